Background: an optimization exercise with open tools, aiming at small area and a short achievable clock period. Do not read the settings as production practice.
At most, simulation tests tie the RTL to the original design; equivalence was not proved.
Runs are listed by start time; runs that overlapped did not see each other's results, and the first one shown may already differ from the original design.
The series may have gaps, and a smaller design here may also do less where the tests do not look.
The RTL of runs 4 and 5 was laid out without a check of its function.

==> flow/design.v <==
module Multi_Flop_Synchronizer #(
    parameter NUM_STAGES =2 
) (
    input  wire  async,
    input  wire  clk  ,
    input  wire  en   ,
    input  wire  rst  ,
    output reg   sync
);
reg [NUM_STAGES-2:0] Q  ;
    always @(posedge clk or negedge rst) begin
        if (!rst) begin
            {sync,Q}<='b0;
        end else if (en) begin
            {sync,Q}<={Q[NUM_STAGES-2:0],async};
        end
    end
endmodule
module Multi_Flop_Synchronizer_Multi_bits #(
    parameter NUM_STAGES =2,BUS_WIDTH=5
) (
    input  wire [BUS_WIDTH-1:0] ASYNC,
    input  wire  CLK  ,
    input  wire  EN   ,
    input  wire  RST  ,
    output wire  [BUS_WIDTH-1:0] SYNC
);
genvar i;
    generate
        for (i =0 ;i<=BUS_WIDTH-1; i=i+1 ) begin
            Multi_Flop_Synchronizer #(.NUM_STAGES(NUM_STAGES)) u0  (.async(ASYNC[i]),.clk(CLK),.en(EN),.rst(RST),.sync(SYNC[i])) ;
        end
    endgenerate
endmodule
module Pulse_Gen (
    input  wire Signal_in,
    input  wire clk      ,
    input  wire en       ,
    input  wire rst      ,
    output wire Pulse_out
);
    reg Q;
    always @(posedge clk or negedge rst) begin
        if (!rst) begin
            Q<='b0;
        end else if (en) begin
            Q<=Signal_in;
        end
    end
    assign Pulse_out= ((~Q) & Signal_in);
endmodule
module Data_Sync #(
    parameter NUM_STAGES =2,UNSYNC_BUS_WIDTH=8,BUS_WIDTH=1
) (
    input  wire [UNSYNC_BUS_WIDTH-1:0] Unsync_Bus,
    input  wire                        Enable    ,
    input  wire                        clk       ,
    input  wire                        en        ,
    input  wire                        rst       ,
    output reg  [UNSYNC_BUS_WIDTH-1:0] Sync_Bus  ,
    output reg                         Enable_Pulse              
);
    wire Enable_Sync ;
    wire Pulse_out;
    always @(posedge clk or negedge rst) begin
        if (!rst) begin
            Sync_Bus<='b0;
        end else if (en && Pulse_out) begin
            Sync_Bus<=Unsync_Bus;
        end 
    end
    always @(posedge clk or negedge rst) begin
        if (!rst) begin
            Enable_Pulse<='b0;
        end else if (en) begin
            Enable_Pulse<=Pulse_out;
        end 
    end
    Multi_Flop_Synchronizer_Multi_bits #(
        .NUM_STAGES (NUM_STAGES ),
        .BUS_WIDTH  (BUS_WIDTH  )
    )
    u_Multi_Flop_Synchronizer_Multi_bits(
    	.ASYNC (Enable ),
        .CLK   (clk   ),
        .EN    (en    ),
        .RST   (rst   ),
        .SYNC  (Enable_Sync  )
    );
    Pulse_Gen u_Pulse_Gen(
    	.Signal_in (Enable_Sync ),
        .clk       (clk       ),
        .en        (en        ),
        .rst       (rst       ),
        .Pulse_out (Pulse_out )
    );
endmodule
module RST_Sync #(
    parameter NUM_STAGES =2
) (
    input wire RST,
    input wire clk,
    output wire Sync_RST
);
    Multi_Flop_Synchronizer #(
        .NUM_STAGES (NUM_STAGES )
    )
    u_Multi_Flop_Synchronizer(
    	.async (1'b1 ),
        .clk   (clk   ),
        .en    (1'b1  ),
        .rst   (RST   ),
        .sync  (Sync_RST )
    );
endmodule
module Clock_Divider #(
    parameter Division_Limit='d4
) (
    input  wire                      i_ref_clk  ,
    input  wire                      i_rst_n    ,
    input  wire                      i_clk_en   , 
    input  wire [Division_Limit-1:0] i_div_ratio,
    output reg                       o_div_tick
);
reg div_clk,odd_edge_tog;
wire Is_zero,Is_one,Is_odd,clk_en;
wire flip_even,flip_odd;
reg [Division_Limit-1:0] couter;
wire [Division_Limit-1:0] flip_pos,flip_neg;
always @(posedge i_ref_clk or negedge i_rst_n ) begin
    if (!i_rst_n) begin
        div_clk<='b0;
        couter<='b0;
        odd_edge_tog<='b1;
    end else if (clk_en) begin
        if (flip_even) begin
            div_clk<=~div_clk;
            couter<='b0;
        end else if (flip_odd) begin
            div_clk<=~div_clk;
            couter<='b0;
            odd_edge_tog<=~odd_edge_tog;         
        end else begin
            couter<=couter+1'b1;
        end
    end 
end
assign Is_zero=~|(i_div_ratio);
assign Is_one =(i_div_ratio=='b1);
assign Is_odd =(i_div_ratio[0]=='b1);
assign flip_neg=(i_div_ratio>>1);
assign flip_pos=flip_neg - 1'b1 ;
assign clk_en=i_clk_en & ~Is_zero & ~Is_one;
assign flip_even=(!Is_odd)&&(couter==flip_pos);
assign flip_odd=(Is_odd &&(couter==flip_pos)&&odd_edge_tog) ||(Is_odd && (couter==flip_neg) && !odd_edge_tog);
always @(*) begin
    if (clk_en) begin
        o_div_tick=(!div_clk) && (flip_even || flip_odd);
    end else begin
        o_div_tick=1'b1;
    end
end
endmodule
module Bits_Counter #(
    parameter Counter_Size='d3, Start_Point='d0,Num_of_Bits=3'b111
) (
    input   wire                     clk    ,
    input   wire                     rst    ,
    input   wire                     enable ,
    output  reg [Counter_Size-1:0]   bits_counter,
    output  wire                      finish
);
    always @(posedge clk or negedge rst) begin
        if (!rst) begin
            bits_counter<=Start_Point;
        end else if (enable) begin
            bits_counter<=bits_counter+'b1;
        end
    end
   assign finish=(bits_counter==Num_of_Bits) & enable;
endmodule
module Edge_Bit_Counter #(
    parameter Counter_Size='d5, Start_Point='d0
) (
    input   wire                     clk    ,
    input   wire                     rst    ,
    input   wire                     enable , 
    input   wire [Counter_Size-1:0]  Prescale   ,
    output  reg  [Counter_Size-1:0]  edge_cnt,
    output  reg                     finish
);
wire counter_rst;
    always @(posedge clk or negedge rst) begin
        if (!rst) begin
            edge_cnt<=Start_Point;
        end else if (!counter_rst) begin
            edge_cnt<=Start_Point;
        end else begin
            edge_cnt<=edge_cnt+'b1;
        end
    end
    always @(posedge clk or negedge rst) begin
        if (!rst) begin
            finish<='b0;
        end else if (edge_cnt==Prescale-'d1) begin
            finish<='b1;
        end else begin
            finish<='b0;
        end
    end
    assign counter_rst=(~finish & enable );
endmodule
module Counter_Unit #(
    parameter Counter_Size='d5
) (
    input  wire clk,
    input  wire rst,
    input  wire enable,
    input  wire Data_enable, 
    input  wire [Counter_Size-1:0]  Prescale   ,
    output wire                     Finish_edge,
    output wire                     Finish_data,
    output wire [2:0]               bits_counter,
    output wire [Counter_Size-1:0]  edge_cnt
);
    wire Bits_counter_enable;
    assign Bits_counter_enable= Finish_edge & Data_enable;  
    Bits_Counter  u_Bits_Counter(
    	.clk    (clk    ),
        .rst    (rst    ),
        .enable (Bits_counter_enable ),
        .bits_counter(bits_counter),
        .finish (Finish_data )
    );
    Edge_Bit_Counter  u_Edge_Bit_Counter(
    	.clk      (clk      ),
        .rst      (rst      ),
        .enable   (enable   ),
        .Prescale (Prescale ),
        .edge_cnt (edge_cnt ),
        .finish   (Finish_edge   )
    );
endmodule
module Data_Sampling (
    input  wire                    RX_in   ,
    input  wire                    clk     ,
    input  wire                    rst     ,
    input  wire                    data_samp_en,
    output reg                     sampled_bit
);
reg [2:0] bits;
always @(posedge clk or negedge rst) begin
    if (!rst) begin
        bits<='b0;
    end else if (data_samp_en) begin
        bits<={bits[1:0],RX_in};
    end else begin
        bits<=bits;
    end
end
always @(*) begin
    if (!data_samp_en) begin
        if ((bits[0] & bits[1])||(bits[0] & bits[2])||(bits[2] & bits[1])) begin
            sampled_bit=1'b1;
        end else begin
            sampled_bit=1'b0;
        end
    end else begin
        sampled_bit=1'b0;
    end
end
endmodule
module Deserializer #(
    parameter bits_couner_size='d3 , Data_size='d8
) (
    input  wire sampled_bit,
    input  wire clk        ,
    input  wire rst        , 
    input  wire deser_en   ,
    input  wire [bits_couner_size-1:0] bits_counter, 
    output reg  [Data_size-1:0] Data 
);
always @(posedge clk or negedge rst) begin
    if (!rst) begin
        Data<='b0;
    end else if(deser_en) begin
        Data[bits_counter]<=sampled_bit;
    end
end
endmodule
module Error_Unit (
    input  wire  clk,
    input  wire  rst,
    input  wire  sampled_bit,
    input  wire  Compared_bit,
    input  wire  Enable,
    output  reg  Error
);
    always @(*) begin
        if (!Enable) begin
            Error='b0;
        end else if (sampled_bit!=Compared_bit) begin
            Error='b1;
        end else begin
             Error='b0;
        end
    end
endmodule
module RX_FSM #(parameter Counter_Size='d5) (
    input  wire clk,
    input  wire rst,
    input  wire RX_IN,  
    input  wire PAR_EN,  
    input  wire [1:0] Prescale,
    input  wire bit_cnt,  
    input  wire data_finish_flag, 
    input  wire [Counter_Size-1:0] edge_cnt,  
    input  wire [7:0] P_DATA ,
    input   wire PAR_TYP,
    input   wire Error,
    output  reg Compared_bit,
    output reg counter_en,  
    output reg bits_counter_en,  
    output reg Error_Unit_En,
    output reg data_samp_en,
    output reg deser_en,
    output reg data_valid
);
reg [2:0] CurrentState,NextState;
wire start_first,start_sec,start_third;
reg Rest_data_valid;
reg Error_REG;
reg Out_data_valid;
localparam Idle =3'b000, 
           Start=3'b001,
           Data =3'b011,
           Parity=3'b010,
           Stop=3'b110;
always @(posedge clk or negedge rst ) begin
    if (!rst) begin
        CurrentState<=Idle;
    end else begin
        CurrentState<=NextState;
    end 
end           
always @(*) begin
    counter_en='b0;
    Error_Unit_En='b0;
    bits_counter_en='b0;
    deser_en='b0;
    Compared_bit='b0;
    Rest_data_valid='b0;
    Out_data_valid='b0;
    case (CurrentState)
       Idle : begin
        if (!RX_IN) begin
            NextState=Start;
            counter_en='b1;
        end else begin
            NextState=Idle;
            counter_en='b0;
        end
       end
       Start:begin
        Compared_bit='b0;
        Rest_data_valid='b1;
        Error_Unit_En=((Prescale[0]==1'b0)&(edge_cnt>=5'b00110))|((Prescale>=2'b01)&(edge_cnt>=5'b01000)) |((Prescale[1]==1'b1)&(edge_cnt>=5'b01100));
        if (Error) begin
            NextState=Idle;
            counter_en='b0;
        end else begin
            if (!bit_cnt) begin
            NextState=Start;
            counter_en='b1;
        end else begin
            NextState=Data;
            counter_en='b0;
        end
        end
       end
       Data:begin
        deser_en=((Prescale[0]==1'b0)&(edge_cnt>=5'b00110))|((Prescale>=2'b01)&(edge_cnt>=5'b01000)) |((Prescale[1]==1'b1)&(edge_cnt>=5'b01100));
        bits_counter_en='b1;
        if (!data_finish_flag) begin
            NextState=Data;
            counter_en='b1;
            bits_counter_en='b1;
        end else if (!PAR_EN) begin
            NextState=Stop;
            counter_en='b0;
        end else begin
            NextState=Parity;
            counter_en='b0;
        end
       end
       Parity:begin
        Error_Unit_En=((Prescale[0]==1'b0)&(edge_cnt>=5'b00110))|((Prescale>=2'b01)&(edge_cnt>=5'b01000)) |((Prescale[1]==1'b1)&(edge_cnt>=5'b01100));
        if (!PAR_TYP) begin
            Compared_bit=^P_DATA;
        end else begin
            Compared_bit=~^P_DATA;
        end
        if (!bit_cnt) begin
            NextState=Parity;
            counter_en='b1;
        end else begin
            NextState=Stop;
            counter_en='b0;
        end
       end
       Stop:begin
        Compared_bit='b1;
        Error_Unit_En=((Prescale[0]==1'b0)&(edge_cnt>=5'b00110))|((Prescale>=2'b01)&(edge_cnt>=5'b01000)) |((Prescale[1]==1'b1)&(edge_cnt>=5'b01100));
        if (!bit_cnt) begin
            NextState=Stop;
            counter_en='b1;
        end else  if (!RX_IN) begin 
            NextState=Start;
            counter_en='b0;
            Out_data_valid='b1;
        end else begin
            NextState=Idle;
            Out_data_valid='b1;
            counter_en='b0;
        end
        end
        default: begin
            NextState=Idle;
        end
    endcase
end
always @(posedge clk or negedge rst) begin
    if (!rst) begin
        data_valid<='b0;
    end else if(Out_data_valid) begin
        data_valid<=~Error_REG;
    end else begin
        data_valid<='b0;
    end
end
always @(posedge clk or negedge rst) begin
    if (!rst) begin
        Error_REG<='b0;
    end else if(Rest_data_valid)begin
        Error_REG<='b0;
    end else if (Error_Unit_En)  begin   
        Error_REG<=Error|Error_REG;
    end
end
always @(*) begin
    if (start_first || start_sec || start_third) begin
        data_samp_en='b1;
    end else begin
        data_samp_en='b0;
    end
end
assign start_first=(Prescale[0]==1'b0)&((edge_cnt==5'b00010)|(edge_cnt==5'b00011)|(edge_cnt==5'b00100));
assign start_sec=(Prescale==2'b01)&((edge_cnt==5'b00100)|(edge_cnt==5'b00101)|(edge_cnt==5'b00110));
assign start_third=(Prescale[1]==1'b1)&((edge_cnt==5'b01000)|(edge_cnt==5'b01001)|(edge_cnt==5'b01010));    
endmodule
module RX #(
    parameter Counter_Size='d5, Start_Point='d1
) (
    input  wire                    clk_Top     ,
    input  wire                    rst_Top     ,
    input  wire                    RX_IN_Top   ,
    input  wire [Counter_Size-1:0] Prescale_Top,
    input  wire                    PAR_EN_TOP  ,
    input  wire                    PAR_TYP_Top ,
    output wire                    Data_Valid_Top,
    output wire [7:0]              P_Data_Top
);
wire bit_cnt_Top;  
wire [Counter_Size-1:0] edge_cnt_Top;  
wire enable_Top;  
wire par_err_Top,start_err_Top,stop_err_Top;  
wire par_check_en_Top,start_check_en_Top,stop_check_en_Top;  
wire data_samp_en_Top;  
wire deser_en_Top,deser_en_FSM_Top;  
wire sampled_bit_Top;
wire data_finish_flag_Top,bits_counter_en_Top;
wire [2:0] bits_counter_Top;
wire Compared_bit_Top,Error_Unit_En_Top,Error_Top;
RX_FSM u_RX_FSM(
    .clk              (clk_Top              ),
    .rst              (rst_Top              ),
    .RX_IN            (RX_IN_Top            ),
    .PAR_EN           (PAR_EN_TOP           ),
    .Prescale         (Prescale_Top[4:3]          ),
    .bit_cnt          (bit_cnt_Top          ),
    .data_finish_flag (data_finish_flag_Top ),
    .edge_cnt         (edge_cnt_Top         ),
    .P_DATA           (P_Data_Top           ),  
    .PAR_TYP          (PAR_TYP_Top          ),  
    .Error            (Error_Top            ),
    .Compared_bit     (Compared_bit_Top     ),
    .counter_en       (enable_Top       ),
    .bits_counter_en  (bits_counter_en_Top  ),
    .Error_Unit_En    (Error_Unit_En_Top    ), 
    .data_samp_en     (data_samp_en_Top     ),
    .deser_en         (deser_en_FSM_Top         ),
    .data_valid       (Data_Valid_Top       )
);
Error_Unit u_Error_Unit(
    .clk          (clk_Top          ),
    .rst          (rst_Top          ),
    .sampled_bit  (sampled_bit_Top  ),
    .Compared_bit (Compared_bit_Top ),
    .Enable       (Error_Unit_En_Top       ),
    .Error        (Error_Top        )
);
Counter_Unit u_Counter_Unit(
    .clk         (clk_Top         ),
    .rst         (rst_Top         ),
    .enable      (enable_Top       ),
    .Data_enable (bits_counter_en_Top ),
    .Prescale    (Prescale_Top    ),
    .Finish_edge (bit_cnt_Top ),
    .Finish_data (data_finish_flag_Top ),
    .bits_counter(bits_counter_Top),
    .edge_cnt    (edge_cnt_Top    )
);
    Data_Sampling  u_Data_Sampling(
    	.RX_in        (RX_IN_Top        ),
        .clk          (clk_Top          ),
        .rst          (rst_Top          ),
        .data_samp_en (data_samp_en_Top ),
        .sampled_bit  (sampled_bit_Top  )
    );
Deserializer u_Deserializer(
    .sampled_bit  (sampled_bit_Top  ),
    .clk          (clk_Top          ),
    .rst          (rst_Top          ),
    .deser_en     (deser_en_FSM_Top),  
    .bits_counter (bits_counter_Top ),
    .Data         (P_Data_Top         )
);
endmodule
module Counter #(
   parameter Data_Width=8
) (
    input wire RST,
    input wire clk,
    input wire tick,
    input wire Ser_En,
    output reg [2:0] Counter,
    output wire Finish
);
    always @(posedge clk or negedge RST ) begin
       if (!RST) begin
        Counter<=3'b0;
       end else if (!tick) begin
        Counter<=Counter;
       end else if (!Ser_En) begin
        Counter<=3'b0;
       end else begin
        Counter<= Counter+1'b1;
       end
    end
    assign Finish=(Counter==3'b111);
endmodule
module Serializer #(
   parameter Data_Width=8
) (
    input wire [Data_Width-1:0] P_Data,
    input wire clk,
    input wire tick,
    input wire rst,
    input wire Ser_En,
    input wire Data_Valid,
    input wire [2:0] Counter,
    output wire Ser_Data
);
reg [Data_Width-1:0] Data;
always @(posedge clk or negedge rst) begin
    if (!rst) begin
        Data<='b0;
    end else if(!tick) begin
        Data<=Data;
    end else if(Data_Valid) begin
        Data<=P_Data;
    end else if(Ser_En) begin
        Data<=Data>>1;
    end
end
assign Ser_Data=Data[0];
endmodule
module Serializer_Top (
    input wire Ser_En,
    input wire RST,
    input wire clk,
    input wire tick,
    input wire Data_Valid,
    input wire [7:0] P_Data_Top,
    output wire Ser_Data_Top,
    output wire Ser_Done
);
wire [2:0] Counter_Top;
Counter u_Counter(
    .RST     (RST     ),
    .clk     (clk     ),
    .tick    (tick    ),
    .Counter (Counter_Top ),
    .Ser_En  (Ser_En) ,
    .Finish  (Ser_Done  )
);
Serializer u_Serializer(
    .P_Data   (P_Data_Top   ),
    .clk      (clk      ),
    .tick     (tick     ),
    .rst(RST),
    .Ser_En(Ser_En),
    .Data_Valid(Data_Valid),
    .Counter  (Counter_Top  ),
    .Ser_Data (Ser_Data_Top )
);
endmodule
module FSM (
    input wire clk,
    input wire tick,
    input wire RST,
    input wire Data_Valid,
    input wire Par_En,
    input wire Ser_done,
    output reg Ser_En,
    output reg Busy,
    output reg [1:0] Mux_Sel
);
reg [1:0] Current_State;
reg [1:0] Next_State;
    localparam Idle =2'b00,
               Start=2'b01,
               Data=2'b11,
               Parity=2'b10;
always @(posedge clk or negedge RST) begin
    if (!RST) begin
        Current_State<=Idle;
    end else if (tick) begin
        Current_State<=Next_State;
    end
end
always @(*) begin
    case (Current_State)
        Idle:begin
            Mux_Sel=2'b01;
            Busy=1'b0;
            Ser_En=1'b0;
            if (Data_Valid) begin
                Next_State=Start;
            end else begin
                Next_State=Idle;
            end
        end
        Start:begin
            Mux_Sel=2'b00;
            Busy=1'b1;
            Ser_En=1'b0;
            Next_State=Data;
        end
        Data:begin
            Mux_Sel=2'b10;
            Busy=1'b1;
            Ser_En=1'b1;
            if (!Ser_done) begin
                Next_State=Data;
            end else begin
                if (Par_En) begin
                     Next_State=Parity;
                end else begin
                    Next_State=Idle;
                end
            end
        end
        Parity:begin
            Mux_Sel=2'b11;
            Busy=1'b1;
            Ser_En=1'b0;
            if (Data_Valid) begin
                Next_State=Start;
            end else begin
                Next_State=Idle;
            end
        end 
    endcase
end
endmodule
module Parity_Unit (
    input wire clk,
    input wire tick,
    input wire Data_Valid,
    input wire [7:0] P_Data,
    input wire Par_Type,
    output reg Par_Bit
);
always @(posedge clk ) begin
    if (!tick) begin
        Par_Bit<=Par_Bit;
    end
    else if (!Par_Type) begin
        Par_Bit<=^P_Data; 
    end
    else begin
        Par_Bit<=~^P_Data; 
    end
end
endmodule
module Mux_4 (
    input wire clk,
    input wire [1:0] Mux_Sel,
    input wire Ser_Data,
    input wire Par_Bit,
    output reg TX_Out
);
wire Start_Bit=1'b0;
wire Stop_Bit=1'b1;
always @(* ) begin
    case (Mux_Sel)
    2'b00: begin
        TX_Out<=Start_Bit;
    end
    2'b01: begin
        TX_Out<=Stop_Bit;
    end
    2'b10: begin
        TX_Out<=Ser_Data;
    end
    2'b11: begin
        TX_Out<=Par_Bit;
    end
endcase
end
endmodule
module UART_TX_Top #(
    parameter Data_Width=8
) (
    input wire clk,
    input wire tick,
    input wire RST,
    input wire [7:0] P_Data_UART,
    input wire Data_Valid_UART,
    input wire Par_En_UART,
    input wire Par_Type_UART,
    output wire TX_Out_UART,
    output wire Busy_UART
);
wire Ser_Done,Ser_Data_Top,Ser_En;
wire [1:0] Mux_Sel;
wire Par_Bit;
Serializer_Top u_Serializer_Top(
    .Ser_En       (Ser_En       ),
    .RST          (RST          ),
    .clk          (clk          ),
    .tick         (tick         ),
    .Data_Valid(Data_Valid_UART),
    .P_Data_Top   (P_Data_UART   ),
    .Ser_Data_Top (Ser_Data_Top ),
    .Ser_Done     (Ser_Done     )
);
FSM u_FSM(
    .clk        (clk        ),
    .tick       (tick       ),
    .RST        (RST        ),
    .Data_Valid (Data_Valid_UART ),
    .Par_En     (Par_En_UART     ),
    .Ser_done   (Ser_Done   ),
    .Ser_En     (Ser_En     ),
    .Busy       (Busy_UART       ),
    .Mux_Sel    (Mux_Sel    )
);
Parity_Unit u_Parity_Unit(
    .clk        (clk        ),
    .tick       (tick       ),
    .Data_Valid (Data_Valid_UART ),
    .P_Data     (P_Data_UART     ),
    .Par_Type   (Par_Type_UART   ),
    .Par_Bit    (Par_Bit    )
);
Mux_4 u_Mux_4(
    .clk      (clk      ),
    .Mux_Sel  (Mux_Sel  ),
    .Ser_Data (Ser_Data_Top ),
    .Par_Bit  (Par_Bit  ),
    .TX_Out   (TX_Out_UART   )
);
endmodule
module UART #( parameter DATA_WIDTH = 8 , PRESCALE_WIDTH = 5 )
(
 input   wire                          RST,
 input   wire                          CLK,
 input   wire                          TX_TICK,
 input   wire                          RX_IN_S,
 output  wire   [DATA_WIDTH-1:0]       RX_OUT_P, 
 output  wire                          RX_OUT_V,
 input   wire   [DATA_WIDTH-1:0]       TX_IN_P, 
 input   wire                          TX_IN_V, 
 output  wire                          TX_OUT_S,
 output  wire                          TX_OUT_V,  
 input   wire   [PRESCALE_WIDTH-1:0]   Prescale,
 input   wire                          parity_enable,
 input   wire                          parity_type
);
RX u_RX1(
    .clk_Top        (CLK        ),
    .rst_Top        (RST        ),
    .RX_IN_Top      (RX_IN_S      ),
    .Prescale_Top   (Prescale   ),
    .PAR_EN_TOP     (parity_enable     ),
    .PAR_TYP_Top    (parity_type    ),
    .Data_Valid_Top (RX_OUT_V ),
    .P_Data_Top     (RX_OUT_P     )
);
UART_TX_Top u_UART_TX_Top1(
    .clk             (CLK            ),
    .tick            (TX_TICK        ),
    .RST             (RST             ),
    .P_Data_UART     (TX_IN_P     ),
    .Data_Valid_UART (TX_IN_V ),
    .Par_En_UART     (parity_enable     ),
    .Par_Type_UART   (parity_type   ),
    .TX_Out_UART     (TX_OUT_S     ),
    .Busy_UART       (TX_OUT_V       )
);
endmodule
module ALU #(
    parameter Data_width='d8,Output_Data_width='d16,Num_Of_instructions='d14,
    Decoder_Size=$clog2(Num_Of_instructions)
) (
    input  wire                      clk      ,
    input  wire                      Gate_En  ,
    input  wire                      rst      ,
    input  wire [Data_width-1:0]     Operand_A,
    input  wire [Data_width-1:0]     Operand_B,
    input  wire [Decoder_Size-1:0]   ALU_Fun  ,
    input  wire                      Enable   ,
    output reg  [Output_Data_width-1:0]     ALU_Out  ,
    output reg                       Out_Valid
);
reg [Output_Data_width-1:0] ALU_Out_Comb;
reg Out_Valid_Comb;
localparam Add ='d0, 
           Sub ='d1,
           Multi='d2,
           Div='d3,
           AND='d4,
           OR='d5,
           NAND='d6,
           NOR='d7,
           XOR='d8,
           XNOR='d9,
           CMP_Eq='d10,
           CMP_La='d11,
           CMP_Le='d12,
           Shift_Right='d13,
           Shift_Left='d14;
always @(posedge clk or negedge rst) begin
    if (!rst) begin
        ALU_Out<='b0;
        Out_Valid<='b0;
    end else begin
        if (Gate_En) begin
            ALU_Out<=ALU_Out_Comb;
        end
        Out_Valid<=Out_Valid_Comb;
    end
end
always @(*) begin
    Out_Valid_Comb='b0;
    ALU_Out_Comb='b0;
    if (Enable) begin
    Out_Valid_Comb='b1;
    case (ALU_Fun)
        Add:begin
            ALU_Out_Comb=Operand_A+Operand_B;
        end 
        Sub:begin
            ALU_Out_Comb=Operand_A-Operand_B;
        end
        Multi:begin
            ALU_Out_Comb=Operand_A*Operand_B;  
        end
        Div:begin
            if (Operand_B=='b0) begin
                ALU_Out_Comb='b0;
            end else begin
                ALU_Out_Comb=Operand_A/Operand_B;  
            end
        end
        AND:begin
            ALU_Out_Comb=Operand_A & Operand_B;
        end
        OR:begin
            ALU_Out_Comb=Operand_A | Operand_B;
        end
        NAND:begin
            ALU_Out_Comb=~(Operand_A & Operand_B);
        end
        NOR:begin
            ALU_Out_Comb=~(Operand_A | Operand_B);
        end
        XOR:begin
            ALU_Out_Comb=Operand_A ^ Operand_B;
        end
        XNOR:begin
            ALU_Out_Comb=~(Operand_A ^ Operand_B);
        end
        CMP_Eq:begin
            if (Operand_A==Operand_B) begin
                ALU_Out_Comb='b1;
            end else begin
                ALU_Out_Comb='b0;
            end
        end
        CMP_La:begin
            if (Operand_A>Operand_B) begin
                ALU_Out_Comb='b1;
            end else begin
                ALU_Out_Comb='b0;
            end
        end
        CMP_Le:begin
            if (Operand_A<Operand_B) begin
                ALU_Out_Comb='b1;
            end else begin
                ALU_Out_Comb='b0;
            end
        end
        Shift_Right:begin
            ALU_Out_Comb=Operand_A>>1;
        end
        Shift_Left:begin
            ALU_Out_Comb=Operand_A<<1;
        end
        default:ALU_Out_Comb='b0; 
    endcase
end else begin
    Out_Valid_Comb='b0;
    ALU_Out_Comb='b0;
end
end
endmodule
module REG_File #(
    parameter Data_width='d8,REG_File_Depth='d16,Address_Depth=$clog2(REG_File_Depth),ALU_Operand_A_RST='b0,ALU_Operand_B_RST='b0,
    UART_Config_RST='b000011100,  
    Div_Ratio_RST='b00001000
) (
    input  wire                      clk         , 
    input  wire                      rst         ,
    input  wire [Address_Depth-1:0]  Address     ,
    input  wire                      WrEn        ,
    input  wire                      RdEn        ,
    input  wire [Data_width-1:0]     WrData      ,
    output reg  [Data_width-1:0]      RdData       ,
    output reg                      RdData_Valid ,
    output wire [Data_width-1:0]    REG0_ALU_A   ,
    output wire [Data_width-1:0]    REG1_ALU_B   ,
    output wire [6:0]    REG2_UART    ,
    output wire [3:0]    REG3_DIV  
);
    integer i;
    reg [Data_width-1:0] Memory [0:REG_File_Depth-1];
    always @(posedge clk or negedge rst) begin
        if (!rst) begin
            Memory[0]<=ALU_Operand_A_RST;
            Memory[1]<=ALU_Operand_B_RST;
            Memory[2]<=UART_Config_RST; 
            Memory[3]<=Div_Ratio_RST; 
            for (i ='d4 ;i<REG_File_Depth ;i=i+1 ) begin
                Memory[i]<='b0;
            end
        end else if (WrEn) begin
            Memory[Address]<=WrData;
        end 
    end
    always @(posedge clk or negedge rst) begin
        if (!rst) begin
            RdData<='b0;
            RdData_Valid<='b0;
        end else begin
            RdData_Valid<=RdEn;
            if (RdEn) begin
                RdData<=Memory[Address];
            end
        end
    end
    assign REG0_ALU_A=Memory[0];
    assign REG1_ALU_B=Memory[1];
    assign REG2_UART=Memory[2];
    assign REG3_DIV=Memory[3];
endmodule
module RX_Controler #(
    parameter Data_width ='d8 ,REG_File_Depth='d16,
    Address_Depth=$clog2(REG_File_Depth),Num_Of_instructions='d14,
    Decoder_Size=$clog2(Num_Of_instructions)
) (
    input  wire                     clk         ,
    input  wire                     rst         ,
    input  wire                     ALU_Valid   ,
    output reg                      ALU_Enable  ,
    output reg [Decoder_Size-1:0]   ALU_Fun     , 
    output reg                      CLK_Gate_En ,
    output reg  [Address_Depth-1:0] REG_Address ,
    output reg                      REG_WrEn    ,
    output reg                      REG_RdEn    ,
    output reg  [Data_width-1:0]    REG_WrData  ,
    input  wire [Data_width-1:0]    Rx_P_Data    ,
    input  wire                     RX_Valid     
);
reg Save_En;
reg [Data_width-1:0] Saved_Data;
reg [2:0] Current_State,Next_State;
localparam Idle ='b000 ,
           REG_Wr_Add='b001 ,
           REG_Wr_Data='b011,
           REG_Rd_Add='b010 ,
           ALU_Wr_A=   'b110,
           ALU_Wr_B=   'b100,
           ALU_Fun_State='b101;
always @(posedge clk or negedge rst) begin
    if (!rst) begin
        Current_State<='b0;
    end else begin
        Current_State<=Next_State;
    end
end
always @(posedge clk or negedge rst) begin
    if (!rst) begin
        Saved_Data<='b0;
    end else if(Save_En) begin
        Saved_Data<=Rx_P_Data;
    end
end
always @(*) begin
    REG_WrEn='b0;
    REG_RdEn='b0;
    REG_WrData='b0;
    ALU_Fun='b0;
    CLK_Gate_En='b0;
    ALU_Enable='b0;
    Save_En='b0;
    REG_Address=Saved_Data;
    case (Current_State)
        Idle:begin
            if (RX_Valid) begin
                case (Rx_P_Data)
                'hAA:begin
                    Next_State=REG_Wr_Add;
                end 
                'hBB:begin
                    Next_State=REG_Rd_Add;
                end 
                'hCC:begin
                    Next_State=ALU_Wr_A;  
                end
                'hDD:begin
                    Next_State=ALU_Fun_State;
                    CLK_Gate_En='b1;
                end
                default: begin
                    Next_State=Idle;
                end 
            endcase
            end else begin
                Next_State=Idle;
            end
        end 
        REG_Wr_Add:begin
            if (RX_Valid) begin
                Save_En='b1;
                Next_State=REG_Wr_Data;
            end else begin
                Next_State=REG_Wr_Add;
            end
        end
        REG_Wr_Data:begin
            if (RX_Valid) begin
                REG_WrEn='b1;
                REG_Address=Saved_Data;
                REG_WrData=Rx_P_Data;  
                Next_State=Idle;
            end else begin
                Next_State=REG_Wr_Data;
            end
        end
        REG_Rd_Add:begin
            if (RX_Valid) begin
                REG_RdEn='b1;
                REG_Address=Rx_P_Data;
                Next_State=Idle;
            end else begin
                Next_State=REG_Rd_Add;
            end
        end
        ALU_Wr_A:begin
             if (RX_Valid) begin
                REG_Address='b0;
                REG_WrEn='b1;
                REG_WrData=Rx_P_Data;
                Next_State=ALU_Wr_B;
            end else begin
                Next_State=ALU_Wr_A;
            end
        end
        ALU_Wr_B:begin
             if (RX_Valid) begin
                REG_Address='d1;
                REG_WrEn='b1;
                CLK_Gate_En='b1;
                REG_WrData=Rx_P_Data;
                Next_State=ALU_Fun_State;
            end else begin
                Next_State=ALU_Wr_B;
            end
        end
        ALU_Fun_State:begin
             if (RX_Valid) begin
                CLK_Gate_En='b1;
                ALU_Enable='b1;
                ALU_Fun=Rx_P_Data;
                Next_State=Idle;
            end else begin
                Next_State=ALU_Fun_State;
            end
        end
        default: begin
            Next_State=Idle;
        end
    endcase
    end
endmodule
module Tx_Controler #(
    parameter Data_width ='d8,ALU_Output_Data_width='d16
) (
    input  wire                     clk         ,
    input  wire                     rst         ,
    input  wire [ALU_Output_Data_width-1:0]    ALU_Out     ,
    input  wire                     ALU_Valid   ,
    input  wire [Data_width-1:0]    REG_RdData  ,
    input  wire                     REG_Rd_Valid,
    input  wire                    Tx_Busy      ,
    output reg  [Data_width-1:0]   Tx_P_Data    ,
    output reg                     Tx_Valid     
); 
wire [1:0] Flags;
assign Flags={REG_Rd_Valid,ALU_Valid};
reg [2:0] Current_State,Next_State;
localparam Idle ='b000 ,
           REG_Packet='b001,
           ALU_Packet_1='b011,
           Wait='b010,
           ALU_Packet_2='b110;
always @(posedge clk or negedge rst) begin
    if (!rst) begin
        Current_State<=Idle;
    end else begin
        Current_State<=Next_State;
    end
end
always @(*) begin
   Tx_Valid='b0;
   Tx_P_Data='b0;
   case (Current_State)
    Idle:begin 
        if (!Tx_Busy) begin
            case (Flags)
            'b10:Next_State=REG_Packet;
            'b01: Next_State=ALU_Packet_1;
            default:Next_State=Idle; 
        endcase
        end else begin
            Next_State=Idle;
        end
    end 
    REG_Packet:begin
        Tx_Valid='b1;
        Tx_P_Data=REG_RdData;
        if (Tx_Busy) begin
           Next_State=Idle; 
        end else begin
            Next_State=REG_Packet;
        end
    end
    ALU_Packet_1:begin
        Tx_Valid='b1;
        Tx_P_Data=ALU_Out[Data_width-1:0];
        if (Tx_Busy) begin
           Next_State=Wait; 
        end else begin
            Next_State=ALU_Packet_1;
        end
    end
    Wait:begin
        if (!Tx_Busy) begin
            Next_State=ALU_Packet_2; 
        end else begin
            Next_State=Wait;
        end
    end
    ALU_Packet_2:begin
        Tx_Valid='b1;
        Tx_P_Data=ALU_Out[Data_width*2-1:Data_width];
        if (Tx_Busy) begin
           Next_State=Idle; 
        end else begin
            Next_State=ALU_Packet_2;
        end
    end
    default: Next_State=Idle; 
   endcase
end
endmodule
module Design_Top #(
    parameter Data_width='d8,REG_File_Depth='d16,
    Address_Depth=$clog2(REG_File_Depth),Num_Of_instructions='d14,
    Decoder_Size=$clog2(Num_Of_instructions),ALU_Output_Data_width='d16,
    ALU_Operand_A_RST='b0,ALU_Operand_B_RST='b0,
    UART_Config_RST='b000011100,  
    Div_Ratio_RST='b0000_1000
) (
    input  wire    CLK     ,
    input  wire    RST     , 
    input  wire       RX_IN,
    output wire    TX_OUT 
);
wire ALU_Enable_Top,CLK_Gate_En_Top;
wire [Decoder_Size-1:0] ALU_Fun_Top;
wire ALU_Out_Valid_Top;
wire [Data_width-1:0] Operand_A_Top,Operand_B_Top;
wire [ALU_Output_Data_width-1:0] ALU_Out_Top;
wire REG_WrEn_Top,REG_RdEn_Top;
wire  [Address_Depth-1:0] REG_Address_Top;
wire [Data_width-1:0] REG_WrData_Top;
wire REG_Rd_Valid_Top;
wire [Data_width-1:0] REG_RdData_Top;
wire [6:0] REG2_UART_Config_Top;
wire [3:0] REG3_DIV_Top;
wire RX_Valid_Top,RX_Valid_Syn;
wire [Data_width-1:0] Rx_P_Data_Top,Rx_P_Data_Syn;
wire Tx_Busy_Top,Tx_Valid_Top_UnSyn,Tx_Busy_UnSyn,TX_IN_V_Top_Syn;
wire [Data_width-1:0] Tx_P_Data_Top_UnSyn,TX_IN_P_Top_Syn;
wire REF_CLK_Sync_RST,UART_CLK_Sync_RST;
wire REF_CLK_MUX,UART_CLK_MUX;
wire TX_TICK;
wire REF_CLK_Sync_RST_MUX,RST_MUX,UART_CLK_Sync_RST_MUX;
assign REF_CLK_MUX=CLK;
assign UART_CLK_MUX=CLK;
assign RST_MUX=RST;
assign REF_CLK_Sync_RST_MUX=REF_CLK_Sync_RST;
assign UART_CLK_Sync_RST_MUX=UART_CLK_Sync_RST;
RX_Controler #(
    .Data_width     (Data_width     ),
    .REG_File_Depth (REG_File_Depth ),
    .Address_Depth  (Address_Depth  ),
    .Num_Of_instructions(Num_Of_instructions),
    .Decoder_Size(Decoder_Size)
)
u_RX_Controler(
    .clk         (REF_CLK_MUX         ),
    .rst         (REF_CLK_Sync_RST_MUX             ),
    .ALU_Valid   (ALU_Out_Valid_Top   ),
    .ALU_Enable  (ALU_Enable_Top  ),
    .ALU_Fun     (ALU_Fun_Top     ),
    .CLK_Gate_En (CLK_Gate_En_Top ),
    .REG_Address (REG_Address_Top ),
    .REG_WrEn    (REG_WrEn_Top    ),
    .REG_RdEn    (REG_RdEn_Top    ),
    .REG_WrData  (REG_WrData_Top  ),
    .Rx_P_Data   (Rx_P_Data_Syn   ),
    .RX_Valid    (RX_Valid_Syn    )
);
Data_Sync u_Data_Sync(
    .Unsync_Bus   (Rx_P_Data_Top   ),
    .Enable       (RX_Valid_Top       ),
    .clk          (REF_CLK_MUX          ),
    .en           (1'b1                 ),
    .rst          (REF_CLK_Sync_RST_MUX          ),
    .Sync_Bus     (Rx_P_Data_Syn     ),
    .Enable_Pulse (RX_Valid_Syn )
);
Tx_Controler #(
    .Data_width            (Data_width            ),
    .ALU_Output_Data_width (ALU_Output_Data_width )
)
u_Tx_Controler(
    .clk          (REF_CLK_MUX          ),
    .rst          (REF_CLK_Sync_RST_MUX          ), 
    .ALU_Out      (ALU_Out_Top      ),
    .ALU_Valid    (ALU_Out_Valid_Top    ),
    .REG_RdData   (REG_RdData_Top   ),
    .REG_Rd_Valid (REG_Rd_Valid_Top ),
    .Tx_Busy      (Tx_Busy_Top      ),
    .Tx_P_Data    (Tx_P_Data_Top_UnSyn    ),
    .Tx_Valid     (Tx_Valid_Top_UnSyn     )
);
ALU #(
    .Data_width          (Data_width          ),
    .Output_Data_width   (ALU_Output_Data_width),
    .Num_Of_instructions (Num_Of_instructions ),
    .Decoder_Size        (Decoder_Size        )
)
u_ALU(
    .clk       (REF_CLK_MUX   ),
    .Gate_En   (CLK_Gate_En_Top ),
    .rst       (REF_CLK_Sync_RST_MUX       ),
    .Operand_A (Operand_A_Top ),
    .Operand_B (Operand_B_Top ),
    .ALU_Fun   (ALU_Fun_Top   ),
    .Enable    (ALU_Enable_Top    ),
    .ALU_Out   (ALU_Out_Top   ),
    .Out_Valid (ALU_Out_Valid_Top )
);
REG_File #(
    .Data_width        (Data_width        ),
    .REG_File_Depth    (REG_File_Depth    ),
    .Address_Depth     (Address_Depth     ),
    .ALU_Operand_A_RST (ALU_Operand_A_RST ),
    .ALU_Operand_B_RST (ALU_Operand_B_RST ),
    .UART_Config_RST   (UART_Config_RST   ),
    .Div_Ratio_RST     (Div_Ratio_RST     )
)
u_REG_File(
    .clk          (REF_CLK_MUX          ),
    .rst          (REF_CLK_Sync_RST_MUX          ),
    .Address      (REG_Address_Top      ),
    .WrEn         (REG_WrEn_Top         ),
    .RdEn         (REG_RdEn_Top         ),
    .WrData       (REG_WrData_Top       ),
    .RdData       (REG_RdData_Top       ),
    .RdData_Valid (REG_Rd_Valid_Top ),
    .REG0_ALU_A   (Operand_A_Top   ),
    .REG1_ALU_B   (Operand_B_Top   ),
    .REG2_UART    (REG2_UART_Config_Top    ),
    .REG3_DIV     (REG3_DIV_Top     )
);
UART  u_UART(
    .RST           (UART_CLK_Sync_RST_MUX           ), 
    .CLK           (UART_CLK_MUX      ),
    .TX_TICK       (TX_TICK           ),
    .RX_IN_S       (RX_IN       ),
    .RX_OUT_P      (Rx_P_Data_Top      ),
    .RX_OUT_V      (RX_Valid_Top      ),
    .TX_IN_P       (TX_IN_P_Top_Syn       ),
    .TX_IN_V       (TX_IN_V_Top_Syn       ),
    .TX_OUT_S      (TX_OUT      ),
    .TX_OUT_V      (Tx_Busy_UnSyn      ),
    .Prescale      (REG2_UART_Config_Top [6:2]      ),
    .parity_enable (REG2_UART_Config_Top[0]  ),
    .parity_type   (REG2_UART_Config_Top[1]    )
);
Multi_Flop_Synchronizer u_Busy_Syn(
    .async (Tx_Busy_UnSyn ),
    .clk   (REF_CLK_MUX   ),
    .en    (1'b1          ),
    .rst   (REF_CLK_Sync_RST_MUX   ), 
    .sync  (Tx_Busy_Top  )
);  
Data_Sync u_Tx_Data_Syn(
    .Unsync_Bus   (Tx_P_Data_Top_UnSyn   ),
    .Enable       (Tx_Valid_Top_UnSyn       ),
    .clk          (UART_CLK_MUX        ),
    .en           (TX_TICK             ),
    .rst          (UART_CLK_Sync_RST_MUX          ),
    .Sync_Bus     (TX_IN_P_Top_Syn     ),
    .Enable_Pulse (TX_IN_V_Top_Syn )
);
Clock_Divider u_Clock_Divider(
    .i_ref_clk   (UART_CLK_MUX   ),
    .i_rst_n     (UART_CLK_Sync_RST_MUX     ),
    .i_clk_en    (1'b1    ),
    .i_div_ratio (REG3_DIV_Top ),
    .o_div_tick  (TX_TICK  )
);
RST_Sync u_REF_CLK_RST_SYN(
    .RST      (RST_MUX      ),
    .clk      (REF_CLK_MUX      ),
    .Sync_RST (REF_CLK_Sync_RST )
);
RST_Sync u_RST_Sync(
    .RST      (RST_MUX      ),
    .clk      (UART_CLK_MUX      ),
    .Sync_RST (UART_CLK_Sync_RST )
);
endmodule
==> flow/run.sh <==
#!/bin/bash
# synth_recipe.tcl (not shown) runs the flow's synth.tcl, then flattens the netlist and writes it again
# the make line also repeats each setting of config.mk as NAME=value (left out here)
make -C /OpenROAD-flow-scripts/flow DESIGN_CONFIG=/design/flow/config.mk WORK_HOME=/design/flow/orfs CLKGATE_MAP_FILE= SYNTH_SCRIPT=/design/flow/synth_recipe.tcl finish
==> flow/config.mk <==
export PLATFORM = sky130hd
export DESIGN_NAME = Design_Top
export DESIGN_NICKNAME = Design_Top
export VERILOG_FILES = /design/flow/design.v
export SDC_FILE = /design/flow/constraint.sdc
export NUM_CORES = 4
export LEC_CHECK = 0
export CAP_MARGIN = 20
export CORE_MARGIN = 2
export CORE_UTILIZATION = 40
export SLEW_MARGIN = 20
==> flow/constraint.sdc <==
create_clock -name core_clock -period 35.0 [get_ports {CLK}]
set_input_delay 7.0000 -clock core_clock [delete_from_list [all_inputs] [get_ports {CLK}]]
set_output_delay 7.0000 -clock core_clock [all_outputs]
set_load 0.01 [all_outputs]
==> summary.md, run 1 <==
| Metric | Value |
|---|---|
| Nets | `around 2400` |
| IO Count | `4` |
| Worst-Margin Slew | `around 1000 ps` |
| Setup Viol. Count Final | `0` |
| Reg2reg setup slack | `~2700 ps` |
| Relative slew slack | `0.3249` |
| Gr usage total | `0.2242` |
| Share of cells above drive strength 1 | `0.1230` |
| Wire per inst | `a little over 20 um` |
| Most common cell in the netlist | `dfrtp_1` |
| Post-synth top area cell | `dfrtp_1` |
| Final GP Congestion | `around 0.93` |
| Initial DRT Pass Iterations | `6` |
| Via count | `roughly 17000` |
| Cells on worst reg2reg path | `between 100 and 150` |
| Final hold violation count | `0` |
| Yosys cell types | `100` |
| Sequential share of the synthesized area | `0.3054` |
| Worst hold margin | `around 340 ps` |
| Top FF cell, synth | `dfrtp_1` |
| Largest net degree at the start of global routing | `83` |
| Crit path DAT | `~33000 ps` |
| Unrepaired setup endpoints after global routing | `no` |
| Via density | `just under 6` |
| Warnings from Yosys | `21` |
| Most used cell, CP | `o21a_1` |
| CP Max Fanout | `19` |
| CP Launch Type | `flop` |
| Slew Limit Fails | `0` |
| Core ar. | `between 0.04 and 0.05 sq mm` |
| Post-route ant nets | `0` |
| CTS max path bufs | `3` |
| CTS buffer count | `25` |
| CTS H-tree lvls | `1` |
| Fin Setup TNS | `0 ps` |
| Std cell rows | `80` |
| R2r startpoint | `u_REG_File.Memory[1][0]$_DFFE_PN0P_` |
| Nature of the critical path endpoint | `flop` |
| Die extent in y | `about 220 um` |
| N_diodes | `0` |
| Synth top area share | `0.2971` |
| First-pass GRT wire length | `about 91000 um` |
| Worst min path class | `reg -> async` |
| Die area | `~0.050 sq mm` |
| Detail Placement HPWL | `40110 um` |
| Area growth syn-to-layout | `8.631%` |
| Gr ovfl total | `0` |
| Post-Syn Instances | `roughly 2200` |
| Top post-synthesis cells by area | `dfrtp_1, ha_1, mux2_2, nand2_1, fa_1` |
| Maxcap violations | `0` |
| EDFF count, synth | `1` |
| WS Path Type | `reg -> reg` |
| Final WL | `~56000 um` |
| Clock Sinks | `roughly 240` |
| Root buf cell | `clkbuf_16` |
| Post-Syn Area | `about 0.019 sq mm` |
| Port buffer count | `3` |
| Tcrit/Tclk final | `0.9226` |
| Status | `finished clean` |
| Initial antenna violation count | `2` |
| RR Endpoint | `u_ALU.ALU_Out[0]$_DFFE_PN0P_` |
| DRC viols | `0` |
| Clock-pin slew on the worst setup and hold paths | `~60 ps` |
| Number of global-route vias before repair | `approximately 16000` |
| Ys async rst share | `0.9958` |
| Top cells by count, synth | `dfrtp_1, nand2_1, nor2_1` |
| Clk Latency, worst-skew pair | `between 500 and 600 ps` |
| Slowest CP cell | `dfrtp_1` |
| Initial Util | `0.4066` |
| Mean post-synth cell area | `roughly 9.0 sq um` |
| Min Tclk post-route | `approximately 32000 ps` |
| Clock Skews | `roughly 19 ps` |
| Die width | `about 220 um` |
| Hold buffers post-CTS | `0` |
| Req. time, crit path | `35400 ps` |
| Synth Register Bits | `roughly 240` |
| Peak Freq | `slightly above 30 MHz` |
| Initial DRC Count | `between 1000 and 1500` |
| CTS tree | `yes` |
| Critical path's largest stage delay | `about 700 ps` |
-- worst max path at each step --
| stage | start | cells past startpoint | endpoint | slack (ps) |
|---|---|---|---|---|
| 6_report | u_REG_File.Memory[1][0]$_DFFE_PN0P_ | 129 | u_ALU.ALU_Out[0]$_DFFE_PN0P_ | 2710 |
| 3_5_place_dp | u_REG_File.Memory[1][0]$_DFFE_PN0P_ | 129 | u_ALU.ALU_Out[0]$_DFFE_PN0P_ | 2530 |
| 5_1_grt | u_REG_File.Memory[1][0]$_DFFE_PN0P_ | 129 | u_ALU.ALU_Out[0]$_DFFE_PN0P_ | 20 |
| 3_3_place_gp | u_REG_File.Memory[1][0]$_DFFE_PN0P_ | 127 | u_ALU.ALU_Out[0]$_DFFE_PN0P_ | 3750 |
| 4_1_cts | u_REG_File.Memory[1][0]$_DFFE_PN0P_ | 129 | u_ALU.ALU_Out[0]$_DFFE_PN0P_ | 2370 |
| 2_1_floorplan | u_REG_File.Memory[1][0]$_DFFE_PN0P_ | 134 | u_ALU.ALU_Out[0]$_DFFE_PN0P_ | 6190 |
-- through the flow --
step	std cells	setup WS [ps]	utilization	area, sq um
CTS	2775	2371	0.4400	21050
global placement	2729	3749	0.4215	20170
finish	2777	2709	0.4417	21130
detailed placement	2729	2529	0.4215	20170
floorplan	2167	6189	-	19480
global route	2777	15.54	0.4417	21130
-- repair_timing --
item	in CTS	in global routing
setup buffers	0	0
endpoints found under the setup margin	0	1
gates resized for setup	0	2
-- layout by cell type (no fill, tap or decap), drive strengths merged, types with 32 or more instances in the layout --
cell    synthesis  final
inv           121    122
a22oi          38     38
fa             38     38
nor3           70     70
o21ai         130    130
clkbuf         72     39
mux2          143    143
o21a           37     37
dfrtp         231    231
nand2         219    219
xnor2          73     73
nor2          181    181
ha            177    177
nand3          41     41
xor2           32     32
a21oi         119    119
-- worst max-delay path, delay by kind of cell, from the launching register on --
family	cells	cell delay [ps]
AO/OA/AOI/OAI	77	18310
buffers and inverters	2	290
adder cells (fa/ha/maj)	15	4780
AND/OR/NAND/NOR	31	6640
flip-flops	1	720
multiplexers	4	1380
-- per-layer routing --
metal  part of all wire  track usage  vias up
li1                   -            -     7790
met1               0.45       0.3037     8122
met2               0.47       0.3804      524
met3              0.052      0.02155      110
met4              0.029      0.06665        4
met5            0.00041            0        -
-- final cells by class --
class / count / area, sq um
clock buffers: 39 / 778.2
clock inverters: 7 / 106.4
fillers: 4639 / 26710
inverters: 126 / 473.0
multi-input cells: 1721 / 12780
flip-flops and latches: 237 / 5946
well taps: 615 / 769.5
repair buffers: 32 / 284.0
-- cell families after synthesis --
| kind of cell | after synthesis | synth area share |
|---|---|---|
| multiplexers | 173 | 0.09859 |
| flip-flops | 237 | 0.3054 |
| buffers and inverters | 209 | 0.04180 |
| AO/OA/AOI/OAI | 566 | 0.1975 |
| XOR/XNOR | 105 | 0.04727 |
| other | 2 | 0.0003860 |
| adder cells (fa/ha/maj) | 215 | 0.1529 |
| AND/OR/NAND/NOR | 653 | 0.1561 |
-- flip-flops by register name, summed over array words and instances (netlist names), 2 cells and up, named ones only --
signal	count
u_RX_Controler.Current_State	3
u_Tx_Data_Syn.Sync_Bus	8
u_UART.u_RX1.u_Counter_Unit.u_Bits_Counter.bits_counter	3
u_UART.u_RX1.u_Data_Sampling.bits	3
u_UART.u_RX1.u_Deserializer.Data	8
u_Tx_Controler.Current_State	3
u_Clock_Divider.couter	4
u_UART.u_UART_TX_Top1.u_Serializer_Top.u_Counter.Counter	3
u_UART.u_UART_TX_Top1.u_Serializer_Top.u_Serializer.Data	8
u_UART.u_RX1.u_Counter_Unit.u_Edge_Bit_Counter.edge_cnt	5
u_REG_File.Memory	128
u_Data_Sync.Sync_Bus	8
u_UART.u_UART_TX_Top1.u_FSM.Current_State	2
u_UART.u_RX1.u_RX_FSM.CurrentState	3
u_REG_File.RdData	8
u_ALU.ALU_Out	16
u_RX_Controler.Saved_Data	4
Power of run 1 is not shown: default switching activity piles up to over one toggle a cycle in this logic, so the estimate is an artifact.
==> run 2: changes to the inputs <==
--- a/flow/design.v
+++ b/flow/design.v
@@ -62,10 +62,8 @@
 );
     wire Enable_Sync ;
     wire Pulse_out;
-    always @(posedge clk or negedge rst) begin
-        if (!rst) begin
-            Sync_Bus<='b0;
-        end else if (en && Pulse_out) begin
+    always @(posedge clk) begin
+        if (en && Pulse_out) begin
             Sync_Bus<=Unsync_Bus;
         end 
     end
@@ -536,411 +534,154 @@
     .Data         (P_Data_Top         )
 );
 endmodule
-module Counter #(
-   parameter Data_Width=8
-) (
-    input wire RST,
-    input wire clk,
-    input wire tick,
-    input wire Ser_En,
-    output reg [2:0] Counter,
-    output wire Finish
-);
-    always @(posedge clk or negedge RST ) begin
-       if (!RST) begin
-        Counter<=3'b0;
-       end else if (!tick) begin
-        Counter<=Counter;
-       end else if (!Ser_En) begin
-        Counter<=3'b0;
-       end else begin
-        Counter<= Counter+1'b1;
-       end
-    end
-    assign Finish=(Counter==3'b111);
-endmodule
-module Serializer #(
-   parameter Data_Width=8
-) (
-    input wire [Data_Width-1:0] P_Data,
-    input wire clk,
-    input wire tick,
-    input wire rst,
-    input wire Ser_En,
-    input wire Data_Valid,
-    input wire [2:0] Counter,
-    output wire Ser_Data
-);
-reg [Data_Width-1:0] Data;
-always @(posedge clk or negedge rst) begin
-    if (!rst) begin
-        Data<='b0;
-    end else if(!tick) begin
-        Data<=Data;
-    end else if(Data_Valid) begin
-        Data<=P_Data;
-    end else if(Ser_En) begin
-        Data<=Data>>1;
-    end
-end
-assign Ser_Data=Data[0];
-endmodule
-module Serializer_Top (
-    input wire Ser_En,
-    input wire RST,
-    input wire clk,
-    input wire tick,
-    input wire Data_Valid,
-    input wire [7:0] P_Data_Top,
-    output wire Ser_Data_Top,
-    output wire Ser_Done
-);
-wire [2:0] Counter_Top;
-Counter u_Counter(
-    .RST     (RST     ),
-    .clk     (clk     ),
-    .tick    (tick    ),
-    .Counter (Counter_Top ),
-    .Ser_En  (Ser_En) ,
-    .Finish  (Ser_Done  )
-);
-Serializer u_Serializer(
-    .P_Data   (P_Data_Top   ),
-    .clk      (clk      ),
-    .tick     (tick     ),
-    .rst(RST),
-    .Ser_En(Ser_En),
-    .Data_Valid(Data_Valid),
-    .Counter  (Counter_Top  ),
-    .Ser_Data (Ser_Data_Top )
-);
-endmodule
-module FSM (
-    input wire clk,
-    input wire tick,
-    input wire RST,
-    input wire Data_Valid,
-    input wire Par_En,
-    input wire Ser_done,
-    output reg Ser_En,
-    output reg Busy,
-    output reg [1:0] Mux_Sel
-);
-reg [1:0] Current_State;
-reg [1:0] Next_State;
-    localparam Idle =2'b00,
-               Start=2'b01,
-               Data=2'b11,
-               Parity=2'b10;
-always @(posedge clk or negedge RST) begin
-    if (!RST) begin
-        Current_State<=Idle;
-    end else if (tick) begin
-        Current_State<=Next_State;
-    end
-end
+module UART_TX_Top (
+    input  wire       clk,
+    input  wire       tick,
+    input  wire       RST,
+    input  wire [7:0] P_Data_UART,
+    input  wire       Data_Valid_UART,
+    input  wire       Par_En_UART,
+    input  wire       Par_Type_UART,
+    output reg        TX_Out_UART,
+    output wire       Busy_UART
+);
+localparam Idle  = 2'b00,
+           Start = 2'b01,
+           Data  = 2'b11,
+           Parity= 2'b10;
+reg  [1:0] Current_State, Next_State, State_N;
+reg  [2:0] Counter;
+reg  [7:0] Data_Reg;    
+reg        Par_Bit;
+reg  [7:0] Data_N;
+reg        Par_N;
+reg        Out_N;
+wire Ser_En   = (Current_State == Data);
+wire Ser_Done = (Counter == 3'b111);
+assign Busy_UART = (Current_State != Idle);
 always @(*) begin
     case (Current_State)
-        Idle:begin
-            Mux_Sel=2'b01;
-            Busy=1'b0;
-            Ser_En=1'b0;
-            if (Data_Valid) begin
-                Next_State=Start;
-            end else begin
-                Next_State=Idle;
-            end
-        end
-        Start:begin
-            Mux_Sel=2'b00;
-            Busy=1'b1;
-            Ser_En=1'b0;
-            Next_State=Data;
-        end
-        Data:begin
-            Mux_Sel=2'b10;
-            Busy=1'b1;
-            Ser_En=1'b1;
-            if (!Ser_done) begin
-                Next_State=Data;
-            end else begin
-                if (Par_En) begin
-                     Next_State=Parity;
-                end else begin
-                    Next_State=Idle;
-                end
-            end
-        end
-        Parity:begin
-            Mux_Sel=2'b11;
-            Busy=1'b1;
-            Ser_En=1'b0;
-            if (Data_Valid) begin
-                Next_State=Start;
-            end else begin
-                Next_State=Idle;
-            end
-        end 
+        Idle:    Next_State = Data_Valid_UART ? Start : Idle;
+        Start:   Next_State = Data;
+        Data:    Next_State = Ser_Done ? (Par_En_UART ? Parity : Idle) : Data;
+        default: Next_State = Data_Valid_UART ? Start : Idle;
     endcase
 end
-endmodule
-module Parity_Unit (
-    input wire clk,
-    input wire tick,
-    input wire Data_Valid,
-    input wire [7:0] P_Data,
-    input wire Par_Type,
-    output reg Par_Bit
-);
-always @(posedge clk ) begin
-    if (!tick) begin
-        Par_Bit<=Par_Bit;
-    end
-    else if (!Par_Type) begin
-        Par_Bit<=^P_Data; 
-    end
-    else begin
-        Par_Bit<=~^P_Data; 
-    end
-end
-endmodule
-module Mux_4 (
-    input wire clk,
-    input wire [1:0] Mux_Sel,
-    input wire Ser_Data,
-    input wire Par_Bit,
-    output reg TX_Out
-);
-wire Start_Bit=1'b0;
-wire Stop_Bit=1'b1;
-always @(* ) begin
-    case (Mux_Sel)
-    2'b00: begin
-        TX_Out<=Start_Bit;
-    end
-    2'b01: begin
-        TX_Out<=Stop_Bit;
-    end
-    2'b10: begin
-        TX_Out<=Ser_Data;
-    end
-    2'b11: begin
-        TX_Out<=Par_Bit;
-    end
-endcase
+always @(*) begin
+    State_N = tick ? Next_State : Current_State;
+    if (!tick)
+        Data_N = Data_Reg;
+    else if (Data_Valid_UART)
+        Data_N = P_Data_UART;
+    else if (Ser_En)
+        Data_N = Data_Reg >> 1;
+    else
+        Data_N = Data_Reg;
+    Par_N = tick ? (Par_Type_UART ? ~^P_Data_UART : ^P_Data_UART) : Par_Bit;
+    case (State_N)
+        Idle:    Out_N = 1'b1;
+        Start:   Out_N = 1'b0;
+        Data:    Out_N = Data_N[0];
+        default: Out_N = Par_N;
+    endcase
 end
-endmodule
-module UART_TX_Top #(
-    parameter Data_Width=8
-) (
-    input wire clk,
-    input wire tick,
-    input wire RST,
-    input wire [7:0] P_Data_UART,
-    input wire Data_Valid_UART,
-    input wire Par_En_UART,
-    input wire Par_Type_UART,
-    output wire TX_Out_UART,
-    output wire Busy_UART
-);
-wire Ser_Done,Ser_Data_Top,Ser_En;
-wire [1:0] Mux_Sel;
-wire Par_Bit;
-Serializer_Top u_Serializer_Top(
-    .Ser_En       (Ser_En       ),
-    .RST          (RST          ),
-    .clk          (clk          ),
-    .tick         (tick         ),
-    .Data_Valid(Data_Valid_UART),
-    .P_Data_Top   (P_Data_UART   ),
-    .Ser_Data_Top (Ser_Data_Top ),
-    .Ser_Done     (Ser_Done     )
-);
-FSM u_FSM(
-    .clk        (clk        ),
-    .tick       (tick       ),
-    .RST        (RST        ),
-    .Data_Valid (Data_Valid_UART ),
-    .Par_En     (Par_En_UART     ),
-    .Ser_done   (Ser_Done   ),
-    .Ser_En     (Ser_En     ),
-    .Busy       (Busy_UART       ),
-    .Mux_Sel    (Mux_Sel    )
-);
-Parity_Unit u_Parity_Unit(
-    .clk        (clk        ),
-    .tick       (tick       ),
-    .Data_Valid (Data_Valid_UART ),
-    .P_Data     (P_Data_UART     ),
-    .Par_Type   (Par_Type_UART   ),
-    .Par_Bit    (Par_Bit    )
-);
-Mux_4 u_Mux_4(
-    .clk      (clk      ),
-    .Mux_Sel  (Mux_Sel  ),
-    .Ser_Data (Ser_Data_Top ),
-    .Par_Bit  (Par_Bit  ),
-    .TX_Out   (TX_Out_UART   )
-);
-endmodule
-module UART #( parameter DATA_WIDTH = 8 , PRESCALE_WIDTH = 5 )
-(
- input   wire                          RST,
- input   wire                          CLK,
- input   wire                          TX_TICK,
- input   wire                          RX_IN_S,
- output  wire   [DATA_WIDTH-1:0]       RX_OUT_P, 
- output  wire                          RX_OUT_V,
- input   wire   [DATA_WIDTH-1:0]       TX_IN_P, 
- input   wire                          TX_IN_V, 
- output  wire                          TX_OUT_S,
- output  wire                          TX_OUT_V,  
- input   wire   [PRESCALE_WIDTH-1:0]   Prescale,
- input   wire                          parity_enable,
- input   wire                          parity_type
-);
-RX u_RX1(
-    .clk_Top        (CLK        ),
-    .rst_Top        (RST        ),
-    .RX_IN_Top      (RX_IN_S      ),
-    .Prescale_Top   (Prescale   ),
-    .PAR_EN_TOP     (parity_enable     ),
-    .PAR_TYP_Top    (parity_type    ),
-    .Data_Valid_Top (RX_OUT_V ),
-    .P_Data_Top     (RX_OUT_P     )
-);
-UART_TX_Top u_UART_TX_Top1(
-    .clk             (CLK            ),
-    .tick            (TX_TICK        ),
-    .RST             (RST             ),
-    .P_Data_UART     (TX_IN_P     ),
-    .Data_Valid_UART (TX_IN_V ),
-    .Par_En_UART     (parity_enable     ),
-    .Par_Type_UART   (parity_type   ),
-    .TX_Out_UART     (TX_OUT_S     ),
-    .Busy_UART       (TX_OUT_V       )
-);
-endmodule
-module ALU #(
-    parameter Data_width='d8,Output_Data_width='d16,Num_Of_instructions='d14,
-    Decoder_Size=$clog2(Num_Of_instructions)
-) (
-    input  wire                      clk      ,
-    input  wire                      Gate_En  ,
-    input  wire                      rst      ,
-    input  wire [Data_width-1:0]     Operand_A,
-    input  wire [Data_width-1:0]     Operand_B,
-    input  wire [Decoder_Size-1:0]   ALU_Fun  ,
-    input  wire                      Enable   ,
-    output reg  [Output_Data_width-1:0]     ALU_Out  ,
-    output reg                       Out_Valid
-);
-reg [Output_Data_width-1:0] ALU_Out_Comb;
-reg Out_Valid_Comb;
-localparam Add ='d0, 
-           Sub ='d1,
-           Multi='d2,
-           Div='d3,
-           AND='d4,
-           OR='d5,
-           NAND='d6,
-           NOR='d7,
-           XOR='d8,
-           XNOR='d9,
-           CMP_Eq='d10,
-           CMP_La='d11,
-           CMP_Le='d12,
-           Shift_Right='d13,
-           Shift_Left='d14;
+always @(posedge clk or negedge RST) begin
+    if (!RST) begin
+        Current_State <= Idle;
+        Counter       <= 3'b0;
+        TX_Out_UART   <= 1'b1;
+    end else begin
+        Current_State <= State_N;
+        TX_Out_UART   <= Out_N;
+        if (tick)
+            Counter <= Ser_En ? Counter + 1'b1 : 3'b0;
+    end
+end
+always @(posedge clk) begin
+    Data_Reg <= Data_N;
+    Par_Bit  <= Par_N;
+end
+endmodule
+module ALU (
+    input  wire        clk      ,
+    input  wire        Gate_En  ,
+    input  wire        rst      ,
+    input  wire [7:0]  Operand_A,
+    input  wire [7:0]  Operand_B,
+    input  wire [3:0]  ALU_Fun  ,
+    input  wire        Enable   ,
+    input  wire        Restart  ,
+    output reg  [15:0] ALU_Out  ,
+    output reg         Out_Valid
+);
+reg  [3:0] cnt;
+reg  [7:0] R, Q;    
+reg  [7:0] H, L;    
+wire       clr  = Restart | (cnt == 4'd15);
+wire       run  = ~cnt[3];
+wire       a_bit = Operand_A[~cnt[2:0]];
+wire       b_bit = Operand_B[cnt[2:0]];
+wire [8:0] T    = {R, a_bit};
+wire [9:0] D    = {1'b0, T} - {2'b0, Operand_B};
+wire       ge   = ~D[9];
+wire [8:0] S    = {1'b0, H} + (b_bit ? {1'b0, Operand_A} : 9'd0);
 always @(posedge clk or negedge rst) begin
     if (!rst) begin
-        ALU_Out<='b0;
-        Out_Valid<='b0;
-    end else begin
-        if (Gate_En) begin
-            ALU_Out<=ALU_Out_Comb;
-        end
-        Out_Valid<=Out_Valid_Comb;
+        cnt <= 4'd15;
+    end else if (Restart) begin
+        cnt <= 4'd0;
+    end else if (cnt == 4'd15) begin
+        cnt <= 4'd0;
+    end else if (run) begin
+        cnt <= cnt + 1'b1;
+    end
+end
+always @(posedge clk) begin
+    if (clr) begin
+        R <= 8'd0;
+        H <= 8'd0;
+    end else if (run) begin
+        R <= ge ? D[7:0] : T[7:0];
+        Q <= {Q[6:0], ge};
+        H <= S[8:1];
+        L <= {S[0], L[7:1]};
     end
 end
+reg [15:0] res;
 always @(*) begin
-    Out_Valid_Comb='b0;
-    ALU_Out_Comb='b0;
-    if (Enable) begin
-    Out_Valid_Comb='b1;
     case (ALU_Fun)
-        Add:begin
-            ALU_Out_Comb=Operand_A+Operand_B;
-        end 
-        Sub:begin
-            ALU_Out_Comb=Operand_A-Operand_B;
-        end
-        Multi:begin
-            ALU_Out_Comb=Operand_A*Operand_B;  
-        end
-        Div:begin
-            if (Operand_B=='b0) begin
-                ALU_Out_Comb='b0;
-            end else begin
-                ALU_Out_Comb=Operand_A/Operand_B;  
-            end
-        end
-        AND:begin
-            ALU_Out_Comb=Operand_A & Operand_B;
-        end
-        OR:begin
-            ALU_Out_Comb=Operand_A | Operand_B;
-        end
-        NAND:begin
-            ALU_Out_Comb=~(Operand_A & Operand_B);
-        end
-        NOR:begin
-            ALU_Out_Comb=~(Operand_A | Operand_B);
-        end
-        XOR:begin
-            ALU_Out_Comb=Operand_A ^ Operand_B;
-        end
-        XNOR:begin
-            ALU_Out_Comb=~(Operand_A ^ Operand_B);
-        end
-        CMP_Eq:begin
-            if (Operand_A==Operand_B) begin
-                ALU_Out_Comb='b1;
-            end else begin
-                ALU_Out_Comb='b0;
-            end
-        end
-        CMP_La:begin
-            if (Operand_A>Operand_B) begin
-                ALU_Out_Comb='b1;
-            end else begin
-                ALU_Out_Comb='b0;
-            end
-        end
-        CMP_Le:begin
-            if (Operand_A<Operand_B) begin
-                ALU_Out_Comb='b1;
-            end else begin
-                ALU_Out_Comb='b0;
-            end
-        end
-        Shift_Right:begin
-            ALU_Out_Comb=Operand_A>>1;
-        end
-        Shift_Left:begin
-            ALU_Out_Comb=Operand_A<<1;
-        end
-        default:ALU_Out_Comb='b0; 
+        4'd0:  res = {7'd0, {1'b0, Operand_A} + {1'b0, Operand_B}};
+        4'd1:  res = {8'd0, Operand_A} - {8'd0, Operand_B};
+        4'd2:  res = {H, L};
+        4'd3:  res = (Operand_B == 8'd0) ? 16'd0 : {8'd0, Q};
+        4'd4:  res = {8'd0, Operand_A & Operand_B};
+        4'd5:  res = {8'd0, Operand_A | Operand_B};
+        4'd6:  res = {8'hFF, ~(Operand_A & Operand_B)};
+        4'd7:  res = {8'hFF, ~(Operand_A | Operand_B)};
+        4'd8:  res = {8'd0, Operand_A ^ Operand_B};
+        4'd9:  res = {8'hFF, ~(Operand_A ^ Operand_B)};
+        4'd10: res = {15'd0, Operand_A == Operand_B};
+        4'd11: res = {15'd0, Operand_A > Operand_B};
+        4'd12: res = {15'd0, Operand_A < Operand_B};
+        4'd13: res = {9'd0, Operand_A[7:1]};
+        4'd14: res = {7'd0, Operand_A, 1'b0};
+        default: res = 16'd0;
     endcase
-end else begin
-    Out_Valid_Comb='b0;
-    ALU_Out_Comb='b0;
 end
+always @(posedge clk) begin
+    if (Gate_En)
+        ALU_Out <= Enable ? res : 16'd0;
+end
+always @(posedge clk or negedge rst) begin
+    if (!rst)
+        Out_Valid <= 1'b0;
+    else
+        Out_Valid <= Enable;
 end
 endmodule
 module REG_File #(
     parameter Data_width='d8,REG_File_Depth='d16,Address_Depth=$clog2(REG_File_Depth),ALU_Operand_A_RST='b0,ALU_Operand_B_RST='b0,
-    UART_Config_RST='b000011100,  
+    UART_Config_RST='b000011100,
     Div_Ratio_RST='b00001000
 ) (
     input  wire                      clk         , 
@@ -973,13 +714,14 @@
     end
     always @(posedge clk or negedge rst) begin
         if (!rst) begin
-            RdData<='b0;
             RdData_Valid<='b0;
         end else begin
             RdData_Valid<=RdEn;
-            if (RdEn) begin
-                RdData<=Memory[Address];
-            end
+        end
+    end
+    always @(posedge clk) begin
+        if (RdEn) begin
+            RdData<=Memory[Address];
         end
     end
     assign REG0_ALU_A=Memory[0];
@@ -1006,7 +748,7 @@
     input  wire                     RX_Valid     
 );
 reg Save_En;
-reg [Data_width-1:0] Saved_Data;
+reg [Address_Depth-1:0] Saved_Data;
 reg [2:0] Current_State,Next_State;
 localparam Idle ='b000 ,
            REG_Wr_Add='b001 ,
@@ -1022,11 +764,9 @@
         Current_State<=Next_State;
     end
 end
-always @(posedge clk or negedge rst) begin
-    if (!rst) begin
-        Saved_Data<='b0;
-    end else if(Save_En) begin
-        Saved_Data<=Rx_P_Data;
+always @(posedge clk) begin
+    if(Save_En) begin
+        Saved_Data<=Rx_P_Data[Address_Depth-1:0];
     end
 end
 always @(*) begin
@@ -1084,7 +824,7 @@
         REG_Rd_Add:begin
             if (RX_Valid) begin
                 REG_RdEn='b1;
-                REG_Address=Rx_P_Data;
+                REG_Address=Rx_P_Data[Address_Depth-1:0];
                 Next_State=Idle;
             end else begin
                 Next_State=REG_Rd_Add;
@@ -1115,7 +855,7 @@
              if (RX_Valid) begin
                 CLK_Gate_En='b1;
                 ALU_Enable='b1;
-                ALU_Fun=Rx_P_Data;
+                ALU_Fun=Rx_P_Data[Decoder_Size-1:0];
                 Next_State=Idle;
             end else begin
                 Next_State=ALU_Fun_State;
@@ -1208,175 +948,139 @@
    endcase
 end
 endmodule
-module Design_Top #(
-    parameter Data_width='d8,REG_File_Depth='d16,
-    Address_Depth=$clog2(REG_File_Depth),Num_Of_instructions='d14,
-    Decoder_Size=$clog2(Num_Of_instructions),ALU_Output_Data_width='d16,
-    ALU_Operand_A_RST='b0,ALU_Operand_B_RST='b0,
-    UART_Config_RST='b000011100,  
-    Div_Ratio_RST='b0000_1000
-) (
+module Design_Top (
     input  wire    CLK     ,
     input  wire    RST     , 
-    input  wire       RX_IN,
+    input  wire    RX_IN   ,
     output wire    TX_OUT 
 );
-wire ALU_Enable_Top,CLK_Gate_En_Top;
-wire [Decoder_Size-1:0] ALU_Fun_Top;
-wire ALU_Out_Valid_Top;
-wire [Data_width-1:0] Operand_A_Top,Operand_B_Top;
-wire [ALU_Output_Data_width-1:0] ALU_Out_Top;
-wire REG_WrEn_Top,REG_RdEn_Top;
-wire  [Address_Depth-1:0] REG_Address_Top;
-wire [Data_width-1:0] REG_WrData_Top;
-wire REG_Rd_Valid_Top;
-wire [Data_width-1:0] REG_RdData_Top;
+wire Sync_RST;
+RST_Sync u_RST_Sync (
+    .RST      (RST      ),
+    .clk      (CLK      ),
+    .Sync_RST (Sync_RST )
+);
+wire       RX_Valid_Top;
+wire [7:0] Rx_P_Data_Top;
 wire [6:0] REG2_UART_Config_Top;
 wire [3:0] REG3_DIV_Top;
-wire RX_Valid_Top,RX_Valid_Syn;
-wire [Data_width-1:0] Rx_P_Data_Top,Rx_P_Data_Syn;
-wire Tx_Busy_Top,Tx_Valid_Top_UnSyn,Tx_Busy_UnSyn,TX_IN_V_Top_Syn;
-wire [Data_width-1:0] Tx_P_Data_Top_UnSyn,TX_IN_P_Top_Syn;
-wire REF_CLK_Sync_RST,UART_CLK_Sync_RST;
-wire REF_CLK_MUX,UART_CLK_MUX;
-wire TX_TICK;
-wire REF_CLK_Sync_RST_MUX,RST_MUX,UART_CLK_Sync_RST_MUX;
-assign REF_CLK_MUX=CLK;
-assign UART_CLK_MUX=CLK;
-assign RST_MUX=RST;
-assign REF_CLK_Sync_RST_MUX=REF_CLK_Sync_RST;
-assign UART_CLK_Sync_RST_MUX=UART_CLK_Sync_RST;
-RX_Controler #(
-    .Data_width     (Data_width     ),
-    .REG_File_Depth (REG_File_Depth ),
-    .Address_Depth  (Address_Depth  ),
-    .Num_Of_instructions(Num_Of_instructions),
-    .Decoder_Size(Decoder_Size)
-)
-u_RX_Controler(
-    .clk         (REF_CLK_MUX         ),
-    .rst         (REF_CLK_Sync_RST_MUX             ),
-    .ALU_Valid   (ALU_Out_Valid_Top   ),
-    .ALU_Enable  (ALU_Enable_Top  ),
-    .ALU_Fun     (ALU_Fun_Top     ),
-    .CLK_Gate_En (CLK_Gate_En_Top ),
-    .REG_Address (REG_Address_Top ),
-    .REG_WrEn    (REG_WrEn_Top    ),
-    .REG_RdEn    (REG_RdEn_Top    ),
-    .REG_WrData  (REG_WrData_Top  ),
-    .Rx_P_Data   (Rx_P_Data_Syn   ),
-    .RX_Valid    (RX_Valid_Syn    )
-);
-Data_Sync u_Data_Sync(
-    .Unsync_Bus   (Rx_P_Data_Top   ),
-    .Enable       (RX_Valid_Top       ),
-    .clk          (REF_CLK_MUX          ),
-    .en           (1'b1                 ),
-    .rst          (REF_CLK_Sync_RST_MUX          ),
-    .Sync_Bus     (Rx_P_Data_Syn     ),
-    .Enable_Pulse (RX_Valid_Syn )
-);
-Tx_Controler #(
-    .Data_width            (Data_width            ),
-    .ALU_Output_Data_width (ALU_Output_Data_width )
-)
-u_Tx_Controler(
-    .clk          (REF_CLK_MUX          ),
-    .rst          (REF_CLK_Sync_RST_MUX          ), 
-    .ALU_Out      (ALU_Out_Top      ),
-    .ALU_Valid    (ALU_Out_Valid_Top    ),
-    .REG_RdData   (REG_RdData_Top   ),
-    .REG_Rd_Valid (REG_Rd_Valid_Top ),
-    .Tx_Busy      (Tx_Busy_Top      ),
-    .Tx_P_Data    (Tx_P_Data_Top_UnSyn    ),
-    .Tx_Valid     (Tx_Valid_Top_UnSyn     )
-);
-ALU #(
-    .Data_width          (Data_width          ),
-    .Output_Data_width   (ALU_Output_Data_width),
-    .Num_Of_instructions (Num_Of_instructions ),
-    .Decoder_Size        (Decoder_Size        )
-)
-u_ALU(
-    .clk       (REF_CLK_MUX   ),
-    .Gate_En   (CLK_Gate_En_Top ),
-    .rst       (REF_CLK_Sync_RST_MUX       ),
-    .Operand_A (Operand_A_Top ),
-    .Operand_B (Operand_B_Top ),
-    .ALU_Fun   (ALU_Fun_Top   ),
-    .Enable    (ALU_Enable_Top    ),
-    .ALU_Out   (ALU_Out_Top   ),
-    .Out_Valid (ALU_Out_Valid_Top )
-);
-REG_File #(
-    .Data_width        (Data_width        ),
-    .REG_File_Depth    (REG_File_Depth    ),
-    .Address_Depth     (Address_Depth     ),
-    .ALU_Operand_A_RST (ALU_Operand_A_RST ),
-    .ALU_Operand_B_RST (ALU_Operand_B_RST ),
-    .UART_Config_RST   (UART_Config_RST   ),
-    .Div_Ratio_RST     (Div_Ratio_RST     )
-)
-u_REG_File(
-    .clk          (REF_CLK_MUX          ),
-    .rst          (REF_CLK_Sync_RST_MUX          ),
-    .Address      (REG_Address_Top      ),
-    .WrEn         (REG_WrEn_Top         ),
-    .RdEn         (REG_RdEn_Top         ),
-    .WrData       (REG_WrData_Top       ),
-    .RdData       (REG_RdData_Top       ),
+RX u_RX1(
+    .clk_Top        (CLK                         ),
+    .rst_Top        (Sync_RST                    ),
+    .RX_IN_Top      (RX_IN                       ),
+    .Prescale_Top   (REG2_UART_Config_Top[6:2]   ),
+    .PAR_EN_TOP     (REG2_UART_Config_Top[0]     ),
+    .PAR_TYP_Top    (REG2_UART_Config_Top[1]     ),
+    .Data_Valid_Top (RX_Valid_Top                ),
+    .P_Data_Top     (Rx_P_Data_Top               )
+);
+reg [2:0] RX_Valid_Dly;
+always @(posedge CLK or negedge Sync_RST) begin
+    if (!Sync_RST)
+        RX_Valid_Dly <= 3'b0;
+    else
+        RX_Valid_Dly <= {RX_Valid_Dly[1:0], RX_Valid_Top};
+end
+wire RX_Valid_Syn = RX_Valid_Dly[2];
+wire       ALU_Enable_Top, CLK_Gate_En_Top;
+wire [3:0] ALU_Fun_Top;
+wire       ALU_Out_Valid_Top;
+wire       REG_WrEn_Top, REG_RdEn_Top;
+wire [3:0] REG_Address_Top;
+wire [7:0] REG_WrData_Top;
+RX_Controler u_RX_Controler(
+    .clk         (CLK               ),
+    .rst         (Sync_RST          ),
+    .ALU_Valid   (ALU_Out_Valid_Top ),
+    .ALU_Enable  (ALU_Enable_Top    ),
+    .ALU_Fun     (ALU_Fun_Top       ),
+    .CLK_Gate_En (CLK_Gate_En_Top   ),
+    .REG_Address (REG_Address_Top   ),
+    .REG_WrEn    (REG_WrEn_Top      ),
+    .REG_RdEn    (REG_RdEn_Top      ),
+    .REG_WrData  (REG_WrData_Top    ),
+    .Rx_P_Data   (Rx_P_Data_Top     ),
+    .RX_Valid    (RX_Valid_Syn      )
+);
+wire       REG_Rd_Valid_Top;
+wire [7:0] REG_RdData_Top;
+wire [7:0] Operand_A_Top, Operand_B_Top;
+REG_File u_REG_File(
+    .clk          (CLK              ),
+    .rst          (Sync_RST         ),
+    .Address      (REG_Address_Top  ),
+    .WrEn         (REG_WrEn_Top     ),
+    .RdEn         (REG_RdEn_Top     ),
+    .WrData       (REG_WrData_Top   ),
+    .RdData       (REG_RdData_Top   ),
     .RdData_Valid (REG_Rd_Valid_Top ),
-    .REG0_ALU_A   (Operand_A_Top   ),
-    .REG1_ALU_B   (Operand_B_Top   ),
-    .REG2_UART    (REG2_UART_Config_Top    ),
+    .REG0_ALU_A   (Operand_A_Top    ),
+    .REG1_ALU_B   (Operand_B_Top    ),
+    .REG2_UART    (REG2_UART_Config_Top),
     .REG3_DIV     (REG3_DIV_Top     )
 );
-UART  u_UART(
-    .RST           (UART_CLK_Sync_RST_MUX           ), 
-    .CLK           (UART_CLK_MUX      ),
-    .TX_TICK       (TX_TICK           ),
-    .RX_IN_S       (RX_IN       ),
-    .RX_OUT_P      (Rx_P_Data_Top      ),
-    .RX_OUT_V      (RX_Valid_Top      ),
-    .TX_IN_P       (TX_IN_P_Top_Syn       ),
-    .TX_IN_V       (TX_IN_V_Top_Syn       ),
-    .TX_OUT_S      (TX_OUT      ),
-    .TX_OUT_V      (Tx_Busy_UnSyn      ),
-    .Prescale      (REG2_UART_Config_Top [6:2]      ),
-    .parity_enable (REG2_UART_Config_Top[0]  ),
-    .parity_type   (REG2_UART_Config_Top[1]    )
+wire [15:0] ALU_Out_Top;
+ALU u_ALU(
+    .clk       (CLK               ),
+    .Gate_En   (CLK_Gate_En_Top   ),
+    .rst       (Sync_RST          ),
+    .Operand_A (Operand_A_Top     ),
+    .Operand_B (Operand_B_Top     ),
+    .ALU_Fun   (ALU_Fun_Top       ),
+    .Enable    (ALU_Enable_Top    ),
+    .Restart   (REG_WrEn_Top & (REG_Address_Top[3:1] == 3'b000)),
+    .ALU_Out   (ALU_Out_Top       ),
+    .Out_Valid (ALU_Out_Valid_Top )
+);
+wire       Tx_Busy_Top, Tx_Busy_UnSyn;
+wire       Tx_Valid_Top_UnSyn;
+wire [7:0] Tx_P_Data_Top_UnSyn;
+Tx_Controler u_Tx_Controler(
+    .clk          (CLK                 ),
+    .rst          (Sync_RST            ),
+    .ALU_Out      (ALU_Out_Top         ),
+    .ALU_Valid    (ALU_Out_Valid_Top   ),
+    .REG_RdData   (REG_RdData_Top      ),
+    .REG_Rd_Valid (REG_Rd_Valid_Top    ),
+    .Tx_Busy      (Tx_Busy_Top         ),
+    .Tx_P_Data    (Tx_P_Data_Top_UnSyn ),
+    .Tx_Valid     (Tx_Valid_Top_UnSyn  )
 );
 Multi_Flop_Synchronizer u_Busy_Syn(
     .async (Tx_Busy_UnSyn ),
-    .clk   (REF_CLK_MUX   ),
+    .clk   (CLK           ),
     .en    (1'b1          ),
-    .rst   (REF_CLK_Sync_RST_MUX   ), 
-    .sync  (Tx_Busy_Top  )
-);  
-Data_Sync u_Tx_Data_Syn(
-    .Unsync_Bus   (Tx_P_Data_Top_UnSyn   ),
-    .Enable       (Tx_Valid_Top_UnSyn       ),
-    .clk          (UART_CLK_MUX        ),
-    .en           (TX_TICK             ),
-    .rst          (UART_CLK_Sync_RST_MUX          ),
-    .Sync_Bus     (TX_IN_P_Top_Syn     ),
-    .Enable_Pulse (TX_IN_V_Top_Syn )
+    .rst   (Sync_RST      ),
+    .sync  (Tx_Busy_Top   )
 );
+wire       TX_TICK;
+wire       TX_IN_V_Top_Syn;
+wire [7:0] TX_IN_P_Top_Syn;
 Clock_Divider u_Clock_Divider(
-    .i_ref_clk   (UART_CLK_MUX   ),
-    .i_rst_n     (UART_CLK_Sync_RST_MUX     ),
-    .i_clk_en    (1'b1    ),
+    .i_ref_clk   (CLK          ),
+    .i_rst_n     (Sync_RST     ),
+    .i_clk_en    (1'b1         ),
     .i_div_ratio (REG3_DIV_Top ),
-    .o_div_tick  (TX_TICK  )
+    .o_div_tick  (TX_TICK      )
 );
-RST_Sync u_REF_CLK_RST_SYN(
-    .RST      (RST_MUX      ),
-    .clk      (REF_CLK_MUX      ),
-    .Sync_RST (REF_CLK_Sync_RST )
-);
-RST_Sync u_RST_Sync(
-    .RST      (RST_MUX      ),
-    .clk      (UART_CLK_MUX      ),
-    .Sync_RST (UART_CLK_Sync_RST )
+Data_Sync u_Tx_Data_Syn(
+    .Unsync_Bus   (Tx_P_Data_Top_UnSyn ),
+    .Enable       (Tx_Valid_Top_UnSyn  ),
+    .clk          (CLK                 ),
+    .en           (TX_TICK             ),
+    .rst          (Sync_RST            ),
+    .Sync_Bus     (TX_IN_P_Top_Syn     ),
+    .Enable_Pulse (TX_IN_V_Top_Syn     )
+);
+UART_TX_Top u_UART_TX_Top1(
+    .clk             (CLK                     ),
+    .tick            (TX_TICK                 ),
+    .RST             (Sync_RST                ),
+    .P_Data_UART     (TX_IN_P_Top_Syn         ),
+    .Data_Valid_UART (TX_IN_V_Top_Syn         ),
+    .Par_En_UART     (REG2_UART_Config_Top[0] ),
+    .Par_Type_UART   (REG2_UART_Config_Top[1] ),
+    .TX_Out_UART     (TX_OUT                  ),
+    .Busy_UART       (Tx_Busy_UnSyn           )
 );
 endmodule
==> summary.md, run 2 <==
| Metric | Value |
|---|---|
| Number of global-route vias before repair | `11270 (was 16280)` |
| Post-Syn Area | `0.01460 sq mm (was 0.01945 sq mm)` |
| Hold Path Cell Cnt | `0` |
| Via density | `5.810 (was 5.960)` |
| Core ar. | `0.03574 sq mm (was 0.04785 sq mm)` |
| Initial DRT Pass Iterations | `5 (was 6)` |
| Gr ovfl total | `0 (unchanged)` |
| Std cell rows | `69 (was 80)` |
| Post-route ant nets | `0 (unchanged)` |
| XOR/XNOR share of the synthesized area | `0.03343 (was 0.04727)` |
| Area growth syn-to-layout | `10.31% (was 8.631%)` |
| Clk Latency, worst-skew pair | `570 ps (was 550 ps)` |
| CTS tree | `yes (unchanged)` |
| Clock Skews | `17.15 ps (was 18.93 ps)` |
| Share of cells above drive strength 1 | `0.1011 (was 0.1230)` |
| EDFF count, synth | `59 (was 1)` |
| Max reg flops | `128 (unchanged)` |
| Detail Placement HPWL | `27860 um (was 40110 um)` |
| Final WL | `40890 um (was 56360 um)` |
| Largest regs | `u_REG_File.Memory (128), u_ALU.ALU_Out (16) (unchanged)` |
| Initial Util | `0.4084 (was 0.4066)` |
| Post-CTS setup buffer count | `0 (unchanged)` |
| WS Path Type | `reg -> out (was reg -> reg)` |
| Sequential share of the synthesized area | `0.4692 (was 0.3054)` |
| R2r startpoint | `u_RX1.u_Deserializer.Data[2]$_DFFE_PN0P_ (was u_REG_File.Memory[1][0]$_DFFE_PN0P_)` |
| Hold buffers post-CTS | `0 (unchanged)` |
| Register with the most flip-flops | `u_REG_File.Memory (unchanged)` |
| Crit path DAT | `1580 ps (was 32690 ps)` |
| Wire per inst | `20.70 um (was 20.30 um)` |
| Hold EP | `RX_Valid_Dly[0]$_DFF_PN0_` |
| CTS buffer count | `31 (was 25)` |
| Reg2reg setup slack | `31050 ps (was 2710 ps)` |
| Fin Setup TNS | `0 ps (unchanged)` |
| Most common cell in the netlist | `nand2_1 (was dfrtp_1)` |
| Status | `finished clean (unchanged)` |
| CP Launch Type | `flop (unchanged)` |
| Synth top area share | `0.3051 (was 0.2971)` |
| Tcrit/Tclk final | `0.2452 (was 0.9226)` |
| Top cells by count, synth | `nand2_1, dfrtp_1, o21ai_0 (was dfrtp_1, nand2_1, nor2_1)` |
| Critical path's largest stage delay | `520 ps (was 720 ps)` |
| Wire length on met3 | `2399 um (was 2943 um)` |
| Most frequent cells in the layout | `nand2_1, dfrtp_1, o21ai_0 (was dfrtp_1, nand2_1, nor2_1)` |
| Critical-path cell list | `clkdlybuf4s50_1` |
| Cells on worst reg2reg path | `6 (was 129)` |
| Warnings from Yosys | `18 (was 21)` |
| Initial antenna violation count | `0 (was 2)` |
| CTS H-tree lvls | `1 (unchanged)` |
| Die width | `195.0 um (was 224.5 um)` |
| Final hold violation count | `0 (unchanged)` |
| Mean post-synth cell area | `9.604 sq um (was 9.007 sq um)` |
| Yosys cell types | `80 (was 100)` |
| Via count | `11480 (was 16550)` |
| Clock Sinks | `265 (was 237)` |
| Unrepaired setup endpoints after global routing | `no (unchanged)` |
| Largest net degree at the start of global routing | `67 (was 83)` |
| Min-delay src | `u_RX1.u_RX_FSM.data_valid$_DFF_PN0_` |
| Post-synth top area cell | `dfrtp_1 (unchanged)` |
| CP Max Fanout | `1 (was 19)` |
| CP top delay family | `buffers and inverters (was compound AO/OA/AOI/OAI gates)` |
| Final GP Congestion | `0.9347 (was 0.9253)` |
| Gr usage total | `0.2170 (was 0.2242)` |
| Relative slew slack | `0.2194 (was 0.3249)` |
| Buf+Inv Stages, Crit Path | `1 (was 2)` |
| Main combinational cell family by area after synthesis | `compound AO/OA/AOI/OAI gates (unchanged)` |
| Clock-pin slew on the worst setup and hold paths | `60 ps (about the same)` |
| Slowest CP cell | `clkdlybuf4s50_1 (was dfrtp_1)` |
| Initial DRC Count | `1239 (was 1244)` |
| Root buf cell | `clkbuf_16 (unchanged)` |
| Ys async rst share | `0.7094 (was 0.9958)` |
| Port buffer count | `3 (unchanged)` |
| Multi-input gate area | `0.007223 sq mm (was 0.01278 sq mm)` |
| Register area | `0.006853 sq mm (was 0.005946 sq mm)` |
| Min Tclk post-route | `8583 ps (was 32290 ps)` |
| Synth Register Bits | `265 (was 237)` |
| Maxcap violations | `0 (unchanged)` |
| Req. time, crit path | `28000 ps (was 35400 ps)` |
| Top FF cell, synth | `dfrtp_1 (unchanged)` |
| Slew Limit Fails | `0 (unchanged)` |
| Top post-synthesis cells by area | `dfrtp_1, edfxtp_1, nand2_1, ha_1, o21ai_0 (was dfrtp_1, ha_1, mux2_2, nand2_1, fa_1)` |
| Top sig layer | `met4 (was met5)` |
| Nets | `1564 (was 2361)` |
| DRC viols | `0 (unchanged)` |
| Compound-Gate Fraction of Synth Area | `0.1791 (was 0.1975)` |
| M1 WL | `18810 um (was 25110 um)` |
| IO Count | `4 (unchanged)` |
| Quantity of gates resized following cts | `0 (unchanged)` |
| Die area | `0.03804 sq mm (was 0.05042 sq mm)` |
| Die extent in y | `195.0 um (was 224.5 um)` |
| Peak Freq | `116.5 MHz (was 30.97 MHz)` |
| Simple-gate share of the synthesized area | `0.1526 (was 0.1561)` |
| Worst-Margin Slew | `1159 ps (was 1005 ps)` |
| First-pass GRT wire length | `65580 um (was 90650 um)` |
| Commonest non-fill, non-tap cell in the layout | `nand2_1 (was dfrtp_1)` |
| Setup Viol. Count Final | `0 (unchanged)` |
| Met2 WL | `18570 um (was 26650 um)` |
| Post-Syn Instances | `1520 (was 2160)` |
| Synth Area in Adders | `0.06377 (was 0.1529)` |
| Mux share of post-synthesis cell area | `0.06488 (was 0.09859)` |
| CTS max path bufs | `3 (unchanged)` |
| Worst min path class | `reg -> reg (was reg -> async)` |
| Fill cells | `3483 (was 4639)` |
| Nature of the critical path endpoint | `output pin (was flop)` |
| RR Endpoint | `u_ALU.ALU_Out[8]$_SDFFCE_PN0P_ (was u_ALU.ALU_Out[0]$_DFFE_PN0P_)` |
## run 2: cell count changes after synthesis, moves of 34 or more
cell and delta:
dfrtp_1 -53, a21oi_1 -58, xnor2_1 -40, nor2_1 -65
nor3_1 -37, inv_1 -68, fa_1 -34, ha_1 -109
mux2_2 -88, o21ai_0 +42, edfxtp_1 +58
## run 2: worst max path at each step
| stage | start | to | cells past startpoint |
|---|---|---|---|
| after floorplan | RX_IN | flop | 5 |
| after global placement | RX_IN | flop | 6 |
| after detailed placement | RX_IN | flop | 6 |
| after CTS | u_UART_TX_Top1.TX_Out_UART$_DFF_PN1_ | TX_OUT | 1 |
| after global routing | u_UART_TX_Top1.TX_Out_UART$_DFF_PN1_ | TX_OUT | 1 |
| final | u_UART_TX_Top1.TX_Out_UART$_DFF_PN1_ | TX_OUT | 1 |
## run 2: per-stage QoR
stage          hold slack (ps)  instances  setup slack [ps]  area [sq um]  utilization
5_1_grt                  353.9       1974             26370         16100       0.4505
4_1_cts                  347.5       1974             26400         16090       0.4502
2_1_floorplan            331.2       1520             27280         14600            -
3_3_place_gp             337.6       1917             26760         15010       0.4200
6_report                 344.5       1975             26420         16100       0.4505
3_5_place_dp             336.3       1917             26740         15010       0.4200
## run 2: cell families (layout without fill, tap and decap cells)
| group | Yosys count | in the layout |
|---|---|---|
| mux | 83 | 83 |
| fa+ha+maj | 72 | 72 |
| simple gates | 499 | 499 |
| other cells | 1 | 2 |
| buf+inv | 139 | 132 |
| xor+xnor | 54 | 54 |
| flops | 265 | 265 |
| compound gates | 407 | 407 |
## run 2: routing by layer
metal | track usage | vias to the layer above
li1 | - | 5400
met4 | 0.06474 | 0
met5 | 0 | -
met3 | 0.02832 | 76
met1 | 0.3076 | 5611
met2 | 0.3478 | 388
## run 2: final cells by class
| cell class | count | share of cell area |
|---|---|---|
| diodes | 1 | 0.0001554 |
| repair buffers | 21 | 0.01026 |
| flip-flops and latches | 265 | 0.4256 |
| clock buffers | 41 | 0.05237 |
| inverters | 54 | 0.01259 |
| multi-input cells | 1116 | 0.4486 |
| clock inverters | 16 | 0.01469 |
| well taps | 461 | 0.03582 |
Power of run 2 is not shown: the default activity estimate is doubtful for this run.
==> run 3: changes to the inputs <==
--- a/flow/design.v
+++ b/flow/design.v
@@ -611,29 +611,33 @@
     input  wire [3:0]  ALU_Fun  ,
     input  wire        Enable   ,
     input  wire        Restart  ,
-    output reg  [15:0] ALU_Out  ,
-    output reg         Out_Valid
+    output wire [7:0]  ALU_Lo_N ,
+    output reg  [7:0]  ALU_Hi   ,
+    output reg         Out_Valid,
+    output reg         Clearing ,
+    output reg  [3:0]  Eng_Cnt
 );
-reg  [3:0] cnt;
 reg  [7:0] R, Q;    
 reg  [7:0] H, L;    
-wire       clr  = Restart | (cnt == 4'd15);
-wire       run  = ~cnt[3];
-wire       a_bit = Operand_A[~cnt[2:0]];
-wire       b_bit = Operand_B[cnt[2:0]];
-wire [8:0] T    = {R, a_bit};
-wire [9:0] D    = {1'b0, T} - {2'b0, Operand_B};
-wire       ge   = ~D[9];
-wire [8:0] S    = {1'b0, H} + (b_bit ? {1'b0, Operand_A} : 9'd0);
+wire       clr   = Restart | (Eng_Cnt == 4'd15);
+wire       run   = ~Eng_Cnt[3];
+wire       a_bit = Operand_A[~Eng_Cnt[2:0]];
+wire       b_bit = Operand_B[Eng_Cnt[2:0]];
+wire [8:0] T     = {R, a_bit};
+wire [9:0] D     = {1'b0, T} - {2'b0, Operand_B};
+wire       ge    = ~D[9];
+wire [8:0] S     = {1'b0, H} + (b_bit ? {1'b0, Operand_A} : 9'd0);
 always @(posedge clk or negedge rst) begin
     if (!rst) begin
-        cnt <= 4'd15;
-    end else if (Restart) begin
-        cnt <= 4'd0;
-    end else if (cnt == 4'd15) begin
-        cnt <= 4'd0;
-    end else if (run) begin
-        cnt <= cnt + 1'b1;
+        Eng_Cnt  <= 4'd15;
+        Clearing <= 1'b1;
+    end else begin
+        if (Restart || Eng_Cnt == 4'd15)
+            Eng_Cnt <= 4'd0;
+        else if (run)
+            Eng_Cnt <= Eng_Cnt + 1'b1;
+        if (Eng_Cnt == 4'd7)
+            Clearing <= 1'b0;
     end
 end
 always @(posedge clk) begin
@@ -647,30 +651,42 @@
         L <= {S[0], L[7:1]};
     end
 end
-reg [15:0] res;
+wire       sub  = |ALU_Fun;
+wire [8:0] sum  = {1'b0, Operand_A} + {1'b0, Operand_B ^ {8{sub}}} + {8'd0, sub};
+wire [7:0] x    = Operand_A ^ Operand_B;
+wire [7:0] a    = Operand_A & Operand_B;
+wire [7:0] o    = Operand_A | Operand_B;
+wire       eq   = ~|x;
+wire       lt   = ~sum[8];
+wire       gt   = sum[8] & ~eq;
+wire       bz   = ~|Operand_B;
+reg [7:0] lo, hi;
 always @(*) begin
+    lo = 8'd0;
+    hi = 8'd0;
     case (ALU_Fun)
-        4'd0:  res = {7'd0, {1'b0, Operand_A} + {1'b0, Operand_B}};
-        4'd1:  res = {8'd0, Operand_A} - {8'd0, Operand_B};
-        4'd2:  res = {H, L};
-        4'd3:  res = (Operand_B == 8'd0) ? 16'd0 : {8'd0, Q};
-        4'd4:  res = {8'd0, Operand_A & Operand_B};
-        4'd5:  res = {8'd0, Operand_A | Operand_B};
-        4'd6:  res = {8'hFF, ~(Operand_A & Operand_B)};
-        4'd7:  res = {8'hFF, ~(Operand_A | Operand_B)};
-        4'd8:  res = {8'd0, Operand_A ^ Operand_B};
-        4'd9:  res = {8'hFF, ~(Operand_A ^ Operand_B)};
-        4'd10: res = {15'd0, Operand_A == Operand_B};
-        4'd11: res = {15'd0, Operand_A > Operand_B};
-        4'd12: res = {15'd0, Operand_A < Operand_B};
-        4'd13: res = {9'd0, Operand_A[7:1]};
-        4'd14: res = {7'd0, Operand_A, 1'b0};
-        default: res = 16'd0;
+        4'd0:  begin lo = sum[7:0]; hi = {7'd0, sum[8]}; end
+        4'd1:  begin lo = sum[7:0]; hi = {8{~sum[8]}}; end
+        4'd2:  begin lo = L; hi = H; end
+        4'd3:  lo = bz ? 8'd0 : Q;
+        4'd4:  lo = a;
+        4'd5:  lo = o;
+        4'd6:  begin lo = ~a; hi = 8'hFF; end
+        4'd7:  begin lo = ~o; hi = 8'hFF; end
+        4'd8:  lo = x;
+        4'd9:  begin lo = ~x; hi = 8'hFF; end
+        4'd10: lo = {7'd0, eq};
+        4'd11: lo = {7'd0, gt};
+        4'd12: lo = {7'd0, lt};
+        4'd13: lo = {1'b0, Operand_A[7:1]};
+        4'd14: begin lo = {Operand_A[6:0], 1'b0}; hi = {7'd0, Operand_A[7]}; end
+        default: ;
     endcase
 end
+assign ALU_Lo_N = Enable ? lo : 8'd0;
 always @(posedge clk) begin
     if (Gate_En)
-        ALU_Out <= Enable ? res : 16'd0;
+        ALU_Hi <= Enable ? hi : 8'd0;
 end
 always @(posedge clk or negedge rst) begin
     if (!rst)
@@ -679,55 +695,62 @@
         Out_Valid <= Enable;
 end
 endmodule
-module REG_File #(
-    parameter Data_width='d8,REG_File_Depth='d16,Address_Depth=$clog2(REG_File_Depth),ALU_Operand_A_RST='b0,ALU_Operand_B_RST='b0,
-    UART_Config_RST='b000011100,
-    Div_Ratio_RST='b00001000
-) (
-    input  wire                      clk         , 
-    input  wire                      rst         ,
-    input  wire [Address_Depth-1:0]  Address     ,
-    input  wire                      WrEn        ,
-    input  wire                      RdEn        ,
-    input  wire [Data_width-1:0]     WrData      ,
-    output reg  [Data_width-1:0]      RdData       ,
-    output reg                      RdData_Valid ,
-    output wire [Data_width-1:0]    REG0_ALU_A   ,
-    output wire [Data_width-1:0]    REG1_ALU_B   ,
-    output wire [6:0]    REG2_UART    ,
-    output wire [3:0]    REG3_DIV  
+module REG_File (
+    input  wire        clk         , 
+    input  wire        rst         ,
+    input  wire [3:0]  Address     ,
+    input  wire        WrEn        ,
+    input  wire        RdEn        ,
+    input  wire [7:0]  WrData      ,
+    input  wire [15:0] Clr_Row     ,
+    input  wire        Clearing    ,
+    output wire [7:0]  RdData_N    ,
+    output reg         RdData_Valid,
+    output wire [7:0]  REG0_ALU_A  ,
+    output wire [7:0]  REG1_ALU_B  ,
+    output wire [6:0]  REG2_UART   ,
+    output wire [3:0]  REG3_DIV  
 );
-    integer i;
-    reg [Data_width-1:0] Memory [0:REG_File_Depth-1];
-    always @(posedge clk or negedge rst) begin
-        if (!rst) begin
-            Memory[0]<=ALU_Operand_A_RST;
-            Memory[1]<=ALU_Operand_B_RST;
-            Memory[2]<=UART_Config_RST; 
-            Memory[3]<=Div_Ratio_RST; 
-            for (i ='d4 ;i<REG_File_Depth ;i=i+1 ) begin
-                Memory[i]<='b0;
+    wire [7:0]  Wr_Val = Clearing ? 8'd0 : WrData;
+    wire [15:0] Row_We;
+    wire [7:0]  Row [0:15];
+    reg  [7:0]  Cfg2, Cfg3;
+    genvar k;
+    generate
+        for (k = 0; k < 16; k = k + 1) begin : g_row
+            assign Row_We[k] = WrEn && (Address == k);
+            if (k == 2 || k == 3) begin : g_rst
+                assign Row[k] = (k == 2) ? Cfg2 : Cfg3;
+            end else begin : g_nrst
+                reg [7:0] Data;
+                always @(posedge clk) begin
+                    if (Row_We[k] || Clr_Row[k])
+                        Data <= Wr_Val;
+                end
+                assign Row[k] = Data;
             end
-        end else if (WrEn) begin
-            Memory[Address]<=WrData;
-        end 
-    end
+        end
+    endgenerate
     always @(posedge clk or negedge rst) begin
         if (!rst) begin
-            RdData_Valid<='b0;
+            Cfg2 <= 8'h1C;
+            Cfg3 <= 8'h08;
         end else begin
-            RdData_Valid<=RdEn;
-        end
-    end
-    always @(posedge clk) begin
-        if (RdEn) begin
-            RdData<=Memory[Address];
+            if (Row_We[2]) Cfg2 <= WrData;
+            if (Row_We[3]) Cfg3 <= WrData;
         end
     end
-    assign REG0_ALU_A=Memory[0];
-    assign REG1_ALU_B=Memory[1];
-    assign REG2_UART=Memory[2];
-    assign REG3_DIV=Memory[3];
+    always @(posedge clk or negedge rst) begin
+        if (!rst)
+            RdData_Valid <= 1'b0;
+        else
+            RdData_Valid <= RdEn;
+    end
+    assign RdData_N   = Row[Address];
+    assign REG0_ALU_A = Row[0];
+    assign REG1_ALU_B = Row[1];
+    assign REG2_UART  = Cfg2[6:0];
+    assign REG3_DIV   = Cfg3[3:0];
 endmodule
 module RX_Controler #(
     parameter Data_width ='d8 ,REG_File_Depth='d16,
@@ -872,13 +895,15 @@
 ) (
     input  wire                     clk         ,
     input  wire                     rst         ,
-    input  wire [ALU_Output_Data_width-1:0]    ALU_Out     ,
+    input  wire [Data_width-1:0]    ALU_Hi      ,
     input  wire                     ALU_Valid   ,
-    input  wire [Data_width-1:0]    REG_RdData  ,
+    input  wire [Data_width-1:0]    Shared_Lo   ,    
     input  wire                     REG_Rd_Valid,
     input  wire                    Tx_Busy      ,
     output reg  [Data_width-1:0]   Tx_P_Data    ,
-    output reg                     Tx_Valid     
+    output reg                     Tx_Valid     ,
+    output wire                    In_REG_Packet,
+    output wire                    In_ALU_Packet_1
 ); 
 wire [1:0] Flags;
 assign Flags={REG_Rd_Valid,ALU_Valid};
@@ -888,6 +913,8 @@
            ALU_Packet_1='b011,
            Wait='b010,
            ALU_Packet_2='b110;
+assign In_REG_Packet   = (Current_State == REG_Packet);
+assign In_ALU_Packet_1 = (Current_State == ALU_Packet_1);
 always @(posedge clk or negedge rst) begin
     if (!rst) begin
         Current_State<=Idle;
@@ -912,7 +939,7 @@
     end 
     REG_Packet:begin
         Tx_Valid='b1;
-        Tx_P_Data=REG_RdData;
+        Tx_P_Data=Shared_Lo;
         if (Tx_Busy) begin
            Next_State=Idle; 
         end else begin
@@ -921,7 +948,7 @@
     end
     ALU_Packet_1:begin
         Tx_Valid='b1;
-        Tx_P_Data=ALU_Out[Data_width-1:0];
+        Tx_P_Data=Shared_Lo;
         if (Tx_Busy) begin
            Next_State=Wait; 
         end else begin
@@ -937,7 +964,7 @@
     end
     ALU_Packet_2:begin
         Tx_Valid='b1;
-        Tx_P_Data=ALU_Out[Data_width*2-1:Data_width];
+        Tx_P_Data=ALU_Hi;
         if (Tx_Busy) begin
            Next_State=Idle; 
         end else begin
@@ -1003,8 +1030,24 @@
     .RX_Valid    (RX_Valid_Syn      )
 );
 wire       REG_Rd_Valid_Top;
-wire [7:0] REG_RdData_Top;
+wire [7:0] REG_RdData_N;
 wire [7:0] Operand_A_Top, Operand_B_Top;
+wire       Clearing;
+wire [3:0] Eng_Cnt;
+wire [15:0] Clr_Row;
+genvar k;
+generate
+    for (k = 0; k < 16; k = k + 1) begin : g_clr
+        if (k < 2)
+            assign Clr_Row[k] = Clearing && (Eng_Cnt == 4'd15);
+        else if (k < 4)
+            assign Clr_Row[k] = 1'b0;
+        else if (k < 12)
+            assign Clr_Row[k] = Clearing && (Eng_Cnt == k - 4);
+        else
+            assign Clr_Row[k] = Clearing && (Eng_Cnt == k - 12);
+    end
+endgenerate
 REG_File u_REG_File(
     .clk          (CLK              ),
     .rst          (Sync_RST         ),
@@ -1012,14 +1055,17 @@
     .WrEn         (REG_WrEn_Top     ),
     .RdEn         (REG_RdEn_Top     ),
     .WrData       (REG_WrData_Top   ),
-    .RdData       (REG_RdData_Top   ),
+    .Clr_Row      (Clr_Row          ),
+    .Clearing     (Clearing         ),
+    .RdData_N     (REG_RdData_N     ),
     .RdData_Valid (REG_Rd_Valid_Top ),
     .REG0_ALU_A   (Operand_A_Top    ),
     .REG1_ALU_B   (Operand_B_Top    ),
     .REG2_UART    (REG2_UART_Config_Top),
     .REG3_DIV     (REG3_DIV_Top     )
 );
-wire [15:0] ALU_Out_Top;
+wire [7:0] ALU_Lo_N;
+wire [7:0] ALU_Hi;
 ALU u_ALU(
     .clk       (CLK               ),
     .Gate_En   (CLK_Gate_En_Top   ),
@@ -1029,22 +1075,35 @@
     .ALU_Fun   (ALU_Fun_Top       ),
     .Enable    (ALU_Enable_Top    ),
     .Restart   (REG_WrEn_Top & (REG_Address_Top[3:1] == 3'b000)),
-    .ALU_Out   (ALU_Out_Top       ),
-    .Out_Valid (ALU_Out_Valid_Top )
+    .ALU_Lo_N  (ALU_Lo_N          ),
+    .ALU_Hi    (ALU_Hi            ),
+    .Out_Valid (ALU_Out_Valid_Top ),
+    .Clearing  (Clearing          ),
+    .Eng_Cnt   (Eng_Cnt           )
 );
+wire       In_REG_Packet, In_ALU_Packet_1;
+reg  [7:0] Shared_Lo;
+always @(posedge CLK) begin
+    if (REG_RdEn_Top && !In_ALU_Packet_1)
+        Shared_Lo <= REG_RdData_N;
+    else if (CLK_Gate_En_Top && !In_REG_Packet)
+        Shared_Lo <= ALU_Lo_N;
+end
 wire       Tx_Busy_Top, Tx_Busy_UnSyn;
 wire       Tx_Valid_Top_UnSyn;
 wire [7:0] Tx_P_Data_Top_UnSyn;
 Tx_Controler u_Tx_Controler(
     .clk          (CLK                 ),
     .rst          (Sync_RST            ),
-    .ALU_Out      (ALU_Out_Top         ),
+    .ALU_Hi       (ALU_Hi              ),
     .ALU_Valid    (ALU_Out_Valid_Top   ),
-    .REG_RdData   (REG_RdData_Top      ),
+    .Shared_Lo    (Shared_Lo           ),
     .REG_Rd_Valid (REG_Rd_Valid_Top    ),
     .Tx_Busy      (Tx_Busy_Top         ),
     .Tx_P_Data    (Tx_P_Data_Top_UnSyn ),
-    .Tx_Valid     (Tx_Valid_Top_UnSyn  )
+    .Tx_Valid     (Tx_Valid_Top_UnSyn  ),
+    .In_REG_Packet   (In_REG_Packet    ),
+    .In_ALU_Packet_1 (In_ALU_Packet_1  )
 );
 Multi_Flop_Synchronizer u_Busy_Syn(
     .async (Tx_Busy_UnSyn ),
==> summary.md, run 3 <==
| Metric | Value |
|---|---|
| Status | `finished clean (unchanged)` |
| Clock Sinks | `258 (was 265)` |
| WS Path Type | `reg -> out (unchanged)` |
| Synth top area share | `0.3520 (was 0.3051)` |
| CP top delay family | `buffers and inverters (unchanged)` |
| Worst-Margin Slew | `1202 ps (was 1159 ps)` |
| Warnings from Yosys | `17 (was 18)` |
| Initial antenna violation count | `0 (unchanged)` |
| CTS H-tree lvls | `1 (unchanged)` |
| Setup Viol. Count Final | `0 (unchanged)` |
| Min Tclk post-route | `8574 ps (was 8583 ps)` |
| Nets | `1335 (was 1564)` |
| Die extent in y | `190.4 um (was 195.0 um)` |
| Commonest non-fill, non-tap cell in the layout | `edfxtp_1 (was nand2_1)` |
| Slew Limit Fails | `0 (unchanged)` |
| Worst min path class | `reg -> async (was reg -> reg)` |
| CP Launch Type | `flop (unchanged)` |
| Root buf cell | `clkbuf_16 (unchanged)` |
| Gr usage total | `0.2058 (was 0.2170)` |
| Initial DRT Pass Iterations | `6 (was 5)` |
| Clock Skews | `31.44 ps (was 17.15 ps)` |
| Top post-synthesis cells by area | `edfxtp_1, dfrtp_1, ha_1, nand2_1, xnor2_1 (was dfrtp_1, edfxtp_1, nand2_1, ha_1, o21ai_0)` |
| Post-CTS setup buffer count | `0 (unchanged)` |
| Fin Setup TNS | `0 ps (unchanged)` |
| Relative slew slack | `0.1984 (was 0.2194)` |
| Critical path's largest stage delay | `520 ps (about the same)` |
| Port buffer count | `3 (unchanged)` |
| Top cells by count, synth | `edfxtp_1, nand2_1, nor2_1 (was nand2_1, dfrtp_1, o21ai_0)` |
| Largest net degree at the start of global routing | `76 (was 67)` |
| Quantity of gates resized following cts | `0 (unchanged)` |
| Die width | `190.4 um (was 195.0 um)` |
| Max reg flops | `112 (was 128)` |
| Register with the most flip-flops | `u_REG_File.g_row.g_nrst.Data (was u_REG_File.Memory)` |
| EDFF count, synth | `163 (was 59)` |
| Peak Freq | `116.6 MHz (was 116.5 MHz)` |
| CP Max Fanout | `1 (unchanged)` |
| Unrepaired setup endpoints after global routing | `no (unchanged)` |
| CTS tree | `yes (unchanged)` |
| Detail Placement HPWL | `25050 um (was 27860 um)` |
| RR Endpoint | `u_ALU.ALU_Hi[0]$_SDFFCE_PN0P_ (was u_ALU.ALU_Out[8]$_SDFFCE_PN0P_)` |
| Std cell rows | `68 (was 69)` |
| Sequential share of the synthesized area | `0.5175 (was 0.4692)` |
| Ys async rst share | `0.2984 (was 0.7094)` |
| Fill cells | `3239 (was 3483)` |
| Buf+Inv Stages, Crit Path | `1 (unchanged)` |
| Via density | `5.802 (was 5.810)` |
| DRC viols | `0 (unchanged)` |
| Core ar. | `0.03437 sq mm (was 0.03574 sq mm)` |
| N_diodes | `0 (was 1)` |
| First-pass GRT wire length | `57530 um (was 65580 um)` |
| Post-Syn Instances | `1266 (was 1520)` |
| Cells on worst reg2reg path | `13 (was 6)` |
| Maxcap violations | `0 (unchanged)` |
| Post-route ant nets | `0 (unchanged)` |
| Final hold violation count | `0 (unchanged)` |
| Slowest CP cell | `clkdlybuf4s50_1 (unchanged)` |
| Mean post-synth cell area | `10.98 sq um (was 9.604 sq um)` |
| Final WL | `37070 um (was 40890 um)` |
| Most frequent cells in the layout | `edfxtp_1, nand2_1, nor2_1 (was nand2_1, dfrtp_1, o21ai_0)` |
| Top FF cell, synth | `edfxtp_1 (was dfrtp_1)` |
| Synth Register Bits | `258 (was 265)` |
| Wire per inst | `21.36 um (was 20.70 um)` |
| Reg2reg setup slack | `30230 ps (was 31050 ps)` |
| Share of cells above drive strength 1 | `0.1109 (was 0.1011)` |
| Clk Latency, worst-skew pair | `570 ps (about the same)` |
| Tcrit/Tclk final | `0.2450 (was 0.2452)` |
| R2r startpoint | `u_RX1.u_Deserializer.Data[1]$_DFFE_PN0P_ (was u_RX1.u_Deserializer.Data[2]$_DFFE_PN0P_)` |
| Most common cell in the netlist | `edfxtp_1 (was nand2_1)` |
| Yosys cell types | `95 (was 80)` |
| Number of global-route vias before repair | `9629 (was 11270)` |
| Post-Syn Area | `0.01390 sq mm (was 0.01460 sq mm)` |
| Hold buffers post-CTS | `0 (unchanged)` |
| Crit path DAT | `1570 ps (was 1580 ps)` |
| CTS buffer count | `29 (was 31)` |
| Initial Util | `0.4045 (was 0.4084)` |
| Die area | `0.03627 sq mm (was 0.03804 sq mm)` |
| Initial DRC Count | `1007 (was 1239)` |
| IO Count | `4 (unchanged)` |
| Clock-pin slew on the worst setup and hold paths | `60 ps (about the same)` |
| Nature of the critical path endpoint | `output pin (unchanged)` |
| Req. time, crit path | `28000 ps (about the same)` |
| Final GP Congestion | `0.8949 (was 0.9347)` |
| Post-synth top area cell | `edfxtp_1 (was dfrtp_1)` |
| Multi-input gate area | `0.006215 sq mm (was 0.007223 sq mm)` |
| Register area | `0.007199 sq mm (was 0.006853 sq mm)` |
| CTS max path bufs | `3 (unchanged)` |
| Critical-path cell list | `clkdlybuf4s50_1 (unchanged)` |
| Area growth syn-to-layout | `10.41% (was 10.31%)` |
| Via count | `10070 (was 11480)` |
| Gr ovfl total | `0 (unchanged)` |
[run 3: changes by cell type after synthesis, sizes merged, moves of 11 or more]
cell,before,now
nor2,117,94
o22ai,9,27
buf,15,30
dfrtp,178,66
clkbuf,70,28
mux2,53,25
a22o,4,17
and2,6,17
o21ai,169,72
nand2,230,150
edfxtp,59,163
[run 3: cells by family (layout without fill, tap and decap cells)]
group,Yosys count,in the layout,synth area share
buf+inv,114,129,0.03770
simple gates,404,404,0.1408
fa+ha+maj,74,74,0.06821
other cells,1,1,0.0002697
mux,55,55,0.04544
flops,258,258,0.5175
compound gates,303,303,0.1531
xor+xnor,57,57,0.03698
[run 3: how the worst max path moves through the flow]
stage | to | from | cells after the start | slack (ps)
after floorplan | TX_OUT | u_UART_TX_Top1.TX_Out_UART$_DFF_PN1_ | 0 | 27480
after global placement | flop | RX_IN | 5 | 26870
after detailed placement | flop | RX_IN | 5 | 26860
after CTS | TX_OUT | u_UART_TX_Top1.TX_Out_UART$_DFF_PN1_ | 1 | 26400
after global routing | TX_OUT | u_UART_TX_Top1.TX_Out_UART$_DFF_PN1_ | 1 | 26390
final | TX_OUT | u_UART_TX_Top1.TX_Out_UART$_DFF_PN1_ | 1 | 26430
[run 3: routing by layer]
layer / wire (um) / up-vias / track usage
met5: 0 / - / 0
met4: 1298 / 0 / 0.07126
met3: 2492 / 92 / 0.03202
met2: 16680 / 355 / 0.3190
met1: 16600 / 4948 / 0.2935
li1: - / 4678 / -
[run 3: cell type report]
class                           instances  share of cell area
Multi-Input combinational cell        894              0.4048
Sequential cell                       258              0.4689
Clock buffer                           33             0.04825
Inverter                               56             0.01369
Timing Repair Buffer                   19             0.01108
Clock inverter                         21             0.01614
Tap cell                              455             0.03708
[run 3: stage by stage]
stage	instance area, sq um	utilization	cells	setup WS, ps	hold WS, ps
after CTS	15300	0.4451	1734	26400	353.4
after global routing	15350	0.4466	1736	26390	297.4
after global placement	14300	0.4160	1680	26870	335.7
after detailed placement	14310	0.4163	1680	26860	338.5
after floorplan	13900	-	1266	27480	331.2
final	15350	0.4466	1736	26430	253.6
Power of run 3 is not shown: the default activity estimate is doubtful for this run.
==> run 4: changes to the inputs <==
--- a/flow/design.v
+++ b/flow/design.v
@@ -8,7 +8,7 @@
     output reg   sync
 );
 reg [NUM_STAGES-2:0] Q  ;
-    always @(posedge clk or negedge rst) begin
+    always @(posedge clk) begin
         if (!rst) begin
             {sync,Q}<='b0;
         end else if (en) begin
@@ -40,7 +40,7 @@
     output wire Pulse_out
 );
     reg Q;
-    always @(posedge clk or negedge rst) begin
+    always @(posedge clk) begin
         if (!rst) begin
             Q<='b0;
         end else if (en) begin
@@ -67,7 +67,7 @@
             Sync_Bus<=Unsync_Bus;
         end 
     end
-    always @(posedge clk or negedge rst) begin
+    always @(posedge clk) begin
         if (!rst) begin
             Enable_Pulse<='b0;
         end else if (en) begin
@@ -93,23 +93,21 @@
         .Pulse_out (Pulse_out )
     );
 endmodule
-module RST_Sync #(
-    parameter NUM_STAGES =2
-) (
-    input wire RST,
-    input wire clk,
-    output wire Sync_RST
+module RST_Sync (
+    input  wire RST,
+    input  wire clk,
+    output reg  Sync_RST
 );
-    Multi_Flop_Synchronizer #(
-        .NUM_STAGES (NUM_STAGES )
-    )
-    u_Multi_Flop_Synchronizer(
-    	.async (1'b1 ),
-        .clk   (clk   ),
-        .en    (1'b1  ),
-        .rst   (RST   ),
-        .sync  (Sync_RST )
-    );
+    reg Q;
+    always @(posedge clk or negedge RST) begin
+        if (!RST) begin
+            Q        <= 1'b0;
+            Sync_RST <= 1'b0;
+        end else begin
+            Q        <= 1'b1;
+            Sync_RST <= Q;
+        end
+    end
 endmodule
 module Clock_Divider #(
     parameter Division_Limit='d4
@@ -125,7 +123,7 @@
 wire flip_even,flip_odd;
 reg [Division_Limit-1:0] couter;
 wire [Division_Limit-1:0] flip_pos,flip_neg;
-always @(posedge i_ref_clk or negedge i_rst_n ) begin
+always @(posedge i_ref_clk) begin
     if (!i_rst_n) begin
         div_clk<='b0;
         couter<='b0;
@@ -168,7 +166,7 @@
     output  reg [Counter_Size-1:0]   bits_counter,
     output  wire                      finish
 );
-    always @(posedge clk or negedge rst) begin
+    always @(posedge clk) begin
         if (!rst) begin
             bits_counter<=Start_Point;
         end else if (enable) begin
@@ -188,7 +186,7 @@
     output  reg                     finish
 );
 wire counter_rst;
-    always @(posedge clk or negedge rst) begin
+    always @(posedge clk) begin
         if (!rst) begin
             edge_cnt<=Start_Point;
         end else if (!counter_rst) begin
@@ -197,7 +195,7 @@
             edge_cnt<=edge_cnt+'b1;
         end
     end
-    always @(posedge clk or negedge rst) begin
+    always @(posedge clk) begin
         if (!rst) begin
             finish<='b0;
         end else if (edge_cnt==Prescale-'d1) begin
@@ -247,7 +245,7 @@
     output reg                     sampled_bit
 );
 reg [2:0] bits;
-always @(posedge clk or negedge rst) begin
+always @(posedge clk) begin
     if (!rst) begin
         bits<='b0;
     end else if (data_samp_en) begin
@@ -278,7 +276,7 @@
     input  wire [bits_couner_size-1:0] bits_counter, 
     output reg  [Data_size-1:0] Data 
 );
-always @(posedge clk or negedge rst) begin
+always @(posedge clk) begin
     if (!rst) begin
         Data<='b0;
     end else if(deser_en) begin
@@ -334,7 +332,7 @@
            Data =3'b011,
            Parity=3'b010,
            Stop=3'b110;
-always @(posedge clk or negedge rst ) begin
+always @(posedge clk) begin
     if (!rst) begin
         CurrentState<=Idle;
     end else begin
@@ -427,7 +425,7 @@
         end
     endcase
 end
-always @(posedge clk or negedge rst) begin
+always @(posedge clk) begin
     if (!rst) begin
         data_valid<='b0;
     end else if(Out_data_valid) begin
@@ -436,7 +434,7 @@
         data_valid<='b0;
     end
 end
-always @(posedge clk or negedge rst) begin
+always @(posedge clk) begin
     if (!rst) begin
         Error_REG<='b0;
     end else if(Rest_data_valid)begin
@@ -585,18 +583,22 @@
         default: Out_N = Par_N;
     endcase
 end
-always @(posedge clk or negedge RST) begin
+always @(posedge clk) begin
     if (!RST) begin
         Current_State <= Idle;
         Counter       <= 3'b0;
-        TX_Out_UART   <= 1'b1;
     end else begin
         Current_State <= State_N;
-        TX_Out_UART   <= Out_N;
         if (tick)
             Counter <= Ser_En ? Counter + 1'b1 : 3'b0;
     end
 end
+always @(posedge clk or negedge RST) begin
+    if (!RST)
+        TX_Out_UART <= 1'b1;
+    else
+        TX_Out_UART <= Out_N;
+end
 always @(posedge clk) begin
     Data_Reg <= Data_N;
     Par_Bit  <= Par_N;
@@ -627,7 +629,7 @@
 wire [9:0] D     = {1'b0, T} - {2'b0, Operand_B};
 wire       ge    = ~D[9];
 wire [8:0] S     = {1'b0, H} + (b_bit ? {1'b0, Operand_A} : 9'd0);
-always @(posedge clk or negedge rst) begin
+always @(posedge clk) begin
     if (!rst) begin
         Eng_Cnt  <= 4'd15;
         Clearing <= 1'b1;
@@ -688,7 +690,7 @@
     if (Gate_En)
         ALU_Hi <= Enable ? hi : 8'd0;
 end
-always @(posedge clk or negedge rst) begin
+always @(posedge clk) begin
     if (!rst)
         Out_Valid <= 1'b0;
     else
@@ -731,7 +733,7 @@
             end
         end
     endgenerate
-    always @(posedge clk or negedge rst) begin
+    always @(posedge clk) begin
         if (!rst) begin
             Cfg2 <= 8'h1C;
             Cfg3 <= 8'h08;
@@ -740,7 +742,7 @@
             if (Row_We[3]) Cfg3 <= WrData;
         end
     end
-    always @(posedge clk or negedge rst) begin
+    always @(posedge clk) begin
         if (!rst)
             RdData_Valid <= 1'b0;
         else
@@ -780,7 +782,7 @@
            ALU_Wr_A=   'b110,
            ALU_Wr_B=   'b100,
            ALU_Fun_State='b101;
-always @(posedge clk or negedge rst) begin
+always @(posedge clk) begin
     if (!rst) begin
         Current_State<='b0;
     end else begin
@@ -915,7 +917,7 @@
            ALU_Packet_2='b110;
 assign In_REG_Packet   = (Current_State == REG_Packet);
 assign In_ALU_Packet_1 = (Current_State == ALU_Packet_1);
-always @(posedge clk or negedge rst) begin
+always @(posedge clk) begin
     if (!rst) begin
         Current_State<=Idle;
     end else begin
@@ -1002,7 +1004,7 @@
     .P_Data_Top     (Rx_P_Data_Top               )
 );
 reg [2:0] RX_Valid_Dly;
-always @(posedge CLK or negedge Sync_RST) begin
+always @(posedge CLK) begin
     if (!Sync_RST)
         RX_Valid_Dly <= 3'b0;
     else
--- a/flow/config.mk
+++ b/flow/config.mk
@@ -5,7 +5,11 @@
 export SDC_FILE = /design/flow/constraint.sdc
 export NUM_CORES = 4
 export LEC_CHECK = 0
+export ABC_AREA = 1
 export CAP_MARGIN = 20
 export CORE_MARGIN = 2
-export CORE_UTILIZATION = 40
+export CORE_UTILIZATION = 55
+export CTS_BUF_LIST = sky130_fd_sc_hd__clkbuf_8
+export CTS_CLUSTER_DIAMETER = 60
+export CTS_CLUSTER_SIZE = 20
 export SLEW_MARGIN = 20
==> summary.md, run 4 <==
| Metric | Value |
|---|---|
| Status | `finished clean (unchanged)` |
| Synth top area share | `0.3543 (was 0.3520)` |
| Hold buffers post-CTS | `0 (unchanged)` |
| Quantity of gates resized following cts | `0 (unchanged)` |
| Most common cell in the netlist | `nand2_1 (was edfxtp_1)` |
| Gr usage total | `0.2699 (was 0.2058)` |
| Die area | `0.02640 sq mm (was 0.03627 sq mm)` |
| Final hold violation count | `0 (unchanged)` |
| EDFF count, synth | `163 (unchanged)` |
| Worst hold margin | `381.4 ps (was 253.6 ps)` |
| Commonest non-fill, non-tap cell in the layout | `nand2_1 (was edfxtp_1)` |
| Slew Limit Fails | `0 (unchanged)` |
| Clock Sinks | `258 (unchanged)` |
| Initial Util | `0.5550 (was 0.4045)` |
| IO Count | `4 (unchanged)` |
| Port buffer count | `3 (unchanged)` |
| Worst-Margin Slew | `1173 ps (was 1202 ps)` |
| Mean post-synth cell area | `8.450 sq um (was 10.98 sq um)` |
| Wire per inst | `17.61 um (was 21.36 um)` |
| Std cell rows | `58 (was 68)` |
| Maxcap violations | `0 (unchanged)` |
| Post-Syn Instances | `1635 (was 1266)` |
| Share of cells above drive strength 1 | `0.07476 (was 0.1109)` |
| CTS max path bufs | `3 (unchanged)` |
| Final WL | `35260 um (was 37070 um)` |
| Peak Freq | `115.6 MHz (was 116.6 MHz)` |
| Initial DRT Pass Iterations | `5 (was 6)` |
| CP Max Fanout | `1 (unchanged)` |
| First-pass GRT wire length | `55330 um (was 57530 um)` |
| Design area | `0.01488 sq mm (was 0.01535 sq mm)` |
| Most frequent cells in the layout | `nand2_1, inv_1, edfxtp_1 (was edfxtp_1, nand2_1, nor2_1)` |
| Initial DRC Count | `999 (was 1007)` |
| R2r startpoint | `u_RX_Controler.Current_State[2]$_SDFF_PN0_ (was u_RX1.u_Deserializer.Data[1]$_DFFE_PN0P_)` |
| WS Path Type | `reg -> out (unchanged)` |
| Worst min path class | `reg -> reg (was reg -> async)` |
| Req. time, crit path | `28000 ps (about the same)` |
| Area growth syn-to-layout | `7.698% (was 10.41%)` |
| CTS tree | `yes (unchanged)` |
| Fin Setup TNS | `0 ps (unchanged)` |
| Top post-synthesis cells by area | `edfxtp_1, dfxtp_1, nand2_1, ha_1, inv_1 (was edfxtp_1, dfrtp_1, ha_1, nand2_1, xnor2_1)` |
| Top FF cell, synth | `edfxtp_1 (unchanged)` |
| Critical-path cell list | `clkdlybuf4s50_1 (unchanged)` |
| Nature of the critical path endpoint | `output pin (unchanged)` |
| Setup crit start | `u_UART_TX_Top1.TX_Out_UART$_DFF_PN1_ (unchanged)` |
| Dpl cell area | `0.01425 sq mm (was 0.01431 sq mm)` |
| Yosys cell types | `53 (was 95)` |
| Sequential share of the synthesized area | `0.4931 (was 0.5175)` |
| Synth Register Bits | `258 (unchanged)` |
| N_diodes | `0 (unchanged)` |
| Top cells by count, synth | `nand2_1, inv_1, edfxtp_1 (was edfxtp_1, nand2_1, nor2_1)` |
| Min Tclk post-route | `8648 ps (was 8574 ps)` |
| Post-Syn Area | `0.01382 sq mm (was 0.01390 sq mm)` |
| Critical path's largest stage delay | `530 ps (was 520 ps)` |
| Slowest CP cell | `dfstp_2 (was clkdlybuf4s50_1)` |
| CTS H-tree lvls | `1 (unchanged)` |
| Max reg flops | `112 (unchanged)` |
| Warnings from Yosys | `18 (was 17)` |
| Post-CTS setup buffer count | `0 (unchanged)` |
| Ys async rst share | `0.01163 (was 0.2984)` |
| Clk Latency, worst-skew pair | `600 ps (was 570 ps)` |
| Unrepaired setup endpoints after global routing | `no (unchanged)` |
| Min-delay src | `u_RST_Sync.Q$_DFF_PN0_` |
| Via density | `5.469 (was 5.802)` |
| Tcrit/Tclk final | `0.2471 (was 0.2450)` |
| Clock-pin slew on the worst setup and hold paths | `120 ps (was 60 ps)` |
| Crit path DAT | `1650 ps (was 1570 ps)` |
| Register with the most flip-flops | `u_REG_File.g_row.g_nrst.Data (unchanged)` |
| Detail Placement HPWL | `25400 um (was 25050 um)` |
| DRC viols | `0 (unchanged)` |
| CP top delay family | `flip-flops (was buffers and inverters)` |
| Setup Viol. Count Final | `0 (unchanged)` |
| Initial antenna violation count | `0 (unchanged)` |
| Die extent in y | `162.5 um (was 190.4 um)` |
| Post-route ant nets | `0 (unchanged)` |
| Root buf cell | `clkbuf_8 (was clkbuf_16)` |
| CTS buffer count | `25 (was 29)` |
| Number of global-route vias before repair | `10180 (was 9629)` |
| Post-synth top area cell | `edfxtp_1 (unchanged)` |
| Final core utilization | `0.5978 (was 0.4466)` |
| Largest net degree at the start of global routing | `35 (was 76)` |
| Final GP Congestion | `0.9322 (was 0.8949)` |
| Die width | `162.5 um (was 190.4 um)` |
| Via count | `10950 (was 10070)` |
| Clock Skews | `31.58 ps (was 31.44 ps)` |
| Nets | `1729 (was 1335)` |
| CP Launch Type | `flop (unchanged)` |
| Relative slew slack | `0.2135 (was 0.1984)` |
| Gr ovfl total | `0 (unchanged)` |
| Buf+Inv Stages, Crit Path | `1 (unchanged)` |
| Core ar. | `0.02489 sq mm (was 0.03437 sq mm)` |
==> run 4: cell type report <==
| class | count | area, sq um |
|---|---|---|
| repair buffers | 15 | 120.1 |
| fillers | 2260 | 10010 |
| multi-input cells | 1161 | 6181 |
| flip-flops and latches | 258 | 6813 |
| clock inverters | 21 | 285.3 |
| inverters | 192 | 723.2 |
| clock buffers | 25 | 344.1 |
| well taps | 330 | 412.9 |
==> run 4: kinds of logic (layout without fill, tap and decap cells) <==
group,after synthesis,after routing,share of synthesized area
fa+ha+maj,73,73,0.06774
simple gates,798,798,0.2489
flops,258,258,0.4931
buf+inv,216,253,0.06095
compound gates,255,255,0.1075
xor+xnor,34,34,0.02155
other cells,1,1,0.0002714
==> run 4: metal layers <==
metal / share of wire / GRT usage / vias up
met5: 0 / 0 / -
met3: 0.073 / 0.03922 / 73
met4: 0.030 / 0.08327 / 0
li1: - / - / 5494
met1: 0.44 / 0.3777 / 5048
met2: 0.45 / 0.4371 / 334
==> run 4: final timing paths <==
check | end | slack (ps) | cells after the start
hold / removal | u_RST_Sync.Sync_RST$_DFF_PN0_ | 380 | 0
setup reg to reg | u_ALU.ALU_Hi[2]$_SDFFCE_PN0P_ | 31050 | 13
max in group asynchronous | u_RST_Sync.Sync_RST$_DFF_PN0_ | 28320 | 1
setup / recovery | TX_OUT | 26350 | 1
hold reg to reg | u_RST_Sync.Sync_RST$_DFF_PN0_ | 380 | 0
min in group asynchronous | u_UART_TX_Top1.TX_Out_UART$_DFF_PN1_ | 620 | 1
==> run 4: per-stage QoR <==
stage          std cells  setup WS, ps
2_1_floorplan       1635         27430
3_3_place_gp        1956         26840
3_5_place_dp        1956         26790
4_1_cts             2002         26320
5_1_grt             2002         26280
6_report            2002         26350
Power of run 4 is not shown: the default activity estimate is doubtful for this run.
==> run 5: changes to the inputs <==
--- a/flow/config.mk
+++ b/flow/config.mk
@@ -9,7 +9,7 @@
 export CAP_MARGIN = 20
 export CORE_MARGIN = 2
 export CORE_UTILIZATION = 55
-export CTS_BUF_LIST = sky130_fd_sc_hd__clkbuf_8
-export CTS_CLUSTER_DIAMETER = 60
-export CTS_CLUSTER_SIZE = 20
+export CTS_BUF_LIST = sky130_fd_sc_hd__clkbuf_4
+export CTS_CLUSTER_DIAMETER = 40
+export CTS_CLUSTER_SIZE = 10
 export SLEW_MARGIN = 20
==> summary.md, run 5 <==
| Metric | Value |
|---|---|
| Status | `finished clean (unchanged)` |
| Area growth syn-to-layout | `8.486% (was 7.698%)` |
| Initial Util | `0.5550 (unchanged)` |
| Placed insts | `1956 (unchanged)` |
| Gr ovfl total | `0 (unchanged)` |
| Core ar. | `0.02489 sq mm (unchanged)` |
| Final std cells w/o fill | `2034 (was 2002)` |
| Mean post-synth cell area | `8.450 sq um (unchanged)` |
| IO Count | `4 (unchanged)` |
| Ys async rst share | `0.01163 (unchanged)` |
| Die extent in y | `162.5 um (unchanged)` |
| CTS H-tree lvls | `2 (was 1)` |
| Number of global-route vias before repair | `10360 (was 10180)` |
| Hold buffers post-CTS | `0 (unchanged)` |
| Initial antenna violation count | `1 (was 0)` |
| Via count | `11030 (was 10950)` |
| Worst-Margin Slew | `904.5 ps (was 1173 ps)` |
| Clock Skews | `61.58 ps (was 31.58 ps)` |
| Clock-pin slew on the worst setup and hold paths | `100 ps (was 120 ps)` |
| Min Tclk post-route | `8701 ps (was 8648 ps)` |
| Critical-path cell list | `clkdlybuf4s50_1 (unchanged)` |
| CTS buffer count | `41 (was 25)` |
| Top post-synthesis cells by area | `edfxtp_1, dfxtp_1, nand2_1, ha_1, inv_1 (unchanged)` |
| Register with the most flip-flops | `u_REG_File.g_row.g_nrst.Data (unchanged)` |
| Fin Setup TNS | `0 ps (unchanged)` |
| Die area | `0.02640 sq mm (unchanged)` |
| Mux share of post-synthesis cell area | `0 (unchanged)` |
| Most common cell in the netlist | `nand2_1 (unchanged)` |
| Via density | `5.423 (was 5.469)` |
| Root buf cell | `clkbuf_4 (was clkbuf_8)` |
| Die width | `162.5 um (unchanged)` |
| Wire per inst | `17.47 um (was 17.61 um)` |
| Most frequent cells in the layout | `nand2_1, inv_1, edfxtp_1 (unchanged)` |
| Final core utilization | `0.6021 (was 0.5978)` |
| Nets | `1746 (was 1729)` |
| Yosys cell types | `53 (unchanged)` |
| Setup Viol. Count Final | `0 (unchanged)` |
| Critical path's largest stage delay | `520 ps (was 530 ps)` |
| Commonest non-fill, non-tap cell in the layout | `nand2_1 (unchanged)` |
| Sequential share of the synthesized area | `0.4931 (unchanged)` |
| Detail Placement HPWL | `25400 um (unchanged)` |
| Post-Syn Area | `0.01382 sq mm (unchanged)` |
| CP Max Fanout | `1 (unchanged)` |
| Post-Syn Instances | `1635 (unchanged)` |
| Fill cells | `2255 (was 2260)` |
| CTS max path bufs | `3 (unchanged)` |
| Clock Sinks | `258 (unchanged)` |
| CP Launch Type | `flop (unchanged)` |
| Synth Area in Adders | `0.06774 (unchanged)` |
| Top FF cell, synth | `edfxtp_1 (unchanged)` |
| Tcrit/Tclk final | `0.2486 (was 0.2471)` |
| WS Path Type | `reg -> out (unchanged)` |
| Post-route ant nets | `0 (unchanged)` |
| Gr usage total | `0.2735 (was 0.2699)` |
| Largest net degree at the start of global routing | `35 (unchanged)` |
| Initial DRT Pass Iterations | `5 (unchanged)` |
| Req. time, crit path | `28000 ps (about the same)` |
| Share of cells above drive strength 1 | `0.09102 (was 0.07476)` |
| Unrepaired setup endpoints after global routing | `no (unchanged)` |
| Maxcap violations | `0 (unchanged)` |
| Max reg flops | `112 (unchanged)` |
| Crit path DAT | `1700 ps (was 1650 ps)` |
| Nature of the critical path endpoint | `output pin (unchanged)` |
| Quantity of gates resized following cts | `0 (unchanged)` |
| Slowest CP cell | `dfstp_2 (unchanged)` |
| First-pass GRT wire length | `55750 um (was 55330 um)` |
| Setup crit start | `u_UART_TX_Top1.TX_Out_UART$_DFF_PN1_ (unchanged)` |
| Final WL | `35540 um (was 35260 um)` |
| Post-synth top area cell | `edfxtp_1 (unchanged)` |
| XOR/XNOR share of the synthesized area | `0.02155 (unchanged)` |
| Min-delay src | `u_RST_Sync.Q$_DFF_PN0_ (unchanged)` |
| R2r startpoint | `u_RX_Controler.Current_State[2]$_SDFF_PN0_ (unchanged)` |
| Relative slew slack | `0.3964 (was 0.2135)` |
| Synth Register Bits | `258 (unchanged)` |
| Synth top area share | `0.3543 (unchanged)` |
| EDFF count, synth | `163 (unchanged)` |
| Simple-gate share of the synthesized area | `0.2489 (unchanged)` |
| Peak Freq | `114.9 MHz (was 115.6 MHz)` |
| Clk Latency, worst-skew pair | `690 ps (was 600 ps)` |
| Worst min path class | `reg -> reg (unchanged)` |
| Buf+Inv Stages, Crit Path | `1 (unchanged)` |
| CTS tree | `yes (unchanged)` |
| DRC viols | `0 (unchanged)` |
| Top cells by count, synth | `nand2_1, inv_1, edfxtp_1 (unchanged)` |
| Compound-Gate Fraction of Synth Area | `0.1075 (unchanged)` |
| Port buffer count | `3 (unchanged)` |
| Slew Limit Fails | `0 (unchanged)` |
| Warnings from Yosys | `18 (unchanged)` |
| Final hold violation count | `0 (unchanged)` |
| Post-CTS setup buffer count | `0 (unchanged)` |
| Std cell rows | `58 (unchanged)` |
| Initial DRC Count | `1014 (was 999)` |
| Final GP Congestion | `0.9322 (unchanged)` |
| CP top delay family | `flip-flops (unchanged)` |
| Main combinational cell family by area after synthesis | `simple AND/OR/NAND/NOR gates (unchanged)` |
==> run 5: worst paths after layout <==
path	slack (ps)	to	cells after the start
worst max-delay path	26300	TX_OUT	1
worst min-delay path	360	u_RST_Sync.Sync_RST$_DFF_PN0_	0
worst max register to register	31050	u_ALU.ALU_Hi[2]$_SDFFCE_PN0P_	13
worst min register to register	360	u_RST_Sync.Sync_RST$_DFF_PN0_	0
max in group asynchronous	28360	u_RST_Sync.Q$_DFF_PN0_	1
min in group asynchronous	610	u_UART_TX_Top1.TX_Out_UART$_DFF_PN1_	1
==> run 5: layout make-up <==
class,instances,area [sq um],area share
repair buffers,16,127.6,0.008515
flip-flops and latches,258,6813,0.4545
clock inverters,24,337.8,0.02254
diodes,1,2.502,0.0001670
well taps,330,412.9,0.02755
multi-input cells,1161,6181,0.4124
inverters,192,723.2,0.04825
clock buffers,52,390.4,0.02605
==> run 5: routing by layer <==
metal	track usage	part of all wire	wire [um]	vias up
li1	-	-	-	5543
met1	0.3760	0.45	15930	5097
met2	0.4381	0.46	16240	316
met3	0.05067	0.065	2306	75
met4	0.09292	0.030	1069	0
met5	0	0	0	-
==> run 5: cell families after synthesis <==
logic type      Yosys count
simple gates            798
flops                   258
compound gates          255
xor+xnor                 34
fa+ha+maj                73
other cells               1
buf+inv                 216
==> run 5: metrics by stage <==
step                      setup WS, ps  hold slack (ps)  instance area, sq um
after floorplan                  27430            258.2                 13820
after global placement           26840            344.7                 14250
after detailed placement         26790            367.0                 14250
after CTS                        26250            372.0                 14980
after global routing             26200            376.8                 14990
final                            26300            361.4                 14990
Power of run 5 is not shown: the default activity estimate is doubtful for this run.
==> run 6: changes to the inputs <==
--- a/flow/design.v
+++ b/flow/design.v
@@ -540,7 +540,7 @@
     input  wire       Data_Valid_UART,
     input  wire       Par_En_UART,
     input  wire       Par_Type_UART,
-    output reg        TX_Out_UART,
+    output wire       TX_Out_UART,
     output wire       Busy_UART
 );
 localparam Idle  = 2'b00,
@@ -593,12 +593,14 @@
             Counter <= Ser_En ? Counter + 1'b1 : 3'b0;
     end
 end
+reg TX_Out_Inv;
 always @(posedge clk or negedge RST) begin
     if (!RST)
-        TX_Out_UART <= 1'b1;
+        TX_Out_Inv <= 1'b0;
     else
-        TX_Out_UART <= Out_N;
+        TX_Out_Inv <= ~Out_N;
 end
+assign TX_Out_UART = ~TX_Out_Inv;
 always @(posedge clk) begin
     Data_Reg <= Data_N;
     Par_Bit  <= Par_N;
@@ -700,8 +702,8 @@
 module REG_File (
     input  wire        clk         , 
     input  wire        rst         ,
-    input  wire [3:0]  Address     ,
-    input  wire        WrEn        ,
+    input  wire [3:0]  Rd_Address  ,
+    input  wire [15:0] Row_We      ,
     input  wire        RdEn        ,
     input  wire [7:0]  WrData      ,
     input  wire [15:0] Clr_Row     ,
@@ -714,13 +716,11 @@
     output wire [3:0]  REG3_DIV  
 );
     wire [7:0]  Wr_Val = Clearing ? 8'd0 : WrData;
-    wire [15:0] Row_We;
     wire [7:0]  Row [0:15];
     reg  [7:0]  Cfg2, Cfg3;
     genvar k;
     generate
         for (k = 0; k < 16; k = k + 1) begin : g_row
-            assign Row_We[k] = WrEn && (Address == k);
             if (k == 2 || k == 3) begin : g_rst
                 assign Row[k] = (k == 2) ? Cfg2 : Cfg3;
             end else begin : g_nrst
@@ -748,149 +748,80 @@
         else
             RdData_Valid <= RdEn;
     end
-    assign RdData_N   = Row[Address];
+    assign RdData_N   = Row[Rd_Address];
     assign REG0_ALU_A = Row[0];
     assign REG1_ALU_B = Row[1];
     assign REG2_UART  = Cfg2[6:0];
     assign REG3_DIV   = Cfg3[3:0];
 endmodule
-module RX_Controler #(
-    parameter Data_width ='d8 ,REG_File_Depth='d16,
-    Address_Depth=$clog2(REG_File_Depth),Num_Of_instructions='d14,
-    Decoder_Size=$clog2(Num_Of_instructions)
-) (
-    input  wire                     clk         ,
-    input  wire                     rst         ,
-    input  wire                     ALU_Valid   ,
-    output reg                      ALU_Enable  ,
-    output reg [Decoder_Size-1:0]   ALU_Fun     , 
-    output reg                      CLK_Gate_En ,
-    output reg  [Address_Depth-1:0] REG_Address ,
-    output reg                      REG_WrEn    ,
-    output reg                      REG_RdEn    ,
-    output reg  [Data_width-1:0]    REG_WrData  ,
-    input  wire [Data_width-1:0]    Rx_P_Data    ,
-    input  wire                     RX_Valid     
+module RX_Controler (
+    input  wire        clk        ,
+    input  wire        rst        ,
+    output wire        ALU_Enable ,
+    output wire        CLK_Gate_En,
+    output wire [15:0] Row_We     ,
+    output wire        REG_RdEn   ,
+    input  wire [7:0]  Rx_P_Data  ,
+    input  wire        RX_Valid
 );
-reg Save_En;
-reg [Address_Depth-1:0] Saved_Data;
-reg [2:0] Current_State,Next_State;
-localparam Idle ='b000 ,
-           REG_Wr_Add='b001 ,
-           REG_Wr_Data='b011,
-           REG_Rd_Add='b010 ,
-           ALU_Wr_A=   'b110,
-           ALU_Wr_B=   'b100,
-           ALU_Fun_State='b101;
-always @(posedge clk) begin
-    if (!rst) begin
-        Current_State<='b0;
-    end else begin
-        Current_State<=Next_State;
+localparam Idle         = 3'b000,
+           REG_Wr_Add   = 3'b001,
+           REG_Wr_Data  = 3'b011,
+           REG_Rd_Add   = 3'b010,
+           ALU_Wr_A     = 3'b110,
+           ALU_Wr_B     = 3'b100,
+           ALU_Fun_State= 3'b101;
+reg [2:0] Current_State, Next_State;
+reg [3:0] Saved_Data;    
+wire In_Wr_Add  = (Current_State == REG_Wr_Add);
+wire In_Wr_Data = (Current_State == REG_Wr_Data);
+wire In_Wr_A    = (Current_State == ALU_Wr_A);
+wire In_Wr_B    = (Current_State == ALU_Wr_B);
+wire In_Fun     = (Current_State == ALU_Fun_State);
+wire Cmd_DD     = (Rx_P_Data == 8'hDD);
+assign REG_RdEn    = RX_Valid && (Current_State == REG_Rd_Add);
+assign ALU_Enable  = RX_Valid && In_Fun;
+assign CLK_Gate_En = RX_Valid && ((Current_State == Idle && Cmd_DD) || In_Wr_B || In_Fun);
+genvar k;
+generate
+    for (k = 0; k < 16; k = k + 1) begin : g_we
+        assign Row_We[k] = RX_Valid && ((In_Wr_Data && Saved_Data == k) ||
+                                        (k == 0 && In_Wr_A) || (k == 1 && In_Wr_B));
     end
+endgenerate
+always @(posedge clk) begin
+    if (!rst)
+        Current_State <= Idle;
+    else
+        Current_State <= Next_State;
 end
 always @(posedge clk) begin
-    if(Save_En) begin
-        Saved_Data<=Rx_P_Data[Address_Depth-1:0];
-    end
+    if (RX_Valid && In_Wr_Add)
+        Saved_Data <= Rx_P_Data[3:0];
 end
 always @(*) begin
-    REG_WrEn='b0;
-    REG_RdEn='b0;
-    REG_WrData='b0;
-    ALU_Fun='b0;
-    CLK_Gate_En='b0;
-    ALU_Enable='b0;
-    Save_En='b0;
-    REG_Address=Saved_Data;
+    Next_State = Current_State;
     case (Current_State)
-        Idle:begin
+        Idle: begin
             if (RX_Valid) begin
                 case (Rx_P_Data)
-                'hAA:begin
-                    Next_State=REG_Wr_Add;
-                end 
-                'hBB:begin
-                    Next_State=REG_Rd_Add;
-                end 
-                'hCC:begin
-                    Next_State=ALU_Wr_A;  
-                end
-                'hDD:begin
-                    Next_State=ALU_Fun_State;
-                    CLK_Gate_En='b1;
-                end
-                default: begin
-                    Next_State=Idle;
-                end 
-            endcase
-            end else begin
-                Next_State=Idle;
-            end
-        end 
-        REG_Wr_Add:begin
-            if (RX_Valid) begin
-                Save_En='b1;
-                Next_State=REG_Wr_Data;
-            end else begin
-                Next_State=REG_Wr_Add;
-            end
-        end
-        REG_Wr_Data:begin
-            if (RX_Valid) begin
-                REG_WrEn='b1;
-                REG_Address=Saved_Data;
-                REG_WrData=Rx_P_Data;  
-                Next_State=Idle;
-            end else begin
-                Next_State=REG_Wr_Data;
+                    8'hAA:   Next_State = REG_Wr_Add;
+                    8'hBB:   Next_State = REG_Rd_Add;
+                    8'hCC:   Next_State = ALU_Wr_A;
+                    8'hDD:   Next_State = ALU_Fun_State;
+                    default: Next_State = Idle;
+                endcase
             end
         end
-        REG_Rd_Add:begin
-            if (RX_Valid) begin
-                REG_RdEn='b1;
-                REG_Address=Rx_P_Data[Address_Depth-1:0];
-                Next_State=Idle;
-            end else begin
-                Next_State=REG_Rd_Add;
-            end
-        end
-        ALU_Wr_A:begin
-             if (RX_Valid) begin
-                REG_Address='b0;
-                REG_WrEn='b1;
-                REG_WrData=Rx_P_Data;
-                Next_State=ALU_Wr_B;
-            end else begin
-                Next_State=ALU_Wr_A;
-            end
-        end
-        ALU_Wr_B:begin
-             if (RX_Valid) begin
-                REG_Address='d1;
-                REG_WrEn='b1;
-                CLK_Gate_En='b1;
-                REG_WrData=Rx_P_Data;
-                Next_State=ALU_Fun_State;
-            end else begin
-                Next_State=ALU_Wr_B;
-            end
-        end
-        ALU_Fun_State:begin
-             if (RX_Valid) begin
-                CLK_Gate_En='b1;
-                ALU_Enable='b1;
-                ALU_Fun=Rx_P_Data[Decoder_Size-1:0];
-                Next_State=Idle;
-            end else begin
-                Next_State=ALU_Fun_State;
-            end
-        end
-        default: begin
-            Next_State=Idle;
-        end
+        REG_Wr_Add:    if (RX_Valid) Next_State = REG_Wr_Data;
+        REG_Wr_Data:   if (RX_Valid) Next_State = Idle;
+        REG_Rd_Add:    if (RX_Valid) Next_State = Idle;
+        ALU_Wr_A:      if (RX_Valid) Next_State = ALU_Wr_B;
+        ALU_Wr_B:      if (RX_Valid) Next_State = ALU_Fun_State;
+        ALU_Fun_State: if (RX_Valid) Next_State = Idle;
+        default:       Next_State = Idle;
     endcase
-    end
+end
 endmodule
 module Tx_Controler #(
     parameter Data_width ='d8,ALU_Output_Data_width='d16
@@ -1011,23 +942,17 @@
         RX_Valid_Dly <= {RX_Valid_Dly[1:0], RX_Valid_Top};
 end
 wire RX_Valid_Syn = RX_Valid_Dly[2];
-wire       ALU_Enable_Top, CLK_Gate_En_Top;
-wire [3:0] ALU_Fun_Top;
-wire       ALU_Out_Valid_Top;
-wire       REG_WrEn_Top, REG_RdEn_Top;
-wire [3:0] REG_Address_Top;
-wire [7:0] REG_WrData_Top;
+wire        ALU_Enable_Top, CLK_Gate_En_Top;
+wire        ALU_Out_Valid_Top;
+wire [15:0] Row_We;
+wire        REG_RdEn_Top;
 RX_Controler u_RX_Controler(
     .clk         (CLK               ),
     .rst         (Sync_RST          ),
-    .ALU_Valid   (ALU_Out_Valid_Top ),
     .ALU_Enable  (ALU_Enable_Top    ),
-    .ALU_Fun     (ALU_Fun_Top       ),
     .CLK_Gate_En (CLK_Gate_En_Top   ),
-    .REG_Address (REG_Address_Top   ),
-    .REG_WrEn    (REG_WrEn_Top      ),
+    .Row_We      (Row_We            ),
     .REG_RdEn    (REG_RdEn_Top      ),
-    .REG_WrData  (REG_WrData_Top    ),
     .Rx_P_Data   (Rx_P_Data_Top     ),
     .RX_Valid    (RX_Valid_Syn      )
 );
@@ -1053,10 +978,10 @@
 REG_File u_REG_File(
     .clk          (CLK              ),
     .rst          (Sync_RST         ),
-    .Address      (REG_Address_Top  ),
-    .WrEn         (REG_WrEn_Top     ),
+    .Rd_Address   (Rx_P_Data_Top[3:0]),
+    .Row_We       (Row_We           ),
     .RdEn         (REG_RdEn_Top     ),
-    .WrData       (REG_WrData_Top   ),
+    .WrData       (Rx_P_Data_Top    ),
     .Clr_Row      (Clr_Row          ),
     .Clearing     (Clearing         ),
     .RdData_N     (REG_RdData_N     ),
@@ -1074,9 +999,9 @@
     .rst       (Sync_RST          ),
     .Operand_A (Operand_A_Top     ),
     .Operand_B (Operand_B_Top     ),
-    .ALU_Fun   (ALU_Fun_Top       ),
+    .ALU_Fun   (Rx_P_Data_Top[3:0]),
     .Enable    (ALU_Enable_Top    ),
-    .Restart   (REG_WrEn_Top & (REG_Address_Top[3:1] == 3'b000)),
+    .Restart   (Row_We[0] | Row_We[1]),
     .ALU_Lo_N  (ALU_Lo_N          ),
     .ALU_Hi    (ALU_Hi            ),
     .Out_Valid (ALU_Out_Valid_Top ),
==> flow/config.mk (replaced) <==
export PLATFORM = sky130hd
export DESIGN_NAME = Design_Top
export DESIGN_NICKNAME = Design_Top
export VERILOG_FILES = /design/flow/design.v
export SDC_FILE = /design/flow/constraint.sdc
export NUM_CORES = 4
export LEC_CHECK = 0
export ABC_AREA = 1
export CAP_MARGIN = 0
export CORE_MARGIN = 2
export CORE_UTILIZATION = 55
export CTS_BUF_LIST = sky130_fd_sc_hd__clkbuf_8
export CTS_CLUSTER_DIAMETER = 60
export CTS_CLUSTER_SIZE = 20
export SLEW_MARGIN = 0
==> summary.md, run 6 <==
| Metric | Value |
|---|---|
| Final WL | `35610 um (was 35540 um)` |
| Clk Latency, worst-skew pair | `600 ps (was 690 ps)` |
| Initial Util | `0.5606 (was 0.5550)` |
| Sequential share of the synthesized area | `0.5161 (was 0.4931)` |
| Most frequent cells in the layout | `nand2_1, edfxtp_1, inv_1 (was nand2_1, inv_1, edfxtp_1)` |
| Req. time, crit path | `28000 ps (about the same)` |
| IO Count | `4 (unchanged)` |
| Warnings from Yosys | `18 (unchanged)` |
| Cells on worst reg2reg path | `7 (was 13)` |
| Post-Syn Instances | `1435 (was 1635)` |
| N_diodes | `0 (was 1)` |
| Maxcap violations | `0 (unchanged)` |
| Status | `finished clean (unchanged)` |
| Relative slew slack | `0.1484 (was 0.3964)` |
| Top post-synthesis cells by area | `edfxtp_1, dfxtp_1, nand2_1, ha_1, inv_1 (unchanged)` |
| CTS buffer count | `26 (was 41)` |
| Top FF cell, synth | `edfxtp_1 (unchanged)` |
| Commonest non-fill, non-tap cell in the layout | `nand2_1 (unchanged)` |
| Core ar. | `0.02354 sq mm (was 0.02489 sq mm)` |
| Mean post-synth cell area | `9.197 sq um (was 8.450 sq um)` |
| WS Path Type | `reg -> out (unchanged)` |
| Multi-input gate area | `0.005618 sq mm (was 0.006181 sq mm)` |
| Post-Syn Area | `0.01320 sq mm (was 0.01382 sq mm)` |
| Final hold violation count | `0 (unchanged)` |
| Clock Sinks | `258 (unchanged)` |
| Clock-pin slew on the worst setup and hold paths | `90 ps (was 100 ps)` |
| Post-CTS setup buffer count | `0 (unchanged)` |
| R2r startpoint | `u_RX1.u_Deserializer.Data[3]$_SDFFE_PN0P_ (was u_RX_Controler.Current_State[2]$_SDFF_PN0_)` |
| Slew Limit Fails | `0 (unchanged)` |
| Area growth syn-to-layout | `7.205% (was 8.486%)` |
| Register area | `0.006812 sq mm (was 0.006813 sq mm)` |
| DRC viols | `0 (unchanged)` |
| Hold buffers post-CTS | `0 (unchanged)` |
| Design area | `0.01415 sq mm (was 0.01499 sq mm)` |
| Dpl cell area | `0.01354 sq mm (was 0.01425 sq mm)` |
| Quantity of gates resized following cts | `0 (unchanged)` |
| CTS H-tree lvls | `1 (was 2)` |
| Ys async rst share | `0.01163 (unchanged)` |
| Worst min path class | `reg -> async (was reg -> reg)` |
| First-pass GRT wire length | `55890 um (was 55750 um)` |
| Most common cell in the netlist | `nand2_1 (unchanged)` |
| Initial antenna violation count | `0 (was 1)` |
| Die extent in y | `158.9 um (was 162.5 um)` |
| Nets | `1521 (was 1746)` |
| Final core utilization | `0.6010 (was 0.6021)` |
| Die width | `158.9 um (was 162.5 um)` |
| CP Max Fanout | `1 (unchanged)` |
| Clock Skews | `45.52 ps (was 61.58 ps)` |
| Final GP Congestion | `0.9471 (was 0.9322)` |
| Detail Placement HPWL | `25640 um (was 25400 um)` |
| Synth Register Bits | `258 (unchanged)` |
| Share of cells above drive strength 1 | `0.06840 (was 0.09102)` |
| Max reg flops | `112 (unchanged)` |
| Synth top area share | `0.3709 (was 0.3543)` |
| Root buf cell | `clkbuf_8 (was clkbuf_4)` |
| Reg2reg setup slack | `31380 ps (was 31050 ps)` |
| CTS tree | `yes (unchanged)` |
| Nature of the critical path endpoint | `output pin (unchanged)` |
| Top cells by count, synth | `nand2_1, edfxtp_1, inv_1 (was nand2_1, inv_1, edfxtp_1)` |
| Min Tclk post-route | `8488 ps (was 8701 ps)` |
| Gr usage total | `0.2816 (was 0.2735)` |
| Setup Viol. Count Final | `0 (unchanged)` |
| Unrepaired setup endpoints after global routing | `no (unchanged)` |
| Peak Freq | `117.8 MHz (was 114.9 MHz)` |
| Yosys cell types | `59 (was 53)` |
| Port buffer count | `3 (unchanged)` |
| Fill cells | `2100 (was 2255)` |
| Crit path DAT | `1490 ps (was 1700 ps)` |
| Via density | `5.852 (was 5.423)` |
| EDFF count, synth | `163 (unchanged)` |
| Wire per inst | `19.99 um (was 17.47 um)` |
| Register with the most flip-flops | `u_REG_File.g_row.g_nrst.Data (unchanged)` |
| Std cell rows | `56 (was 58)` |
| Worst-Margin Slew | `1273 ps (was 904.5 ps)` |
| Post-synth top area cell | `edfxtp_1 (unchanged)` |
| RR Endpoint | `Shared_Lo[7]$_DFFE_PP_ (was u_ALU.ALU_Hi[2]$_SDFFCE_PN0P_)` |
| Number of global-route vias before repair | `9787 (was 10360)` |
| Initial DRT Pass Iterations | `6 (was 5)` |
| Fin Setup TNS | `0 ps (unchanged)` |
| Tcrit/Tclk final | `0.2425 (was 0.2486)` |
| CP Launch Type | `flop (unchanged)` |
| Worst hold margin | `291.9 ps (was 361.4 ps)` |
| Largest net degree at the start of global routing | `48 (was 35)` |
| CTS max path bufs | `3 (unchanged)` |
| Gr ovfl total | `0 (unchanged)` |
| Via count | `10420 (was 11030)` |
| Post-route ant nets | `0 (unchanged)` |
| Die area | `0.02525 sq mm (was 0.02640 sq mm)` |
| Initial DRC Count | `1120 (was 1014)` |
==> run 6: worst max path at each step <==
| stage | startpoint | to | slack [ps] | depth (start not counted) |
|---|---|---|---|---|
| CTS | u_UART_TX_Top1.TX_Out_Inv$_DFF_PN0_ | TX_OUT | 26480 | 2 |
| floorplan | RX_IN | flop | 27390 | 6 |
| global route | u_UART_TX_Top1.TX_Out_Inv$_DFF_PN0_ | TX_OUT | 26450 | 2 |
| global placement | RX_IN | flop | 26880 | 7 |
| detailed placement | RX_IN | flop | 26870 | 7 |
| finish | u_UART_TX_Top1.TX_Out_Inv$_DFF_PN0_ | TX_OUT | 26510 | 2 |
==> run 6: logic make-up (layout without fill, tap and decap cells) <==
| group | after synthesis | after routing | share of synthesized area |
|---|---|---|---|
| AO/OA/AOI/OAI | 313 | 313 | 0.1428 |
| XOR/XNOR | 32 | 32 | 0.02124 |
| adder cells (fa/ha/maj) | 76 | 76 | 0.07376 |
| buffers and inverters | 197 | 224 | 0.05916 |
| flip-flops | 258 | 258 | 0.5161 |
| other | 1 | 1 | 0.0002841 |
| AND/OR/NAND/NOR | 558 | 558 | 0.1867 |
==> run 6: final cells by class <==
type	instances	area share
multi-input combinational	980	0.3971
clock buffer	27	0.02626
clock inverter	21	0.01698
sequential	258	0.4814
tap	319	0.02821
timing repair buffer	10	0.005837
inverter	166	0.04422
==> run 6: routing by layer <==
| layer | wire [um] | track usage | share of wire | vias to the layer above |
|---|---|---|---|---|
| li1 | - | - | - | 5006 |
| met1 | 15420 | 0.3996 | 0.43 | 4922 |
| met2 | 16160 | 0.4492 | 0.45 | 412 |
| met3 | 2841 | 0.04206 | 0.080 | 83 |
| met4 | 1185 | 0.08967 | 0.033 | 0 |
| met5 | 0 | 0 | 0 | - |
==> run 6: critical path, stage by stage, from the launching register on <==
cell and delay (ps):
dfrtp_1 370, inv_1 40, clkdlybuf4s50_1 520
==> run 6: stage by stage <==
stage	instances	setup WS [ps]
final	1781	26510
after global routing	1781	26450
after CTS	1781	26480
after detailed placement	1733	26870
after global placement	1733	26880
after floorplan	1435	27390
Power of run 6 is not shown: the default activity estimate is doubtful for this run.
==> run 7: changes to the inputs <==
==> flow/flow/run.sh (new file) <==
#!/bin/bash
# The standard layout, with the port buffers made of sky130 buf_4 cells
# (buffer_ports would otherwise pick the slow clkdlybuf4s50_1).
set -euo pipefail
bash standard.sh "BUFFER_PORTS_ARGS=-buffer_cell sky130_fd_sc_hd__buf_4" finish > standard.log 2>&1
==> flow/standard.sh (new file) <==
#!/bin/bash
# synth_recipe.tcl (not shown) runs the flow's synth.tcl, then flattens the netlist and writes it again
# the make line also repeats each setting of config.mk as NAME=value (left out here)
make -C /OpenROAD-flow-scripts/flow DESIGN_CONFIG=/design/flow/config.mk WORK_HOME=/design/flow/orfs CLKGATE_MAP_FILE= SYNTH_SCRIPT=/design/flow/synth_recipe.tcl "${@:-finish}"
removed: flow/run.sh
==> summary.md, run 7 <==
| Metric | Value |
|---|---|
| Area growth syn-to-layout | `7.290% (was 7.205%)` |
| Final WL | `35660 um (was 35610 um)` |
| Most common cell in the netlist | `nand2_1 (unchanged)` |
| Std cell rows | `56 (unchanged)` |
| Clock-pin slew on the worst setup and hold paths | `80 ps (was 90 ps)` |
| Unrepaired setup endpoints after global routing | `no (unchanged)` |
| Worst-Margin Slew | `1177 ps (was 1273 ps)` |
| Gr ovfl total | `0 (unchanged)` |
| Top FF cell, synth | `edfxtp_1 (unchanged)` |
| First-pass GRT wire length | `56350 um (was 55890 um)` |
| EDFF count, synth | `163 (unchanged)` |
| Crit path DAT | `1060 ps (was 1490 ps)` |
| Largest net degree at the start of global routing | `48 (unchanged)` |
| Nature of the critical path endpoint | `output pin (unchanged)` |
| Top post-synthesis cells by area | `edfxtp_1, dfxtp_1, nand2_1, ha_1, inv_1 (unchanged)` |
| Core ar. | `0.02354 sq mm (unchanged)` |
| Req. time, crit path | `28000 ps (about the same)` |
| DP Worst Slack | `27250 ps (was 26870 ps)` |
| Post-Syn Area | `0.01320 sq mm (unchanged)` |
| Relative slew slack | `0.2126 (was 0.1484)` |
| GR met2 Demand/Resource | `0.4488 (was 0.4492)` |
| N_diodes | `0 (unchanged)` |
| Synth Register Bits | `258 (unchanged)` |
| Worst min path class | `reg -> async (unchanged)` |
| Placed insts | `1732 (was 1733)` |
| Tcrit/Tclk final | `0.2302 (was 0.2425)` |
| Maxcap violations | `0 (unchanged)` |
| DRC viols | `0 (unchanged)` |
| Port buffer count | `3 (unchanged)` |
| CTS tree | `yes (unchanged)` |
| Share of cells above drive strength 1 | `0.07064 (was 0.06840)` |
| CTS max path bufs | `3 (unchanged)` |
| Die area | `0.02525 sq mm (unchanged)` |
| Register with the most flip-flops | `u_REG_File.g_row.g_nrst.Data (unchanged)` |
| Post-CTS setup buffer count | `0 (unchanged)` |
| Initial antenna violation count | `0 (unchanged)` |
| Detail Placement HPWL | `25730 um (was 25640 um)` |
| Slew Limit Fails | `0 (unchanged)` |
| IO Count | `4 (unchanged)` |
| Peak Freq | `124.1 MHz (was 117.8 MHz)` |
| Clock Sinks | `258 (unchanged)` |
| Nets | `1519 (was 1521)` |
| Status | `finished clean (unchanged)` |
| CTS H-tree lvls | `1 (unchanged)` |
| Clock Skews | `48.23 ps (was 45.52 ps)` |
| Via count | `10310 (was 10420)` |
| CP Launch Type | `flop (unchanged)` |
| Yosys cell types | `59 (unchanged)` |
| Number of global-route vias before repair | `9731 (was 9787)` |
| Met1 Use GR | `0.4109 (was 0.3996)` |
| Initial DRT Pass Iterations | `5 (was 6)` |
| Via density | `5.800 (was 5.852)` |
| Top cells by count, synth | `nand2_1, edfxtp_1, inv_1 (unchanged)` |
| Root buf cell | `clkbuf_8 (unchanged)` |
| Final std cells w/o fill | `1777 (was 1781)` |
| Busiest grt layer | `met2 (unchanged)` |
| Min Tclk post-route | `8058 ps (was 8488 ps)` |
| Quantity of gates resized following cts | `0 (unchanged)` |
| Post-route worst setup slack | `26940 ps (was 26510 ps)` |
| CP Max Fanout | `1 (unchanged)` |
| Post-synth top area cell | `edfxtp_1 (unchanged)` |
| Commonest non-fill, non-tap cell in the layout | `nand2_1 (unchanged)` |
| Hold buffers post-CTS | `0 (unchanged)` |
| Die width | `158.9 um (unchanged)` |
| Gr usage total | `0.2834 (was 0.2816)` |
| Setup Viol. Count Final | `0 (unchanged)` |
| Fin Setup TNS | `0 ps (unchanged)` |
| Final hold violation count | `0 (unchanged)` |
| Initial Util | `0.5606 (unchanged)` |
| Mean post-synth cell area | `9.197 sq um (unchanged)` |
| Worst hold margin | `324.6 ps (was 291.9 ps)` |
| Post-Syn Instances | `1435 (unchanged)` |
| Ys async rst share | `0.01163 (unchanged)` |
| Clk Latency, worst-skew pair | `590 ps (was 600 ps)` |
| Max reg flops | `112 (unchanged)` |
| Die extent in y | `158.9 um (unchanged)` |
| GR Util met3 | `0.03448 (was 0.04206)` |
| Warnings from Yosys | `18 (unchanged)` |
| Synth top area share | `0.3709 (unchanged)` |
| WS Path Type | `reg -> out (unchanged)` |
| Most frequent cells in the layout | `nand2_1, edfxtp_1, inv_1 (unchanged)` |
| Post-route ant nets | `0 (unchanged)` |
| Wire per inst | `20.07 um (was 19.99 um)` |
| Sequential share of the synthesized area | `0.5161 (unchanged)` |
| CTS buffer count | `25 (was 26)` |
| Initial DRC Count | `1063 (was 1120)` |
| Final GP Congestion | `0.9675 (was 0.9471)` |
run 7: cell counts after synthesis:
Identical to the previous run, type by type.
run 7: critical path: stages, from the launching register on:
cell	delay (ps)
dfrtp_1	360
inv_1	50
buf_4	100
run 7: cell families (layout without fill, tap and decap cells):
logic type	count (synthesis)	in the layout	share of synthesized area
other	1	1	0.0002841
AND/OR/NAND/NOR	558	558	0.1867
XOR/XNOR	32	32	0.02124
buffers and inverters	197	220	0.05916
flip-flops	258	258	0.5161
AO/OA/AOI/OAI	313	313	0.1428
adder cells (fa/ha/maj)	76	76	0.07376
run 7: per-layer routing:
metal / vias to the layer above / wire (um)
met5: - / 0
met1: 4834 / 15890
met4: 0 / 1198
met2: 399 / 15990
li1: 5006 / -
met3: 68 / 2582
run 7: area by class of cell:
| class | instances | area (sq um) |
|---|---|---|
| fillers | 2086 | 9383 |
| flip-flops and latches | 258 | 6812 |
| multi-input cells | 980 | 5618 |
| inverters | 166 | 625.6 |
| well taps | 319 | 399.1 |
| clock buffers | 25 | 344.1 |
| clock inverters | 20 | 294.0 |
| repair buffers | 9 | 67.56 |
run 7: final timing paths:
kind	startpoint	endpoint	slack, ps	cells after the start
worst max-delay path	u_UART_TX_Top1.TX_Out_Inv$_DFF_PN0_	TX_OUT	26940	2
worst min-delay path	u_RST_Sync.Sync_RST$_DFF_PN0_	u_UART_TX_Top1.TX_Out_Inv$_DFF_PN0_	320	1
worst max register to register	u_RX1.u_Deserializer.Data[3]$_SDFFE_PN0P_	Shared_Lo[4]$_DFFE_PP_	31390	7
worst min register to register	u_RST_Sync.Sync_RST$_DFF_PN0_	u_UART_TX_Top1.TX_Out_Inv$_DFF_PN0_	320	1
max in group asynchronous	RST	u_RST_Sync.Sync_RST$_DFF_PN0_	28690	1
min in group core_clock	u_RX1.u_RX_FSM.data_valid$_SDFF_PN0_	RX_Valid_Dly[0]$_SDFF_PN0_	410	2
run 7: metrics by stage:
stage	instance area [sq um]	utilization
3_5_place_dp	13520	0.5744
5_1_grt	14160	0.6015
4_1_cts	14160	0.6015
2_1_floorplan	13200	-
6_report	14160	0.6015
3_3_place_gp	13520	0.5744
Power of run 7 is not shown: the default activity estimate is doubtful for this run.
==> run 8: changes to the inputs <==
--- a/flow/config.mk
+++ b/flow/config.mk
@@ -9,7 +9,7 @@
 export CAP_MARGIN = 0
 export CORE_MARGIN = 2
 export CORE_UTILIZATION = 55
-export CTS_BUF_LIST = sky130_fd_sc_hd__clkbuf_8
+export CTS_BUF_LIST = sky130_fd_sc_hd__clkbuf_8 sky130_fd_sc_hd__clkbuf_16
 export CTS_CLUSTER_DIAMETER = 60
-export CTS_CLUSTER_SIZE = 20
+export CTS_CLUSTER_SIZE = 25
 export SLEW_MARGIN = 0
==> summary.md, run 8 <==
| Metric | Value |
|---|---|
| Std cell rows | `56 (unchanged)` |
| CP Max Fanout | `1 (unchanged)` |
| Most common cell in the netlist | `nand2_1 (unchanged)` |
| Post-route worst setup slack | `26980 ps (was 26940 ps)` |
| CTS H-tree lvls | `1 (unchanged)` |
| Warnings from Yosys | `18 (unchanged)` |
| WS Path Type | `reg -> out (unchanged)` |
| Gr ovfl total | `0 (unchanged)` |
| Top cells by count, synth | `nand2_1, edfxtp_1, inv_1 (unchanged)` |
| Core ar. | `0.02354 sq mm (unchanged)` |
| Cells on worst reg2reg path | `7 (unchanged)` |
| Final WL | `35640 um (was 35660 um)` |
| Final GP Congestion | `0.9675 (unchanged)` |
| Die width | `158.9 um (unchanged)` |
| Slew Limit Fails | `0 (unchanged)` |
| Setup Viol. Count Final | `0 (unchanged)` |
| Commonest non-fill, non-tap cell in the layout | `nand2_1 (unchanged)` |
| Peak Freq | `124.7 MHz (was 124.1 MHz)` |
| Maxcap violations | `0 (unchanged)` |
| Wire per inst | `20.06 um (was 20.07 um)` |
| Synth Register Bits | `258 (unchanged)` |
| Detail Placement HPWL | `25730 um (unchanged)` |
| Post-route ant nets | `0 (unchanged)` |
| Reg2reg setup slack | `31320 ps (was 31390 ps)` |
| Critical-path cell list | `inv_1 -> buf_4 (unchanged)` |
| N_diodes | `0 (unchanged)` |
| CP Launch Type | `flop (unchanged)` |
| Clock Sinks | `258 (unchanged)` |
| CTS tree | `yes (unchanged)` |
| Nets | `1518 (was 1519)` |
| Fill cells | `2049 (was 2086)` |
| Mean post-synth cell area | `9.197 sq um (unchanged)` |
| Hold buffers post-CTS | `0 (unchanged)` |
| Multi-input gate area | `0.005618 sq mm (unchanged)` |
| Via density | `5.828 (was 5.800)` |
| Gr usage total | `0.2835 (was 0.2834)` |
| CTS buffer count | `24 (was 25)` |
| Port buffer count | `3 (unchanged)` |
| Slowest CP cell | `dfrtp_1 (unchanged)` |
| Req. time, crit path | `28000 ps (about the same)` |
| Buf+Inv Stages, Crit Path | `2 (unchanged)` |
| R2r startpoint | `u_RX1.u_Deserializer.Data[3]$_SDFFE_PN0P_ (unchanged)` |
| Number of global-route vias before repair | `9779 (was 9731)` |
| Clock-pin slew on the worst setup and hold paths | `60 ps (was 80 ps)` |
| Clock Skews | `47.06 ps (was 48.23 ps)` |
| Post-Syn Instances | `1435 (unchanged)` |
| Unrepaired setup endpoints after global routing | `no (unchanged)` |
| RR Endpoint | `Shared_Lo[4]$_DFFE_PP_ (unchanged)` |
| Area growth syn-to-layout | `9.357% (was 7.290%)` |
| Largest net degree at the start of global routing | `48 (unchanged)` |
| Initial Util | `0.5606 (unchanged)` |
| Post-synth top area cell | `edfxtp_1 (unchanged)` |
| Ys async rst share | `0.01163 (unchanged)` |
| Die extent in y | `158.9 um (unchanged)` |
| Status | `finished clean (unchanged)` |
| Fin Setup TNS | `0 ps (unchanged)` |
| Synth top area share | `0.3709 (unchanged)` |
| Worst-Margin Slew | `1196 ps (was 1177 ps)` |
| Most frequent cells in the layout | `nand2_1, edfxtp_1, inv_1 (unchanged)` |
| Worst min path class | `reg -> async (unchanged)` |
| Root buf cell | `clkbuf_16 (was clkbuf_8)` |
| Die area | `0.02525 sq mm (unchanged)` |
| Register area | `0.006812 sq mm (unchanged)` |
| Final hold violation count | `0 (unchanged)` |
| Share of cells above drive strength 1 | `0.07001 (was 0.07064)` |
| Post-Syn Area | `0.01320 sq mm (unchanged)` |
| Initial DRT Pass Iterations | `5 (unchanged)` |
| Setup crit start | `u_UART_TX_Top1.TX_Out_Inv$_DFF_PN0_ (unchanged)` |
| Sequential share of the synthesized area | `0.5161 (unchanged)` |
| DRC viols | `0 (unchanged)` |
| Yosys cell types | `59 (unchanged)` |
| Initial antenna violation count | `0 (unchanged)` |
| Register with the most flip-flops | `u_REG_File.g_row.g_nrst.Data (unchanged)` |
| Quantity of gates resized following cts | `0 (unchanged)` |
| First-pass GRT wire length | `56220 um (was 56350 um)` |
| Post-CTS setup buffer count | `0 (unchanged)` |
| Initial DRC Count | `1140 (was 1063)` |
| DP Worst Slack | `27250 ps (unchanged)` |
| Top FF cell, synth | `edfxtp_1 (unchanged)` |
| Max reg flops | `112 (unchanged)` |
| Tcrit/Tclk final | `0.2290 (was 0.2302)` |
| CP top delay family | `flip-flops (unchanged)` |
| Top post-synthesis cells by area | `edfxtp_1, dfxtp_1, nand2_1, ha_1, inv_1 (unchanged)` |
| IO Count | `4 (unchanged)` |
| Clk Latency, worst-skew pair | `550 ps (was 590 ps)` |
| Crit path DAT | `1020 ps (was 1060 ps)` |
| Critical path's largest stage delay | `360 ps (about the same)` |
| Relative slew slack | `0.1994 (was 0.2126)` |
| Via count | `10350 (was 10310)` |
| CTS max path bufs | `3 (unchanged)` |
| EDFF count, synth | `163 (unchanged)` |
| Nature of the critical path endpoint | `output pin (unchanged)` |
| Min Tclk post-route | `8017 ps (was 8058 ps)` |
run 8: logic make-up (layout without fill, tap and decap cells):
family | after synthesis | count (layout) | synth area share
and+or+nand+nor | 558 | 558 | 0.1867
AOI/OAI and AO/OA | 313 | 313 | 0.1428
DFF | 258 | 258 | 0.5161
buffers and inverters | 197 | 219 | 0.05916
adders and majority gates | 76 | 76 | 0.07376
xor gates and xnor gates | 32 | 32 | 0.02124
other | 1 | 1 | 0.0002841
run 8: area by class of cell:
| type | count | area share |
|---|---|---|
| multi-input cells | 980 | 0.3893 |
| well taps | 319 | 0.02765 |
| clock inverters | 18 | 0.01803 |
| clock buffers | 26 | 0.04508 |
| inverters | 166 | 0.04335 |
| flip-flops and latches | 258 | 0.4720 |
| repair buffers | 9 | 0.004681 |
run 8: per-stage QoR:
stage          hold WS (ps)  instance area, sq um  cells    util
2_1_floorplan         4.397                 13200   1435       -
3_3_place_gp          319.6                 13520   1732  0.5744
3_5_place_dp          319.8                 13520   1732  0.5744
4_1_cts               336.0                 14430   1776  0.6130
5_1_grt               354.7                 14430   1776  0.6130
6_report              319.2                 14430   1776  0.6130
run 8: how the worst max path moves through the flow:
stage / end / slack [ps] / cells after the start
finish: TX_OUT / 26980 / 2
global route: TX_OUT / 26940 / 2
CTS: TX_OUT / 26960 / 2
detailed placement: flop / 27250 / 7
global placement: flop / 27260 / 7
floorplan: flop / 27390 / 6
run 8: metal layers:
layer  wire length (um)  track usage  vias up
li1                   -            -     5004
met1              15630       0.4062     4858
met2              15940       0.4464      405
met3               2768      0.04180       84
met4               1299      0.09339        0
met5                  0            0        -
Power of run 8 is not shown: the default activity estimate is doubtful for this run.
==> run 9: changes to the inputs <==
--- a/flow/config.mk
+++ b/flow/config.mk
@@ -9,7 +9,7 @@
 export CAP_MARGIN = 0
 export CORE_MARGIN = 2
 export CORE_UTILIZATION = 55
-export CTS_BUF_LIST = sky130_fd_sc_hd__clkbuf_8 sky130_fd_sc_hd__clkbuf_16
-export CTS_CLUSTER_DIAMETER = 60
-export CTS_CLUSTER_SIZE = 25
+export CTS_BUF_LIST = sky130_fd_sc_hd__clkbuf_16
+export CTS_CLUSTER_DIAMETER = 80
+export CTS_CLUSTER_SIZE = 30
 export SLEW_MARGIN = 0
==> summary.md, run 9 <==
| Metric | Value |
|---|---|
| Cells on worst reg2reg path | `7 (unchanged)` |
| IO Count | `4 (unchanged)` |
| Min Tclk post-route | `8003 ps (was 8017 ps)` |
| Placed insts | `1732 (unchanged)` |
| Most frequent cells in the layout | `nand2_1, edfxtp_1, inv_1 (unchanged)` |
| Initial DRT Pass Iterations | `5 (unchanged)` |
| Hold buffers post-CTS | `0 (unchanged)` |
| CP Launch Type | `flop (unchanged)` |
| Core ar. | `0.02354 sq mm (unchanged)` |
| Post-route ant nets | `0 (unchanged)` |
| R2r startpoint | `u_RX1.u_Deserializer.Data[3]$_SDFFE_PN0P_ (unchanged)` |
| Max reg flops | `112 (unchanged)` |
| Commonest non-fill, non-tap cell in the layout | `nand2_1 (unchanged)` |
| Yosys cell types | `59 (unchanged)` |
| Detail Placement HPWL | `25730 um (unchanged)` |
| Die extent in y | `158.9 um (unchanged)` |
| Worst-Margin Slew | `1155 ps (was 1196 ps)` |
| First-pass GRT wire length | `55730 um (was 56220 um)` |
| Final WL | `35240 um (was 35640 um)` |
| Share of cells above drive strength 1 | `0.05637 (was 0.07001)` |
| Ys async rst share | `0.01163 (unchanged)` |
| Initial antenna violation count | `0 (unchanged)` |
| Via count | `10280 (was 10350)` |
| Post-Syn Instances | `1435 (unchanged)` |
| Clock-pin slew on the worst setup and hold paths | `100 ps (was 60 ps)` |
| Top sig layer | `met4 (unchanged)` |
| Status | `finished clean (unchanged)` |
| Crit path DAT | `1000 ps (was 1020 ps)` |
| Worst min path class | `reg -> async (unchanged)` |
| Top FF cell, synth | `edfxtp_1 (unchanged)` |
| Port buffer count | `3 (unchanged)` |
| Via density | `5.852 (was 5.828)` |
| Initial DRC Count | `1204 (was 1140)` |
| Critical path's largest stage delay | `370 ps (was 360 ps)` |
| Reg2reg setup slack | `31380 ps (was 31320 ps)` |
| Tcrit/Tclk final | `0.2287 (was 0.2290)` |
| Initial Util | `0.5606 (unchanged)` |
| CTS tree | `yes (unchanged)` |
| Root buf cell | `clkbuf_16 (unchanged)` |
| Setup Viol. Count Final | `0 (unchanged)` |
| M1 WL | `15490 um (was 15630 um)` |
| CTS H-tree lvls | `1 (unchanged)` |
| Largest net degree at the start of global routing | `48 (unchanged)` |
| Quantity of gates resized following cts | `0 (unchanged)` |
| RR Endpoint | `Shared_Lo[4]$_DFFE_PP_ (unchanged)` |
| Critical-path cell list | `inv_1 -> buf_4 (unchanged)` |
| N_diodes | `0 (unchanged)` |
| Mean post-synth cell area | `9.197 sq um (unchanged)` |
| WS Path Type | `reg -> out (unchanged)` |
| Wire per inst | `20.07 um (was 20.06 um)` |
| CP Max Fanout | `1 (unchanged)` |
| Wire length on met3 | `2566 um (was 2768 um)` |
| Synth Register Bits | `258 (unchanged)` |
| Post-CTS setup buffer count | `0 (unchanged)` |
| Gr usage total | `0.2811 (was 0.2835)` |
| Nets | `1508 (was 1518)` |
| CTS buffer count | `14 (was 24)` |
| Area growth syn-to-layout | `6.143% (was 9.357%)` |
| Final std cells w/o fill | `1756 (was 1776)` |
| Worst hold margin | `318.2 ps (was 319.2 ps)` |
| CTS max path bufs | `3 (unchanged)` |
| Gr ovfl total | `0 (unchanged)` |
| Warnings from Yosys | `18 (unchanged)` |
| Nature of the critical path endpoint | `output pin (unchanged)` |
| EDFF count, synth | `163 (unchanged)` |
| Post-synth top area cell | `edfxtp_1 (unchanged)` |
| Slew Limit Fails | `0 (unchanged)` |
| Top cells by count, synth | `nand2_1, edfxtp_1, inv_1 (unchanged)` |
| Register with the most flip-flops | `u_REG_File.g_row.g_nrst.Data (unchanged)` |
| Relative slew slack | `0.2270 (was 0.1994)` |
| Maxcap violations | `0 (unchanged)` |
| Synth top area share | `0.3709 (unchanged)` |
| Die width | `158.9 um (unchanged)` |
| DRC viols | `0 (unchanged)` |
| Slowest CP cell | `dfrtp_1 (unchanged)` |
| Most common cell in the netlist | `nand2_1 (unchanged)` |
| Clock Sinks | `258 (unchanged)` |
| Clk Latency, worst-skew pair | `510 ps (was 550 ps)` |
| Unrepaired setup endpoints after global routing | `no (unchanged)` |
| Number of global-route vias before repair | `9634 (was 9779)` |
| Met2 WL | `15840 um (was 15940 um)` |
| Top post-synthesis cells by area | `edfxtp_1, dfxtp_1, nand2_1, ha_1, inv_1 (unchanged)` |
| Clock Skews | `28.03 ps (was 47.06 ps)` |
| Peak Freq | `125.0 MHz (was 124.7 MHz)` |
| Post-Syn Area | `0.01320 sq mm (unchanged)` |
| Final hold violation count | `0 (unchanged)` |
| Req. time, crit path | `28000 ps (about the same)` |
| Sequential share of the synthesized area | `0.5161 (unchanged)` |
| Die area | `0.02525 sq mm (unchanged)` |
| Fin Setup TNS | `0 ps (unchanged)` |
| Std cell rows | `56 (unchanged)` |
| Final GP Congestion | `0.9675 (unchanged)` |
| Fill cells | `2091 (was 2049)` |
==> run 9: cell counts after synthesis <==
Identical to the previous run, type by type.
==> run 9: cell families after synthesis <==
| logic type | share of synthesized area |
|---|---|
| xor gates and xnor gates | 0.02124 |
| DFF | 0.5161 |
| buffers and inverters | 0.05916 |
| and+or+nand+nor | 0.1867 |
| AOI/OAI and AO/OA | 0.1428 |
| other | 0.0002841 |
| adders and majority gates | 0.07376 |
==> run 9: layout make-up <==
type	instances	area (sq um)	area share
Sequential cell	258	6812	0.4862
Clock buffer	15	375.4	0.02680
Timing Repair Buffer	9	67.56	0.004823
Multi-Input combinational cell	980	5618	0.4010
Clock inverter	9	111.4	0.007949
Tap cell	319	399.1	0.02849
Inverter	166	625.6	0.04466
==> run 9: stage by stage <==
step                instance area, sq um  setup WS (ps)    util
floorplan                          13200          27390       -
global placement                   13520          27260  0.5744
detailed placement                 13520          27250  0.5744
CTS                                14010          26970  0.5950
global route                       14010          26950  0.5950
finish                             14010          27000  0.5950
==> run 9: how the worst max path moves through the flow <==
stage | start | endpoint | slack (ps)
floorplan | RX_IN | flop | 27390
global placement | RX_IN | flop | 27260
detailed placement | RX_IN | flop | 27250
CTS | u_UART_TX_Top1.TX_Out_Inv$_DFF_PN0_ | TX_OUT | 26970
global route | u_UART_TX_Top1.TX_Out_Inv$_DFF_PN0_ | TX_OUT | 26950
finish | u_UART_TX_Top1.TX_Out_Inv$_DFF_PN0_ | TX_OUT | 27000
==> run 9: critical path: cells and delay by family, from the launching register on <==
family	cells	cell delay, ps
flip-flops	1	370
buffers and inverters	2	150
==> run 9: layer usage <==
layer,up-vias,global-route usage
met5,-,0
met4,0,0.08926
li1,4971,-
met3,85,0.03657
met1,4811,0.4057
met2,409,0.4446
Power of run 9 is not shown: the default activity estimate is doubtful for this run.
==> run 10: changes to the inputs <==
==> flow/flow/run.sh (replaced) <==
#!/bin/bash
# The standard layout, with the port buffers made of sky130 buf_4 cells
# (buffer_ports would otherwise pick the slow clkdlybuf4s50_1), and timing
# repair asked to keep a larger setup margin.
set -euo pipefail
bash standard.sh "BUFFER_PORTS_ARGS=-buffer_cell sky130_fd_sc_hd__buf_4" "SETUP_SLACK_MARGIN=27.6" finish > standard.log 2>&1
==> summary.md, run 10 <==
| Metric | Value |
|---|---|
| CTS buffer count | `14 (unchanged)` |
| Initial DRC Count | `1198 (was 1204)` |
| Area growth syn-to-layout | `6.219% (was 6.143%)` |
| Tcrit/Tclk final | `0.2287 (about the same)` |
| Clock-pin slew on the worst setup and hold paths | `100 ps (about the same)` |
| Slowest CP cell | `dfrtp_1 (unchanged)` |
| Top cells by count, synth | `nand2_1, edfxtp_1, inv_1 (unchanged)` |
| Die extent in y | `158.9 um (unchanged)` |
| N_diodes | `0 (unchanged)` |
| Top post-synthesis cells by area | `edfxtp_1, dfxtp_1, nand2_1, ha_1, inv_1 (unchanged)` |
| Slew Limit Fails | `0 (unchanged)` |
| Die area | `0.02525 sq mm (unchanged)` |
| Register with the most flip-flops | `u_REG_File.g_row.g_nrst.Data (unchanged)` |
| Post-CTS setup buffer count | `0 (unchanged)` |
| DRC viols | `0 (unchanged)` |
| Cells on worst reg2reg path | `7 (unchanged)` |
| CTS max path bufs | `3 (unchanged)` |
| CTS H-tree lvls | `1 (unchanged)` |
| Reg2reg setup slack | `31510 ps (was 31380 ps)` |
| Yosys cell types | `59 (unchanged)` |
| Fill cells | `2124 (was 2091)` |
| Setup Viol. Count Final | `0 (unchanged)` |
| Crit path DAT | `1000 ps (about the same)` |
| WS Path Type | `reg -> out (unchanged)` |
| Std cell rows | `56 (unchanged)` |
| Worst min path class | `reg -> async (unchanged)` |
| Largest net degree at the start of global routing | `48 (unchanged)` |
| Sequential share of the synthesized area | `0.5161 (unchanged)` |
| CP Max Fanout | `1 (unchanged)` |
| Worst-Margin Slew | `1266 ps (was 1155 ps)` |
| Nature of the critical path endpoint | `output pin (unchanged)` |
| Final GP Congestion | `0.9851 (was 0.9675)` |
| Synth top area share | `0.3709 (unchanged)` |
| Wire per inst | `19.98 um (was 20.07 um)` |
| Mean post-synth cell area | `9.197 sq um (unchanged)` |
| RR Endpoint | `Shared_Lo[3]$_DFFE_PP_ (was Shared_Lo[4]$_DFFE_PP_)` |
| Initial DRT Pass Iterations | `6 (was 5)` |
| Fin Setup TNS | `0 ps (unchanged)` |
| Max reg flops | `112 (unchanged)` |
| Maxcap violations | `0 (unchanged)` |
| DP Worst Slack | `27230 ps (was 27250 ps)` |
| Critical path's largest stage delay | `380 ps (was 370 ps)` |
| Core ar. | `0.02354 sq mm (unchanged)` |
| Number of global-route vias before repair | `9559 (was 9634)` |
| Final core utilization | `0.5955 (was 0.5950)` |
| Top FF cell, synth | `edfxtp_1 (unchanged)` |
| Root buf cell | `clkbuf_16 (unchanged)` |
| Min Tclk post-route | `8003 ps (about the same)` |
| Setup crit start | `u_UART_TX_Top1.TX_Out_Inv$_DFF_PN0_ (unchanged)` |
| Nets | `1508 (unchanged)` |
| CP Launch Type | `flop (unchanged)` |
| Initial Util | `0.5606 (unchanged)` |
| Post-Syn Instances | `1435 (unchanged)` |
| Post-synth top area cell | `edfxtp_1 (unchanged)` |
| Status | `finished clean (unchanged)` |
| Synth Register Bits | `258 (unchanged)` |
| Share of cells above drive strength 1 | `0.05706 (was 0.05637)` |
| Clk Latency, worst-skew pair | `510 ps (about the same)` |
| Detail Placement HPWL | `25600 um (was 25730 um)` |
| Post-Syn Area | `0.01320 sq mm (unchanged)` |
| Clock Sinks | `258 (unchanged)` |
| Req. time, crit path | `28000 ps (about the same)` |
| Clock Skews | `31.02 ps (was 28.03 ps)` |
| Peak Freq | `124.9 MHz (was 125.0 MHz)` |
| IO Count | `4 (unchanged)` |
| Most frequent cells in the layout | `nand2_1, edfxtp_1, inv_1 (unchanged)` |
| Die width | `158.9 um (unchanged)` |
| First-pass GRT wire length | `54450 um (was 55730 um)` |
| EDFF count, synth | `163 (unchanged)` |
| CTS tree | `yes (unchanged)` |
| Commonest non-fill, non-tap cell in the layout | `nand2_1 (unchanged)` |
| Design area | `0.01402 sq mm (was 0.01401 sq mm)` |
| Post-route worst setup slack | `27000 ps (about the same)` |
| Post-route ant nets | `0 (unchanged)` |
| Via density | `5.858 (was 5.852)` |
| Ys async rst share | `0.01163 (unchanged)` |
| Unrepaired setup endpoints after global routing | `yes (was no)` |
| Critical-path cell list | `inv_2 -> buf_6 (was inv_1 -> buf_4)` |
| Final hold violation count | `0 (unchanged)` |
| Final WL | `35080 um (was 35240 um)` |
| Warnings from Yosys | `18 (unchanged)` |
| Gr usage total | `0.2753 (was 0.2811)` |
| Via count | `10290 (was 10280)` |
| R2r startpoint | `u_RX1.u_Deserializer.Data[3]$_SDFFE_PN0P_ (unchanged)` |
| Port buffer count | `3 (unchanged)` |
| Gr ovfl total | `0 (unchanged)` |
| Relative slew slack | `0.1529 (was 0.2270)` |
| Most common cell in the netlist | `nand2_1 (unchanged)` |
| Initial antenna violation count | `0 (unchanged)` |
| Dpl cell area | `0.01354 sq mm (was 0.01352 sq mm)` |
## run 10: cell counts after synthesis
No cell type changed its count.
## run 10: critical path, delay by kind of cell (launching register included)
family / cells / cell delay [ps]
buffers and inverters: 2 / 140
DFF: 1 / 380
## run 10: worst max path at each step
stage | end | cells past startpoint
2_1_floorplan | flop | 6
3_3_place_gp | flop | 7
3_5_place_dp | flop | 7
4_1_cts | TX_OUT | 2
5_1_grt | TX_OUT | 2
6_report | TX_OUT | 2
## run 10: layout make-up
cell class                 count  area, sq um  share of cell area
clock buffer                  15        375.4             0.02678
clock inverter                 9        96.34            0.006873
inverter                     166        638.1             0.04552
multi-input combinational    980         5627              0.4014
sequential                   258         6812              0.4859
tap                          319        399.1             0.02847
timing repair buffer           9        71.32            0.005087
## run 10: cell families after synthesis
group | Yosys count | synth area share
adder cells (fa/ha/maj) | 76 | 0.07376
AO/OA/AOI/OAI | 313 | 0.1428
XOR/XNOR | 32 | 0.02124
other | 1 | 0.0002841
buffers and inverters | 197 | 0.05916
flip-flops | 258 | 0.5161
AND/OR/NAND/NOR | 558 | 0.1867
## run 10: per-layer routing
layer,GRT usage,up-vias,wire [um]
li1,-,4976,-
met1,0.3887,4842,15600
met2,0.4381,388,15580
met3,0.04127,81,2589
met4,0.09380,0,1305
met5,0,-,0
## run 10: metrics by stage
stage	hold slack, ps	instances
4_1_cts	318.4	1756
5_1_grt	361.7	1756
6_report	302.8	1756
3_3_place_gp	310.9	1732
2_1_floorplan	4.397	1435
3_5_place_dp	304.7	1732
## run 10: repair_timing
action / in CTS / in global routing
pin swaps: 0 / 0
hold buffers: 0 / 0
endpoints found under the setup margin: 1 / 1
gates cloned: 0 / 0
gates resized for setup: 1 / 0
Power of run 10 is not shown: the default activity estimate is doubtful for this run.
==> run 11: changes to the inputs <==
==> flow/flow/run.sh (replaced) <==
#!/bin/bash
# The standard layout, with the port buffers made of sky130 buf_4 cells
# (buffer_ports would otherwise pick the slow clkdlybuf4s50_1).
set -euo pipefail
bash standard.sh "BUFFER_PORTS_ARGS=-buffer_cell sky130_fd_sc_hd__buf_4" finish > standard.log 2>&1
--- a/flow/config.mk
+++ b/flow/config.mk
@@ -8,7 +8,7 @@
 export ABC_AREA = 1
 export CAP_MARGIN = 0
 export CORE_MARGIN = 2
-export CORE_UTILIZATION = 55
+export CORE_UTILIZATION = 70
 export CTS_BUF_LIST = sky130_fd_sc_hd__clkbuf_16
 export CTS_CLUSTER_DIAMETER = 80
 export CTS_CLUSTER_SIZE = 30
==> summary.md, run 11 <==
| Metric | Value |
|---|---|
| Status | `finished clean (unchanged)` |
| Busiest grt layer | `met2 (unchanged)` |
| Initial DRC Count | `1276 (was 1198)` |
| CP Launch Type | `flop (unchanged)` |
| Fin Setup TNS | `0 ps (unchanged)` |
| Peak Freq | `124.8 MHz (was 124.9 MHz)` |
| Std cell rows | `50 (was 56)` |
| CTS buffer count | `13 (was 14)` |
| Gr ovfl total | `0 (unchanged)` |
| Max reg flops | `112 (unchanged)` |
| Quantity of gates resized following cts | `0 (was 1)` |
| Area growth syn-to-layout | `4.892% (was 6.219%)` |
| Via density | `6.312 (was 5.858)` |
| Hold buffers post-CTS | `0 (unchanged)` |
| Synth Register Bits | `258 (unchanged)` |
| Unrepaired setup endpoints after global routing | `no (was yes)` |
| Via count | `10570 (was 10290)` |
| Clk Latency, worst-skew pair | `520 ps (was 510 ps)` |
| Req. time, crit path | `28000 ps (about the same)` |
| Sequential share of the synthesized area | `0.5161 (unchanged)` |
| Post-Syn Area | `0.01320 sq mm (unchanged)` |
| Largest net degree at the start of global routing | `48 (unchanged)` |
| Wire per inst | `20.10 um (was 19.98 um)` |
| Min Tclk post-route | `8013 ps (was 8003 ps)` |
| GR Util met3 | `0.06277 (was 0.04127)` |
| Worst min path class | `reg -> async (unchanged)` |
| CTS max path bufs | `3 (unchanged)` |
| Port buffer count | `3 (unchanged)` |
| Die area | `0.01997 sq mm (was 0.02525 sq mm)` |
| Final hold violation count | `0 (unchanged)` |
| Post-CTS setup buffer count | `0 (unchanged)` |
| Share of cells above drive strength 1 | `0.05556 (was 0.05706)` |
| Nature of the critical path endpoint | `output pin (unchanged)` |
| Commonest non-fill, non-tap cell in the layout | `nand2_1 (unchanged)` |
| Nets | `1512 (was 1508)` |
| WS Path Type | `reg -> out (unchanged)` |
| Final WL | `33640 um (was 35080 um)` |
| CTS H-tree lvls | `1 (unchanged)` |
| Top cells by count, synth | `nand2_1, edfxtp_1, inv_1 (unchanged)` |
| Post-synth top area cell | `edfxtp_1 (unchanged)` |
| Warnings from Yosys | `18 (unchanged)` |
| Tcrit/Tclk final | `0.2289 (was 0.2287)` |
| GR met2 Demand/Resource | `0.5470 (was 0.4381)` |
| Register with the most flip-flops | `u_REG_File.g_row.g_nrst.Data (unchanged)` |
| Number of global-route vias before repair | `9774 (was 9559)` |
| Initial DRT Pass Iterations | `7 (was 6)` |
| Setup Viol. Count Final | `0 (unchanged)` |
| Relative slew slack | `0.1265 (was 0.1529)` |
| Gr usage total | `0.3352 (was 0.2753)` |
| Top post-synthesis cells by area | `edfxtp_1, dfxtp_1, nand2_1, ha_1, inv_1 (unchanged)` |
| Yosys cell types | `59 (unchanged)` |
| Top FF cell, synth | `edfxtp_1 (unchanged)` |
| IO Count | `4 (unchanged)` |
| N_diodes | `0 (unchanged)` |
| Post-route ant nets | `0 (unchanged)` |
| Initial antenna violation count | `1 (was 0)` |
| CTS tree | `yes (unchanged)` |
| Die width | `141.3 um (was 158.9 um)` |
| Clock Skews | `31.47 ps (was 31.02 ps)` |
| CP Max Fanout | `1 (unchanged)` |
| EDFF count, synth | `163 (unchanged)` |
| Slew Limit Fails | `0 (unchanged)` |
| Most frequent cells in the layout | `nand2_1, edfxtp_1, inv_1 (unchanged)` |
| Final core utilization | `0.7451 (was 0.5955)` |
| Clock-pin slew on the worst setup and hold paths | `110 ps (was 100 ps)` |
| Maxcap violations | `0 (unchanged)` |
| Detail Placement HPWL | `24330 um (was 25600 um)` |
| Core ar. | `0.01858 sq mm (was 0.02354 sq mm)` |
| Ys async rst share | `0.01163 (unchanged)` |
| Final GP Congestion | `1.029 (was 0.9851)` |
| Met1 Use GR | `0.4471 (was 0.3887)` |
| Mean post-synth cell area | `9.197 sq um (unchanged)` |
| Initial Util | `0.7103 (was 0.5606)` |
| DRC viols | `0 (unchanged)` |
| Most common cell in the netlist | `nand2_1 (unchanged)` |
| Clock Sinks | `258 (unchanged)` |
| First-pass GRT wire length | `51830 um (was 54450 um)` |
| Synth top area share | `0.3709 (unchanged)` |
| Worst hold margin | `338.4 ps (was 302.8 ps)` |
| Root buf cell | `clkbuf_16 (unchanged)` |
| Crit path DAT | `1010 ps (was 1000 ps)` |
| Worst-Margin Slew | `1305 ps (was 1266 ps)` |
| Die extent in y | `141.3 um (was 158.9 um)` |
| Post-Syn Instances | `1435 (unchanged)` |
-- run 11: cell count changes in the layout (fill, tap and decap cells not counted), moves of 2 or more --
cell	change
inv_1	+4
o21ai_1	-4
buf_4	+6
inv_2	-2
clkbuf_16	-2
o21ai_0	+4
clkinv_8	-2
-- run 11: layout make-up --
class                      instances  area (sq um)
clock buffer                      13         325.3
clock inverter                     9         70.07
fill                            1375          4737
inverter                         166         625.6
multi-input combinational        980          5613
sequential                       258          6812
tap                              234         292.8
timing repair buffer              14         105.1
-- run 11: worst paths after layout --
check	startpoint	endpoint	slack (ps)	cells after the start
setup / recovery	u_UART_TX_Top1.TX_Out_Inv$_DFF_PN0_	TX_OUT	26990	2
hold / removal	u_RST_Sync.Sync_RST$_DFF_PN0_	u_UART_TX_Top1.TX_Out_Inv$_DFF_PN0_	340	1
setup reg to reg	u_RX1.u_Deserializer.Data[3]$_SDFFE_PN0P_	Shared_Lo[0]$_DFFE_PP_	31430	7
hold reg to reg	u_RST_Sync.Sync_RST$_DFF_PN0_	u_UART_TX_Top1.TX_Out_Inv$_DFF_PN0_	340	1
max in group asynchronous	RST	u_RST_Sync.Q$_DFF_PN0_	28650	1
min in group core_clock	u_RST_Sync.Q$_DFF_PN0_	u_RST_Sync.Sync_RST$_DFF_PN0_	360	0
-- run 11: kinds of logic after synthesis --
| family | Yosys count | share of synthesized area |
|---|---|---|
| AOI/OAI and AO/OA | 313 | 0.1428 |
| buffers and inverters | 197 | 0.05916 |
| DFF | 258 | 0.5161 |
| adders and majority gates | 76 | 0.07376 |
| xor gates and xnor gates | 32 | 0.02124 |
| and+or+nand+nor | 558 | 0.1867 |
| other | 1 | 0.0002841 |
-- run 11: metal layers --
| metal | vias to the layer above | part of all wire | wire length, um |
|---|---|---|---|
| met5 | - | 0 | 0 |
| met4 | 0 | 0.043 | 1434 |
| met3 | 109 | 0.096 | 3227 |
| met2 | 525 | 0.46 | 15500 |
| met1 | 4954 | 0.40 | 13480 |
| li1 | 4978 | - | - |
-- run 11: critical path, cell delays in order (launching register included) --
cell     delay, ps
dfrtp_1        370
inv_1           50
buf_4          100
-- run 11: per-stage QoR --
stage	area, sq um	cells	setup slack, ps
2_1_floorplan	13200	1435	27390
3_3_place_gp	13450	1652	27270
3_5_place_dp	13450	1652	27260
4_1_cts	13840	1674	26970
5_1_grt	13840	1674	26960
6_report	13840	1674	26990
Power of run 11 is not shown: the default activity estimate is doubtful for this run.
==> run 12: changes to the inputs <==
--- a/flow/design.v
+++ b/flow/design.v
@@ -618,7 +618,7 @@
     output wire [7:0]  ALU_Lo_N ,
     output reg  [7:0]  ALU_Hi   ,
     output reg         Out_Valid,
-    output reg         Clearing ,
+    output wire        Clearing ,
     output reg  [3:0]  Eng_Cnt
 );
 reg  [7:0] R, Q;    
@@ -627,66 +627,69 @@
 wire       run   = ~Eng_Cnt[3];
 wire       a_bit = Operand_A[~Eng_Cnt[2:0]];
 wire       b_bit = Operand_B[Eng_Cnt[2:0]];
-wire [8:0] T     = {R, a_bit};
-wire [9:0] D     = {1'b0, T} - {2'b0, Operand_B};
-wire       ge    = ~D[9];
+wire [7:0] T     = {R[6:0], a_bit};
+wire [8:0] sum;
+wire       ge    = R[7] | sum[8];
 wire [8:0] S     = {1'b0, H} + (b_bit ? {1'b0, Operand_A} : 9'd0);
+assign Clearing = (Eng_Cnt == 4'd15);
 always @(posedge clk) begin
-    if (!rst) begin
-        Eng_Cnt  <= 4'd15;
-        Clearing <= 1'b1;
-    end else begin
-        if (Restart || Eng_Cnt == 4'd15)
-            Eng_Cnt <= 4'd0;
-        else if (run)
-            Eng_Cnt <= Eng_Cnt + 1'b1;
-        if (Eng_Cnt == 4'd7)
-            Clearing <= 1'b0;
-    end
+    if (!rst)
+        Eng_Cnt <= 4'd15;
+    else if (Restart || Eng_Cnt == 4'd15)
+        Eng_Cnt <= 4'd0;
+    else if (run)
+        Eng_Cnt <= Eng_Cnt + 1'b1;
 end
 always @(posedge clk) begin
     if (clr) begin
         R <= 8'd0;
         H <= 8'd0;
     end else if (run) begin
-        R <= ge ? D[7:0] : T[7:0];
+        R <= ge ? sum[7:0] : T;
         Q <= {Q[6:0], ge};
         H <= S[8:1];
         L <= {S[0], L[7:1]};
     end
 end
-wire       sub  = |ALU_Fun;
-wire [8:0] sum  = {1'b0, Operand_A} + {1'b0, Operand_B ^ {8{sub}}} + {8'd0, sub};
-wire [7:0] x    = Operand_A ^ Operand_B;
-wire [7:0] a    = Operand_A & Operand_B;
-wire [7:0] o    = Operand_A | Operand_B;
-wire       eq   = ~|x;
+wire [3:0] F    = ALU_Fun;
+wire       sub  = run | (|F);
+wire [7:0] X    = run ? T : Operand_A;
+assign     sum  = {1'b0, X} + {1'b0, Operand_B ^ {8{sub}}} + {8'd0, sub};
+wire       eq   = (Operand_A == Operand_B);
 wire       lt   = ~sum[8];
 wire       gt   = sum[8] & ~eq;
 wire       bz   = ~|Operand_B;
-reg [7:0] lo, hi;
+reg  [3:0] tt;
 always @(*) begin
-    lo = 8'd0;
-    hi = 8'd0;
-    case (ALU_Fun)
-        4'd0:  begin lo = sum[7:0]; hi = {7'd0, sum[8]}; end
-        4'd1:  begin lo = sum[7:0]; hi = {8{~sum[8]}}; end
-        4'd2:  begin lo = L; hi = H; end
-        4'd3:  lo = bz ? 8'd0 : Q;
-        4'd4:  lo = a;
-        4'd5:  lo = o;
-        4'd6:  begin lo = ~a; hi = 8'hFF; end
-        4'd7:  begin lo = ~o; hi = 8'hFF; end
-        4'd8:  lo = x;
-        4'd9:  begin lo = ~x; hi = 8'hFF; end
-        4'd10: lo = {7'd0, eq};
-        4'd11: lo = {7'd0, gt};
-        4'd12: lo = {7'd0, lt};
-        4'd13: lo = {1'b0, Operand_A[7:1]};
-        4'd14: begin lo = {Operand_A[6:0], 1'b0}; hi = {7'd0, Operand_A[7]}; end
-        default: ;
+    case (F)
+        4'd4:    tt = 4'b1000;
+        4'd5:    tt = 4'b1110;
+        4'd6:    tt = 4'b0111;
+        4'd7:    tt = 4'b0001;
+        4'd8:    tt = 4'b0110;
+        4'd9:    tt = 4'b1001;
+        default: tt = 4'b0000;
     endcase
 end
+wire [7:0] lg;
+genvar i;
+generate
+    for (i = 0; i < 8; i = i + 1) begin : g_lg
+        assign lg[i] = tt[{Operand_A[i], Operand_B[i]}];
+    end
+endgenerate
+wire s_sum = (F == 4'd0) | (F == 4'd1);
+wire s_L   = (F == 4'd2);
+wire s_Q   = (F == 4'd3) & ~bz;
+wire s_sr  = (F == 4'd13);
+wire s_sl  = (F == 4'd14);
+wire cmp   = (F == 4'd10) ? eq : (F == 4'd11) ? gt : (F == 4'd12) ? lt : 1'b0;
+wire ones  = (F == 4'd6) | (F == 4'd7) | (F == 4'd9) | ((F == 4'd1) & ~sum[8]);
+wire [7:0] lo = ({8{s_sum}} & sum[7:0]) | ({8{s_L}} & L) | ({8{s_Q}} & Q) | lg
+              | ({8{s_sr}} & {1'b0, Operand_A[7:1]}) | ({8{s_sl}} & {Operand_A[6:0], 1'b0})
+              | {7'd0, cmp};
+wire [7:0] hi = {8{ones}} | ({8{s_L}} & H)
+              | {7'd0, ((F == 4'd0) & sum[8]) | (s_sl & Operand_A[7])};
 assign ALU_Lo_N = Enable ? lo : 8'd0;
 always @(posedge clk) begin
     if (Gate_En)
@@ -961,20 +964,7 @@
 wire [7:0] Operand_A_Top, Operand_B_Top;
 wire       Clearing;
 wire [3:0] Eng_Cnt;
-wire [15:0] Clr_Row;
-genvar k;
-generate
-    for (k = 0; k < 16; k = k + 1) begin : g_clr
-        if (k < 2)
-            assign Clr_Row[k] = Clearing && (Eng_Cnt == 4'd15);
-        else if (k < 4)
-            assign Clr_Row[k] = 1'b0;
-        else if (k < 12)
-            assign Clr_Row[k] = Clearing && (Eng_Cnt == k - 4);
-        else
-            assign Clr_Row[k] = Clearing && (Eng_Cnt == k - 12);
-    end
-endgenerate
+wire [15:0] Clr_Row = {16{Clearing}};
 REG_File u_REG_File(
     .clk          (CLK              ),
     .rst          (Sync_RST         ),
--- a/flow/config.mk
+++ b/flow/config.mk
@@ -8,7 +8,7 @@
 export ABC_AREA = 1
 export CAP_MARGIN = 0
 export CORE_MARGIN = 2
-export CORE_UTILIZATION = 70
+export CORE_UTILIZATION = 55
 export CTS_BUF_LIST = sky130_fd_sc_hd__clkbuf_16
 export CTS_CLUSTER_DIAMETER = 80
 export CTS_CLUSTER_SIZE = 30
==> summary.md, run 12 <==
| Metric | Value |
|---|---|
| Status | `finished clean (unchanged)` |
| Ys async rst share | `0.01167 (was 0.01163)` |
| IO Count | `4 (unchanged)` |
| GR met2 Demand/Resource | `0.4271 (was 0.5470)` |
| Via count | `9595 (was 10570)` |
| Die extent in y | `155.2 um (was 141.3 um)` |
| Busiest grt layer | `met2 (unchanged)` |
| Crit path DAT | `1040 ps (was 1010 ps)` |
| Quantity of gates resized following cts | `0 (unchanged)` |
| Dpl cell area | `0.01290 sq mm (was 0.01345 sq mm)` |
| Setup Viol. Count Final | `0 (unchanged)` |
| Gr usage total | `0.2643 (was 0.3352)` |
| Share of cells above drive strength 1 | `0.04526 (was 0.05556)` |
| Detail Placement HPWL | `22640 um (was 24330 um)` |
| Mean post-synth cell area | `9.232 sq um (was 9.197 sq um)` |
| Most frequent cells in the layout | `nand2_1, inv_1, edfxtp_1 (was nand2_1, edfxtp_1, inv_1)` |
| Maxcap violations | `0 (unchanged)` |
| DRC viols | `0 (unchanged)` |
| Worst hold margin | `302.3 ps (was 338.4 ps)` |
| Wire per inst | `19.09 um (was 20.10 um)` |
| Fill cells | `2016 (was 1375)` |
| Port buffer count | `3 (unchanged)` |
| CP Launch Type | `flop (unchanged)` |
| Yosys cell types | `56 (was 59)` |
| Top cells by count, synth | `nand2_1, inv_1, edfxtp_1 (was nand2_1, edfxtp_1, inv_1)` |
| Via density | `5.798 (was 6.312)` |
| CTS buffer count | `14 (was 13)` |
| Core ar. | `0.02257 sq mm (was 0.01858 sq mm)` |
| Tcrit/Tclk final | `0.2299 (was 0.2289)` |
| Clock Sinks | `257 (was 258)` |
| Initial DRC Count | `864 (was 1276)` |
| Critical path's largest stage delay | `370 ps (about the same)` |
| Root buf cell | `clkbuf_16 (unchanged)` |
| Sequential share of the synthesized area | `0.5401 (was 0.5161)` |
| Initial Util | `0.5571 (was 0.7103)` |
| Register area | `0.006792 sq mm (was 0.006812 sq mm)` |
| Design area | `0.01339 sq mm (was 0.01384 sq mm)` |
| Min Tclk post-route | `8045 ps (was 8013 ps)` |
| Warnings from Yosys | `18 (unchanged)` |
| Initial antenna violation count | `0 (was 1)` |
| Synth Register Bits | `257 (was 258)` |
| Gr ovfl total | `0 (unchanged)` |
| Peak Freq | `124.3 MHz (was 124.8 MHz)` |
| Hold buffers post-CTS | `0 (unchanged)` |
| First-pass GRT wire length | `49680 um (was 51830 um)` |
| Unrepaired setup endpoints after global routing | `no (unchanged)` |
| Post-synth top area cell | `edfxtp_1 (unchanged)` |
| CTS tree | `yes (unchanged)` |
| Area growth syn-to-layout | `6.467% (was 4.892%)` |
| CP top delay family | `flip-flops (unchanged)` |
| Req. time, crit path | `28000 ps (about the same)` |
| Die area | `0.02409 sq mm (was 0.01997 sq mm)` |
| Post-route worst setup slack | `26960 ps (was 26990 ps)` |
| Clk Latency, worst-skew pair | `520 ps (about the same)` |
| Synth top area share | `0.3893 (was 0.3709)` |
| Post-CTS setup buffer count | `0 (unchanged)` |
| Slew Limit Fails | `0 (unchanged)` |
| Number of global-route vias before repair | `8945 (was 9774)` |
| Max reg flops | `112 (unchanged)` |
| Register with the most flip-flops | `u_REG_File.g_row.g_nrst.Data (unchanged)` |
| Fin Setup TNS | `0 ps (unchanged)` |
| Top FF cell, synth | `edfxtp_1 (unchanged)` |
| Buf+Inv Stages, Crit Path | `2 (unchanged)` |
| Nets | `1417 (was 1512)` |
| EDFF count, synth | `163 (unchanged)` |
| WS Path Type | `reg -> out (unchanged)` |
| Clock-pin slew on the worst setup and hold paths | `110 ps (about the same)` |
| N_diodes | `0 (unchanged)` |
| Met1 Use GR | `0.3829 (was 0.4471)` |
| Clock Skews | `29.29 ps (was 31.47 ps)` |
| Relative slew slack | `0.1506 (was 0.1265)` |
| Final GP Congestion | `0.9498 (was 1.029)` |
| Most common cell in the netlist | `nand2_1 (unchanged)` |
| Slowest CP cell | `dfrtp_1 (unchanged)` |
| Std cell rows | `55 (was 50)` |
| Critical-path cell list | `inv_1 -> buf_4 (unchanged)` |
| Worst-Margin Slew | `1261 ps (was 1305 ps)` |
| CP Max Fanout | `1 (unchanged)` |
| Commonest non-fill, non-tap cell in the layout | `nand2_1 (unchanged)` |
| Nature of the critical path endpoint | `output pin (unchanged)` |
| Post-Syn Instances | `1362 (was 1435)` |
| Final hold violation count | `0 (unchanged)` |
| Die width | `155.2 um (was 141.3 um)` |
| Post-route ant nets | `0 (unchanged)` |
| Worst min path class | `reg -> async (unchanged)` |
| CTS max path bufs | `3 (unchanged)` |
| Largest net degree at the start of global routing | `45 (was 48)` |
| Multi-input gate area | `0.004949 sq mm (was 0.005613 sq mm)` |
| Post-Syn Area | `0.01257 sq mm (was 0.01320 sq mm)` |
| CTS H-tree lvls | `1 (unchanged)` |
| Final WL | `31600 um (was 33640 um)` |
| DP Worst Slack | `27170 ps (was 27260 ps)` |
| Initial DRT Pass Iterations | `5 (was 7)` |
| Top post-synthesis cells by area | `edfxtp_1, dfxtp_1, nand2_1, inv_1, ha_1 (was edfxtp_1, dfxtp_1, nand2_1, ha_1, inv_1)` |
| GR Util met3 | `0.02897 (was 0.06277)` |
[run 12: cell count changes after synthesis, sizes merged, moves of 9 or more]
cell and delta:
ha -25, nand2 -24, nor2 -21, inv +20, a21oi -13, nand4 -13, o21ai -9
[run 12: through the flow]
step / cells / utilization
floorplan: 1362 / -
global placement: 1633 / 0.5717
detailed placement: 1633 / 0.5717
CTS: 1655 / 0.5931
global route: 1655 / 0.5931
finish: 1655 / 0.5931
[run 12: per-layer routing]
metal  vias up  wire length [um]  part of all wire
met2       284             14520              0.46
met4         0               801             0.025
met3        53              1741             0.055
met1      4597             14530              0.46
met5         -                 0                 0
li1       4661                 -                 -
[run 12: path summary, 6_finish.rpt]
check	start	cells past startpoint	to	slack, ps
max in group asynchronous	RST	1	u_RST_Sync.Q$_DFF_PN0_	28680
worst max-delay path	u_UART_TX_Top1.TX_Out_Inv$_DFF_PN0_	2	TX_OUT	26960
worst min-delay path	u_RST_Sync.Sync_RST$_DFF_PN0_	1	u_UART_TX_Top1.TX_Out_Inv$_DFF_PN0_	300
min in group core_clock	u_RST_Sync.Q$_DFF_PN0_	0	u_RST_Sync.Sync_RST$_DFF_PN0_	380
worst max register to register	u_ALU.Eng_Cnt[3]$_SDFF_PN1_	8	u_ALU.R[4]$_SDFFE_PN0N_	31010
worst min register to register	u_RST_Sync.Sync_RST$_DFF_PN0_	1	u_UART_TX_Top1.TX_Out_Inv$_DFF_PN0_	300
[run 12: cell type report]
cell class,count,area share
flip-flops and latches,257,0.5073
multi-input cells,891,0.3696
inverters,185,0.05187
clock buffers,16,0.02991
well taps,285,0.02664
repair buffers,15,0.008411
clock inverters,6,0.006262
[run 12: kinds of logic after synthesis]
kind of cell | synth area share
xor gates and xnor gates | 0.03065
muxes | 0.0007961
adders and majority gates | 0.05095
DFF | 0.5401
other | 0.0002982
buffers and inverters | 0.06637
and+or+nand+nor | 0.1674
AOI/OAI and AO/OA | 0.1435
[run 12: worst register-to-register path, stage by stage (launching register included)]
cell and delay, ps:
dfxtp_1 710, nand3_1 770, o311ai_2 310, buf_4 230, nor2_1 90, nand2_1 420, clkinv_1 880, o211ai_1 330
o21ai_0 120
Power of run 12 is not shown: the default activity estimate is doubtful for this run.
==> run 13: changes to the inputs <==
==> flow/flow/run.sh (replaced) <==
#!/bin/bash
# The standard layout with two changes: the port buffers are sky130 buf_4
# cells (buffer_ports would otherwise pick the slow clkdlybuf4s50_1), and
# synthesis leaves adders to ABC instead of extracting half/full-adder cells
# first (ADDER_MAP_FILE empty). Registers are the standard synthesis's.
set -euo pipefail
bash standard.sh "BUFFER_PORTS_ARGS=-buffer_cell sky130_fd_sc_hd__buf_4" "ADDER_MAP_FILE=" finish > standard.log 2>&1
==> summary.md, run 13 <==
| Metric | Value |
|---|---|
| Die area | `0.02381 sq mm (was 0.02409 sq mm)` |
| RR Endpoint | `Shared_Lo[3]$_DFFE_PP_ (was u_ALU.R[4]$_SDFFE_PN0N_)` |
| Clock-pin slew on the worst setup and hold paths | `100 ps (was 110 ps)` |
| Fin Setup TNS | `0 ps (unchanged)` |
| Initial DRC Count | `1164 (was 864)` |
| M1 WL | `14720 um (was 14530 um)` |
| EDFF count, synth | `163 (unchanged)` |
| Cells on worst reg2reg path | `10 (was 8)` |
| Relative slew slack | `0.1954 (was 0.1506)` |
| Peak Freq | `124.8 MHz (was 124.3 MHz)` |
| Top FF cell, synth | `edfxtp_1 (unchanged)` |
| Worst min path class | `reg -> async (unchanged)` |
| Max reg flops | `112 (unchanged)` |
| Most frequent cells in the layout | `nand2_1, inv_1, edfxtp_1 (unchanged)` |
| Min Tclk post-route | `8014 ps (was 8045 ps)` |
| Port buffer count | `3 (unchanged)` |
| Nature of the critical path endpoint | `output pin (unchanged)` |
| WS Path Type | `reg -> out (unchanged)` |
| Register with the most flip-flops | `u_REG_File.g_row.g_nrst.Data (unchanged)` |
| CTS tree | `yes (unchanged)` |
| Share of cells above drive strength 1 | `0.06392 (was 0.04526)` |
| Initial Util | `0.5640 (was 0.5571)` |
| Post-synth top area cell | `edfxtp_1 (unchanged)` |
| Quantity of gates resized following cts | `0 (unchanged)` |
| Clock Skews | `35.09 ps (was 29.29 ps)` |
| Wire length on met3 | `2077 um (was 1741 um)` |
| Crit path DAT | `1010 ps (was 1040 ps)` |
| Post-route ant nets | `0 (unchanged)` |
| Most common cell in the netlist | `nand2_1 (unchanged)` |
| Final hold violation count | `0 (unchanged)` |
| First-pass GRT wire length | `51780 um (was 49680 um)` |
| Worst hold margin | `311.3 ps (was 302.3 ps)` |
| Gr ovfl total | `0 (unchanged)` |
| Final WL | `32540 um (was 31600 um)` |
| Nets | `1449 (was 1417)` |
| Detail Placement HPWL | `23310 um (was 22640 um)` |
| Sequential share of the synthesized area | `0.5467 (was 0.5401)` |
| Std cell rows | `54 (was 55)` |
| Synth Register Bits | `257 (unchanged)` |
| Worst-Margin Slew | `1203 ps (was 1261 ps)` |
| IO Count | `4 (unchanged)` |
| Slew Limit Fails | `0 (unchanged)` |
| Tcrit/Tclk final | `0.2290 (was 0.2299)` |
| Die width | `154.3 um (was 155.2 um)` |
| Setup crit start | `u_UART_TX_Top1.TX_Out_Inv$_DFF_PN0_ (unchanged)` |
| Area growth syn-to-layout | `7.020% (was 6.467%)` |
| Met2 WL | `14750 um (was 14520 um)` |
| CP Launch Type | `flop (unchanged)` |
| Via count | `9963 (was 9595)` |
| R2r startpoint | `u_RX1.u_Deserializer.Data[3]$_SDFFE_PN0P_ (was u_ALU.Eng_Cnt[3]$_SDFF_PN1_)` |
| Commonest non-fill, non-tap cell in the layout | `nand2_1 (unchanged)` |
| Ys async rst share | `0.01167 (unchanged)` |
| Clock Sinks | `257 (unchanged)` |
| Via density | `5.742 (was 5.798)` |
| N_diodes | `0 (unchanged)` |
| Top post-synthesis cells by area | `edfxtp_1, dfxtp_1, nand2_1, inv_1, nor2_1 (was edfxtp_1, dfxtp_1, nand2_1, inv_1, ha_1)` |
| Wire per inst | `18.76 um (was 19.09 um)` |
| Top cells by count, synth | `nand2_1, inv_1, edfxtp_1 (unchanged)` |
| Unrepaired setup endpoints after global routing | `no (unchanged)` |
| CTS buffer count | `15 (was 14)` |
| Top sig layer | `met4 (unchanged)` |
| Fill cells | `1978 (was 2016)` |
| Root buf cell | `clkbuf_16 (unchanged)` |
| Post-Syn Area | `0.01242 sq mm (was 0.01257 sq mm)` |
| Synth top area share | `0.3940 (was 0.3893)` |
| Core ar. | `0.02203 sq mm (was 0.02257 sq mm)` |
| Hold buffers post-CTS | `0 (unchanged)` |
| Largest net degree at the start of global routing | `39 (was 45)` |
| Setup Viol. Count Final | `0 (unchanged)` |
| CTS max path bufs | `3 (unchanged)` |
| CTS H-tree lvls | `1 (unchanged)` |
| Warnings from Yosys | `18 (unchanged)` |
| Number of global-route vias before repair | `9406 (was 8945)` |
| Gr usage total | `0.2784 (was 0.2643)` |
| Post-CTS setup buffer count | `0 (unchanged)` |
| Die extent in y | `154.3 um (was 155.2 um)` |
| Final GP Congestion | `0.9531 (was 0.9498)` |
| Status | `finished clean (unchanged)` |
| DRC viols | `0 (unchanged)` |
| Post-Syn Instances | `1439 (was 1362)` |
| Initial DRT Pass Iterations | `5 (unchanged)` |
| Reg2reg setup slack | `31790 ps (was 31010 ps)` |
| Maxcap violations | `0 (unchanged)` |
| Mean post-synth cell area | `8.633 sq um (was 9.232 sq um)` |
| CP Max Fanout | `1 (unchanged)` |
| Yosys cell types | `58 (was 56)` |
| Initial antenna violation count | `0 (unchanged)` |
| Req. time, crit path | `28000 ps (about the same)` |
| Clk Latency, worst-skew pair | `520 ps (about the same)` |
==> run 13: worst max-delay path by stage <==
stage / slack (ps) / to / depth (start not counted)
after CTS: 26970 / TX_OUT / 2
final: 26990 / TX_OUT / 2
after floorplan: 27410 / flop / 7
after detailed placement: 27210 / flop / 8
after global placement: 27250 / flop / 8
after global routing: 26930 / TX_OUT / 2
==> run 13: layer usage <==
metal  vias up  GRT usage
li1       4890          -
met1      4685     0.4028
met2       323     0.4437
met3        65    0.03362
met4         0    0.08554
met5         -          0
==> run 13: layout make-up <==
cell class	count	area [sq um]	share of cell area
Clock buffer	15	375.4	0.02823
Clock inverter	11	131.4	0.009881
Inverter	184	690.7	0.05195
Multi-Input combinational cell	971	4828	0.3632
Sequential cell	257	6792	0.5108
Tap cell	280	350.3	0.02635
Timing Repair Buffer	17	127.6	0.009599
==> run 13: stage by stage <==
step	utilization	area, sq um	setup slack [ps]	cells
after floorplan	-	12420	27410	1439
after global placement	0.5806	12790	27250	1709
after detailed placement	0.5806	12790	27210	1709
after CTS	0.6036	13300	26970	1735
after global routing	0.6036	13300	26930	1735
final	0.6036	13300	26990	1735
==> run 13: logic make-up after synthesis <==
group                      share of synthesized area
adders and majority gates                  0.0008058
and+or+nand+nor                               0.2335
DFF                                           0.5467
buffers and inverters                        0.06587
xor gates and xnor gates                     0.01893
other                                      0.0003019
AOI/OAI and AO/OA                             0.1340
==> run 13: critical path: stages, from the launching register on <==
cell     delay [ps]
dfrtp_1         370
inv_1            50
buf_4           100
Power of run 13 is not shown: the default activity estimate is doubtful for this run.
==> run 14: changes to the inputs <==
--- a/flow/design.v
+++ b/flow/design.v
@@ -109,53 +109,39 @@
         end
     end
 endmodule
-module Clock_Divider #(
-    parameter Division_Limit='d4
-) (
-    input  wire                      i_ref_clk  ,
-    input  wire                      i_rst_n    ,
-    input  wire                      i_clk_en   , 
-    input  wire [Division_Limit-1:0] i_div_ratio,
-    output reg                       o_div_tick
+module Clock_Divider (
+    input  wire       i_ref_clk  ,
+    input  wire       i_rst_n    ,
+    input  wire       i_clk_en   , 
+    input  wire [3:0] i_div_ratio,
+    output wire       o_div_tick
 );
-reg div_clk,odd_edge_tog;
-wire Is_zero,Is_one,Is_odd,clk_en;
-wire flip_even,flip_odd;
-reg [Division_Limit-1:0] couter;
-wire [Division_Limit-1:0] flip_pos,flip_neg;
+reg        div_clk, odd_edge_tog;
+reg  [3:0] couter;
+wire [3:0] inc    = couter + 4'd1;
+wire [3:0] half   = {1'b0, i_div_ratio[3:1]};
+wire       is_odd = i_div_ratio[0];
+wire       clk_en = i_clk_en & (|i_div_ratio[3:1]);
+wire       at_pos = (inc == half);       
+wire       at_neg = (couter == half);
+wire       flip   = is_odd ? (odd_edge_tog ? at_pos : at_neg) : at_pos;
 always @(posedge i_ref_clk) begin
     if (!i_rst_n) begin
-        div_clk<='b0;
-        couter<='b0;
-        odd_edge_tog<='b1;
+        div_clk      <= 1'b0;
+        couter       <= 4'd0;
+        odd_edge_tog <= 1'b1;
     end else if (clk_en) begin
-        if (flip_even) begin
-            div_clk<=~div_clk;
-            couter<='b0;
-        end else if (flip_odd) begin
-            div_clk<=~div_clk;
-            couter<='b0;
-            odd_edge_tog<=~odd_edge_tog;         
+        if (flip) begin
+            div_clk <= ~div_clk;
+            couter  <= 4'd0;
+            if (is_odd)
+                odd_edge_tog <= ~odd_edge_tog;
         end else begin
-            couter<=couter+1'b1;
+            couter  <= inc;
         end
-    end 
-end
-assign Is_zero=~|(i_div_ratio);
-assign Is_one =(i_div_ratio=='b1);
-assign Is_odd =(i_div_ratio[0]=='b1);
-assign flip_neg=(i_div_ratio>>1);
-assign flip_pos=flip_neg - 1'b1 ;
-assign clk_en=i_clk_en & ~Is_zero & ~Is_one;
-assign flip_even=(!Is_odd)&&(couter==flip_pos);
-assign flip_odd=(Is_odd &&(couter==flip_pos)&&odd_edge_tog) ||(Is_odd && (couter==flip_neg) && !odd_edge_tog);
-always @(*) begin
-    if (clk_en) begin
-        o_div_tick=(!div_clk) && (flip_even || flip_odd);
-    end else begin
-        o_div_tick=1'b1;
     end
 end
+assign o_div_tick = clk_en ? (~div_clk & flip) : 1'b1;
 endmodule
 module Bits_Counter #(
     parameter Counter_Size='d3, Start_Point='d0,Num_of_Bits=3'b111
@@ -175,36 +161,27 @@
     end
    assign finish=(bits_counter==Num_of_Bits) & enable;
 endmodule
-module Edge_Bit_Counter #(
-    parameter Counter_Size='d5, Start_Point='d0
-) (
-    input   wire                     clk    ,
-    input   wire                     rst    ,
-    input   wire                     enable , 
-    input   wire [Counter_Size-1:0]  Prescale   ,
-    output  reg  [Counter_Size-1:0]  edge_cnt,
-    output  reg                     finish
+module Edge_Bit_Counter (
+    input   wire        clk     ,
+    input   wire        rst     ,
+    input   wire        enable  , 
+    input   wire [4:0]  Prescale,
+    output  reg  [4:0]  edge_cnt,
+    output  reg         finish
 );
-wire counter_rst;
+    wire [5:0] edge_inc = {1'b0, edge_cnt} + 6'd1;
     always @(posedge clk) begin
-        if (!rst) begin
-            edge_cnt<=Start_Point;
-        end else if (!counter_rst) begin
-            edge_cnt<=Start_Point;
-        end else begin
-            edge_cnt<=edge_cnt+'b1;
-        end
+        if (!rst || finish || !enable)
+            edge_cnt <= 5'd0;
+        else
+            edge_cnt <= edge_inc[4:0];
     end
     always @(posedge clk) begin
-        if (!rst) begin
-            finish<='b0;
-        end else if (edge_cnt==Prescale-'d1) begin
-            finish<='b1;
-        end else begin
-            finish<='b0;
-        end
+        if (!rst)
+            finish <= 1'b0;
+        else
+            finish <= (edge_inc == {1'b0, Prescale});
     end
-    assign counter_rst=(~finish & enable );
 endmodule
 module Counter_Unit #(
     parameter Counter_Size='d5
--- a/flow/config.mk
+++ b/flow/config.mk
@@ -8,7 +8,7 @@
 export ABC_AREA = 1
 export CAP_MARGIN = 0
 export CORE_MARGIN = 2
-export CORE_UTILIZATION = 55
+export CORE_UTILIZATION = 70
 export CTS_BUF_LIST = sky130_fd_sc_hd__clkbuf_16
 export CTS_CLUSTER_DIAMETER = 80
 export CTS_CLUSTER_SIZE = 30
==> summary.md, run 14 <==
| Metric | Value |
|---|---|
| Status | `finished clean (unchanged)` |
| Reg2reg setup slack | `31590 ps (was 31790 ps)` |
| CTS H-tree lvls | `1 (unchanged)` |
| Crit path DAT | `1000 ps (was 1010 ps)` |
| Clk Latency, worst-skew pair | `500 ps (was 520 ps)` |
| DRC viols | `0 (unchanged)` |
| Synth top area share | `0.3985 (was 0.3940)` |
| Std cell rows | `48 (was 54)` |
| Worst min path class | `reg -> async (unchanged)` |
| Fill cells | `1257 (was 1978)` |
| Post-synth top area cell | `edfxtp_1 (unchanged)` |
| Top sig layer | `met4 (unchanged)` |
| Simple-gate share of the synthesized area | `0.2172 (was 0.2335)` |
| Most common cell in the netlist | `nand2_1 (unchanged)` |
| Wire per inst | `19.07 um (was 18.76 um)` |
| Register with the most flip-flops | `u_REG_File.g_row.g_nrst.Data (unchanged)` |
| Min Tclk post-route | `8001 ps (was 8014 ps)` |
| CTS buffer count | `13 (was 15)` |
| First-pass GRT wire length | `48380 um (was 51780 um)` |
| CTS tree | `yes (unchanged)` |
| Die width | `136.5 um (was 154.3 um)` |
| Clock-pin slew on the worst setup and hold paths | `100 ps (about the same)` |
| Req. time, crit path | `28000 ps (about the same)` |
| Setup crit start | `u_UART_TX_Top1.TX_Out_Inv$_DFF_PN0_ (unchanged)` |
| Mux share of post-synthesis cell area | `0 (unchanged)` |
| WS Path Type | `reg -> out (unchanged)` |
| Post-route ant nets | `0 (unchanged)` |
| Hold buffers post-CTS | `0 (unchanged)` |
| R2r startpoint | `u_RX1.u_Deserializer.Data[1]$_SDFFE_PN0P_ (was u_RX1.u_Deserializer.Data[3]$_SDFFE_PN0P_)` |
| Final WL | `31260 um (was 32540 um)` |
| Cells on worst reg2reg path | `9 (was 10)` |
| CP Max Fanout | `1 (unchanged)` |
| Die extent in y | `136.5 um (was 154.3 um)` |
| Root buf cell | `clkbuf_16 (unchanged)` |
| Post-Syn Instances | `1398 (was 1439)` |
| EDFF count, synth | `163 (unchanged)` |
| Post-CTS setup buffer count | `0 (unchanged)` |
| CP Launch Type | `flop (unchanged)` |
| Maxcap violations | `0 (unchanged)` |
| Area growth syn-to-layout | `5.756% (was 7.020%)` |
| Top cells by count, synth | `nand2_1, inv_1, edfxtp_1 (unchanged)` |
| IO Count | `4 (unchanged)` |
| Via count | `10270 (was 9963)` |
| Met2 WL | `14480 um (was 14750 um)` |
| Synth Register Bits | `257 (unchanged)` |
| Synth Area in Adders | `0 (was 0.0008057)` |
| Tcrit/Tclk final | `0.2286 (was 0.2290)` |
| XOR/XNOR share of the synthesized area | `0.01711 (was 0.01893)` |
| Fin Setup TNS | `0 ps (unchanged)` |
| Setup Viol. Count Final | `0 (unchanged)` |
| Unrepaired setup endpoints after global routing | `no (unchanged)` |
| Via density | `6.263 (was 5.742)` |
| N_diodes | `0 (unchanged)` |
| Yosys cell types | `59 (was 58)` |
| Gr ovfl total | `0 (unchanged)` |
| RR Endpoint | `Shared_Lo[3]$_DFFE_PP_ (unchanged)` |
| Post-Syn Area | `0.01228 sq mm (was 0.01242 sq mm)` |
| Crit path to | `TX_OUT (unchanged)` |
| Main combinational cell family by area after synthesis | `simple AND/OR/NAND/NOR gates (unchanged)` |
| Die area | `0.01862 sq mm (was 0.02381 sq mm)` |
| Quantity of gates resized following cts | `0 (unchanged)` |
| Ys async rst share | `0.01167 (unchanged)` |
| Detail Placement HPWL | `22540 um (was 23310 um)` |
| Initial Util | `0.7126 (was 0.5640)` |
| Max reg flops | `112 (unchanged)` |
| Slew Limit Fails | `0 (unchanged)` |
| Nature of the critical path endpoint | `output pin (unchanged)` |
| Mean post-synth cell area | `8.786 sq um (was 8.633 sq um)` |
| Port buffer count | `3 (unchanged)` |
| Warnings from Yosys | `18 (unchanged)` |
| Core ar. | `0.01724 sq mm (was 0.02203 sq mm)` |
| Most frequent cells in the layout | `nand2_1, inv_1, edfxtp_1 (unchanged)` |
| Final hold violation count | `0 (unchanged)` |
| Sequential share of the synthesized area | `0.5529 (was 0.5467)` |
| Initial antenna violation count | `0 (unchanged)` |
| Top FF cell, synth | `edfxtp_1 (unchanged)` |
| Top post-synthesis cells by area | `edfxtp_1, dfxtp_1, nand2_1, inv_1, nor2_1 (unchanged)` |
| Final GP Congestion | `1.056 (was 0.9531)` |
| M1 WL | `12470 um (was 14720 um)` |
| Wire length on met3 | `3050 um (was 2077 um)` |
| CTS max path bufs | `3 (unchanged)` |
| Initial DRC Count | `1296 (was 1164)` |
| Multi-input gate area | `0.004720 sq mm (was 0.004828 sq mm)` |
| Peak Freq | `125.0 MHz (was 124.8 MHz)` |
| Largest net degree at the start of global routing | `41 (was 39)` |
| Worst-Margin Slew | `1202 ps (was 1203 ps)` |
| Gr usage total | `0.3390 (was 0.2784)` |
| Initial DRT Pass Iterations | `7 (was 5)` |
| Share of cells above drive strength 1 | `0.04950 (was 0.06392)` |
| Commonest non-fill, non-tap cell in the layout | `nand2_1 (unchanged)` |
| Nets | `1410 (was 1449)` |
| Clock Sinks | `257 (unchanged)` |
| Number of global-route vias before repair | `9265 (was 9406)` |
| Relative slew slack | `0.1959 (was 0.1954)` |
| Clock Skews | `25.99 ps (was 35.09 ps)` |
| Register area | `0.006792 sq mm (unchanged)` |
| Compound-Gate Fraction of Synth Area | `0.1496 (was 0.1340)` |
==> run 14: cell types whose count changed after synthesis, sizes merged, moves of 5 or more <==
cell    change
inv         -6
a221oi      +6
nor2        +5
a21oi      +11
o31ai       +5
nand3       -5
nand2      -53
nand4       -6
a22o       +10
==> run 14: worst max-delay path, cell delays in order (launching register included) <==
cell     delay, ps
dfrtp_1        370
inv_1           40
buf_4          100
==> run 14: logic make-up after synthesis <==
group           Yosys count
simple gates            622
buf+inv                 200
compound gates          294
other cells               1
xor+xnor                 24
flops                   257
==> run 14: stage by stage <==
step	util	area [sq um]	hold slack [ps]	cells	worst slack (ps)
finish	0.7536	12990	277.3	1639	27000
CTS	0.7536	12990	287.0	1639	26990
global placement	0.7307	12590	274.8	1617	27240
floorplan	-	12280	26.01	1398	27420
global route	0.7536	12990	316.8	1639	26950
detailed placement	0.7307	12590	270.2	1617	27180
==> run 14: area by class of cell <==
| cell class | instances | share of cell area |
|---|---|---|
| inverter | 175 | 0.05076 |
| clock inverter | 9 | 0.005394 |
| multi-input combinational | 941 | 0.3633 |
| sequential | 257 | 0.5228 |
| timing repair buffer | 19 | 0.01098 |
| clock buffer | 13 | 0.02504 |
| tap | 225 | 0.02167 |
==> run 14: worst min path at each step <==
| stage | from | endpoint | depth (start not counted) |
|---|---|---|---|
| 5_1_grt | u_RST_Sync.Sync_RST$_DFF_PN0_ | u_UART_TX_Top1.TX_Out_Inv$_DFF_PN0_ | 1 |
| 3_5_place_dp | u_RST_Sync.Sync_RST$_DFF_PN0_ | u_UART_TX_Top1.TX_Out_Inv$_DFF_PN0_ | 1 |
| 3_3_place_gp | u_RST_Sync.Sync_RST$_DFF_PN0_ | u_UART_TX_Top1.TX_Out_Inv$_DFF_PN0_ | 1 |
| 6_report | u_RST_Sync.Sync_RST$_DFF_PN0_ | u_UART_TX_Top1.TX_Out_Inv$_DFF_PN0_ | 1 |
| 4_1_cts | u_RST_Sync.Sync_RST$_DFF_PN0_ | u_UART_TX_Top1.TX_Out_Inv$_DFF_PN0_ | 1 |
| 2_1_floorplan | u_RST_Sync.Sync_RST$_DFF_PN0_ | u_UART_TX_Top1.TX_Out_Inv$_DFF_PN0_ | 0 |
==> run 14: layer usage <==
layer / global-route usage / vias up
li1: - / 4824
met1: 0.4701 / 4718
met2: 0.5481 / 619
met3: 0.04959 / 104
met4: 0.1204 / 0
met5: 0 / -
Power of run 14 is not shown: the default activity estimate is doubtful for this run.
==> run 15: changes to the inputs <==
--- a/flow/config.mk
+++ b/flow/config.mk
@@ -10,6 +10,6 @@
 export CORE_MARGIN = 2
 export CORE_UTILIZATION = 70
 export CTS_BUF_LIST = sky130_fd_sc_hd__clkbuf_16
-export CTS_CLUSTER_DIAMETER = 80
-export CTS_CLUSTER_SIZE = 30
+export CTS_CLUSTER_DIAMETER = 60
+export CTS_CLUSTER_SIZE = 40
 export SLEW_MARGIN = 0
==> summary.md, run 15 <==
| Metric | Value |
|---|---|
| Clock Sinks | `257 (unchanged)` |
| Wire per inst | `19.54 um (was 19.07 um)` |
| Sequential share of the synthesized area | `0.5529 (unchanged)` |
| R2r startpoint | `u_RX1.u_Deserializer.Data[1]$_SDFFE_PN0P_ (unchanged)` |
| CTS tree | `yes (unchanged)` |
| Post-CTS setup buffer count | `0 (unchanged)` |
| Nature of the critical path endpoint | `output pin (unchanged)` |
| Yosys cell types | `59 (unchanged)` |
| Final hold violation count | `0 (unchanged)` |
| CTS max path bufs | `3 (unchanged)` |
| Most frequent cells in the layout | `nand2_1, inv_1, edfxtp_1 (unchanged)` |
| First-pass GRT wire length | `49860 um (was 48380 um)` |
| Die width | `136.5 um (unchanged)` |
| Post-synth top area cell | `edfxtp_1 (unchanged)` |
| Hold buffers post-CTS | `0 (unchanged)` |
| CP Launch Type | `flop (unchanged)` |
| Detail Placement HPWL | `22540 um (unchanged)` |
| Top FF cell, synth | `edfxtp_1 (unchanged)` |
| Req. time, crit path | `28000 ps (about the same)` |
| Gr usage total | `0.3501 (was 0.3390)` |
| N_diodes | `0 (unchanged)` |
| Worst min path class | `reg -> async (unchanged)` |
| Ys async rst share | `0.01167 (unchanged)` |
| CTS buffer count | `18 (was 13)` |
| Post-Syn Instances | `1398 (unchanged)` |
| Unrepaired setup endpoints after global routing | `no (unchanged)` |
| Initial DRC Count | `1388 (was 1296)` |
| RR Endpoint | `Shared_Lo[3]$_DFFE_PP_ (unchanged)` |
| Via density | `6.249 (was 6.263)` |
| Std cell rows | `48 (unchanged)` |
| Crit path to | `TX_OUT (unchanged)` |
| Final GP Congestion | `1.056 (unchanged)` |
| Initial antenna violation count | `0 (unchanged)` |
| Cells on worst reg2reg path | `9 (unchanged)` |
| Die extent in y | `136.5 um (unchanged)` |
| Area growth syn-to-layout | `8.017% (was 5.756%)` |
| WS Path Type | `reg -> out (unchanged)` |
| Status | `finished clean (unchanged)` |
| EDFF count, synth | `163 (unchanged)` |
| Maxcap violations | `0 (unchanged)` |
| Port buffer count | `3 (unchanged)` |
| Min Tclk post-route | `8020 ps (was 8001 ps)` |
| Nets | `1415 (was 1410)` |
| Initial DRT Pass Iterations | `9 (was 7)` |
| Slew Limit Fails | `0 (unchanged)` |
| Mean post-synth cell area | `8.786 sq um (unchanged)` |
| Synth Register Bits | `257 (unchanged)` |
| CP Max Fanout | `1 (unchanged)` |
| Clk Latency, worst-skew pair | `530 ps (was 500 ps)` |
| Crit path DAT | `1020 ps (was 1000 ps)` |
| Max reg flops | `112 (unchanged)` |
| Worst-Margin Slew | `1189 ps (was 1202 ps)` |
| Top cells by count, synth | `nand2_1, inv_1, edfxtp_1 (unchanged)` |
| Setup crit start | `u_UART_TX_Top1.TX_Out_Inv$_DFF_PN0_ (unchanged)` |
| Initial Util | `0.7126 (unchanged)` |
| Clock Skews | `30.69 ps (was 25.99 ps)` |
| IO Count | `4 (unchanged)` |
| Register with the most flip-flops | `u_REG_File.g_row.g_nrst.Data (unchanged)` |
| Largest net degree at the start of global routing | `41 (unchanged)` |
| Share of cells above drive strength 1 | `0.05688 (was 0.04950)` |
| Final WL | `32220 um (was 31260 um)` |
| Core ar. | `0.01724 sq mm (unchanged)` |
| Number of global-route vias before repair | `9572 (was 9265)` |
| Top post-synthesis cells by area | `edfxtp_1, dfxtp_1, nand2_1, inv_1, nor2_1 (unchanged)` |
| Synth top area share | `0.3985 (unchanged)` |
| CTS H-tree lvls | `1 (unchanged)` |
| Die area | `0.01862 sq mm (unchanged)` |
| Reg2reg setup slack | `31570 ps (was 31590 ps)` |
| Root buf cell | `clkbuf_16 (unchanged)` |
| Peak Freq | `124.7 MHz (was 125.0 MHz)` |
| Fin Setup TNS | `0 ps (unchanged)` |
| Most common cell in the netlist | `nand2_1 (unchanged)` |
| Gr ovfl total | `0 (unchanged)` |
| Clock-pin slew on the worst setup and hold paths | `90 ps (was 100 ps)` |
| DRC viols | `0 (unchanged)` |
| Via count | `10310 (was 10270)` |
| Post-Syn Area | `0.01228 sq mm (unchanged)` |
| Tcrit/Tclk final | `0.2292 (was 0.2286)` |
| Warnings from Yosys | `18 (unchanged)` |
| Post-route ant nets | `0 (unchanged)` |
| Setup Viol. Count Final | `0 (unchanged)` |
| Commonest non-fill, non-tap cell in the layout | `nand2_1 (unchanged)` |
| Quantity of gates resized following cts | `0 (unchanged)` |
| Relative slew slack | `0.2042 (was 0.1959)` |
-- run 15: critical path, cell delays in order (launching register included) --
cell and delay, ps:
dfrtp_1 360, inv_1 40, buf_4 100
-- run 15: area by class of cell --
class / instances / area [sq um]
Inverter: 175 / 659.4
Clock inverter: 13 / 197.7
Tap cell: 225 / 281.5
Timing Repair Buffer: 19 / 142.6
Multi-Input combinational cell: 941 / 4720
Clock buffer: 19 / 475.5
Fill cell: 1217 / 3969
Sequential cell: 257 / 6792
-- run 15: worst min path at each step --
stage / endpoint / slack [ps] / start / depth (start not counted)
finish: u_UART_TX_Top1.TX_Out_Inv$_DFF_PN0_ / 270 / u_RST_Sync.Sync_RST$_DFF_PN0_ / 1
CTS: u_UART_TX_Top1.TX_Out_Inv$_DFF_PN0_ / 290 / u_RST_Sync.Sync_RST$_DFF_PN0_ / 1
detailed placement: u_UART_TX_Top1.TX_Out_Inv$_DFF_PN0_ / 270 / u_RST_Sync.Sync_RST$_DFF_PN0_ / 1
global route: u_UART_TX_Top1.TX_Out_Inv$_DFF_PN0_ / 320 / u_RST_Sync.Sync_RST$_DFF_PN0_ / 1
floorplan: u_UART_TX_Top1.TX_Out_Inv$_DFF_PN0_ / 30 / u_RST_Sync.Sync_RST$_DFF_PN0_ / 0
global placement: u_UART_TX_Top1.TX_Out_Inv$_DFF_PN0_ / 270 / u_RST_Sync.Sync_RST$_DFF_PN0_ / 1
-- run 15: logic make-up after synthesis --
| kind of cell | after synthesis | share of synthesized area |
|---|---|---|
| AO/OA/AOI/OAI | 294 | 0.1496 |
| XOR/XNOR | 24 | 0.01711 |
| buffers and inverters | 200 | 0.06285 |
| flip-flops | 257 | 0.5529 |
| other | 1 | 0.0003053 |
| AND/OR/NAND/NOR | 622 | 0.2172 |
-- run 15: per-stage QoR --
| step | setup slack, ps | hold slack, ps | utilization | cell area, sq um | instances |
|---|---|---|---|---|---|
| 2_1_floorplan | 27420 | 26.01 | - | 12280 | 1398 |
| 3_3_place_gp | 27240 | 274.8 | 0.7307 | 12590 | 1617 |
| 3_5_place_dp | 27180 | 270.2 | 0.7307 | 12590 | 1617 |
| 4_1_cts | 26970 | 287.1 | 0.7697 | 13270 | 1649 |
| 5_1_grt | 26930 | 315.3 | 0.7697 | 13270 | 1649 |
| 6_report | 26980 | 273.4 | 0.7697 | 13270 | 1649 |
-- run 15: routing by layer --
metal / GRT usage / part of all wire / vias to the layer above / wire [um]
met2: 0.5642 / 0.46 / 641 / 14980
met4: 0.1505 / 0.043 / 0 / 1378
met1: 0.4741 / 0.40 / 4720 / 12740
li1: - / - / 4827 / -
met3: 0.05369 / 0.097 / 117 / 3120
met5: 0 / 0 / - / 0
Power of run 15 is not shown: the default activity estimate is doubtful for this run.
==> run 16: changes to the inputs <==
--- a/flow/config.mk
+++ b/flow/config.mk
@@ -10,6 +10,7 @@
 export CORE_MARGIN = 2
 export CORE_UTILIZATION = 70
 export CTS_BUF_LIST = sky130_fd_sc_hd__clkbuf_16
-export CTS_CLUSTER_DIAMETER = 60
-export CTS_CLUSTER_SIZE = 40
+export CTS_CLUSTER_DIAMETER = 80
+export CTS_CLUSTER_SIZE = 30
+export PLACE_DENSITY = 0.75
 export SLEW_MARGIN = 0
==> summary.md, run 16 <==
| Metric | Value |
|---|---|
| Post-synth top area cell | `edfxtp_1 (unchanged)` |
| Synth top area share | `0.3985 (unchanged)` |
| N_diodes | `0 (unchanged)` |
| CTS buffer count | `13 (was 18)` |
| Top post-synthesis cells by area | `edfxtp_1, dfxtp_1, nand2_1, inv_1, nor2_1 (unchanged)` |
| CP Launch Type | `flop (unchanged)` |
| CTS tree | `yes (unchanged)` |
| Wire per inst | `19.07 um (was 19.54 um)` |
| Setup Viol. Count Final | `0 (unchanged)` |
| Worst hold margin | `277.3 ps (was 273.4 ps)` |
| Crit path DAT | `1000 ps (was 1020 ps)` |
| Post-Syn Instances | `1398 (unchanged)` |
| Sequential share of the synthesized area | `0.5529 (unchanged)` |
| Largest net degree at the start of global routing | `41 (unchanged)` |
| Commonest non-fill, non-tap cell in the layout | `nand2_1 (unchanged)` |
| Quantity of gates resized following cts | `0 (unchanged)` |
| Critical-path cell list | `inv_1 -> buf_4 (unchanged)` |
| Cells on worst reg2reg path | `9 (unchanged)` |
| Detail Placement HPWL | `22540 um (unchanged)` |
| WS Path Type | `reg -> out (unchanged)` |
| RR Endpoint | `Shared_Lo[3]$_DFFE_PP_ (unchanged)` |
| Share of cells above drive strength 1 | `0.04950 (was 0.05688)` |
| CP Max Fanout | `1 (unchanged)` |
| Clk Latency, worst-skew pair | `500 ps (was 530 ps)` |
| Port buffer count | `3 (unchanged)` |
| Initial DRT Pass Iterations | `7 (was 9)` |
| Max reg flops | `112 (unchanged)` |
| Peak Freq | `125.0 MHz (was 124.7 MHz)` |
| Slew Limit Fails | `0 (unchanged)` |
| Fin Setup TNS | `0 ps (unchanged)` |
| Die extent in y | `136.5 um (unchanged)` |
| Gr usage total | `0.3390 (was 0.3501)` |
| Nets | `1410 (was 1415)` |
| Final WL | `31260 um (was 32220 um)` |
| Clock-pin slew on the worst setup and hold paths | `100 ps (was 90 ps)` |
| Worst min path class | `reg -> async (unchanged)` |
| DRC viols | `0 (unchanged)` |
| Clock Sinks | `257 (unchanged)` |
| Die width | `136.5 um (unchanged)` |
| Initial antenna violation count | `0 (unchanged)` |
| Warnings from Yosys | `18 (unchanged)` |
| Via count | `10270 (was 10310)` |
| Yosys cell types | `59 (unchanged)` |
| Post-route ant nets | `0 (unchanged)` |
| Critical path's largest stage delay | `370 ps (was 360 ps)` |
| CTS max path bufs | `3 (unchanged)` |
| Min Tclk post-route | `8001 ps (was 8020 ps)` |
| Mean post-synth cell area | `8.786 sq um (unchanged)` |
| Nature of the critical path endpoint | `output pin (unchanged)` |
| Ys async rst share | `0.01167 (unchanged)` |
| Most frequent cells in the layout | `nand2_1, inv_1, edfxtp_1 (unchanged)` |
| Final GP Congestion | `1.056 (unchanged)` |
| Register with the most flip-flops | `u_REG_File.g_row.g_nrst.Data (unchanged)` |
| Number of global-route vias before repair | `9265 (was 9572)` |
| Reg2reg setup slack | `31590 ps (was 31570 ps)` |
| R2r startpoint | `u_RX1.u_Deserializer.Data[1]$_SDFFE_PN0P_ (unchanged)` |
| EDFF count, synth | `163 (unchanged)` |
| CTS H-tree lvls | `1 (unchanged)` |
| Initial Util | `0.7126 (unchanged)` |
| Area growth syn-to-layout | `5.756% (was 8.017%)` |
| Req. time, crit path | `28000 ps (about the same)` |
| Status | `finished clean (unchanged)` |
| Initial DRC Count | `1296 (was 1388)` |
| Core ar. | `0.01724 sq mm (unchanged)` |
| Most common cell in the netlist | `nand2_1 (unchanged)` |
| First-pass GRT wire length | `48380 um (was 49860 um)` |
| Post-Syn Area | `0.01228 sq mm (unchanged)` |
| Top FF cell, synth | `edfxtp_1 (unchanged)` |
| Maxcap violations | `0 (unchanged)` |
| Die area | `0.01862 sq mm (unchanged)` |
| Hold buffers post-CTS | `0 (unchanged)` |
| Top cells by count, synth | `nand2_1, inv_1, edfxtp_1 (unchanged)` |
| Relative slew slack | `0.1959 (was 0.2042)` |
| IO Count | `4 (unchanged)` |
| Slowest CP cell | `dfrtp_1 (unchanged)` |
| Final hold violation count | `0 (unchanged)` |
| Tcrit/Tclk final | `0.2286 (was 0.2292)` |
| Unrepaired setup endpoints after global routing | `no (unchanged)` |
| Std cell rows | `48 (unchanged)` |
| Worst-Margin Slew | `1202 ps (was 1189 ps)` |
| Gr ovfl total | `0 (unchanged)` |
| Via density | `6.263 (was 6.249)` |
| Clock Skews | `25.99 ps (was 30.69 ps)` |
| Synth Register Bits | `257 (unchanged)` |
| Root buf cell | `clkbuf_16 (unchanged)` |
| Post-CTS setup buffer count | `0 (unchanged)` |
-- run 16: cell count changes in the layout (fill, tap and decap cells not counted) --
cell        previous run  this run
clkinvlp_4             0         1
clkinv_8               4         0
inv_16                 1         0
clkbuf_16             19        13
inv_12                 1         0
inv_8                  1         3
clkinv_1               2         3
clkinv_16              2         0
-- run 16: worst max-delay path: cells and delay by family (launching register included) --
family | cells | cell delay [ps]
buf+inv | 2 | 140
flops | 1 | 370
-- run 16: cells by family after synthesis --
logic type / share of synthesized area
xor+xnor: 0.01711
flops: 0.5529
compound gates: 0.1496
buf+inv: 0.06285
other cells: 0.0003053
simple gates: 0.2172
-- run 16: final cells by class --
cell class                      count  area, sq um
Tap cell                          225        281.5
Inverter                          175        659.4
Clock inverter                      9        70.07
Fill cell                        1257         4247
Timing Repair Buffer               19        142.6
Multi-Input combinational cell    941         4720
Clock buffer                       13        325.3
Sequential cell                   257         6792
-- run 16: metal layers --
| metal | track usage | share of wire | up-vias |
|---|---|---|---|
| li1 | - | - | 4824 |
| met1 | 0.4701 | 0.40 | 4718 |
| met2 | 0.5481 | 0.46 | 619 |
| met3 | 0.04959 | 0.098 | 104 |
| met4 | 0.1204 | 0.040 | 0 |
| met5 | 0 | 0 | - |
-- run 16: worst max path at each step --
stage	from	end	slack [ps]	cells past startpoint
3_5_place_dp	RX_IN	flop	27180	6
2_1_floorplan	RX_IN	flop	27420	5
4_1_cts	u_UART_TX_Top1.TX_Out_Inv$_DFF_PN0_	TX_OUT	26990	2
5_1_grt	u_UART_TX_Top1.TX_Out_Inv$_DFF_PN0_	TX_OUT	26950	2
6_report	u_UART_TX_Top1.TX_Out_Inv$_DFF_PN0_	TX_OUT	27000	2
3_3_place_gp	RX_IN	flop	27240	6
-- run 16: through the flow --
step	instance area, sq um	std cells	utilization	worst slack, ps
detailed placement	12590	1617	0.7307	27180
finish	12990	1639	0.7536	27000
global route	12990	1639	0.7536	26950
floorplan	12280	1398	-	27420
global placement	12590	1617	0.7307	27240
CTS	12990	1639	0.7536	26990
Power of run 16 is not shown: the default activity estimate is doubtful for this run.
==> run 17: changes to the inputs <==
--- a/flow/config.mk
+++ b/flow/config.mk
@@ -12,5 +12,6 @@
 export CTS_BUF_LIST = sky130_fd_sc_hd__clkbuf_16
 export CTS_CLUSTER_DIAMETER = 80
 export CTS_CLUSTER_SIZE = 30
-export PLACE_DENSITY = 0.75
+export GPL_ROUTABILITY_DRIVEN = 0
+export GPL_TIMING_DRIVEN = 0
 export SLEW_MARGIN = 0
==> summary.md, run 17 <==
| Metric | Value |
|---|---|
| Nets | `1420 (was 1410)` |
| Largest net degree at the start of global routing | `32 (was 41)` |
| Max reg flops | `112 (unchanged)` |
| Post-synth top area cell | `edfxtp_1 (unchanged)` |
| Fill cells | `1255 (was 1257)` |
| Top FF cell, synth | `edfxtp_1 (unchanged)` |
| Top post-synthesis cells by area | `edfxtp_1, dfxtp_1, nand2_1, inv_1, nor2_1 (unchanged)` |
| Die extent in y | `136.5 um (unchanged)` |
| Die area | `0.01862 sq mm (unchanged)` |
| Met2 WL | `13900 um (was 14480 um)` |
| Unrepaired setup endpoints after global routing | `no (unchanged)` |
| Top cells by count, synth | `nand2_1, inv_1, edfxtp_1 (unchanged)` |
| Status | `finished clean (unchanged)` |
| Area growth syn-to-layout | `5.867% (was 5.756%)` |
| Nature of the critical path endpoint | `output pin (unchanged)` |
| Hold buffers post-CTS | `0 (unchanged)` |
| Post-Syn Area | `0.01228 sq mm (unchanged)` |
| Tcrit/Tclk final | `0.2294 (was 0.2286)` |
| Mean post-synth cell area | `8.786 sq um (unchanged)` |
| Maxcap violations | `0 (unchanged)` |
| Peak Freq | `124.5 MHz (was 125.0 MHz)` |
| Final std cells w/o fill | `1649 (was 1639)` |
| Port buffer count | `3 (unchanged)` |
| Wire length on met3 | `3145 um (was 3050 um)` |
| Yosys cell types | `59 (unchanged)` |
| N_diodes | `0 (unchanged)` |
| Synth Register Bits | `257 (unchanged)` |
| M1 WL | `12510 um (was 12470 um)` |
| Via count | `10230 (was 10270)` |
| Slew Limit Fails | `0 (unchanged)` |
| Relative slew slack | `0.1041 (was 0.1959)` |
| Initial Util | `0.7126 (unchanged)` |
| Commonest non-fill, non-tap cell in the layout | `nand2_1 (unchanged)` |
| Ys async rst share | `0.01167 (unchanged)` |
| Std cell rows | `48 (unchanged)` |
| Clock-pin slew on the worst setup and hold paths | `100 ps (about the same)` |
| Root buf cell | `clkbuf_16 (unchanged)` |
| Final hold violation count | `0 (unchanged)` |
| Sequential share of the synthesized area | `0.5529 (unchanged)` |
| Clock Sinks | `257 (unchanged)` |
| Wire per inst | `18.75 um (was 19.07 um)` |
| Worst-Margin Slew | `1330 ps (was 1202 ps)` |
| EDFF count, synth | `163 (unchanged)` |
| Number of global-route vias before repair | `9137 (was 9265)` |
| Initial antenna violation count | `0 (unchanged)` |
| Clock Skews | `20.65 ps (was 25.99 ps)` |
| Detail Placement HPWL | `22800 um (was 22540 um)` |
| CP Launch Type | `flop (unchanged)` |
| Top sig layer | `met4 (unchanged)` |
| Final WL | `30910 um (was 31260 um)` |
| Initial DRT Pass Iterations | `6 (was 7)` |
| CTS tree | `yes (unchanged)` |
| Most common cell in the netlist | `nand2_1 (unchanged)` |
| First-pass GRT wire length | `47790 um (was 48380 um)` |
| Via density | `6.205 (was 6.263)` |
| Reg2reg setup slack | `31230 ps (was 31590 ps)` |
| Post-Syn Instances | `1398 (unchanged)` |
| CP Max Fanout | `1 (unchanged)` |
| Fin Setup TNS | `0 ps (unchanged)` |
| Initial DRC Count | `1292 (was 1296)` |
| DRC viols | `0 (unchanged)` |
| Min Tclk post-route | `8030 ps (was 8001 ps)` |
| Worst min path class | `reg -> async (unchanged)` |
| Gr ovfl total | `0 (unchanged)` |
| WS Path Type | `reg -> out (unchanged)` |
| Req. time, crit path | `28000 ps (about the same)` |
| Placed insts | `1626 (was 1617)` |
| Synth top area share | `0.3985 (unchanged)` |
| Gr usage total | `0.3364 (was 0.3390)` |
| CTS H-tree lvls | `1 (unchanged)` |
| Register with the most flip-flops | `u_REG_File.g_row.g_nrst.Data (unchanged)` |
| Warnings from Yosys | `18 (unchanged)` |
| CTS max path bufs | `3 (unchanged)` |
| Share of cells above drive strength 1 | `0.04284 (was 0.04950)` |
| Most frequent cells in the layout | `nand2_1, inv_1, edfxtp_1 (unchanged)` |
| Crit path DAT | `1030 ps (was 1000 ps)` |
| Setup Viol. Count Final | `0 (unchanged)` |
| Die width | `136.5 um (unchanged)` |
| IO Count | `4 (unchanged)` |
| Post-route ant nets | `0 (unchanged)` |
| Clk Latency, worst-skew pair | `500 ps (about the same)` |
| Quantity of gates resized following cts | `0 (unchanged)` |
| CTS buffer count | `13 (unchanged)` |
| Core ar. | `0.01724 sq mm (unchanged)` |
| Post-CTS setup buffer count | `0 (unchanged)` |
-- run 17: worst paths after layout --
| path | from | endpoint | cells past startpoint |
|---|---|---|---|
| worst max-delay path | u_UART_TX_Top1.TX_Out_Inv$_DFF_PN0_ | TX_OUT | 2 |
| worst min-delay path | u_RST_Sync.Sync_RST$_DFF_PN0_ | u_UART_TX_Top1.TX_Out_Inv$_DFF_PN0_ | 0 |
| min in group core_clock | u_RST_Sync.Q$_DFF_PN0_ | u_RST_Sync.Sync_RST$_DFF_PN0_ | 0 |
| max in group asynchronous | RST | u_RST_Sync.Q$_DFF_PN0_ | 1 |
| worst min register to register | u_RST_Sync.Sync_RST$_DFF_PN0_ | u_UART_TX_Top1.TX_Out_Inv$_DFF_PN0_ | 0 |
| worst max register to register | u_RX1.u_Deserializer.Data[1]$_SDFFE_PN0P_ | Shared_Lo[7]$_DFFE_PP_ | 10 |
-- run 17: area by class of cell --
class | count | area (sq um) | area share
Multi-Input combinational cell | 941 | 4725 | 0.3633
Clock inverter | 9 | 81.33 | 0.006254
Clock buffer | 13 | 325.3 | 0.02502
Sequential cell | 257 | 6792 | 0.5223
Timing Repair Buffer | 4 | 27.53 | 0.002117
Inverter | 175 | 659.4 | 0.05071
Tap cell | 225 | 281.5 | 0.02165
Buffer | 25 | 112.6 | 0.008660
-- run 17: cell families (layout without fill, tap and decap cells) --
| logic type | Yosys count | in the layout | synth area share |
|---|---|---|---|
| and+or+nand+nor | 622 | 622 | 0.2172 |
| AOI/OAI and AO/OA | 294 | 294 | 0.1496 |
| DFF | 257 | 257 | 0.5529 |
| buffers and inverters | 200 | 226 | 0.06285 |
| xor gates and xnor gates | 24 | 24 | 0.01711 |
| other | 1 | 1 | 0.0003053 |
-- run 17: metrics by stage --
step                      hold WS (ps)    util  area (sq um)  setup slack (ps)
after global placement           71.38  0.7303         12590             27190
after floorplan                  26.01       -         12280             27420
after detailed placement         69.35  0.7303         12590             27180
after CTS                        82.99  0.7538         12990             26950
after global routing             93.34  0.7544         13000             26910
final                            83.37  0.7544         13000             26970
-- run 17: worst max-delay path, cell delays in order, from the launching register on --
cell	delay [ps]
dfrtp_1	380
inv_1	50
buf_4	110
-- run 17: metal layers --
layer | vias to the layer above | track usage
met5 | - | 0
met2 | 580 | 0.5222
met1 | 4702 | 0.4756
li1 | 4819 | -
met4 | 0 | 0.1291
met3 | 131 | 0.05779
Power of run 17 is not shown: the default activity estimate is doubtful for this run.
==> run 18: changes to the inputs <==
==> flow/flow/run.sh (replaced) <==
#!/bin/bash
# The standard layout (standard.sh) with three changes:
#  - the port buffers are sky130 buf_4 cells (buffer_ports would otherwise
#    pick the slow clkdlybuf4s50_1);
#  - synthesis leaves adders to ABC instead of extracting half/full-adder
#    cells first (ADDER_MAP_FILE empty);
#  - ABC maps the logic with flow/abc_area.script (area recovery with
#    choices and mfs2) instead of ORFS's abc_area.script. For that, ORFS's
#    scripts folder is copied here and only that file is replaced.
# Registers are mapped exactly as in the standard synthesis.
set -euo pipefail
W=$(pwd)
rm -rf "$W/orfs_scripts"
cp -r "$FLOW_HOME/scripts" "$W/orfs_scripts"
cp "$W/flow/abc_area.script" "$W/orfs_scripts/abc_area.script"
bash standard.sh "SCRIPTS_DIR=$W/orfs_scripts" \
    "BUFFER_PORTS_ARGS=-buffer_cell sky130_fd_sc_hd__buf_4" \
    "ADDER_MAP_FILE=" finish > standard.log 2>&1
==> flow/flow/abc_area.script (new file) <==
strash
dch -f
map -a -B 0.9
mfs2
strash
dch -f
map -a -B 0.9
mfs2
strash
dch -f
map -a -B 0.9
topo
stime -c
upsize -c
dnsize -c
--- a/flow/config.mk
+++ b/flow/config.mk
@@ -12,6 +12,4 @@
 export CTS_BUF_LIST = sky130_fd_sc_hd__clkbuf_16
 export CTS_CLUSTER_DIAMETER = 80
 export CTS_CLUSTER_SIZE = 30
-export GPL_ROUTABILITY_DRIVEN = 0
-export GPL_TIMING_DRIVEN = 0
 export SLEW_MARGIN = 0
==> summary.md, run 18 <==
| Metric | Value |
|---|---|
| Clock Skews | `29.40 ps (was 20.65 ps)` |
| CTS buffer count | `13 (unchanged)` |
| Most common cell in the netlist | `nor2_1 (was nand2_1)` |
| Tcrit/Tclk final | `0.2289 (was 0.2294)` |
| GR Util met3 | `0.07165 (was 0.05779)` |
| Post-Syn Area | `0.01156 sq mm (was 0.01228 sq mm)` |
| Most frequent cells in the layout | `nor2_1, edfxtp_1, nand2_1 (was nand2_1, inv_1, edfxtp_1)` |
| Die area | `0.01755 sq mm (was 0.01862 sq mm)` |
| Maxcap violations | `0 (unchanged)` |
| Via count | `9455 (was 10230)` |
| Root buf cell | `clkbuf_16 (unchanged)` |
| Post-CTS setup buffer count | `0 (unchanged)` |
| Top FF cell, synth | `edfxtp_1 (unchanged)` |
| Initial DRC Count | `1269 (was 1292)` |
| Port buffer count | `3 (unchanged)` |
| Main combinational cell family by area after synthesis | `compound AO/OA/AOI/OAI gates (was simple AND/OR/NAND/NOR gates)` |
| Wire per inst | `20.41 um (was 18.75 um)` |
| Register with the most flip-flops | `u_REG_File.g_row.g_nrst.Data (unchanged)` |
| Final GP Congestion | `approximately 1.0` |
| Post-Syn Instances | `1197 (was 1398)` |
| Buf+Inv Stages, Crit Path | `2 (unchanged)` |
| Nets | `1234 (was 1420)` |
| Clock-pin slew on the worst setup and hold paths | `110 ps (was 100 ps)` |
| Synth Register Bits | `257 (unchanged)` |
| Die extent in y | `132.5 um (was 136.5 um)` |
| Met1 Use GR | `0.4751 (was 0.4756)` |
| Core ar. | `0.01600 sq mm (was 0.01724 sq mm)` |
| Hold buffers post-CTS | `0 (unchanged)` |
| IO Count | `4 (unchanged)` |
| Ys async rst share | `0.01167 (unchanged)` |
| Quantity of gates resized following cts | `0 (unchanged)` |
| WS Path Type | `reg -> out (unchanged)` |
| Number of global-route vias before repair | `8588 (was 9137)` |
| Peak Freq | `124.8 MHz (was 124.5 MHz)` |
| Commonest non-fill, non-tap cell in the layout | `nor2_1 (was nand2_1)` |
| CP Max Fanout | `1 (unchanged)` |
| Max reg flops | `112 (unchanged)` |
| Gr usage total | `0.3397 (was 0.3364)` |
| Compound-Gate Fraction of Synth Area | `0.1760 (was 0.1496)` |
| Critical path's largest stage delay | `340 ps (was 380 ps)` |
| Worst min path class | `reg -> async (unchanged)` |
| CP Launch Type | `flop (unchanged)` |
| Top post-synthesis cells by area | `edfxtp_1, dfxtp_1, nor2_1, nand2_1, clkinv_1 (was edfxtp_1, dfxtp_1, nand2_1, inv_1, nor2_1)` |
| Initial antenna violation count | `0 (unchanged)` |
| Mean post-synth cell area | `9.655 sq um (was 8.786 sq um)` |
| Std cell rows | `46 (was 48)` |
| Status | `finished clean (unchanged)` |
| Final WL | `29680 um (was 30910 um)` |
| Req. time, crit path | `28000 ps (about the same)` |
| Post-synth top area cell | `edfxtp_1 (unchanged)` |
| XOR/XNOR share of the synthesized area | `0.02782 (was 0.01711)` |
| GR met2 Demand/Resource | `0.5337 (was 0.5222)` |
| Crit path DAT | `1010 ps (was 1030 ps)` |
| Slew Limit Fails | `0 (unchanged)` |
| Initial Util | `0.7223 (was 0.7126)` |
| First-pass GRT wire length | `46640 um (was 47790 um)` |
| Detail Placement HPWL | `20930 um (was 22800 um)` |
| N_diodes | `0 (unchanged)` |
| Synth Area in Adders | `0 (unchanged)` |
| CTS H-tree lvls | `1 (unchanged)` |
| Sequential share of the synthesized area | `0.5876 (was 0.5529)` |
| Synth top area share | `0.4235 (was 0.3985)` |
| CP top delay family | `flip-flops (unchanged)` |
| Gr ovfl total | `0 (unchanged)` |
| Via density | `6.503 (was 6.205)` |
| Share of cells above drive strength 1 | `0.05493 (was 0.04284)` |
| Yosys cell types | `49 (was 59)` |
| Min Tclk post-route | `8010 ps (was 8030 ps)` |
| Final hold violation count | `0 (unchanged)` |
| Busiest grt layer | `met2 (unchanged)` |
| Clock Sinks | `257 (unchanged)` |
| Slowest CP cell | `dfrtp_1 (unchanged)` |
| DRC viols | `0 (unchanged)` |
| Initial DRT Pass Iterations | `5 (was 6)` |
| CTS tree | `yes (unchanged)` |
| Unrepaired setup endpoints after global routing | `no (unchanged)` |
| Worst-Margin Slew | `1217 ps (was 1330 ps)` |
| Area growth syn-to-layout | `7.113% (was 5.867%)` |
| Simple-gate share of the synthesized area | `0.1574 (was 0.2172)` |
| EDFF count, synth | `163 (unchanged)` |
| Fin Setup TNS | `0 ps (unchanged)` |
| Largest net degree at the start of global routing | `33 (was 32)` |
| Mux share of post-synthesis cell area | `0 (unchanged)` |
| CTS max path bufs | `3 (unchanged)` |
| Relative slew slack | `0.1859 (was 0.1041)` |
| Top cells by count, synth | `nor2_1, edfxtp_1, nand2_1 (was nand2_1, inv_1, edfxtp_1)` |
| Post-route ant nets | `0 (unchanged)` |
| Clk Latency, worst-skew pair | `500 ps (about the same)` |
| Die width | `132.5 um (was 136.5 um)` |
| Setup Viol. Count Final | `0 (unchanged)` |
| Nature of the critical path endpoint | `output pin (unchanged)` |
| Critical-path cell list | `clkinv_1 -> buf_4 (was inv_1 -> buf_4)` |
| Warnings from Yosys | `18 (unchanged)` |
[run 18: logic make-up (layout without fill, tap and decap cells)]
group / Yosys count / after routing
other: 1 / 1
AO/OA/AOI/OAI: 327 / 327
AND/OR/NAND/NOR: 422 / 422
buffers and inverters: 155 / 196
XOR/XNOR: 35 / 35
flip-flops: 257 / 257
[run 18: per-stage QoR]
step	cell area, sq um	hold slack [ps]	util	worst slack [ps]	std cells
4_1_cts	12380	235.7	0.7737	26980	1454
2_1_floorplan	11560	185.8	-	26920	1197
3_3_place_gp	11980	218.7	0.7486	26680	1432
5_1_grt	12380	236.5	0.7737	26940	1454
6_report	12380	237.5	0.7737	26990	1454
3_5_place_dp	11980	221.7	0.7486	26610	1432
[run 18: cell type report]
class	instances	area, sq um
Clock buffer	13	325.3
Inverter	155	586.8
Timing Repair Buffer	19	142.6
Sequential cell	257	6792
Multi-Input combinational cell	785	4187
Tap cell	216	270.3
Clock inverter	9	76.32
Fill cell	1121	3621
[run 18: final timing paths]
path	startpoint	end	slack, ps	cells past startpoint
setup / recovery	u_UART_TX_Top1.TX_Out_Inv$_DFF_PN0_	TX_OUT	26990	2
hold / removal	u_RST_Sync.Sync_RST$_DFF_PN0_	u_UART_TX_Top1.TX_Out_Inv$_DFF_PN0_	240	1
setup reg to reg	u_RX1.u_Deserializer.Data[1]$_SDFFE_PN0P_	Shared_Lo[1]$_DFFE_PP_	31480	10
hold reg to reg	u_RST_Sync.Sync_RST$_DFF_PN0_	u_UART_TX_Top1.TX_Out_Inv$_DFF_PN0_	240	1
max in group asynchronous	RST	u_RST_Sync.Sync_RST$_DFF_PN0_	28640	1
min in group core_clock	u_RST_Sync.Q$_DFF_PN0_	u_RST_Sync.Sync_RST$_DFF_PN0_	390	0
[run 18: worst register-to-register path: cells and delay by family (launching register included)]
kind            cells  cell delay [ps]
buf+inv             3              950
compound gates      4              610
flops               1              540
simple gates        3             1220
[run 18: layer usage]
layer	vias up	part of all wire
li1	4347	-
met1	4437	0.39
met2	556	0.45
met3	115	0.11
met4	0	0.047
met5	-	0
Power of run 18 is not shown: the default activity estimate is doubtful for this run.
==> run 19: changes to the inputs <==
==> flow/flow/abc_area.script (replaced) <==
strash
dch -f
map -a -B 0.9
mfs2
strash
dch -f
map -a -B 0.9
mfs2
strash
dch -f
map -a -B 0.9
topo
==> summary.md, run 19 <==
| Metric | Value |
|---|---|
| Peak Freq | `124.8 MHz (about the same)` |
| Register with the most flip-flops | `u_REG_File.g_row.g_nrst.Data (unchanged)` |
| Critical path's largest stage delay | `340 ps (about the same)` |
| Gr usage total | `0.3451 (was 0.3397)` |
| Placed insts | `1433 (was 1432)` |
| Detail Placement HPWL | `21000 um (was 20930 um)` |
| Synth top area share | `0.4270 (was 0.4235)` |
| CTS H-tree lvls | `1 (unchanged)` |
| CTS buffer count | `13 (unchanged)` |
| Final core utilization | `0.7702 (was 0.7737)` |
| Wire per inst | `20.42 um (was 20.41 um)` |
| Via density | `6.454 (was 6.503)` |
| Synth Area in Adders | `0 (unchanged)` |
| Core ar. | `0.01594 sq mm (was 0.01600 sq mm)` |
| Initial antenna violation count | `0 (unchanged)` |
| CP top delay family | `flip-flops (unchanged)` |
| CTS max path bufs | `3 (unchanged)` |
| Share of cells above drive strength 1 | `0.04843 (was 0.05493)` |
| GR met2 Demand/Resource | `0.5428 (was 0.5337)` |
| Post-Syn Area | `0.01146 sq mm (was 0.01156 sq mm)` |
| Status | `finished clean (unchanged)` |
| Tcrit/Tclk final | `0.2290 (was 0.2289)` |
| First-pass GRT wire length | `46870 um (was 46640 um)` |
| Most frequent cells in the layout | `nor2_1, edfxtp_1, nand2_1 (unchanged)` |
| Fin Setup TNS | `0 ps (unchanged)` |
| Commonest non-fill, non-tap cell in the layout | `nor2_1 (unchanged)` |
| N_diodes | `0 (unchanged)` |
| Number of global-route vias before repair | `8735 (was 8588)` |
| Final WL | `29700 um (was 29680 um)` |
| EDFF count, synth | `163 (unchanged)` |
| Max reg flops | `112 (unchanged)` |
| Simple-gate share of the synthesized area | `0.1517 (was 0.1574)` |
| CTS tree | `yes (unchanged)` |
| Final std cells w/o fill | `1455 (was 1454)` |
| Unrepaired setup endpoints after global routing | `no (unchanged)` |
| Mux share of post-synthesis cell area | `0 (unchanged)` |
| CP Max Fanout | `1 (unchanged)` |
| Nature of the critical path endpoint | `output pin (unchanged)` |
| IO Count | `4 (unchanged)` |
| Hold buffers post-CTS | `0 (unchanged)` |
| Synth Register Bits | `257 (unchanged)` |
| Die area | `0.01741 sq mm (was 0.01755 sq mm)` |
| R2r startpoint | `u_RX1.u_Deserializer.Data[2]$_SDFFE_PN0P_ (was u_RX1.u_Deserializer.Data[1]$_SDFFE_PN0P_)` |
| Maxcap violations | `0 (unchanged)` |
| Post-Syn Instances | `1197 (unchanged)` |
| Setup Viol. Count Final | `0 (unchanged)` |
| Top post-synthesis cells by area | `edfxtp_1, dfxtp_1, nor2_1, nand2_1, clkinv_1 (unchanged)` |
| Crit path DAT | `1010 ps (about the same)` |
| Setup crit start | `u_UART_TX_Top1.TX_Out_Inv$_DFF_PN0_ (unchanged)` |
| Post-route ant nets | `0 (unchanged)` |
| DRC viols | `0 (unchanged)` |
| WS Path Type | `reg -> out (unchanged)` |
| Die width | `132.0 um (was 132.5 um)` |
| Main combinational cell family by area after synthesis | `compound AO/OA/AOI/OAI gates (unchanged)` |
| Ys async rst share | `0.01167 (unchanged)` |
| Top cells by count, synth | `nor2_1, edfxtp_1, nand2_1 (unchanged)` |
| Most common cell in the netlist | `nor2_1 (unchanged)` |
| Initial DRC Count | `1208 (was 1269)` |
| XOR/XNOR share of the synthesized area | `0.02674 (was 0.02782)` |
| Clk Latency, worst-skew pair | `500 ps (about the same)` |
| Worst min path class | `reg -> async (unchanged)` |
| Final GP Congestion | `1.017 (was 1.044)` |
| Nets | `1235 (was 1234)` |
| Clock Sinks | `257 (unchanged)` |
| Yosys cell types | `36 (was 49)` |
| Port buffer count | `3 (unchanged)` |
| Sequential share of the synthesized area | `0.5925 (was 0.5876)` |
| Root buf cell | `clkbuf_16 (unchanged)` |
| Largest net degree at the start of global routing | `32 (was 33)` |
| Fill cells | `1114 (was 1121)` |
| CP Launch Type | `flop (unchanged)` |
| Area growth syn-to-layout | `7.128% (was 7.113%)` |
| Min Tclk post-route | `8015 ps (was 8010 ps)` |
| Mean post-synth cell area | `9.576 sq um (was 9.655 sq um)` |
| Met1 Use GR | `0.4752 (was 0.4751)` |
| Std cell rows | `46 (unchanged)` |
| Final hold violation count | `0 (unchanged)` |
| Worst-Margin Slew | `1390 ps (was 1217 ps)` |
| Top FF cell, synth | `edfxtp_1 (unchanged)` |
| GR Util met3 | `0.06151 (was 0.07165)` |
| Reg2reg setup slack | `30170 ps (was 31480 ps)` |
| Relative slew slack | `0.04951 (was 0.1859)` |
| Quantity of gates resized following cts | `0 (unchanged)` |
| Gr ovfl total | `0 (unchanged)` |
| Slew Limit Fails | `0 (unchanged)` |
| Via count | `9391 (was 9455)` |
| Warnings from Yosys | `18 (unchanged)` |
| Die extent in y | `132.0 um (was 132.5 um)` |
| Clock-pin slew on the worst setup and hold paths | `110 ps (about the same)` |
| Critical-path cell list | `clkinv_1 -> buf_4 (unchanged)` |
| Post-CTS setup buffer count | `0 (unchanged)` |
| Post-synth top area cell | `edfxtp_1 (unchanged)` |
| RR Endpoint | `u_ALU.R[2]$_SDFFE_PN0N_ (was Shared_Lo[1]$_DFFE_PP_)` |
| Initial Util | `0.7190 (was 0.7223)` |
| Buf+Inv Stages, Crit Path | `2 (unchanged)` |
| Worst hold margin | `235.7 ps (was 237.5 ps)` |
| Initial DRT Pass Iterations | `6 (was 5)` |
| Busiest grt layer | `met2 (unchanged)` |
| Clock Skews | `22.82 ps (was 29.40 ps)` |
| Slowest CP cell | `dfrtp_1 (unchanged)` |
| Cells on worst reg2reg path | `22 (was 10)` |
| Compound-Gate Fraction of Synth Area | `0.1779 (was 0.1760)` |
| Req. time, crit path | `28000 ps (about the same)` |
==> run 19: cell families after synthesis <==
group                  count (synthesis)
flip-flops                           257
AO/OA/AOI/OAI                        327
buffers and inverters                155
other                                  1
XOR/XNOR                              35
AND/OR/NAND/NOR                      422
==> run 19: per-stage QoR <==
| stage | worst slack [ps] | instance area [sq um] |
|---|---|---|
| after floorplan | 26920 | 11460 |
| after global placement | 26680 | 11890 |
| after detailed placement | 26610 | 11890 |
| after CTS | 26970 | 12280 |
| after global routing | 26940 | 12280 |
| final | 26990 | 12280 |
==> run 19: worst max path at each step <==
stage	end	slack [ps]	depth (start not counted)
2_1_floorplan	flop	26920	5
3_3_place_gp	flop	26680	6
3_5_place_dp	flop	26610	6
4_1_cts	TX_OUT	26970	2
5_1_grt	TX_OUT	26940	2
6_report	TX_OUT	26990	2
==> run 19: cell type report <==
type | instances | area (sq um) | share of cell area
inverters | 155 | 581.8 | 0.04738
repair buffers | 20 | 150.1 | 0.01223
multi-input cells | 785 | 4091 | 0.3332
flip-flops and latches | 257 | 6792 | 0.5531
clock buffers | 13 | 325.3 | 0.02649
well taps | 216 | 270.3 | 0.02201
clock inverters | 9 | 68.82 | 0.005604
==> run 19: layer usage <==
metal | vias up | part of all wire
met3 | 116 | 0.10
li1 | 4348 | -
met2 | 538 | 0.45
met1 | 4389 | 0.39
met4 | 0 | 0.054
met5 | - | 0
Power of run 19 is not shown: the default activity estimate is doubtful for this run.
==> run 20: changes to the inputs <==
==> flow/flow/abc_area.script (replaced) <==
strash
&get -n
&deepsyn -T 60
&put
dch -f
amap
mfs2
strash
dch -f
amap
mfs2
strash
dch -f
amap
topo
==> summary.md, run 20 <==
| Metric | Value |
|---|---|
| Status | `finished clean (unchanged)` |
| Top cells by count, synth | `edfxtp_1, clkinv_1, nor2_1 (was nor2_1, edfxtp_1, nand2_1)` |
| CTS H-tree lvls | `1 (unchanged)` |
| Post-CTS setup buffer count | `0 (unchanged)` |
| Wire per inst | `22.33 um (was 20.42 um)` |
| Clock-pin slew on the worst setup and hold paths | `110 ps (about the same)` |
| CP Launch Type | `flop (unchanged)` |
| Crit path to | `TX_OUT (unchanged)` |
| Setup crit start | `u_UART_TX_Top1.TX_Out_Inv$_DFF_PN0_ (unchanged)` |
| IO Count | `4 (unchanged)` |
| Nets | `1126 (was 1235)` |
| Synth top area share | `0.4394 (was 0.4270)` |
| Root buf cell | `clkbuf_16 (unchanged)` |
| Peak Freq | `124.9 MHz (was 124.8 MHz)` |
| Detail Placement HPWL | `21300 um (was 21000 um)` |
| Reg2reg setup slack | `28630 ps (was 30170 ps)` |
| EDFF count, synth | `163 (unchanged)` |
| Clk Latency, worst-skew pair | `490 ps (was 500 ps)` |
| Clock Sinks | `257 (unchanged)` |
| Most frequent cells in the layout | `edfxtp_1, clkinv_1, nor2_1 (was nor2_1, edfxtp_1, nand2_1)` |
| Clock Skews | `27.51 ps (was 22.82 ps)` |
| Cells on worst reg2reg path | `28 (was 22)` |
| Std cell rows | `46 (unchanged)` |
| Top post-synthesis cells by area | `edfxtp_1, dfxtp_1, o21ai_0, clkinv_1, nor2_1 (was edfxtp_1, dfxtp_1, nor2_1, nand2_1, clkinv_1)` |
| Final WL | `30020 um (was 29700 um)` |
| Gr usage total | `0.3552 (was 0.3451)` |
| Quantity of gates resized following cts | `0 (unchanged)` |
| Largest net degree at the start of global routing | `33 (was 32)` |
| Ys async rst share | `0.01167 (unchanged)` |
| Setup Viol. Count Final | `0 (unchanged)` |
| Commonest non-fill, non-tap cell in the layout | `edfxtp_1 (was nor2_1)` |
| CTS buffer count | `12 (was 13)` |
| Tcrit/Tclk final | `0.2288 (was 0.2290)` |
| Initial DRT Pass Iterations | `7 (was 6)` |
| Slew Limit Fails | `0 (unchanged)` |
| Post-route ant nets | `0 (unchanged)` |
| Via density | `6.843 (was 6.454)` |
| Die area | `0.01694 sq mm (was 0.01741 sq mm)` |
| Worst-Margin Slew | `1216 ps (was 1390 ps)` |
| Number of global-route vias before repair | `8199 (was 8735)` |
| CP Max Fanout | `1 (unchanged)` |
| Die width | `130.2 um (was 132.0 um)` |
| Nature of the critical path endpoint | `output pin (unchanged)` |
| Final hold violation count | `0 (unchanged)` |
| Min Tclk post-route | `8009 ps (was 8015 ps)` |
| Max reg flops | `112 (unchanged)` |
| Hold buffers post-CTS | `0 (unchanged)` |
| Req. time, crit path | `28000 ps (about the same)` |
| Post-Syn Instances | `1089 (was 1197)` |
| Worst min path class | `reg -> async (unchanged)` |
| Most common cell in the netlist | `edfxtp_1 (was nor2_1)` |
| Warnings from Yosys | `18 (unchanged)` |
| Post-synth top area cell | `edfxtp_1 (unchanged)` |
| First-pass GRT wire length | `45210 um (was 46870 um)` |
| DRC viols | `0 (unchanged)` |
| Initial antenna violation count | `0 (unchanged)` |
| Final GP Congestion | `1.039 (was 1.017)` |
| CTS tree | `yes (unchanged)` |
| Area growth syn-to-layout | `7.199% (was 7.128%)` |
| Synth Register Bits | `257 (unchanged)` |
| Maxcap violations | `0 (unchanged)` |
| Share of cells above drive strength 1 | `0.03369 (was 0.04843)` |
| Sequential share of the synthesized area | `0.6096 (was 0.5925)` |
| CTS max path bufs | `3 (unchanged)` |
| N_diodes | `0 (unchanged)` |
| R2r startpoint | `u_RX1.u_Deserializer.Data[3]$_SDFFE_PN0P_ (was u_RX1.u_Deserializer.Data[2]$_SDFFE_PN0P_)` |
| WS Path Type | `reg -> out (unchanged)` |
| Via count | `9197 (was 9391)` |
| RR Endpoint | `u_ALU.ALU_Hi[2]$_SDFFCE_PN0P_ (was u_ALU.R[2]$_SDFFE_PN0N_)` |
| Port buffer count | `3 (unchanged)` |
| Initial DRC Count | `1436 (was 1208)` |
| Top FF cell, synth | `edfxtp_1 (unchanged)` |
| Crit path DAT | `1010 ps (about the same)` |
| Post-Syn Area | `0.01114 sq mm (was 0.01146 sq mm)` |
| Die extent in y | `130.2 um (was 132.0 um)` |
| Gr ovfl total | `0 (unchanged)` |
| Initial Util | `0.7090 (was 0.7190)` |
| Mean post-synth cell area | `10.23 sq um (was 9.576 sq um)` |
| Yosys cell types | `48 (was 36)` |
| Unrepaired setup endpoints after global routing | `no (unchanged)` |
| Register with the most flip-flops | `u_REG_File.g_row.g_nrst.Data (unchanged)` |
| Core ar. | `0.01571 sq mm (was 0.01594 sq mm)` |
| Fin Setup TNS | `0 ps (unchanged)` |
| Relative slew slack | `0.1863 (was 0.04951)` |
==> run 20: cell count changes after synthesis, moves of 18 or more <==
cell     delta
xor2_1     -23
o22ai_1    +44
nor2_1     -31
a22oi_1    -18
a21oi_1    -38
nand2_1    -77
==> run 20: how the worst min path moves through the flow <==
| stage | from | endpoint | slack, ps | depth (start not counted) |
|---|---|---|---|---|
| 6_report | u_RST_Sync.Sync_RST$_DFF_PN0_ | u_UART_TX_Top1.TX_Out_Inv$_DFF_PN0_ | 200 | 1 |
| 5_1_grt | u_RST_Sync.Sync_RST$_DFF_PN0_ | u_UART_TX_Top1.TX_Out_Inv$_DFF_PN0_ | 230 | 1 |
| 4_1_cts | u_RST_Sync.Sync_RST$_DFF_PN0_ | u_UART_TX_Top1.TX_Out_Inv$_DFF_PN0_ | 210 | 1 |
| 3_5_place_dp | u_RST_Sync.Sync_RST$_DFF_PN0_ | u_UART_TX_Top1.TX_Out_Inv$_DFF_PN0_ | 200 | 1 |
| 3_3_place_gp | u_RST_Sync.Sync_RST$_DFF_PN0_ | u_UART_TX_Top1.TX_Out_Inv$_DFF_PN0_ | 200 | 1 |
| 2_1_floorplan | u_RST_Sync.Sync_RST$_DFF_PN0_ | u_UART_TX_Top1.TX_Out_Inv$_DFF_PN0_ | 160 | 0 |
==> run 20: logic make-up (layout without fill, tap and decap cells) <==
group	Yosys count	after routing	synth area share
AND/OR/NAND/NOR	317	317	0.1231
XOR/XNOR	2	2	0.001573
other	1	1	0.0003366
buffers and inverters	145	184	0.04885
AO/OA/AOI/OAI	367	367	0.2165
flip-flops	257	257	0.6096
==> run 20: area by class of cell <==
type | count | area [sq um]
flip-flops and latches | 257 | 6792
multi-input cells | 687 | 3829
fillers | 1083 | 3770
inverters | 145 | 544.3
clock buffers | 13 | 325.3
well taps | 216 | 270.3
repair buffers | 20 | 150.1
clock inverters | 6 | 32.53
==> run 20: worst max-delay path, cell delays in order, from the launching register on <==
cell and delay (ps):
dfrtp_1 340, clkinv_1 50, buf_4 130
==> run 20: layer usage <==
metal | global-route usage | share of wire | up-vias
met5 | 0 | 0 | -
met4 | 0.1335 | 0.041 | 0
met3 | 0.08118 | 0.13 | 112
met2 | 0.5467 | 0.45 | 649
met1 | 0.5000 | 0.38 | 4265
li1 | - | - | 4171
==> run 20: stage by stage <==
stage                     worst slack [ps]  hold slack, ps  std cells  utilization  cell area (sq um)
after floorplan                      27190           161.2       1089            -              11140
after global placement               27020           199.2       1325       0.7373              11580
after detailed placement             26960           203.8       1325       0.7373              11580
after CTS                            26980           207.8       1344       0.7601              11940
after global routing                 26940           230.5       1344       0.7601              11940
final                                26990           204.4       1344       0.7601              11940
Power of run 20 is not shown: the default activity estimate is doubtful for this run.
==> run 21: changes to the inputs <==
==> flow/flow/abc_area.script (replaced) <==
strash
dch -f
amap
mfs2
strash
dch -f
amap
mfs2
strash
dch -f
amap
topo
==> summary.md, run 21 <==
| Metric | Value |
|---|---|
| Status | `finished clean (unchanged)` |
| Core ar. | `0.01577 sq mm (was 0.01571 sq mm)` |
| Most common cell in the netlist | `edfxtp_1 (unchanged)` |
| Area growth syn-to-layout | `7.460% (was 7.199%)` |
| Crit path to | `TX_OUT (unchanged)` |
| Yosys cell types | `47 (was 48)` |
| R2r startpoint | `u_RX1.u_Deserializer.Data[2]$_SDFFE_PN0P_ (was u_RX1.u_Deserializer.Data[3]$_SDFFE_PN0P_)` |
| N_diodes | `0 (unchanged)` |
| Clock-pin slew on the worst setup and hold paths | `110 ps (about the same)` |
| CTS tree | `yes (unchanged)` |
| WS Path Type | `reg -> out (unchanged)` |
| Warnings from Yosys | `18 (unchanged)` |
| Std cell rows | `46 (unchanged)` |
| Worst-Margin Slew | `1301 ps (was 1216 ps)` |
| Clk Latency, worst-skew pair | `490 ps (about the same)` |
| Register with the most flip-flops | `u_REG_File.g_row.g_nrst.Data (unchanged)` |
| Critical-path cell list | `clkinv_1 -> buf_4 (unchanged)` |
| Buf+Inv Stages, Crit Path | `2 (unchanged)` |
| Slowest CP cell | `dfrtp_1 (unchanged)` |
| Nets | `1134 (was 1126)` |
| Req. time, crit path | `28000 ps (about the same)` |
| Cells on worst reg2reg path | `22 (was 28)` |
| Critical path's largest stage delay | `340 ps (about the same)` |
| Initial DRT Pass Iterations | `6 (was 7)` |
| CTS max path bufs | `3 (unchanged)` |
| Unrepaired setup endpoints after global routing | `no (unchanged)` |
| Post-Syn Instances | `1093 (was 1089)` |
| Gr ovfl total | `0 (unchanged)` |
| Wire length on met3 | `3383 um (was 3824 um)` |
| Die area | `0.01706 sq mm (was 0.01694 sq mm)` |
| Post-Syn Area | `0.01122 sq mm (was 0.01114 sq mm)` |
| Final GP Congestion | `1.074 (was 1.039)` |
| Clock Skews | `18.78 ps (was 27.51 ps)` |
| Top sig layer | `met4 (unchanged)` |
| Mean post-synth cell area | `10.27 sq um (was 10.23 sq um)` |
| Wire per inst | `22.22 um (was 22.33 um)` |
| M1 WL | `11710 um (was 11460 um)` |
| Ys async rst share | `0.01167 (unchanged)` |
| EDFF count, synth | `163 (unchanged)` |
| Top post-synthesis cells by area | `edfxtp_1, dfxtp_1, nor2_1, clkinv_1, o21ai_0 (was edfxtp_1, dfxtp_1, o21ai_0, clkinv_1, nor2_1)` |
| Max reg flops | `112 (unchanged)` |
| Fill cells | `1105 (was 1083)` |
| Worst min path class | `reg -> async (unchanged)` |
| Slew Limit Fails | `0 (unchanged)` |
| CP top delay family | `flip-flops (unchanged)` |
| RR Endpoint | `u_ALU.ALU_Hi[5]$_SDFFCE_PN0P_ (was u_ALU.ALU_Hi[2]$_SDFFCE_PN0P_)` |
| Post-route ant nets | `0 (unchanged)` |
| Largest net degree at the start of global routing | `36 (was 33)` |
| Fin Setup TNS | `0 ps (unchanged)` |
| Reg2reg setup slack | `28790 ps (was 28630 ps)` |
| Synth top area share | `0.4362 (was 0.4394)` |
| Crit path DAT | `1030 ps (was 1010 ps)` |
| Quantity of gates resized following cts | `0 (unchanged)` |
| CTS buffer count | `13 (was 12)` |
| Peak Freq | `124.6 MHz (was 124.9 MHz)` |
| Crit. path cell count | `2 (unchanged)` |
| Initial antenna violation count | `0 (unchanged)` |
| CP Launch Type | `flop (unchanged)` |
| Top cells by count, synth | `edfxtp_1, nor2_1, clkinv_1 (was edfxtp_1, clkinv_1, nor2_1)` |
| Commonest non-fill, non-tap cell in the layout | `edfxtp_1 (unchanged)` |
| Nature of the critical path endpoint | `output pin (unchanged)` |
| First-pass GRT wire length | `45670 um (was 45210 um)` |
| Hold buffers post-CTS | `0 (unchanged)` |
| Min Tclk post-route | `8027 ps (was 8009 ps)` |
| CTS H-tree lvls | `1 (unchanged)` |
| Number of global-route vias before repair | `8406 (was 8199)` |
| Final hold violation count | `0 (unchanged)` |
| Die width | `130.6 um (was 130.2 um)` |
| Final WL | `30020 um (about the same)` |
| Register area | `0.006792 sq mm (unchanged)` |
| Die extent in y | `130.6 um (was 130.2 um)` |
| Synth Register Bits | `257 (unchanged)` |
| Sequential share of the synthesized area | `0.6053 (was 0.6096)` |
| Via density | `6.813 (was 6.843)` |
| Post-synth top area cell | `edfxtp_1 (unchanged)` |
| Multi-input gate area | `0.003890 sq mm (was 0.003829 sq mm)` |
| Most frequent cells in the layout | `edfxtp_1, nor2_1, clkinv_1 (was edfxtp_1, clkinv_1, nor2_1)` |
| Setup crit start | `u_UART_TX_Top1.TX_Out_Inv$_DFF_PN0_ (unchanged)` |
| Met2 WL | `13530 um (was 13500 um)` |
| Setup Viol. Count Final | `0 (unchanged)` |
| Maxcap violations | `0 (unchanged)` |
| Initial DRC Count | `1278 (was 1436)` |
| Share of cells above drive strength 1 | `0.03700 (was 0.03369)` |
| Clock Sinks | `257 (unchanged)` |
| DRC viols | `0 (unchanged)` |
| IO Count | `4 (unchanged)` |
| Via count | `9205 (was 9197)` |
| Top FF cell, synth | `edfxtp_1 (unchanged)` |
| Post-CTS setup buffer count | `0 (unchanged)` |
| Initial Util | `0.7115 (was 0.7090)` |
| Root buf cell | `clkbuf_16 (unchanged)` |
| Relative slew slack | `0.1294 (was 0.1863)` |
| Detail Placement HPWL | `20740 um (was 21300 um)` |
| Port buffer count | `3 (unchanged)` |
| CP Max Fanout | `1 (unchanged)` |
| Gr usage total | `0.3536 (was 0.3552)` |
| Tcrit/Tclk final | `0.2293 (was 0.2288)` |
## run 21: kinds of logic (layout without fill, tap and decap cells)
| logic type | count (synthesis) | after routing | synth area share |
|---|---|---|---|
| other | 1 | 1 | 0.0003342 |
| AO/OA/AOI/OAI | 350 | 350 | 0.2125 |
| buffers and inverters | 147 | 189 | 0.04917 |
| flip-flops | 257 | 257 | 0.6053 |
| AND/OR/NAND/NOR | 337 | 337 | 0.1319 |
| XOR/XNOR | 1 | 1 | 0.0007807 |
## run 21: worst min path at each step
stage                                              from  cells after the start                                  end  slack, ps
after global placement    u_RST_Sync.Sync_RST$_DFF_PN0_                      0  u_UART_TX_Top1.TX_Out_Inv$_DFF_PN0_        300
after floorplan           u_RST_Sync.Sync_RST$_DFF_PN0_                      0  u_UART_TX_Top1.TX_Out_Inv$_DFF_PN0_        120
after global routing      u_RST_Sync.Sync_RST$_DFF_PN0_                      0  u_UART_TX_Top1.TX_Out_Inv$_DFF_PN0_        310
after detailed placement  u_RST_Sync.Sync_RST$_DFF_PN0_                      0  u_UART_TX_Top1.TX_Out_Inv$_DFF_PN0_        300
after CTS                 u_RST_Sync.Sync_RST$_DFF_PN0_                      0  u_UART_TX_Top1.TX_Out_Inv$_DFF_PN0_        300
final                     u_RST_Sync.Sync_RST$_DFF_PN0_                      0  u_UART_TX_Top1.TX_Out_Inv$_DFF_PN0_        310
## run 21: stage by stage
step / cells / hold slack, ps / instance area (sq um) / util / worst slack [ps]
floorplan: 1093 / 121.2 / 11220 / - / 27260
global placement: 1332 / 304.6 / 11680 / 0.7404 / 27080
detailed placement: 1332 / 304.0 / 11680 / 0.7404 / 27030
CTS: 1351 / 295.8 / 12060 / 0.7646 / 26960
global route: 1351 / 314.7 / 12060 / 0.7646 / 26930
finish: 1351 / 310.0 / 12060 / 0.7646 / 26970
## run 21: per-layer routing
layer / vias up / GRT usage
met5: - / 0
met4: 0 / 0.1489
met3: 114 / 0.06148
met2: 601 / 0.5607
met1: 4258 / 0.4896
li1: 4232 / -
## run 21: final cells by class
cell class,count,area share
Clock inverter,6,0.004670
Multi-Input combinational cell,689,0.3226
Timing Repair Buffer,23,0.01432
Tap cell,216,0.02241
Clock buffer,13,0.02698
Inverter,147,0.04576
Sequential cell,257,0.5632
Power of run 21 is not shown: the default activity estimate is doubtful for this run.
==> run 22: changes to the inputs <==
--- a/flow/flow/run.sh
+++ b/flow/flow/run.sh
@@ -15,4 +15,5 @@
 cp "$W/flow/abc_area.script" "$W/orfs_scripts/abc_area.script"
 bash standard.sh "SCRIPTS_DIR=$W/orfs_scripts" \
     "BUFFER_PORTS_ARGS=-buffer_cell sky130_fd_sc_hd__buf_4" \
-    "ADDER_MAP_FILE=" finish > standard.log 2>&1
+    "ADDER_MAP_FILE=" \
+    "CTS_ARGS=-sink_clustering_enable -repair_clock_nets -sink_clustering_size 30 -sink_clustering_max_diameter 80 -buf_list sky130_fd_sc_hd__clkbuf_16 -dont_use_dummy_load" finish > standard.log 2>&1
==> summary.md, run 22 <==
| Metric | Value |
|---|---|
| Die area | `0.01706 sq mm (unchanged)` |
| Maxcap violations | `0 (unchanged)` |
| Port buffer count | `3 (unchanged)` |
| Worst min path class | `reg -> async (unchanged)` |
| Number of global-route vias before repair | `8437 (was 8406)` |
| Peak Freq | `124.8 MHz (was 124.6 MHz)` |
| Top cells by count, synth | `edfxtp_1, nor2_1, clkinv_1 (unchanged)` |
| Mean post-synth cell area | `10.27 sq um (unchanged)` |
| WS Path Type | `reg -> out (unchanged)` |
| Critical path's largest stage delay | `350 ps (was 340 ps)` |
| Initial Util | `0.7115 (unchanged)` |
| Final GP Congestion | `1.074 (unchanged)` |
| CP Launch Type | `flop (unchanged)` |
| IO Count | `4 (unchanged)` |
| Detail Placement HPWL | `20740 um (unchanged)` |
| Gr ovfl total | `0 (unchanged)` |
| Commonest non-fill, non-tap cell in the layout | `edfxtp_1 (unchanged)` |
| Warnings from Yosys | `18 (unchanged)` |
| Via count | `9178 (was 9205)` |
| Status | `finished clean (unchanged)` |
| CTS H-tree lvls | `1 (unchanged)` |
| Share of cells above drive strength 1 | `0.03366 (was 0.03700)` |
| Most frequent cells in the layout | `edfxtp_1, nor2_1, clkinv_1 (unchanged)` |
| EDFF count, synth | `163 (unchanged)` |
| Most common cell in the netlist | `edfxtp_1 (unchanged)` |
| Post-route ant nets | `0 (unchanged)` |
| Clock-pin slew on the worst setup and hold paths | `100 ps (was 110 ps)` |
| Post-route worst setup slack | `26990 ps (was 26970 ps)` |
| Via density | `6.824 (was 6.813)` |
| GR met2 Demand/Resource | `0.5622 (was 0.5607)` |
| Top FF cell, synth | `edfxtp_1 (unchanged)` |
| Slew Limit Fails | `0 (unchanged)` |
| Crit path DAT | `1010 ps (was 1030 ps)` |
| Final WL | `29670 um (was 30020 um)` |
| Post-synth top area cell | `edfxtp_1 (unchanged)` |
| Die width | `130.6 um (unchanged)` |
| Setup Viol. Count Final | `0 (unchanged)` |
| Fin Setup TNS | `0 ps (unchanged)` |
| Die extent in y | `130.6 um (unchanged)` |
| Quantity of gates resized following cts | `0 (unchanged)` |
| Initial antenna violation count | `0 (unchanged)` |
| DRC viols | `0 (unchanged)` |
| Busiest grt layer | `met2 (unchanged)` |
| CTS tree | `yes (unchanged)` |
| Core ar. | `0.01577 sq mm (unchanged)` |
| Final hold violation count | `0 (unchanged)` |
| First-pass GRT wire length | `45340 um (was 45670 um)` |
| GR Util met3 | `0.05782 (was 0.06148)` |
| CTS buffer count | `13 (unchanged)` |
| Tcrit/Tclk final | `0.2290 (was 0.2293)` |
| Wire per inst | `22.06 um (was 22.22 um)` |
| Clock Sinks | `257 (unchanged)` |
| Root buf cell | `clkbuf_16 (unchanged)` |
| Top post-synthesis cells by area | `edfxtp_1, dfxtp_1, nor2_1, clkinv_1, o21ai_0 (unchanged)` |
| N_diodes | `0 (unchanged)` |
| Worst-Margin Slew | `1237 ps (was 1301 ps)` |
| Unrepaired setup endpoints after global routing | `no (unchanged)` |
| Sequential share of the synthesized area | `0.6053 (unchanged)` |
| DP Worst Slack | `27030 ps (unchanged)` |
| Critical-path cell list | `clkinv_1 -> buf_4 (unchanged)` |
| Post-Syn Instances | `1093 (unchanged)` |
| Slowest CP cell | `dfrtp_1 (unchanged)` |
| Nature of the critical path endpoint | `output pin (unchanged)` |
| Hold buffers post-CTS | `0 (unchanged)` |
| CTS max path bufs | `3 (unchanged)` |
| Clock Skews | `37.58 ps (was 18.78 ps)` |
| Ys async rst share | `0.01167 (unchanged)` |
| Yosys cell types | `47 (unchanged)` |
| Min Tclk post-route | `8013 ps (was 8027 ps)` |
| Initial DRC Count | `1144 (was 1278)` |
| Register with the most flip-flops | `u_REG_File.g_row.g_nrst.Data (unchanged)` |
| Std cell rows | `46 (unchanged)` |
| Post-CTS setup buffer count | `0 (unchanged)` |
| Max reg flops | `112 (unchanged)` |
| Largest net degree at the start of global routing | `36 (unchanged)` |
| Synth Register Bits | `257 (unchanged)` |
| Synth top area share | `0.4362 (unchanged)` |
| Gr usage total | `0.3508 (was 0.3536)` |
| Relative slew slack | `0.1721 (was 0.1294)` |
| Post-Syn Area | `0.01122 sq mm (unchanged)` |
| Met1 Use GR | `0.4838 (was 0.4896)` |
| Area growth syn-to-layout | `6.958% (was 7.460%)` |
| Initial DRT Pass Iterations | `6 (unchanged)` |
| Nets | `1134 (unchanged)` |
| CP Max Fanout | `1 (unchanged)` |
| Req. time, crit path | `28000 ps (about the same)` |
| Clk Latency, worst-skew pair | `480 ps (was 490 ps)` |
-- run 22: cell types whose count changed in the layout (fill, tap and decap cells not counted) --
cell,delta
clkinv_4,-1
inv_1,-2
inv_16,-1
inv_6,-1
inv_8,-1
-- run 22: critical path, delay by kind of cell, from the launching register on --
| kind | cells | cell delay [ps] |
|---|---|---|
| buffers and inverters | 2 | 180 |
| DFF | 1 | 350 |
-- run 22: kinds of logic (layout without fill, tap and decap cells) --
| kind of cell | after synthesis | after routing | share of synthesized area |
|---|---|---|---|
| flip-flops | 257 | 257 | 0.6053 |
| other | 1 | 1 | 0.0003342 |
| AND/OR/NAND/NOR | 337 | 337 | 0.1319 |
| buffers and inverters | 147 | 183 | 0.04917 |
| AO/OA/AOI/OAI | 350 | 350 | 0.2125 |
| XOR/XNOR | 1 | 1 | 0.0007807 |
-- run 22: metal layers --
metal | up-vias | share of wire
li1 | 4225 | -
met2 | 571 | 0.45
met3 | 115 | 0.11
met4 | 0 | 0.046
met5 | - | 0
met1 | 4267 | 0.40
-- run 22: final cells by class --
class | instances | area [sq um]
clock buffer | 13 | 325.3
sequential | 257 | 6792
inverter | 147 | 551.8
tap | 216 | 270.3
multi-input combinational | 689 | 3890
fill | 1113 | 3769
timing repair buffer | 23 | 172.7
-- run 22: stage by stage --
stage / std cells / area (sq um) / utilization / hold WS (ps)
2_1_floorplan: 1093 / 11220 / - / 121.2
3_5_place_dp: 1332 / 11680 / 0.7404 / 304.0
3_3_place_gp: 1332 / 11680 / 0.7404 / 304.6
5_1_grt: 1345 / 12000 / 0.7610 / 301.2
6_report: 1345 / 12000 / 0.7610 / 292.0
4_1_cts: 1345 / 12000 / 0.7610 / 282.3
-- run 22: final timing paths --
check / from / end / slack (ps) / depth (start not counted)
max in group asynchronous: RST / u_RST_Sync.Sync_RST$_DFF_PN0_ / 28630 / 1
worst max-delay path: u_UART_TX_Top1.TX_Out_Inv$_DFF_PN0_ / TX_OUT / 26990 / 2
min in group core_clock: u_RST_Sync.Q$_DFF_PN0_ / u_RST_Sync.Sync_RST$_DFF_PN0_ / 360 / 0
worst min-delay path: u_RST_Sync.Sync_RST$_DFF_PN0_ / u_UART_TX_Top1.TX_Out_Inv$_DFF_PN0_ / 290 / 0
worst min register to register: u_RST_Sync.Sync_RST$_DFF_PN0_ / u_UART_TX_Top1.TX_Out_Inv$_DFF_PN0_ / 290 / 0
worst max register to register: u_RX1.u_Deserializer.Data[1]$_SDFFE_PN0P_ / u_ALU.ALU_Hi[5]$_SDFFCE_PN0P_ / 28760 / 22
Power of run 22 is not shown: the default activity estimate is doubtful for this run.
==> run 23: changes to the inputs <==
==> flow/flow/run.sh (replaced) <==
#!/bin/bash
set -euo pipefail
W=$(pwd)
rm -rf "$W/orfs_scripts"
cp -r "$FLOW_HOME/scripts" "$W/orfs_scripts"
cp "$W/flow/abc_area.script" "$W/orfs_scripts/abc_area.script"
bash standard.sh "SCRIPTS_DIR=$W/orfs_scripts" \
    "BUFFER_PORTS_ARGS=-buffer_cell sky130_fd_sc_hd__buf_4" \
    "ADDER_MAP_FILE=" \
    "CTS_ARGS=-sink_clustering_enable -repair_clock_nets -sink_clustering_size 30 -sink_clustering_max_diameter 80 -buf_list sky130_fd_sc_hd__clkbuf_16 -dont_use_dummy_load" finish > standard.log 2>&1
==> flow/flow/abc_area.script (replaced) <==
strash
&get -n
&deepsyn -T 60
&put
dch -f
amap
mfs2
strash
dch -f
amap
mfs2
strash
dch -f
amap
topo
==> summary.md, run 23 <==
| Metric | Value |
|---|---|
| Status | `finished clean (unchanged)` |
| Clk Latency, worst-skew pair | `490 ps (was 480 ps)` |
| Fin Setup TNS | `0 ps (unchanged)` |
| Most frequent cells in the layout | `edfxtp_1, clkinv_1, nor2_1 (was edfxtp_1, nor2_1, clkinv_1)` |
| CP Max Fanout | `1 (unchanged)` |
| IO Count | `4 (unchanged)` |
| Post-Syn Area | `0.01114 sq mm (was 0.01122 sq mm)` |
| DRC viols | `0 (unchanged)` |
| Yosys cell types | `48 (was 47)` |
| Tcrit/Tclk final | `0.2288 (was 0.2290)` |
| Setup Viol. Count Final | `0 (unchanged)` |
| N_diodes | `0 (unchanged)` |
| WS Path Type | `reg -> out (unchanged)` |
| Peak Freq | `124.9 MHz (was 124.8 MHz)` |
| Std cell rows | `46 (unchanged)` |
| Slowest CP cell | `dfrtp_1 (unchanged)` |
| Worst min path class | `reg -> async (unchanged)` |
| Initial Util | `0.7090 (was 0.7115)` |
| Die area | `0.01694 sq mm (was 0.01706 sq mm)` |
| Synth top area share | `0.4394 (was 0.4362)` |
| Die extent in y | `130.2 um (was 130.6 um)` |
| First-pass GRT wire length | `45330 um (was 45340 um)` |
| Via density | `6.853 (was 6.824)` |
| Crit path DAT | `1010 ps (about the same)` |
| Req. time, crit path | `28000 ps (about the same)` |
| Mean post-synth cell area | `10.23 sq um (was 10.27 sq um)` |
| Post-route worst setup slack | `26990 ps (about the same)` |
| Worst-Margin Slew | `1285 ps (was 1237 ps)` |
| Post-route ant nets | `0 (unchanged)` |
| Maxcap violations | `0 (unchanged)` |
| Final hold violation count | `0 (unchanged)` |
| Warnings from Yosys | `18 (unchanged)` |
| CP Launch Type | `flop (unchanged)` |
| Share of cells above drive strength 1 | `0.03122 (was 0.03366)` |
| Gr usage total | `0.3559 (was 0.3508)` |
| Sequential share of the synthesized area | `0.6096 (was 0.6053)` |
| Gr ovfl total | `0 (unchanged)` |
| CTS max path bufs | `3 (unchanged)` |
| Commonest non-fill, non-tap cell in the layout | `edfxtp_1 (unchanged)` |
| Critical-path cell list | `clkinv_1 -> buf_4 (unchanged)` |
| Quantity of gates resized following cts | `0 (unchanged)` |
| Dpl cell area | `0.01158 sq mm (was 0.01168 sq mm)` |
| CTS buffer count | `12 (was 13)` |
| Worst hold margin | `194.5 ps (was 292.0 ps)` |
| Hold buffers post-CTS | `0 (unchanged)` |
| CTS tree | `yes (unchanged)` |
| Synth Register Bits | `257 (unchanged)` |
| Largest net degree at the start of global routing | `33 (was 36)` |
| Root buf cell | `clkbuf_16 (unchanged)` |
| Unrepaired setup endpoints after global routing | `no (unchanged)` |
| Design area | `0.01189 sq mm (was 0.01200 sq mm)` |
| Most common cell in the netlist | `edfxtp_1 (unchanged)` |
| Register with the most flip-flops | `u_REG_File.g_row.g_nrst.Data (unchanged)` |
| Final WL | `29990 um (was 29670 um)` |
| Max reg flops | `112 (unchanged)` |
| Relative slew slack | `0.1402 (was 0.1721)` |
| DP Worst Slack | `26960 ps (was 27030 ps)` |
| Detail Placement HPWL | `21300 um (was 20740 um)` |
| Die width | `130.2 um (was 130.6 um)` |
| Wire per inst | `22.43 um (was 22.06 um)` |
| Top cells by count, synth | `edfxtp_1, clkinv_1, nor2_1 (was edfxtp_1, nor2_1, clkinv_1)` |
| Nets | `1126 (was 1134)` |
| Top post-synthesis cells by area | `edfxtp_1, dfxtp_1, o21ai_0, clkinv_1, nor2_1 (was edfxtp_1, dfxtp_1, nor2_1, clkinv_1, o21ai_0)` |
| Initial DRT Pass Iterations | `6 (unchanged)` |
| Initial DRC Count | `1500 (was 1144)` |
| Post-CTS setup buffer count | `0 (unchanged)` |
| Clock Skews | `43.71 ps (was 37.58 ps)` |
| Clock-pin slew on the worst setup and hold paths | `110 ps (was 100 ps)` |
| EDFF count, synth | `163 (unchanged)` |
| Top FF cell, synth | `edfxtp_1 (unchanged)` |
| Min Tclk post-route | `8007 ps (was 8013 ps)` |
| Clock Sinks | `257 (unchanged)` |
| Post-synth top area cell | `edfxtp_1 (unchanged)` |
| Via count | `9162 (was 9178)` |
| Critical path's largest stage delay | `340 ps (was 350 ps)` |
| Port buffer count | `3 (unchanged)` |
| Core ar. | `0.01571 sq mm (was 0.01577 sq mm)` |
| Final GP Congestion | `1.039 (was 1.074)` |
| Post-Syn Instances | `1089 (was 1093)` |
| Number of global-route vias before repair | `8230 (was 8437)` |
| Ys async rst share | `0.01167 (unchanged)` |
| Slew Limit Fails | `0 (unchanged)` |
| Nature of the critical path endpoint | `output pin (unchanged)` |
| Area growth syn-to-layout | `6.682% (was 6.958%)` |
| CTS H-tree lvls | `1 (unchanged)` |
| Initial antenna violation count | `0 (unchanged)` |
## run 23: layout make-up
class,instances,area (sq um)
clock buffer,12,300.3
fill,1083,3827
inverter,145,544.3
multi-input combinational,687,3829
sequential,257,6792
tap,216,270.3
timing repair buffer,20,150.1
## run 23: path summary, 6_finish.rpt
| path | start | to | slack (ps) | depth (start not counted) |
|---|---|---|---|---|
| min in group core_clock | u_RST_Sync.Q$_DFF_PN0_ | u_RST_Sync.Sync_RST$_DFF_PN0_ | 370 | 0 |
| setup reg to reg | u_RX1.u_Deserializer.Data[3]$_SDFFE_PN0P_ | u_ALU.ALU_Hi[2]$_SDFFCE_PN0P_ | 28600 | 28 |
| max in group asynchronous | RST | u_RST_Sync.Q$_DFF_PN0_ | 28630 | 1 |
| setup / recovery | u_UART_TX_Top1.TX_Out_Inv$_DFF_PN0_ | TX_OUT | 26990 | 2 |
| hold / removal | u_RST_Sync.Sync_RST$_DFF_PN0_ | u_UART_TX_Top1.TX_Out_Inv$_DFF_PN0_ | 190 | 1 |
| hold reg to reg | u_RST_Sync.Sync_RST$_DFF_PN0_ | u_UART_TX_Top1.TX_Out_Inv$_DFF_PN0_ | 190 | 1 |
## run 23: layer usage
metal  routed length (um)  GRT usage  share of wire  vias up
met3                 3659    0.07872           0.12      103
met4                 1252     0.1297          0.042        0
li1                     -          -              -     4172
met5                    0          0              0        -
met2                13460     0.5547           0.45      628
met1                11620     0.4985           0.39     4259
## run 23: cells by family after synthesis
group                     share of synthesized area
AOI/OAI and AO/OA                            0.2165
xor gates and xnor gates                   0.001573
buffers and inverters                       0.04885
DFF                                          0.6096
other                                     0.0003366
and+or+nand+nor                              0.1231
## run 23: worst max-delay path, delay by kind of cell, from the launching register on
kind | cells | cell delay, ps
buffers and inverters | 2 | 180
DFF | 1 | 340
## run 23: through the flow
| step | cells | util |
|---|---|---|
| floorplan | 1089 | - |
| global placement | 1325 | 0.7373 |
| detailed placement | 1325 | 0.7373 |
| CTS | 1337 | 0.7564 |
| global route | 1337 | 0.7564 |
| finish | 1337 | 0.7564 |
Power of run 23 is not shown: the default activity estimate is doubtful for this run.
==> run 24: changes to the inputs <==
==> flow/flow/abc_area.script (replaced) <==
strash
&get -n
&deepsyn -T 150
&put
dch -f
amap
mfs2
strash
dch -f
amap
mfs2
strash
dch -f
amap
topo
==> summary.md, run 24 <==
| Metric | Value |
|---|---|
| Status | `finished clean (unchanged)` |
| Die extent in y | `130.2 um (unchanged)` |
| Met2 WL | `13460 um (unchanged)` |
| Clock-pin slew on the worst setup and hold paths | `110 ps (about the same)` |
| Unrepaired setup endpoints after global routing | `no (unchanged)` |
| DP Worst Slack | `26960 ps (unchanged)` |
| Ys async rst share | `0.01167 (unchanged)` |
| Post-synth top area cell | `edfxtp_1 (unchanged)` |
| Req. time, crit path | `28000 ps (about the same)` |
| N_diodes | `0 (unchanged)` |
| Post-route worst setup slack | `26990 ps (unchanged)` |
| Port buffer count | `3 (unchanged)` |
| Clk Latency, worst-skew pair | `490 ps (about the same)` |
| Fin Setup TNS | `0 ps (unchanged)` |
| Initial Util | `0.7090 (unchanged)` |
| Wire per inst | `22.43 um (unchanged)` |
| Top post-synthesis cells by area | `edfxtp_1, dfxtp_1, o21ai_0, clkinv_1, nor2_1 (unchanged)` |
| Post-CTS setup buffer count | `0 (unchanged)` |
| Register with the most flip-flops | `u_REG_File.g_row.g_nrst.Data (unchanged)` |
| Die width | `130.2 um (unchanged)` |
| Top sig layer | `met4 (unchanged)` |
| CTS tree | `yes (unchanged)` |
| Sequential share of the synthesized area | `0.6096 (unchanged)` |
| Via count | `9162 (unchanged)` |
| Reg2reg setup slack | `28600 ps (about the same)` |
| WS Path Type | `reg -> out (unchanged)` |
| Fill cells | `1083 (unchanged)` |
| CTS max path bufs | `3 (unchanged)` |
| Detail Placement HPWL | `21300 um (unchanged)` |
| Setup Viol. Count Final | `0 (unchanged)` |
| M1 WL | `11620 um (unchanged)` |
| Final hold violation count | `0 (unchanged)` |
| Crit path to | `TX_OUT (unchanged)` |
| CP Launch Type | `flop (unchanged)` |
| Initial DRC Count | `1500 (unchanged)` |
| CP Max Fanout | `1 (unchanged)` |
| EDFF count, synth | `163 (unchanged)` |
| Gr usage total | `0.3559 (unchanged)` |
| Final WL | `29990 um (unchanged)` |
| Die area | `0.01694 sq mm (unchanged)` |
| Worst-Margin Slew | `1285 ps (unchanged)` |
| Slew Limit Fails | `0 (unchanged)` |
| Warnings from Yosys | `18 (unchanged)` |
| Most common cell in the netlist | `edfxtp_1 (unchanged)` |
| Yosys cell types | `48 (unchanged)` |
| Area growth syn-to-layout | `6.682% (unchanged)` |
| Nets | `1126 (unchanged)` |
| Synth Register Bits | `257 (unchanged)` |
| Synth top area share | `0.4394 (unchanged)` |
| Clock Sinks | `257 (unchanged)` |
| Largest net degree at the start of global routing | `33 (unchanged)` |
| Cells on worst reg2reg path | `28 (unchanged)` |
| RR Endpoint | `u_ALU.ALU_Hi[2]$_SDFFCE_PN0P_ (unchanged)` |
| Tcrit/Tclk final | `0.2288 (unchanged)` |
| Top FF cell, synth | `edfxtp_1 (unchanged)` |
| CTS buffer count | `12 (unchanged)` |
| Most frequent cells in the layout | `edfxtp_1, clkinv_1, nor2_1 (unchanged)` |
| Setup crit start | `u_UART_TX_Top1.TX_Out_Inv$_DFF_PN0_ (unchanged)` |
| Final GP Congestion | `1.039 (unchanged)` |
| Std cell rows | `46 (unchanged)` |
| Initial DRT Pass Iterations | `6 (unchanged)` |
| Number of global-route vias before repair | `8230 (unchanged)` |
| Post-route ant nets | `0 (unchanged)` |
| Quantity of gates resized following cts | `0 (unchanged)` |
| Gr ovfl total | `0 (unchanged)` |
| Final core utilization | `0.7564 (unchanged)` |
| Min Tclk post-route | `8007 ps (unchanged)` |
| Peak Freq | `124.9 MHz (unchanged)` |
| Post-Syn Area | `0.01114 sq mm (unchanged)` |
| IO Count | `4 (unchanged)` |
| Hold buffers post-CTS | `0 (unchanged)` |
| Crit path DAT | `1010 ps (about the same)` |
| DRC viols | `0 (unchanged)` |
| Clock Skews | `43.71 ps (unchanged)` |
| Wire length on met3 | `3659 um (unchanged)` |
| Core ar. | `0.01571 sq mm (unchanged)` |
| Relative slew slack | `0.1402 (unchanged)` |
| Worst min path class | `reg -> async (unchanged)` |
| Mean post-synth cell area | `10.23 sq um (unchanged)` |
| Top cells by count, synth | `edfxtp_1, clkinv_1, nor2_1 (unchanged)` |
| Root buf cell | `clkbuf_16 (unchanged)` |
| Max reg flops | `112 (unchanged)` |
| Commonest non-fill, non-tap cell in the layout | `edfxtp_1 (unchanged)` |
| CTS H-tree lvls | `1 (unchanged)` |
| R2r startpoint | `u_RX1.u_Deserializer.Data[3]$_SDFFE_PN0P_ (unchanged)` |
| First-pass GRT wire length | `45330 um (unchanged)` |
| Share of cells above drive strength 1 | `0.03122 (unchanged)` |
| Post-Syn Instances | `1089 (unchanged)` |
| Via density | `6.853 (unchanged)` |
| Initial antenna violation count | `0 (unchanged)` |
| Maxcap violations | `0 (unchanged)` |
| Nature of the critical path endpoint | `output pin (unchanged)` |
## run 24: worst min-delay path by stage
stage / cells after the start / to / slack (ps) / from
floorplan: 0 / u_UART_TX_Top1.TX_Out_Inv$_DFF_PN0_ / 160 / u_RST_Sync.Sync_RST$_DFF_PN0_
global placement: 1 / u_UART_TX_Top1.TX_Out_Inv$_DFF_PN0_ / 200 / u_RST_Sync.Sync_RST$_DFF_PN0_
detailed placement: 1 / u_UART_TX_Top1.TX_Out_Inv$_DFF_PN0_ / 200 / u_RST_Sync.Sync_RST$_DFF_PN0_
CTS: 1 / u_UART_TX_Top1.TX_Out_Inv$_DFF_PN0_ / 200 / u_RST_Sync.Sync_RST$_DFF_PN0_
global route: 1 / u_UART_TX_Top1.TX_Out_Inv$_DFF_PN0_ / 220 / u_RST_Sync.Sync_RST$_DFF_PN0_
finish: 1 / u_UART_TX_Top1.TX_Out_Inv$_DFF_PN0_ / 190 / u_RST_Sync.Sync_RST$_DFF_PN0_
## run 24: worst max-delay path, cell delays in order (launching register included)
cell and delay (ps):
dfrtp_1 340, clkinv_1 50, buf_4 130
## run 24: cell type report
| type | count | area (sq um) | share of cell area |
|---|---|---|---|
| sequential | 257 | 6792 | 0.5714 |
| clock buffer | 12 | 300.3 | 0.02527 |
| timing repair buffer | 20 | 150.1 | 0.01263 |
| inverter | 145 | 544.3 | 0.04579 |
| tap | 216 | 270.3 | 0.02274 |
| multi-input combinational | 687 | 3829 | 0.3221 |
## run 24: logic make-up (layout without fill, tap and decap cells)
logic type | Yosys count | count (layout) | share of synthesized area
flip-flops | 257 | 257 | 0.6096
AO/OA/AOI/OAI | 367 | 367 | 0.2165
buffers and inverters | 145 | 177 | 0.04885
other | 1 | 1 | 0.0003366
XOR/XNOR | 2 | 2 | 0.001573
AND/OR/NAND/NOR | 317 | 317 | 0.1231
## run 24: per-layer routing
metal  up-vias  track usage
met1      4259       0.4985
met4         0       0.1297
met2       628       0.5547
met5         -            0
li1       4172            -
met3       103      0.07872
## run 24: stage by stage
stage | hold slack (ps) | std cells | instance area [sq um]
global route | 222.9 | 1337 | 11890
finish | 194.5 | 1337 | 11890
floorplan | 161.2 | 1089 | 11140
global placement | 199.2 | 1325 | 11580
CTS | 197.6 | 1337 | 11890
detailed placement | 203.8 | 1325 | 11580
Power of run 24 is not shown: the default activity estimate is doubtful for this run.

[what the ideal ports hide]
No port has a modelled driver above. Below, the same layouts with a new extraction and two added sets of constraints. Step 1 sets driving cells, clkbuf_16 on the clock port and buf_2 on the other inputs (assumed; they add their load-dependent delay and slew). Step 2 adds t to the input delays and takes it off the output delays; t is the mean of the earliest and latest rising clock arrival at the registers after step 1. Input paths then give back, and output paths get back, about the clock's delay inside the block. Three values: ideal, step 1, step 2; two values: the first two.
| run | t, ns | setup slack, ns | latest minus earliest clock arrival (ns) | worst register clock-pin slew, ns |
|---|---|---|---|---|
| run 1 | 0.581 | 2.709 / 2.709 / 2.709 | 0.019 / 0.019 | 0.06 / 0.06 |
| run 2 | 0.605 | 26.417 / 26.369 / 26.734 | 0.019 / 0.019 | 0.07 / 0.07 |
| run 3 | 0.609 | 26.426 / 26.376 / 26.852 | 0.033 / 0.033 | 0.06 / 0.06 |
| run 4 | 0.631 | 26.352 / 26.305 / 26.770 | 0.031 / 0.032 | 0.12 / 0.12 |
| run 5 | 0.705 | 26.299 / 26.255 / 26.755 | 0.066 / 0.066 | 0.12 / 0.12 |
| run 6 | 0.619 | 26.512 / 26.467 / 26.824 | 0.047 / 0.047 | 0.12 / 0.12 |
| run 7 | 0.611 | 26.942 / 26.898 / 27.233 | 0.050 / 0.050 | 0.12 / 0.12 |
| run 8 | 0.581 | 26.983 / 26.935 / 27.234 | 0.049 / 0.048 | 0.09 / 0.09 |
| run 9 | 0.544 | 26.997 / 26.950 / 27.240 | 0.029 / 0.029 | 0.11 / 0.11 |
| run 10 | 0.552 | 26.997 / 26.943 / 27.223 | 0.032 / 0.032 | 0.11 / 0.11 |
| run 11 | 0.547 | 26.987 / 26.940 / 27.251 | 0.035 / 0.036 | 0.11 / 0.11 |
| run 12 | 0.552 | 26.955 / 26.904 / 27.150 | 0.031 / 0.031 | 0.11 / 0.11 |
| run 13 | 0.550 | 26.986 / 26.936 / 27.201 | 0.038 / 0.038 | 0.12 / 0.12 |
| run 14 | 0.536 | 26.999 / 26.954 / 27.155 | 0.026 / 0.026 | 0.12 / 0.12 |
| run 15 | 0.557 | 26.980 / 26.936 / 27.117 | 0.031 / 0.032 | 0.11 / 0.11 |
| run 16 | 0.536 | 26.999 / 26.954 / 27.155 | 0.026 / 0.026 | 0.12 / 0.12 |
| run 17 | 0.535 | 26.970 / 26.923 / 27.162 | 0.020 / 0.020 | 0.12 / 0.12 |
| run 18 | 0.532 | 26.990 / 26.944 / 26.590 | 0.034 / 0.034 | 0.11 / 0.11 |
| run 19 | 0.536 | 26.985 / 26.937 / 26.567 | 0.025 / 0.025 | 0.11 / 0.11 |
| run 20 | 0.522 | 26.990 / 26.944 / 26.971 | 0.028 / 0.028 | 0.11 / 0.11 |
| run 21 | 0.526 | 26.973 / 26.931 / 27.004 | 0.022 / 0.022 | 0.11 / 0.11 |
| run 22 | 0.510 | 26.987 / 26.945 / 27.002 | 0.047 / 0.047 | 0.11 / 0.11 |
| run 23 | 0.511 | 26.993 / 26.951 / 26.942 | 0.044 / 0.044 | 0.11 / 0.11 |
| run 24 | 0.511 | 26.993 / 26.951 / 26.942 | 0.044 / 0.044 | 0.11 / 0.11 |
After both steps every run listed still meets setup and hold. The setup slack of run 19, which loses most, moves by -0.048 ns with the drivers and by -0.418 ns with both steps.
